This is an optimization exercise on Yosys and OpenROAD, whose aim is small area and a short achievable clock period, not a production implementation. Function was checked by simulation only, so behaviour that the tests miss may differ from the original. Runs are listed by start time; runs that overlapped did not see each other's results, and the first one shown may already differ from the original design. Some runs may be left out. An edit can pass the tests and still lose a function that they never use.

<file path="design.v">
`timescale 1ns/100ps
module mac_unit #(parameter IP_SIZE=8,parameter OP_SIZE=24) (clk, rst, x_new, w_new, x_old, w_old, pe_val);
input clk;
input rst;
input [IP_SIZE-1:0] x_new;
input [IP_SIZE-1:0] w_new;
output [IP_SIZE-1:0] x_old;
output [IP_SIZE-1:0] w_old;
output [OP_SIZE-1:0] pe_val;
reg [IP_SIZE-1:0] x_new_reg;
reg [IP_SIZE-1:0] w_new_reg;
reg [OP_SIZE-1:0] partial_sum_reg;
always @ (posedge clk) begin
    if (rst) begin
        x_new_reg <= 0;
        w_new_reg <= 0;
    end
    else begin
        x_new_reg <= x_new;
        w_new_reg <= w_new;
    end
end
assign x_old = x_new_reg;
assign w_old = w_new_reg;
always @ (posedge clk) begin
    if (rst) begin
        partial_sum_reg <= 0;
    end
    else begin
        partial_sum_reg <= pe_val;
    end
end
assign pe_val = partial_sum_reg + (x_new*w_new);
endmodule
`timescale 1ns/100ps
module systolic_array#(
    parameter NUM_ROW = 8,
    parameter NUM_COL = 8,
    parameter IN_WORD_SIZE = 8,
    parameter OUT_WORD_SIZE = 24
)(
    clk,
    rst,
    top_inputs,
    left_inputs,
    compute_done,
    cycles_count,
    pe_register_vals
);
input clk;
input rst;
input [NUM_COL *  IN_WORD_SIZE -1 : 0] top_inputs;
input [NUM_ROW *  IN_WORD_SIZE -1 : 0] left_inputs;
output reg compute_done;
output reg  [OUT_WORD_SIZE-1:0] cycles_count;
output [0: OUT_WORD_SIZE * NUM_ROW * NUM_COL -1] pe_register_vals;
reg [IN_WORD_SIZE -1:0] x_new [0:63];
reg [IN_WORD_SIZE -1:0] w_new [0:63];
wire [IN_WORD_SIZE -1:0] x_old [0:63];
wire [IN_WORD_SIZE -1:0] w_old [0:63];
reg [IN_WORD_SIZE-1:0]row2_temp;
reg [IN_WORD_SIZE-1:0]col2_temp;
reg [IN_WORD_SIZE-1:0]row3_temp1;
reg [IN_WORD_SIZE-1:0]row3_temp2;
reg [IN_WORD_SIZE-1:0]col3_temp1;
reg [IN_WORD_SIZE-1:0]col3_temp2;
reg [IN_WORD_SIZE-1:0]row4_temp1;
reg [IN_WORD_SIZE-1:0]row4_temp2;
reg [IN_WORD_SIZE-1:0]row4_temp3;
reg [IN_WORD_SIZE-1:0]col4_temp1;
reg [IN_WORD_SIZE-1:0]col4_temp2;
reg [IN_WORD_SIZE-1:0]col4_temp3;
reg [IN_WORD_SIZE-1:0]row5_temp1;
reg [IN_WORD_SIZE-1:0]row5_temp2;
reg [IN_WORD_SIZE-1:0]row5_temp3;
reg [IN_WORD_SIZE-1:0]row5_temp4;
reg [IN_WORD_SIZE-1:0]col5_temp1;
reg [IN_WORD_SIZE-1:0]col5_temp2;
reg [IN_WORD_SIZE-1:0]col5_temp3;
reg [IN_WORD_SIZE-1:0]col5_temp4;
reg [IN_WORD_SIZE-1:0]row6_temp1;
reg [IN_WORD_SIZE-1:0]row6_temp2;
reg [IN_WORD_SIZE-1:0]row6_temp3;
reg [IN_WORD_SIZE-1:0]row6_temp4;
reg [IN_WORD_SIZE-1:0]row6_temp5;
reg [IN_WORD_SIZE-1:0]col6_temp1;
reg [IN_WORD_SIZE-1:0]col6_temp2;
reg [IN_WORD_SIZE-1:0]col6_temp3;
reg [IN_WORD_SIZE-1:0]col6_temp4;
reg [IN_WORD_SIZE-1:0]col6_temp5;
reg [IN_WORD_SIZE-1:0]row7_temp1;
reg [IN_WORD_SIZE-1:0]row7_temp2;
reg [IN_WORD_SIZE-1:0]row7_temp3;
reg [IN_WORD_SIZE-1:0]row7_temp4;
reg [IN_WORD_SIZE-1:0]row7_temp5;
reg [IN_WORD_SIZE-1:0]row7_temp6;
reg [IN_WORD_SIZE-1:0]col7_temp1;
reg [IN_WORD_SIZE-1:0]col7_temp2;
reg [IN_WORD_SIZE-1:0]col7_temp3;
reg [IN_WORD_SIZE-1:0]col7_temp4;
reg [IN_WORD_SIZE-1:0]col7_temp5;
reg [IN_WORD_SIZE-1:0]col7_temp6;
reg [IN_WORD_SIZE-1:0]row8_temp1;
reg [IN_WORD_SIZE-1:0]row8_temp2;
reg [IN_WORD_SIZE-1:0]row8_temp3;
reg [IN_WORD_SIZE-1:0]row8_temp4;
reg [IN_WORD_SIZE-1:0]row8_temp5;
reg [IN_WORD_SIZE-1:0]row8_temp6;
reg [IN_WORD_SIZE-1:0]row8_temp7;
reg [IN_WORD_SIZE-1:0]col8_temp1;
reg [IN_WORD_SIZE-1:0]col8_temp2;
reg [IN_WORD_SIZE-1:0]col8_temp3;
reg [IN_WORD_SIZE-1:0]col8_temp4;
reg [IN_WORD_SIZE-1:0]col8_temp5;
reg [IN_WORD_SIZE-1:0]col8_temp6;
reg [IN_WORD_SIZE-1:0]col8_temp7;
always @ (posedge clk) begin
    if (rst) begin
        cycles_count <= 0;
        end
    else begin
        cycles_count <= cycles_count + 1;
    end
end
always @(posedge clk) begin
    if (rst) begin
        x_new[0] <= 0;
        w_new[0] <= 0;
    end
    else begin
        x_new[0] <= left_inputs [7:0];
        w_new[0] <= top_inputs [7:0];
    end
end
always @(posedge clk) begin
    if (rst) begin
        row2_temp <= 0;
        col2_temp <= 0;
        x_new[8] <= 0;
        w_new[1] <= 0;
    end
    else begin
        row2_temp <= left_inputs [15:8];
        x_new [8] <= row2_temp;
        col2_temp <= top_inputs[15:8];
        w_new[1] <= col2_temp;
    end
end
always @(posedge clk) begin
    if (rst) begin
        row3_temp1 <= 0;
        row3_temp2 <= 0;
        x_new [16] <= 0;
        col3_temp1 <= 0;
        col3_temp2 <= 0;
        w_new [2] <= 0;
    end
    else begin
        row3_temp1 <= left_inputs[23:16];
        row3_temp2 <= row3_temp1;
        x_new [16] <= row3_temp2;
        col3_temp1 <= top_inputs[23:16];
        col3_temp2 <= col3_temp1;
        w_new [2] <= col3_temp2;
    end
end
always @(posedge clk) begin
    if (rst) begin
        row4_temp1 <= 0;
        row4_temp2 <= 0;
        row4_temp3 <= 0;
        x_new [24] <= 0;
        col4_temp1 <= 0;
        col4_temp2 <= 0;
        col4_temp3 <= 0;
        w_new [3] <= 0;
    end
    else begin
        row4_temp1 <= left_inputs[31:24];
        row4_temp2 <= row4_temp1;
        row4_temp3 <= row4_temp2;
        x_new [24] <= row4_temp3;
        col4_temp1 <= top_inputs[31:24];
        col4_temp2 <= col4_temp1;
        col4_temp3 <= col4_temp2;
        w_new [3] <= col4_temp3;
    end
end
always @(posedge clk) begin
    if (rst) begin
        row5_temp1 <= 0;
        row5_temp2 <= 0;
        row5_temp3 <= 0;
        row5_temp4 <= 0;
        x_new [32] <= 0;
        col5_temp1 <= 0;
        col5_temp2 <= 0;
        col5_temp3 <= 0;
        col5_temp4 <= 0;
        w_new [4] <= 0;
    end
    else begin
        row5_temp1 <= left_inputs[39:32];
        row5_temp2 <= row5_temp1;
        row5_temp3 <= row5_temp2;
        row5_temp4 <= row5_temp3;
        x_new [32] <= row5_temp4;
        col5_temp1 <= top_inputs[39:32];
        col5_temp2 <= col5_temp1;
        col5_temp3 <= col5_temp2;
        col5_temp4 <= col5_temp3;
        w_new [4] <= col5_temp4;
    end
end
always @(posedge clk) begin
    if (rst) begin
        row6_temp1 <= 0;
        row6_temp2 <= 0;
        row6_temp3 <= 0;
        row6_temp4 <= 0;
        row6_temp5 <= 0;
        x_new [40] <= 0;
        col6_temp1 <= 0;
        col6_temp2 <= 0;
        col6_temp3 <= 0;
        col6_temp4 <= 0;
        col6_temp5 <= 0;
        w_new [5] <= 0;
    end
    else begin
        row6_temp1 <= left_inputs[47:40];
        row6_temp2 <= row6_temp1;
        row6_temp3 <= row6_temp2;
        row6_temp4 <= row6_temp3;
        row6_temp5 <= row6_temp4;
        x_new [40] <= row6_temp5;
        col6_temp1 <= top_inputs[47:40];
        col6_temp2 <= col6_temp1;
        col6_temp3 <= col6_temp2;
        col6_temp4 <= col6_temp3;
        col6_temp5 <= col6_temp4;
        w_new [5] <= col6_temp5;
    end
end
always @(posedge clk) begin
    if (rst) begin
        row7_temp1 <= 0;
        row7_temp2 <= 0;
        row7_temp3 <= 0;
        row7_temp4 <= 0;
        row7_temp5 <= 0;
        row7_temp6 <= 0;
        x_new [48] <= 0;
        col7_temp1 <= 0;
        col7_temp2 <= 0;
        col7_temp3 <= 0;
        col7_temp4 <= 0;
        col7_temp5 <= 0;
        col7_temp6 <= 0;
        w_new [6] <= 0;
    end
    else begin
        row7_temp1 <= left_inputs[55:48];
        row7_temp2 <= row7_temp1;
        row7_temp3 <= row7_temp2;
        row7_temp4 <= row7_temp3;
        row7_temp5 <= row7_temp4;
        row7_temp6 <= row7_temp5;
        x_new [48] <= row7_temp6;
        col7_temp1 <= top_inputs[55:48];
        col7_temp2 <= col7_temp1;
        col7_temp3 <= col7_temp2;
        col7_temp4 <= col7_temp3;
        col7_temp5 <= col7_temp4;
        col7_temp6 <= col7_temp5;
        w_new [6] <= col7_temp6;
    end
end
always @(posedge clk) begin
    if (rst) begin
        row8_temp1 <= 0;
        row8_temp2 <= 0;
        row8_temp3 <= 0;
        row8_temp4 <= 0;
        row8_temp5 <= 0;
        row8_temp6 <= 0;
        row8_temp7 <= 0;
        x_new [56] <= 0;
        col8_temp1 <= 0;
        col8_temp2 <= 0;
        col8_temp3 <= 0;
        col8_temp4 <= 0;
        col8_temp5 <= 0;
        col8_temp6 <= 0;
        col8_temp7 <= 0;
        w_new [7] <= 0;
    end
    else begin
        row8_temp1 <= left_inputs[63:56];
        row8_temp2 <= row8_temp1;
        row8_temp3 <= row8_temp2;
        row8_temp4 <= row8_temp3;
        row8_temp5 <= row8_temp4;
        row8_temp6 <= row8_temp5;
        row8_temp7 <= row8_temp6;
        x_new [56] <= row8_temp7;
        col8_temp1 <= top_inputs[63:56];
        col8_temp2 <= col8_temp1;
        col8_temp3 <= col8_temp2;
        col8_temp4 <= col8_temp3;
        col8_temp5 <= col8_temp4;
        col8_temp6 <= col8_temp5;
        col8_temp7 <= col8_temp6;
        w_new [7] <= col8_temp7;
    end
end
mac_unit m0 (clk,rst,x_new[0],w_new[0],x_old[0],w_old[0],pe_register_vals[0:23]);
mac_unit m1 (clk,rst,x_old[0],w_new[1],x_old[1],w_old[1],pe_register_vals[24:47]);
mac_unit m2 (clk,rst,x_old[1],w_new[2],x_old[2],w_old[2],pe_register_vals[48:71]);
mac_unit m3 (clk,rst,x_old[2],w_new[3],x_old[3],w_old[3],pe_register_vals[72:95]);
mac_unit m4 (clk,rst,x_old[3],w_new[4],x_old[4],w_old[4],pe_register_vals[96:119]);
mac_unit m5 (clk,rst,x_old[4],w_new[5],x_old[5],w_old[5],pe_register_vals[120:143]);
mac_unit m6 (clk,rst,x_old[5],w_new[6],x_old[6],w_old[6],pe_register_vals[144:167]);
mac_unit m7 (clk,rst,x_old[6],w_new[7],x_old[7],w_old[7],pe_register_vals[168:191]);
mac_unit m8 (clk,rst,x_new[8],w_old[0],x_old[8],w_old[8],pe_register_vals[192:215]);
mac_unit m9 (clk,rst,x_old[8],w_old[1],x_old[9],w_old[9],pe_register_vals[216:239]);
mac_unit m10(clk,rst,x_old[9],w_old[2],x_old[10],w_old[10],pe_register_vals[240:263]);
mac_unit m11(clk,rst,x_old[10],w_old[3],x_old[11],w_old[11],pe_register_vals[264:287]);
mac_unit m12(clk,rst,x_old[11],w_old[4],x_old[12],w_old[12],pe_register_vals[288:311]);
mac_unit m13(clk,rst,x_old[12],w_old[5],x_old[13],w_old[13],pe_register_vals[312:335]);
mac_unit m14(clk,rst,x_old[13],w_old[6],x_old[14],w_old[14],pe_register_vals[336:359]);
mac_unit m15(clk,rst,x_old[14],w_old[7],x_old[15],w_old[15],pe_register_vals[360:383]);
mac_unit m16(clk,rst,x_new[16],w_old[8],x_old[16],w_old[16],pe_register_vals[384:407]);
mac_unit m17(clk,rst,x_old[16],w_old[9],x_old[17],w_old[17],pe_register_vals[408:431]);
mac_unit m18(clk,rst,x_old[17],w_old[10],x_old[18],w_old[18],pe_register_vals[432:455]);
mac_unit m19(clk,rst,x_old[18],w_old[11],x_old[19],w_old[19],pe_register_vals[456:479]);
mac_unit m20(clk,rst,x_old[19],w_old[12],x_old[20],w_old[20],pe_register_vals[480:503]);
mac_unit m21(clk,rst,x_old[20],w_old[13],x_old[21],w_old[21],pe_register_vals[504:527]);
mac_unit m22(clk,rst,x_old[21],w_old[14],x_old[22],w_old[22],pe_register_vals[528:551]);
mac_unit m23(clk,rst,x_old[22],w_old[15],x_old[23],w_old[23],pe_register_vals[552:575]);
mac_unit m24(clk,rst,x_new[24],w_old[16],x_old[24],w_old[24],pe_register_vals[576:599]);
mac_unit m25(clk,rst,x_old[24],w_old[17],x_old[25],w_old[25],pe_register_vals[600:623]);
mac_unit m26(clk,rst,x_old[25],w_old[18],x_old[26],w_old[26],pe_register_vals[624:647]);
mac_unit m27(clk,rst,x_old[26],w_old[19],x_old[27],w_old[27],pe_register_vals[648:671]);
mac_unit m28(clk,rst,x_old[27],w_old[20],x_old[28],w_old[28],pe_register_vals[672:695]);
mac_unit m29(clk,rst,x_old[28],w_old[21],x_old[29],w_old[29],pe_register_vals[696:719]);
mac_unit m30(clk,rst,x_old[29],w_old[22],x_old[30],w_old[30],pe_register_vals[720:743]);
mac_unit m31(clk,rst,x_old[30],w_old[23],x_old[31],w_old[31],pe_register_vals[744:767]);
mac_unit m32(clk,rst,x_new[32],w_old[24],x_old[32],w_old[32],pe_register_vals[768:791]);
mac_unit m33(clk,rst,x_old[32],w_old[25],x_old[33],w_old[33],pe_register_vals[792:815]);
mac_unit m34(clk,rst,x_old[33],w_old[26],x_old[34],w_old[34],pe_register_vals[816:839]);
mac_unit m35(clk,rst,x_old[34],w_old[27],x_old[35],w_old[35],pe_register_vals[840:863]);
mac_unit m36(clk,rst,x_old[35],w_old[28],x_old[36],w_old[36],pe_register_vals[864:887]);
mac_unit m37(clk,rst,x_old[36],w_old[29],x_old[37],w_old[37],pe_register_vals[888:911]);
mac_unit m38(clk,rst,x_old[37],w_old[30],x_old[38],w_old[38],pe_register_vals[912:935]);
mac_unit m39(clk,rst,x_old[38],w_old[31],x_old[39],w_old[39],pe_register_vals[936:959]);
mac_unit m40(clk,rst,x_new[40],w_old[32],x_old[40],w_old[40],pe_register_vals[960:983]);
mac_unit m41(clk,rst,x_old[40],w_old[33],x_old[41],w_old[41],pe_register_vals[984:1007]);
mac_unit m42(clk,rst,x_old[41],w_old[34],x_old[42],w_old[42],pe_register_vals[1008:1031]);
mac_unit m43(clk,rst,x_old[42],w_old[35],x_old[43],w_old[43],pe_register_vals[1032:1055]);
mac_unit m44(clk,rst,x_old[43],w_old[36],x_old[44],w_old[44],pe_register_vals[1056:1079]);
mac_unit m45(clk,rst,x_old[44],w_old[37],x_old[45],w_old[45],pe_register_vals[1080:1103]);
mac_unit m46(clk,rst,x_old[45],w_old[38],x_old[46],w_old[46],pe_register_vals[1104:1127]);
mac_unit m47(clk,rst,x_old[46],w_old[39],x_old[47],w_old[47],pe_register_vals[1128:1151]);
mac_unit m48(clk,rst,x_new[48],w_old[40],x_old[48],w_old[48],pe_register_vals[1152:1175]);
mac_unit m49(clk,rst,x_old[48],w_old[41],x_old[49],w_old[49],pe_register_vals[1176:1199]);
mac_unit m50(clk,rst,x_old[49],w_old[42],x_old[50],w_old[50],pe_register_vals[1200:1223]);
mac_unit m51(clk,rst,x_old[50],w_old[43],x_old[51],w_old[51],pe_register_vals[1224:1247]);
mac_unit m52(clk,rst,x_old[51],w_old[44],x_old[52],w_old[52],pe_register_vals[1248:1271]);
mac_unit m53(clk,rst,x_old[52],w_old[45],x_old[53],w_old[53],pe_register_vals[1272:1295]);
mac_unit m54(clk,rst,x_old[53],w_old[46],x_old[54],w_old[54],pe_register_vals[1296:1319]);
mac_unit m55(clk,rst,x_old[54],w_old[47],x_old[55],w_old[55],pe_register_vals[1320:1343]);
mac_unit m56(clk,rst,x_new[56],w_old[48],x_old[56],w_old[56],pe_register_vals[1344:1367]);
mac_unit m57(clk,rst,x_old[56],w_old[49],x_old[57],w_old[57],pe_register_vals[1368:1391]);
mac_unit m58(clk,rst,x_old[57],w_old[50],x_old[58],w_old[58],pe_register_vals[1392:1415]);
mac_unit m59(clk,rst,x_old[58],w_old[51],x_old[59],w_old[59],pe_register_vals[1416:1439]);
mac_unit m60(clk,rst,x_old[59],w_old[52],x_old[60],w_old[60],pe_register_vals[1440:1463]);
mac_unit m61(clk,rst,x_old[60],w_old[53],x_old[61],w_old[61],pe_register_vals[1464:1487]);
mac_unit m62(clk,rst,x_old[61],w_old[54],x_old[62],w_old[62],pe_register_vals[1488:1511]);
mac_unit m63(clk,rst,x_old[62],w_old[55],x_old[63],w_old[63],pe_register_vals[1512:1535]);
always @(posedge clk)
begin
    if(rst)
        begin
            compute_done <= 1'b0;
        end
    else
        begin
            if (cycles_count == 22)
            begin
                compute_done <= 1'b1;
            end
        end
end
endmodule
</file>
<file path="run.sh">
#!/bin/bash
# synth_recipe.tcl (not shown) runs the flow's synth.tcl, then flattens the netlist and writes it again
# the make line also repeats each setting of config.mk as NAME=value (left out here)
make -C /OpenROAD-flow-scripts/flow DESIGN_CONFIG=/design/flow/config.mk WORK_HOME=/design/flow/orfs CLKGATE_MAP_FILE= SYNTH_SCRIPT=/design/flow/synth_recipe.tcl finish
</file>
<file path="config.mk">
export PLATFORM = sky130hd
export DESIGN_NAME = systolic_array
export DESIGN_NICKNAME = systolic_array
export VERILOG_FILES = /design/flow/design.v
export SDC_FILE = /design/flow/constraint.sdc
export NUM_CORES = 4
export LEC_CHECK = 0
export CAP_MARGIN = 20
export CORE_MARGIN = 2
export CORE_UTILIZATION = 40
export SLEW_MARGIN = 20
</file>
<file path="constraint.sdc">
create_clock -name core_clock -period 10.0 [get_ports {clk}]
set_input_delay 2.0000 -clock core_clock [delete_from_list [all_inputs] [get_ports {clk}]]
set_output_delay 2.0000 -clock core_clock [all_outputs]
set_load 0.01 [all_outputs]
</file>
==> run_results.csv, run 1 <==
group,metric,value,unit
logic_synthesis,synth_area,278000,um^2
worst_setup_path,worst-path-buf-inv,4,
logic_synthesis,synth_top_area_share,21.9,%
run_status,outcome,"finished clean",
cells_and_area,drive_above_1_share,5.12,%
logic_synthesis,synthCells,30627,
worst_setup_path,reg2reg_slack,3.59,ns
worst_setup_path,worstSetupEndpointType,"output port",
worst_setup_path,cpPeakStageDelay,0.62,ns
routing,wl_per_cell,20.1,um
routing,ant_nets,0,
logic_synthesis,ys_seq_area_share,21.9,%
timing,setup_violations,0,
worst_setup_path,arrival,7.76,ns
clocking,cts.htree.levels,5,
floorplan,row_count,306,
worst_setup_path,crit_chain,"and2_1, fa_1, fa_1, fa_1, inv_1, fa_1, inv_1, ha_1, or2_2, o31ai_1, a21oi_1, a21oi_1, xnor2_1, ha_1, nand4_1, nor2_1, nand3_1, a21oi_1, a31oi_1, nor3b_2, xor2_1, buf_4, clkdlybuf4s50_1",
placed_design,pre_cts_slack,0.506,ns
clocking,clk_pin_slew_worst_paths,0.06,ns
placed_design,io_buffers,1690,
logic_synthesis,synth_nets,36579,
clocking,cts_tree,"built",
routing,route.detailed.drc,0,
clocking,clock_latency,1.06,ns
timing,slew_viol_final,0,
cells_and_area,syn_to_final_growth,15.9,%
floorplan,die_area,701000,um^2
timing,skew,0.0627,ns
logic_synthesis,synth_edf_count,0,
clocking,cts.sinks,3033,
global_route,grt_overflow,0,
floorplan,die_w,837,um
logic_synthesis,synthArstFlopShare,0,%
logic_synthesis,synth_area_leader_cell,"dfxtp_1",
logic_synthesis,synthFlopType,"dfxtp_1",
timing,clock.fmax,0.102,GHz
worst_setup_path,critical_path.slowest_cell,"clkdlybuf4s50_1",
global_route,grt_use_total,23.6,%
clocking,cts_inserted_buffers,389,
floorplan,die_h,837,um
timing,fin_crit_sh,97.6,%
worst_setup_path,cp-start-kind,"flip-flop",
routing,dr_total_vias,214351,
routing,routed_wl,848000,um
clocking,cts-root-buf,"clkbuf_16",
logic_synthesis,syn_area_per_cell,9.07,um^2
timing,slew_headroom,9.76,%
cells_and_area,nNetsFinal,38318,
placed_design,place_congestion,0.916,
worst_setup_path,path_delay_family,"adder cells",
cells_and_area,finish.utilization,46.4,%
clocking,clockBufferDepth,4,
logic_synthesis,synth.area.top_cells,"dfxtp_1 22%, fa_1 17%, ha_1 16%",
routing,drtIter0Drc,10347,
timing,worstMarginPinSlew,1.35,ns
timing,finalHoldViolCount,0,
global_route,grt_pass1_vias,217370,
worst_setup_path,worstPathMaxFanout,9,
global_route,antenna_found_initial,60,
floorplan,initial_core_util,40.1,%
routing,avgViaCountPerCell,5.08,
logic_synthesis,ys_ff_latch,3033,
worst_setup_path,cp_common_cell,"fa_1",
timing,fin_ws,0.242,ns
worst_setup_path,crit_type,"reg2out",
floorplan,io_pins,1691,
global_route,grt_max_degree,189,
logic_synthesis,yosysWarnings,6,
min_path,hp-class,"reg2reg",
routing,drt-pass1-iter-count,6,
flow_run,cap_violations,0,
clocking,hold_buffers,0,
placed_design,dp_hpwl,695000,um
worst_setup_path,required,8.00,ns
timing,layout_min_cycle_time,9.76,ns
global_route,grt_pass1_wl,1300000,um
logic_synthesis,yosysUniqueCellTypes,98,
floorplan,core-area,693000,um^2
## logic make-up after synthesis
kind of cell,share of synthesized area [%]
AOI/OAI and AO/OA,10.2
xor gates and xnor gates,6.29
adders and majority gates,32.6
muxes,1.14
buffers and inverters,5.55
DFF,21.9
and+or+nand+nor,22.3
## metrics by stage
| step | cells | hold WS, ns | setup TNS, ns | cell area, um^2 |
|---|---|---|---|---|
| 6_report | 42236 | 0.415 | 0 | 322000 |
| 5_1_grt | 42219 | 0.441 | -0.531 | 322000 |
| 4_1_cts | 41929 | 0.409 | 0 | 320000 |
| 3_5_place_dp | 41205 | 0.420 | 0 | 305000 |
| 3_3_place_gp | 41204 | 0.416 | 0 | 305000 |
| 2_1_floorplan | 30627 | 0.414 | 0 | 278000 |
## worst reg2reg max path: cells and delay by family (launching register included)
family	cells	cell delay, ns
buf+inv	3	0.32
simple gates	5	0.88
xor+xnor	2	0.23
compound gates	5	1.70
fa+ha+maj	6	2.78
flops	1	0.40
## cell usage after synthesis, types with 30 or more instances
master / number
and2_1: 4560
inv_1: 3637
ha_1: 3454
dfxtp_1: 3033
fa_1: 2368
nor2b_1: 1972
a21oi_1: 1525
nand2_1: 1412
xnor2_1: 1285
nor2_1: 1129
xor2_1: 709
a21o_1: 607
o21ai_0: 579
clkbuf_1: 461
nand3_1: 419
nor3_1: 414
and3_1: 240
mux2_2: 236
o21a_1: 230
o21bai_1: 199
a31oi_1: 191
nand2b_1: 188
nand4_1: 157
a211oi_1: 147
or3_1: 143
o211ai_1: 138
or2_2: 123
o31ai_1: 109
nor3b_1: 71
a2111oi_0: 68
a21boi_0: 55
mux2i_1: 52
a41o_1: 43
and4_1: 42
nor4_1: 41
o31a_1: 38
a211o_1: 36
a41oi_1: 35
a31o_2: 31
nand3b_1: 31
o41ai_1: 30
## path summary, 6_finish.rpt
path / start / end / cells past startpoint
min: row8_temp4[5] / row8_temp5[5] / 1
min reg2reg: row8_temp4[5] / row8_temp5[5] / 1
max reg2reg: w_new[3][2] / m3.partial_sum_reg[23] / 21
max: m9.w_new_reg[3] / pe_register_vals[409] / 23
## cell type report
type	instances	area [um^2]
fill	66636	371000
clock inverter	205	3040
sequential	3033	61000
inverter	3638	13700
clock buffer	519	11000
tap	9240	11600
timing repair buffer	1815	18000
multi-input combinational	23489	203000
antenna	297	743
## cells in the final DEF, fill, tap and decap left out, drive strengths merged, types with 297 or more instances in the layout
master	Yosys	final
fa	2368	2368
diode	0	297
nor3	414	414
o21ai	587	587
ha	3454	3454
nand3	419	419
xor2	709	709
nor2	1129	1129
dfxtp	3033	3033
clkdlybuf4s50	0	1672
nor2b	1972	1972
and2	4560	4560
a21oi	1526	1526
clkbuf	461	521
nand2	1412	1412
xnor2	1285	1285
a21o	607	607
inv	3638	3667
## routing by layer
layer  wire [um]  GRT usage (%)  vias to the layer above
li1            -              -                   104196
met1      344000           28.1                   104957
met2      418000           41.9                     3987
met3       35200           3.02                     1201
met4       50900           11.9                       10
met5          68              0                        -
## what timing repair did
item,4_1_cts,5_1_grt
buffers inserted,0,10
gates resized for setup,136,384
setup endpoints to repair,159,372
pin swaps,2,26
gates cloned,0,0
Power of run 1 is not shown: the default activity estimate is doubtful for this run.
==> inputs of run 2 (changes only) <==
==> design.v (replaced) <==
`timescale 1ns/100ps
module mac_unit (
    input             clk,
    input             clr,
    input      [7:0]  x,
    input      [7:0]  w,
    output reg [23:0] acc
);
wire pp0_0 = x[0] & w[0];
wire pp0_1 = x[0] & w[1];
wire pp0_2 = x[0] & w[2];
wire pp0_3 = x[0] & w[3];
wire pp0_4 = x[0] & w[4];
wire pp0_5 = x[0] & w[5];
wire pp0_6 = x[0] & w[6];
wire pp0_7 = x[0] & w[7];
wire pp1_0 = x[1] & w[0];
wire pp1_1 = x[1] & w[1];
wire pp1_2 = x[1] & w[2];
wire pp1_3 = x[1] & w[3];
wire pp1_4 = x[1] & w[4];
wire pp1_5 = x[1] & w[5];
wire pp1_6 = x[1] & w[6];
wire pp1_7 = x[1] & w[7];
wire pp2_0 = x[2] & w[0];
wire pp2_1 = x[2] & w[1];
wire pp2_2 = x[2] & w[2];
wire pp2_3 = x[2] & w[3];
wire pp2_4 = x[2] & w[4];
wire pp2_5 = x[2] & w[5];
wire pp2_6 = x[2] & w[6];
wire pp2_7 = x[2] & w[7];
wire pp3_0 = x[3] & w[0];
wire pp3_1 = x[3] & w[1];
wire pp3_2 = x[3] & w[2];
wire pp3_3 = x[3] & w[3];
wire pp3_4 = x[3] & w[4];
wire pp3_5 = x[3] & w[5];
wire pp3_6 = x[3] & w[6];
wire pp3_7 = x[3] & w[7];
wire pp4_0 = x[4] & w[0];
wire pp4_1 = x[4] & w[1];
wire pp4_2 = x[4] & w[2];
wire pp4_3 = x[4] & w[3];
wire pp4_4 = x[4] & w[4];
wire pp4_5 = x[4] & w[5];
wire pp4_6 = x[4] & w[6];
wire pp4_7 = x[4] & w[7];
wire pp5_0 = x[5] & w[0];
wire pp5_1 = x[5] & w[1];
wire pp5_2 = x[5] & w[2];
wire pp5_3 = x[5] & w[3];
wire pp5_4 = x[5] & w[4];
wire pp5_5 = x[5] & w[5];
wire pp5_6 = x[5] & w[6];
wire pp5_7 = x[5] & w[7];
wire pp6_0 = x[6] & w[0];
wire pp6_1 = x[6] & w[1];
wire pp6_2 = x[6] & w[2];
wire pp6_3 = x[6] & w[3];
wire pp6_4 = x[6] & w[4];
wire pp6_5 = x[6] & w[5];
wire pp6_6 = x[6] & w[6];
wire pp6_7 = x[6] & w[7];
wire pp7_0 = x[7] & w[0];
wire pp7_1 = x[7] & w[1];
wire pp7_2 = x[7] & w[2];
wire pp7_3 = x[7] & w[3];
wire pp7_4 = x[7] & w[4];
wire pp7_5 = x[7] & w[5];
wire pp7_6 = x[7] & w[6];
wire pp7_7 = x[7] & w[7];
wire hs0 = acc[5] ^ pp0_5;
wire hc0 = acc[5] & pp0_5;
wire fs0 = acc[6] ^ pp0_6 ^ pp1_5;
wire fc0 = (acc[6] & pp0_6) | (acc[6] & pp1_5) | (pp0_6 & pp1_5);
wire hs1 = pp2_4 ^ pp3_3;
wire hc1 = pp2_4 & pp3_3;
wire fs1 = acc[7] ^ pp0_7 ^ pp1_6;
wire fc1 = (acc[7] & pp0_7) | (acc[7] & pp1_6) | (pp0_7 & pp1_6);
wire fs2 = pp2_5 ^ pp3_4 ^ pp4_3;
wire fc2 = (pp2_5 & pp3_4) | (pp2_5 & pp4_3) | (pp3_4 & pp4_3);
wire hs2 = pp5_2 ^ pp6_1;
wire hc2 = pp5_2 & pp6_1;
wire fs3 = acc[8] ^ pp1_7 ^ pp2_6;
wire fc3 = (acc[8] & pp1_7) | (acc[8] & pp2_6) | (pp1_7 & pp2_6);
wire fs4 = pp3_5 ^ pp4_4 ^ pp5_3;
wire fc4 = (pp3_5 & pp4_4) | (pp3_5 & pp5_3) | (pp4_4 & pp5_3);
wire hs3 = pp6_2 ^ pp7_1;
wire hc3 = pp6_2 & pp7_1;
wire fs5 = acc[9] ^ pp2_7 ^ pp3_6;
wire fc5 = (acc[9] & pp2_7) | (acc[9] & pp3_6) | (pp2_7 & pp3_6);
wire fs6 = pp4_5 ^ pp5_4 ^ pp6_3;
wire fc6 = (pp4_5 & pp5_4) | (pp4_5 & pp6_3) | (pp5_4 & pp6_3);
wire fs7 = acc[10] ^ pp3_7 ^ pp4_6;
wire fc7 = (acc[10] & pp3_7) | (acc[10] & pp4_6) | (pp3_7 & pp4_6);
wire hs4 = acc[3] ^ pp0_3;
wire hc4 = acc[3] & pp0_3;
wire fs8 = acc[4] ^ pp0_4 ^ pp1_3;
wire fc8 = (acc[4] & pp0_4) | (acc[4] & pp1_3) | (pp0_4 & pp1_3);
wire hs5 = pp2_2 ^ pp3_1;
wire hc5 = pp2_2 & pp3_1;
wire fs9 = pp1_4 ^ pp2_3 ^ pp3_2;
wire fc9 = (pp1_4 & pp2_3) | (pp1_4 & pp3_2) | (pp2_3 & pp3_2);
wire fs10 = pp4_1 ^ pp5_0 ^ hs0;
wire fc10 = (pp4_1 & pp5_0) | (pp4_1 & hs0) | (pp5_0 & hs0);
wire fs11 = pp4_2 ^ pp5_1 ^ pp6_0;
wire fc11 = (pp4_2 & pp5_1) | (pp4_2 & pp6_0) | (pp5_1 & pp6_0);
wire fs12 = hc0 ^ hs1 ^ fs0;
wire fc12 = (hc0 & hs1) | (hc0 & fs0) | (hs1 & fs0);
wire fs13 = pp7_0 ^ hc1 ^ hs2;
wire fc13 = (pp7_0 & hc1) | (pp7_0 & hs2) | (hc1 & hs2);
wire fs14 = fc0 ^ fs1 ^ fs2;
wire fc14 = (fc0 & fs1) | (fc0 & fs2) | (fs1 & fs2);
wire fs15 = hc2 ^ hs3 ^ fc1;
wire fc15 = (hc2 & hs3) | (hc2 & fc1) | (hs3 & fc1);
wire fs16 = fc2 ^ fs3 ^ fs4;
wire fc16 = (fc2 & fs3) | (fc2 & fs4) | (fs3 & fs4);
wire fs17 = pp7_2 ^ hc3 ^ fc3;
wire fc17 = (pp7_2 & hc3) | (pp7_2 & fc3) | (hc3 & fc3);
wire fs18 = fc4 ^ fs5 ^ fs6;
wire fc18 = (fc4 & fs5) | (fc4 & fs6) | (fs5 & fs6);
wire fs19 = pp5_5 ^ pp6_4 ^ pp7_3;
wire fc19 = (pp5_5 & pp6_4) | (pp5_5 & pp7_3) | (pp6_4 & pp7_3);
wire fs20 = fc5 ^ fc6 ^ fs7;
wire fc20 = (fc5 & fc6) | (fc5 & fs7) | (fc6 & fs7);
wire fs21 = acc[11] ^ pp4_7 ^ pp5_6;
wire fc21 = (acc[11] & pp4_7) | (acc[11] & pp5_6) | (pp4_7 & pp5_6);
wire fs22 = pp6_5 ^ pp7_4 ^ fc7;
wire fc22 = (pp6_5 & pp7_4) | (pp6_5 & fc7) | (pp7_4 & fc7);
wire fs23 = acc[12] ^ pp5_7 ^ pp6_6;
wire fc23 = (acc[12] & pp5_7) | (acc[12] & pp6_6) | (pp5_7 & pp6_6);
wire hs6 = acc[2] ^ pp0_2;
wire hc6 = acc[2] & pp0_2;
wire fs24 = pp1_2 ^ pp2_1 ^ pp3_0;
wire fc24 = (pp1_2 & pp2_1) | (pp1_2 & pp3_0) | (pp2_1 & pp3_0);
wire fs25 = pp4_0 ^ hc4 ^ hs5;
wire fc25 = (pp4_0 & hc4) | (pp4_0 & hs5) | (hc4 & hs5);
wire fs26 = hc5 ^ fc8 ^ fs9;
wire fc26 = (hc5 & fc8) | (hc5 & fs9) | (fc8 & fs9);
wire fs27 = fc9 ^ fs11 ^ fc10;
wire fc27 = (fc9 & fs11) | (fc9 & fc10) | (fs11 & fc10);
wire fs28 = fc11 ^ fs13 ^ fc12;
wire fc28 = (fc11 & fs13) | (fc11 & fc12) | (fs13 & fc12);
wire fs29 = fc13 ^ fc14 ^ fs15;
wire fc29 = (fc13 & fc14) | (fc13 & fs15) | (fc14 & fs15);
wire fs30 = fc15 ^ fc16 ^ fs17;
wire fc30 = (fc15 & fc16) | (fc15 & fs17) | (fc16 & fs17);
wire fs31 = fs19 ^ fc17 ^ fc18;
wire fc31 = (fs19 & fc17) | (fs19 & fc18) | (fc17 & fc18);
wire fs32 = fc19 ^ fs21 ^ fc20;
wire fc32 = (fc19 & fs21) | (fc19 & fc20) | (fs21 & fc20);
wire fs33 = pp7_5 ^ fc21 ^ fs23;
wire fc33 = (pp7_5 & fc21) | (pp7_5 & fs23) | (fc21 & fs23);
wire fs34 = acc[13] ^ pp6_7 ^ pp7_6;
wire fc34 = (acc[13] & pp6_7) | (acc[13] & pp7_6) | (pp6_7 & pp7_6);
wire hs7 = acc[1] ^ pp0_1;
wire hc7 = acc[1] & pp0_1;
wire fs35 = pp1_1 ^ pp2_0 ^ hs6;
wire fc35 = (pp1_1 & pp2_0) | (pp1_1 & hs6) | (pp2_0 & hs6);
wire fs36 = hc6 ^ hs4 ^ fs24;
wire fc36 = (hc6 & hs4) | (hc6 & fs24) | (hs4 & fs24);
wire fs37 = fc24 ^ fs8 ^ fs25;
wire fc37 = (fc24 & fs8) | (fc24 & fs25) | (fs8 & fs25);
wire fs38 = fc25 ^ fs10 ^ fs26;
wire fc38 = (fc25 & fs10) | (fc25 & fs26) | (fs10 & fs26);
wire fs39 = fc26 ^ fs12 ^ fs27;
wire fc39 = (fc26 & fs12) | (fc26 & fs27) | (fs12 & fs27);
wire fs40 = fs14 ^ fc27 ^ fs28;
wire fc40 = (fs14 & fc27) | (fs14 & fs28) | (fc27 & fs28);
wire fs41 = fs16 ^ fc28 ^ fs29;
wire fc41 = (fs16 & fc28) | (fs16 & fs29) | (fc28 & fs29);
wire fs42 = fs18 ^ fc29 ^ fs30;
wire fc42 = (fs18 & fc29) | (fs18 & fs30) | (fc29 & fs30);
wire fs43 = fs20 ^ fc30 ^ fs31;
wire fc43 = (fs20 & fc30) | (fs20 & fs31) | (fc30 & fs31);
wire fs44 = fs22 ^ fc31 ^ fs32;
wire fc44 = (fs22 & fc31) | (fs22 & fs32) | (fc31 & fs32);
wire fs45 = fc22 ^ fs33 ^ fc32;
wire fc45 = (fc22 & fs33) | (fc22 & fc32) | (fs33 & fc32);
wire fs46 = fc23 ^ fs34 ^ fc33;
wire fc46 = (fc23 & fs34) | (fc23 & fc33) | (fs34 & fc33);
wire fs47 = acc[14] ^ pp7_7 ^ fc34;
wire fc47 = (acc[14] & pp7_7) | (acc[14] & fc34) | (pp7_7 & fc34);
wire sumg0 = acc[0] & pp0_0;
wire sump0 = acc[0] ^ pp0_0;
wire sumg1 = pp1_0 & hs7;
wire sump1 = pp1_0 ^ hs7;
wire sumg2 = hc7 & fs35;
wire sump2 = hc7 ^ fs35;
wire sumg3 = fc35 & fs36;
wire sump3 = fc35 ^ fs36;
wire sumg4 = fc36 & fs37;
wire sump4 = fc36 ^ fs37;
wire sumg5 = fc37 & fs38;
wire sump5 = fc37 ^ fs38;
wire sumg6 = fc38 & fs39;
wire sump6 = fc38 ^ fs39;
wire sumg7 = fc39 & fs40;
wire sump7 = fc39 ^ fs40;
wire sumg8 = fc40 & fs41;
wire sump8 = fc40 ^ fs41;
wire sumg9 = fc41 & fs42;
wire sump9 = fc41 ^ fs42;
wire sumg10 = fc42 & fs43;
wire sump10 = fc42 ^ fs43;
wire sumg11 = fc43 & fs44;
wire sump11 = fc43 ^ fs44;
wire sumg12 = fc44 & fs45;
wire sump12 = fc44 ^ fs45;
wire sumg13 = fs46 & fc45;
wire sump13 = fs46 ^ fc45;
wire sumg14 = fs47 & fc46;
wire sump14 = fs47 ^ fc46;
wire sumg15 = acc[15] & fc47;
wire sump15 = acc[15] ^ fc47;
wire sumG0 = sumg1 | (sump1 & sumg0);
wire sumP0 = sump1 & sump0;
wire sumG1 = sumg3 | (sump3 & sumg2);
wire sumP1 = sump3 & sump2;
wire sumG2 = sumg5 | (sump5 & sumg4);
wire sumP2 = sump5 & sump4;
wire sumG3 = sumg7 | (sump7 & sumg6);
wire sumP3 = sump7 & sump6;
wire sumG4 = sumg9 | (sump9 & sumg8);
wire sumP4 = sump9 & sump8;
wire sumG5 = sumg11 | (sump11 & sumg10);
wire sumP5 = sump11 & sump10;
wire sumG6 = sumg13 | (sump13 & sumg12);
wire sumP6 = sump13 & sump12;
wire sumG7 = sumg15 | (sump15 & sumg14);
wire sumP7 = sump15 & sump14;
wire sumP8 = acc[17] & acc[16];
wire sumP9 = acc[19] & acc[18];
wire sumP10 = acc[21] & acc[20];
wire sumP11 = acc[23] & acc[22];
wire sumG12 = sumg2 | (sump2 & sumG0);
wire sumP12 = sump2 & sumP0;
wire sumG13 = sumG1 | (sumP1 & sumG0);
wire sumP13 = sumP1 & sumP0;
wire sumG14 = sumg6 | (sump6 & sumG2);
wire sumP14 = sump6 & sumP2;
wire sumG15 = sumG3 | (sumP3 & sumG2);
wire sumP15 = sumP3 & sumP2;
wire sumG16 = sumg10 | (sump10 & sumG4);
wire sumP16 = sump10 & sumP4;
wire sumG17 = sumG5 | (sumP5 & sumG4);
wire sumP17 = sumP5 & sumP4;
wire sumG18 = sumg14 | (sump14 & sumG6);
wire sumP18 = sump14 & sumP6;
wire sumG19 = sumG7 | (sumP7 & sumG6);
wire sumP19 = sumP7 & sumP6;
wire sumP20 = acc[18] & sumP8;
wire sumP21 = sumP9 & sumP8;
wire sumP22 = acc[22] & sumP10;
wire sumP23 = sumP11 & sumP10;
wire sumG24 = sumg4 | (sump4 & sumG13);
wire sumP24 = sump4 & sumP13;
wire sumG25 = sumG2 | (sumP2 & sumG13);
wire sumP25 = sumP2 & sumP13;
wire sumG26 = sumG14 | (sumP14 & sumG13);
wire sumP26 = sumP14 & sumP13;
wire sumG27 = sumG15 | (sumP15 & sumG13);
wire sumP27 = sumP15 & sumP13;
wire sumG28 = sumg12 | (sump12 & sumG17);
wire sumP28 = sump12 & sumP17;
wire sumG29 = sumG6 | (sumP6 & sumG17);
wire sumP29 = sumP6 & sumP17;
wire sumG30 = sumG18 | (sumP18 & sumG17);
wire sumP30 = sumP18 & sumP17;
wire sumG31 = sumG19 | (sumP19 & sumG17);
wire sumP31 = sumP19 & sumP17;
wire sumP32 = acc[20] & sumP21;
wire sumP33 = sumP10 & sumP21;
wire sumP34 = sumP22 & sumP21;
wire sumP35 = sumP23 & sumP21;
wire sumG36 = sumg8 | (sump8 & sumG27);
wire sumP36 = sump8 & sumP27;
wire sumG37 = sumG4 | (sumP4 & sumG27);
wire sumP37 = sumP4 & sumP27;
wire sumG38 = sumG16 | (sumP16 & sumG27);
wire sumP38 = sumP16 & sumP27;
wire sumG39 = sumG17 | (sumP17 & sumG27);
wire sumP39 = sumP17 & sumP27;
wire sumG40 = sumG28 | (sumP28 & sumG27);
wire sumP40 = sumP28 & sumP27;
wire sumG41 = sumG29 | (sumP29 & sumG27);
wire sumP41 = sumP29 & sumP27;
wire sumG42 = sumG30 | (sumP30 & sumG27);
wire sumP42 = sumP30 & sumP27;
wire sumG43 = sumG31 | (sumP31 & sumG27);
wire sumP43 = sumP31 & sumP27;
wire sumG44 = acc[16] & sumG43;
wire sumP44 = acc[16] & sumP43;
wire sumG45 = sumP8 & sumG43;
wire sumP45 = sumP8 & sumP43;
wire sumG46 = sumP20 & sumG43;
wire sumP46 = sumP20 & sumP43;
wire sumG47 = sumP21 & sumG43;
wire sumP47 = sumP21 & sumP43;
wire sumG48 = sumP32 & sumG43;
wire sumP48 = sumP32 & sumP43;
wire sumG49 = sumP33 & sumG43;
wire sumP49 = sumP33 & sumP43;
wire sumG50 = sumP34 & sumG43;
wire sumP50 = sumP34 & sumP43;
wire sumG51 = sumP35 & sumG43;
wire sumP51 = sumP35 & sumP43;
wire [23:0] sum = {acc[23] ^ sumG50, acc[22] ^ sumG49, acc[21] ^ sumG48, acc[20] ^ sumG47, acc[19] ^ sumG46, acc[18] ^ sumG45, acc[17] ^ sumG44, acc[16] ^ sumG43, sump15 ^ sumG42, sump14 ^ sumG41, sump13 ^ sumG40, sump12 ^ sumG39, sump11 ^ sumG38, sump10 ^ sumG37, sump9 ^ sumG36, sump8 ^ sumG27, sump7 ^ sumG26, sump6 ^ sumG25, sump5 ^ sumG24, sump4 ^ sumG13, sump3 ^ sumG12, sump2 ^ sumG0, sump1 ^ sumg0, sump0};
always @(posedge clk) begin
    if (clr)
        acc <= 24'd0;
    else
        acc <= sum;
end
endmodule
module mac_unit0 (
    input         clk,
    input         clr,
    input  [7:0]  x,
    input  [7:0]  w,
    output [23:0] sum
);
reg [23:0] acc;
reg [15:0] ps, pc;
wire pp0_0 = x[0] & w[0];
wire pp0_1 = x[0] & w[1];
wire pp0_2 = x[0] & w[2];
wire pp0_3 = x[0] & w[3];
wire pp0_4 = x[0] & w[4];
wire pp0_5 = x[0] & w[5];
wire pp0_6 = x[0] & w[6];
wire pp0_7 = x[0] & w[7];
wire pp1_0 = x[1] & w[0];
wire pp1_1 = x[1] & w[1];
wire pp1_2 = x[1] & w[2];
wire pp1_3 = x[1] & w[3];
wire pp1_4 = x[1] & w[4];
wire pp1_5 = x[1] & w[5];
wire pp1_6 = x[1] & w[6];
wire pp1_7 = x[1] & w[7];
wire pp2_0 = x[2] & w[0];
wire pp2_1 = x[2] & w[1];
wire pp2_2 = x[2] & w[2];
wire pp2_3 = x[2] & w[3];
wire pp2_4 = x[2] & w[4];
wire pp2_5 = x[2] & w[5];
wire pp2_6 = x[2] & w[6];
wire pp2_7 = x[2] & w[7];
wire pp3_0 = x[3] & w[0];
wire pp3_1 = x[3] & w[1];
wire pp3_2 = x[3] & w[2];
wire pp3_3 = x[3] & w[3];
wire pp3_4 = x[3] & w[4];
wire pp3_5 = x[3] & w[5];
wire pp3_6 = x[3] & w[6];
wire pp3_7 = x[3] & w[7];
wire pp4_0 = x[4] & w[0];
wire pp4_1 = x[4] & w[1];
wire pp4_2 = x[4] & w[2];
wire pp4_3 = x[4] & w[3];
wire pp4_4 = x[4] & w[4];
wire pp4_5 = x[4] & w[5];
wire pp4_6 = x[4] & w[6];
wire pp4_7 = x[4] & w[7];
wire pp5_0 = x[5] & w[0];
wire pp5_1 = x[5] & w[1];
wire pp5_2 = x[5] & w[2];
wire pp5_3 = x[5] & w[3];
wire pp5_4 = x[5] & w[4];
wire pp5_5 = x[5] & w[5];
wire pp5_6 = x[5] & w[6];
wire pp5_7 = x[5] & w[7];
wire pp6_0 = x[6] & w[0];
wire pp6_1 = x[6] & w[1];
wire pp6_2 = x[6] & w[2];
wire pp6_3 = x[6] & w[3];
wire pp6_4 = x[6] & w[4];
wire pp6_5 = x[6] & w[5];
wire pp6_6 = x[6] & w[6];
wire pp6_7 = x[6] & w[7];
wire pp7_0 = x[7] & w[0];
wire pp7_1 = x[7] & w[1];
wire pp7_2 = x[7] & w[2];
wire pp7_3 = x[7] & w[3];
wire pp7_4 = x[7] & w[4];
wire pp7_5 = x[7] & w[5];
wire pp7_6 = x[7] & w[6];
wire pp7_7 = x[7] & w[7];
wire hs0 = pp0_6 ^ pp1_5;
wire hc0 = pp0_6 & pp1_5;
wire fs0 = pp0_7 ^ pp1_6 ^ pp2_5;
wire fc0 = (pp0_7 & pp1_6) | (pp0_7 & pp2_5) | (pp1_6 & pp2_5);
wire hs1 = pp3_4 ^ pp4_3;
wire hc1 = pp3_4 & pp4_3;
wire fs1 = pp1_7 ^ pp2_6 ^ pp3_5;
wire fc1 = (pp1_7 & pp2_6) | (pp1_7 & pp3_5) | (pp2_6 & pp3_5);
wire hs2 = pp4_4 ^ pp5_3;
wire hc2 = pp4_4 & pp5_3;
wire fs2 = pp2_7 ^ pp3_6 ^ pp4_5;
wire fc2 = (pp2_7 & pp3_6) | (pp2_7 & pp4_5) | (pp3_6 & pp4_5);
wire hs3 = pp0_4 ^ pp1_3;
wire hc3 = pp0_4 & pp1_3;
wire fs3 = pp0_5 ^ pp1_4 ^ pp2_3;
wire fc3 = (pp0_5 & pp1_4) | (pp0_5 & pp2_3) | (pp1_4 & pp2_3);
wire hs4 = pp3_2 ^ pp4_1;
wire hc4 = pp3_2 & pp4_1;
wire fs4 = pp2_4 ^ pp3_3 ^ pp4_2;
wire fc4 = (pp2_4 & pp3_3) | (pp2_4 & pp4_2) | (pp3_3 & pp4_2);
wire fs5 = pp5_1 ^ pp6_0 ^ hs0;
wire fc5 = (pp5_1 & pp6_0) | (pp5_1 & hs0) | (pp6_0 & hs0);
wire fs6 = pp5_2 ^ pp6_1 ^ pp7_0;
wire fc6 = (pp5_2 & pp6_1) | (pp5_2 & pp7_0) | (pp6_1 & pp7_0);
wire fs7 = hc0 ^ hs1 ^ fs0;
wire fc7 = (hc0 & hs1) | (hc0 & fs0) | (hs1 & fs0);
wire fs8 = pp6_2 ^ pp7_1 ^ hc1;
wire fc8 = (pp6_2 & pp7_1) | (pp6_2 & hc1) | (pp7_1 & hc1);
wire fs9 = hs2 ^ fc0 ^ fs1;
wire fc9 = (hs2 & fc0) | (hs2 & fs1) | (fc0 & fs1);
wire fs10 = pp5_4 ^ pp6_3 ^ pp7_2;
wire fc10 = (pp5_4 & pp6_3) | (pp5_4 & pp7_2) | (pp6_3 & pp7_2);
wire fs11 = hc2 ^ fc1 ^ fs2;
wire fc11 = (hc2 & fc1) | (hc2 & fs2) | (fc1 & fs2);
wire fs12 = pp3_7 ^ pp4_6 ^ pp5_5;
wire fc12 = (pp3_7 & pp4_6) | (pp3_7 & pp5_5) | (pp4_6 & pp5_5);
wire fs13 = pp6_4 ^ pp7_3 ^ fc2;
wire fc13 = (pp6_4 & pp7_3) | (pp6_4 & fc2) | (pp7_3 & fc2);
wire fs14 = pp4_7 ^ pp5_6 ^ pp6_5;
wire fc14 = (pp4_7 & pp5_6) | (pp4_7 & pp6_5) | (pp5_6 & pp6_5);
wire hs5 = pp0_3 ^ pp1_2;
wire hc5 = pp0_3 & pp1_2;
wire fs15 = pp2_2 ^ pp3_1 ^ pp4_0;
wire fc15 = (pp2_2 & pp3_1) | (pp2_2 & pp4_0) | (pp3_1 & pp4_0);
wire fs16 = pp5_0 ^ hc3 ^ hs4;
wire fc16 = (pp5_0 & hc3) | (pp5_0 & hs4) | (hc3 & hs4);
wire fs17 = hc4 ^ fc3 ^ fs4;
wire fc17 = (hc4 & fc3) | (hc4 & fs4) | (fc3 & fs4);
wire fs18 = fc4 ^ fs6 ^ fc5;
wire fc18 = (fc4 & fs6) | (fc4 & fc5) | (fs6 & fc5);
wire fs19 = fc6 ^ fs8 ^ fc7;
wire fc19 = (fc6 & fs8) | (fc6 & fc7) | (fs8 & fc7);
wire fs20 = fs10 ^ fc8 ^ fc9;
wire fc20 = (fs10 & fc8) | (fs10 & fc9) | (fc8 & fc9);
wire fs21 = fc10 ^ fs12 ^ fs13;
wire fc21 = (fc10 & fs12) | (fc10 & fs13) | (fs12 & fs13);
wire fs22 = pp7_4 ^ fc12 ^ fs14;
wire fc22 = (pp7_4 & fc12) | (pp7_4 & fs14) | (fc12 & fs14);
wire fs23 = pp5_7 ^ pp6_6 ^ pp7_5;
wire fc23 = (pp5_7 & pp6_6) | (pp5_7 & pp7_5) | (pp6_6 & pp7_5);
wire hs6 = pp0_2 ^ pp1_1;
wire hc6 = pp0_2 & pp1_1;
wire fs24 = pp2_1 ^ pp3_0 ^ hs5;
wire fc24 = (pp2_1 & pp3_0) | (pp2_1 & hs5) | (pp3_0 & hs5);
wire fs25 = hc5 ^ hs3 ^ fs15;
wire fc25 = (hc5 & hs3) | (hc5 & fs15) | (hs3 & fs15);
wire fs26 = fc15 ^ fs3 ^ fs16;
wire fc26 = (fc15 & fs3) | (fc15 & fs16) | (fs3 & fs16);
wire fs27 = fc16 ^ fs5 ^ fs17;
wire fc27 = (fc16 & fs5) | (fc16 & fs17) | (fs5 & fs17);
wire fs28 = fc17 ^ fs7 ^ fs18;
wire fc28 = (fc17 & fs7) | (fc17 & fs18) | (fs7 & fs18);
wire fs29 = fs9 ^ fc18 ^ fs19;
wire fc29 = (fs9 & fc18) | (fs9 & fs19) | (fc18 & fs19);
wire fs30 = fs11 ^ fc19 ^ fs20;
wire fc30 = (fs11 & fc19) | (fs11 & fs20) | (fc19 & fs20);
wire fs31 = fc11 ^ fc20 ^ fs21;
wire fc31 = (fc11 & fc20) | (fc11 & fs21) | (fc20 & fs21);
wire fs32 = fc13 ^ fs22 ^ fc21;
wire fc32 = (fc13 & fs22) | (fc13 & fc21) | (fs22 & fc21);
wire fs33 = fc14 ^ fs23 ^ fc22;
wire fc33 = (fc14 & fs23) | (fc14 & fc22) | (fs23 & fc22);
wire fs34 = pp6_7 ^ pp7_6 ^ fc23;
wire fc34 = (pp6_7 & pp7_6) | (pp6_7 & fc23) | (pp7_6 & fc23);
wire [15:0] ps_d = {1'b0, pp7_7, fs34, fs33, fc31, fc30, fc29, fc28, fc27, fc26, fc25, fc24, hc6, pp2_0, pp0_1, pp0_0};
wire [15:0] pc_d = {1'b0, fc34, fc33, fc32, fs32, fs31, fs30, fs29, fs28, fs27, fs26, fs25, fs24, hs6, pp1_0, 1'b0};
always @(posedge clk) begin
    if (clr) begin
        ps <= 16'd0;
        pc <= 16'd0;
    end else begin
        ps <= ps_d;
        pc <= pc_d;
    end
end
wire ahs0 = acc[0] ^ pc[0];
wire ahc0 = acc[0] & pc[0];
wire afs0 = acc[1] ^ pc[1] ^ ps[1];
wire afc0 = (acc[1] & pc[1]) | (acc[1] & ps[1]) | (pc[1] & ps[1]);
wire afs1 = acc[2] ^ pc[2] ^ ps[2];
wire afc1 = (acc[2] & pc[2]) | (acc[2] & ps[2]) | (pc[2] & ps[2]);
wire afs2 = acc[3] ^ pc[3] ^ ps[3];
wire afc2 = (acc[3] & pc[3]) | (acc[3] & ps[3]) | (pc[3] & ps[3]);
wire afs3 = acc[4] ^ pc[4] ^ ps[4];
wire afc3 = (acc[4] & pc[4]) | (acc[4] & ps[4]) | (pc[4] & ps[4]);
wire afs4 = acc[5] ^ pc[5] ^ ps[5];
wire afc4 = (acc[5] & pc[5]) | (acc[5] & ps[5]) | (pc[5] & ps[5]);
wire afs5 = acc[6] ^ pc[6] ^ ps[6];
wire afc5 = (acc[6] & pc[6]) | (acc[6] & ps[6]) | (pc[6] & ps[6]);
wire afs6 = acc[7] ^ pc[7] ^ ps[7];
wire afc6 = (acc[7] & pc[7]) | (acc[7] & ps[7]) | (pc[7] & ps[7]);
wire afs7 = acc[8] ^ pc[8] ^ ps[8];
wire afc7 = (acc[8] & pc[8]) | (acc[8] & ps[8]) | (pc[8] & ps[8]);
wire afs8 = acc[9] ^ pc[9] ^ ps[9];
wire afc8 = (acc[9] & pc[9]) | (acc[9] & ps[9]) | (pc[9] & ps[9]);
wire afs9 = acc[10] ^ pc[10] ^ ps[10];
wire afc9 = (acc[10] & pc[10]) | (acc[10] & ps[10]) | (pc[10] & ps[10]);
wire afs10 = acc[11] ^ pc[11] ^ ps[11];
wire afc10 = (acc[11] & pc[11]) | (acc[11] & ps[11]) | (pc[11] & ps[11]);
wire afs11 = acc[12] ^ pc[12] ^ ps[12];
wire afc11 = (acc[12] & pc[12]) | (acc[12] & ps[12]) | (pc[12] & ps[12]);
wire afs12 = acc[13] ^ pc[13] ^ ps[13];
wire afc12 = (acc[13] & pc[13]) | (acc[13] & ps[13]) | (pc[13] & ps[13]);
wire afs13 = acc[14] ^ pc[14] ^ ps[14];
wire afc13 = (acc[14] & pc[14]) | (acc[14] & ps[14]) | (pc[14] & ps[14]);
wire afs14 = acc[15] ^ pc[15] ^ ps[15];
wire afc14 = (acc[15] & pc[15]) | (acc[15] & ps[15]) | (pc[15] & ps[15]);
wire sumg0 = ps[0] & ahs0;
wire sump0 = ps[0] ^ ahs0;
wire sumg1 = ahc0 & afs0;
wire sump1 = ahc0 ^ afs0;
wire sumg2 = afc0 & afs1;
wire sump2 = afc0 ^ afs1;
wire sumg3 = afc1 & afs2;
wire sump3 = afc1 ^ afs2;
wire sumg4 = afc2 & afs3;
wire sump4 = afc2 ^ afs3;
wire sumg5 = afc3 & afs4;
wire sump5 = afc3 ^ afs4;
wire sumg6 = afc4 & afs5;
wire sump6 = afc4 ^ afs5;
wire sumg7 = afc5 & afs6;
wire sump7 = afc5 ^ afs6;
wire sumg8 = afc6 & afs7;
wire sump8 = afc6 ^ afs7;
wire sumg9 = afc7 & afs8;
wire sump9 = afc7 ^ afs8;
wire sumg10 = afc8 & afs9;
wire sump10 = afc8 ^ afs9;
wire sumg11 = afc9 & afs10;
wire sump11 = afc9 ^ afs10;
wire sumg12 = afc10 & afs11;
wire sump12 = afc10 ^ afs11;
wire sumg13 = afc11 & afs12;
wire sump13 = afc11 ^ afs12;
wire sumg14 = afc12 & afs13;
wire sump14 = afc12 ^ afs13;
wire sumg15 = afc13 & afs14;
wire sump15 = afc13 ^ afs14;
wire sumg16 = acc[16] & afc14;
wire sump16 = acc[16] ^ afc14;
wire sumG0 = sumg1 | (sump1 & sumg0);
wire sumP0 = sump1 & sump0;
wire sumG1 = sumg3 | (sump3 & sumg2);
wire sumP1 = sump3 & sump2;
wire sumG2 = sumg5 | (sump5 & sumg4);
wire sumP2 = sump5 & sump4;
wire sumG3 = sumg7 | (sump7 & sumg6);
wire sumP3 = sump7 & sump6;
wire sumG4 = sumg9 | (sump9 & sumg8);
wire sumP4 = sump9 & sump8;
wire sumG5 = sumg11 | (sump11 & sumg10);
wire sumP5 = sump11 & sump10;
wire sumG6 = sumg13 | (sump13 & sumg12);
wire sumP6 = sump13 & sump12;
wire sumG7 = sumg15 | (sump15 & sumg14);
wire sumP7 = sump15 & sump14;
wire sumG8 = acc[17] & sumg16;
wire sumP8 = acc[17] & sump16;
wire sumP9 = acc[19] & acc[18];
wire sumP10 = acc[21] & acc[20];
wire sumP11 = acc[23] & acc[22];
wire sumG12 = sumg2 | (sump2 & sumG0);
wire sumP12 = sump2 & sumP0;
wire sumG13 = sumG1 | (sumP1 & sumG0);
wire sumP13 = sumP1 & sumP0;
wire sumG14 = sumg6 | (sump6 & sumG2);
wire sumP14 = sump6 & sumP2;
wire sumG15 = sumG3 | (sumP3 & sumG2);
wire sumP15 = sumP3 & sumP2;
wire sumG16 = sumg10 | (sump10 & sumG4);
wire sumP16 = sump10 & sumP4;
wire sumG17 = sumG5 | (sumP5 & sumG4);
wire sumP17 = sumP5 & sumP4;
wire sumG18 = sumg14 | (sump14 & sumG6);
wire sumP18 = sump14 & sumP6;
wire sumG19 = sumG7 | (sumP7 & sumG6);
wire sumP19 = sumP7 & sumP6;
wire sumG20 = acc[18] & sumG8;
wire sumP20 = acc[18] & sumP8;
wire sumG21 = sumP9 & sumG8;
wire sumP21 = sumP9 & sumP8;
wire sumP22 = acc[22] & sumP10;
wire sumP23 = sumP11 & sumP10;
wire sumG24 = sumg4 | (sump4 & sumG13);
wire sumP24 = sump4 & sumP13;
wire sumG25 = sumG2 | (sumP2 & sumG13);
wire sumP25 = sumP2 & sumP13;
wire sumG26 = sumG14 | (sumP14 & sumG13);
wire sumP26 = sumP14 & sumP13;
wire sumG27 = sumG15 | (sumP15 & sumG13);
wire sumP27 = sumP15 & sumP13;
wire sumG28 = sumg12 | (sump12 & sumG17);
wire sumP28 = sump12 & sumP17;
wire sumG29 = sumG6 | (sumP6 & sumG17);
wire sumP29 = sumP6 & sumP17;
wire sumG30 = sumG18 | (sumP18 & sumG17);
wire sumP30 = sumP18 & sumP17;
wire sumG31 = sumG19 | (sumP19 & sumG17);
wire sumP31 = sumP19 & sumP17;
wire sumG32 = acc[20] & sumG21;
wire sumP32 = acc[20] & sumP21;
wire sumG33 = sumP10 & sumG21;
wire sumP33 = sumP10 & sumP21;
wire sumG34 = sumP22 & sumG21;
wire sumP34 = sumP22 & sumP21;
wire sumG35 = sumP23 & sumG21;
wire sumP35 = sumP23 & sumP21;
wire sumG36 = sumg8 | (sump8 & sumG27);
wire sumP36 = sump8 & sumP27;
wire sumG37 = sumG4 | (sumP4 & sumG27);
wire sumP37 = sumP4 & sumP27;
wire sumG38 = sumG16 | (sumP16 & sumG27);
wire sumP38 = sumP16 & sumP27;
wire sumG39 = sumG17 | (sumP17 & sumG27);
wire sumP39 = sumP17 & sumP27;
wire sumG40 = sumG28 | (sumP28 & sumG27);
wire sumP40 = sumP28 & sumP27;
wire sumG41 = sumG29 | (sumP29 & sumG27);
wire sumP41 = sumP29 & sumP27;
wire sumG42 = sumG30 | (sumP30 & sumG27);
wire sumP42 = sumP30 & sumP27;
wire sumG43 = sumG31 | (sumP31 & sumG27);
wire sumP43 = sumP31 & sumP27;
wire sumG44 = sumg16 | (sump16 & sumG43);
wire sumP44 = sump16 & sumP43;
wire sumG45 = sumG8 | (sumP8 & sumG43);
wire sumP45 = sumP8 & sumP43;
wire sumG46 = sumG20 | (sumP20 & sumG43);
wire sumP46 = sumP20 & sumP43;
wire sumG47 = sumG21 | (sumP21 & sumG43);
wire sumP47 = sumP21 & sumP43;
wire sumG48 = sumG32 | (sumP32 & sumG43);
wire sumP48 = sumP32 & sumP43;
wire sumG49 = sumG33 | (sumP33 & sumG43);
wire sumP49 = sumP33 & sumP43;
wire sumG50 = sumG34 | (sumP34 & sumG43);
wire sumP50 = sumP34 & sumP43;
wire sumG51 = sumG35 | (sumP35 & sumG43);
wire sumP51 = sumP35 & sumP43;
assign sum = {acc[23] ^ sumG50, acc[22] ^ sumG49, acc[21] ^ sumG48, acc[20] ^ sumG47, acc[19] ^ sumG46, acc[18] ^ sumG45, acc[17] ^ sumG44, sump16 ^ sumG43, sump15 ^ sumG42, sump14 ^ sumG41, sump13 ^ sumG40, sump12 ^ sumG39, sump11 ^ sumG38, sump10 ^ sumG37, sump9 ^ sumG36, sump8 ^ sumG27, sump7 ^ sumG26, sump6 ^ sumG25, sump5 ^ sumG24, sump4 ^ sumG13, sump3 ^ sumG12, sump2 ^ sumG0, sump1 ^ sumg0, sump0};
always @(posedge clk) begin
    if (clr)
        acc <= 24'd0;
    else
        acc <= sum;
end
endmodule
`timescale 1ns/100ps
module systolic_array #(
    parameter NUM_ROW = 8,
    parameter NUM_COL = 8,
    parameter IN_WORD_SIZE = 8,
    parameter OUT_WORD_SIZE = 24
)(
    input                                           clk,
    input                                           rst,
    input      [NUM_COL*IN_WORD_SIZE-1:0]           top_inputs,
    input      [NUM_ROW*IN_WORD_SIZE-1:0]           left_inputs,
    output reg                                      compute_done,
    output reg [OUT_WORD_SIZE-1:0]                  cycles_count,
    output     [0:OUT_WORD_SIZE*NUM_ROW*NUM_COL-1]  pe_register_vals
);
localparam W = IN_WORD_SIZE;
localparam ND = NUM_ROW + NUM_COL - 2;    
always @(posedge clk) begin
    if (rst)
        cycles_count <= 0;
    else
        cycles_count <= cycles_count + 1;
end
always @(posedge clk) begin
    if (rst)
        compute_done <= 1'b0;
    else if (cycles_count == 22)
        compute_done <= 1'b1;
end
reg [ND-1:0] rst_hist;
always @(posedge clk)
    rst_hist <= {rst_hist[ND-2:0] | {(ND-1){rst}}, rst};
wire [ND:0] clr = {rst_hist | {ND{rst}}, rst};
genvar i, j;
generate
for (i = 0; i < NUM_ROW; i = i + 1) begin : row
    localparam N = i + NUM_COL - 1;
    reg  [W*N-1:0] dl;
    wire [W*(N+1)-1:0] st = {dl, left_inputs[W*i +: W]};
    always @(posedge clk)
        dl <= st[W*N-1:0];
end
for (j = 0; j < NUM_COL; j = j + 1) begin : col
    localparam N = j + NUM_ROW - 1;
    reg  [W*N-1:0] dl;
    wire [W*(N+1)-1:0] st = {dl, top_inputs[W*j +: W]};
    always @(posedge clk)
        dl <= st[W*N-1:0];
end
for (i = 0; i < NUM_ROW; i = i + 1) begin : pr
    for (j = 0; j < NUM_COL; j = j + 1) begin : pc
        if (i + j == 0) begin : g0
            mac_unit0 pe (
                .clk (clk),
                .clr (clr[0]),
                .x   (left_inputs[0 +: W]),
                .w   (top_inputs[0 +: W]),
                .sum (pe_register_vals[0 +: OUT_WORD_SIZE])
            );
        end else begin : g
            mac_unit pe (
                .clk (clk),
                .clr (clr[i+j]),
                .x   (row[i].st[W*(i+j) +: W]),
                .w   (col[j].st[W*(i+j) +: W]),
                .acc (pe_register_vals[OUT_WORD_SIZE*(NUM_COL*i+j) +: OUT_WORD_SIZE])
            );
        end
    end
end
endgenerate
endmodule
--- a/config.mk
+++ b/config.mk
@@ -7,5 +7,6 @@
 export LEC_CHECK = 0
 export CAP_MARGIN = 20
 export CORE_MARGIN = 2
-export CORE_UTILIZATION = 40
+export CORE_UTILIZATION = 50
+export SETUP_SLACK_MARGIN = 5
 export SLEW_MARGIN = 20
==> run 2 against run 1 <==
- still clean
- flip-flop and latch count down 85
- worst setup slack gained 4.1 ns
- final area shrank 21%
- clock skew shrank 0.022 ns
- cell count fell by 29%
- utilization increased by 13 points
- global-route usage rose by 5.9 points
- critical endpoint is now pe_register_vals[12]
- largest cell class unchanged
- highest routed layer unchanged
==> run_results.csv, run 2 <==
group,metric,value,unit
logic_synthesis,synth.area.top_cells,"fa_1 31%, dfxtp_1 27%, ha_1 8.9%",
logic_synthesis,ys_seq_area_share,27.4,%
logic_synthesis,yosysWarnings,3,
floorplan,core-area,428000,um^2
clocking,clk_pin_slew_worst_paths,0.06,ns
logic_synthesis,synthCells,21892,
routing,drtIter0Drc,7017,
logic_synthesis,yosysUniqueCellTypes,81,
global_route,grt_max_degree,95,
placed_design,dp_hpwl,517000,um
cells_and_area,nNetsFinal,28813,
cells_and_area,reg_top3,"pr.pc.g.pe.acc: 1512 flops, col.dl: 672 flops, row.dl: 672 flops",
timing,rsz0062_at_grt,"true",
cells_and_area,largest_reg_flops,1512,
clocking,cts-root-buf,"clkbuf_16",
routing,avgViaCountPerCell,5.08,
logic_synthesis,synthTopCellsByCount,"4360 x inv_1, 3328 x fa_1, 2948 x dfxtp_1",
clocking,cts.sinks,2948,
logic_synthesis,synth_top_area_share,31.0,%
worst_setup_path,cp-start-kind,"flip-flop",
timing,worstMarginPinSlew,1.01,ns
timing,finalHoldViolCount,0,
global_route,antenna_found_initial,17,
flow_run,cap_violations,0,
cells_and_area,syn_to_final_growth,17.7,%
worst_setup_path,worstPathMaxFanout,3,
worst_setup_path,arrival,3.71,ns
routing,dr_total_vias,151223,
cells_and_area,drive_above_1_share,6.08,%
logic_synthesis,ys_ff_latch,2948,
timing,clock.fmax,0.175,GHz
floorplan,row_count,240,
global_route,grt_overflow,0,
floorplan,die_h,660,um
cells_and_area,finish.utilization,59.2,%
worst_setup_path,worstSetupEndpointType,"output port",
timing,slew_viol_final,0,
routing,drt-pass1-iter-count,5,
global_route,grt_pass1_wl,976000,um
routing,wl_per_cell,21.4,um
timing,fin_setup_tns,0,ns
run_status,outcome,"finished clean",
logic_synthesis,synthArstFlopShare,0,%
clocking,clock_latency,0.98,ns
timing,setup_violations,0,
clocking,cts.htree.levels,5,
routing,route.detailed.drc,0,
timing,slew_headroom,32.8,%
floorplan,die_area,436000,um^2
clocking,cts_inserted_buffers,349,
clocking,clockBufferDepth,4,
worst_setup_path,required,8.00,ns
cells_and_area,final_common_cell,"inv_1",
global_route,grt_use_total,29.5,%
logic_synthesis,synth_area_leader_cell,"fa_1",
global_route,grt_pass1_vias,159822,
cells_and_area,layout_common_cells,"4352 x inv_1, 3324 x fa_1, 2454 x nand2_1, 2429 x dfxtp_1, 2218 x and2_1",
floorplan,io_pins,1691,
worst_setup_path,crit_type,"reg2out",
logic_synthesis,synth_edf_count,0,
floorplan,die_w,660,um
logic_synthesis,yosysMostFrequentCell,"inv_1",
cells_and_area,top_register,"pr.pc.g.pe.acc",
timing,fin_crit_sh,57.1,%
routing,routed_wl,636000,um
timing,skew,0.0406,ns
logic_synthesis,synth_area,215000,um^2
min_path,hp-class,"reg2reg",
logic_synthesis,synthFlopType,"dfxtp_1",
logic_synthesis,syn_area_per_cell,9.83,um^2
logic_synthesis,synth_nets,26888,
timing,layout_min_cycle_time,5.71,ns
floorplan,initial_core_util,50.3,%
clocking,cts_tree,"built",
placed_design,place_congestion,0.925,
placed_design,io_buffers,1690,
routing,ant_nets,0,
-- run 2: area by class of cell --
class	instances	area, um^2
fillers	37580	175000
multi-input cells	14392	140000
flip-flops and latches	2948	59900
repair buffers	1761	17400
inverters	4365	16400
clock buffers	454	9910
well taps	5687	7120
clock inverters	178	2470
diodes	12	30.0
-- run 2: through the flow --
step           area, um^2  instances  hold slack [ns]  setup slack (ns)
2_1_floorplan      215000      21892            0.310              5.26
3_3_place_gp       239000      29117            0.310              4.43
3_5_place_dp       239000      29117            0.312              4.47
4_1_cts            252000      29756            0.303              4.22
5_1_grt            253000      29787            0.308              4.07
6_report           253000      29797            0.298              4.29
-- run 2: layer usage --
| layer | GRT usage (%) | vias up | part of all wire [%] | wire length [um] |
|---|---|---|---|---|
| met5 | 0 | - | 0.011 | 69 |
| met4 | 17.7 | 10 | 7.2 | 46100 |
| met3 | 6.68 | 1061 | 6.6 | 42000 |
| met2 | 48.8 | 3444 | 47 | 299000 |
| met1 | 35.1 | 76091 | 39 | 249000 |
| li1 | - | 70617 | - | - |
-- run 2: cell families after synthesis --
family,after synthesis,share of synthesized area (%)
flops,2948,27.4
buf+inv,4553,7.97
fa+ha+maj,4866,39.9
mux,6,0.0279
xor+xnor,883,3.59
compound gates,1799,5.40
simple gates,6837,15.7
-- run 2: path summary, 6_finish.rpt --
check / slack [ns] / cells past startpoint / startpoint / to
hold reg to reg: 0.30 / 0 / row[5].dl[31] / row[5].dl[39]
setup reg to reg: 5.16 / 17 / row[7].dl[65] / pr[7].pc[2].g.pe.acc[23]
setup / recovery: 4.29 / 12 / pr[0].pc[0].g0.pe.pc[2] / pe_register_vals[12]
hold / removal: 0.30 / 0 / row[5].dl[31] / row[5].dl[39]
-- run 2: what timing repair did --
item,4_1_cts,5_1_grt
hold buffers,0,0
cloned,0,1
gates resized for setup,250,655
pin swaps,34,46
setup buffers,7,28
endpoints found under the setup margin,139,398
-- run 2: worst max-delay path, stage by stage (launching register included) --
cell and delay, ns:
dfxtp_2 0.32, fa_2 0.60, ha_4 0.22, a211oi_4 0.31
o21a_4 0.20, buf_6 0.10, buf_6 0.09, o21ai_4 0.05
a21o_1 0.16, a21o_1 0.20, a21oi_2 0.19, xnor2_2 0.15
buf_2 0.18
Power of run 2 is not shown: the default activity estimate is doubtful for this run.
==> inputs of run 3 (changes only) <==
==> design.v (replaced) <==
`timescale 1ns/100ps
module mac_unit (
    input             clk,
    input             clr,
    input      [7:0]  x,
    input      [7:0]  w,
    output reg [23:0] acc
);
wire pp0_0 = x[0] & w[0];
wire pp0_1 = x[0] & w[1];
wire pp0_2 = x[0] & w[2];
wire pp0_3 = x[0] & w[3];
wire pp0_4 = x[0] & w[4];
wire pp0_5 = x[0] & w[5];
wire pp0_6 = x[0] & w[6];
wire pp0_7 = x[0] & w[7];
wire pp1_0 = x[1] & w[0];
wire pp1_1 = x[1] & w[1];
wire pp1_2 = x[1] & w[2];
wire pp1_3 = x[1] & w[3];
wire pp1_4 = x[1] & w[4];
wire pp1_5 = x[1] & w[5];
wire pp1_6 = x[1] & w[6];
wire pp1_7 = x[1] & w[7];
wire pp2_0 = x[2] & w[0];
wire pp2_1 = x[2] & w[1];
wire pp2_2 = x[2] & w[2];
wire pp2_3 = x[2] & w[3];
wire pp2_4 = x[2] & w[4];
wire pp2_5 = x[2] & w[5];
wire pp2_6 = x[2] & w[6];
wire pp2_7 = x[2] & w[7];
wire pp3_0 = x[3] & w[0];
wire pp3_1 = x[3] & w[1];
wire pp3_2 = x[3] & w[2];
wire pp3_3 = x[3] & w[3];
wire pp3_4 = x[3] & w[4];
wire pp3_5 = x[3] & w[5];
wire pp3_6 = x[3] & w[6];
wire pp3_7 = x[3] & w[7];
wire pp4_0 = x[4] & w[0];
wire pp4_1 = x[4] & w[1];
wire pp4_2 = x[4] & w[2];
wire pp4_3 = x[4] & w[3];
wire pp4_4 = x[4] & w[4];
wire pp4_5 = x[4] & w[5];
wire pp4_6 = x[4] & w[6];
wire pp4_7 = x[4] & w[7];
wire pp5_0 = x[5] & w[0];
wire pp5_1 = x[5] & w[1];
wire pp5_2 = x[5] & w[2];
wire pp5_3 = x[5] & w[3];
wire pp5_4 = x[5] & w[4];
wire pp5_5 = x[5] & w[5];
wire pp5_6 = x[5] & w[6];
wire pp5_7 = x[5] & w[7];
wire pp6_0 = x[6] & w[0];
wire pp6_1 = x[6] & w[1];
wire pp6_2 = x[6] & w[2];
wire pp6_3 = x[6] & w[3];
wire pp6_4 = x[6] & w[4];
wire pp6_5 = x[6] & w[5];
wire pp6_6 = x[6] & w[6];
wire pp6_7 = x[6] & w[7];
wire pp7_0 = x[7] & w[0];
wire pp7_1 = x[7] & w[1];
wire pp7_2 = x[7] & w[2];
wire pp7_3 = x[7] & w[3];
wire pp7_4 = x[7] & w[4];
wire pp7_5 = x[7] & w[5];
wire pp7_6 = x[7] & w[6];
wire pp7_7 = x[7] & w[7];
wire hs0, hc0;
ha_cell ha0 (acc[5], pp0_5, hs0, hc0);
wire fs0, fc0;
fa_cell fa0 (acc[6], pp0_6, pp1_5, fs0, fc0);
wire hs1, hc1;
ha_cell ha1 (pp2_4, pp3_3, hs1, hc1);
wire fs1, fc1;
fa_cell fa1 (acc[7], pp0_7, pp1_6, fs1, fc1);
wire fs2, fc2;
fa_cell fa2 (pp2_5, pp3_4, pp4_3, fs2, fc2);
wire hs2, hc2;
ha_cell ha2 (pp5_2, pp6_1, hs2, hc2);
wire fs3, fc3;
fa_cell fa3 (acc[8], pp1_7, pp2_6, fs3, fc3);
wire fs4, fc4;
fa_cell fa4 (pp3_5, pp4_4, pp5_3, fs4, fc4);
wire hs3, hc3;
ha_cell ha3 (pp6_2, pp7_1, hs3, hc3);
wire fs5, fc5;
fa_cell fa5 (acc[9], pp2_7, pp3_6, fs5, fc5);
wire fs6, fc6;
fa_cell fa6 (pp4_5, pp5_4, pp6_3, fs6, fc6);
wire fs7, fc7;
fa_cell fa7 (acc[10], pp3_7, pp4_6, fs7, fc7);
wire hs4, hc4;
ha_cell ha4 (acc[3], pp0_3, hs4, hc4);
wire fs8, fc8;
fa_cell fa8 (acc[4], pp0_4, pp1_3, fs8, fc8);
wire hs5, hc5;
ha_cell ha5 (pp2_2, pp3_1, hs5, hc5);
wire fs9, fc9;
fa_cell fa9 (pp1_4, pp2_3, pp3_2, fs9, fc9);
wire fs10, fc10;
fa_cell fa10 (pp4_1, pp5_0, hs0, fs10, fc10);
wire fs11, fc11;
fa_cell fa11 (pp4_2, pp5_1, pp6_0, fs11, fc11);
wire fs12, fc12;
fa_cell fa12 (hc0, hs1, fs0, fs12, fc12);
wire fs13, fc13;
fa_cell fa13 (pp7_0, hc1, hs2, fs13, fc13);
wire fs14, fc14;
fa_cell fa14 (fc0, fs1, fs2, fs14, fc14);
wire fs15, fc15;
fa_cell fa15 (hc2, hs3, fc1, fs15, fc15);
wire fs16, fc16;
fa_cell fa16 (fc2, fs3, fs4, fs16, fc16);
wire fs17, fc17;
fa_cell fa17 (pp7_2, hc3, fc3, fs17, fc17);
wire fs18, fc18;
fa_cell fa18 (fc4, fs5, fs6, fs18, fc18);
wire fs19, fc19;
fa_cell fa19 (pp5_5, pp6_4, pp7_3, fs19, fc19);
wire fs20, fc20;
fa_cell fa20 (fc5, fc6, fs7, fs20, fc20);
wire fs21, fc21;
fa_cell fa21 (acc[11], pp4_7, pp5_6, fs21, fc21);
wire fs22, fc22;
fa_cell fa22 (pp6_5, pp7_4, fc7, fs22, fc22);
wire fs23, fc23;
fa_cell fa23 (acc[12], pp5_7, pp6_6, fs23, fc23);
wire hs6, hc6;
ha_cell ha6 (acc[2], pp0_2, hs6, hc6);
wire fs24, fc24;
fa_cell fa24 (pp1_2, pp2_1, pp3_0, fs24, fc24);
wire fs25, fc25;
fa_cell fa25 (pp4_0, hc4, hs5, fs25, fc25);
wire fs26, fc26;
fa_cell fa26 (hc5, fc8, fs9, fs26, fc26);
wire fs27, fc27;
fa_cell fa27 (fc9, fs11, fc10, fs27, fc27);
wire fs28, fc28;
fa_cell fa28 (fc11, fs13, fc12, fs28, fc28);
wire fs29, fc29;
fa_cell fa29 (fc13, fc14, fs15, fs29, fc29);
wire fs30, fc30;
fa_cell fa30 (fc15, fc16, fs17, fs30, fc30);
wire fs31, fc31;
fa_cell fa31 (fs19, fc17, fc18, fs31, fc31);
wire fs32, fc32;
fa_cell fa32 (fc19, fs21, fc20, fs32, fc32);
wire fs33, fc33;
fa_cell fa33 (pp7_5, fc21, fs23, fs33, fc33);
wire fs34, fc34;
fa_cell fa34 (acc[13], pp6_7, pp7_6, fs34, fc34);
wire hs7, hc7;
ha_cell ha7 (acc[1], pp0_1, hs7, hc7);
wire fs35, fc35;
fa_cell fa35 (pp1_1, pp2_0, hs6, fs35, fc35);
wire fs36, fc36;
fa_cell fa36 (hc6, hs4, fs24, fs36, fc36);
wire fs37, fc37;
fa_cell fa37 (fc24, fs8, fs25, fs37, fc37);
wire fs38, fc38;
fa_cell fa38 (fc25, fs10, fs26, fs38, fc38);
wire fs39, fc39;
fa_cell fa39 (fc26, fs12, fs27, fs39, fc39);
wire fs40, fc40;
fa_cell fa40 (fs14, fc27, fs28, fs40, fc40);
wire fs41, fc41;
fa_cell fa41 (fs16, fc28, fs29, fs41, fc41);
wire fs42, fc42;
fa_cell fa42 (fs18, fc29, fs30, fs42, fc42);
wire fs43, fc43;
fa_cell fa43 (fs20, fc30, fs31, fs43, fc43);
wire fs44, fc44;
fa_cell fa44 (fs22, fc31, fs32, fs44, fc44);
wire fs45, fc45;
fa_cell fa45 (fc22, fs33, fc32, fs45, fc45);
wire fs46, fc46;
fa_cell fa46 (fc23, fs34, fc33, fs46, fc46);
wire fs47, fc47;
fa_cell fa47 (acc[14], pp7_7, fc34, fs47, fc47);
wire sumg0 = acc[0] & pp0_0;
wire sump0 = acc[0] ^ pp0_0;
wire sumg1 = pp1_0 & hs7;
wire sump1 = pp1_0 ^ hs7;
wire sumg2 = hc7 & fs35;
wire sump2 = hc7 ^ fs35;
wire sumg3 = fc35 & fs36;
wire sump3 = fc35 ^ fs36;
wire sumg4 = fc36 & fs37;
wire sump4 = fc36 ^ fs37;
wire sumg5 = fc37 & fs38;
wire sump5 = fc37 ^ fs38;
wire sumg6 = fc38 & fs39;
wire sump6 = fc38 ^ fs39;
wire sumg7 = fc39 & fs40;
wire sump7 = fc39 ^ fs40;
wire sumg8 = fc40 & fs41;
wire sump8 = fc40 ^ fs41;
wire sumg9 = fc41 & fs42;
wire sump9 = fc41 ^ fs42;
wire sumg10 = fc42 & fs43;
wire sump10 = fc42 ^ fs43;
wire sumg11 = fc43 & fs44;
wire sump11 = fc43 ^ fs44;
wire sumg12 = fc44 & fs45;
wire sump12 = fc44 ^ fs45;
wire sumg13 = fs46 & fc45;
wire sump13 = fs46 ^ fc45;
wire sumg14 = fs47 & fc46;
wire sump14 = fs47 ^ fc46;
wire sumg15 = acc[15] & fc47;
wire sump15 = acc[15] ^ fc47;
wire sumG0 = sumg1 | (sump1 & sumg0);
wire sumP0 = sump1 & sump0;
wire sumG1 = sumg3 | (sump3 & sumg2);
wire sumP1 = sump3 & sump2;
wire sumG2 = sumg5 | (sump5 & sumg4);
wire sumP2 = sump5 & sump4;
wire sumG3 = sumg7 | (sump7 & sumg6);
wire sumP3 = sump7 & sump6;
wire sumG4 = sumg9 | (sump9 & sumg8);
wire sumP4 = sump9 & sump8;
wire sumG5 = sumg11 | (sump11 & sumg10);
wire sumP5 = sump11 & sump10;
wire sumG6 = sumg13 | (sump13 & sumg12);
wire sumP6 = sump13 & sump12;
wire sumG7 = sumg15 | (sump15 & sumg14);
wire sumP7 = sump15 & sump14;
wire sumP8 = acc[17] & acc[16];
wire sumP9 = acc[19] & acc[18];
wire sumP10 = acc[21] & acc[20];
wire sumP11 = acc[23] & acc[22];
wire sumG12 = sumg2 | (sump2 & sumG0);
wire sumP12 = sump2 & sumP0;
wire sumG13 = sumG1 | (sumP1 & sumG0);
wire sumP13 = sumP1 & sumP0;
wire sumG14 = sumg6 | (sump6 & sumG2);
wire sumP14 = sump6 & sumP2;
wire sumG15 = sumG3 | (sumP3 & sumG2);
wire sumP15 = sumP3 & sumP2;
wire sumG16 = sumg10 | (sump10 & sumG4);
wire sumP16 = sump10 & sumP4;
wire sumG17 = sumG5 | (sumP5 & sumG4);
wire sumP17 = sumP5 & sumP4;
wire sumG18 = sumg14 | (sump14 & sumG6);
wire sumP18 = sump14 & sumP6;
wire sumG19 = sumG7 | (sumP7 & sumG6);
wire sumP19 = sumP7 & sumP6;
wire sumP20 = acc[18] & sumP8;
wire sumP21 = sumP9 & sumP8;
wire sumP22 = acc[22] & sumP10;
wire sumP23 = sumP11 & sumP10;
wire sumG24 = sumg4 | (sump4 & sumG13);
wire sumP24 = sump4 & sumP13;
wire sumG25 = sumG2 | (sumP2 & sumG13);
wire sumP25 = sumP2 & sumP13;
wire sumG26 = sumG14 | (sumP14 & sumG13);
wire sumP26 = sumP14 & sumP13;
wire sumG27 = sumG15 | (sumP15 & sumG13);
wire sumP27 = sumP15 & sumP13;
wire sumG28 = sumg12 | (sump12 & sumG17);
wire sumP28 = sump12 & sumP17;
wire sumG29 = sumG6 | (sumP6 & sumG17);
wire sumP29 = sumP6 & sumP17;
wire sumG30 = sumG18 | (sumP18 & sumG17);
wire sumP30 = sumP18 & sumP17;
wire sumG31 = sumG19 | (sumP19 & sumG17);
wire sumP31 = sumP19 & sumP17;
wire sumP32 = acc[20] & sumP21;
wire sumP33 = sumP10 & sumP21;
wire sumP34 = sumP22 & sumP21;
wire sumP35 = sumP23 & sumP21;
wire sumG36 = sumg8 | (sump8 & sumG27);
wire sumP36 = sump8 & sumP27;
wire sumG37 = sumG4 | (sumP4 & sumG27);
wire sumP37 = sumP4 & sumP27;
wire sumG38 = sumG16 | (sumP16 & sumG27);
wire sumP38 = sumP16 & sumP27;
wire sumG39 = sumG17 | (sumP17 & sumG27);
wire sumP39 = sumP17 & sumP27;
wire sumG40 = sumG28 | (sumP28 & sumG27);
wire sumP40 = sumP28 & sumP27;
wire sumG41 = sumG29 | (sumP29 & sumG27);
wire sumP41 = sumP29 & sumP27;
wire sumG42 = sumG30 | (sumP30 & sumG27);
wire sumP42 = sumP30 & sumP27;
wire sumG43 = sumG31 | (sumP31 & sumG27);
wire sumP43 = sumP31 & sumP27;
wire sumG44 = acc[16] & sumG43;
wire sumP44 = acc[16] & sumP43;
wire sumG45 = sumP8 & sumG43;
wire sumP45 = sumP8 & sumP43;
wire sumG46 = sumP20 & sumG43;
wire sumP46 = sumP20 & sumP43;
wire sumG47 = sumP21 & sumG43;
wire sumP47 = sumP21 & sumP43;
wire sumG48 = sumP32 & sumG43;
wire sumP48 = sumP32 & sumP43;
wire sumG49 = sumP33 & sumG43;
wire sumP49 = sumP33 & sumP43;
wire sumG50 = sumP34 & sumG43;
wire sumP50 = sumP34 & sumP43;
wire sumG51 = sumP35 & sumG43;
wire sumP51 = sumP35 & sumP43;
wire [23:0] sum = {acc[23] ^ sumG50, acc[22] ^ sumG49, acc[21] ^ sumG48, acc[20] ^ sumG47, acc[19] ^ sumG46, acc[18] ^ sumG45, acc[17] ^ sumG44, acc[16] ^ sumG43, sump15 ^ sumG42, sump14 ^ sumG41, sump13 ^ sumG40, sump12 ^ sumG39, sump11 ^ sumG38, sump10 ^ sumG37, sump9 ^ sumG36, sump8 ^ sumG27, sump7 ^ sumG26, sump6 ^ sumG25, sump5 ^ sumG24, sump4 ^ sumG13, sump3 ^ sumG12, sump2 ^ sumG0, sump1 ^ sumg0, sump0};
always @(posedge clk) begin
    if (clr)
        acc <= 24'd0;
    else
        acc <= sum;
end
endmodule
module mac_unit0 (
    input         clk,
    input         clr,
    input  [7:0]  x,
    input  [7:0]  w,
    output [23:0] sum
);
wire [23:0] acc = sum;
reg r_sumg0, r_sump0, r_sumG0, r_sumP0, r_sumG12, r_sumP12, r_sumG13, r_sumP13, r_sumG24, r_sumP24, r_sumG25, r_sumP25, r_sumG26, r_sumP26, r_sumG27, r_sumP27, r_sumg8, r_sump8, r_sumG4, r_sumP4, r_sumG16, r_sumP16, r_sumG17, r_sumP17, r_sumG28, r_sumP28, r_sumG29, r_sumP29, r_sumG30, r_sumP30, r_sumG31, r_sumP31, r_acc16, r_sumP8, r_sumP20, r_sumP21, r_sumP32, r_sumP33, r_sumP34, r_sumP35, r_sump1, r_sump2, r_sump3, r_sump4, r_sump5, r_sump6, r_sump7, r_sump9, r_sump10, r_sump11, r_sump12, r_sump13, r_sump14, r_sump15, r_acc17, r_acc18, r_acc19, r_acc20, r_acc21, r_acc22, r_acc23;
wire pp0_0 = x[0] & w[0];
wire pp0_1 = x[0] & w[1];
wire pp0_2 = x[0] & w[2];
wire pp0_3 = x[0] & w[3];
wire pp0_4 = x[0] & w[4];
wire pp0_5 = x[0] & w[5];
wire pp0_6 = x[0] & w[6];
wire pp0_7 = x[0] & w[7];
wire pp1_0 = x[1] & w[0];
wire pp1_1 = x[1] & w[1];
wire pp1_2 = x[1] & w[2];
wire pp1_3 = x[1] & w[3];
wire pp1_4 = x[1] & w[4];
wire pp1_5 = x[1] & w[5];
wire pp1_6 = x[1] & w[6];
wire pp1_7 = x[1] & w[7];
wire pp2_0 = x[2] & w[0];
wire pp2_1 = x[2] & w[1];
wire pp2_2 = x[2] & w[2];
wire pp2_3 = x[2] & w[3];
wire pp2_4 = x[2] & w[4];
wire pp2_5 = x[2] & w[5];
wire pp2_6 = x[2] & w[6];
wire pp2_7 = x[2] & w[7];
wire pp3_0 = x[3] & w[0];
wire pp3_1 = x[3] & w[1];
wire pp3_2 = x[3] & w[2];
wire pp3_3 = x[3] & w[3];
wire pp3_4 = x[3] & w[4];
wire pp3_5 = x[3] & w[5];
wire pp3_6 = x[3] & w[6];
wire pp3_7 = x[3] & w[7];
wire pp4_0 = x[4] & w[0];
wire pp4_1 = x[4] & w[1];
wire pp4_2 = x[4] & w[2];
wire pp4_3 = x[4] & w[3];
wire pp4_4 = x[4] & w[4];
wire pp4_5 = x[4] & w[5];
wire pp4_6 = x[4] & w[6];
wire pp4_7 = x[4] & w[7];
wire pp5_0 = x[5] & w[0];
wire pp5_1 = x[5] & w[1];
wire pp5_2 = x[5] & w[2];
wire pp5_3 = x[5] & w[3];
wire pp5_4 = x[5] & w[4];
wire pp5_5 = x[5] & w[5];
wire pp5_6 = x[5] & w[6];
wire pp5_7 = x[5] & w[7];
wire pp6_0 = x[6] & w[0];
wire pp6_1 = x[6] & w[1];
wire pp6_2 = x[6] & w[2];
wire pp6_3 = x[6] & w[3];
wire pp6_4 = x[6] & w[4];
wire pp6_5 = x[6] & w[5];
wire pp6_6 = x[6] & w[6];
wire pp6_7 = x[6] & w[7];
wire pp7_0 = x[7] & w[0];
wire pp7_1 = x[7] & w[1];
wire pp7_2 = x[7] & w[2];
wire pp7_3 = x[7] & w[3];
wire pp7_4 = x[7] & w[4];
wire pp7_5 = x[7] & w[5];
wire pp7_6 = x[7] & w[6];
wire pp7_7 = x[7] & w[7];
wire hs0, hc0;
ha_cell ha0 (acc[5], pp0_5, hs0, hc0);
wire fs0, fc0;
fa_cell fa0 (acc[6], pp0_6, pp1_5, fs0, fc0);
wire hs1, hc1;
ha_cell ha1 (pp2_4, pp3_3, hs1, hc1);
wire fs1, fc1;
fa_cell fa1 (acc[7], pp0_7, pp1_6, fs1, fc1);
wire fs2, fc2;
fa_cell fa2 (pp2_5, pp3_4, pp4_3, fs2, fc2);
wire hs2, hc2;
ha_cell ha2 (pp5_2, pp6_1, hs2, hc2);
wire fs3, fc3;
fa_cell fa3 (acc[8], pp1_7, pp2_6, fs3, fc3);
wire fs4, fc4;
fa_cell fa4 (pp3_5, pp4_4, pp5_3, fs4, fc4);
wire hs3, hc3;
ha_cell ha3 (pp6_2, pp7_1, hs3, hc3);
wire fs5, fc5;
fa_cell fa5 (acc[9], pp2_7, pp3_6, fs5, fc5);
wire fs6, fc6;
fa_cell fa6 (pp4_5, pp5_4, pp6_3, fs6, fc6);
wire fs7, fc7;
fa_cell fa7 (acc[10], pp3_7, pp4_6, fs7, fc7);
wire hs4, hc4;
ha_cell ha4 (acc[3], pp0_3, hs4, hc4);
wire fs8, fc8;
fa_cell fa8 (acc[4], pp0_4, pp1_3, fs8, fc8);
wire hs5, hc5;
ha_cell ha5 (pp2_2, pp3_1, hs5, hc5);
wire fs9, fc9;
fa_cell fa9 (pp1_4, pp2_3, pp3_2, fs9, fc9);
wire fs10, fc10;
fa_cell fa10 (pp4_1, pp5_0, hs0, fs10, fc10);
wire fs11, fc11;
fa_cell fa11 (pp4_2, pp5_1, pp6_0, fs11, fc11);
wire fs12, fc12;
fa_cell fa12 (hc0, hs1, fs0, fs12, fc12);
wire fs13, fc13;
fa_cell fa13 (pp7_0, hc1, hs2, fs13, fc13);
wire fs14, fc14;
fa_cell fa14 (fc0, fs1, fs2, fs14, fc14);
wire fs15, fc15;
fa_cell fa15 (hc2, hs3, fc1, fs15, fc15);
wire fs16, fc16;
fa_cell fa16 (fc2, fs3, fs4, fs16, fc16);
wire fs17, fc17;
fa_cell fa17 (pp7_2, hc3, fc3, fs17, fc17);
wire fs18, fc18;
fa_cell fa18 (fc4, fs5, fs6, fs18, fc18);
wire fs19, fc19;
fa_cell fa19 (pp5_5, pp6_4, pp7_3, fs19, fc19);
wire fs20, fc20;
fa_cell fa20 (fc5, fc6, fs7, fs20, fc20);
wire fs21, fc21;
fa_cell fa21 (acc[11], pp4_7, pp5_6, fs21, fc21);
wire fs22, fc22;
fa_cell fa22 (pp6_5, pp7_4, fc7, fs22, fc22);
wire fs23, fc23;
fa_cell fa23 (acc[12], pp5_7, pp6_6, fs23, fc23);
wire hs6, hc6;
ha_cell ha6 (acc[2], pp0_2, hs6, hc6);
wire fs24, fc24;
fa_cell fa24 (pp1_2, pp2_1, pp3_0, fs24, fc24);
wire fs25, fc25;
fa_cell fa25 (pp4_0, hc4, hs5, fs25, fc25);
wire fs26, fc26;
fa_cell fa26 (hc5, fc8, fs9, fs26, fc26);
wire fs27, fc27;
fa_cell fa27 (fc9, fs11, fc10, fs27, fc27);
wire fs28, fc28;
fa_cell fa28 (fc11, fs13, fc12, fs28, fc28);
wire fs29, fc29;
fa_cell fa29 (fc13, fc14, fs15, fs29, fc29);
wire fs30, fc30;
fa_cell fa30 (fc15, fc16, fs17, fs30, fc30);
wire fs31, fc31;
fa_cell fa31 (fs19, fc17, fc18, fs31, fc31);
wire fs32, fc32;
fa_cell fa32 (fc19, fs21, fc20, fs32, fc32);
wire fs33, fc33;
fa_cell fa33 (pp7_5, fc21, fs23, fs33, fc33);
wire fs34, fc34;
fa_cell fa34 (acc[13], pp6_7, pp7_6, fs34, fc34);
wire hs7, hc7;
ha_cell ha7 (acc[1], pp0_1, hs7, hc7);
wire fs35, fc35;
fa_cell fa35 (pp1_1, pp2_0, hs6, fs35, fc35);
wire fs36, fc36;
fa_cell fa36 (hc6, hs4, fs24, fs36, fc36);
wire fs37, fc37;
fa_cell fa37 (fc24, fs8, fs25, fs37, fc37);
wire fs38, fc38;
fa_cell fa38 (fc25, fs10, fs26, fs38, fc38);
wire fs39, fc39;
fa_cell fa39 (fc26, fs12, fs27, fs39, fc39);
wire fs40, fc40;
fa_cell fa40 (fs14, fc27, fs28, fs40, fc40);
wire fs41, fc41;
fa_cell fa41 (fs16, fc28, fs29, fs41, fc41);
wire fs42, fc42;
fa_cell fa42 (fs18, fc29, fs30, fs42, fc42);
wire fs43, fc43;
fa_cell fa43 (fs20, fc30, fs31, fs43, fc43);
wire fs44, fc44;
fa_cell fa44 (fs22, fc31, fs32, fs44, fc44);
wire fs45, fc45;
fa_cell fa45 (fc22, fs33, fc32, fs45, fc45);
wire fs46, fc46;
fa_cell fa46 (fc23, fs34, fc33, fs46, fc46);
wire fs47, fc47;
fa_cell fa47 (acc[14], pp7_7, fc34, fs47, fc47);
wire sumg0 = acc[0] & pp0_0;
wire sump0 = acc[0] ^ pp0_0;
wire sumg1 = pp1_0 & hs7;
wire sump1 = pp1_0 ^ hs7;
wire sumg2 = hc7 & fs35;
wire sump2 = hc7 ^ fs35;
wire sumg3 = fc35 & fs36;
wire sump3 = fc35 ^ fs36;
wire sumg4 = fc36 & fs37;
wire sump4 = fc36 ^ fs37;
wire sumg5 = fc37 & fs38;
wire sump5 = fc37 ^ fs38;
wire sumg6 = fc38 & fs39;
wire sump6 = fc38 ^ fs39;
wire sumg7 = fc39 & fs40;
wire sump7 = fc39 ^ fs40;
wire sumg8 = fc40 & fs41;
wire sump8 = fc40 ^ fs41;
wire sumg9 = fc41 & fs42;
wire sump9 = fc41 ^ fs42;
wire sumg10 = fc42 & fs43;
wire sump10 = fc42 ^ fs43;
wire sumg11 = fc43 & fs44;
wire sump11 = fc43 ^ fs44;
wire sumg12 = fc44 & fs45;
wire sump12 = fc44 ^ fs45;
wire sumg13 = fs46 & fc45;
wire sump13 = fs46 ^ fc45;
wire sumg14 = fs47 & fc46;
wire sump14 = fs47 ^ fc46;
wire sumg15 = acc[15] & fc47;
wire sump15 = acc[15] ^ fc47;
wire sumG0 = sumg1 | (sump1 & sumg0);
wire sumP0 = sump1 & sump0;
wire sumG1 = sumg3 | (sump3 & sumg2);
wire sumP1 = sump3 & sump2;
wire sumG2 = sumg5 | (sump5 & sumg4);
wire sumP2 = sump5 & sump4;
wire sumG3 = sumg7 | (sump7 & sumg6);
wire sumP3 = sump7 & sump6;
wire sumG4 = sumg9 | (sump9 & sumg8);
wire sumP4 = sump9 & sump8;
wire sumG5 = sumg11 | (sump11 & sumg10);
wire sumP5 = sump11 & sump10;
wire sumG6 = sumg13 | (sump13 & sumg12);
wire sumP6 = sump13 & sump12;
wire sumG7 = sumg15 | (sump15 & sumg14);
wire sumP7 = sump15 & sump14;
wire sumP8 = acc[17] & acc[16];
wire sumP9 = acc[19] & acc[18];
wire sumP10 = acc[21] & acc[20];
wire sumP11 = acc[23] & acc[22];
wire sumG12 = sumg2 | (sump2 & sumG0);
wire sumP12 = sump2 & sumP0;
wire sumG13 = sumG1 | (sumP1 & sumG0);
wire sumP13 = sumP1 & sumP0;
wire sumG14 = sumg6 | (sump6 & sumG2);
wire sumP14 = sump6 & sumP2;
wire sumG15 = sumG3 | (sumP3 & sumG2);
wire sumP15 = sumP3 & sumP2;
wire sumG16 = sumg10 | (sump10 & sumG4);
wire sumP16 = sump10 & sumP4;
wire sumG17 = sumG5 | (sumP5 & sumG4);
wire sumP17 = sumP5 & sumP4;
wire sumG18 = sumg14 | (sump14 & sumG6);
wire sumP18 = sump14 & sumP6;
wire sumG19 = sumG7 | (sumP7 & sumG6);
wire sumP19 = sumP7 & sumP6;
wire sumP20 = acc[18] & sumP8;
wire sumP21 = sumP9 & sumP8;
wire sumP22 = acc[22] & sumP10;
wire sumP23 = sumP11 & sumP10;
wire sumG24 = sumg4 | (sump4 & sumG13);
wire sumP24 = sump4 & sumP13;
wire sumG25 = sumG2 | (sumP2 & sumG13);
wire sumP25 = sumP2 & sumP13;
wire sumG26 = sumG14 | (sumP14 & sumG13);
wire sumP26 = sumP14 & sumP13;
wire sumG27 = sumG15 | (sumP15 & sumG13);
wire sumP27 = sumP15 & sumP13;
wire sumG28 = sumg12 | (sump12 & sumG17);
wire sumP28 = sump12 & sumP17;
wire sumG29 = sumG6 | (sumP6 & sumG17);
wire sumP29 = sumP6 & sumP17;
wire sumG30 = sumG18 | (sumP18 & sumG17);
wire sumP30 = sumP18 & sumP17;
wire sumG31 = sumG19 | (sumP19 & sumG17);
wire sumP31 = sumP19 & sumP17;
wire sumP32 = acc[20] & sumP21;
wire sumP33 = sumP10 & sumP21;
wire sumP34 = sumP22 & sumP21;
wire sumP35 = sumP23 & sumP21;
always @(posedge clk) begin
    if (clr) begin
        r_sumg0 <= 1'b0;
        r_sump0 <= 1'b0;
        r_sumG0 <= 1'b0;
        r_sumP0 <= 1'b0;
        r_sumG12 <= 1'b0;
        r_sumP12 <= 1'b0;
        r_sumG13 <= 1'b0;
        r_sumP13 <= 1'b0;
        r_sumG24 <= 1'b0;
        r_sumP24 <= 1'b0;
        r_sumG25 <= 1'b0;
        r_sumP25 <= 1'b0;
        r_sumG26 <= 1'b0;
        r_sumP26 <= 1'b0;
        r_sumG27 <= 1'b0;
        r_sumP27 <= 1'b0;
        r_sumg8 <= 1'b0;
        r_sump8 <= 1'b0;
        r_sumG4 <= 1'b0;
        r_sumP4 <= 1'b0;
        r_sumG16 <= 1'b0;
        r_sumP16 <= 1'b0;
        r_sumG17 <= 1'b0;
        r_sumP17 <= 1'b0;
        r_sumG28 <= 1'b0;
        r_sumP28 <= 1'b0;
        r_sumG29 <= 1'b0;
        r_sumP29 <= 1'b0;
        r_sumG30 <= 1'b0;
        r_sumP30 <= 1'b0;
        r_sumG31 <= 1'b0;
        r_sumP31 <= 1'b0;
        r_acc16 <= 1'b0;
        r_sumP8 <= 1'b0;
        r_sumP20 <= 1'b0;
        r_sumP21 <= 1'b0;
        r_sumP32 <= 1'b0;
        r_sumP33 <= 1'b0;
        r_sumP34 <= 1'b0;
        r_sumP35 <= 1'b0;
        r_sump1 <= 1'b0;
        r_sump2 <= 1'b0;
        r_sump3 <= 1'b0;
        r_sump4 <= 1'b0;
        r_sump5 <= 1'b0;
        r_sump6 <= 1'b0;
        r_sump7 <= 1'b0;
        r_sump9 <= 1'b0;
        r_sump10 <= 1'b0;
        r_sump11 <= 1'b0;
        r_sump12 <= 1'b0;
        r_sump13 <= 1'b0;
        r_sump14 <= 1'b0;
        r_sump15 <= 1'b0;
        r_acc17 <= 1'b0;
        r_acc18 <= 1'b0;
        r_acc19 <= 1'b0;
        r_acc20 <= 1'b0;
        r_acc21 <= 1'b0;
        r_acc22 <= 1'b0;
        r_acc23 <= 1'b0;
    end else begin
        r_sumg0 <= sumg0;
        r_sump0 <= sump0;
        r_sumG0 <= sumG0;
        r_sumP0 <= sumP0;
        r_sumG12 <= sumG12;
        r_sumP12 <= sumP12;
        r_sumG13 <= sumG13;
        r_sumP13 <= sumP13;
        r_sumG24 <= sumG24;
        r_sumP24 <= sumP24;
        r_sumG25 <= sumG25;
        r_sumP25 <= sumP25;
        r_sumG26 <= sumG26;
        r_sumP26 <= sumP26;
        r_sumG27 <= sumG27;
        r_sumP27 <= sumP27;
        r_sumg8 <= sumg8;
        r_sump8 <= sump8;
        r_sumG4 <= sumG4;
        r_sumP4 <= sumP4;
        r_sumG16 <= sumG16;
        r_sumP16 <= sumP16;
        r_sumG17 <= sumG17;
        r_sumP17 <= sumP17;
        r_sumG28 <= sumG28;
        r_sumP28 <= sumP28;
        r_sumG29 <= sumG29;
        r_sumP29 <= sumP29;
        r_sumG30 <= sumG30;
        r_sumP30 <= sumP30;
        r_sumG31 <= sumG31;
        r_sumP31 <= sumP31;
        r_acc16 <= acc[16];
        r_sumP8 <= sumP8;
        r_sumP20 <= sumP20;
        r_sumP21 <= sumP21;
        r_sumP32 <= sumP32;
        r_sumP33 <= sumP33;
        r_sumP34 <= sumP34;
        r_sumP35 <= sumP35;
        r_sump1 <= sump1;
        r_sump2 <= sump2;
        r_sump3 <= sump3;
        r_sump4 <= sump4;
        r_sump5 <= sump5;
        r_sump6 <= sump6;
        r_sump7 <= sump7;
        r_sump9 <= sump9;
        r_sump10 <= sump10;
        r_sump11 <= sump11;
        r_sump12 <= sump12;
        r_sump13 <= sump13;
        r_sump14 <= sump14;
        r_sump15 <= sump15;
        r_acc17 <= acc[17];
        r_acc18 <= acc[18];
        r_acc19 <= acc[19];
        r_acc20 <= acc[20];
        r_acc21 <= acc[21];
        r_acc22 <= acc[22];
        r_acc23 <= acc[23];
    end
end
wire sumG36 = r_sumg8 | (r_sump8 & r_sumG27);
wire sumP36 = r_sump8 & r_sumP27;
wire sumG37 = r_sumG4 | (r_sumP4 & r_sumG27);
wire sumP37 = r_sumP4 & r_sumP27;
wire sumG38 = r_sumG16 | (r_sumP16 & r_sumG27);
wire sumP38 = r_sumP16 & r_sumP27;
wire sumG39 = r_sumG17 | (r_sumP17 & r_sumG27);
wire sumP39 = r_sumP17 & r_sumP27;
wire sumG40 = r_sumG28 | (r_sumP28 & r_sumG27);
wire sumP40 = r_sumP28 & r_sumP27;
wire sumG41 = r_sumG29 | (r_sumP29 & r_sumG27);
wire sumP41 = r_sumP29 & r_sumP27;
wire sumG42 = r_sumG30 | (r_sumP30 & r_sumG27);
wire sumP42 = r_sumP30 & r_sumP27;
wire sumG43 = r_sumG31 | (r_sumP31 & r_sumG27);
wire sumP43 = r_sumP31 & r_sumP27;
wire sumG44 = r_acc16 & sumG43;
wire sumP44 = r_acc16 & sumP43;
wire sumG45 = r_sumP8 & sumG43;
wire sumP45 = r_sumP8 & sumP43;
wire sumG46 = r_sumP20 & sumG43;
wire sumP46 = r_sumP20 & sumP43;
wire sumG47 = r_sumP21 & sumG43;
wire sumP47 = r_sumP21 & sumP43;
wire sumG48 = r_sumP32 & sumG43;
wire sumP48 = r_sumP32 & sumP43;
wire sumG49 = r_sumP33 & sumG43;
wire sumP49 = r_sumP33 & sumP43;
wire sumG50 = r_sumP34 & sumG43;
wire sumP50 = r_sumP34 & sumP43;
wire sumG51 = r_sumP35 & sumG43;
wire sumP51 = r_sumP35 & sumP43;
assign sum = {r_acc23 ^ sumG50, r_acc22 ^ sumG49, r_acc21 ^ sumG48, r_acc20 ^ sumG47, r_acc19 ^ sumG46, r_acc18 ^ sumG45, r_acc17 ^ sumG44, r_acc16 ^ sumG43, r_sump15 ^ sumG42, r_sump14 ^ sumG41, r_sump13 ^ sumG40, r_sump12 ^ sumG39, r_sump11 ^ sumG38, r_sump10 ^ sumG37, r_sump9 ^ sumG36, r_sump8 ^ r_sumG27, r_sump7 ^ r_sumG26, r_sump6 ^ r_sumG25, r_sump5 ^ r_sumG24, r_sump4 ^ r_sumG13, r_sump3 ^ r_sumG12, r_sump2 ^ r_sumG0, r_sump1 ^ r_sumg0, r_sump0};
endmodule
module fa_cell (input a, input b, input c, output s, output co);
assign s = a ^ b ^ c;
assign co = (a & b) | (a & c) | (b & c);
endmodule
module ha_cell (input a, input b, output s, output co);
assign s = a ^ b;
assign co = a & b;
endmodule
`timescale 1ns/100ps
module systolic_array #(
    parameter NUM_ROW = 8,
    parameter NUM_COL = 8,
    parameter IN_WORD_SIZE = 8,
    parameter OUT_WORD_SIZE = 24
)(
    input                                           clk,
    input                                           rst,
    input      [NUM_COL*IN_WORD_SIZE-1:0]           top_inputs,
    input      [NUM_ROW*IN_WORD_SIZE-1:0]           left_inputs,
    output reg                                      compute_done,
    output reg [OUT_WORD_SIZE-1:0]                  cycles_count,
    output     [0:OUT_WORD_SIZE*NUM_ROW*NUM_COL-1]  pe_register_vals
);
localparam W = IN_WORD_SIZE;
localparam ND = NUM_ROW + NUM_COL - 2;    
always @(posedge clk) begin
    if (rst)
        cycles_count <= 0;
    else
        cycles_count <= cycles_count + 1;
end
always @(posedge clk) begin
    if (rst)
        compute_done <= 1'b0;
    else if (cycles_count == 22)
        compute_done <= 1'b1;
end
reg [ND-1:0] rst_hist;
always @(posedge clk)
    rst_hist <= {rst_hist[ND-2:0] | {(ND-1){rst}}, rst};
wire [ND:0] clr = {rst_hist | {ND{rst}}, rst};
genvar i, j;
generate
for (i = 0; i < NUM_ROW; i = i + 1) begin : row
    localparam N = i + NUM_COL - 1;
    reg  [W*N-1:0] dl;
    wire [W*(N+1)-1:0] st = {dl, left_inputs[W*i +: W]};
    always @(posedge clk)
        dl <= st[W*N-1:0];
end
for (j = 0; j < NUM_COL; j = j + 1) begin : col
    localparam N = j + NUM_ROW - 1;
    reg  [W*N-1:0] dl;
    wire [W*(N+1)-1:0] st = {dl, top_inputs[W*j +: W]};
    always @(posedge clk)
        dl <= st[W*N-1:0];
end
for (i = 0; i < NUM_ROW; i = i + 1) begin : pr
    for (j = 0; j < NUM_COL; j = j + 1) begin : pc
        if (i + j == 0) begin : g0
            mac_unit0 pe (
                .clk (clk),
                .clr (clr[0]),
                .x   (left_inputs[0 +: W]),
                .w   (top_inputs[0 +: W]),
                .sum (pe_register_vals[0 +: OUT_WORD_SIZE])
            );
        end else begin : g
            mac_unit pe (
                .clk (clk),
                .clr (clr[i+j]),
                .x   (row[i].st[W*(i+j) +: W]),
                .w   (col[j].st[W*(i+j) +: W]),
                .acc (pe_register_vals[OUT_WORD_SIZE*(NUM_COL*i+j) +: OUT_WORD_SIZE])
            );
        end
    end
end
endgenerate
endmodule
--- a/config.mk
+++ b/config.mk
@@ -10,3 +10,5 @@
 export CORE_UTILIZATION = 50
 export SETUP_SLACK_MARGIN = 5
 export SLEW_MARGIN = 20
+export SYNTH_HIERARCHICAL = 1
+export SYNTH_MINIMUM_KEEP_SIZE = 0
==> run 3 against run 2 <==
- still clean on timing, DRC and antenna
- register-to-register slack better by 0.05 ns
- utilization down 0.37 points
- global-route usage grew 0.23 points
- fmax grew 16%
- clock skew increased by 0.024 ns
- non-clock buffer count decreased by 55
- critical path depth down 1
- critical endpoint is now pr[0].pc[0].g0.pe.r_sumG31
==> run_results.csv, run 3 <==
group,metric,value,unit
routing,ant_nets,0,
timing,worstMarginPinSlew,1.07,ns
logic_synthesis,synthCells,18412,
logic_synthesis,syn_area_per_cell,11.3,um^2
logic_synthesis,synth_xor_area_share,2.76,%
worst_setup_path,arrival,5.74,ns
floorplan,row_count,237,
clocking,cts.sinks,2948,
floorplan,die_w,650,um
logic_synthesis,yosysWarnings,9,
timing,rsz0062_at_grt,"true",
worst_setup_path,crit_type,"in2reg",
global_route,antenna_found_initial,28,
timing,skew,0.0641,ns
placed_design,place_inst,25476,
placed_design,dp_hpwl,504000,um
clocking,cts.htree.levels,5,
worst_setup_path,worstPathMaxFanout,9,
routing,dr_total_vias,139652,
cells_and_area,syn_to_final_growth,17.2,%
routing,wl_per_cell,23.9,um
routing,route.detailed.drc,0,
logic_synthesis,synth_area,209000,um^2
cells_and_area,reg_top3,"pr.pc.g.pe.acc: 1512 flops, col.dl: 672 flops, row.dl: 672 flops",
cells_and_area,fillers,35395,
routing,drt-pass1-iter-count,5,
cells_and_area,finish.utilization,58.8,%
floorplan,die_area,423000,um^2
routing,route.met2.wl,296000,um
worst_setup_path,worstRegToRegCells,15,
timing,layout_min_cycle_time,4.92,ns
timing,hold_slack,0.302,ns
cells_and_area,register_area,59000,um^2
logic_synthesis,synth_edf_count,0,
flow_run,cap_violations,0,
clocking,cts-root-buf,"clkbuf_16",
clocking,clock_latency,1.00,ns
cells_and_area,layout_common_cells,"4100 x and2_1, 3322 x fa_1, 2946 x dfxtp_1, 1683 x clkdlybuf4s50_1, 1540 x ha_1",
floorplan,die_h,650,um
logic_synthesis,synthTopCellsByCount,"4100 x and2_1, 3324 x fa_1, 2948 x dfxtp_1",
logic_synthesis,synth_top_family_by_area,"adder cells",
logic_synthesis,synthArstFlopShare,0,%
floorplan,initial_core_util,50.2,%
logic_synthesis,synth-simple-area-share,19.2,%
worst_setup_path,required,10.81,ns
routing,avgViaCountPerCell,5.34,
logic_synthesis,ys_seq_area_share,28.2,%
clocking,cts_tree,"built",
routing,routed.top_layer,"met4",
clocking,cts_inserted_buffers,347,
logic_synthesis,synth_adder_area_share,41.1,%
clocking,clk_pin_slew_worst_paths,0.06,ns
logic_synthesis,synthMuxAreaShare,0.0216,%
logic_synthesis,synth_top_area_share,31.8,%
worst_setup_path,cp-start-kind,"primary input",
timing,fin_crit_sh,49.2,%
placed_design,place_congestion,0.912,
floorplan,io_pins,1691,
timing,slew_viol_final,0,
global_route,grt_use_total,29.7,%
logic_synthesis,synthFlopType,"dfxtp_1",
routing,drtIter0Drc,6484,
placed_design,io_buffers,1690,
floorplan,core-area,416000,um^2
global_route,grt_max_degree,135,
routing,route.met3.wl,36200,um
logic_synthesis,synth.area.top_cells,"fa_1 32%, dfxtp_1 28%, and2_1 12%",
cells_and_area,nNetsFinal,25322,
min_path,hold_depth,0,
logic_synthesis,synth_nets,23406,
global_route,grt_pass1_wl,955000,um
global_route,grt_overflow,0,
timing,fin_setup_tns,0,ns
timing,slew_headroom,28.8,%
clocking,clockBufferDepth,4,
logic_synthesis,synth_compound_area_share,7.31,%
routing,routed_wl,623000,um
cells_and_area,layoutNonFillerInstCount,26134,
global_route,grt_pass1_vias,150609,
cells_and_area,multiInputGateArea,147000,um^2
timing,finalHoldViolCount,0,
cells_and_area,drive_above_1_share,5.57,%
routing,wl_met1,248000,um
cells_and_area,top_register,"pr.pc.g.pe.acc",
logic_synthesis,yosysUniqueCellTypes,59,
logic_synthesis,synth_area_leader_cell,"fa_1",
cells_and_area,largest_reg_flops,1512,
timing,clock.fmax,0.203,GHz
logic_synthesis,yosysMostFrequentCell,"and2_1",
timing,setup_violations,0,
run_status,outcome,"finished clean",
logic_synthesis,ys_ff_latch,2948,
worst_setup_path,worstSetupEndpointType,"flip-flop",
min_path,hp-class,"reg2reg",
cells_and_area,final_common_cell,"and2_1",
## run 3: layout make-up
class | instances | area share (%)
multi-input cells | 14681 | 60.0
flip-flops and latches | 2948 | 24.1
repair buffers | 1706 | 6.98
clock buffers | 453 | 3.99
well taps | 5497 | 2.81
clock inverters | 181 | 1.09
inverters | 644 | 0.987
diodes | 24 | 0.0245
## run 3: worst max-delay path, cell delays in order
cell and delay (ns):
clkdlybuf4s50_1 0.60, and2_1 0.25, fa_1 0.44, fa_2 0.41, fa_1 0.53, fa_1 0.41, ha_1 0.32, a21oi_2 0.21
o21ai_2 0.11, a221oi_2 0.33, a211oi_1 0.12
## run 3: per-layer routing
metal | vias to the layer above | track usage (%)
li1 | 64603 | -
met1 | 71175 | 35.8
met2 | 2901 | 49.5
met3 | 973 | 6.27
met4 | 0 | 16.9
met5 | - | 0
## run 3: modules after synthesis (local to each module, per instance)
module          flip-flops and latches  copies in the design  area (um^2)
fa_cell                              0                  3072         20.0
ha_cell                              0                   512         12.5
mac_unit                            24                    63         1750
mac_unit0                           53                     1         2540
systolic_array                    1383                     1        28500
## run 3: kinds of logic after synthesis
logic type	count (synthesis)
compound gates	2124
buf+inv	783
xor+xnor	659
simple gates	7030
fa+ha+maj	4864
mux	4
flops	2948
## run 3: repair_timing
action,in CTS,in global routing
hold buffers,0,0
cloned,0,0
hold endpoints to repair,0,0
resized for setup,1,7
endpoints found under the setup margin,1,3
buffers inserted,0,0
## run 3: final timing paths
check	end	start	slack, ns
worst min-delay path	col[2].dl[12]	col[2].dl[4]	0.30
worst max-delay path	pr[0].pc[0].g0.pe.r_sumG31	top_inputs[4]	5.08
worst max register to register	pr[6].pc[2].g.pe.acc[17]	row[6].dl[59]	5.21
worst min register to register	col[2].dl[12]	col[2].dl[4]	0.30
## run 3: stage by stage
step	setup slack [ns]	cell area, um^2
after floorplan	5.00	209000
after global placement	4.10	232000
after detailed placement	4.06	232000
after CTS	5.13	245000
after global routing	4.98	245000
final	5.08	245000
Power of run 3 is not shown: the default activity estimate is doubtful for this run.
==> inputs of run 4 (changes only) <==
==> flow/run.sh (new file) <==
#!/bin/bash
set -euo pipefail
cd "$(dirname "$0")/.."
bash standard.sh "BUFFER_PORTS_ARGS=-buffer_cell sky130_fd_sc_hd__buf_1" \
    SETUP_SLACK_MARGIN=6 finish > orfs_make.log 2>&1
==> standard.sh (new file) <==
#!/bin/bash
# synth_recipe.tcl (not shown) runs the flow's synth.tcl, then flattens the netlist and writes it again
# the make line also repeats each setting of config.mk as NAME=value (left out here)
make -C /OpenROAD-flow-scripts/flow DESIGN_CONFIG=/design/flow/config.mk WORK_HOME=/design/flow/orfs CLKGATE_MAP_FILE= SYNTH_SCRIPT=/design/flow/synth_recipe.tcl "${@:-finish}"
--- a/config.mk
+++ b/config.mk
@@ -8,7 +8,6 @@
 export CAP_MARGIN = 20
 export CORE_MARGIN = 2
 export CORE_UTILIZATION = 50
-export SETUP_SLACK_MARGIN = 5
 export SLEW_MARGIN = 20
 export SYNTH_HIERARCHICAL = 1
 export SYNTH_MINIMUM_KEEP_SIZE = 0
removed: run.sh
==> run 4 against run 3 <==
- clock-buffer cell count up 12
- fmax up 16%
- still clean on timing, DRC and antenna
- utilization grew 4.5 points
- area after synthesis did not move
- largest cell class unchanged
- non-clock buffer count rose by 1303
- routed wire length up 4.8%
- flip-flop and latch count stayed put
- highest routed layer unchanged
==> run_results.csv, run 4 <==
group,metric,value,unit
cells_and_area,multiInputGateArea,163000,um^2
global_route,grt_use_total,30.3,%
logic_synthesis,synth_nets,23406,
logic_synthesis,synth_area,209000,um^2
clocking,clockBufferDepth,4,
logic_synthesis,synth_edf_count,0,
logic_synthesis,ys_seq_area_share,28.2,%
worst_setup_path,cp.depth,15,
global_route,grt_max_degree,117,
worst_setup_path,cp-start-kind,"flip-flop",
cells_and_area,top_register,"pr.pc.g.pe.acc",
worst_setup_path,crit_type,"reg2reg",
logic_synthesis,syn_area_per_cell,11.3,um^2
worst_setup_path,crit_chain,"buf_6, and2_4, fa_2, fa_2, fa_1, fa_1, ha_4, a21oi_4, o21a_1, o21ai_2, a22o_4, a31o_1, a21o_1, ha_4, nor2b_1",
logic_synthesis,synthTopCellsByCount,"4100 x and2_1, 3324 x fa_1, 2948 x dfxtp_1",
worst_setup_path,critPathLaunch,"row[6].dl[97]",
worst_setup_path,worstRegToRegCells,15,
logic_synthesis,yosysUniqueCellTypes,59,
timing,worstMarginPinSlew,1.07,ns
floorplan,die_h,650,um
timing,finalHoldViolCount,0,
floorplan,core-area,416000,um^2
timing,layout_min_cycle_time,4.25,ns
worst_setup_path,r2r-end,"pr[6].pc[7].g.pe.acc[16]",
placed_design,place_congestion,0.898,
cells_and_area,drive_above_1_share,27.0,%
cells_and_area,fillers,33469,
global_route,grt_pass1_vias,156203,
cells_and_area,reg_top3,"pr.pc.g.pe.acc: 1512 flops, col.dl: 672 flops, row.dl: 672 flops",
cells_and_area,largest_reg_flops,1512,
logic_synthesis,yosysMostFrequentCell,"and2_1",
clocking,clk_pin_slew_worst_paths,0.06,ns
worst_setup_path,worst-path-buf-inv,1,
placed_design,io_buffers,1690,
min_path,hold_depth,0,
routing,wl_per_cell,23.8,um
floorplan,io_pins,1691,
timing,skew,0.0468,ns
logic_synthesis,synthCells,18412,
logic_synthesis,synth_top_area_share,31.8,%
worst_setup_path,endpoint,"pr[6].pc[7].g.pe.acc[16]",
worst_setup_path,critical_path.slowest_cell,"fa_1",
routing,dr_total_vias,148195,
floorplan,row_count,237,
clocking,cts_tree,"built",
cells_and_area,layout_common_cells,"3721 x and2_1, 2697 x fa_1, 2003 x dfxtp_1, 1633 x buf_1, 1146 x nor2_1",
clocking,cts.sinks,2948,
run_status,outcome,"finished clean",
logic_synthesis,synthArstFlopShare,0,%
routing,avgViaCountPerCell,5.39,
cells_and_area,syn_to_final_growth,26.2,%
clocking,cts_inserted_buffers,351,
worst_setup_path,cpPeakStageDelay,0.57,ns
floorplan,die_w,650,um
cells_and_area,register_area,62100,um^2
floorplan,initial_core_util,50.2,%
timing,slew_headroom,28.8,%
routing,routed_wl,653000,um
global_route,grt_pass1_wl,978000,um
cells_and_area,nNetsFinal,26679,
min_path,hp-class,"reg2reg",
timing,clock.fmax,0.235,GHz
logic_synthesis,synth.area.top_cells,"fa_1 32%, dfxtp_1 28%, and2_1 12%",
routing,route.detailed.drc,0,
placed_design,dp_hpwl,495000,um
flow_run,cap_violations,0,
worst_setup_path,worstPathMaxFanout,4,
cells_and_area,final_common_cell,"and2_1",
worst_setup_path,required,10.79,ns
timing,fin_crit_sh,42.5,%
worst_setup_path,arrival,5.04,ns
logic_synthesis,synthFlopType,"dfxtp_1",
timing,rsz0062_at_grt,"true",
clocking,clock_latency,0.97,ns
logic_synthesis,yosysWarnings,9,
worst_setup_path,regToRegStartpoint,"row[6].dl[97]",
logic_synthesis,ys_ff_latch,2948,
timing,slew_viol_final,0,
clocking,cts.htree.levels,5,
logic_synthesis,synth_area_leader_cell,"fa_1",
routing,drtIter0Drc,6838,
timing,setup_violations,0,
worst_setup_path,worstSetupEndpointType,"flip-flop",
cells_and_area,finish.utilization,63.3,%
worst_setup_path,reg2reg_slack,5.75,ns
global_route,grt_overflow,0,
timing,fin_setup_tns,0,ns
clocking,cts-root-buf,"clkbuf_16",
clocking,hold_buffers,0,
routing,ant_nets,0,
floorplan,die_area,423000,um^2
global_route,antenna_found_initial,13,
worst_setup_path,path_delay_family,"adder cells",
routing,drt-pass1-iter-count,5,
==> run 4: worst min-delay path by stage <==
stage                        from  slack (ns)       endpoint
finish              row[5].dl[26]        0.31  row[5].dl[34]
global route        row[5].dl[26]        0.32  row[5].dl[34]
CTS                 row[5].dl[26]        0.30  row[5].dl[34]
detailed placement   row[2].dl[1]        0.31   row[2].dl[9]
global placement    row[4].dl[15]        0.31  row[4].dl[23]
floorplan            col[2].dl[7]        0.31  col[2].dl[15]
==> run 4: final cells by class <==
class,count,area share (%)
Antenna cell,7,0.00664
Clock buffer,465,3.77
Clock inverter,171,0.787
Inverter,644,0.919
Multi-Input combinational cell,14731,61.7
Sequential cell,2948,23.6
Tap cell,5497,2.61
Timing Repair Buffer,3009,6.70
==> run 4: logic make-up after synthesis <==
kind of cell               share of synthesized area, %
xor gates and xnor gates                           2.76
and+or+nand+nor                                    19.2
DFF                                                28.2
buffers and inverters                              1.41
AOI/OAI and AO/OA                                  7.31
adders and majority gates                          41.1
muxes                                            0.0216
==> run 4: worst reg2reg max path, stage by stage (launching register included) <==
cell and delay (ns):
dfxtp_4 0.36, buf_6 0.11, and2_4 0.15, fa_2 0.45, fa_2 0.37, fa_1 0.49, fa_1 0.57, ha_4 0.24
a21oi_4 0.14, o21a_1 0.17, o21ai_2 0.07, a22o_4 0.24, a31o_1 0.19, a21o_1 0.19, ha_4 0.23, nor2b_1 0.11
==> run 4: routing by layer <==
metal	part of all wire (%)	global-route usage [%]	vias to the layer above
li1	-	-	67472
met4	7.6	18.8	0
met2	48	49.9	3295
met1	39	36.6	76329
met3	5.7	6.14	1099
met5	0	0	-
==> run 4: metrics by stage <==
stage	cell area [um^2]	hold slack [ns]	instances	worst slack, ns
after floorplan	212000	0.310	18412	5.08
after global placement	225000	0.310	25481	4.52
after detailed placement	225000	0.312	25481	4.47
after CTS	252000	0.300	26992	5.75
after global routing	264000	0.319	27467	5.64
final	264000	0.308	27472	5.75
==> run 4: repair_timing <==
action                                  4_1_cts  5_1_grt
buffers inserted                            841      455
gates resized for setup                    2547     1670
endpoints found under the hold margin         0        0
endpoints found under the setup margin      775      861
gates cloned                                 34       18
pin swaps                                  1063      996
==> run 4: per-module statistics from Yosys, one instance, submodules excluded <==
module / cells / flip-flops and latches
fa_cell: 1 / 0
mac_unit: 207 / 24
ha_cell: 1 / 0
mac_unit0: 275 / 53
systolic_array: 1512 / 1383
Power of run 4 is not shown: the default activity estimate is doubtful for this run.
==> inputs of run 5 (changes only) <==
--- a/design.v
+++ b/design.v
@@ -1,103 +1,114 @@
 `timescale 1ns/100ps
 module mac_unit (
-    input             clk,
-    input             clr,
-    input      [7:0]  x,
-    input      [7:0]  w,
-    output reg [23:0] acc
+    input         clk,
+    input         clr,
+    input  [7:0]  xn,
+    input  [7:0]  wn,
+    output [23:0] acc
 );
-wire pp0_0 = x[0] & w[0];
-wire pp0_1 = x[0] & w[1];
-wire pp0_2 = x[0] & w[2];
-wire pp0_3 = x[0] & w[3];
-wire pp0_4 = x[0] & w[4];
-wire pp0_5 = x[0] & w[5];
-wire pp0_6 = x[0] & w[6];
-wire pp0_7 = x[0] & w[7];
-wire pp1_0 = x[1] & w[0];
-wire pp1_1 = x[1] & w[1];
-wire pp1_2 = x[1] & w[2];
-wire pp1_3 = x[1] & w[3];
-wire pp1_4 = x[1] & w[4];
-wire pp1_5 = x[1] & w[5];
-wire pp1_6 = x[1] & w[6];
-wire pp1_7 = x[1] & w[7];
-wire pp2_0 = x[2] & w[0];
-wire pp2_1 = x[2] & w[1];
-wire pp2_2 = x[2] & w[2];
-wire pp2_3 = x[2] & w[3];
-wire pp2_4 = x[2] & w[4];
-wire pp2_5 = x[2] & w[5];
-wire pp2_6 = x[2] & w[6];
-wire pp2_7 = x[2] & w[7];
-wire pp3_0 = x[3] & w[0];
-wire pp3_1 = x[3] & w[1];
-wire pp3_2 = x[3] & w[2];
-wire pp3_3 = x[3] & w[3];
-wire pp3_4 = x[3] & w[4];
-wire pp3_5 = x[3] & w[5];
-wire pp3_6 = x[3] & w[6];
-wire pp3_7 = x[3] & w[7];
-wire pp4_0 = x[4] & w[0];
-wire pp4_1 = x[4] & w[1];
-wire pp4_2 = x[4] & w[2];
-wire pp4_3 = x[4] & w[3];
-wire pp4_4 = x[4] & w[4];
-wire pp4_5 = x[4] & w[5];
-wire pp4_6 = x[4] & w[6];
-wire pp4_7 = x[4] & w[7];
-wire pp5_0 = x[5] & w[0];
-wire pp5_1 = x[5] & w[1];
-wire pp5_2 = x[5] & w[2];
-wire pp5_3 = x[5] & w[3];
-wire pp5_4 = x[5] & w[4];
-wire pp5_5 = x[5] & w[5];
-wire pp5_6 = x[5] & w[6];
-wire pp5_7 = x[5] & w[7];
-wire pp6_0 = x[6] & w[0];
-wire pp6_1 = x[6] & w[1];
-wire pp6_2 = x[6] & w[2];
-wire pp6_3 = x[6] & w[3];
-wire pp6_4 = x[6] & w[4];
-wire pp6_5 = x[6] & w[5];
-wire pp6_6 = x[6] & w[6];
-wire pp6_7 = x[6] & w[7];
-wire pp7_0 = x[7] & w[0];
-wire pp7_1 = x[7] & w[1];
-wire pp7_2 = x[7] & w[2];
-wire pp7_3 = x[7] & w[3];
-wire pp7_4 = x[7] & w[4];
-wire pp7_5 = x[7] & w[5];
-wire pp7_6 = x[7] & w[6];
-wire pp7_7 = x[7] & w[7];
+reg [15:0] acc_lo;
+reg [7:0]  acc_hi;
+reg        cy;
+wire [7:0] u;
+assign u[0] = 1'b1;
+genvar k;
+generate for (k = 1; k < 8; k = k + 1) begin : inc
+    assign u[k] = &acc_hi[k-1:0];
+end endgenerate
+wire [7:0] hi = acc_hi ^ (u & {8{cy}});
+assign acc = {hi, acc_lo};
+wire pp0_0 = ~(xn[0] | wn[0]);
+wire pp0_1 = ~(xn[0] | wn[1]);
+wire pp0_2 = ~(xn[0] | wn[2]);
+wire pp0_3 = ~(xn[0] | wn[3]);
+wire pp0_4 = ~(xn[0] | wn[4]);
+wire pp0_5 = ~(xn[0] | wn[5]);
+wire pp0_6 = ~(xn[0] | wn[6]);
+wire pp0_7 = ~(xn[0] | wn[7]);
+wire pp1_0 = ~(xn[1] | wn[0]);
+wire pp1_1 = ~(xn[1] | wn[1]);
+wire pp1_2 = ~(xn[1] | wn[2]);
+wire pp1_3 = ~(xn[1] | wn[3]);
+wire pp1_4 = ~(xn[1] | wn[4]);
+wire pp1_5 = ~(xn[1] | wn[5]);
+wire pp1_6 = ~(xn[1] | wn[6]);
+wire pp1_7 = ~(xn[1] | wn[7]);
+wire pp2_0 = ~(xn[2] | wn[0]);
+wire pp2_1 = ~(xn[2] | wn[1]);
+wire pp2_2 = ~(xn[2] | wn[2]);
+wire pp2_3 = ~(xn[2] | wn[3]);
+wire pp2_4 = ~(xn[2] | wn[4]);
+wire pp2_5 = ~(xn[2] | wn[5]);
+wire pp2_6 = ~(xn[2] | wn[6]);
+wire pp2_7 = ~(xn[2] | wn[7]);
+wire pp3_0 = ~(xn[3] | wn[0]);
+wire pp3_1 = ~(xn[3] | wn[1]);
+wire pp3_2 = ~(xn[3] | wn[2]);
+wire pp3_3 = ~(xn[3] | wn[3]);
+wire pp3_4 = ~(xn[3] | wn[4]);
+wire pp3_5 = ~(xn[3] | wn[5]);
+wire pp3_6 = ~(xn[3] | wn[6]);
+wire pp3_7 = ~(xn[3] | wn[7]);
+wire pp4_0 = ~(xn[4] | wn[0]);
+wire pp4_1 = ~(xn[4] | wn[1]);
+wire pp4_2 = ~(xn[4] | wn[2]);
+wire pp4_3 = ~(xn[4] | wn[3]);
+wire pp4_4 = ~(xn[4] | wn[4]);
+wire pp4_5 = ~(xn[4] | wn[5]);
+wire pp4_6 = ~(xn[4] | wn[6]);
+wire pp4_7 = ~(xn[4] | wn[7]);
+wire pp5_0 = ~(xn[5] | wn[0]);
+wire pp5_1 = ~(xn[5] | wn[1]);
+wire pp5_2 = ~(xn[5] | wn[2]);
+wire pp5_3 = ~(xn[5] | wn[3]);
+wire pp5_4 = ~(xn[5] | wn[4]);
+wire pp5_5 = ~(xn[5] | wn[5]);
+wire pp5_6 = ~(xn[5] | wn[6]);
+wire pp5_7 = ~(xn[5] | wn[7]);
+wire pp6_0 = ~(xn[6] | wn[0]);
+wire pp6_1 = ~(xn[6] | wn[1]);
+wire pp6_2 = ~(xn[6] | wn[2]);
+wire pp6_3 = ~(xn[6] | wn[3]);
+wire pp6_4 = ~(xn[6] | wn[4]);
+wire pp6_5 = ~(xn[6] | wn[5]);
+wire pp6_6 = ~(xn[6] | wn[6]);
+wire pp6_7 = ~(xn[6] | wn[7]);
+wire pp7_0 = ~(xn[7] | wn[0]);
+wire pp7_1 = ~(xn[7] | wn[1]);
+wire pp7_2 = ~(xn[7] | wn[2]);
+wire pp7_3 = ~(xn[7] | wn[3]);
+wire pp7_4 = ~(xn[7] | wn[4]);
+wire pp7_5 = ~(xn[7] | wn[5]);
+wire pp7_6 = ~(xn[7] | wn[6]);
+wire pp7_7 = ~(xn[7] | wn[7]);
 wire hs0, hc0;
-ha_cell ha0 (acc[5], pp0_5, hs0, hc0);
+ha_cell ha0 (acc_lo[5], pp0_5, hs0, hc0);
 wire fs0, fc0;
-fa_cell fa0 (acc[6], pp0_6, pp1_5, fs0, fc0);
+fa_cell fa0 (acc_lo[6], pp0_6, pp1_5, fs0, fc0);
 wire hs1, hc1;
 ha_cell ha1 (pp2_4, pp3_3, hs1, hc1);
 wire fs1, fc1;
-fa_cell fa1 (acc[7], pp0_7, pp1_6, fs1, fc1);
+fa_cell fa1 (acc_lo[7], pp0_7, pp1_6, fs1, fc1);
 wire fs2, fc2;
 fa_cell fa2 (pp2_5, pp3_4, pp4_3, fs2, fc2);
 wire hs2, hc2;
 ha_cell ha2 (pp5_2, pp6_1, hs2, hc2);
 wire fs3, fc3;
-fa_cell fa3 (acc[8], pp1_7, pp2_6, fs3, fc3);
+fa_cell fa3 (acc_lo[8], pp1_7, pp2_6, fs3, fc3);
 wire fs4, fc4;
 fa_cell fa4 (pp3_5, pp4_4, pp5_3, fs4, fc4);
 wire hs3, hc3;
 ha_cell ha3 (pp6_2, pp7_1, hs3, hc3);
 wire fs5, fc5;
-fa_cell fa5 (acc[9], pp2_7, pp3_6, fs5, fc5);
+fa_cell fa5 (acc_lo[9], pp2_7, pp3_6, fs5, fc5);
 wire fs6, fc6;
 fa_cell fa6 (pp4_5, pp5_4, pp6_3, fs6, fc6);
 wire fs7, fc7;
-fa_cell fa7 (acc[10], pp3_7, pp4_6, fs7, fc7);
+fa_cell fa7 (acc_lo[10], pp3_7, pp4_6, fs7, fc7);
 wire hs4, hc4;
-ha_cell ha4 (acc[3], pp0_3, hs4, hc4);
+ha_cell ha4 (acc_lo[3], pp0_3, hs4, hc4);
 wire fs8, fc8;
-fa_cell fa8 (acc[4], pp0_4, pp1_3, fs8, fc8);
+fa_cell fa8 (acc_lo[4], pp0_4, pp1_3, fs8, fc8);
 wire hs5, hc5;
 ha_cell ha5 (pp2_2, pp3_1, hs5, hc5);
 wire fs9, fc9;
@@ -125,13 +136,13 @@
 wire fs20, fc20;
 fa_cell fa20 (fc5, fc6, fs7, fs20, fc20);
 wire fs21, fc21;
-fa_cell fa21 (acc[11], pp4_7, pp5_6, fs21, fc21);
+fa_cell fa21 (acc_lo[11], pp4_7, pp5_6, fs21, fc21);
 wire fs22, fc22;
 fa_cell fa22 (pp6_5, pp7_4, fc7, fs22, fc22);
 wire fs23, fc23;
-fa_cell fa23 (acc[12], pp5_7, pp6_6, fs23, fc23);
+fa_cell fa23 (acc_lo[12], pp5_7, pp6_6, fs23, fc23);
 wire hs6, hc6;
-ha_cell ha6 (acc[2], pp0_2, hs6, hc6);
+ha_cell ha6 (acc_lo[2], pp0_2, hs6, hc6);
 wire fs24, fc24;
 fa_cell fa24 (pp1_2, pp2_1, pp3_0, fs24, fc24);
 wire fs25, fc25;
@@ -153,9 +164,9 @@
 wire fs33, fc33;
 fa_cell fa33 (pp7_5, fc21, fs23, fs33, fc33);
 wire fs34, fc34;
-fa_cell fa34 (acc[13], pp6_7, pp7_6, fs34, fc34);
+fa_cell fa34 (acc_lo[13], pp6_7, pp7_6, fs34, fc34);
 wire hs7, hc7;
-ha_cell ha7 (acc[1], pp0_1, hs7, hc7);
+ha_cell ha7 (acc_lo[1], pp0_1, hs7, hc7);
 wire fs35, fc35;
 fa_cell fa35 (pp1_1, pp2_0, hs6, fs35, fc35);
 wire fs36, fc36;
@@ -181,9 +192,9 @@
 wire fs46, fc46;
 fa_cell fa46 (fc23, fs34, fc33, fs46, fc46);
 wire fs47, fc47;
-fa_cell fa47 (acc[14], pp7_7, fc34, fs47, fc47);
-wire sumg0 = acc[0] & pp0_0;
-wire sump0 = acc[0] ^ pp0_0;
+fa_cell fa47 (acc_lo[14], pp7_7, fc34, fs47, fc47);
+wire sumg0 = acc_lo[0] & pp0_0;
+wire sump0 = acc_lo[0] ^ pp0_0;
 wire sumg1 = pp1_0 & hs7;
 wire sump1 = pp1_0 ^ hs7;
 wire sumg2 = hc7 & fs35;
@@ -212,8 +223,8 @@
 wire sump13 = fs46 ^ fc45;
 wire sumg14 = fs47 & fc46;
 wire sump14 = fs47 ^ fc46;
-wire sumg15 = acc[15] & fc47;
-wire sump15 = acc[15] ^ fc47;
+wire sumg15 = acc_lo[15] & fc47;
+wire sump15 = acc_lo[15] ^ fc47;
 wire sumG0 = sumg1 | (sump1 & sumg0);
 wire sumP0 = sump1 & sump0;
 wire sumG1 = sumg3 | (sump3 & sumg2);
@@ -230,88 +241,65 @@
 wire sumP6 = sump13 & sump12;
 wire sumG7 = sumg15 | (sump15 & sumg14);
 wire sumP7 = sump15 & sump14;
-wire sumP8 = acc[17] & acc[16];
-wire sumP9 = acc[19] & acc[18];
-wire sumP10 = acc[21] & acc[20];
-wire sumP11 = acc[23] & acc[22];
-wire sumG12 = sumg2 | (sump2 & sumG0);
-wire sumP12 = sump2 & sumP0;
-wire sumG13 = sumG1 | (sumP1 & sumG0);
-wire sumP13 = sumP1 & sumP0;
-wire sumG14 = sumg6 | (sump6 & sumG2);
-wire sumP14 = sump6 & sumP2;
-wire sumG15 = sumG3 | (sumP3 & sumG2);
-wire sumP15 = sumP3 & sumP2;
-wire sumG16 = sumg10 | (sump10 & sumG4);
-wire sumP16 = sump10 & sumP4;
-wire sumG17 = sumG5 | (sumP5 & sumG4);
-wire sumP17 = sumP5 & sumP4;
-wire sumG18 = sumg14 | (sump14 & sumG6);
-wire sumP18 = sump14 & sumP6;
-wire sumG19 = sumG7 | (sumP7 & sumG6);
-wire sumP19 = sumP7 & sumP6;
-wire sumP20 = acc[18] & sumP8;
-wire sumP21 = sumP9 & sumP8;
-wire sumP22 = acc[22] & sumP10;
-wire sumP23 = sumP11 & sumP10;
-wire sumG24 = sumg4 | (sump4 & sumG13);
-wire sumP24 = sump4 & sumP13;
-wire sumG25 = sumG2 | (sumP2 & sumG13);
-wire sumP25 = sumP2 & sumP13;
-wire sumG26 = sumG14 | (sumP14 & sumG13);
-wire sumP26 = sumP14 & sumP13;
-wire sumG27 = sumG15 | (sumP15 & sumG13);
-wire sumP27 = sumP15 & sumP13;
-wire sumG28 = sumg12 | (sump12 & sumG17);
-wire sumP28 = sump12 & sumP17;
-wire sumG29 = sumG6 | (sumP6 & sumG17);
-wire sumP29 = sumP6 & sumP17;
-wire sumG30 = sumG18 | (sumP18 & sumG17);
-wire sumP30 = sumP18 & sumP17;
-wire sumG31 = sumG19 | (sumP19 & sumG17);
-wire sumP31 = sumP19 & sumP17;
-wire sumP32 = acc[20] & sumP21;
-wire sumP33 = sumP10 & sumP21;
-wire sumP34 = sumP22 & sumP21;
-wire sumP35 = sumP23 & sumP21;
-wire sumG36 = sumg8 | (sump8 & sumG27);
-wire sumP36 = sump8 & sumP27;
-wire sumG37 = sumG4 | (sumP4 & sumG27);
-wire sumP37 = sumP4 & sumP27;
-wire sumG38 = sumG16 | (sumP16 & sumG27);
-wire sumP38 = sumP16 & sumP27;
-wire sumG39 = sumG17 | (sumP17 & sumG27);
-wire sumP39 = sumP17 & sumP27;
-wire sumG40 = sumG28 | (sumP28 & sumG27);
-wire sumP40 = sumP28 & sumP27;
-wire sumG41 = sumG29 | (sumP29 & sumG27);
-wire sumP41 = sumP29 & sumP27;
-wire sumG42 = sumG30 | (sumP30 & sumG27);
-wire sumP42 = sumP30 & sumP27;
-wire sumG43 = sumG31 | (sumP31 & sumG27);
-wire sumP43 = sumP31 & sumP27;
-wire sumG44 = acc[16] & sumG43;
-wire sumP44 = acc[16] & sumP43;
-wire sumG45 = sumP8 & sumG43;
-wire sumP45 = sumP8 & sumP43;
-wire sumG46 = sumP20 & sumG43;
-wire sumP46 = sumP20 & sumP43;
-wire sumG47 = sumP21 & sumG43;
-wire sumP47 = sumP21 & sumP43;
-wire sumG48 = sumP32 & sumG43;
-wire sumP48 = sumP32 & sumP43;
-wire sumG49 = sumP33 & sumG43;
-wire sumP49 = sumP33 & sumP43;
-wire sumG50 = sumP34 & sumG43;
-wire sumP50 = sumP34 & sumP43;
-wire sumG51 = sumP35 & sumG43;
-wire sumP51 = sumP35 & sumP43;
-wire [23:0] sum = {acc[23] ^ sumG50, acc[22] ^ sumG49, acc[21] ^ sumG48, acc[20] ^ sumG47, acc[19] ^ sumG46, acc[18] ^ sumG45, acc[17] ^ sumG44, acc[16] ^ sumG43, sump15 ^ sumG42, sump14 ^ sumG41, sump13 ^ sumG40, sump12 ^ sumG39, sump11 ^ sumG38, sump10 ^ sumG37, sump9 ^ sumG36, sump8 ^ sumG27, sump7 ^ sumG26, sump6 ^ sumG25, sump5 ^ sumG24, sump4 ^ sumG13, sump3 ^ sumG12, sump2 ^ sumG0, sump1 ^ sumg0, sump0};
+wire sumG8 = sumg2 | (sump2 & sumG0);
+wire sumP8 = sump2 & sumP0;
+wire sumG9 = sumG1 | (sumP1 & sumG0);
+wire sumP9 = sumP1 & sumP0;
+wire sumG10 = sumg6 | (sump6 & sumG2);
+wire sumP10 = sump6 & sumP2;
+wire sumG11 = sumG3 | (sumP3 & sumG2);
+wire sumP11 = sumP3 & sumP2;
+wire sumG12 = sumg10 | (sump10 & sumG4);
+wire sumP12 = sump10 & sumP4;
+wire sumG13 = sumG5 | (sumP5 & sumG4);
+wire sumP13 = sumP5 & sumP4;
+wire sumG14 = sumg14 | (sump14 & sumG6);
+wire sumP14 = sump14 & sumP6;
+wire sumG15 = sumG7 | (sumP7 & sumG6);
+wire sumP15 = sumP7 & sumP6;
+wire sumG16 = sumg4 | (sump4 & sumG9);
+wire sumP16 = sump4 & sumP9;
+wire sumG17 = sumG2 | (sumP2 & sumG9);
+wire sumP17 = sumP2 & sumP9;
+wire sumG18 = sumG10 | (sumP10 & sumG9);
+wire sumP18 = sumP10 & sumP9;
+wire sumG19 = sumG11 | (sumP11 & sumG9);
+wire sumP19 = sumP11 & sumP9;
+wire sumG20 = sumg12 | (sump12 & sumG13);
+wire sumP20 = sump12 & sumP13;
+wire sumG21 = sumG6 | (sumP6 & sumG13);
+wire sumP21 = sumP6 & sumP13;
+wire sumG22 = sumG14 | (sumP14 & sumG13);
+wire sumP22 = sumP14 & sumP13;
+wire sumG23 = sumG15 | (sumP15 & sumG13);
+wire sumP23 = sumP15 & sumP13;
+wire sumG24 = sumg8 | (sump8 & sumG19);
+wire sumP24 = sump8 & sumP19;
+wire sumG25 = sumG4 | (sumP4 & sumG19);
+wire sumP25 = sumP4 & sumP19;
+wire sumG26 = sumG12 | (sumP12 & sumG19);
+wire sumP26 = sumP12 & sumP19;
+wire sumG27 = sumG13 | (sumP13 & sumG19);
+wire sumP27 = sumP13 & sumP19;
+wire sumG28 = sumG20 | (sumP20 & sumG19);
+wire sumP28 = sumP20 & sumP19;
+wire sumG29 = sumG21 | (sumP21 & sumG19);
+wire sumP29 = sumP21 & sumP19;
+wire sumG30 = sumG22 | (sumP22 & sumG19);
+wire sumP30 = sumP22 & sumP19;
+wire sumG31 = sumG23 | (sumP23 & sumG19);
+wire sumP31 = sumP23 & sumP19;
+wire [16:0] sum = {sumG31, sump15 ^ sumG30, sump14 ^ sumG29, sump13 ^ sumG28, sump12 ^ sumG27, sump11 ^ sumG26, sump10 ^ sumG25, sump9 ^ sumG24, sump8 ^ sumG19, sump7 ^ sumG18, sump6 ^ sumG17, sump5 ^ sumG16, sump4 ^ sumG9, sump3 ^ sumG8, sump2 ^ sumG0, sump1 ^ sumg0, sump0};
 always @(posedge clk) begin
-    if (clr)
-        acc <= 24'd0;
-    else
-        acc <= sum;
+    if (clr) begin
+        acc_lo <= 16'd0;
+        acc_hi <= 8'd0;
+        cy     <= 1'b0;
+    end else begin
+        acc_lo <= sum[15:0];
+        acc_hi <= hi;
+        cy     <= sum[16];
+    end
 end
 endmodule
 module mac_unit0 (
@@ -798,14 +786,14 @@
 for (i = 0; i < NUM_ROW; i = i + 1) begin : row
     localparam N = i + NUM_COL - 1;
     reg  [W*N-1:0] dl;
-    wire [W*(N+1)-1:0] st = {dl, left_inputs[W*i +: W]};
+    wire [W*(N+1)-1:0] st = {dl, ~left_inputs[W*i +: W]};
     always @(posedge clk)
         dl <= st[W*N-1:0];
 end
 for (j = 0; j < NUM_COL; j = j + 1) begin : col
     localparam N = j + NUM_ROW - 1;
     reg  [W*N-1:0] dl;
-    wire [W*(N+1)-1:0] st = {dl, top_inputs[W*j +: W]};
+    wire [W*(N+1)-1:0] st = {dl, ~top_inputs[W*j +: W]};
     always @(posedge clk)
         dl <= st[W*N-1:0];
 end
@@ -823,8 +811,8 @@
             mac_unit pe (
                 .clk (clk),
                 .clr (clr[i+j]),
-                .x   (row[i].st[W*(i+j) +: W]),
-                .w   (col[j].st[W*(i+j) +: W]),
+                .xn  (row[i].st[W*(i+j) +: W]),
+                .wn  (col[j].st[W*(i+j) +: W]),
                 .acc (pe_register_vals[OUT_WORD_SIZE*(NUM_COL*i+j) +: OUT_WORD_SIZE])
             );
         end
==> flow/run.sh (replaced) <==
#!/bin/bash
set -euo pipefail
cd "$(dirname "$0")/.."
bash standard.sh "BUFFER_PORTS_ARGS=-buffer_cell sky130_fd_sc_hd__buf_1" \
    SETUP_SLACK_MARGIN=6 TNS_END_PERCENT=5 finish > orfs_make.log 2>&1
==> run 5 against run 4 <==
- first-iteration DRC count up 12%
- register-to-register slack worse by 0.07 ns
- global-route usage decreased by 2.3 points
- die area shrank 2.0%
- flip-flop and latch count grew 63
- via count fell by 7.1%
- critical path type is now reg2out
- routed wire length down 11%
- fmax down 3.2%
- utilization decreased by 6.5 points
==> run_results.csv, run 5 <==
group,metric,value,unit
floorplan,die_w,644,um
placed_design,io_buffers,1690,
flow_run,cap_violations,0,
logic_synthesis,synth_nets,24096,
worst_setup_path,worst-path-buf-inv,1,
clocking,cts.htree.levels,5,
logic_synthesis,synthTopCellsByCount,"4890 x nor2_1, 3324 x fa_1, 3011 x dfxtp_1",
worst_setup_path,path_delay_family,"simple AND/OR/NAND/NOR gates",
logic_synthesis,synthFlopType,"dfxtp_1",
global_route,antenna_found_initial,10,
cells_and_area,final_common_cell,"nor2_1",
cells_and_area,top_register,"pr.pc.g.pe.acc_lo",
clocking,cts.sinks,3011,
logic_synthesis,synth_edf_count,0,
floorplan,io_pins,1691,
cells_and_area,finish.utilization,56.8,%
worst_setup_path,crit_chain,"nand3_4, nor2_4, and3_4, nand2_2, xnor2_2, buf_2",
logic_synthesis,syn_area_per_cell,10.7,um^2
routing,wl_per_cell,22.5,um
clocking,cts_inserted_buffers,350,
logic_synthesis,synthArstFlopShare,0,%
routing,drt-pass1-iter-count,5,
timing,setup_violations,0,
timing,skew,0.0306,ns
logic_synthesis,synth_top_area_share,32.5,%
worst_setup_path,worstSetupEndpointType,"output port",
worst_setup_path,critPathLaunch,"pr[1].pc[3].g.pe.cy",
cells_and_area,reg_top3,"pr.pc.g.pe.acc_lo: 1008 flops, col.dl: 672 flops, row.dl: 672 flops",
routing,routed_wl,582000,um
timing,slew_headroom,31.7,%
timing,layout_min_cycle_time,4.39,ns
logic_synthesis,yosysWarnings,9,
placed_design,dp_hpwl,466000,um
timing,clock.fmax,0.228,GHz
worst_setup_path,endpoint,"pe_register_vals[265]",
logic_synthesis,synthCells,19102,
routing,ant_nets,0,
clocking,cts_tree,"built",
cells_and_area,fillers,35175,
worst_setup_path,cpPeakStageDelay,0.40,ns
worst_setup_path,worstRegToRegCells,12,
logic_synthesis,yosysMostFrequentCell,"nor2_1",
routing,route.detailed.drc,0,
logic_synthesis,ys_seq_area_share,29.4,%
floorplan,die_h,644,um
global_route,grt_overflow,0,
logic_synthesis,yosysUniqueCellTypes,58,
worst_setup_path,cp-start-kind,"flip-flop",
global_route,grt_max_degree,129,
placed_design,place_congestion,0.908,
clocking,clock_latency,0.96,ns
timing,finalHoldViolCount,0,
cells_and_area,drive_above_1_share,12.3,%
clocking,hold_buffers,0,
cells_and_area,largest_reg_flops,1008,
worst_setup_path,worstPathMaxFanout,3,
cells_and_area,layout_common_cells,"4755 x nor2_1, 3274 x fa_1, 2519 x dfxtp_1, 1587 x buf_1, 1508 x ha_1",
timing,worstMarginPinSlew,1.02,ns
routing,dr_total_vias,137634,
cells_and_area,syn_to_final_growth,13.5,%
cells_and_area,nNetsFinal,25141,
min_path,hp-class,"reg2reg",
worst_setup_path,arrival,2.39,ns
worst_setup_path,cp.depth,6,
floorplan,die_area,415000,um^2
routing,avgViaCountPerCell,5.31,
clocking,clk_pin_slew_worst_paths,0.07,ns
timing,fin_crit_sh,43.9,%
logic_synthesis,ys_ff_latch,3011,
timing,rsz0062_at_grt,"true",
cells_and_area,multiInputGateArea,142000,um^2
run_status,outcome,"finished clean",
timing,slew_viol_final,0,
worst_setup_path,required,8.00,ns
global_route,grt_pass1_vias,144442,
worst_setup_path,critical_path.slowest_cell,"dfxtp_4",
logic_synthesis,synth_area_leader_cell,"fa_1",
clocking,cts-root-buf,"clkbuf_16",
worst_setup_path,regToRegStartpoint,"row[7].dl[60]",
worst_setup_path,reg2reg_slack,5.68,ns
clocking,clockBufferDepth,4,
timing,fin_setup_tns,0,ns
floorplan,core-area,409000,um^2
floorplan,initial_core_util,50.1,%
logic_synthesis,synth_area,205000,um^2
global_route,grt_pass1_wl,892000,um
cells_and_area,register_area,61300,um^2
worst_setup_path,r2r-end,"pr[7].pc[1].g.pe.acc_lo[14]",
global_route,grt_use_total,28.0,%
routing,drtIter0Drc,7681,
logic_synthesis,synth.area.top_cells,"fa_1 32%, dfxtp_1 29%, ha_1 9.4%",
worst_setup_path,crit_type,"reg2out",
floorplan,row_count,235,
run 5: worst min path at each step:
stage	start	to	slack [ns]	cells past startpoint
2_1_floorplan	col[2].dl[2]	col[2].dl[10]	0.31	0
3_3_place_gp	col[4].dl[18]	col[4].dl[26]	0.31	0
3_5_place_dp	col[6].dl[24]	col[6].dl[32]	0.31	0
4_1_cts	col[7].dl[42]	col[7].dl[50]	0.31	0
5_1_grt	col[3].dl[12]	col[3].dl[20]	0.31	0
6_report	col[7].dl[42]	col[7].dl[50]	0.31	0
run 5: through the flow:
stage	instance area [um^2]	setup WS (ns)	cells	hold WS [ns]
after floorplan	205000	5.06	19102	0.310
after global placement	214000	4.57	25054	0.310
after global routing	232000	5.48	25898	0.314
after CTS	228000	5.45	25759	0.309
final	232000	5.61	25900	0.306
after detailed placement	214000	4.54	25054	0.312
run 5: layer usage:
metal  up-vias  part of all wire [%]  track usage (%)
met1     70550                    40             34.7
met3       882                   5.7             5.14
li1      62761                     -                -
met2      3437                    48             46.9
met5         -                0.0050                0
met4         4                   6.1             14.4
run 5: cell families after synthesis:
group / count (synthesis) / share of synthesized area, %
AOI/OAI and AO/OA: 1055 / 4.24
DFF: 3011 / 29.4
adders and majority gates: 4864 / 41.9
xor gates and xnor gates: 912 / 3.90
and+or+nand+nor: 7336 / 16.3
buffers and inverters: 1734 / 3.20
muxes: 190 / 1.01
run 5: what timing repair did:
item / 4_1_cts / 5_1_grt
gates cloned: 0 / 1
pin swaps: 113 / 222
setup buffers: 58 / 133
gates resized for setup: 375 / 1206
setup endpoints to repair: 923 / 980
run 5: area by class of cell:
cell class | count | area share [%]
Antenna cell | 7 | 0.00754
Clock buffer | 461 | 4.22
Clock inverter | 186 | 1.06
Inverter | 524 | 0.847
Multi-Input combinational cell | 14357 | 61.0
Sequential cell | 3011 | 26.4
Tap cell | 5451 | 2.94
Timing Repair Buffer | 1903 | 3.59
run 5: modules after synthesis (local to each module, per instance):
module          flops+latches  cells  copies in the design  area [um^2]
systolic_array           1383   1635                     1        28900
ha_cell                     0      1                   512         12.5
mac_unit                   25    216                    63         1670
fa_cell                     0      1                  3072         20.0
mac_unit0                  53    275                     1         2530
Power of run 5 is not shown: the default activity estimate is doubtful for this run.
==> inputs of run 6 (changes only) <==
==> design.v: back to that of run 3 <==
==> run 6 against run 5 <==
- still clean on timing, DRC and antenna
- register-to-register slack better by 0.04 ns
- final area is 6.7% higher
- synthesized cell count decreased by 3.6%
- flip-flop and latch count shrank 63
- non-clock buffer count grew 525
- worst hold slack better by 0.0088 ns
- critical path depth rose by 5
- sequential share of layout area is 1.5 points lower
- fmax grew 1.6%
- utilization grew 2.7 points
- via count rose by 4.6%
- highest routed layer is now met4
==> run_results.csv, run 6 <==
group,metric,value,unit
run_status,outcome,"finished clean",
timing,slew_headroom,27.0,%
timing,finalHoldViolCount,0,
cells_and_area,design_area,248000,um^2
timing,rsz0062_at_grt,"true",
global_route,grt_pass1_vias,153923,
worst_setup_path,crit_chain,"buf_2, and2_1, fa_2, fa_2, fa_1, fa_1, ha_2, nor2b_1, and2_1, and3_4, and3_1",
logic_synthesis,synth_area_leader_cell,"fa_1",
routing,dr_total_vias,144025,
logic_synthesis,synth_nets,23406,
routing,wl_per_cell,23.6,um
floorplan,core-area,416000,um^2
floorplan,initial_core_util,50.2,%
timing,layout_min_cycle_time,4.32,ns
routing,wl_met1,249000,um
placed_design,io_buffers,1690,
routing,routed.top_layer,"met4",
logic_synthesis,synthFlopType,"dfxtp_1",
logic_synthesis,synthCells,18412,
timing,skew,0.0499,ns
logic_synthesis,ys_ff_latch,2948,
worst_setup_path,r2r-end,"pr[7].pc[0].g.pe.acc[17]",
clocking,cts.sinks,2948,
worst_setup_path,worstPathMaxFanout,9,
worst_setup_path,crit_type,"in2reg",
routing,drtIter0Drc,6713,
global_route,grt_max_degree,129,
timing,fin_setup_tns,0,ns
cells_and_area,nNetsFinal,26052,
cells_and_area,reg_top3,"pr.pc.g.pe.acc: 1512 flops, col.dl: 672 flops, row.dl: 672 flops",
flow_run,cap_violations,0,
logic_synthesis,synth_compound_area_share,7.31,%
timing,slew_viol_final,0,
logic_synthesis,synthTopCellsByCount,"4100 x and2_1, 3324 x fa_1, 2948 x dfxtp_1",
cells_and_area,drive_above_1_share,17.8,%
clocking,cts_tree,"built",
routing,ant_nets,0,
routing,routed_wl,634000,um
worst_setup_path,reg2reg_slack,5.72,ns
logic_synthesis,yosysWarnings,9,
worst_setup_path,endpoint,"pr[0].pc[0].g0.pe.r_sumP29",
placed_design,dpl_cell_area,222000,um^2
global_route,grt_use_total,30.0,%
cells_and_area,fillers,35305,
cells_and_area,syn_to_final_growth,18.6,%
logic_synthesis,synth_area,209000,um^2
clocking,cts.htree.levels,5,
logic_synthesis,ys_seq_area_share,28.2,%
logic_synthesis,synth_xor_area_share,2.76,%
routing,route.met2.wl,303000,um
placed_design,dp_hpwl,496000,um
logic_synthesis,synth_top_family_by_area,"adder cells",
timing,fin_ws,5.68,ns
worst_setup_path,critical_path.slowest_cell,"fa_2",
floorplan,row_count,237,
cells_and_area,multiInputGateArea,152000,um^2
routing,drt-pass1-iter-count,5,
logic_synthesis,synth.area.top_cells,"fa_1 32%, dfxtp_1 28%, and2_1 12%",
min_path,hp-class,"reg2reg",
cells_and_area,top_register,"pr.pc.g.pe.acc",
cells_and_area,layout_common_cells,"3998 x and2_1, 2980 x fa_1, 2024 x dfxtp_1, 1672 x buf_1, 1308 x ha_1",
cells_and_area,finish.utilization,59.5,%
logic_synthesis,syn_area_per_cell,11.3,um^2
global_route,grt_pass1_wl,966000,um
clocking,cts_inserted_buffers,351,
worst_setup_path,worstRegToRegCells,15,
floorplan,io_pins,1691,
global_route,grt_overflow,0,
logic_synthesis,synth_adder_area_share,41.1,%
floorplan,die_h,650,um
logic_synthesis,synth-simple-area-share,19.2,%
logic_synthesis,synth_edf_count,0,
clocking,clk_pin_slew_worst_paths,0.06,ns
placed_design,place_congestion,0.903,
worst_setup_path,worst-path-buf-inv,1,
worst_setup_path,path_delay_family,"adder cells",
floorplan,die_w,650,um
worst_setup_path,cpPeakStageDelay,0.56,ns
timing,setup_violations,0,
clocking,clock_latency,0.99,ns
logic_synthesis,yosysMostFrequentCell,"and2_1",
placed_design,pre_cts_slack,4.45,ns
worst_setup_path,required,10.84,ns
worst_setup_path,cp.depth,11,
global_route,antenna_found_initial,18,
timing,fin_crit_sh,43.2,%
worst_setup_path,regToRegStartpoint,"col[0].dl[54]",
worst_setup_path,critPathLaunch,"left_inputs[0]",
routing,avgViaCountPerCell,5.36,
logic_synthesis,yosysUniqueCellTypes,59,
routing,route.met3.wl,36900,um
floorplan,die_area,423000,um^2
worst_setup_path,arrival,5.16,ns
clocking,cts-root-buf,"clkbuf_16",
routing,route.detailed.drc,0,
cells_and_area,register_area,61700,um^2
cells_and_area,final_common_cell,"and2_1",
worst_setup_path,cp-start-kind,"primary input",
clocking,clockBufferDepth,4,
cells_and_area,largest_reg_flops,1512,
logic_synthesis,synthArstFlopShare,0,%
logic_synthesis,synthMuxAreaShare,0.0216,%
timing,clock.fmax,0.231,GHz
logic_synthesis,synth_top_area_share,31.8,%
clocking,hold_buffers,0,
worst_setup_path,worstSetupEndpointType,"flip-flop",
timing,worstMarginPinSlew,1.10,ns
-- run 6: changes by cell type in the layout (fill, tap and decap cells not counted), moves of 207 or more --
cell | previous run | this run
nor2_1 | 4755 | 1175
and2_1 | 54 | 3998
a21oi_1 | 256 | 468
a21oi_2 | 13 | 286
fa_1 | 3274 | 2980
fa_2 | 50 | 344
xnor2_1 | 568 | 248
dfxtp_1 | 2519 | 2024
nor2b_1 | 908 | 216
buf_4 | 203 | 693
nor3_1 | 5 | 364
dfxtp_4 | 163 | 620
o21ai_0 | 115 | 322
or3_1 | 5 | 257
-- run 6: cells by family (layout without fill, tap and decap cells) --
| family | Yosys count | in the layout |
|---|---|---|
| xor gates and xnor gates | 659 | 659 |
| and+or+nand+nor | 7030 | 7030 |
| AOI/OAI and AO/OA | 2124 | 2128 |
| muxes | 4 | 4 |
| DFF | 2948 | 2948 |
| adders and majority gates | 4864 | 4864 |
| other | 0 | 16 |
| buffers and inverters | 783 | 3717 |
-- run 6: final cells by class --
class                           count  share of cell area, %
Tap cell                         5497                   2.77
Sequential cell                  2948                   24.9
Timing Repair Buffer             2428                   4.88
Clock inverter                    192                   1.13
Antenna cell                       16                 0.0162
Clock buffer                      453                   3.95
Multi-Input combinational cell  14685                   61.4
Inverter                          644                  0.977
-- run 6: worst min path at each step --
stage                  start             to  depth (start not counted)  slack, ns
2_1_floorplan   col[2].dl[2]  col[2].dl[10]                          0       0.31
3_3_place_gp   row[3].dl[15]  row[3].dl[23]                          0       0.31
3_5_place_dp    col[3].dl[5]  col[3].dl[13]                          0       0.31
4_1_cts         row[2].dl[3]  row[2].dl[11]                          0       0.32
5_1_grt         row[6].dl[2]  row[6].dl[10]                          0       0.31
6_report        row[2].dl[3]  row[2].dl[11]                          0       0.32
-- run 6: repair_timing --
item	CTS	global route
setup buffers	549	171
pin swaps	634	299
cloned	0	4
setup endpoints to repair	864	808
resized for setup	2268	355
-- run 6: metrics by stage --
stage,std cells,hold WS [ns]
floorplan,18412,0.310
global placement,25478,0.310
detailed placement,25478,0.312
CTS,26672,0.316
global route,26855,0.315
finish,26863,0.315
-- run 6: per-layer routing --
metal	vias up	track usage, %
li1	66102	-
met1	73618	36.1
met2	3220	49.9
met3	1085	6.28
met4	0	17.2
met5	-	0
-- run 6: modules after synthesis, one instance, submodules excluded --
| module | times used | cells inside | cell area [um^2] |
|---|---|---|---|
| fa_cell | 3072 | 1 | 20.0 |
| ha_cell | 512 | 1 | 12.5 |
| mac_unit | 63 | 207 | 1750 |
| mac_unit0 | 1 | 275 | 2540 |
| systolic_array | 1 | 1512 | 28500 |
Power of run 6 is not shown: the default activity estimate is doubtful for this run.
==> inputs of run 7 (changes only) <==
--- a/design.v
+++ b/design.v
@@ -1,103 +1,116 @@
 `timescale 1ns/100ps
 module mac_unit (
-    input             clk,
-    input             clr,
-    input      [7:0]  x,
-    input      [7:0]  w,
-    output reg [23:0] acc
+    input         clk,
+    input         clr,
+    input  [7:0]  xn,
+    input  [7:0]  wn,
+    output [23:0] acc
 );
-wire pp0_0 = x[0] & w[0];
-wire pp0_1 = x[0] & w[1];
-wire pp0_2 = x[0] & w[2];
-wire pp0_3 = x[0] & w[3];
-wire pp0_4 = x[0] & w[4];
-wire pp0_5 = x[0] & w[5];
-wire pp0_6 = x[0] & w[6];
-wire pp0_7 = x[0] & w[7];
-wire pp1_0 = x[1] & w[0];
-wire pp1_1 = x[1] & w[1];
-wire pp1_2 = x[1] & w[2];
-wire pp1_3 = x[1] & w[3];
-wire pp1_4 = x[1] & w[4];
-wire pp1_5 = x[1] & w[5];
-wire pp1_6 = x[1] & w[6];
-wire pp1_7 = x[1] & w[7];
-wire pp2_0 = x[2] & w[0];
-wire pp2_1 = x[2] & w[1];
-wire pp2_2 = x[2] & w[2];
-wire pp2_3 = x[2] & w[3];
-wire pp2_4 = x[2] & w[4];
-wire pp2_5 = x[2] & w[5];
-wire pp2_6 = x[2] & w[6];
-wire pp2_7 = x[2] & w[7];
-wire pp3_0 = x[3] & w[0];
-wire pp3_1 = x[3] & w[1];
-wire pp3_2 = x[3] & w[2];
-wire pp3_3 = x[3] & w[3];
-wire pp3_4 = x[3] & w[4];
-wire pp3_5 = x[3] & w[5];
-wire pp3_6 = x[3] & w[6];
-wire pp3_7 = x[3] & w[7];
-wire pp4_0 = x[4] & w[0];
-wire pp4_1 = x[4] & w[1];
-wire pp4_2 = x[4] & w[2];
-wire pp4_3 = x[4] & w[3];
-wire pp4_4 = x[4] & w[4];
-wire pp4_5 = x[4] & w[5];
-wire pp4_6 = x[4] & w[6];
-wire pp4_7 = x[4] & w[7];
-wire pp5_0 = x[5] & w[0];
-wire pp5_1 = x[5] & w[1];
-wire pp5_2 = x[5] & w[2];
-wire pp5_3 = x[5] & w[3];
-wire pp5_4 = x[5] & w[4];
-wire pp5_5 = x[5] & w[5];
-wire pp5_6 = x[5] & w[6];
-wire pp5_7 = x[5] & w[7];
-wire pp6_0 = x[6] & w[0];
-wire pp6_1 = x[6] & w[1];
-wire pp6_2 = x[6] & w[2];
-wire pp6_3 = x[6] & w[3];
-wire pp6_4 = x[6] & w[4];
-wire pp6_5 = x[6] & w[5];
-wire pp6_6 = x[6] & w[6];
-wire pp6_7 = x[6] & w[7];
-wire pp7_0 = x[7] & w[0];
-wire pp7_1 = x[7] & w[1];
-wire pp7_2 = x[7] & w[2];
-wire pp7_3 = x[7] & w[3];
-wire pp7_4 = x[7] & w[4];
-wire pp7_5 = x[7] & w[5];
-wire pp7_6 = x[7] & w[6];
-wire pp7_7 = x[7] & w[7];
+reg [15:0] acc_lo;
+reg [7:0]  acc_hi;
+reg        cy;
+wire [7:0] u, t;
+genvar k;
+generate for (k = 1; k < 8; k = k + 1) begin : inc
+    assign u[k] = &acc_hi[k-1:0];
+    nand2_cell tn (cy, u[k], t[k]);
+end endgenerate
+assign u[0] = 1'b1;
+assign t[0] = ~cy;
+wire [7:0] hi = ~(acc_hi ^ t);
+assign acc = {hi, acc_lo};
+wire pp0_0 = ~(xn[0] | wn[0]);
+wire pp0_1 = ~(xn[0] | wn[1]);
+wire pp0_2 = ~(xn[0] | wn[2]);
+wire pp0_3 = ~(xn[0] | wn[3]);
+wire pp0_4 = ~(xn[0] | wn[4]);
+wire pp0_5 = ~(xn[0] | wn[5]);
+wire pp0_6 = ~(xn[0] | wn[6]);
+wire pp0_7 = ~(xn[0] | wn[7]);
+wire pp1_0 = ~(xn[1] | wn[0]);
+wire pp1_1 = ~(xn[1] | wn[1]);
+wire pp1_2 = ~(xn[1] | wn[2]);
+wire pp1_3 = ~(xn[1] | wn[3]);
+wire pp1_4 = ~(xn[1] | wn[4]);
+wire pp1_5 = ~(xn[1] | wn[5]);
+wire pp1_6 = ~(xn[1] | wn[6]);
+wire pp1_7 = ~(xn[1] | wn[7]);
+wire pp2_0 = ~(xn[2] | wn[0]);
+wire pp2_1 = ~(xn[2] | wn[1]);
+wire pp2_2 = ~(xn[2] | wn[2]);
+wire pp2_3 = ~(xn[2] | wn[3]);
+wire pp2_4 = ~(xn[2] | wn[4]);
+wire pp2_5 = ~(xn[2] | wn[5]);
+wire pp2_6 = ~(xn[2] | wn[6]);
+wire pp2_7 = ~(xn[2] | wn[7]);
+wire pp3_0 = ~(xn[3] | wn[0]);
+wire pp3_1 = ~(xn[3] | wn[1]);
+wire pp3_2 = ~(xn[3] | wn[2]);
+wire pp3_3 = ~(xn[3] | wn[3]);
+wire pp3_4 = ~(xn[3] | wn[4]);
+wire pp3_5 = ~(xn[3] | wn[5]);
+wire pp3_6 = ~(xn[3] | wn[6]);
+wire pp3_7 = ~(xn[3] | wn[7]);
+wire pp4_0 = ~(xn[4] | wn[0]);
+wire pp4_1 = ~(xn[4] | wn[1]);
+wire pp4_2 = ~(xn[4] | wn[2]);
+wire pp4_3 = ~(xn[4] | wn[3]);
+wire pp4_4 = ~(xn[4] | wn[4]);
+wire pp4_5 = ~(xn[4] | wn[5]);
+wire pp4_6 = ~(xn[4] | wn[6]);
+wire pp4_7 = ~(xn[4] | wn[7]);
+wire pp5_0 = ~(xn[5] | wn[0]);
+wire pp5_1 = ~(xn[5] | wn[1]);
+wire pp5_2 = ~(xn[5] | wn[2]);
+wire pp5_3 = ~(xn[5] | wn[3]);
+wire pp5_4 = ~(xn[5] | wn[4]);
+wire pp5_5 = ~(xn[5] | wn[5]);
+wire pp5_6 = ~(xn[5] | wn[6]);
+wire pp5_7 = ~(xn[5] | wn[7]);
+wire pp6_0 = ~(xn[6] | wn[0]);
+wire pp6_1 = ~(xn[6] | wn[1]);
+wire pp6_2 = ~(xn[6] | wn[2]);
+wire pp6_3 = ~(xn[6] | wn[3]);
+wire pp6_4 = ~(xn[6] | wn[4]);
+wire pp6_5 = ~(xn[6] | wn[5]);
+wire pp6_6 = ~(xn[6] | wn[6]);
+wire pp6_7 = ~(xn[6] | wn[7]);
+wire pp7_0 = ~(xn[7] | wn[0]);
+wire pp7_1 = ~(xn[7] | wn[1]);
+wire pp7_2 = ~(xn[7] | wn[2]);
+wire pp7_3 = ~(xn[7] | wn[3]);
+wire pp7_4 = ~(xn[7] | wn[4]);
+wire pp7_5 = ~(xn[7] | wn[5]);
+wire pp7_6 = ~(xn[7] | wn[6]);
+wire pp7_7 = ~(xn[7] | wn[7]);
 wire hs0, hc0;
-ha_cell ha0 (acc[5], pp0_5, hs0, hc0);
+ha_cell ha0 (acc_lo[5], pp0_5, hs0, hc0);
 wire fs0, fc0;
-fa_cell fa0 (acc[6], pp0_6, pp1_5, fs0, fc0);
+fa_cell fa0 (acc_lo[6], pp0_6, pp1_5, fs0, fc0);
 wire hs1, hc1;
 ha_cell ha1 (pp2_4, pp3_3, hs1, hc1);
 wire fs1, fc1;
-fa_cell fa1 (acc[7], pp0_7, pp1_6, fs1, fc1);
+fa_cell fa1 (acc_lo[7], pp0_7, pp1_6, fs1, fc1);
 wire fs2, fc2;
 fa_cell fa2 (pp2_5, pp3_4, pp4_3, fs2, fc2);
 wire hs2, hc2;
 ha_cell ha2 (pp5_2, pp6_1, hs2, hc2);
 wire fs3, fc3;
-fa_cell fa3 (acc[8], pp1_7, pp2_6, fs3, fc3);
+fa_cell fa3 (acc_lo[8], pp1_7, pp2_6, fs3, fc3);
 wire fs4, fc4;
 fa_cell fa4 (pp3_5, pp4_4, pp5_3, fs4, fc4);
 wire hs3, hc3;
 ha_cell ha3 (pp6_2, pp7_1, hs3, hc3);
 wire fs5, fc5;
-fa_cell fa5 (acc[9], pp2_7, pp3_6, fs5, fc5);
+fa_cell fa5 (acc_lo[9], pp2_7, pp3_6, fs5, fc5);
 wire fs6, fc6;
 fa_cell fa6 (pp4_5, pp5_4, pp6_3, fs6, fc6);
 wire fs7, fc7;
-fa_cell fa7 (acc[10], pp3_7, pp4_6, fs7, fc7);
+fa_cell fa7 (acc_lo[10], pp3_7, pp4_6, fs7, fc7);
 wire hs4, hc4;
-ha_cell ha4 (acc[3], pp0_3, hs4, hc4);
+ha_cell ha4 (acc_lo[3], pp0_3, hs4, hc4);
 wire fs8, fc8;
-fa_cell fa8 (acc[4], pp0_4, pp1_3, fs8, fc8);
+fa_cell fa8 (acc_lo[4], pp0_4, pp1_3, fs8, fc8);
 wire hs5, hc5;
 ha_cell ha5 (pp2_2, pp3_1, hs5, hc5);
 wire fs9, fc9;
@@ -125,13 +138,13 @@
 wire fs20, fc20;
 fa_cell fa20 (fc5, fc6, fs7, fs20, fc20);
 wire fs21, fc21;
-fa_cell fa21 (acc[11], pp4_7, pp5_6, fs21, fc21);
+fa_cell fa21 (acc_lo[11], pp4_7, pp5_6, fs21, fc21);
 wire fs22, fc22;
 fa_cell fa22 (pp6_5, pp7_4, fc7, fs22, fc22);
 wire fs23, fc23;
-fa_cell fa23 (acc[12], pp5_7, pp6_6, fs23, fc23);
+fa_cell fa23 (acc_lo[12], pp5_7, pp6_6, fs23, fc23);
 wire hs6, hc6;
-ha_cell ha6 (acc[2], pp0_2, hs6, hc6);
+ha_cell ha6 (acc_lo[2], pp0_2, hs6, hc6);
 wire fs24, fc24;
 fa_cell fa24 (pp1_2, pp2_1, pp3_0, fs24, fc24);
 wire fs25, fc25;
@@ -153,9 +166,9 @@
 wire fs33, fc33;
 fa_cell fa33 (pp7_5, fc21, fs23, fs33, fc33);
 wire fs34, fc34;
-fa_cell fa34 (acc[13], pp6_7, pp7_6, fs34, fc34);
+fa_cell fa34 (acc_lo[13], pp6_7, pp7_6, fs34, fc34);
 wire hs7, hc7;
-ha_cell ha7 (acc[1], pp0_1, hs7, hc7);
+ha_cell ha7 (acc_lo[1], pp0_1, hs7, hc7);
 wire fs35, fc35;
 fa_cell fa35 (pp1_1, pp2_0, hs6, fs35, fc35);
 wire fs36, fc36;
@@ -181,137 +194,206 @@
 wire fs46, fc46;
 fa_cell fa46 (fc23, fs34, fc33, fs46, fc46);
 wire fs47, fc47;
-fa_cell fa47 (acc[14], pp7_7, fc34, fs47, fc47);
-wire sumg0 = acc[0] & pp0_0;
-wire sump0 = acc[0] ^ pp0_0;
-wire sumg1 = pp1_0 & hs7;
-wire sump1 = pp1_0 ^ hs7;
-wire sumg2 = hc7 & fs35;
-wire sump2 = hc7 ^ fs35;
-wire sumg3 = fc35 & fs36;
-wire sump3 = fc35 ^ fs36;
-wire sumg4 = fc36 & fs37;
-wire sump4 = fc36 ^ fs37;
-wire sumg5 = fc37 & fs38;
-wire sump5 = fc37 ^ fs38;
-wire sumg6 = fc38 & fs39;
-wire sump6 = fc38 ^ fs39;
-wire sumg7 = fc39 & fs40;
-wire sump7 = fc39 ^ fs40;
-wire sumg8 = fc40 & fs41;
-wire sump8 = fc40 ^ fs41;
-wire sumg9 = fc41 & fs42;
-wire sump9 = fc41 ^ fs42;
-wire sumg10 = fc42 & fs43;
-wire sump10 = fc42 ^ fs43;
-wire sumg11 = fc43 & fs44;
-wire sump11 = fc43 ^ fs44;
-wire sumg12 = fc44 & fs45;
-wire sump12 = fc44 ^ fs45;
-wire sumg13 = fs46 & fc45;
-wire sump13 = fs46 ^ fc45;
-wire sumg14 = fs47 & fc46;
-wire sump14 = fs47 ^ fc46;
-wire sumg15 = acc[15] & fc47;
-wire sump15 = acc[15] ^ fc47;
-wire sumG0 = sumg1 | (sump1 & sumg0);
-wire sumP0 = sump1 & sump0;
-wire sumG1 = sumg3 | (sump3 & sumg2);
-wire sumP1 = sump3 & sump2;
-wire sumG2 = sumg5 | (sump5 & sumg4);
-wire sumP2 = sump5 & sump4;
-wire sumG3 = sumg7 | (sump7 & sumg6);
-wire sumP3 = sump7 & sump6;
-wire sumG4 = sumg9 | (sump9 & sumg8);
-wire sumP4 = sump9 & sump8;
-wire sumG5 = sumg11 | (sump11 & sumg10);
-wire sumP5 = sump11 & sump10;
-wire sumG6 = sumg13 | (sump13 & sumg12);
-wire sumP6 = sump13 & sump12;
-wire sumG7 = sumg15 | (sump15 & sumg14);
-wire sumP7 = sump15 & sump14;
-wire sumP8 = acc[17] & acc[16];
-wire sumP9 = acc[19] & acc[18];
-wire sumP10 = acc[21] & acc[20];
-wire sumP11 = acc[23] & acc[22];
-wire sumG12 = sumg2 | (sump2 & sumG0);
-wire sumP12 = sump2 & sumP0;
-wire sumG13 = sumG1 | (sumP1 & sumG0);
-wire sumP13 = sumP1 & sumP0;
-wire sumG14 = sumg6 | (sump6 & sumG2);
-wire sumP14 = sump6 & sumP2;
-wire sumG15 = sumG3 | (sumP3 & sumG2);
-wire sumP15 = sumP3 & sumP2;
-wire sumG16 = sumg10 | (sump10 & sumG4);
-wire sumP16 = sump10 & sumP4;
-wire sumG17 = sumG5 | (sumP5 & sumG4);
-wire sumP17 = sumP5 & sumP4;
-wire sumG18 = sumg14 | (sump14 & sumG6);
-wire sumP18 = sump14 & sumP6;
-wire sumG19 = sumG7 | (sumP7 & sumG6);
-wire sumP19 = sumP7 & sumP6;
-wire sumP20 = acc[18] & sumP8;
-wire sumP21 = sumP9 & sumP8;
-wire sumP22 = acc[22] & sumP10;
-wire sumP23 = sumP11 & sumP10;
-wire sumG24 = sumg4 | (sump4 & sumG13);
-wire sumP24 = sump4 & sumP13;
-wire sumG25 = sumG2 | (sumP2 & sumG13);
-wire sumP25 = sumP2 & sumP13;
-wire sumG26 = sumG14 | (sumP14 & sumG13);
-wire sumP26 = sumP14 & sumP13;
-wire sumG27 = sumG15 | (sumP15 & sumG13);
-wire sumP27 = sumP15 & sumP13;
-wire sumG28 = sumg12 | (sump12 & sumG17);
-wire sumP28 = sump12 & sumP17;
-wire sumG29 = sumG6 | (sumP6 & sumG17);
-wire sumP29 = sumP6 & sumP17;
-wire sumG30 = sumG18 | (sumP18 & sumG17);
-wire sumP30 = sumP18 & sumP17;
-wire sumG31 = sumG19 | (sumP19 & sumG17);
-wire sumP31 = sumP19 & sumP17;
-wire sumP32 = acc[20] & sumP21;
-wire sumP33 = sumP10 & sumP21;
-wire sumP34 = sumP22 & sumP21;
-wire sumP35 = sumP23 & sumP21;
-wire sumG36 = sumg8 | (sump8 & sumG27);
-wire sumP36 = sump8 & sumP27;
-wire sumG37 = sumG4 | (sumP4 & sumG27);
-wire sumP37 = sumP4 & sumP27;
-wire sumG38 = sumG16 | (sumP16 & sumG27);
-wire sumP38 = sumP16 & sumP27;
-wire sumG39 = sumG17 | (sumP17 & sumG27);
-wire sumP39 = sumP17 & sumP27;
-wire sumG40 = sumG28 | (sumP28 & sumG27);
-wire sumP40 = sumP28 & sumP27;
-wire sumG41 = sumG29 | (sumP29 & sumG27);
-wire sumP41 = sumP29 & sumP27;
-wire sumG42 = sumG30 | (sumP30 & sumG27);
-wire sumP42 = sumP30 & sumP27;
-wire sumG43 = sumG31 | (sumP31 & sumG27);
-wire sumP43 = sumP31 & sumP27;
-wire sumG44 = acc[16] & sumG43;
-wire sumP44 = acc[16] & sumP43;
-wire sumG45 = sumP8 & sumG43;
-wire sumP45 = sumP8 & sumP43;
-wire sumG46 = sumP20 & sumG43;
-wire sumP46 = sumP20 & sumP43;
-wire sumG47 = sumP21 & sumG43;
-wire sumP47 = sumP21 & sumP43;
-wire sumG48 = sumP32 & sumG43;
-wire sumP48 = sumP32 & sumP43;
-wire sumG49 = sumP33 & sumG43;
-wire sumP49 = sumP33 & sumP43;
-wire sumG50 = sumP34 & sumG43;
-wire sumP50 = sumP34 & sumP43;
-wire sumG51 = sumP35 & sumG43;
-wire sumP51 = sumP35 & sumP43;
-wire [23:0] sum = {acc[23] ^ sumG50, acc[22] ^ sumG49, acc[21] ^ sumG48, acc[20] ^ sumG47, acc[19] ^ sumG46, acc[18] ^ sumG45, acc[17] ^ sumG44, acc[16] ^ sumG43, sump15 ^ sumG42, sump14 ^ sumG41, sump13 ^ sumG40, sump12 ^ sumG39, sump11 ^ sumG38, sump10 ^ sumG37, sump9 ^ sumG36, sump8 ^ sumG27, sump7 ^ sumG26, sump6 ^ sumG25, sump5 ^ sumG24, sump4 ^ sumG13, sump3 ^ sumG12, sump2 ^ sumG0, sump1 ^ sumg0, sump0};
+fa_cell fa47 (acc_lo[14], pp7_7, fc34, fs47, fc47);
+wire sumg0, sump0;
+ha_cell sumha0 (acc_lo[0], pp0_0, sump0, sumg0);
+wire sumg1, sump1;
+ha_cell sumha1 (pp1_0, hs7, sump1, sumg1);
+wire sumg2, sump2;
+ha_cell sumha2 (hc7, fs35, sump2, sumg2);
+wire sumg3, sump3;
+ha_cell sumha3 (fc35, fs36, sump3, sumg3);
+wire sumg4, sump4;
+ha_cell sumha4 (fc36, fs37, sump4, sumg4);
+wire sumg5, sump5;
+ha_cell sumha5 (fc37, fs38, sump5, sumg5);
+wire sumg6, sump6;
+ha_cell sumha6 (fc38, fs39, sump6, sumg6);
+wire sumg7, sump7;
+ha_cell sumha7 (fc39, fs40, sump7, sumg7);
+wire sumg8, sump8;
+ha_cell sumha8 (fc40, fs41, sump8, sumg8);
+wire sumg9, sump9;
+ha_cell sumha9 (fc41, fs42, sump9, sumg9);
+wire sumg10, sump10;
+ha_cell sumha10 (fc42, fs43, sump10, sumg10);
+wire sumg11, sump11;
+ha_cell sumha11 (fc43, fs44, sump11, sumg11);
+wire sumg12, sump12;
+ha_cell sumha12 (fc44, fs45, sump12, sumg12);
+wire sumg13, sump13;
+ha_cell sumha13 (fs46, fc45, sump13, sumg13);
+wire sumg14, sump14;
+ha_cell sumha14 (fs47, fc46, sump14, sumg14);
+wire sumg15, sump15;
+ha_cell sumha15 (acc_lo[15], fc47, sump15, sumg15);
+wire sumn0;
+aoi21_cell sumn0_g (sump1, sumg0, sumg1, sumn0);
+wire sumn1;
+nand2_cell sumn1_p (sump1, sump0, sumn1);
+wire sumn2;
+aoi21_cell sumn2_g (sump3, sumg2, sumg3, sumn2);
+wire sumn3;
+nand2_cell sumn3_p (sump3, sump2, sumn3);
+wire sumn4;
+aoi21_cell sumn4_g (sump5, sumg4, sumg5, sumn4);
+wire sumn5;
+nand2_cell sumn5_p (sump5, sump4, sumn5);
+wire sumn6;
+aoi21_cell sumn6_g (sump7, sumg6, sumg7, sumn6);
+wire sumn7;
+nand2_cell sumn7_p (sump7, sump6, sumn7);
+wire sumn8;
+aoi21_cell sumn8_g (sump9, sumg8, sumg9, sumn8);
+wire sumn9;
+nand2_cell sumn9_p (sump9, sump8, sumn9);
+wire sumn10;
+aoi21_cell sumn10_g (sump11, sumg10, sumg11, sumn10);
+wire sumn11;
+nand2_cell sumn11_p (sump11, sump10, sumn11);
+wire sumn12;
+aoi21_cell sumn12_g (sump13, sumg12, sumg13, sumn12);
+wire sumn13;
+nand2_cell sumn13_p (sump13, sump12, sumn13);
+wire sumn14;
+aoi21_cell sumn14_g (sump15, sumg14, sumg15, sumn14);
+wire sumn15;
+nand2_cell sumn15_p (sump15, sump14, sumn15);
+wire sumn16;
+wire sumn17;
+inv_cell sumn17_i (sumn0, sumn17);
+aoi21_cell sumn16_g (sump2, sumn17, sumg2, sumn16);
+wire sumn18;
+wire sumn19;
+inv_cell sumn19_i (sumn1, sumn19);
+nand2_cell sumn18_p (sump2, sumn19, sumn18);
+wire sumn20;
+oai21_cell sumn20_g (sumn3, sumn0, sumn2, sumn20);
+wire sumn21;
+nor2_cell sumn21_p (sumn3, sumn1, sumn21);
+wire sumn22;
+wire sumn23;
+inv_cell sumn23_i (sumn4, sumn23);
+aoi21_cell sumn22_g (sump6, sumn23, sumg6, sumn22);
+wire sumn24;
+wire sumn25;
+inv_cell sumn25_i (sumn5, sumn25);
+nand2_cell sumn24_p (sump6, sumn25, sumn24);
+wire sumn26;
+oai21_cell sumn26_g (sumn7, sumn4, sumn6, sumn26);
+wire sumn27;
+nor2_cell sumn27_p (sumn7, sumn5, sumn27);
+wire sumn28;
+wire sumn29;
+inv_cell sumn29_i (sumn8, sumn29);
+aoi21_cell sumn28_g (sump10, sumn29, sumg10, sumn28);
+wire sumn30;
+wire sumn31;
+inv_cell sumn31_i (sumn9, sumn31);
+nand2_cell sumn30_p (sump10, sumn31, sumn30);
+wire sumn32;
+oai21_cell sumn32_g (sumn11, sumn8, sumn10, sumn32);
+wire sumn33;
+nor2_cell sumn33_p (sumn11, sumn9, sumn33);
+wire sumn34;
+wire sumn35;
+inv_cell sumn35_i (sumn12, sumn35);
+aoi21_cell sumn34_g (sump14, sumn35, sumg14, sumn34);
+wire sumn36;
+wire sumn37;
+inv_cell sumn37_i (sumn13, sumn37);
+nand2_cell sumn36_p (sump14, sumn37, sumn36);
+wire sumn38;
+oai21_cell sumn38_g (sumn15, sumn12, sumn14, sumn38);
+wire sumn39;
+nor2_cell sumn39_p (sumn15, sumn13, sumn39);
+wire sumn40;
+aoi21_cell sumn40_g (sump4, sumn20, sumg4, sumn40);
+wire sumn41;
+nand2_cell sumn41_p (sump4, sumn21, sumn41);
+wire sumn42;
+wire sumn43;
+inv_cell sumn43_i (sumn20, sumn43);
+oai21_cell sumn42_g (sumn5, sumn43, sumn4, sumn42);
+wire sumn44;
+wire sumn45;
+inv_cell sumn45_i (sumn21, sumn45);
+nor2_cell sumn44_p (sumn5, sumn45, sumn44);
+wire sumn46;
+oai21_cell sumn46_g (sumn24, sumn43, sumn22, sumn46);
+wire sumn47;
+nor2_cell sumn47_p (sumn24, sumn45, sumn47);
+wire sumn48;
+aoi21_cell sumn48_g (sumn27, sumn20, sumn26, sumn48);
+wire sumn49;
+nand2_cell sumn49_p (sumn27, sumn21, sumn49);
+wire sumn50;
+aoi21_cell sumn50_g (sump12, sumn32, sumg12, sumn50);
+wire sumn51;
+nand2_cell sumn51_p (sump12, sumn33, sumn51);
+wire sumn52;
+wire sumn53;
+inv_cell sumn53_i (sumn32, sumn53);
+oai21_cell sumn52_g (sumn13, sumn53, sumn12, sumn52);
+wire sumn54;
+wire sumn55;
+inv_cell sumn55_i (sumn33, sumn55);
+nor2_cell sumn54_p (sumn13, sumn55, sumn54);
+wire sumn56;
+oai21_cell sumn56_g (sumn36, sumn53, sumn34, sumn56);
+wire sumn57;
+nor2_cell sumn57_p (sumn36, sumn55, sumn57);
+wire sumn58;
+aoi21_cell sumn58_g (sumn39, sumn32, sumn38, sumn58);
+wire sumn59;
+nand2_cell sumn59_p (sumn39, sumn33, sumn59);
+wire sumn60;
+wire sumn61;
+inv_cell sumn61_i (sumn48, sumn61);
+aoi21_cell sumn60_g (sump8, sumn61, sumg8, sumn60);
+wire sumn62;
+wire sumn63;
+inv_cell sumn63_i (sumn49, sumn63);
+nand2_cell sumn62_p (sump8, sumn63, sumn62);
+wire sumn64;
+oai21_cell sumn64_g (sumn9, sumn48, sumn8, sumn64);
+wire sumn65;
+nor2_cell sumn65_p (sumn9, sumn49, sumn65);
+wire sumn66;
+oai21_cell sumn66_g (sumn30, sumn48, sumn28, sumn66);
+wire sumn67;
+nor2_cell sumn67_p (sumn30, sumn49, sumn67);
+wire sumn68;
+aoi21_cell sumn68_g (sumn33, sumn61, sumn32, sumn68);
+wire sumn69;
+nand2_cell sumn69_p (sumn33, sumn63, sumn69);
+wire sumn70;
+oai21_cell sumn70_g (sumn51, sumn48, sumn50, sumn70);
+wire sumn71;
+nor2_cell sumn71_p (sumn51, sumn49, sumn71);
+wire sumn72;
+aoi21_cell sumn72_g (sumn54, sumn61, sumn52, sumn72);
+wire sumn73;
+nand2_cell sumn73_p (sumn54, sumn63, sumn73);
+wire sumn74;
+aoi21_cell sumn74_g (sumn57, sumn61, sumn56, sumn74);
+wire sumn75;
+nand2_cell sumn75_p (sumn57, sumn63, sumn75);
+wire sumn76;
+oai21_cell sumn76_g (sumn59, sumn48, sumn58, sumn76);
+wire sumn77;
+nor2_cell sumn77_p (sumn59, sumn49, sumn77);
+wire [16:0] sum = {sumn76, ~(sump15 ^ sumn74), ~(sump14 ^ sumn72), sump13 ^ sumn70, ~(sump12 ^ sumn68), sump11 ^ sumn66, sump10 ^ sumn64, ~(sump9 ^ sumn60), ~(sump8 ^ sumn48), sump7 ^ sumn46, sump6 ^ sumn42, ~(sump5 ^ sumn40), sump4 ^ sumn20, ~(sump3 ^ sumn16), ~(sump2 ^ sumn0), sump1 ^ sumg0, sump0};
 always @(posedge clk) begin
-    if (clr)
-        acc <= 24'd0;
-    else
-        acc <= sum;
+    if (clr) begin
+        acc_lo <= 16'd0;
+        acc_hi <= 8'd0;
+        cy     <= 1'b0;
+    end else begin
+        acc_lo <= sum[15:0];
+        acc_hi <= hi;
+        cy     <= sum[16];
+    end
 end
 endmodule
 module mac_unit0 (
@@ -760,6 +842,21 @@
 assign s = a ^ b;
 assign co = a & b;
 endmodule
+module aoi21_cell (input a1, input a2, input b1, output y);
+assign y = ~((a1 & a2) | b1);
+endmodule
+module oai21_cell (input a1, input a2, input b1, output y);
+assign y = ~((a1 | a2) & b1);
+endmodule
+module nand2_cell (input a, input b, output y);
+assign y = ~(a & b);
+endmodule
+module nor2_cell (input a, input b, output y);
+assign y = ~(a | b);
+endmodule
+module inv_cell (input a, output y);
+assign y = ~a;
+endmodule
 `timescale 1ns/100ps
 module systolic_array #(
     parameter NUM_ROW = 8,
@@ -798,14 +895,14 @@
 for (i = 0; i < NUM_ROW; i = i + 1) begin : row
     localparam N = i + NUM_COL - 1;
     reg  [W*N-1:0] dl;
-    wire [W*(N+1)-1:0] st = {dl, left_inputs[W*i +: W]};
+    wire [W*(N+1)-1:0] st = {dl, ~left_inputs[W*i +: W]};
     always @(posedge clk)
         dl <= st[W*N-1:0];
 end
 for (j = 0; j < NUM_COL; j = j + 1) begin : col
     localparam N = j + NUM_ROW - 1;
     reg  [W*N-1:0] dl;
-    wire [W*(N+1)-1:0] st = {dl, top_inputs[W*j +: W]};
+    wire [W*(N+1)-1:0] st = {dl, ~top_inputs[W*j +: W]};
     always @(posedge clk)
         dl <= st[W*N-1:0];
 end
@@ -823,8 +920,8 @@
             mac_unit pe (
                 .clk (clk),
                 .clr (clr[i+j]),
-                .x   (row[i].st[W*(i+j) +: W]),
-                .w   (col[j].st[W*(i+j) +: W]),
+                .xn  (row[i].st[W*(i+j) +: W]),
+                .wn  (col[j].st[W*(i+j) +: W]),
                 .acc (pe_register_vals[OUT_WORD_SIZE*(NUM_COL*i+j) +: OUT_WORD_SIZE])
             );
         end
==> run 7 against run 6 <==
- utilization down 2.9 points
- critical endpoint is now pe_register_vals[985]
- fmax up 0.10%
- via count up 1.6%
- still clean
- final area down 4.9%
- highest routed layer is now met5
- non-clock buffer count down 562
- cell count up 3.3%
==> run_results.csv, run 7 <==
group,metric,value,unit
logic_synthesis,synthCells,20863,
logic_synthesis,synthTopCellsByCount,"5329 x nor2_1, 3072 x fa_1, 3011 x dfxtp_1",
worst_setup_path,required,8.00,ns
timing,finalHoldViolCount,0,
min_path,hold_end,"row[6].dl[44]",
logic_synthesis,ys_ff_latch,3011,
clocking,cts.sinks,3011,
floorplan,row_count,237,
worst_setup_path,worstSetupEndpointType,"output port",
global_route,grt_overflow,0,
placed_design,dp_hpwl,518000,um
clocking,clockBufferDepth,4,
logic_synthesis,synthFlopType,"dfxtp_1",
clocking,cts_inserted_buffers,349,
logic_synthesis,synth_edf_count,0,
flow_run,cap_violations,0,
floorplan,die_h,651,um
timing,worstMarginPinSlew,1.11,ns
logic_synthesis,yosysWarnings,9,
placed_design,place_congestion,0.921,
logic_synthesis,yosysMostFrequentCell,"nor2_1",
routing,ant_nets,0,
cells_and_area,syn_to_final_growth,12.7,%
timing,rsz0062_at_grt,"true",
timing,slew_headroom,25.8,%
worst_setup_path,regToRegStartpoint,"row[3].dl[56]",
clocking,cts.htree.levels,5,
logic_synthesis,synth_top_area_share,29.4,%
clocking,hold_buffers,0,
cells_and_area,top_register,"pr.pc.g.pe.acc_lo",
timing,slew_viol_final,0,
global_route,antenna_found_initial,30,
clocking,clk_pin_slew_worst_paths,0.07,ns
routing,routed_wl,636000,um
logic_synthesis,synth_area_leader_cell,"fa_1",
logic_synthesis,synth_nets,25605,
cells_and_area,layout_common_cells,"5293 x nor2_1, 3060 x fa_1, 2340 x dfxtp_1, 1575 x buf_1, 1506 x ha_1",
routing,drtIter0Drc,7792,
global_route,grt_use_total,29.9,%
worst_setup_path,cp-start-kind,"flip-flop",
logic_synthesis,synthArstFlopShare,0,%
min_path,hp-class,"reg2reg",
cells_and_area,final_common_cell,"nor2_1",
cells_and_area,largest_reg_flops,1008,
floorplan,initial_core_util,50.2,%
routing,wl_per_cell,22.9,um
clocking,cts-root-buf,"clkbuf_16",
routing,dr_total_vias,146300,
run_status,outcome,"finished clean",
worst_setup_path,reg2reg_slack,5.77,ns
logic_synthesis,synth.area.top_cells,"fa_1 29%, dfxtp_1 29%, nor2_1 9.6%",
worst_setup_path,path_delay_family,"simple AND/OR/NAND/NOR gates",
global_route,grt_max_degree,129,
logic_synthesis,yosysUniqueCellTypes,49,
worst_setup_path,crit_chain,"and4_4, buf_4, and3_4, nand2_4, xnor2_4, buf_6",
timing,clock.fmax,0.232,GHz
worst_setup_path,worstPathMaxFanout,3,
worst_setup_path,worst-path-buf-inv,2,
worst_setup_path,critical_path.slowest_cell,"dfxtp_2",
worst_setup_path,r2r-end,"pr[3].pc[5].g.pe.acc_lo[15]",
min_path,hold_path.startpoint,"row[6].dl[36]",
timing,fin_setup_tns,0,ns
global_route,grt_pass1_wl,958000,um
worst_setup_path,crit_type,"reg2out",
floorplan,core-area,417000,um^2
timing,skew,0.0428,ns
logic_synthesis,synth_area,209000,um^2
cells_and_area,drive_above_1_share,15.0,%
logic_synthesis,ys_seq_area_share,28.8,%
worst_setup_path,cp.depth,6,
floorplan,io_pins,1691,
placed_design,io_buffers,1690,
worst_setup_path,cpPeakStageDelay,0.35,ns
worst_setup_path,worstRegToRegCells,13,
routing,route.detailed.drc,0,
clocking,clock_latency,0.99,ns
timing,layout_min_cycle_time,4.32,ns
floorplan,die_area,424000,um^2
floorplan,die_w,651,um
timing,fin_crit_sh,43.2,%
cells_and_area,reg_top3,"pr.pc.g.pe.acc_lo: 1008 flops, col.dl: 672 flops, row.dl: 672 flops",
timing,setup_violations,0,
clocking,cts_tree,"built",
logic_synthesis,syn_area_per_cell,10.0,um^2
routing,avgViaCountPerCell,5.27,
worst_setup_path,arrival,2.32,ns
cells_and_area,nNetsFinal,26677,
routing,drt-pass1-iter-count,6,
global_route,grt_pass1_vias,153317,
min_path,hold_depth,0,
[run 7: worst max-delay path by stage]
stage                                  to  slack, ns                  startpoint
5_1_grt             pe_register_vals[528]       5.60  pr[2].pc[6].g.pe.acc_hi[0]
4_1_cts             pe_register_vals[673]       5.64  pr[3].pc[4].g.pe.acc_hi[0]
3_3_place_gp   pr[0].pc[0].g0.pe.r_sumG31       4.47              left_inputs[2]
6_report            pe_register_vals[985]       5.68  pr[5].pc[1].g.pe.acc_hi[3]
2_1_floorplan  pr[0].pc[0].g0.pe.r_sumG31       5.06              left_inputs[2]
3_5_place_dp   pr[0].pc[0].g0.pe.r_sumG31       4.54              left_inputs[2]
[run 7: modules after synthesis, one instance, submodules excluded]
module	cells inside	times used	flops+latches
systolic_array	1632	1	1383
fa_cell	1	3072	0
ha_cell	1	1520	0
aoi21_cell	1	1260	0
oai21_cell	1	756	0
mac_unit	161	63	25
nand2_cell	1	1197	0
nor2_cell	1	315	0
mac_unit0	275	1	53
inv_cell	1	693	0
[run 7: repair_timing]
item,CTS,global route
pin swaps,52,58
gates cloned,0,1
resized for setup,354,1087
endpoints found under the hold margin,0,0
buffers inserted,54,96
setup endpoints to repair,936,1039
[run 7: stage by stage]
| stage | cells | hold slack [ns] | instance area (um^2) | utilization, % | worst slack (ns) |
|---|---|---|---|---|---|
| 6_report | 27738 | 0.295 | 236000 | 56.6 | 5.68 |
| 5_1_grt | 27729 | 0.298 | 236000 | 56.6 | 5.60 |
| 4_1_cts | 27622 | 0.303 | 232000 | 55.8 | 5.64 |
| 3_5_place_dp | 26930 | 0.312 | 218000 | 52.4 | 4.54 |
| 3_3_place_gp | 26930 | 0.310 | 218000 | 52.4 | 4.47 |
| 2_1_floorplan | 20863 | 0.310 | 209000 | - | 5.06 |
[run 7: layer usage]
layer / track usage (%) / vias to the layer above / part of all wire [%]
met1: 34.6 / 73631 / 38
met5: 0 / - / 0.0069
met3: 6.64 / 1096 / 6.5
met4: 18.8 / 6 / 7.6
met2: 50.3 / 3895 / 48
li1: - / 67672 / -
[run 7: logic make-up (layout without fill, tap and decap cells)]
family,after synthesis,count (layout),share of synthesized area (%)
other,0,19,0
AOI/OAI and AO/OA,2067,2067,7.24
xor gates and xnor gates,1479,1479,6.19
buffers and inverters,1981,3340,3.64
and+or+nand+nor,7713,7713,15.5
DFF,3011,3011,28.8
adders and majority gates,4612,4612,38.6
[run 7: cell type report]
| cell class | instances | area (um^2) |
|---|---|---|
| fillers | 36747 | 181000 |
| inverters | 836 | 3140 |
| clock inverters | 189 | 2710 |
| multi-input cells | 15871 | 144000 |
| clock buffers | 449 | 9790 |
| well taps | 5497 | 6880 |
| diodes | 19 | 47.5 |
| repair buffers | 1866 | 8120 |
| flip-flops and latches | 3011 | 61600 |
Power of run 7 is not shown: the default activity estimate is doubtful for this run.
==> inputs of run 8 (changes only) <==
--- a/config.mk
+++ b/config.mk
@@ -7,7 +7,7 @@
 export LEC_CHECK = 0
 export CAP_MARGIN = 20
 export CORE_MARGIN = 2
-export CORE_UTILIZATION = 50
+export CORE_UTILIZATION = 60
 export SLEW_MARGIN = 20
 export SYNTH_HIERARCHICAL = 1
 export SYNTH_MINIMUM_KEEP_SIZE = 0
==> run 8 against run 7 <==
- largest cell class unchanged
- global-route usage up 5.4 points
- critical path depth is 5 higher
- worst hold slack got worse by 0.0040 ns
- clock skew rose by 0.0097 ns
- die area is 17% lower
- fmax about the same
- highest routed layer unchanged
==> run_results.csv, run 8 <==
group,metric,value,unit
cells_and_area,syn_to_final_growth,11.5,%
placed_design,dp_hpwl,503000,um
clocking,cts-root-buf,"clkbuf_16",
timing,skew,0.0525,ns
routing,ant_nets,0,
routing,avgViaCountPerCell,5.50,
logic_synthesis,ys_ff_latch,3011,
floorplan,initial_core_util,60.4,%
logic_synthesis,synth_area,209000,um^2
cells_and_area,largest_reg_flops,1008,
cells_and_area,reg_top3,"pr.pc.g.pe.acc_lo: 1008 flops, col.dl: 672 flops, row.dl: 672 flops",
clocking,cts.htree.levels,5,
worst_setup_path,cpPeakStageDelay,0.56,ns
clocking,cts_inserted_buffers,343,
logic_synthesis,synth_top_area_share,29.4,%
global_route,grt_use_total,35.3,%
timing,fin_ws,5.68,ns
clocking,cts_tree,"built",
routing,drtIter0Drc,8858,
clocking,clockBufferDepth,4,
global_route,grt_pass1_wl,943000,um
worst_setup_path,arrival,5.15,ns
logic_synthesis,synthFlopType,"dfxtp_1",
worst_setup_path,worstRegToRegCells,13,
timing,slew_headroom,26.5,%
worst_setup_path,cp_common_cell,"fa_2",
logic_synthesis,yosysUniqueCellTypes,49,
global_route,antenna_found_initial,30,
logic_synthesis,synthTopCellsByCount,"5329 x nor2_1, 3072 x fa_1, 3011 x dfxtp_1",
routing,drt-pass1-iter-count,5,
worst_setup_path,crit_chain,"buf_2, and2_1, fa_2, fa_2, fa_2, fa_1, ha_2, nor2b_1, and2_1, and3_4, and3_1",
worst_setup_path,reg2reg_slack,5.76,ns
worst_setup_path,critical_path.slowest_cell,"fa_2",
timing,finalHoldViolCount,0,
run_status,outcome,"finished clean",
logic_synthesis,yosysWarnings,9,
global_route,grt_max_degree,143,
routing,wl_per_cell,23.2,um
floorplan,die_h,595,um
timing,fin_setup_tns,0,ns
cells_and_area,fillers,27999,
floorplan,io_pins,1691,
clocking,clk_pin_slew_worst_paths,0.06,ns
global_route,grt_overflow,0,
worst_setup_path,cp-start-kind,"primary input",
timing,layout_min_cycle_time,4.32,ns
timing,fin_crit_sh,43.2,%
timing,rsz0062_at_grt,"true",
logic_synthesis,synth_edf_count,0,
logic_synthesis,synth.area.top_cells,"fa_1 29%, dfxtp_1 29%, nor2_1 9.6%",
clocking,hold_buffers,0,
min_path,hold_end,"col[2].dl[12]",
placed_design,pre_cts_slack,4.55,ns
logic_synthesis,synthCells,20863,
timing,slew_viol_final,0,
min_path,hp-class,"reg2reg",
routing,routed_wl,623000,um
logic_synthesis,syn_area_per_cell,10.0,um^2
timing,setup_violations,0,
cells_and_area,layout_common_cells,"5289 x nor2_1, 3060 x fa_1, 2477 x dfxtp_1, 1623 x buf_1, 1519 x ha_1",
routing,dr_total_vias,147377,
worst_setup_path,crit_type,"in2reg",
floorplan,core-area,347000,um^2
global_route,grt_pass1_vias,152997,
worst_setup_path,r2r-end,"pr[7].pc[6].g.pe.acc_lo[15]",
placed_design,io_buffers,1690,
worst_setup_path,worstPathMaxFanout,9,
flow_run,cap_violations,0,
min_path,hold_depth,0,
routing,route.detailed.drc,0,
logic_synthesis,ys_seq_area_share,28.8,%
clocking,cts.sinks,3011,
worst_setup_path,worst-path-buf-inv,1,
logic_synthesis,synth_nets,25605,
cells_and_area,drive_above_1_share,13.8,%
logic_synthesis,synthArstFlopShare,0,%
floorplan,die_w,595,um
cells_and_area,top_register,"pr.pc.g.pe.acc_lo",
placed_design,place_congestion,0.937,
cells_and_area,final_common_cell,"nor2_1",
logic_synthesis,synth_area_leader_cell,"fa_1",
timing,worstMarginPinSlew,1.10,ns
worst_setup_path,worstSetupEndpointType,"flip-flop",
worst_setup_path,path_delay_family,"adder cells",
logic_synthesis,yosysMostFrequentCell,"nor2_1",
timing,clock.fmax,0.232,GHz
worst_setup_path,required,10.83,ns
cells_and_area,nNetsFinal,26678,
floorplan,row_count,216,
clocking,clock_latency,0.96,ns
worst_setup_path,regToRegStartpoint,"row[7].dl[98]",
floorplan,die_area,354000,um^2
min_path,hold_path.startpoint,"col[2].dl[4]",
==> run 8: cell families after synthesis <==
group,after synthesis,share of synthesized area [%]
flip-flops,3011,28.8
AND/OR/NAND/NOR,7713,15.5
XOR/XNOR,1479,6.19
AO/OA/AOI/OAI,2067,7.24
buffers and inverters,1981,3.64
adder cells (fa/ha/maj),4612,38.6
==> run 8: how the worst max path moves through the flow <==
stage | to | startpoint | slack (ns) | cells past startpoint
finish | pr[0].pc[0].g0.pe.r_sumP29 | left_inputs[0] | 5.68 | 11
global route | pr[0].pc[0].g0.pe.r_sumG31 | left_inputs[2] | 5.62 | 11
CTS | pe_register_vals[288] | pr[1].pc[4].g.pe.acc_hi[0] | 5.61 | 5
detailed placement | pr[0].pc[0].g0.pe.r_sumG31 | left_inputs[2] | 4.55 | 11
global placement | pr[0].pc[0].g0.pe.r_sumG31 | left_inputs[3] | 4.51 | 11
floorplan | pr[0].pc[0].g0.pe.r_sumG31 | left_inputs[2] | 5.06 | 10
==> run 8: what timing repair did <==
item                                    CTS  global route
pin swaps                                76            16
endpoints found under the setup margin  897          1090
gates resized for setup                 304           840
cloned                                    0             0
buffers inserted                         96            71
==> run 8: layer usage <==
metal  track usage (%)  up-vias  routed length [um]
met1              41.3    73991              232000
met4              22.2       14               47300
met3              10.2     1176               53300
li1                  -    67668                   -
met5                 0        -                 100
met2              57.2     4528              290000
==> run 8: layout make-up <==
| cell class | count | area (um^2) | area share (%) |
|---|---|---|---|
| clock buffers | 441 | 9570 | 4.10 |
| inverters | 836 | 3140 | 1.35 |
| flip-flops and latches | 3011 | 61400 | 26.3 |
| well taps | 4578 | 5730 | 2.46 |
| multi-input cells | 15871 | 143000 | 61.3 |
| repair buffers | 1873 | 8010 | 3.43 |
| diodes | 12 | 30.0 | 0.0129 |
| clock inverters | 187 | 2300 | 0.988 |
==> run 8: modules after synthesis (local to each module, per instance) <==
module	cells	cell area [um^2]
ha_cell	1	12.5
systolic_array	1632	28900
inv_cell	1	3.75
nor2_cell	1	3.75
mac_unit0	275	2540
nand2_cell	1	3.75
oai21_cell	1	5.00
fa_cell	1	20.0
aoi21_cell	1	8.76
mac_unit	161	1180
==> run 8: metrics by stage <==
| stage | std cells | instance area [um^2] | util (%) | hold WS, ns |
|---|---|---|---|---|
| after detailed placement | 26002 | 217000 | 62.6 | 0.312 |
| after CTS | 26726 | 231000 | 66.5 | 0.298 |
| after global placement | 26002 | 217000 | 62.6 | 0.310 |
| after floorplan | 20863 | 209000 | - | 0.310 |
| after global routing | 26802 | 233000 | 67.3 | 0.298 |
| final | 26809 | 233000 | 67.3 | 0.291 |
Power of run 8 is not shown: the default activity estimate is doubtful for this run.
==> inputs of run 9 (changes only) <==
--- a/design.v
+++ b/design.v
@@ -1,24 +1,11 @@
 `timescale 1ns/100ps
 module mac_unit (
-    input         clk,
-    input         clr,
-    input  [7:0]  xn,
-    input  [7:0]  wn,
-    output [23:0] acc
+    input             clk,
+    input             clr,
+    input      [7:0]  xn,
+    input      [7:0]  wn,
+    output reg [23:0] acc
 );
-reg [15:0] acc_lo;
-reg [7:0]  acc_hi;
-reg        cy;
-wire [7:0] u, t;
-genvar k;
-generate for (k = 1; k < 8; k = k + 1) begin : inc
-    assign u[k] = &acc_hi[k-1:0];
-    nand2_cell tn (cy, u[k], t[k]);
-end endgenerate
-assign u[0] = 1'b1;
-assign t[0] = ~cy;
-wire [7:0] hi = ~(acc_hi ^ t);
-assign acc = {hi, acc_lo};
 wire pp0_0 = ~(xn[0] | wn[0]);
 wire pp0_1 = ~(xn[0] | wn[1]);
 wire pp0_2 = ~(xn[0] | wn[2]);
@@ -84,33 +71,33 @@
 wire pp7_6 = ~(xn[7] | wn[6]);
 wire pp7_7 = ~(xn[7] | wn[7]);
 wire hs0, hc0;
-ha_cell ha0 (acc_lo[5], pp0_5, hs0, hc0);
+ha_cell ha0 (acc[5], pp0_5, hs0, hc0);
 wire fs0, fc0;
-fa_cell fa0 (acc_lo[6], pp0_6, pp1_5, fs0, fc0);
+fa_cell fa0 (acc[6], pp0_6, pp1_5, fs0, fc0);
 wire hs1, hc1;
 ha_cell ha1 (pp2_4, pp3_3, hs1, hc1);
 wire fs1, fc1;
-fa_cell fa1 (acc_lo[7], pp0_7, pp1_6, fs1, fc1);
+fa_cell fa1 (acc[7], pp0_7, pp1_6, fs1, fc1);
 wire fs2, fc2;
 fa_cell fa2 (pp2_5, pp3_4, pp4_3, fs2, fc2);
 wire hs2, hc2;
 ha_cell ha2 (pp5_2, pp6_1, hs2, hc2);
 wire fs3, fc3;
-fa_cell fa3 (acc_lo[8], pp1_7, pp2_6, fs3, fc3);
+fa_cell fa3 (acc[8], pp1_7, pp2_6, fs3, fc3);
 wire fs4, fc4;
 fa_cell fa4 (pp3_5, pp4_4, pp5_3, fs4, fc4);
 wire hs3, hc3;
 ha_cell ha3 (pp6_2, pp7_1, hs3, hc3);
 wire fs5, fc5;
-fa_cell fa5 (acc_lo[9], pp2_7, pp3_6, fs5, fc5);
+fa_cell fa5 (acc[9], pp2_7, pp3_6, fs5, fc5);
 wire fs6, fc6;
 fa_cell fa6 (pp4_5, pp5_4, pp6_3, fs6, fc6);
 wire fs7, fc7;
-fa_cell fa7 (acc_lo[10], pp3_7, pp4_6, fs7, fc7);
+fa_cell fa7 (acc[10], pp3_7, pp4_6, fs7, fc7);
 wire hs4, hc4;
-ha_cell ha4 (acc_lo[3], pp0_3, hs4, hc4);
+ha_cell ha4 (acc[3], pp0_3, hs4, hc4);
 wire fs8, fc8;
-fa_cell fa8 (acc_lo[4], pp0_4, pp1_3, fs8, fc8);
+fa_cell fa8 (acc[4], pp0_4, pp1_3, fs8, fc8);
 wire hs5, hc5;
 ha_cell ha5 (pp2_2, pp3_1, hs5, hc5);
 wire fs9, fc9;
@@ -138,13 +125,13 @@
 wire fs20, fc20;
 fa_cell fa20 (fc5, fc6, fs7, fs20, fc20);
 wire fs21, fc21;
-fa_cell fa21 (acc_lo[11], pp4_7, pp5_6, fs21, fc21);
+fa_cell fa21 (acc[11], pp4_7, pp5_6, fs21, fc21);
 wire fs22, fc22;
 fa_cell fa22 (pp6_5, pp7_4, fc7, fs22, fc22);
 wire fs23, fc23;
-fa_cell fa23 (acc_lo[12], pp5_7, pp6_6, fs23, fc23);
+fa_cell fa23 (acc[12], pp5_7, pp6_6, fs23, fc23);
 wire hs6, hc6;
-ha_cell ha6 (acc_lo[2], pp0_2, hs6, hc6);
+ha_cell ha6 (acc[2], pp0_2, hs6, hc6);
 wire fs24, fc24;
 fa_cell fa24 (pp1_2, pp2_1, pp3_0, fs24, fc24);
 wire fs25, fc25;
@@ -166,9 +153,9 @@
 wire fs33, fc33;
 fa_cell fa33 (pp7_5, fc21, fs23, fs33, fc33);
 wire fs34, fc34;
-fa_cell fa34 (acc_lo[13], pp6_7, pp7_6, fs34, fc34);
+fa_cell fa34 (acc[13], pp6_7, pp7_6, fs34, fc34);
 wire hs7, hc7;
-ha_cell ha7 (acc_lo[1], pp0_1, hs7, hc7);
+ha_cell ha7 (acc[1], pp0_1, hs7, hc7);
 wire fs35, fc35;
 fa_cell fa35 (pp1_1, pp2_0, hs6, fs35, fc35);
 wire fs36, fc36;
@@ -194,9 +181,9 @@
 wire fs46, fc46;
 fa_cell fa46 (fc23, fs34, fc33, fs46, fc46);
 wire fs47, fc47;
-fa_cell fa47 (acc_lo[14], pp7_7, fc34, fs47, fc47);
+fa_cell fa47 (acc[14], pp7_7, fc34, fs47, fc47);
 wire sumg0, sump0;
-ha_cell sumha0 (acc_lo[0], pp0_0, sump0, sumg0);
+ha_cell sumha0 (acc[0], pp0_0, sump0, sumg0);
 wire sumg1, sump1;
 ha_cell sumha1 (pp1_0, hs7, sump1, sumg1);
 wire sumg2, sump2;
@@ -226,7 +213,7 @@
 wire sumg14, sump14;
 ha_cell sumha14 (fs47, fc46, sump14, sumg14);
 wire sumg15, sump15;
-ha_cell sumha15 (acc_lo[15], fc47, sump15, sumg15);
+ha_cell sumha15 (acc[15], fc47, sump15, sumg15);
 wire sumn0;
 aoi21_cell sumn0_g (sump1, sumg0, sumg1, sumn0);
 wire sumn1;
@@ -260,140 +247,201 @@
 wire sumn15;
 nand2_cell sumn15_p (sump15, sump14, sumn15);
 wire sumn16;
+nand2_cell sumn16_p (acc[17], acc[16], sumn16);
 wire sumn17;
-inv_cell sumn17_i (sumn0, sumn17);
-aoi21_cell sumn16_g (sump2, sumn17, sumg2, sumn16);
+nand2_cell sumn17_p (acc[19], acc[18], sumn17);
 wire sumn18;
+nand2_cell sumn18_p (acc[21], acc[20], sumn18);
 wire sumn19;
-inv_cell sumn19_i (sumn1, sumn19);
-nand2_cell sumn18_p (sump2, sumn19, sumn18);
+nand2_cell sumn19_p (acc[23], acc[22], sumn19);
 wire sumn20;
-oai21_cell sumn20_g (sumn3, sumn0, sumn2, sumn20);
 wire sumn21;
-nor2_cell sumn21_p (sumn3, sumn1, sumn21);
+inv_cell sumn21_i (sumn0, sumn21);
+aoi21_cell sumn20_g (sump2, sumn21, sumg2, sumn20);
 wire sumn22;
 wire sumn23;
-inv_cell sumn23_i (sumn4, sumn23);
-aoi21_cell sumn22_g (sump6, sumn23, sumg6, sumn22);
+inv_cell sumn23_i (sumn1, sumn23);
+nand2_cell sumn22_p (sump2, sumn23, sumn22);
 wire sumn24;
+oai21_cell sumn24_g (sumn3, sumn0, sumn2, sumn24);
 wire sumn25;
-inv_cell sumn25_i (sumn5, sumn25);
-nand2_cell sumn24_p (sump6, sumn25, sumn24);
+nor2_cell sumn25_p (sumn3, sumn1, sumn25);
 wire sumn26;
-oai21_cell sumn26_g (sumn7, sumn4, sumn6, sumn26);
 wire sumn27;
-nor2_cell sumn27_p (sumn7, sumn5, sumn27);
+inv_cell sumn27_i (sumn4, sumn27);
+aoi21_cell sumn26_g (sump6, sumn27, sumg6, sumn26);
 wire sumn28;
 wire sumn29;
-inv_cell sumn29_i (sumn8, sumn29);
-aoi21_cell sumn28_g (sump10, sumn29, sumg10, sumn28);
+inv_cell sumn29_i (sumn5, sumn29);
+nand2_cell sumn28_p (sump6, sumn29, sumn28);
 wire sumn30;
+oai21_cell sumn30_g (sumn7, sumn4, sumn6, sumn30);
 wire sumn31;
-inv_cell sumn31_i (sumn9, sumn31);
-nand2_cell sumn30_p (sump10, sumn31, sumn30);
+nor2_cell sumn31_p (sumn7, sumn5, sumn31);
 wire sumn32;
-oai21_cell sumn32_g (sumn11, sumn8, sumn10, sumn32);
 wire sumn33;
-nor2_cell sumn33_p (sumn11, sumn9, sumn33);
+inv_cell sumn33_i (sumn8, sumn33);
+aoi21_cell sumn32_g (sump10, sumn33, sumg10, sumn32);
 wire sumn34;
 wire sumn35;
-inv_cell sumn35_i (sumn12, sumn35);
-aoi21_cell sumn34_g (sump14, sumn35, sumg14, sumn34);
+inv_cell sumn35_i (sumn9, sumn35);
+nand2_cell sumn34_p (sump10, sumn35, sumn34);
 wire sumn36;
+oai21_cell sumn36_g (sumn11, sumn8, sumn10, sumn36);
 wire sumn37;
-inv_cell sumn37_i (sumn13, sumn37);
-nand2_cell sumn36_p (sump14, sumn37, sumn36);
+nor2_cell sumn37_p (sumn11, sumn9, sumn37);
 wire sumn38;
-oai21_cell sumn38_g (sumn15, sumn12, sumn14, sumn38);
 wire sumn39;
-nor2_cell sumn39_p (sumn15, sumn13, sumn39);
+inv_cell sumn39_i (sumn12, sumn39);
+aoi21_cell sumn38_g (sump14, sumn39, sumg14, sumn38);
 wire sumn40;
-aoi21_cell sumn40_g (sump4, sumn20, sumg4, sumn40);
 wire sumn41;
-nand2_cell sumn41_p (sump4, sumn21, sumn41);
+inv_cell sumn41_i (sumn13, sumn41);
+nand2_cell sumn40_p (sump14, sumn41, sumn40);
 wire sumn42;
+oai21_cell sumn42_g (sumn15, sumn12, sumn14, sumn42);
 wire sumn43;
-inv_cell sumn43_i (sumn20, sumn43);
-oai21_cell sumn42_g (sumn5, sumn43, sumn4, sumn42);
+nor2_cell sumn43_p (sumn15, sumn13, sumn43);
 wire sumn44;
 wire sumn45;
-inv_cell sumn45_i (sumn21, sumn45);
-nor2_cell sumn44_p (sumn5, sumn45, sumn44);
+inv_cell sumn45_i (sumn16, sumn45);
+nand2_cell sumn44_p (acc[18], sumn45, sumn44);
 wire sumn46;
-oai21_cell sumn46_g (sumn24, sumn43, sumn22, sumn46);
+nor2_cell sumn46_p (sumn17, sumn16, sumn46);
 wire sumn47;
-nor2_cell sumn47_p (sumn24, sumn45, sumn47);
 wire sumn48;
-aoi21_cell sumn48_g (sumn27, sumn20, sumn26, sumn48);
+inv_cell sumn48_i (sumn18, sumn48);
+nand2_cell sumn47_p (acc[22], sumn48, sumn47);
 wire sumn49;
-nand2_cell sumn49_p (sumn27, sumn21, sumn49);
+nor2_cell sumn49_p (sumn19, sumn18, sumn49);
 wire sumn50;
-aoi21_cell sumn50_g (sump12, sumn32, sumg12, sumn50);
+aoi21_cell sumn50_g (sump4, sumn24, sumg4, sumn50);
 wire sumn51;
-nand2_cell sumn51_p (sump12, sumn33, sumn51);
+nand2_cell sumn51_p (sump4, sumn25, sumn51);
 wire sumn52;
 wire sumn53;
-inv_cell sumn53_i (sumn32, sumn53);
-oai21_cell sumn52_g (sumn13, sumn53, sumn12, sumn52);
+inv_cell sumn53_i (sumn24, sumn53);
+oai21_cell sumn52_g (sumn5, sumn53, sumn4, sumn52);
 wire sumn54;
 wire sumn55;
-inv_cell sumn55_i (sumn33, sumn55);
-nor2_cell sumn54_p (sumn13, sumn55, sumn54);
+inv_cell sumn55_i (sumn25, sumn55);
+nor2_cell sumn54_p (sumn5, sumn55, sumn54);
 wire sumn56;
-oai21_cell sumn56_g (sumn36, sumn53, sumn34, sumn56);
+oai21_cell sumn56_g (sumn28, sumn53, sumn26, sumn56);
 wire sumn57;
-nor2_cell sumn57_p (sumn36, sumn55, sumn57);
+nor2_cell sumn57_p (sumn28, sumn55, sumn57);
 wire sumn58;
-aoi21_cell sumn58_g (sumn39, sumn32, sumn38, sumn58);
+aoi21_cell sumn58_g (sumn31, sumn24, sumn30, sumn58);
 wire sumn59;
-nand2_cell sumn59_p (sumn39, sumn33, sumn59);
+nand2_cell sumn59_p (sumn31, sumn25, sumn59);
 wire sumn60;
+aoi21_cell sumn60_g (sump12, sumn36, sumg12, sumn60);
 wire sumn61;
-inv_cell sumn61_i (sumn48, sumn61);
-aoi21_cell sumn60_g (sump8, sumn61, sumg8, sumn60);
+nand2_cell sumn61_p (sump12, sumn37, sumn61);
 wire sumn62;
 wire sumn63;
-inv_cell sumn63_i (sumn49, sumn63);
-nand2_cell sumn62_p (sump8, sumn63, sumn62);
+inv_cell sumn63_i (sumn36, sumn63);
+oai21_cell sumn62_g (sumn13, sumn63, sumn12, sumn62);
 wire sumn64;
-oai21_cell sumn64_g (sumn9, sumn48, sumn8, sumn64);
 wire sumn65;
-nor2_cell sumn65_p (sumn9, sumn49, sumn65);
+inv_cell sumn65_i (sumn37, sumn65);
+nor2_cell sumn64_p (sumn13, sumn65, sumn64);
 wire sumn66;
-oai21_cell sumn66_g (sumn30, sumn48, sumn28, sumn66);
+oai21_cell sumn66_g (sumn40, sumn63, sumn38, sumn66);
 wire sumn67;
-nor2_cell sumn67_p (sumn30, sumn49, sumn67);
+nor2_cell sumn67_p (sumn40, sumn65, sumn67);
 wire sumn68;
-aoi21_cell sumn68_g (sumn33, sumn61, sumn32, sumn68);
+aoi21_cell sumn68_g (sumn43, sumn36, sumn42, sumn68);
 wire sumn69;
-nand2_cell sumn69_p (sumn33, sumn63, sumn69);
+nand2_cell sumn69_p (sumn43, sumn37, sumn69);
 wire sumn70;
-oai21_cell sumn70_g (sumn51, sumn48, sumn50, sumn70);
+nand2_cell sumn70_p (acc[20], sumn46, sumn70);
 wire sumn71;
-nor2_cell sumn71_p (sumn51, sumn49, sumn71);
 wire sumn72;
-aoi21_cell sumn72_g (sumn54, sumn61, sumn52, sumn72);
+inv_cell sumn72_i (sumn46, sumn72);
+nor2_cell sumn71_p (sumn18, sumn72, sumn71);
 wire sumn73;
-nand2_cell sumn73_p (sumn54, sumn63, sumn73);
+nor2_cell sumn73_p (sumn47, sumn72, sumn73);
 wire sumn74;
-aoi21_cell sumn74_g (sumn57, sumn61, sumn56, sumn74);
+nand2_cell sumn74_p (sumn49, sumn46, sumn74);
 wire sumn75;
-nand2_cell sumn75_p (sumn57, sumn63, sumn75);
 wire sumn76;
-oai21_cell sumn76_g (sumn59, sumn48, sumn58, sumn76);
+inv_cell sumn76_i (sumn58, sumn76);
+aoi21_cell sumn75_g (sump8, sumn76, sumg8, sumn75);
 wire sumn77;
-nor2_cell sumn77_p (sumn59, sumn49, sumn77);
-wire [16:0] sum = {sumn76, ~(sump15 ^ sumn74), ~(sump14 ^ sumn72), sump13 ^ sumn70, ~(sump12 ^ sumn68), sump11 ^ sumn66, sump10 ^ sumn64, ~(sump9 ^ sumn60), ~(sump8 ^ sumn48), sump7 ^ sumn46, sump6 ^ sumn42, ~(sump5 ^ sumn40), sump4 ^ sumn20, ~(sump3 ^ sumn16), ~(sump2 ^ sumn0), sump1 ^ sumg0, sump0};
+wire sumn78;
+inv_cell sumn78_i (sumn59, sumn78);
+nand2_cell sumn77_p (sump8, sumn78, sumn77);
+wire sumn79;
+oai21_cell sumn79_g (sumn9, sumn58, sumn8, sumn79);
+wire sumn80;
+nor2_cell sumn80_p (sumn9, sumn59, sumn80);
+wire sumn81;
+oai21_cell sumn81_g (sumn34, sumn58, sumn32, sumn81);
+wire sumn82;
+nor2_cell sumn82_p (sumn34, sumn59, sumn82);
+wire sumn83;
+aoi21_cell sumn83_g (sumn37, sumn76, sumn36, sumn83);
+wire sumn84;
+nand2_cell sumn84_p (sumn37, sumn78, sumn84);
+wire sumn85;
+oai21_cell sumn85_g (sumn61, sumn58, sumn60, sumn85);
+wire sumn86;
+nor2_cell sumn86_p (sumn61, sumn59, sumn86);
+wire sumn87;
+aoi21_cell sumn87_g (sumn64, sumn76, sumn62, sumn87);
+wire sumn88;
+nand2_cell sumn88_p (sumn64, sumn78, sumn88);
+wire sumn89;
+aoi21_cell sumn89_g (sumn67, sumn76, sumn66, sumn89);
+wire sumn90;
+nand2_cell sumn90_p (sumn67, sumn78, sumn90);
+wire sumn91;
+oai21_cell sumn91_g (sumn69, sumn58, sumn68, sumn91);
+wire sumn92;
+nor2_cell sumn92_p (sumn69, sumn59, sumn92);
+wire sumn93;
+nand2_cell sumn93_g (acc[16], sumn91, sumn93);
+wire sumn94;
+nand2_cell sumn94_p (acc[16], sumn92, sumn94);
+wire sumn95;
+wire sumn96;
+inv_cell sumn96_i (sumn91, sumn96);
+nor2_cell sumn95_g (sumn16, sumn96, sumn95);
+wire sumn97;
+wire sumn98;
+inv_cell sumn98_i (sumn92, sumn98);
+nor2_cell sumn97_p (sumn16, sumn98, sumn97);
+wire sumn99;
+nor2_cell sumn99_g (sumn44, sumn96, sumn99);
+wire sumn100;
+nor2_cell sumn100_p (sumn44, sumn98, sumn100);
+wire sumn101;
+nand2_cell sumn101_g (sumn46, sumn91, sumn101);
+wire sumn102;
+nand2_cell sumn102_p (sumn46, sumn92, sumn102);
+wire sumn103;
+nor2_cell sumn103_g (sumn70, sumn96, sumn103);
+wire sumn104;
+nor2_cell sumn104_p (sumn70, sumn98, sumn104);
+wire sumn105;
+nand2_cell sumn105_g (sumn71, sumn91, sumn105);
+wire sumn106;
+nand2_cell sumn106_p (sumn71, sumn92, sumn106);
+wire sumn107;
+nand2_cell sumn107_g (sumn73, sumn91, sumn107);
+wire sumn108;
+nand2_cell sumn108_p (sumn73, sumn92, sumn108);
+wire sumn109;
+nor2_cell sumn109_g (sumn74, sumn96, sumn109);
+wire sumn110;
+nor2_cell sumn110_p (sumn74, sumn98, sumn110);
+wire [23:0] sum = {~(acc[23] ^ sumn107), ~(acc[22] ^ sumn105), acc[21] ^ sumn103, ~(acc[20] ^ sumn101), acc[19] ^ sumn99, acc[18] ^ sumn95, ~(acc[17] ^ sumn93), acc[16] ^ sumn91, ~(sump15 ^ sumn89), ~(sump14 ^ sumn87), sump13 ^ sumn85, ~(sump12 ^ sumn83), sump11 ^ sumn81, sump10 ^ sumn79, ~(sump9 ^ sumn75), ~(sump8 ^ sumn58), sump7 ^ sumn56, sump6 ^ sumn52, ~(sump5 ^ sumn50), sump4 ^ sumn24, ~(sump3 ^ sumn20), ~(sump2 ^ sumn0), sump1 ^ sumg0, sump0};
 always @(posedge clk) begin
-    if (clr) begin
-        acc_lo <= 16'd0;
-        acc_hi <= 8'd0;
-        cy     <= 1'b0;
-    end else begin
-        acc_lo <= sum[15:0];
-        acc_hi <= hi;
-        cy     <= sum[16];
-    end
+    if (clr)
+        acc <= 24'd0;
+    else
+        acc <= sum;
 end
 endmodule
 module mac_unit0 (
@@ -404,7 +452,7 @@
     output [23:0] sum
 );
 wire [23:0] acc = sum;
-reg r_sumg0, r_sump0, r_sumG0, r_sumP0, r_sumG12, r_sumP12, r_sumG13, r_sumP13, r_sumG24, r_sumP24, r_sumG25, r_sumP25, r_sumG26, r_sumP26, r_sumG27, r_sumP27, r_sumg8, r_sump8, r_sumG4, r_sumP4, r_sumG16, r_sumP16, r_sumG17, r_sumP17, r_sumG28, r_sumP28, r_sumG29, r_sumP29, r_sumG30, r_sumP30, r_sumG31, r_sumP31, r_acc16, r_sumP8, r_sumP20, r_sumP21, r_sumP32, r_sumP33, r_sumP34, r_sumP35, r_sump1, r_sump2, r_sump3, r_sump4, r_sump5, r_sump6, r_sump7, r_sump9, r_sump10, r_sump11, r_sump12, r_sump13, r_sump14, r_sump15, r_acc17, r_acc18, r_acc19, r_acc20, r_acc21, r_acc22, r_acc23;
+reg r_sumg0, r_sump0, r_sumn0, r_sumn1, r_sumn20, r_sumn22, r_sumn24, r_sumn25, r_sumn50, r_sumn51, r_sumn52, r_sumn54, r_sumn56, r_sumn57, r_sumn58, r_sumn59, r_sumg8, r_sump8, r_sumn8, r_sumn9, r_sumn32, r_sumn34, r_sumn36, r_sumn37, r_sumn60, r_sumn61, r_sumn62, r_sumn64, r_sumn66, r_sumn67, r_sumn68, r_sumn69, r_acc16, r_sumn16, r_sumn44, r_sumn46, r_sumn70, r_sumn71, r_sumn73, r_sumn74, r_sump1, r_sump2, r_sump3, r_sump4, r_sump5, r_sump6, r_sump7, r_sump9, r_sump10, r_sump11, r_sump12, r_sump13, r_sump14, r_sump15, r_acc17, r_acc18, r_acc19, r_acc20, r_acc21, r_acc22, r_acc23;
 wire pp0_0 = x[0] & w[0];
 wire pp0_1 = x[0] & w[1];
 wire pp0_2 = x[0] & w[2];
@@ -581,140 +629,230 @@
 fa_cell fa46 (fc23, fs34, fc33, fs46, fc46);
 wire fs47, fc47;
 fa_cell fa47 (acc[14], pp7_7, fc34, fs47, fc47);
-wire sumg0 = acc[0] & pp0_0;
-wire sump0 = acc[0] ^ pp0_0;
-wire sumg1 = pp1_0 & hs7;
-wire sump1 = pp1_0 ^ hs7;
-wire sumg2 = hc7 & fs35;
-wire sump2 = hc7 ^ fs35;
-wire sumg3 = fc35 & fs36;
-wire sump3 = fc35 ^ fs36;
-wire sumg4 = fc36 & fs37;
-wire sump4 = fc36 ^ fs37;
-wire sumg5 = fc37 & fs38;
-wire sump5 = fc37 ^ fs38;
-wire sumg6 = fc38 & fs39;
-wire sump6 = fc38 ^ fs39;
-wire sumg7 = fc39 & fs40;
-wire sump7 = fc39 ^ fs40;
-wire sumg8 = fc40 & fs41;
-wire sump8 = fc40 ^ fs41;
-wire sumg9 = fc41 & fs42;
-wire sump9 = fc41 ^ fs42;
-wire sumg10 = fc42 & fs43;
-wire sump10 = fc42 ^ fs43;
-wire sumg11 = fc43 & fs44;
-wire sump11 = fc43 ^ fs44;
-wire sumg12 = fc44 & fs45;
-wire sump12 = fc44 ^ fs45;
-wire sumg13 = fs46 & fc45;
-wire sump13 = fs46 ^ fc45;
-wire sumg14 = fs47 & fc46;
-wire sump14 = fs47 ^ fc46;
-wire sumg15 = acc[15] & fc47;
-wire sump15 = acc[15] ^ fc47;
-wire sumG0 = sumg1 | (sump1 & sumg0);
-wire sumP0 = sump1 & sump0;
-wire sumG1 = sumg3 | (sump3 & sumg2);
-wire sumP1 = sump3 & sump2;
-wire sumG2 = sumg5 | (sump5 & sumg4);
-wire sumP2 = sump5 & sump4;
-wire sumG3 = sumg7 | (sump7 & sumg6);
-wire sumP3 = sump7 & sump6;
-wire sumG4 = sumg9 | (sump9 & sumg8);
-wire sumP4 = sump9 & sump8;
-wire sumG5 = sumg11 | (sump11 & sumg10);
-wire sumP5 = sump11 & sump10;
-wire sumG6 = sumg13 | (sump13 & sumg12);
-wire sumP6 = sump13 & sump12;
-wire sumG7 = sumg15 | (sump15 & sumg14);
-wire sumP7 = sump15 & sump14;
-wire sumP8 = acc[17] & acc[16];
-wire sumP9 = acc[19] & acc[18];
-wire sumP10 = acc[21] & acc[20];
-wire sumP11 = acc[23] & acc[22];
-wire sumG12 = sumg2 | (sump2 & sumG0);
-wire sumP12 = sump2 & sumP0;
-wire sumG13 = sumG1 | (sumP1 & sumG0);
-wire sumP13 = sumP1 & sumP0;
-wire sumG14 = sumg6 | (sump6 & sumG2);
-wire sumP14 = sump6 & sumP2;
-wire sumG15 = sumG3 | (sumP3 & sumG2);
-wire sumP15 = sumP3 & sumP2;
-wire sumG16 = sumg10 | (sump10 & sumG4);
-wire sumP16 = sump10 & sumP4;
-wire sumG17 = sumG5 | (sumP5 & sumG4);
-wire sumP17 = sumP5 & sumP4;
-wire sumG18 = sumg14 | (sump14 & sumG6);
-wire sumP18 = sump14 & sumP6;
-wire sumG19 = sumG7 | (sumP7 & sumG6);
-wire sumP19 = sumP7 & sumP6;
-wire sumP20 = acc[18] & sumP8;
-wire sumP21 = sumP9 & sumP8;
-wire sumP22 = acc[22] & sumP10;
-wire sumP23 = sumP11 & sumP10;
-wire sumG24 = sumg4 | (sump4 & sumG13);
-wire sumP24 = sump4 & sumP13;
-wire sumG25 = sumG2 | (sumP2 & sumG13);
-wire sumP25 = sumP2 & sumP13;
-wire sumG26 = sumG14 | (sumP14 & sumG13);
-wire sumP26 = sumP14 & sumP13;
-wire sumG27 = sumG15 | (sumP15 & sumG13);
-wire sumP27 = sumP15 & sumP13;
-wire sumG28 = sumg12 | (sump12 & sumG17);
-wire sumP28 = sump12 & sumP17;
-wire sumG29 = sumG6 | (sumP6 & sumG17);
-wire sumP29 = sumP6 & sumP17;
-wire sumG30 = sumG18 | (sumP18 & sumG17);
-wire sumP30 = sumP18 & sumP17;
-wire sumG31 = sumG19 | (sumP19 & sumG17);
-wire sumP31 = sumP19 & sumP17;
-wire sumP32 = acc[20] & sumP21;
-wire sumP33 = sumP10 & sumP21;
-wire sumP34 = sumP22 & sumP21;
-wire sumP35 = sumP23 & sumP21;
+wire sumg0, sump0;
+ha_cell sumha0 (acc[0], pp0_0, sump0, sumg0);
+wire sumg1, sump1;
+ha_cell sumha1 (pp1_0, hs7, sump1, sumg1);
+wire sumg2, sump2;
+ha_cell sumha2 (hc7, fs35, sump2, sumg2);
+wire sumg3, sump3;
+ha_cell sumha3 (fc35, fs36, sump3, sumg3);
+wire sumg4, sump4;
+ha_cell sumha4 (fc36, fs37, sump4, sumg4);
+wire sumg5, sump5;
+ha_cell sumha5 (fc37, fs38, sump5, sumg5);
+wire sumg6, sump6;
+ha_cell sumha6 (fc38, fs39, sump6, sumg6);
+wire sumg7, sump7;
+ha_cell sumha7 (fc39, fs40, sump7, sumg7);
+wire sumg8, sump8;
+ha_cell sumha8 (fc40, fs41, sump8, sumg8);
+wire sumg9, sump9;
+ha_cell sumha9 (fc41, fs42, sump9, sumg9);
+wire sumg10, sump10;
+ha_cell sumha10 (fc42, fs43, sump10, sumg10);
+wire sumg11, sump11;
+ha_cell sumha11 (fc43, fs44, sump11, sumg11);
+wire sumg12, sump12;
+ha_cell sumha12 (fc44, fs45, sump12, sumg12);
+wire sumg13, sump13;
+ha_cell sumha13 (fs46, fc45, sump13, sumg13);
+wire sumg14, sump14;
+ha_cell sumha14 (fs47, fc46, sump14, sumg14);
+wire sumg15, sump15;
+ha_cell sumha15 (acc[15], fc47, sump15, sumg15);
+wire sumn0;
+aoi21_cell sumn0_g (sump1, sumg0, sumg1, sumn0);
+wire sumn1;
+nand2_cell sumn1_p (sump1, sump0, sumn1);
+wire sumn2;
+aoi21_cell sumn2_g (sump3, sumg2, sumg3, sumn2);
+wire sumn3;
+nand2_cell sumn3_p (sump3, sump2, sumn3);
+wire sumn4;
+aoi21_cell sumn4_g (sump5, sumg4, sumg5, sumn4);
+wire sumn5;
+nand2_cell sumn5_p (sump5, sump4, sumn5);
+wire sumn6;
+aoi21_cell sumn6_g (sump7, sumg6, sumg7, sumn6);
+wire sumn7;
+nand2_cell sumn7_p (sump7, sump6, sumn7);
+wire sumn8;
+aoi21_cell sumn8_g (sump9, sumg8, sumg9, sumn8);
+wire sumn9;
+nand2_cell sumn9_p (sump9, sump8, sumn9);
+wire sumn10;
+aoi21_cell sumn10_g (sump11, sumg10, sumg11, sumn10);
+wire sumn11;
+nand2_cell sumn11_p (sump11, sump10, sumn11);
+wire sumn12;
+aoi21_cell sumn12_g (sump13, sumg12, sumg13, sumn12);
+wire sumn13;
+nand2_cell sumn13_p (sump13, sump12, sumn13);
+wire sumn14;
+aoi21_cell sumn14_g (sump15, sumg14, sumg15, sumn14);
+wire sumn15;
+nand2_cell sumn15_p (sump15, sump14, sumn15);
+wire sumn16;
+nand2_cell sumn16_p (acc[17], acc[16], sumn16);
+wire sumn17;
+nand2_cell sumn17_p (acc[19], acc[18], sumn17);
+wire sumn18;
+nand2_cell sumn18_p (acc[21], acc[20], sumn18);
+wire sumn19;
+nand2_cell sumn19_p (acc[23], acc[22], sumn19);
+wire sumn20;
+wire sumn21;
+inv_cell sumn21_i (sumn0, sumn21);
+aoi21_cell sumn20_g (sump2, sumn21, sumg2, sumn20);
+wire sumn22;
+wire sumn23;
+inv_cell sumn23_i (sumn1, sumn23);
+nand2_cell sumn22_p (sump2, sumn23, sumn22);
+wire sumn24;
+oai21_cell sumn24_g (sumn3, sumn0, sumn2, sumn24);
+wire sumn25;
+nor2_cell sumn25_p (sumn3, sumn1, sumn25);
+wire sumn26;
+wire sumn27;
+inv_cell sumn27_i (sumn4, sumn27);
+aoi21_cell sumn26_g (sump6, sumn27, sumg6, sumn26);
+wire sumn28;
+wire sumn29;
+inv_cell sumn29_i (sumn5, sumn29);
+nand2_cell sumn28_p (sump6, sumn29, sumn28);
+wire sumn30;
+oai21_cell sumn30_g (sumn7, sumn4, sumn6, sumn30);
+wire sumn31;
+nor2_cell sumn31_p (sumn7, sumn5, sumn31);
+wire sumn32;
+wire sumn33;
+inv_cell sumn33_i (sumn8, sumn33);
+aoi21_cell sumn32_g (sump10, sumn33, sumg10, sumn32);
+wire sumn34;
+wire sumn35;
+inv_cell sumn35_i (sumn9, sumn35);
+nand2_cell sumn34_p (sump10, sumn35, sumn34);
+wire sumn36;
+oai21_cell sumn36_g (sumn11, sumn8, sumn10, sumn36);
+wire sumn37;
+nor2_cell sumn37_p (sumn11, sumn9, sumn37);
+wire sumn38;
+wire sumn39;
+inv_cell sumn39_i (sumn12, sumn39);
+aoi21_cell sumn38_g (sump14, sumn39, sumg14, sumn38);
+wire sumn40;
+wire sumn41;
+inv_cell sumn41_i (sumn13, sumn41);
+nand2_cell sumn40_p (sump14, sumn41, sumn40);
+wire sumn42;
+oai21_cell sumn42_g (sumn15, sumn12, sumn14, sumn42);
+wire sumn43;
+nor2_cell sumn43_p (sumn15, sumn13, sumn43);
+wire sumn44;
+wire sumn45;
+inv_cell sumn45_i (sumn16, sumn45);
+nand2_cell sumn44_p (acc[18], sumn45, sumn44);
+wire sumn46;
+nor2_cell sumn46_p (sumn17, sumn16, sumn46);
+wire sumn47;
+wire sumn48;
+inv_cell sumn48_i (sumn18, sumn48);
+nand2_cell sumn47_p (acc[22], sumn48, sumn47);
+wire sumn49;
+nor2_cell sumn49_p (sumn19, sumn18, sumn49);
+wire sumn50;
+aoi21_cell sumn50_g (sump4, sumn24, sumg4, sumn50);
+wire sumn51;
+nand2_cell sumn51_p (sump4, sumn25, sumn51);
+wire sumn52;
+wire sumn53;
+inv_cell sumn53_i (sumn24, sumn53);
+oai21_cell sumn52_g (sumn5, sumn53, sumn4, sumn52);
+wire sumn54;
+wire sumn55;
+inv_cell sumn55_i (sumn25, sumn55);
+nor2_cell sumn54_p (sumn5, sumn55, sumn54);
+wire sumn56;
+oai21_cell sumn56_g (sumn28, sumn53, sumn26, sumn56);
+wire sumn57;
+nor2_cell sumn57_p (sumn28, sumn55, sumn57);
+wire sumn58;
+aoi21_cell sumn58_g (sumn31, sumn24, sumn30, sumn58);
+wire sumn59;
+nand2_cell sumn59_p (sumn31, sumn25, sumn59);
+wire sumn60;
+aoi21_cell sumn60_g (sump12, sumn36, sumg12, sumn60);
+wire sumn61;
+nand2_cell sumn61_p (sump12, sumn37, sumn61);
+wire sumn62;
+wire sumn63;
+inv_cell sumn63_i (sumn36, sumn63);
+oai21_cell sumn62_g (sumn13, sumn63, sumn12, sumn62);
+wire sumn64;
+wire sumn65;
+inv_cell sumn65_i (sumn37, sumn65);
+nor2_cell sumn64_p (sumn13, sumn65, sumn64);
+wire sumn66;
+oai21_cell sumn66_g (sumn40, sumn63, sumn38, sumn66);
+wire sumn67;
+nor2_cell sumn67_p (sumn40, sumn65, sumn67);
+wire sumn68;
+aoi21_cell sumn68_g (sumn43, sumn36, sumn42, sumn68);
+wire sumn69;
+nand2_cell sumn69_p (sumn43, sumn37, sumn69);
+wire sumn70;
+nand2_cell sumn70_p (acc[20], sumn46, sumn70);
+wire sumn71;
+wire sumn72;
+inv_cell sumn72_i (sumn46, sumn72);
+nor2_cell sumn71_p (sumn18, sumn72, sumn71);
+wire sumn73;
+nor2_cell sumn73_p (sumn47, sumn72, sumn73);
+wire sumn74;
+nand2_cell sumn74_p (sumn49, sumn46, sumn74);
 always @(posedge clk) begin
     if (clr) begin
         r_sumg0 <= 1'b0;
         r_sump0 <= 1'b0;
-        r_sumG0 <= 1'b0;
-        r_sumP0 <= 1'b0;
-        r_sumG12 <= 1'b0;
-        r_sumP12 <= 1'b0;
-        r_sumG13 <= 1'b0;
-        r_sumP13 <= 1'b0;
-        r_sumG24 <= 1'b0;
-        r_sumP24 <= 1'b0;
-        r_sumG25 <= 1'b0;
-        r_sumP25 <= 1'b0;
-        r_sumG26 <= 1'b0;
-        r_sumP26 <= 1'b0;
-        r_sumG27 <= 1'b0;
-        r_sumP27 <= 1'b0;
+        r_sumn0 <= 1'b1;
+        r_sumn1 <= 1'b1;
+        r_sumn20 <= 1'b1;
+        r_sumn22 <= 1'b1;
+        r_sumn24 <= 1'b0;
+        r_sumn25 <= 1'b0;
+        r_sumn50 <= 1'b1;
+        r_sumn51 <= 1'b1;
+        r_sumn52 <= 1'b0;
+        r_sumn54 <= 1'b0;
+        r_sumn56 <= 1'b0;
+        r_sumn57 <= 1'b0;
+        r_sumn58 <= 1'b1;
+        r_sumn59 <= 1'b1;
         r_sumg8 <= 1'b0;
         r_sump8 <= 1'b0;
-        r_sumG4 <= 1'b0;
-        r_sumP4 <= 1'b0;
-        r_sumG16 <= 1'b0;
-        r_sumP16 <= 1'b0;
-        r_sumG17 <= 1'b0;
-        r_sumP17 <= 1'b0;
-        r_sumG28 <= 1'b0;
-        r_sumP28 <= 1'b0;
-        r_sumG29 <= 1'b0;
-        r_sumP29 <= 1'b0;
-        r_sumG30 <= 1'b0;
-        r_sumP30 <= 1'b0;
-        r_sumG31 <= 1'b0;
-        r_sumP31 <= 1'b0;
+        r_sumn8 <= 1'b1;
+        r_sumn9 <= 1'b1;
+        r_sumn32 <= 1'b1;
+        r_sumn34 <= 1'b1;
+        r_sumn36 <= 1'b0;
+        r_sumn37 <= 1'b0;
+        r_sumn60 <= 1'b1;
+        r_sumn61 <= 1'b1;
+        r_sumn62 <= 1'b0;
+        r_sumn64 <= 1'b0;
+        r_sumn66 <= 1'b0;
+        r_sumn67 <= 1'b0;
+        r_sumn68 <= 1'b1;
+        r_sumn69 <= 1'b1;
         r_acc16 <= 1'b0;
-        r_sumP8 <= 1'b0;
-        r_sumP20 <= 1'b0;
-        r_sumP21 <= 1'b0;
-        r_sumP32 <= 1'b0;
-        r_sumP33 <= 1'b0;
-        r_sumP34 <= 1'b0;
-        r_sumP35 <= 1'b0;
+        r_sumn16 <= 1'b1;
+        r_sumn44 <= 1'b1;
+        r_sumn46 <= 1'b0;
+        r_sumn70 <= 1'b1;
+        r_sumn71 <= 1'b0;
+        r_sumn73 <= 1'b0;
+        r_sumn74 <= 1'b1;
         r_sump1 <= 1'b0;
         r_sump2 <= 1'b0;
         r_sump3 <= 1'b0;
@@ -739,44 +877,44 @@
     end else begin
         r_sumg0 <= sumg0;
         r_sump0 <= sump0;
-        r_sumG0 <= sumG0;
-        r_sumP0 <= sumP0;
-        r_sumG12 <= sumG12;
-        r_sumP12 <= sumP12;
-        r_sumG13 <= sumG13;
-        r_sumP13 <= sumP13;
-        r_sumG24 <= sumG24;
-        r_sumP24 <= sumP24;
-        r_sumG25 <= sumG25;
-        r_sumP25 <= sumP25;
-        r_sumG26 <= sumG26;
-        r_sumP26 <= sumP26;
-        r_sumG27 <= sumG27;
-        r_sumP27 <= sumP27;
+        r_sumn0 <= sumn0;
+        r_sumn1 <= sumn1;
+        r_sumn20 <= sumn20;
+        r_sumn22 <= sumn22;
+        r_sumn24 <= sumn24;
+        r_sumn25 <= sumn25;
+        r_sumn50 <= sumn50;
+        r_sumn51 <= sumn51;
+        r_sumn52 <= sumn52;
+        r_sumn54 <= sumn54;
+        r_sumn56 <= sumn56;
+        r_sumn57 <= sumn57;
+        r_sumn58 <= sumn58;
+        r_sumn59 <= sumn59;
         r_sumg8 <= sumg8;
         r_sump8 <= sump8;
-        r_sumG4 <= sumG4;
-        r_sumP4 <= sumP4;
-        r_sumG16 <= sumG16;
-        r_sumP16 <= sumP16;
-        r_sumG17 <= sumG17;
-        r_sumP17 <= sumP17;
-        r_sumG28 <= sumG28;
-        r_sumP28 <= sumP28;
-        r_sumG29 <= sumG29;
-        r_sumP29 <= sumP29;
-        r_sumG30 <= sumG30;
-        r_sumP30 <= sumP30;
-        r_sumG31 <= sumG31;
-        r_sumP31 <= sumP31;
+        r_sumn8 <= sumn8;
+        r_sumn9 <= sumn9;
+        r_sumn32 <= sumn32;
+        r_sumn34 <= sumn34;
+        r_sumn36 <= sumn36;
+        r_sumn37 <= sumn37;
+        r_sumn60 <= sumn60;
+        r_sumn61 <= sumn61;
+        r_sumn62 <= sumn62;
+        r_sumn64 <= sumn64;
+        r_sumn66 <= sumn66;
+        r_sumn67 <= sumn67;
+        r_sumn68 <= sumn68;
+        r_sumn69 <= sumn69;
         r_acc16 <= acc[16];
-        r_sumP8 <= sumP8;
-        r_sumP20 <= sumP20;
-        r_sumP21 <= sumP21;
-        r_sumP32 <= sumP32;
-        r_sumP33 <= sumP33;
-        r_sumP34 <= sumP34;
-        r_sumP35 <= sumP35;
+        r_sumn16 <= sumn16;
+        r_sumn44 <= sumn44;
+        r_sumn46 <= sumn46;
+        r_sumn70 <= sumn70;
+        r_sumn71 <= sumn71;
+        r_sumn73 <= sumn73;
+        r_sumn74 <= sumn74;
         r_sump1 <= sump1;
         r_sump2 <= sump2;
         r_sump3 <= sump3;
@@ -800,39 +938,79 @@
         r_acc23 <= acc[23];
     end
 end
-wire sumG36 = r_sumg8 | (r_sump8 & r_sumG27);
-wire sumP36 = r_sump8 & r_sumP27;
-wire sumG37 = r_sumG4 | (r_sumP4 & r_sumG27);
-wire sumP37 = r_sumP4 & r_sumP27;
-wire sumG38 = r_sumG16 | (r_sumP16 & r_sumG27);
-wire sumP38 = r_sumP16 & r_sumP27;
-wire sumG39 = r_sumG17 | (r_sumP17 & r_sumG27);
-wire sumP39 = r_sumP17 & r_sumP27;
-wire sumG40 = r_sumG28 | (r_sumP28 & r_sumG27);
-wire sumP40 = r_sumP28 & r_sumP27;
-wire sumG41 = r_sumG29 | (r_sumP29 & r_sumG27);
-wire sumP41 = r_sumP29 & r_sumP27;
-wire sumG42 = r_sumG30 | (r_sumP30 & r_sumG27);
-wire sumP42 = r_sumP30 & r_sumP27;
-wire sumG43 = r_sumG31 | (r_sumP31 & r_sumG27);
-wire sumP43 = r_sumP31 & r_sumP27;
-wire sumG44 = r_acc16 & sumG43;
-wire sumP44 = r_acc16 & sumP43;
-wire sumG45 = r_sumP8 & sumG43;
-wire sumP45 = r_sumP8 & sumP43;
-wire sumG46 = r_sumP20 & sumG43;
-wire sumP46 = r_sumP20 & sumP43;
-wire sumG47 = r_sumP21 & sumG43;
-wire sumP47 = r_sumP21 & sumP43;
-wire sumG48 = r_sumP32 & sumG43;
-wire sumP48 = r_sumP32 & sumP43;
-wire sumG49 = r_sumP33 & sumG43;
-wire sumP49 = r_sumP33 & sumP43;
-wire sumG50 = r_sumP34 & sumG43;
-wire sumP50 = r_sumP34 & sumP43;
-wire sumG51 = r_sumP35 & sumG43;
-wire sumP51 = r_sumP35 & sumP43;
-assign sum = {r_acc23 ^ sumG50, r_acc22 ^ sumG49, r_acc21 ^ sumG48, r_acc20 ^ sumG47, r_acc19 ^ sumG46, r_acc18 ^ sumG45, r_acc17 ^ sumG44, r_acc16 ^ sumG43, r_sump15 ^ sumG42, r_sump14 ^ sumG41, r_sump13 ^ sumG40, r_sump12 ^ sumG39, r_sump11 ^ sumG38, r_sump10 ^ sumG37, r_sump9 ^ sumG36, r_sump8 ^ r_sumG27, r_sump7 ^ r_sumG26, r_sump6 ^ r_sumG25, r_sump5 ^ r_sumG24, r_sump4 ^ r_sumG13, r_sump3 ^ r_sumG12, r_sump2 ^ r_sumG0, r_sump1 ^ r_sumg0, r_sump0};
+wire sumn75;
+wire sumn76;
+inv_cell sumn76_i (r_sumn58, sumn76);
+aoi21_cell sumn75_g (r_sump8, sumn76, r_sumg8, sumn75);
+wire sumn77;
+wire sumn78;
+inv_cell sumn78_i (r_sumn59, sumn78);
+nand2_cell sumn77_p (r_sump8, sumn78, sumn77);
+wire sumn79;
+oai21_cell sumn79_g (r_sumn9, r_sumn58, r_sumn8, sumn79);
+wire sumn80;
+nor2_cell sumn80_p (r_sumn9, r_sumn59, sumn80);
+wire sumn81;
+oai21_cell sumn81_g (r_sumn34, r_sumn58, r_sumn32, sumn81);
+wire sumn82;
+nor2_cell sumn82_p (r_sumn34, r_sumn59, sumn82);
+wire sumn83;
+aoi21_cell sumn83_g (r_sumn37, sumn76, r_sumn36, sumn83);
+wire sumn84;
+nand2_cell sumn84_p (r_sumn37, sumn78, sumn84);
+wire sumn85;
+oai21_cell sumn85_g (r_sumn61, r_sumn58, r_sumn60, sumn85);
+wire sumn86;
+nor2_cell sumn86_p (r_sumn61, r_sumn59, sumn86);
+wire sumn87;
+aoi21_cell sumn87_g (r_sumn64, sumn76, r_sumn62, sumn87);
+wire sumn88;
+nand2_cell sumn88_p (r_sumn64, sumn78, sumn88);
+wire sumn89;
+aoi21_cell sumn89_g (r_sumn67, sumn76, r_sumn66, sumn89);
+wire sumn90;
+nand2_cell sumn90_p (r_sumn67, sumn78, sumn90);
+wire sumn91;
+oai21_cell sumn91_g (r_sumn69, r_sumn58, r_sumn68, sumn91);
+wire sumn92;
+nor2_cell sumn92_p (r_sumn69, r_sumn59, sumn92);
+wire sumn93;
+nand2_cell sumn93_g (r_acc16, sumn91, sumn93);
+wire sumn94;
+nand2_cell sumn94_p (r_acc16, sumn92, sumn94);
+wire sumn95;
+wire sumn96;
+inv_cell sumn96_i (sumn91, sumn96);
+nor2_cell sumn95_g (r_sumn16, sumn96, sumn95);
+wire sumn97;
+wire sumn98;
+inv_cell sumn98_i (sumn92, sumn98);
+nor2_cell sumn97_p (r_sumn16, sumn98, sumn97);
+wire sumn99;
+nor2_cell sumn99_g (r_sumn44, sumn96, sumn99);
+wire sumn100;
+nor2_cell sumn100_p (r_sumn44, sumn98, sumn100);
+wire sumn101;
+nand2_cell sumn101_g (r_sumn46, sumn91, sumn101);
+wire sumn102;
+nand2_cell sumn102_p (r_sumn46, sumn92, sumn102);
+wire sumn103;
+nor2_cell sumn103_g (r_sumn70, sumn96, sumn103);
+wire sumn104;
+nor2_cell sumn104_p (r_sumn70, sumn98, sumn104);
+wire sumn105;
+nand2_cell sumn105_g (r_sumn71, sumn91, sumn105);
+wire sumn106;
+nand2_cell sumn106_p (r_sumn71, sumn92, sumn106);
+wire sumn107;
+nand2_cell sumn107_g (r_sumn73, sumn91, sumn107);
+wire sumn108;
+nand2_cell sumn108_p (r_sumn73, sumn92, sumn108);
+wire sumn109;
+nor2_cell sumn109_g (r_sumn74, sumn96, sumn109);
+wire sumn110;
+nor2_cell sumn110_p (r_sumn74, sumn98, sumn110);
+assign sum = {~(r_acc23 ^ sumn107), ~(r_acc22 ^ sumn105), r_acc21 ^ sumn103, ~(r_acc20 ^ sumn101), r_acc19 ^ sumn99, r_acc18 ^ sumn95, ~(r_acc17 ^ sumn93), r_acc16 ^ sumn91, ~(r_sump15 ^ sumn89), ~(r_sump14 ^ sumn87), r_sump13 ^ sumn85, ~(r_sump12 ^ sumn83), r_sump11 ^ sumn81, r_sump10 ^ sumn79, ~(r_sump9 ^ sumn75), ~(r_sump8 ^ r_sumn58), r_sump7 ^ r_sumn56, r_sump6 ^ r_sumn52, ~(r_sump5 ^ r_sumn50), r_sump4 ^ r_sumn24, ~(r_sump3 ^ r_sumn20), ~(r_sump2 ^ r_sumn0), r_sump1 ^ r_sumg0, r_sump0};
 endmodule
 module fa_cell (input a, input b, input c, output s, output co);
 assign s = a ^ b ^ c;
==> run 9 against run 8 <==
- still clean on timing, DRC and antenna
- flip-flop and latch count is 63 lower
- via count is 0.66% higher
- worst hold slack better by 0.025 ns
- utilization is 1.1 points higher
- highest routed layer unchanged
- register-to-register slack better by 0.10 ns
- sequential share of layout area is 0.42 points lower
==> run_results.csv, run 9 <==
group,metric,value,unit
run_status,outcome,"finished clean",
clocking,clk_pin_slew_worst_paths,0.06,ns
global_route,grt_use_total,34.9,%
global_route,grt.met1_usage,42.5,%
min_path,hold_depth,0,
flow_run,cap_violations,0,
timing,setup_violations,0,
cells_and_area,top_register,"pr.pc.g.pe.acc",
worst_setup_path,worstRegToRegCells,14,
global_route,busiest_layer,"met2",
worst_setup_path,cp-start-kind,"primary input",
timing,skew,0.0655,ns
routing,route.detailed.drc,0,
worst_setup_path,cp_common_cell,"fa_1",
logic_synthesis,synth_top_family_by_area,"adder cells",
global_route,grt_pass1_wl,936000,um
worst_setup_path,r2r-end,"pr[6].pc[2].g.pe.acc[18]",
cells_and_area,final_common_cell,"nor2_1",
timing,layout_min_cycle_time,4.20,ns
timing,clock.fmax,0.238,GHz
logic_synthesis,synth_nets,25940,
min_path,hold_end,"row[6].dl[29]",
floorplan,core-area,346000,um^2
logic_synthesis,yosysWarnings,9,
logic_synthesis,synth_edf_count,0,
logic_synthesis,synth_adder_area_share,38.7,%
timing,finalHoldViolCount,0,
floorplan,die_h,594,um
placed_design,place_congestion,0.961,
min_path,hp-class,"reg2reg",
global_route,grt_max_degree,82,
logic_synthesis,synth_compound_area_share,7.27,%
logic_synthesis,ys_seq_area_share,28.3,%
floorplan,die_area,352000,um^2
floorplan,die_w,594,um
worst_setup_path,crit_chain,"buf_4, and2_1, fa_1, fa_2, fa_1, fa_1, ha_4, nand2_4, o21ai_4, a21oi_2, or2_1",
placed_design,io_buffers,1690,
logic_synthesis,synthMuxAreaShare,0,%
floorplan,row_count,216,
cells_and_area,register_area,61400,um^2
worst_setup_path,arrival,5.02,ns
routing,wl_per_cell,22.6,um
timing,worstMarginPinSlew,1.06,ns
global_route,grt_pass1_vias,153173,
worst_setup_path,cpPeakStageDelay,0.50,ns
clocking,clockBufferDepth,4,
clocking,cts-root-buf,"clkbuf_16",
timing,fin_crit_sh,42.0,%
global_route,antenna_found_initial,36,
worst_setup_path,worstPathMaxFanout,9,
floorplan,initial_core_util,60.3,%
timing,slew_viol_final,0,
cells_and_area,reg_top3,"pr.pc.g.pe.acc: 1512 flops, col.dl: 672 flops, row.dl: 672 flops",
routing,drt-pass1-iter-count,6,
worst_setup_path,critical_path.slowest_cell,"fa_1",
routing,routed_wl,618000,um
worst_setup_path,regToRegStartpoint,"row[6].dl[58]",
logic_synthesis,synth_top_area_share,29.5,%
placed_design,dp_hpwl,492000,um
logic_synthesis,synth_area_leader_cell,"fa_1",
cells_and_area,syn_to_final_growth,13.5,%
routing,ant_nets,0,
cells_and_area,drive_above_1_share,17.3,%
worst_setup_path,crit_type,"in2reg",
clocking,clock_latency,0.97,ns
clocking,cts.sinks,2948,
cells_and_area,multiInputGateArea,144000,um^2
cells_and_area,layout_common_cells,"5880 x nor2_1, 3015 x fa_1, 2053 x dfxtp_1, 1667 x buf_1, 1370 x nand2_1",
floorplan,io_pins,1691,
cells_and_area,fillers,27542,
worst_setup_path,worstSetupEndpointType,"flip-flop",
timing,rsz0062_at_grt,"true",
logic_synthesis,synthArstFlopShare,0,%
clocking,cts_inserted_buffers,336,
logic_synthesis,synth_area,209000,um^2
logic_synthesis,synthTopCellsByCount,"6201 x nor2_1, 3072 x fa_1, 2948 x dfxtp_1",
routing,drtIter0Drc,9274,
logic_synthesis,yosysMostFrequentCell,"nor2_1",
logic_synthesis,synth.area.top_cells,"fa_1 29%, dfxtp_1 28%, nor2_1 11%",
logic_synthesis,yosysUniqueCellTypes,36,
clocking,cts_tree,"built",
global_route,grtUsageMet3,10.8,%
global_route,grt_overflow,0,
routing,dr_total_vias,148349,
timing,fin_setup_tns,0,ns
timing,slew_headroom,29.7,%
cells_and_area,largest_reg_flops,1512,
logic_synthesis,synth-simple-area-share,14.4,%
logic_synthesis,synth_xor_area_share,6.23,%
min_path,hold_path.startpoint,"row[6].dl[21]",
global_route,met2_usage,55.2,%
logic_synthesis,synthFlopType,"dfxtp_1",
worst_setup_path,reg2reg_slack,5.86,ns
logic_synthesis,syn_area_per_cell,9.84,um^2
logic_synthesis,synthCells,21200,
cells_and_area,nNetsFinal,27203,
logic_synthesis,ys_ff_latch,2948,
clocking,cts.htree.levels,5,
routing,avgViaCountPerCell,5.43,
worst_setup_path,required,10.81,ns
[run 9: changes by cell type in the layout (fill, tap and decap cells not counted), sizes merged, moves of 63 or more]
cell	change
and2	-129
nor2	+872
and4	-128
xnor2	-185
buf	+206
and3	-132
inv	+258
nand2	+199
nor2b	-554
dfxtp	-63
xor2	+191
[run 9: per-stage QoR]
step	worst slack (ns)	instances	cell area, um^2	util (%)	hold slack [ns]
floorplan	5.09	21200	209000	-	0.310
global placement	4.51	26346	214000	61.9	0.310
detailed placement	4.47	26346	214000	61.9	0.312
CTS	5.81	27074	231000	66.6	0.307
global route	5.69	27322	237000	68.4	0.322
finish	5.80	27330	237000	68.4	0.316
[run 9: cell type report]
cell class | count | area share, %
Clock inverter | 153 | 0.825
Sequential cell | 2948 | 25.9
Tap cell | 4578 | 2.42
Clock buffer | 457 | 4.05
Timing Repair Buffer | 2071 | 4.04
Multi-Input combinational cell | 16013 | 61.0
Inverter | 1093 | 1.73
Antenna cell | 17 | 0.0180
[run 9: per-layer routing]
layer  vias up  wire length, um
met5         -              126
met1     74361           239000
met2      4523           283000
met3      1076            55100
li1      68369                -
met4        20            40800
[run 9: how the worst max path moves through the flow]
stage | startpoint | endpoint | slack, ns | cells past startpoint
after floorplan | left_inputs[2] | pr[0].pc[0].g0.pe.r_sumn60 | 5.09 | 10
after global placement | left_inputs[3] | pr[0].pc[0].g0.pe.r_sumn66 | 4.51 | 12
after detailed placement | left_inputs[2] | pr[0].pc[0].g0.pe.r_sumn66 | 4.47 | 12
after CTS | top_inputs[3] | pr[0].pc[0].g0.pe.r_sumn62 | 5.81 | 12
after global routing | row[6].dl[64] | pr[6].pc[3].g.pe.acc[19] | 5.69 | 14
final | left_inputs[3] | pr[0].pc[0].g0.pe.r_sumn68 | 5.80 | 11
[run 9: worst max-delay path, delay by kind of cell]
kind                       cells  cell delay (ns)
AOI/OAI and AO/OA              2             0.29
and+or+nand+nor                3             0.43
adders and majority gates      5             2.13
buffers and inverters          1             0.15
[run 9: per-module statistics from Yosys, one instance, submodules excluded, a selection]
module / times used / cells inside / cell area, um^2 / flip-flops and latches
mac_unit0: 1 / 199 / 2030 / 53
mac_unit: 63 / 153 / 1120 / 24
fa_cell: 3072 / 1 / 20.0 / 0
aoi21_cell: 1280 / 1 / 8.76 / 0
oai21_cell: 768 / 1 / 5.00 / 0
inv_cell: 960 / 1 / 3.75 / 0
[run 9: kinds of logic (layout without fill, tap and decap cells)]
kind of cell,after synthesis,in the layout
xor+xnor,1485,1485
fa+ha+maj,4610,4610
compound gates,2067,2067
flops,2948,2948
buf+inv,2239,3774
other cells,0,17
simple gates,7851,7851
[run 9: timing repair]
| item | in CTS | in global routing |
|---|---|---|
| hold buffers | 0 | 0 |
| gates resized for setup | 1326 | 1142 |
| endpoints found under the hold margin | 0 | 0 |
| setup endpoints to repair | 871 | 928 |
| pin swaps | 64 | 194 |
| buffers inserted | 118 | 239 |
Power of run 9 is not shown: the default activity estimate is doubtful for this run.
==> inputs of run 10 (changes only) <==
--- a/design.v
+++ b/design.v
@@ -1,11 +1,24 @@
 `timescale 1ns/100ps
 module mac_unit (
-    input             clk,
-    input             clr,
-    input      [7:0]  xn,
-    input      [7:0]  wn,
-    output reg [23:0] acc
+    input         clk,
+    input         clr,
+    input  [7:0]  xn,
+    input  [7:0]  wn,
+    output [23:0] acc
 );
+reg [15:0] acc_lo;
+reg [7:0]  acc_hi;
+reg        cy;
+wire [7:0] u, t;
+genvar k;
+generate for (k = 1; k < 8; k = k + 1) begin : inc
+    assign u[k] = &acc_hi[k-1:0];
+    nand2_cell tn (cy, u[k], t[k]);
+end endgenerate
+assign u[0] = 1'b1;
+assign t[0] = ~cy;
+wire [7:0] hi = ~(acc_hi ^ t);
+assign acc = {hi, acc_lo};
 wire pp0_0 = ~(xn[0] | wn[0]);
 wire pp0_1 = ~(xn[0] | wn[1]);
 wire pp0_2 = ~(xn[0] | wn[2]);
@@ -71,33 +84,33 @@
 wire pp7_6 = ~(xn[7] | wn[6]);
 wire pp7_7 = ~(xn[7] | wn[7]);
 wire hs0, hc0;
-ha_cell ha0 (acc[5], pp0_5, hs0, hc0);
+ha_cell ha0 (acc_lo[5], pp0_5, hs0, hc0);
 wire fs0, fc0;
-fa_cell fa0 (acc[6], pp0_6, pp1_5, fs0, fc0);
+fa_cell fa0 (acc_lo[6], pp0_6, pp1_5, fs0, fc0);
 wire hs1, hc1;
 ha_cell ha1 (pp2_4, pp3_3, hs1, hc1);
 wire fs1, fc1;
-fa_cell fa1 (acc[7], pp0_7, pp1_6, fs1, fc1);
+fa_cell fa1 (acc_lo[7], pp0_7, pp1_6, fs1, fc1);
 wire fs2, fc2;
 fa_cell fa2 (pp2_5, pp3_4, pp4_3, fs2, fc2);
 wire hs2, hc2;
 ha_cell ha2 (pp5_2, pp6_1, hs2, hc2);
 wire fs3, fc3;
-fa_cell fa3 (acc[8], pp1_7, pp2_6, fs3, fc3);
+fa_cell fa3 (acc_lo[8], pp1_7, pp2_6, fs3, fc3);
 wire fs4, fc4;
 fa_cell fa4 (pp3_5, pp4_4, pp5_3, fs4, fc4);
 wire hs3, hc3;
 ha_cell ha3 (pp6_2, pp7_1, hs3, hc3);
 wire fs5, fc5;
-fa_cell fa5 (acc[9], pp2_7, pp3_6, fs5, fc5);
+fa_cell fa5 (acc_lo[9], pp2_7, pp3_6, fs5, fc5);
 wire fs6, fc6;
 fa_cell fa6 (pp4_5, pp5_4, pp6_3, fs6, fc6);
 wire fs7, fc7;
-fa_cell fa7 (acc[10], pp3_7, pp4_6, fs7, fc7);
+fa_cell fa7 (acc_lo[10], pp3_7, pp4_6, fs7, fc7);
 wire hs4, hc4;
-ha_cell ha4 (acc[3], pp0_3, hs4, hc4);
+ha_cell ha4 (acc_lo[3], pp0_3, hs4, hc4);
 wire fs8, fc8;
-fa_cell fa8 (acc[4], pp0_4, pp1_3, fs8, fc8);
+fa_cell fa8 (acc_lo[4], pp0_4, pp1_3, fs8, fc8);
 wire hs5, hc5;
 ha_cell ha5 (pp2_2, pp3_1, hs5, hc5);
 wire fs9, fc9;
@@ -125,13 +138,13 @@
 wire fs20, fc20;
 fa_cell fa20 (fc5, fc6, fs7, fs20, fc20);
 wire fs21, fc21;
-fa_cell fa21 (acc[11], pp4_7, pp5_6, fs21, fc21);
+fa_cell fa21 (acc_lo[11], pp4_7, pp5_6, fs21, fc21);
 wire fs22, fc22;
 fa_cell fa22 (pp6_5, pp7_4, fc7, fs22, fc22);
 wire fs23, fc23;
-fa_cell fa23 (acc[12], pp5_7, pp6_6, fs23, fc23);
+fa_cell fa23 (acc_lo[12], pp5_7, pp6_6, fs23, fc23);
 wire hs6, hc6;
-ha_cell ha6 (acc[2], pp0_2, hs6, hc6);
+ha_cell ha6 (acc_lo[2], pp0_2, hs6, hc6);
 wire fs24, fc24;
 fa_cell fa24 (pp1_2, pp2_1, pp3_0, fs24, fc24);
 wire fs25, fc25;
@@ -153,9 +166,9 @@
 wire fs33, fc33;
 fa_cell fa33 (pp7_5, fc21, fs23, fs33, fc33);
 wire fs34, fc34;
-fa_cell fa34 (acc[13], pp6_7, pp7_6, fs34, fc34);
+fa_cell fa34 (acc_lo[13], pp6_7, pp7_6, fs34, fc34);
 wire hs7, hc7;
-ha_cell ha7 (acc[1], pp0_1, hs7, hc7);
+ha_cell ha7 (acc_lo[1], pp0_1, hs7, hc7);
 wire fs35, fc35;
 fa_cell fa35 (pp1_1, pp2_0, hs6, fs35, fc35);
 wire fs36, fc36;
@@ -181,9 +194,9 @@
 wire fs46, fc46;
 fa_cell fa46 (fc23, fs34, fc33, fs46, fc46);
 wire fs47, fc47;
-fa_cell fa47 (acc[14], pp7_7, fc34, fs47, fc47);
+fa_cell fa47 (acc_lo[14], pp7_7, fc34, fs47, fc47);
 wire sumg0, sump0;
-ha_cell sumha0 (acc[0], pp0_0, sump0, sumg0);
+ha_cell sumha0 (acc_lo[0], pp0_0, sump0, sumg0);
 wire sumg1, sump1;
 ha_cell sumha1 (pp1_0, hs7, sump1, sumg1);
 wire sumg2, sump2;
@@ -213,7 +226,7 @@
 wire sumg14, sump14;
 ha_cell sumha14 (fs47, fc46, sump14, sumg14);
 wire sumg15, sump15;
-ha_cell sumha15 (acc[15], fc47, sump15, sumg15);
+ha_cell sumha15 (acc_lo[15], fc47, sump15, sumg15);
 wire sumn0;
 aoi21_cell sumn0_g (sump1, sumg0, sumg1, sumn0);
 wire sumn1;
@@ -247,201 +260,140 @@
 wire sumn15;
 nand2_cell sumn15_p (sump15, sump14, sumn15);
 wire sumn16;
-nand2_cell sumn16_p (acc[17], acc[16], sumn16);
 wire sumn17;
-nand2_cell sumn17_p (acc[19], acc[18], sumn17);
+inv_cell sumn17_i (sumn0, sumn17);
+aoi21_cell sumn16_g (sump2, sumn17, sumg2, sumn16);
 wire sumn18;
-nand2_cell sumn18_p (acc[21], acc[20], sumn18);
 wire sumn19;
-nand2_cell sumn19_p (acc[23], acc[22], sumn19);
+inv_cell sumn19_i (sumn1, sumn19);
+nand2_cell sumn18_p (sump2, sumn19, sumn18);
 wire sumn20;
+oai21_cell sumn20_g (sumn3, sumn0, sumn2, sumn20);
 wire sumn21;
-inv_cell sumn21_i (sumn0, sumn21);
-aoi21_cell sumn20_g (sump2, sumn21, sumg2, sumn20);
+nor2_cell sumn21_p (sumn3, sumn1, sumn21);
 wire sumn22;
 wire sumn23;
-inv_cell sumn23_i (sumn1, sumn23);
-nand2_cell sumn22_p (sump2, sumn23, sumn22);
+inv_cell sumn23_i (sumn4, sumn23);
+aoi21_cell sumn22_g (sump6, sumn23, sumg6, sumn22);
 wire sumn24;
-oai21_cell sumn24_g (sumn3, sumn0, sumn2, sumn24);
 wire sumn25;
-nor2_cell sumn25_p (sumn3, sumn1, sumn25);
+inv_cell sumn25_i (sumn5, sumn25);
+nand2_cell sumn24_p (sump6, sumn25, sumn24);
 wire sumn26;
+oai21_cell sumn26_g (sumn7, sumn4, sumn6, sumn26);
 wire sumn27;
-inv_cell sumn27_i (sumn4, sumn27);
-aoi21_cell sumn26_g (sump6, sumn27, sumg6, sumn26);
+nor2_cell sumn27_p (sumn7, sumn5, sumn27);
 wire sumn28;
 wire sumn29;
-inv_cell sumn29_i (sumn5, sumn29);
-nand2_cell sumn28_p (sump6, sumn29, sumn28);
+inv_cell sumn29_i (sumn8, sumn29);
+aoi21_cell sumn28_g (sump10, sumn29, sumg10, sumn28);
 wire sumn30;
-oai21_cell sumn30_g (sumn7, sumn4, sumn6, sumn30);
 wire sumn31;
-nor2_cell sumn31_p (sumn7, sumn5, sumn31);
+inv_cell sumn31_i (sumn9, sumn31);
+nand2_cell sumn30_p (sump10, sumn31, sumn30);
 wire sumn32;
+oai21_cell sumn32_g (sumn11, sumn8, sumn10, sumn32);
 wire sumn33;
-inv_cell sumn33_i (sumn8, sumn33);
-aoi21_cell sumn32_g (sump10, sumn33, sumg10, sumn32);
+nor2_cell sumn33_p (sumn11, sumn9, sumn33);
 wire sumn34;
 wire sumn35;
-inv_cell sumn35_i (sumn9, sumn35);
-nand2_cell sumn34_p (sump10, sumn35, sumn34);
+inv_cell sumn35_i (sumn12, sumn35);
+aoi21_cell sumn34_g (sump14, sumn35, sumg14, sumn34);
 wire sumn36;
-oai21_cell sumn36_g (sumn11, sumn8, sumn10, sumn36);
 wire sumn37;
-nor2_cell sumn37_p (sumn11, sumn9, sumn37);
+inv_cell sumn37_i (sumn13, sumn37);
+nand2_cell sumn36_p (sump14, sumn37, sumn36);
 wire sumn38;
+oai21_cell sumn38_g (sumn15, sumn12, sumn14, sumn38);
 wire sumn39;
-inv_cell sumn39_i (sumn12, sumn39);
-aoi21_cell sumn38_g (sump14, sumn39, sumg14, sumn38);
+nor2_cell sumn39_p (sumn15, sumn13, sumn39);
 wire sumn40;
+aoi21_cell sumn40_g (sump4, sumn20, sumg4, sumn40);
 wire sumn41;
-inv_cell sumn41_i (sumn13, sumn41);
-nand2_cell sumn40_p (sump14, sumn41, sumn40);
+nand2_cell sumn41_p (sump4, sumn21, sumn41);
 wire sumn42;
-oai21_cell sumn42_g (sumn15, sumn12, sumn14, sumn42);
 wire sumn43;
-nor2_cell sumn43_p (sumn15, sumn13, sumn43);
+inv_cell sumn43_i (sumn20, sumn43);
+oai21_cell sumn42_g (sumn5, sumn43, sumn4, sumn42);
 wire sumn44;
 wire sumn45;
-inv_cell sumn45_i (sumn16, sumn45);
-nand2_cell sumn44_p (acc[18], sumn45, sumn44);
+inv_cell sumn45_i (sumn21, sumn45);
+nor2_cell sumn44_p (sumn5, sumn45, sumn44);
 wire sumn46;
-nor2_cell sumn46_p (sumn17, sumn16, sumn46);
+oai21_cell sumn46_g (sumn24, sumn43, sumn22, sumn46);
 wire sumn47;
+nor2_cell sumn47_p (sumn24, sumn45, sumn47);
 wire sumn48;
-inv_cell sumn48_i (sumn18, sumn48);
-nand2_cell sumn47_p (acc[22], sumn48, sumn47);
+aoi21_cell sumn48_g (sumn27, sumn20, sumn26, sumn48);
 wire sumn49;
-nor2_cell sumn49_p (sumn19, sumn18, sumn49);
+nand2_cell sumn49_p (sumn27, sumn21, sumn49);
 wire sumn50;
-aoi21_cell sumn50_g (sump4, sumn24, sumg4, sumn50);
+aoi21_cell sumn50_g (sump12, sumn32, sumg12, sumn50);
 wire sumn51;
-nand2_cell sumn51_p (sump4, sumn25, sumn51);
+nand2_cell sumn51_p (sump12, sumn33, sumn51);
 wire sumn52;
 wire sumn53;
-inv_cell sumn53_i (sumn24, sumn53);
-oai21_cell sumn52_g (sumn5, sumn53, sumn4, sumn52);
+inv_cell sumn53_i (sumn32, sumn53);
+oai21_cell sumn52_g (sumn13, sumn53, sumn12, sumn52);
 wire sumn54;
 wire sumn55;
-inv_cell sumn55_i (sumn25, sumn55);
-nor2_cell sumn54_p (sumn5, sumn55, sumn54);
+inv_cell sumn55_i (sumn33, sumn55);
+nor2_cell sumn54_p (sumn13, sumn55, sumn54);
 wire sumn56;
-oai21_cell sumn56_g (sumn28, sumn53, sumn26, sumn56);
+oai21_cell sumn56_g (sumn36, sumn53, sumn34, sumn56);
 wire sumn57;
-nor2_cell sumn57_p (sumn28, sumn55, sumn57);
+nor2_cell sumn57_p (sumn36, sumn55, sumn57);
 wire sumn58;
-aoi21_cell sumn58_g (sumn31, sumn24, sumn30, sumn58);
+aoi21_cell sumn58_g (sumn39, sumn32, sumn38, sumn58);
 wire sumn59;
-nand2_cell sumn59_p (sumn31, sumn25, sumn59);
+nand2_cell sumn59_p (sumn39, sumn33, sumn59);
 wire sumn60;
-aoi21_cell sumn60_g (sump12, sumn36, sumg12, sumn60);
 wire sumn61;
-nand2_cell sumn61_p (sump12, sumn37, sumn61);
+inv_cell sumn61_i (sumn48, sumn61);
+aoi21_cell sumn60_g (sump8, sumn61, sumg8, sumn60);
 wire sumn62;
 wire sumn63;
-inv_cell sumn63_i (sumn36, sumn63);
-oai21_cell sumn62_g (sumn13, sumn63, sumn12, sumn62);
+inv_cell sumn63_i (sumn49, sumn63);
+nand2_cell sumn62_p (sump8, sumn63, sumn62);
 wire sumn64;
+oai21_cell sumn64_g (sumn9, sumn48, sumn8, sumn64);
 wire sumn65;
-inv_cell sumn65_i (sumn37, sumn65);
-nor2_cell sumn64_p (sumn13, sumn65, sumn64);
+nor2_cell sumn65_p (sumn9, sumn49, sumn65);
 wire sumn66;
-oai21_cell sumn66_g (sumn40, sumn63, sumn38, sumn66);
+oai21_cell sumn66_g (sumn30, sumn48, sumn28, sumn66);
 wire sumn67;
-nor2_cell sumn67_p (sumn40, sumn65, sumn67);
+nor2_cell sumn67_p (sumn30, sumn49, sumn67);
 wire sumn68;
-aoi21_cell sumn68_g (sumn43, sumn36, sumn42, sumn68);
+aoi21_cell sumn68_g (sumn33, sumn61, sumn32, sumn68);
 wire sumn69;
-nand2_cell sumn69_p (sumn43, sumn37, sumn69);
+nand2_cell sumn69_p (sumn33, sumn63, sumn69);
 wire sumn70;
-nand2_cell sumn70_p (acc[20], sumn46, sumn70);
+oai21_cell sumn70_g (sumn51, sumn48, sumn50, sumn70);
 wire sumn71;
+nor2_cell sumn71_p (sumn51, sumn49, sumn71);
 wire sumn72;
-inv_cell sumn72_i (sumn46, sumn72);
-nor2_cell sumn71_p (sumn18, sumn72, sumn71);
+aoi21_cell sumn72_g (sumn54, sumn61, sumn52, sumn72);
 wire sumn73;
-nor2_cell sumn73_p (sumn47, sumn72, sumn73);
+nand2_cell sumn73_p (sumn54, sumn63, sumn73);
 wire sumn74;
-nand2_cell sumn74_p (sumn49, sumn46, sumn74);
+aoi21_cell sumn74_g (sumn57, sumn61, sumn56, sumn74);
 wire sumn75;
+nand2_cell sumn75_p (sumn57, sumn63, sumn75);
 wire sumn76;
-inv_cell sumn76_i (sumn58, sumn76);
-aoi21_cell sumn75_g (sump8, sumn76, sumg8, sumn75);
+oai21_cell sumn76_g (sumn59, sumn48, sumn58, sumn76);
 wire sumn77;
-wire sumn78;
-inv_cell sumn78_i (sumn59, sumn78);
-nand2_cell sumn77_p (sump8, sumn78, sumn77);
-wire sumn79;
-oai21_cell sumn79_g (sumn9, sumn58, sumn8, sumn79);
-wire sumn80;
-nor2_cell sumn80_p (sumn9, sumn59, sumn80);
-wire sumn81;
-oai21_cell sumn81_g (sumn34, sumn58, sumn32, sumn81);
-wire sumn82;
-nor2_cell sumn82_p (sumn34, sumn59, sumn82);
-wire sumn83;
-aoi21_cell sumn83_g (sumn37, sumn76, sumn36, sumn83);
-wire sumn84;
-nand2_cell sumn84_p (sumn37, sumn78, sumn84);
-wire sumn85;
-oai21_cell sumn85_g (sumn61, sumn58, sumn60, sumn85);
-wire sumn86;
-nor2_cell sumn86_p (sumn61, sumn59, sumn86);
-wire sumn87;
-aoi21_cell sumn87_g (sumn64, sumn76, sumn62, sumn87);
-wire sumn88;
-nand2_cell sumn88_p (sumn64, sumn78, sumn88);
-wire sumn89;
-aoi21_cell sumn89_g (sumn67, sumn76, sumn66, sumn89);
-wire sumn90;
-nand2_cell sumn90_p (sumn67, sumn78, sumn90);
-wire sumn91;
-oai21_cell sumn91_g (sumn69, sumn58, sumn68, sumn91);
-wire sumn92;
-nor2_cell sumn92_p (sumn69, sumn59, sumn92);
-wire sumn93;
-nand2_cell sumn93_g (acc[16], sumn91, sumn93);
-wire sumn94;
-nand2_cell sumn94_p (acc[16], sumn92, sumn94);
-wire sumn95;
-wire sumn96;
-inv_cell sumn96_i (sumn91, sumn96);
-nor2_cell sumn95_g (sumn16, sumn96, sumn95);
-wire sumn97;
-wire sumn98;
-inv_cell sumn98_i (sumn92, sumn98);
-nor2_cell sumn97_p (sumn16, sumn98, sumn97);
-wire sumn99;
-nor2_cell sumn99_g (sumn44, sumn96, sumn99);
-wire sumn100;
-nor2_cell sumn100_p (sumn44, sumn98, sumn100);
-wire sumn101;
-nand2_cell sumn101_g (sumn46, sumn91, sumn101);
-wire sumn102;
-nand2_cell sumn102_p (sumn46, sumn92, sumn102);
-wire sumn103;
-nor2_cell sumn103_g (sumn70, sumn96, sumn103);
-wire sumn104;
-nor2_cell sumn104_p (sumn70, sumn98, sumn104);
-wire sumn105;
-nand2_cell sumn105_g (sumn71, sumn91, sumn105);
-wire sumn106;
-nand2_cell sumn106_p (sumn71, sumn92, sumn106);
-wire sumn107;
-nand2_cell sumn107_g (sumn73, sumn91, sumn107);
-wire sumn108;
-nand2_cell sumn108_p (sumn73, sumn92, sumn108);
-wire sumn109;
-nor2_cell sumn109_g (sumn74, sumn96, sumn109);
-wire sumn110;
-nor2_cell sumn110_p (sumn74, sumn98, sumn110);
-wire [23:0] sum = {~(acc[23] ^ sumn107), ~(acc[22] ^ sumn105), acc[21] ^ sumn103, ~(acc[20] ^ sumn101), acc[19] ^ sumn99, acc[18] ^ sumn95, ~(acc[17] ^ sumn93), acc[16] ^ sumn91, ~(sump15 ^ sumn89), ~(sump14 ^ sumn87), sump13 ^ sumn85, ~(sump12 ^ sumn83), sump11 ^ sumn81, sump10 ^ sumn79, ~(sump9 ^ sumn75), ~(sump8 ^ sumn58), sump7 ^ sumn56, sump6 ^ sumn52, ~(sump5 ^ sumn50), sump4 ^ sumn24, ~(sump3 ^ sumn20), ~(sump2 ^ sumn0), sump1 ^ sumg0, sump0};
+nor2_cell sumn77_p (sumn59, sumn49, sumn77);
+wire [16:0] sum = {sumn76, ~(sump15 ^ sumn74), ~(sump14 ^ sumn72), sump13 ^ sumn70, ~(sump12 ^ sumn68), sump11 ^ sumn66, sump10 ^ sumn64, ~(sump9 ^ sumn60), ~(sump8 ^ sumn48), sump7 ^ sumn46, sump6 ^ sumn42, ~(sump5 ^ sumn40), sump4 ^ sumn20, ~(sump3 ^ sumn16), ~(sump2 ^ sumn0), sump1 ^ sumg0, sump0};
 always @(posedge clk) begin
-    if (clr)
-        acc <= 24'd0;
-    else
-        acc <= sum;
+    if (clr) begin
+        acc_lo <= 16'd0;
+        acc_hi <= 8'd0;
+        cy     <= 1'b0;
+    end else begin
+        acc_lo <= sum[15:0];
+        acc_hi <= hi;
+        cy     <= sum[16];
+    end
 end
 endmodule
 module mac_unit0 (
==> run 10 against run 9 <==
- utilization decreased by 1.1 points
- worst hold slack improved by 0.0019 ns
- sequential share of layout area increased by 0.42 points
- routed wire length increased by 0.47%
- die area increased by 0.38%
- clock skew decreased by 0.030 ns
- worst setup slack got worse by 0.099 ns
- final area decreased by 1.5%
- still clean
- non-clock buffer count decreased by 227
- first-iteration DRC count decreased by 3.8%
==> run_results.csv, run 10 <==
group,metric,value,unit
cells_and_area,final_common_cell,"nor2_1",
routing,dr_total_vias,147144,
placed_design,pre_cts_slack,4.55,ns
floorplan,initial_core_util,60.4,%
logic_synthesis,yosysUniqueCellTypes,39,
logic_synthesis,synthFlopType,"dfxtp_1",
placed_design,dp_hpwl,500000,um
worst_setup_path,required,8.00,ns
floorplan,row_count,216,
global_route,grt_pass1_wl,945000,um
global_route,grt_overflow,0,
clocking,clockBufferDepth,4,
logic_synthesis,ys_ff_latch,3011,
routing,ant_nets,0,
timing,setup_violations,0,
timing,slew_viol_final,0,
global_route,grt_max_degree,80,
logic_synthesis,synth_adder_area_share,38.6,%
logic_synthesis,synth_edf_count,0,
timing,fin_crit_sh,43.0,%
worst_setup_path,worstPathMaxFanout,3,
worst_setup_path,critical_path.slowest_cell,"dfxtp_2",
global_route,antenna_found_initial,39,
worst_setup_path,crit_type,"reg2out",
clocking,cts-root-buf,"clkbuf_16",
logic_synthesis,synth_area,209000,um^2
worst_setup_path,cp_common_cell,"and4_4",
cells_and_area,syn_to_final_growth,11.4,%
timing,fin_setup_tns,0,ns
logic_synthesis,synth_nets,25625,
logic_synthesis,synth-simple-area-share,15.6,%
routing,route.met3.wl,54600,um
timing,worstMarginPinSlew,1.04,ns
logic_synthesis,synth_top_family_by_area,"adder cells",
timing,skew,0.0358,ns
floorplan,io_pins,1691,
logic_synthesis,synthTopCellsByCount,"5319 x nor2_1, 3072 x fa_1, 3011 x dfxtp_1",
min_path,hp-class,"reg2reg",
logic_synthesis,synthArstFlopShare,0,%
timing,fin_ws,5.70,ns
placed_design,io_buffers,1690,
clocking,cts_inserted_buffers,336,
worst_setup_path,crit_chain,"and4_4, and4_4, nand2_4, xnor2_4, buf_6",
routing,route.met2.wl,288000,um
clocking,cts.htree.levels,5,
worst_setup_path,arrival,2.30,ns
timing,slew_headroom,30.9,%
logic_synthesis,yosysMostFrequentCell,"nor2_1",
routing,routed_wl,621000,um
placed_design,place_congestion,0.947,
floorplan,die_h,595,um
logic_synthesis,yosysWarnings,9,
cells_and_area,drive_above_1_share,14.0,%
logic_synthesis,ys_seq_area_share,28.8,%
timing,layout_min_cycle_time,4.30,ns
routing,drtIter0Drc,8922,
clocking,clock_latency,0.97,ns
logic_synthesis,synth.area.top_cells,"fa_1 29%, dfxtp_1 29%, nor2_1 9.5%",
logic_synthesis,synth_area_leader_cell,"fa_1",
logic_synthesis,synth_compound_area_share,7.24,%
clocking,cts.sinks,3011,
routing,wl_per_cell,23.2,um
cells_and_area,finish.utilization,67.3,%
cells_and_area,top_register,"pr.pc.g.pe.acc_lo",
routing,avgViaCountPerCell,5.49,
routing,route.detailed.drc,0,
logic_synthesis,syn_area_per_cell,10.0,um^2
cells_and_area,layout_common_cells,"5283 x nor2_1, 3059 x fa_1, 2443 x dfxtp_1, 1615 x buf_1, 1513 x ha_1",
run_status,outcome,"finished clean",
timing,rsz0062_at_grt,"true",
floorplan,die_w,595,um
global_route,grt_pass1_vias,154027,
routing,routed.top_layer,"met5",
clocking,hold_buffers,0,
cells_and_area,largest_reg_flops,1008,
routing,wl_met1,233000,um
floorplan,core-area,347000,um^2
floorplan,die_area,354000,um^2
worst_setup_path,cpPeakStageDelay,0.33,ns
global_route,grt_use_total,35.2,%
logic_synthesis,synth_top_area_share,29.4,%
worst_setup_path,worstSetupEndpointType,"output port",
logic_synthesis,synthCells,20885,
cells_and_area,nNetsFinal,26661,
clocking,clk_pin_slew_worst_paths,0.06,ns
logic_synthesis,synthMuxAreaShare,0,%
routing,drt-pass1-iter-count,6,
cells_and_area,reg_top3,"pr.pc.g.pe.acc_lo: 1008 flops, col.dl: 672 flops, row.dl: 672 flops",
flow_run,cap_violations,0,
timing,finalHoldViolCount,0,
timing,clock.fmax,0.232,GHz
clocking,cts_tree,"built",
logic_synthesis,synth_xor_area_share,6.21,%
worst_setup_path,cp-start-kind,"flip-flop",
==> run 10: cell types whose count changed in the layout (fill, tap and decap cells not counted), moves of 188 or more <==
| cell | before | now |
|---|---|---|
| buf_4 | 345 | 153 |
| dfxtp_1 | 2053 | 2443 |
| dfxtp_4 | 499 | 195 |
| inv_1 | 1075 | 821 |
| nor2_1 | 5880 | 5283 |
| nor2_2 | 246 | 17 |
| nor2b_1 | 100 | 666 |
| xor2_1 | 770 | 582 |
==> run 10: per-module statistics from Yosys (local to each module, per instance), excerpt <==
module,flip-flops and latches,cell area [um^2]
fa_cell,0,20.0
ha_cell,0,12.5
mac_unit,25,1180
nand2_cell,0,3.75
nor2_cell,0,3.75
oai21_cell,0,5.00
systolic_array,1383,28900
==> run 10: kinds of logic (layout without fill, tap and decap cells) <==
kind of cell	after synthesis	after routing
xor gates and xnor gates	1485	1485
and+or+nand+nor	7725	7725
adders and majority gates	4610	4610
DFF	3011	3011
other	0	19
AOI/OAI and AO/OA	2067	2067
buffers and inverters	1987	3298
==> run 10: timing repair <==
action                     CTS  global route
gates resized for setup    286           946
buffers inserted            58            74
pin swaps                   56            43
setup endpoints to repair  863          1037
gates cloned                 0             1
==> run 10: path summary, 6_finish.rpt <==
path | startpoint | to | slack [ns] | depth (start not counted)
max reg2reg | row[1].dl[33] | pr[1].pc[4].g.pe.acc_lo[14] | 5.79 | 13
min | col[7].dl[4] | col[7].dl[12] | 0.32 | 0
max | pr[3].pc[4].g.pe.acc_hi[3] | pe_register_vals[672] | 5.70 | 5
min reg2reg | col[7].dl[4] | col[7].dl[12] | 0.32 | 0
==> run 10: cell type report <==
class / count / area [um^2]
fill: 27816 / 113000
timing repair buffer: 1844 / 7790
tap: 4578 / 5730
sequential: 3011 / 61500
multi-input combinational: 15887 / 143000
clock inverter: 184 / 2510
inverter: 841 / 3160
antenna: 19 / 47.5
clock buffer: 429 / 9330
==> run 10: per-stage QoR <==
step,hold WS [ns],cells,area [um^2]
after floorplan,0.310,20885,209000
after global placement,0.310,26028,217000
after detailed placement,0.312,26028,217000
after CTS,0.306,26699,230000
after global routing,0.320,26782,233000
final,0.318,26793,233000
==> run 10: metal layers <==
layer | GRT usage, % | vias up
met3 | 10.8 | 1157
met2 | 56.9 | 4296
met5 | 0 | -
li1 | - | 67619
met1 | 41.2 | 74058
met4 | 21.6 | 14
==> run 10: worst max-delay path, delay by kind of cell, from the launching register on <==
family                 cells  cell delay [ns]
XOR/XNOR                   1             0.20
buffers and inverters      1             0.20
flip-flops                 1             0.33
AND/OR/NAND/NOR            3             0.62
Power of run 10 is not shown: the default activity estimate is doubtful for this run.
==> inputs of run 11 (changes only) <==
--- a/config.mk
+++ b/config.mk
@@ -8,6 +8,8 @@
 export CAP_MARGIN = 20
 export CORE_MARGIN = 2
 export CORE_UTILIZATION = 60
+export CTS_CLUSTER_DIAMETER = 100
+export CTS_CLUSTER_SIZE = 20
 export SLEW_MARGIN = 20
 export SYNTH_HIERARCHICAL = 1
 export SYNTH_MINIMUM_KEEP_SIZE = 0
==> run 11 against run 10 <==
- worst setup slack got worse by 0.0091 ns
- die area did not move
- global-route usage down 0.31 points
- clock skew about the same
- fmax is 0.21% lower
- via count fell by 0.93%
- synthesized cell count unchanged
- sequential share of layout area up 0.83 points
- routed wire length decreased by 0.99%
- area after synthesis did not move
==> run_results.csv, run 11 <==
group,metric,value,unit
run_status,outcome,"finished clean",
placed_design,place_congestion,0.947,
timing,clock.fmax,0.232,GHz
worst_setup_path,worstRegToRegCells,13,
worst_setup_path,regToRegStartpoint,"row[1].dl[36]",
logic_synthesis,synth.area.top_cells,"fa_1 29%, dfxtp_1 29%, nor2_1 9.5%",
worst_setup_path,path_delay_family,"simple AND/OR/NAND/NOR gates",
placed_design,io_buffers,1690,
timing,finalHoldViolCount,0,
global_route,grt_overflow,0,
placed_design,dp_hpwl,500000,um
timing,layout_min_cycle_time,4.31,ns
routing,avgViaCountPerCell,5.52,
clocking,cts-root-buf,"clkbuf_16",
global_route,grt_use_total,34.9,%
cells_and_area,top_register,"pr.pc.g.pe.acc_lo",
routing,drtIter0Drc,8762,
logic_synthesis,synth_nets,25625,
cells_and_area,final_common_cell,"nor2_1",
routing,route.detailed.drc,0,
worst_setup_path,worstSetupEndpointType,"output port",
clocking,clk_pin_slew_worst_paths,0.08,ns
logic_synthesis,synthFlopType,"dfxtp_1",
floorplan,die_w,595,um
clocking,cts.sinks,3011,
global_route,grt_pass1_wl,936000,um
clocking,cts_inserted_buffers,181,
worst_setup_path,cpPeakStageDelay,0.34,ns
logic_synthesis,synth_top_family_by_area,"adder cells",
worst_setup_path,critical_path.slowest_cell,"dfxtp_2",
logic_synthesis,synth_top_area_share,29.4,%
worst_setup_path,worst-path-buf-inv,1,
logic_synthesis,synthCells,20885,
floorplan,die_area,354000,um^2
worst_setup_path,worstPathMaxFanout,3,
min_path,hold_path.startpoint,"col[5].dl[28]",
cells_and_area,layout_common_cells,"5286 x nor2_1, 3060 x fa_1, 2389 x dfxtp_1, 1618 x buf_1, 1517 x ha_1",
timing,rsz0062_at_grt,"true",
cells_and_area,drive_above_1_share,12.8,%
timing,fin_crit_sh,43.1,%
logic_synthesis,synthMuxAreaShare,0,%
routing,ant_nets,0,
timing,slew_headroom,31.8,%
logic_synthesis,synth_area_leader_cell,"fa_1",
routing,wl_per_cell,23.3,um
routing,dr_total_vias,145772,
cells_and_area,nNetsFinal,26503,
timing,fin_setup_tns,0,ns
worst_setup_path,reg2reg_slack,5.79,ns
worst_setup_path,required,8.00,ns
min_path,hold_depth,0,
cells_and_area,largest_reg_flops,1008,
clocking,clock_latency,0.95,ns
logic_synthesis,synthArstFlopShare,0,%
logic_synthesis,syn_area_per_cell,10.0,um^2
floorplan,io_pins,1691,
routing,drt-pass1-iter-count,6,
worst_setup_path,cp-start-kind,"flip-flop",
cells_and_area,syn_to_final_growth,8.21,%
timing,setup_violations,0,
logic_synthesis,synth_compound_area_share,7.24,%
logic_synthesis,synthTopCellsByCount,"5319 x nor2_1, 3072 x fa_1, 3011 x dfxtp_1",
worst_setup_path,arrival,2.31,ns
logic_synthesis,ys_seq_area_share,28.8,%
clocking,hold_buffers,0,
flow_run,cap_violations,0,
min_path,hold_end,"col[5].dl[36]",
min_path,hp-class,"reg2reg",
worst_setup_path,r2r-end,"pr[1].pc[4].g.pe.acc_lo[14]",
logic_synthesis,synth_edf_count,0,
cells_and_area,reg_top3,"pr.pc.g.pe.acc_lo: 1008 flops, col.dl: 672 flops, row.dl: 672 flops",
floorplan,initial_core_util,60.4,%
floorplan,die_h,595,um
clocking,cts_tree,"built",
logic_synthesis,yosysWarnings,9,
worst_setup_path,crit_chain,"and4_4, and4_4, nand2_4, xnor2_4, buf_8",
logic_synthesis,synth_adder_area_share,38.6,%
timing,worstMarginPinSlew,1.02,ns
logic_synthesis,synth_xor_area_share,6.21,%
floorplan,row_count,216,
floorplan,core-area,347000,um^2
timing,slew_viol_final,0,
timing,skew,0.0361,ns
clocking,clockBufferDepth,4,
worst_setup_path,critPathLaunch,"pr[3].pc[4].g.pe.acc_hi[3]",
logic_synthesis,synth_area,209000,um^2
logic_synthesis,yosysUniqueCellTypes,39,
worst_setup_path,cp_common_cell,"and4_4",
global_route,grt_max_degree,80,
worst_setup_path,crit_type,"reg2out",
global_route,antenna_found_initial,34,
logic_synthesis,synth-simple-area-share,15.6,%
clocking,cts.htree.levels,4,
logic_synthesis,yosysMostFrequentCell,"nor2_1",
routing,routed_wl,615000,um
logic_synthesis,ys_ff_latch,3011,
global_route,grt_pass1_vias,151824,
==> run 11: cell count changes in the layout (fill, tap and decap cells not counted), moves of 11 or more <==
cell / before / now
bufinv_16: 45 / 3
clkbuf_1: 39 / 4
clkbuf_16: 340 / 184
clkbuf_8: 51 / 6
clkinv_2: 46 / 4
clkinv_4: 27 / 6
clkinvlp_4: 32 / 5
dfxtp_1: 2443 / 2389
dfxtp_2: 373 / 409
dfxtp_4: 195 / 213
inv_6: 18 / 7
==> run 11: area by class of cell <==
type | instances | area, um^2
multi-input cells | 15887 | 143000
fillers | 28610 | 120000
flip-flops and latches | 3011 | 61600
repair buffers | 1841 | 7760
well taps | 4578 | 5730
clock buffers | 193 | 4680
inverters | 841 | 3160
clock inverters | 37 | 440
diodes | 25 | 62.6
==> run 11: timing repair <==
item | CTS | global route
gates cloned | 0 | 1
hold endpoints to repair | 0 | 0
setup endpoints to repair | 858 | 1026
setup buffers | 50 | 79
gates resized for setup | 273 | 1007
pin swaps | 55 | 43
==> run 11: per-module statistics from Yosys (local to each module, per instance), excerpt <==
module	cells	copies in the design	cell area (um^2)
inv_cell	1	708	3.75
mac_unit	161	63	1180
systolic_array	1634	1	28900
nand2_cell	1	1219	3.75
nor2_cell	1	326	3.75
oai21_cell	1	768	5.00
ha_cell	1	1536	12.5
==> run 11: layer usage <==
| metal | track usage [%] | part of all wire (%) | up-vias |
|---|---|---|---|
| met5 | 0 | 0.013 | - |
| met4 | 20.1 | 7.0 | 12 |
| met3 | 10.5 | 8.8 | 988 |
| met2 | 56.8 | 47 | 4200 |
| met1 | 41.1 | 38 | 73519 |
| li1 | - | - | 67053 |
==> run 11: worst register-to-register path: stages (launching register included) <==
cell	delay (ns)
dfxtp_1	0.66
nor2_1	0.13
fa_1	0.52
fa_1	0.40
fa_1	0.51
fa_1	0.43
ha_1	0.39
nand2_1	0.09
o21ai_1	0.37
inv_1	0.11
o21ai_1	0.19
a21oi_2	0.06
xor2_1	0.16
nor2_1	0.05
==> run 11: worst max path at each step <==
| stage | endpoint | slack [ns] | depth (start not counted) |
|---|---|---|---|
| 2_1_floorplan | pr[0].pc[0].g0.pe.r_sumn60 | 5.10 | 10 |
| 3_3_place_gp | pr[0].pc[0].g0.pe.r_sumn62 | 4.59 | 12 |
| 3_5_place_dp | pr[0].pc[0].g0.pe.r_sumn62 | 4.55 | 12 |
| 4_1_cts | pe_register_vals[672] | 5.65 | 5 |
| 5_1_grt | pe_register_vals[816] | 5.63 | 5 |
| 6_report | pe_register_vals[672] | 5.69 | 5 |
==> run 11: through the flow <==
step           instance area [um^2]  instances  utilization, %  hold WS, ns  worst slack (ns)
2_1_floorplan                209000      20885               -        0.310              5.10
3_3_place_gp                 217000      26028            62.7        0.310              4.59
3_5_place_dp                 217000      26028            62.7        0.312              4.55
4_1_cts                      224000      26308            64.5        0.318              5.65
5_1_grt                      227000      26395            65.3        0.320              5.63
6_report                     227000      26413            65.4        0.316              5.69
==> run 11: logic make-up (layout without fill, tap and decap cells) <==
logic type | after synthesis | after routing
XOR/XNOR | 1485 | 1485
adder cells (fa/ha/maj) | 4610 | 4610
buffers and inverters | 1987 | 2912
flip-flops | 3011 | 3011
other | 0 | 25
AO/OA/AOI/OAI | 2067 | 2067
AND/OR/NAND/NOR | 7725 | 7725
Power of run 11 is not shown: the default activity estimate is doubtful for this run.
==> inputs of run 12 (changes only) <==
==> design.v: back to that of run 9 <==
==> run 12 against run 11 <==
- still clean on timing, DRC and antenna
- area after synthesis is 0.38% lower
- sequential share of layout area is 0.58 points lower
- routed wire length is 0.22% lower
- final area up 2.0%
- non-clock buffer count is 296 higher
- register-to-register slack improved by 0.11 ns
- critical path depth grew 7
- highest routed layer unchanged
==> run_results.csv, run 12 <==
group,metric,value,unit
worst_setup_path,regToRegStartpoint,"row[1].dl[2]",
worst_setup_path,cp.depth,12,
worst_setup_path,critPathLaunch,"top_inputs[7]",
worst_setup_path,worstPathMaxFanout,9,
worst_setup_path,crit_chain,"buf_2, and2_4, fa_2, fa_2, fa_1, fa_1, ha_4, a21oi_4, o21ai_4, inv_2, o21ai_1, nor2b_1",
flow_run,cap_violations,0,
timing,skew,0.0735,ns
floorplan,die_w,594,um
routing,avgViaCountPerCell,5.44,
clocking,cts-root-buf,"clkbuf_16",
routing,dr_total_vias,147029,
logic_synthesis,synth-simple-area-share,14.4,%
logic_synthesis,syn_area_per_cell,9.84,um^2
logic_synthesis,yosysMostFrequentCell,"nor2_1",
worst_setup_path,cp-start-kind,"primary input",
global_route,grt_overflow,0,
floorplan,row_count,216,
timing,finalHoldViolCount,0,
global_route,grt_pass1_wl,927000,um
worst_setup_path,cpPeakStageDelay,0.56,ns
cells_and_area,layout_common_cells,"5824 x nor2_1, 3007 x fa_1, 2044 x dfxtp_1, 1666 x buf_1, 1372 x nand2_1",
cells_and_area,nNetsFinal,27109,
cells_and_area,layoutNonFillerInstCount,27003,
routing,route.met2.wl,281000,um
logic_synthesis,synth_nets,25940,
floorplan,io_pins,1691,
cells_and_area,reg_top3,"pr.pc.g.pe.acc: 1512 flops, col.dl: 672 flops, row.dl: 672 flops",
clocking,clockBufferDepth,4,
timing,worstMarginPinSlew,1.06,ns
logic_synthesis,yosysUniqueCellTypes,36,
worst_setup_path,critical_path.slowest_cell,"fa_1",
clocking,cts.htree.levels,4,
clocking,clock_latency,0.96,ns
worst_setup_path,reg2reg_slack,5.90,ns
logic_synthesis,synth_adder_area_share,38.7,%
logic_synthesis,synthCells,21200,
routing,wl_met1,239000,um
placed_design,place_inst,26346,
logic_synthesis,synth_top_family_by_area,"adder cells",
worst_setup_path,worstSetupEndpointType,"flip-flop",
floorplan,core-area,346000,um^2
cells_and_area,final_common_cell,"nor2_1",
logic_synthesis,synth_edf_count,0,
logic_synthesis,synth_compound_area_share,7.27,%
floorplan,die_h,594,um
cells_and_area,top_register,"pr.pc.g.pe.acc",
timing,layout_min_cycle_time,4.21,ns
cells_and_area,finish.utilization,66.8,%
logic_synthesis,ys_ff_latch,2948,
logic_synthesis,synth_top_area_share,29.5,%
routing,drtIter0Drc,9584,
routing,routed.top_layer,"met5",
cells_and_area,largest_reg_flops,1512,
worst_setup_path,crit_type,"in2reg",
routing,wl_per_cell,22.7,um
timing,fin_setup_tns,0,ns
cells_and_area,drive_above_1_share,16.8,%
timing,setup_violations,0,
routing,routed_wl,613000,um
timing,slew_headroom,29.3,%
routing,drt-pass1-iter-count,5,
worst_setup_path,r2r-end,"pr[1].pc[0].g.pe.acc[19]",
logic_synthesis,synth_area_leader_cell,"fa_1",
global_route,antenna_found_initial,36,
routing,route.detailed.drc,0,
logic_synthesis,yosysWarnings,9,
routing,ant_nets,0,
timing,fin_crit_sh,42.1,%
global_route,grt_pass1_vias,150857,
worst_setup_path,arrival,5.07,ns
clocking,cts.sinks,2948,
logic_synthesis,synthArstFlopShare,0,%
worst_setup_path,worst-path-buf-inv,2,
timing,slew_viol_final,0,
logic_synthesis,synth_area,209000,um^2
placed_design,place_congestion,0.961,
global_route,grt_max_degree,82,
logic_synthesis,ys_seq_area_share,28.3,%
clocking,cts_inserted_buffers,176,
placed_design,dp_hpwl,492000,um
clocking,clk_pin_slew_worst_paths,0.08,ns
global_route,grt_use_total,34.6,%
run_status,outcome,"finished clean",
cells_and_area,syn_to_final_growth,10.8,%
logic_synthesis,synth_xor_area_share,6.23,%
worst_setup_path,worstRegToRegCells,14,
placed_design,io_buffers,1690,
clocking,hold_buffers,0,
min_path,hp-class,"reg2reg",
logic_synthesis,synthTopCellsByCount,"6201 x nor2_1, 3072 x fa_1, 2948 x dfxtp_1",
worst_setup_path,required,10.86,ns
logic_synthesis,synthMuxAreaShare,0,%
routing,route.met3.wl,53300,um
worst_setup_path,path_delay_family,"adder cells",
timing,rsz0062_at_grt,"true",
logic_synthesis,synth.area.top_cells,"fa_1 29%, dfxtp_1 28%, nor2_1 11%",
floorplan,die_area,352000,um^2
timing,clock.fmax,0.238,GHz
logic_synthesis,synthFlopType,"dfxtp_1",
floorplan,initial_core_util,60.3,%
clocking,cts_tree,"built",
worst_setup_path,endpoint,"pr[0].pc[0].g0.pe.r_sumn66",
==> run 12: changes by cell type in the layout (fill, tap and decap cells not counted), moves of 188 or more <==
cell,delta
nor2_2,+292
nor2_1,+538
inv_1,+250
dfxtp_1,-345
xor2_1,+188
dfxtp_4,+332
nor2b_1,-566
buf_4,+257
==> run 12: kinds of logic after synthesis <==
kind of cell               count (synthesis)
AOI/OAI and AO/OA                       2067
xor gates and xnor gates                1485
adders and majority gates               4610
buffers and inverters                   2239
DFF                                     2948
and+or+nand+nor                         7851
==> run 12: layout make-up <==
class,count,area (um^2)
diodes,17,42.5
fillers,28164,115000
well taps,4578,5730
repair buffers,2137,10000
clock buffers,186,4530
inverters,1093,4100
flip-flops and latches,2948,61500
clock inverters,31,427
multi-input cells,16013,145000
==> run 12: timing repair <==
action	CTS	global route
setup endpoints to repair	885	928
gates resized for setup	1344	1266
pin swaps	69	206
gates cloned	0	0
buffers inserted	120	303
==> run 12: worst register-to-register path, delay by kind of cell, from the launching register on <==
family          cells  cell delay (ns)
buf+inv             1             0.11
fa+ha+maj           5             2.26
compound gates      1             0.22
flops               1             0.47
xor+xnor            1             0.13
simple gates        6             0.76
==> run 12: per-module statistics from Yosys (local to each module, per instance) <==
module | cells inside | flops+latches | cell area (um^2)
systolic_array | 1634 | 1383 | 28900
mac_unit0 | 199 | 53 | 2030
mac_unit | 153 | 24 | 1120
fa_cell | 1 | 0 | 20.0
ha_cell | 1 | 0 | 12.5
aoi21_cell | 1 | 0 | 8.76
oai21_cell | 1 | 0 | 5.00
inv_cell | 1 | 0 | 3.75
nand2_cell | 1 | 0 | 3.75
nor2_cell | 1 | 0 | 3.75
==> run 12: metal layers <==
metal	vias to the layer above	GRT usage (%)
met3	979	9.84
met5	-	0
li1	67919	-
met1	73796	42.7
met2	4319	54.7
met4	16	19.2
==> run 12: worst min path at each step <==
| stage | slack, ns | to | from | cells after the start |
|---|---|---|---|---|
| after global placement | 0.31 | col[6].dl[22] | col[6].dl[14] | 0 |
| after global routing | 0.32 | row[6].dl[28] | row[6].dl[20] | 0 |
| final | 0.30 | col[2].dl[12] | col[2].dl[4] | 0 |
| after detailed placement | 0.31 | col[3].dl[19] | col[3].dl[11] | 0 |
| after CTS | 0.30 | col[2].dl[12] | col[2].dl[4] | 0 |
| after floorplan | 0.31 | col[2].dl[10] | col[2].dl[2] | 0 |
==> run 12: through the flow <==
stage / worst slack, ns / hold WS [ns] / instance area, um^2
global placement: 4.51 / 0.310 / 214000
CTS: 5.81 / 0.301 / 224000
detailed placement: 4.47 / 0.312 / 214000
floorplan: 5.09 / 0.310 / 209000
global route: 5.72 / 0.316 / 231000
finish: 5.79 / 0.299 / 231000
Power of run 12 is not shown: the default activity estimate is doubtful for this run.
==> inputs of run 13 (changes only) <==
--- a/design.v
+++ b/design.v
@@ -1,11 +1,24 @@
 `timescale 1ns/100ps
 module mac_unit (
-    input             clk,
-    input             clr,
-    input      [7:0]  xn,
-    input      [7:0]  wn,
-    output reg [23:0] acc
+    input         clk,
+    input         clr,
+    input  [7:0]  xn,
+    input  [7:0]  wn,
+    output [23:0] acc
 );
+reg [19:0] acc_lo;
+reg [3:0]  acc_hi;
+reg        cy;
+wire [3:0] u, t;
+genvar k;
+generate for (k = 1; k < 4; k = k + 1) begin : inc
+    assign u[k] = &acc_hi[k-1:0];
+    nand2_cell tn (cy, u[k], t[k]);
+end endgenerate
+assign u[0] = 1'b1;
+assign t[0] = ~cy;
+wire [3:0] hi = ~(acc_hi ^ t);
+assign acc = {hi, acc_lo};
 wire pp0_0 = ~(xn[0] | wn[0]);
 wire pp0_1 = ~(xn[0] | wn[1]);
 wire pp0_2 = ~(xn[0] | wn[2]);
@@ -71,33 +84,33 @@
 wire pp7_6 = ~(xn[7] | wn[6]);
 wire pp7_7 = ~(xn[7] | wn[7]);
 wire hs0, hc0;
-ha_cell ha0 (acc[5], pp0_5, hs0, hc0);
+ha_cell ha0 (acc_lo[5], pp0_5, hs0, hc0);
 wire fs0, fc0;
-fa_cell fa0 (acc[6], pp0_6, pp1_5, fs0, fc0);
+fa_cell fa0 (acc_lo[6], pp0_6, pp1_5, fs0, fc0);
 wire hs1, hc1;
 ha_cell ha1 (pp2_4, pp3_3, hs1, hc1);
 wire fs1, fc1;
-fa_cell fa1 (acc[7], pp0_7, pp1_6, fs1, fc1);
+fa_cell fa1 (acc_lo[7], pp0_7, pp1_6, fs1, fc1);
 wire fs2, fc2;
 fa_cell fa2 (pp2_5, pp3_4, pp4_3, fs2, fc2);
 wire hs2, hc2;
 ha_cell ha2 (pp5_2, pp6_1, hs2, hc2);
 wire fs3, fc3;
-fa_cell fa3 (acc[8], pp1_7, pp2_6, fs3, fc3);
+fa_cell fa3 (acc_lo[8], pp1_7, pp2_6, fs3, fc3);
 wire fs4, fc4;
 fa_cell fa4 (pp3_5, pp4_4, pp5_3, fs4, fc4);
 wire hs3, hc3;
 ha_cell ha3 (pp6_2, pp7_1, hs3, hc3);
 wire fs5, fc5;
-fa_cell fa5 (acc[9], pp2_7, pp3_6, fs5, fc5);
+fa_cell fa5 (acc_lo[9], pp2_7, pp3_6, fs5, fc5);
 wire fs6, fc6;
 fa_cell fa6 (pp4_5, pp5_4, pp6_3, fs6, fc6);
 wire fs7, fc7;
-fa_cell fa7 (acc[10], pp3_7, pp4_6, fs7, fc7);
+fa_cell fa7 (acc_lo[10], pp3_7, pp4_6, fs7, fc7);
 wire hs4, hc4;
-ha_cell ha4 (acc[3], pp0_3, hs4, hc4);
+ha_cell ha4 (acc_lo[3], pp0_3, hs4, hc4);
 wire fs8, fc8;
-fa_cell fa8 (acc[4], pp0_4, pp1_3, fs8, fc8);
+fa_cell fa8 (acc_lo[4], pp0_4, pp1_3, fs8, fc8);
 wire hs5, hc5;
 ha_cell ha5 (pp2_2, pp3_1, hs5, hc5);
 wire fs9, fc9;
@@ -125,13 +138,13 @@
 wire fs20, fc20;
 fa_cell fa20 (fc5, fc6, fs7, fs20, fc20);
 wire fs21, fc21;
-fa_cell fa21 (acc[11], pp4_7, pp5_6, fs21, fc21);
+fa_cell fa21 (acc_lo[11], pp4_7, pp5_6, fs21, fc21);
 wire fs22, fc22;
 fa_cell fa22 (pp6_5, pp7_4, fc7, fs22, fc22);
 wire fs23, fc23;
-fa_cell fa23 (acc[12], pp5_7, pp6_6, fs23, fc23);
+fa_cell fa23 (acc_lo[12], pp5_7, pp6_6, fs23, fc23);
 wire hs6, hc6;
-ha_cell ha6 (acc[2], pp0_2, hs6, hc6);
+ha_cell ha6 (acc_lo[2], pp0_2, hs6, hc6);
 wire fs24, fc24;
 fa_cell fa24 (pp1_2, pp2_1, pp3_0, fs24, fc24);
 wire fs25, fc25;
@@ -153,9 +166,9 @@
 wire fs33, fc33;
 fa_cell fa33 (pp7_5, fc21, fs23, fs33, fc33);
 wire fs34, fc34;
-fa_cell fa34 (acc[13], pp6_7, pp7_6, fs34, fc34);
+fa_cell fa34 (acc_lo[13], pp6_7, pp7_6, fs34, fc34);
 wire hs7, hc7;
-ha_cell ha7 (acc[1], pp0_1, hs7, hc7);
+ha_cell ha7 (acc_lo[1], pp0_1, hs7, hc7);
 wire fs35, fc35;
 fa_cell fa35 (pp1_1, pp2_0, hs6, fs35, fc35);
 wire fs36, fc36;
@@ -181,9 +194,9 @@
 wire fs46, fc46;
 fa_cell fa46 (fc23, fs34, fc33, fs46, fc46);
 wire fs47, fc47;
-fa_cell fa47 (acc[14], pp7_7, fc34, fs47, fc47);
+fa_cell fa47 (acc_lo[14], pp7_7, fc34, fs47, fc47);
 wire sumg0, sump0;
-ha_cell sumha0 (acc[0], pp0_0, sump0, sumg0);
+ha_cell sumha0 (acc_lo[0], pp0_0, sump0, sumg0);
 wire sumg1, sump1;
 ha_cell sumha1 (pp1_0, hs7, sump1, sumg1);
 wire sumg2, sump2;
@@ -213,7 +226,7 @@
 wire sumg14, sump14;
 ha_cell sumha14 (fs47, fc46, sump14, sumg14);
 wire sumg15, sump15;
-ha_cell sumha15 (acc[15], fc47, sump15, sumg15);
+ha_cell sumha15 (acc_lo[15], fc47, sump15, sumg15);
 wire sumn0;
 aoi21_cell sumn0_g (sump1, sumg0, sumg1, sumn0);
 wire sumn1;
@@ -247,201 +260,170 @@
 wire sumn15;
 nand2_cell sumn15_p (sump15, sump14, sumn15);
 wire sumn16;
-nand2_cell sumn16_p (acc[17], acc[16], sumn16);
+nand2_cell sumn16_p (acc_lo[17], acc_lo[16], sumn16);
 wire sumn17;
-nand2_cell sumn17_p (acc[19], acc[18], sumn17);
+nand2_cell sumn17_p (acc_lo[19], acc_lo[18], sumn17);
 wire sumn18;
-nand2_cell sumn18_p (acc[21], acc[20], sumn18);
 wire sumn19;
-nand2_cell sumn19_p (acc[23], acc[22], sumn19);
+inv_cell sumn19_i (sumn0, sumn19);
+aoi21_cell sumn18_g (sump2, sumn19, sumg2, sumn18);
 wire sumn20;
 wire sumn21;
-inv_cell sumn21_i (sumn0, sumn21);
-aoi21_cell sumn20_g (sump2, sumn21, sumg2, sumn20);
+inv_cell sumn21_i (sumn1, sumn21);
+nand2_cell sumn20_p (sump2, sumn21, sumn20);
 wire sumn22;
+oai21_cell sumn22_g (sumn3, sumn0, sumn2, sumn22);
 wire sumn23;
-inv_cell sumn23_i (sumn1, sumn23);
-nand2_cell sumn22_p (sump2, sumn23, sumn22);
+nor2_cell sumn23_p (sumn3, sumn1, sumn23);
 wire sumn24;
-oai21_cell sumn24_g (sumn3, sumn0, sumn2, sumn24);
 wire sumn25;
-nor2_cell sumn25_p (sumn3, sumn1, sumn25);
+inv_cell sumn25_i (sumn4, sumn25);
+aoi21_cell sumn24_g (sump6, sumn25, sumg6, sumn24);
 wire sumn26;
 wire sumn27;
-inv_cell sumn27_i (sumn4, sumn27);
-aoi21_cell sumn26_g (sump6, sumn27, sumg6, sumn26);
+inv_cell sumn27_i (sumn5, sumn27);
+nand2_cell sumn26_p (sump6, sumn27, sumn26);
 wire sumn28;
+oai21_cell sumn28_g (sumn7, sumn4, sumn6, sumn28);
 wire sumn29;
-inv_cell sumn29_i (sumn5, sumn29);
-nand2_cell sumn28_p (sump6, sumn29, sumn28);
+nor2_cell sumn29_p (sumn7, sumn5, sumn29);
 wire sumn30;
-oai21_cell sumn30_g (sumn7, sumn4, sumn6, sumn30);
 wire sumn31;
-nor2_cell sumn31_p (sumn7, sumn5, sumn31);
+inv_cell sumn31_i (sumn8, sumn31);
+aoi21_cell sumn30_g (sump10, sumn31, sumg10, sumn30);
 wire sumn32;
 wire sumn33;
-inv_cell sumn33_i (sumn8, sumn33);
-aoi21_cell sumn32_g (sump10, sumn33, sumg10, sumn32);
+inv_cell sumn33_i (sumn9, sumn33);
+nand2_cell sumn32_p (sump10, sumn33, sumn32);
 wire sumn34;
+oai21_cell sumn34_g (sumn11, sumn8, sumn10, sumn34);
 wire sumn35;
-inv_cell sumn35_i (sumn9, sumn35);
-nand2_cell sumn34_p (sump10, sumn35, sumn34);
+nor2_cell sumn35_p (sumn11, sumn9, sumn35);
 wire sumn36;
-oai21_cell sumn36_g (sumn11, sumn8, sumn10, sumn36);
 wire sumn37;
-nor2_cell sumn37_p (sumn11, sumn9, sumn37);
+inv_cell sumn37_i (sumn12, sumn37);
+aoi21_cell sumn36_g (sump14, sumn37, sumg14, sumn36);
 wire sumn38;
 wire sumn39;
-inv_cell sumn39_i (sumn12, sumn39);
-aoi21_cell sumn38_g (sump14, sumn39, sumg14, sumn38);
+inv_cell sumn39_i (sumn13, sumn39);
+nand2_cell sumn38_p (sump14, sumn39, sumn38);
 wire sumn40;
+oai21_cell sumn40_g (sumn15, sumn12, sumn14, sumn40);
 wire sumn41;
-inv_cell sumn41_i (sumn13, sumn41);
-nand2_cell sumn40_p (sump14, sumn41, sumn40);
+nor2_cell sumn41_p (sumn15, sumn13, sumn41);
 wire sumn42;
-oai21_cell sumn42_g (sumn15, sumn12, sumn14, sumn42);
 wire sumn43;
-nor2_cell sumn43_p (sumn15, sumn13, sumn43);
+inv_cell sumn43_i (sumn16, sumn43);
+nand2_cell sumn42_p (acc_lo[18], sumn43, sumn42);
 wire sumn44;
+nor2_cell sumn44_p (sumn17, sumn16, sumn44);
 wire sumn45;
-inv_cell sumn45_i (sumn16, sumn45);
-nand2_cell sumn44_p (acc[18], sumn45, sumn44);
+aoi21_cell sumn45_g (sump4, sumn22, sumg4, sumn45);
 wire sumn46;
-nor2_cell sumn46_p (sumn17, sumn16, sumn46);
+nand2_cell sumn46_p (sump4, sumn23, sumn46);
 wire sumn47;
 wire sumn48;
-inv_cell sumn48_i (sumn18, sumn48);
-nand2_cell sumn47_p (acc[22], sumn48, sumn47);
+inv_cell sumn48_i (sumn22, sumn48);
+oai21_cell sumn47_g (sumn5, sumn48, sumn4, sumn47);
 wire sumn49;
-nor2_cell sumn49_p (sumn19, sumn18, sumn49);
 wire sumn50;
-aoi21_cell sumn50_g (sump4, sumn24, sumg4, sumn50);
+inv_cell sumn50_i (sumn23, sumn50);
+nor2_cell sumn49_p (sumn5, sumn50, sumn49);
 wire sumn51;
-nand2_cell sumn51_p (sump4, sumn25, sumn51);
+oai21_cell sumn51_g (sumn26, sumn48, sumn24, sumn51);
 wire sumn52;
+nor2_cell sumn52_p (sumn26, sumn50, sumn52);
 wire sumn53;
-inv_cell sumn53_i (sumn24, sumn53);
-oai21_cell sumn52_g (sumn5, sumn53, sumn4, sumn52);
+aoi21_cell sumn53_g (sumn29, sumn22, sumn28, sumn53);
 wire sumn54;
+nand2_cell sumn54_p (sumn29, sumn23, sumn54);
 wire sumn55;
-inv_cell sumn55_i (sumn25, sumn55);
-nor2_cell sumn54_p (sumn5, sumn55, sumn54);
+aoi21_cell sumn55_g (sump12, sumn34, sumg12, sumn55);
 wire sumn56;
-oai21_cell sumn56_g (sumn28, sumn53, sumn26, sumn56);
+nand2_cell sumn56_p (sump12, sumn35, sumn56);
 wire sumn57;
-nor2_cell sumn57_p (sumn28, sumn55, sumn57);
 wire sumn58;
-aoi21_cell sumn58_g (sumn31, sumn24, sumn30, sumn58);
+inv_cell sumn58_i (sumn34, sumn58);
+oai21_cell sumn57_g (sumn13, sumn58, sumn12, sumn57);
 wire sumn59;
-nand2_cell sumn59_p (sumn31, sumn25, sumn59);
 wire sumn60;
-aoi21_cell sumn60_g (sump12, sumn36, sumg12, sumn60);
+inv_cell sumn60_i (sumn35, sumn60);
+nor2_cell sumn59_p (sumn13, sumn60, sumn59);
 wire sumn61;
-nand2_cell sumn61_p (sump12, sumn37, sumn61);
+oai21_cell sumn61_g (sumn38, sumn58, sumn36, sumn61);
 wire sumn62;
+nor2_cell sumn62_p (sumn38, sumn60, sumn62);
 wire sumn63;
-inv_cell sumn63_i (sumn36, sumn63);
-oai21_cell sumn62_g (sumn13, sumn63, sumn12, sumn62);
+aoi21_cell sumn63_g (sumn41, sumn34, sumn40, sumn63);
 wire sumn64;
+nand2_cell sumn64_p (sumn41, sumn35, sumn64);
 wire sumn65;
-inv_cell sumn65_i (sumn37, sumn65);
-nor2_cell sumn64_p (sumn13, sumn65, sumn64);
 wire sumn66;
-oai21_cell sumn66_g (sumn40, sumn63, sumn38, sumn66);
+inv_cell sumn66_i (sumn53, sumn66);
+aoi21_cell sumn65_g (sump8, sumn66, sumg8, sumn65);
 wire sumn67;
-nor2_cell sumn67_p (sumn40, sumn65, sumn67);
 wire sumn68;
-aoi21_cell sumn68_g (sumn43, sumn36, sumn42, sumn68);
+inv_cell sumn68_i (sumn54, sumn68);
+nand2_cell sumn67_p (sump8, sumn68, sumn67);
 wire sumn69;
-nand2_cell sumn69_p (sumn43, sumn37, sumn69);
+oai21_cell sumn69_g (sumn9, sumn53, sumn8, sumn69);
 wire sumn70;
-nand2_cell sumn70_p (acc[20], sumn46, sumn70);
+nor2_cell sumn70_p (sumn9, sumn54, sumn70);
 wire sumn71;
+oai21_cell sumn71_g (sumn32, sumn53, sumn30, sumn71);
 wire sumn72;
-inv_cell sumn72_i (sumn46, sumn72);
-nor2_cell sumn71_p (sumn18, sumn72, sumn71);
+nor2_cell sumn72_p (sumn32, sumn54, sumn72);
 wire sumn73;
-nor2_cell sumn73_p (sumn47, sumn72, sumn73);
+aoi21_cell sumn73_g (sumn35, sumn66, sumn34, sumn73);
 wire sumn74;
-nand2_cell sumn74_p (sumn49, sumn46, sumn74);
+nand2_cell sumn74_p (sumn35, sumn68, sumn74);
 wire sumn75;
+oai21_cell sumn75_g (sumn56, sumn53, sumn55, sumn75);
 wire sumn76;
-inv_cell sumn76_i (sumn58, sumn76);
-aoi21_cell sumn75_g (sump8, sumn76, sumg8, sumn75);
+nor2_cell sumn76_p (sumn56, sumn54, sumn76);
 wire sumn77;
+aoi21_cell sumn77_g (sumn59, sumn66, sumn57, sumn77);
 wire sumn78;
-inv_cell sumn78_i (sumn59, sumn78);
-nand2_cell sumn77_p (sump8, sumn78, sumn77);
+nand2_cell sumn78_p (sumn59, sumn68, sumn78);
 wire sumn79;
-oai21_cell sumn79_g (sumn9, sumn58, sumn8, sumn79);
+aoi21_cell sumn79_g (sumn62, sumn66, sumn61, sumn79);
 wire sumn80;
-nor2_cell sumn80_p (sumn9, sumn59, sumn80);
+nand2_cell sumn80_p (sumn62, sumn68, sumn80);
 wire sumn81;
-oai21_cell sumn81_g (sumn34, sumn58, sumn32, sumn81);
+oai21_cell sumn81_g (sumn64, sumn53, sumn63, sumn81);
 wire sumn82;
-nor2_cell sumn82_p (sumn34, sumn59, sumn82);
+nor2_cell sumn82_p (sumn64, sumn54, sumn82);
 wire sumn83;
-aoi21_cell sumn83_g (sumn37, sumn76, sumn36, sumn83);
+nand2_cell sumn83_g (acc_lo[16], sumn81, sumn83);
 wire sumn84;
-nand2_cell sumn84_p (sumn37, sumn78, sumn84);
+nand2_cell sumn84_p (acc_lo[16], sumn82, sumn84);
 wire sumn85;
-oai21_cell sumn85_g (sumn61, sumn58, sumn60, sumn85);
 wire sumn86;
-nor2_cell sumn86_p (sumn61, sumn59, sumn86);
+inv_cell sumn86_i (sumn81, sumn86);
+nor2_cell sumn85_g (sumn16, sumn86, sumn85);
 wire sumn87;
-aoi21_cell sumn87_g (sumn64, sumn76, sumn62, sumn87);
 wire sumn88;
-nand2_cell sumn88_p (sumn64, sumn78, sumn88);
+inv_cell sumn88_i (sumn82, sumn88);
+nor2_cell sumn87_p (sumn16, sumn88, sumn87);
 wire sumn89;
-aoi21_cell sumn89_g (sumn67, sumn76, sumn66, sumn89);
+nor2_cell sumn89_g (sumn42, sumn86, sumn89);
 wire sumn90;
-nand2_cell sumn90_p (sumn67, sumn78, sumn90);
+nor2_cell sumn90_p (sumn42, sumn88, sumn90);
 wire sumn91;
-oai21_cell sumn91_g (sumn69, sumn58, sumn68, sumn91);
+nand2_cell sumn91_g (sumn44, sumn81, sumn91);
 wire sumn92;
-nor2_cell sumn92_p (sumn69, sumn59, sumn92);
-wire sumn93;
-nand2_cell sumn93_g (acc[16], sumn91, sumn93);
-wire sumn94;
-nand2_cell sumn94_p (acc[16], sumn92, sumn94);
-wire sumn95;
-wire sumn96;
-inv_cell sumn96_i (sumn91, sumn96);
-nor2_cell sumn95_g (sumn16, sumn96, sumn95);
-wire sumn97;
-wire sumn98;
-inv_cell sumn98_i (sumn92, sumn98);
-nor2_cell sumn97_p (sumn16, sumn98, sumn97);
-wire sumn99;
-nor2_cell sumn99_g (sumn44, sumn96, sumn99);
-wire sumn100;
-nor2_cell sumn100_p (sumn44, sumn98, sumn100);
-wire sumn101;
-nand2_cell sumn101_g (sumn46, sumn91, sumn101);
-wire sumn102;
-nand2_cell sumn102_p (sumn46, sumn92, sumn102);
-wire sumn103;
-nor2_cell sumn103_g (sumn70, sumn96, sumn103);
-wire sumn104;
-nor2_cell sumn104_p (sumn70, sumn98, sumn104);
-wire sumn105;
-nand2_cell sumn105_g (sumn71, sumn91, sumn105);
-wire sumn106;
-nand2_cell sumn106_p (sumn71, sumn92, sumn106);
-wire sumn107;
-nand2_cell sumn107_g (sumn73, sumn91, sumn107);
-wire sumn108;
-nand2_cell sumn108_p (sumn73, sumn92, sumn108);
-wire sumn109;
-nor2_cell sumn109_g (sumn74, sumn96, sumn109);
-wire sumn110;
-nor2_cell sumn110_p (sumn74, sumn98, sumn110);
-wire [23:0] sum = {~(acc[23] ^ sumn107), ~(acc[22] ^ sumn105), acc[21] ^ sumn103, ~(acc[20] ^ sumn101), acc[19] ^ sumn99, acc[18] ^ sumn95, ~(acc[17] ^ sumn93), acc[16] ^ sumn91, ~(sump15 ^ sumn89), ~(sump14 ^ sumn87), sump13 ^ sumn85, ~(sump12 ^ sumn83), sump11 ^ sumn81, sump10 ^ sumn79, ~(sump9 ^ sumn75), ~(sump8 ^ sumn58), sump7 ^ sumn56, sump6 ^ sumn52, ~(sump5 ^ sumn50), sump4 ^ sumn24, ~(sump3 ^ sumn20), ~(sump2 ^ sumn0), sump1 ^ sumg0, sump0};
+nand2_cell sumn92_p (sumn44, sumn82, sumn92);
+wire [20:0] sum = {~sumn91, acc_lo[19] ^ sumn89, acc_lo[18] ^ sumn85, ~(acc_lo[17] ^ sumn83), acc_lo[16] ^ sumn81, ~(sump15 ^ sumn79), ~(sump14 ^ sumn77), sump13 ^ sumn75, ~(sump12 ^ sumn73), sump11 ^ sumn71, sump10 ^ sumn69, ~(sump9 ^ sumn65), ~(sump8 ^ sumn53), sump7 ^ sumn51, sump6 ^ sumn47, ~(sump5 ^ sumn45), sump4 ^ sumn22, ~(sump3 ^ sumn18), ~(sump2 ^ sumn0), sump1 ^ sumg0, sump0};
 always @(posedge clk) begin
-    if (clr)
-        acc <= 24'd0;
-    else
-        acc <= sum;
+    if (clr) begin
+        acc_lo <= 0;
+        acc_hi <= 0;
+        cy     <= 1'b0;
+    end else begin
+        acc_lo <= sum[19:0];
+        acc_hi <= hi;
+        cy     <= sum[20];
+    end
 end
 endmodule
 module mac_unit0 (
==> run 13 against run 12 <==
- register-to-register slack lost 0.07 ns
- routed wire length grew 0.27%
- synthesized cell count shrank 0.89%
- clock skew shrank 0.024 ns
- final area shrank 0.29%
- first-iteration DRC count shrank 3.4%
- the layout now fails its checks (antenna rules)
- die area is essentially flat
- critical path type unchanged
- largest cell class unchanged
- non-clock buffer count shrank 163
- critical path depth shrank 1
- global-route usage grew 0.25 points
- sequential share of layout area grew 0.54 points
==> run_results.csv, run 13 <==
group,metric,value,unit
run_status,outcome,"failed layout checks",
run_status,failed_checks,"antenna rules",
logic_synthesis,synthArstFlopShare,0,%
worst_setup_path,regToRegStartpoint,"row[3].dl[22]",
global_route,grt_pass1_vias,150137,
routing,drt-pass1-iter-count,6,
routing,route.detailed.drc,0,
clocking,cts_inserted_buffers,179,
timing,clock.fmax,0.234,GHz
logic_synthesis,synth_adder_area_share,38.7,%
floorplan,die_area,352000,um^2
routing,routed_wl,615000,um
logic_synthesis,synth_area_leader_cell,"fa_1",
logic_synthesis,synth_area,208000,um^2
logic_synthesis,synth_compound_area_share,7.27,%
routing,drtIter0Drc,9259,
routing,dr_total_vias,145966,
min_path,hold_depth,0,
logic_synthesis,synth-simple-area-share,14.8,%
logic_synthesis,synth_xor_area_share,6.24,%
floorplan,initial_core_util,60.3,%
global_route,grt_pass1_wl,931000,um
floorplan,core-area,346000,um^2
logic_synthesis,yosysUniqueCellTypes,38,
logic_synthesis,synth.area.top_cells,"fa_1 29%, dfxtp_1 29%, nor2_1 10%",
cells_and_area,syn_to_final_growth,10.6,%
worst_setup_path,crit_type,"in2reg",
global_route,grt_use_total,34.8,%
logic_synthesis,synth_nets,25751,
timing,layout_min_cycle_time,4.28,ns
logic_synthesis,synthMuxAreaShare,0,%
worst_setup_path,worstSetupEndpointType,"flip-flop",
cells_and_area,final_common_cell,"nor2_1",
flow_run,cap_violations,0,
timing,fin_crit_sh,42.8,%
logic_synthesis,synth_top_area_share,29.5,%
global_route,grt_overflow,0,
timing,slew_viol_final,0,
clocking,hold_buffers,0,
logic_synthesis,synthTopCellsByCount,"5823 x nor2_1, 3072 x fa_1, 3011 x dfxtp_1",
placed_design,io_buffers,1690,
worst_setup_path,arrival,5.09,ns
logic_synthesis,synthFlopType,"dfxtp_1",
timing,fin_setup_tns,0,ns
cells_and_area,fillers,28214,
timing,skew,0.0494,ns
floorplan,die_w,593,um
routing,wl_per_cell,23.1,um
timing,setup_violations,0,
cells_and_area,largest_reg_flops,1260,
clocking,clock_latency,0.95,ns
timing,finalHoldViolCount,0,
worst_setup_path,worstRegToRegCells,14,
routing,route.met2.wl,285000,um
floorplan,row_count,216,
logic_synthesis,yosysMostFrequentCell,"nor2_1",
cells_and_area,layout_common_cells,"5549 x nor2_1, 3018 x fa_1, 2121 x dfxtp_1, 1659 x buf_1, 1386 x ha_1",
clocking,cts-root-buf,"clkbuf_16",
timing,slew_headroom,27.8,%
logic_synthesis,synth_top_family_by_area,"adder cells",
logic_synthesis,syn_area_per_cell,9.92,um^2
cells_and_area,drive_above_1_share,16.4,%
timing,rsz0062_at_grt,"true",
logic_synthesis,ys_ff_latch,3011,
clocking,cts.htree.levels,4,
min_path,hold_path.startpoint,"col[6].dl[35]",
placed_design,place_congestion,0.962,
timing,worstMarginPinSlew,1.08,ns
worst_setup_path,worstPathMaxFanout,9,
min_path,hp-class,"reg2reg",
placed_design,dp_hpwl,498000,um
logic_synthesis,synthCells,21011,
floorplan,die_h,593,um
worst_setup_path,r2r-end,"pr[3].pc[0].g.pe.acc_lo[18]",
worst_setup_path,required,10.82,ns
logic_synthesis,yosysWarnings,9,
floorplan,io_pins,1691,
routing,wl_met1,234000,um
logic_synthesis,ys_seq_area_share,28.9,%
clocking,clk_pin_slew_worst_paths,0.09,ns
clocking,cts_tree,"built",
worst_setup_path,cp-start-kind,"primary input",
routing,route.met3.wl,51400,um
routing,avgViaCountPerCell,5.48,
cells_and_area,nNetsFinal,26760,
min_path,hold_end,"col[6].dl[43]",
routing,routed.top_layer,"met5",
clocking,cts.sinks,3011,
clocking,clockBufferDepth,4,
global_route,grt_max_degree,80,
logic_synthesis,synth_edf_count,0,
worst_setup_path,reg2reg_slack,5.83,ns
cells_and_area,top_register,"pr.pc.g.pe.acc_lo",
routing,ant_nets,1,
cells_and_area,reg_top3,"pr.pc.g.pe.acc_lo: 1260 flops, col.dl: 672 flops, row.dl: 672 flops",
global_route,antenna_found_initial,13,
run 13: per-stage QoR:
stage	cells	setup slack [ns]	hold slack [ns]	area [um^2]	util [%]
CTS	26432	5.80	0.318	224000	64.9
detailed placement	26158	4.56	0.312	216000	62.5
global placement	26158	4.60	0.310	216000	62.5
finish	26658	5.72	0.317	231000	66.7
floorplan	21011	5.10	0.310	209000	-
global route	26650	5.69	0.324	231000	66.7
run 13: logic make-up after synthesis:
kind of cell	after synthesis
fa+ha+maj	4610
buf+inv	2113
xor+xnor	1485
compound gates	2067
flops	3011
simple gates	7725
run 13: how the worst max path moves through the flow:
stage                                           from                          to  slack (ns)  cells after the start
final                                 left_inputs[4]  pr[0].pc[0].g0.pe.r_sumn68        5.72                     11
after global routing                   col[1].dl[42]  pr[5].pc[1].g.pe.acc_lo[9]        5.69                     13
after CTS                 pr[0].pc[0].g0.pe.r_sumn58        pe_register_vals[11]        5.80                      4
after detailed placement              left_inputs[2]  pr[0].pc[0].g0.pe.r_sumn62        4.56                     12
after global placement                left_inputs[2]  pr[0].pc[0].g0.pe.r_sumn62        4.60                     12
after floorplan                       left_inputs[1]  pr[0].pc[0].g0.pe.r_sumn60        5.10                     10
run 13: metal layers:
| layer | up-vias | global-route usage (%) |
|---|---|---|
| li1 | 67190 | - |
| met1 | 73466 | 41.9 |
| met2 | 4283 | 56.0 |
| met3 | 1021 | 9.70 |
| met4 | 6 | 20.4 |
| met5 | - | 0 |
run 13: repair_timing:
item | in CTS | in global routing
pin swaps | 33 | 147
endpoints found under the setup margin | 755 | 845
buffers inserted | 47 | 212
gates resized for setup | 1202 | 1138
run 13: worst max-delay path, stage by stage:
cell and delay [ns]:
buf_6 0.12, and2_4 0.15, fa_1 0.50, fa_2 0.40, fa_1 0.51, fa_1 0.54
ha_4 0.33, nand2_4 0.07, o21ai_4 0.19, a21oi_2 0.08, or2_1 0.20
run 13: final cells by class:
cell class	count	area [um^2]	share of cell area, %
sequential	3011	62600	27.1
inverter	967	3630	1.58
clock buffer	198	4730	2.05
clock inverter	29	360	0.156
multi-input combinational	15887	145000	62.8
antenna	14	35.0	0.0152
timing repair buffer	1974	8790	3.81
tap	4578	5730	2.48
run 13: Yosys stat by module, one instance, submodules excluded:
module / flops+latches / cells inside
inv_cell: 0 / 1
systolic_array: 1383 / 1634
mac_unit: 25 / 157
oai21_cell: 0 / 1
nor2_cell: 0 / 1
aoi21_cell: 0 / 1
fa_cell: 0 / 1
ha_cell: 0 / 1
mac_unit0: 53 / 199
nand2_cell: 0 / 1
Power of run 13 is not shown: the default activity estimate is doubtful for this run.

-- what the ideal ports hide --
No port has a modelled driver above. Below, the same layouts with a new extraction and two added sets of constraints. Step 1 sets driving cells, clkbuf_16 on the clock port and buf_2 on the other inputs (assumed; they add their load-dependent delay and slew). Step 2 moves the port delays by t, midway between the first and last clock arrival at a register: inputs arrive t later, outputs are due t later. That takes back most of the time a late clock gives input paths. Three values: no drivers, after step 1, after step 2; two values: the first two.
run	t, ns	setup slack, ns	worst setup path after step 2	slew at the worst register clock pin (ns)	worst data-port slew with drivers (ns)
run 1	1.163	0.242 / 0.099 / 1.263	register to output	0.07 / 0.07	0.24
run 2	1.085	4.294 / 4.169 / 4.633	input to register	0.07 / 0.07	0.09
run 3	1.086	5.077 / 5.128 / 4.083	input to register	0.07 / 0.07	0.16
run 4	1.071	5.751 / 5.695 / 4.742	input to register	0.07 / 0.07	0.10
run 5	1.055	5.611 / 5.494 / 4.731	input to register	0.07 / 0.07	0.18
run 6	1.090	5.680 / 5.725 / 4.701	input to register	0.07 / 0.07	0.18
run 7	1.085	5.684 / 5.563 / 4.719	input to register	0.07 / 0.07	0.29
run 8	1.056	5.683 / 5.578 / 4.707	input to register	0.07 / 0.07	0.22
run 9	1.063	5.795 / 5.731 / 4.828	input to register	0.08 / 0.08	0.19
run 10	1.073	5.696 / 5.572 / 4.787	input to register	0.07 / 0.07	0.24
run 11	1.059	5.687 / 5.564 / 4.800	input to register	0.10 / 0.10	0.25
run 12	1.054	5.793 / 5.729 / 4.830	input to register	0.09 / 0.09	0.19
run 13	1.050	5.724 / 5.742 / 4.760	input to register	0.09 / 0.09	0.18
For run 4, which loses most, drivers alone change the setup slack by -0.056 ns; drivers and shift together by -1.009 ns.
